What follows belongs to an exercise in optimizing a design on an open flow for small area and a short achievable clock period; a production flow would make more cautious choices. At most, simulation tests tie the RTL to the original design; equivalence was not proved. Runs are listed by start time; runs that overlapped did not see each other's results, and the first one shown may already differ from the original design. The series may have gaps, and a smaller design here may also do less where the tests do not look. Only the layout flow was run in runs 4 to 14, 23, 25 to 27, 30 and 33; the RTL was not checked for function there. The clock port is modelled as an ideal driver, which makes a skipped or thinned clock tree look cheaper than it is; a real chip needs a root buffer or a tree.

### design.v
`timescale 1ns / 1ps
module FIR
#(
parameter data_in = 16,
parameter no_tap = 10   
)
(
    input i_clk,
    input signed [data_in-1:0] i_serial_in ,
    input i_data_wr,
    output signed [2*data_in-1:0] o_data_out ,
    output o_data_rdy,
    input i_reset
    );
    reg signed [2*data_in:0] acc;
    reg [$clog2(no_tap):0] counter;
    reg r_data_wr_en;
    wire signed [data_in-1:0] impulse_response [no_tap-1:0];
    reg signed [data_in-1:0] data_reg [no_tap-1:0];
    reg r_data_rdy;
    reg signed [2*data_in-1:0] r_data_out;
    integer i;
    assign impulse_response[0] = 'h0a;
    assign impulse_response[1] = 'h00;
    assign impulse_response[2] = 'h00;
    assign impulse_response[3] = 'hfd;
    assign impulse_response[4] = 'h0c;
    assign impulse_response[5] = 'hfc;
    assign impulse_response[6] = 'h0c;
    assign impulse_response[7] = 'h01;
    assign impulse_response[8] = 'h00;
    assign impulse_response[9] = 'hfd;
    always @(posedge i_clk) begin
        if(i_reset) begin
            acc <= 0;
            counter <= 0;
            r_data_rdy <= 0;
            r_data_out <= 0;
            for(i = 0; i < no_tap; i=i+1) begin
                data_reg[i] <= 0;
            end
        end else begin
        if(r_data_wr_en) begin
            counter <= 0;
            r_data_rdy <= 1;
            r_data_out <= acc;
            acc <= 0;
            data_reg[0] <= i_serial_in;
            for(i = 1; i < no_tap; i=i+1) begin
                data_reg[i] <= data_reg[i-1];
            end
        end else begin
            r_data_rdy <= 0;
            if(counter < no_tap) begin
                counter <= counter + 1;
                acc <= acc + impulse_response[counter]*data_reg[counter];
            end
        end
        end
    end
        always @(posedge i_clk)
         begin
            if(i_reset) begin
                r_data_wr_en <= 0;
            end else if(r_data_wr_en == 0 & i_data_wr ==1) begin
                r_data_wr_en <= 1;
            end else if(r_data_wr_en == 1 & i_data_wr ==0) begin
                r_data_wr_en <= 0;
            end else begin
                r_data_wr_en <= 0;
            end
    end
    assign o_data_rdy = r_data_rdy;
    assign o_data_out = r_data_out;
endmodule
### run.sh
#!/bin/bash
# synth_recipe.tcl (not shown) runs the flow's synth.tcl, then flattens the netlist and writes it again
# the make line also repeats each setting of config.mk as NAME=value (left out here)
make -C /OpenROAD-flow-scripts/flow DESIGN_CONFIG=/design/flow/config.mk WORK_HOME=/design/flow/orfs CLKGATE_MAP_FILE= SYNTH_SCRIPT=/design/flow/synth_recipe.tcl finish
### config.mk
export PLATFORM = sky130hd
export DESIGN_NAME = FIR
export DESIGN_NICKNAME = FIR
export VERILOG_FILES = /design/flow/design.v
export SDC_FILE = /design/flow/constraint.sdc
export NUM_CORES = 4
export LEC_CHECK = 0
export CAP_MARGIN = 20
export CORE_MARGIN = 2
export CORE_UTILIZATION = 40
export SLEW_MARGIN = 20
### constraint.sdc
create_clock -name core_clock -period 10.0 [get_ports {i_clk}]
set_input_delay 2.0000 -clock core_clock [delete_from_list [all_inputs] [get_ports {i_clk}]]
set_output_delay 2.0000 -clock core_clock [all_outputs]
set_load 0.01 [all_outputs]
==> impl_results.md, run 1 <==
* EDFF count, synth at 0
* Io pins at 52
* Drt pass-1 iters at 6
* Die extent in x at 196 um
* Critical Path End Type: register
* Core Box Area at 0.0364 sq mm
* Post_cts resized at 0
* Nets@finish at 1847
* Async SR Flop Fraction at 0
* CTS Root Buffer Type: clkbuf_16
* Drt total wl at 35.1 mm
* Max_cap viols at 0
* Largest register FFs at 160
* Via Count at 10814
* Initial antenna violation count at 0
* Unique masters post-synth at 60
* Clk Latency, worst-skew pair at 550 ps
* Ys flop type: dfxtp_1
* Commonest cells in the netlist: 252 x nor2_1, 231 x dfxtp_1, 195 x mux2i_1
* Vias in the first global route at 11079
* Hold Fails Final Rpt at 0
* Area contributors post-synth: dfxtp_1 31%, fa_1 14%, mux2i_1 13%, ha_1 11%, nor2_1 6.4%
* Least-Margin Pin Slew at 1090 ps
* Share of layout cells above drive strength 1 at 0.0539
* Most common cell in the netlist: nor2_1
* DRT antenna net count at 0
* Die span in y at 196 um
* # Post-CTS Setup Buffers at 0
* RSZ-0062 raised after global routing: false
* I/O Buffers at 51
* Final HPWL DP at 25.2 mm
* Clock skew at 9.53 ps
* Leading area contributor after synthesis: dfxtp_1
* Setup Viol. Count Final at 0
* Clock Tree Buf Depth at 3
* Period utilization at 0.832
* Seq/Total Area, Yosys at 0.313
* TritonCTS clock tree: yes
* Critical path class: reg2reg
* Vias per inst at 5.19
* Total nets after synthesis at 1831
* Post-layout util at 0.457
* GRT Total Usage at 0.189
* Hold Path Class: reg2reg
* Mapped Cells at 1582
* Crit Path Max Fanout at 19
* Final min period at 8320 ps
* Max-slew headroom at 0.272
* Synthesized area at 0.0148 sq mm
* Hold_buf cts at 0
* Num rows at 70
* CTS Buf Count at 27
* CTS H-Tree Depth at 1
* CP Data Arrival Time at 8800 ps
* Setup TNS at 0 ps
* Global-route wire length before repair at 59.1 mm
* Fmax at 120 MHz
* Status: timing/DRC/antenna clean
* Global route overflow at 0
* Total number of yosys warnings at 2
* Clock slew at reported path FFs at 60 ps
* Clock sink count at 231
* Startpoint types: register
* CP max stage cell: fa_1
* Max Slew Vio Count at 0
* RePlAce Congestion at 0.859
* Post-synth top area share at 0.313
* Antenna Cells at 0
* DR DRC count at 0
* Synthesis-to-layout area growth at 12.8%
* Die area at 0.0385 sq mm
* Max incr delay on CP at 560 ps
* Initial core utilization at 0.405
* DR iter-0 viols at 739
* Synth Register Bits at 231
* Largest net degree at the start of global routing at 158
* DR WL/cell at 16.9 um
* Critical Path Most Common Cell: fa_1
* Worst Path Required at 10480 ps
* Final worst slack at 1680 ps
* Mean Syn Cell Area at 9.33 sq um
* Place WS at 1790 ps
[routing by layer]
metal | routed length (um) | share of wire | track usage
met5 | 0 | 0 | 0
met3 | 1580 | 0.045 | 0.0268
met2 | 15700 | 0.45 | 0.302
met4 | 1220 | 0.035 | 0.0626
met1 | 16600 | 0.47 | 0.264
[layout make-up]
class / count / area, sq um
Fill cell: 3531 / 19800
Multi-Input combinational cell: 1078 / 9110
Sequential cell: 231 / 4630
Clock buffer: 33 / 748
Inverter: 193 / 724
Timing Repair Buffer: 67 / 648
Tap cell: 468 / 586
Clock inverter: 13 / 204
[layout by cell type, fill, tap and decap left out, types with 5 or more instances in the layout]
| master | n |
|---|---|
| a21o_1 | 15 |
| nand2_1 | 74 |
| clkbuf_8 | 5 |
| and3_1 | 6 |
| nor3b_1 | 9 |
| a222oi_1 | 16 |
| fa_1 | 102 |
| o21ai_0 | 19 |
| a22oi_1 | 35 |
| a31oi_1 | 7 |
| or3_1 | 7 |
| nor2_1 | 252 |
| or2_2 | 14 |
| ha_1 | 128 |
| buf_4 | 14 |
| xnor2_1 | 9 |
| a221oi_1 | 8 |
| a21oi_1 | 47 |
| and3b_1 | 6 |
| dfxtp_1 | 230 |
| mux2i_1 | 195 |
| nor3_1 | 9 |
| a22o_1 | 6 |
| xor2_1 | 9 |
| nand3_1 | 27 |
| clkdlybuf4s50_1 | 50 |
| and2_1 | 15 |
| bufinv_16 | 5 |
| inv_1 | 193 |
| clkbuf_16 | 27 |
| nand2b_1 | 7 |
[worst max-delay path: cells and delay by family, from the launching register on]
family	cells	cell delay [ps]
buf+inv	6	540
mux	2	380
fa+ha+maj	8	3790
flops	1	420
simple gates	5	1810
compound gates	5	1320
[cell families after synthesis]
group,count (synthesis),synth area share
buffers and inverters,273,0.0709
other,2,0.000509
AO/OA/AOI/OAI,187,0.0902
adder cells (fa/ha/maj),230,0.247
flip-flops,231,0.313
multiplexers,195,0.132
AND/OR/NAND/NOR,445,0.134
XOR/XNOR,19,0.0118
[stage by stage]
step	hold slack [ps]	instances	cell area [sq um]
finish	471	2083	16600
global route	501	2083	16600
CTS	474	2083	16600
detailed placement	464	2037	15700
global placement	460	2037	15700
floorplan	444	1582	14800
[path summary, 6_finish.rpt]
check,cells after the start,start,end,slack [ps]
max reg2reg,26,counter[1],acc[31],1680
max,26,counter[1],acc[31],1680
min reg2reg,2,acc[8],acc[8],470
min,2,acc[8],acc[8],470
Power of run 1 is not shown: the default activity estimate is doubtful for this run.
==> run 2, diff against run 1 <==
==> design.v (replaced) <==
`timescale 1ns / 1ps
module FIR
#(
parameter data_in = 16,
parameter no_tap = 10
)
(
    input i_clk,
    input signed [data_in-1:0] i_serial_in ,
    input i_data_wr,
    output signed [2*data_in-1:0] o_data_out ,
    output o_data_rdy,
    input i_reset
    );
    localparam [25:0] CINIT = 26'h267800c;
    reg [15:0] r [0:9];
    reg [15:0] hold;
    reg [25:0] acc;
    reg [25:0] out;
    reg        rdy;
    reg        wr;           
    reg  [3:0] age;          
    reg  [3:0] k;            
    reg  [3:0] nv;           
    reg        ins;          
    reg sA8, sA256, sA1, sA1la, sB2, sB4p, sB4n;
    reg vp, vl;              
    integer i;
    wire [3:0] age_p  = age + 4'd1 + {3'd0, wr};
    wire [3:0] age_n  = i_reset ? 4'd0 : (age_p >= 4'd10 ? age_p - 4'd10 : age_p);
    wire [3:0] k_n    = wr ? 4'd0 : (k == 4'd11 ? 4'd11 : k + 4'd1);
    wire [3:0] nv_n   = i_reset ? 4'd0 : ((wr && nv != 4'd10) ? nv + 4'd1 : nv);
    wire       re_n   = (k_n != 4'd0) && (k_n <= 4'd10);
    wire [3:0] agel_n = (age_n == 4'd9) ? 4'd0 : age_n + 4'd1;
    always @(posedge i_clk) begin
        age <= age_n;
        k   <= k_n;
        nv  <= nv_n;
        ins <= (age_n == 4'd9);
        vp  <= age_n < nv_n;
        vl  <= agel_n < nv_n;
        sA8   <= re_n && (age_n == 4'd0 || age_n == 4'd4 || age_n == 4'd6);
        sA256 <= re_n && (age_n == 4'd3 || age_n == 4'd5 || age_n == 4'd9);
        sA1   <= re_n && (age_n == 4'd7);
        sA1la <= re_n && (age_n == 4'd2 || age_n == 4'd8);
        sB2   <= re_n && (age_n == 4'd0);
        sB4p  <= re_n && (age_n == 4'd4 || age_n == 4'd6);
        sB4n  <= re_n && (age_n == 4'd3 || age_n == 4'd5 || age_n == 4'd9);
    end
    always @(posedge i_clk) begin
        r[0] <= ins ? hold : r[9];
        for (i = 1; i < 10; i = i + 1) r[i] <= r[i-1];
        if (wr) hold <= i_serial_in;
    end
    wire [15:0] x  = r[0];
    wire [15:0] xl = r[9];
    wire [15:0] fx  = vp ? {~x[15],  x[14:0]}  : 16'h8000;
    wire [15:0] fxl = vl ? {~xl[15], xl[14:0]} : 16'h8000;
    wire [15:0] gx  = vp ? {x[15], ~x[14:0]} : 16'h7fff;
    wire [25:0] laneA = (sA8   ? {7'd0, fx, 3'd0}  : 26'd0)
                      | (sA256 ? {2'd0, fx, 8'd0}  : 26'd0)
                      | (sA1   ? {10'd0, fx}       : 26'd0)
                      | (sA1la ? {10'd0, fxl}      : 26'd0);
    wire [25:0] laneB = (sB2   ? {9'd0, fx, 1'd0}  : 26'd0)
                      | (sB4p  ? {8'd0, fx, 2'd0}  : 26'd0)
                      | (sB4n  ? {8'd0, gx, 2'd0}  : 26'd0);
    wire [25:0] sum = acc + laneA + laneB;
    always @(posedge i_clk) begin
        acc <= wr ? CINIT : sum;
        if (i_reset) out <= 26'd0;
        else if (wr) out <= (nv == 4'd0) ? 26'd0 : sum;
        rdy <= !i_reset && wr;
        wr  <= !i_reset && i_data_wr && !wr;
    end
    assign o_data_rdy = rdy;
    assign o_data_out = {{6{out[25]}}, out};
endmodule
==> impl_results.md, run 2 <==
* Status: timing/DRC/antenna clean
* Share of layout cells above drive strength 1 at 0.0925
* Clock slew at reported path FFs at 70 ps
* CP max stage cell: nor2b_1
* Crit-path leading delay family: compound AO/OA/AOI/OAI gates
* Seq/Total Area, Yosys at 0.547
* Clock sink count at 251
* Max Slew Vio Count at 0
* GR Layer Usage met3 at 0.0293
* Worst Path Required at 10420 ps
* Ys flop type: dfxtp_1
* Commonest cells after routing, fill and taps aside: 234 x dfxtp_1, 72 x inv_1, 60 x a21oi_1, 52 x nand2_1, 51 x clkdlybuf4s50_1
* Final HPWL DP at 13.6 mm
* TritonCTS clock tree: yes
* Final min period at 4560 ps
* Commonest cells in the netlist: 235 x dfxtp_1, 72 x inv_1, 60 x a21oi_1
* Unique masters post-synth at 66
* Crit path from: vp
* Final Cell Area at 0.0111 sq mm
* Met2 GRT Util at 0.247
* Antenna Cells at 0
* Hold_buf cts at 0
* EDFF count, synth at 16
* Most common cell in the netlist: dfxtp_1
* Max_cap viols at 0
* Global route overflow at 0
* # Post-CTS Setup Buffers at 0
* Least-Margin Pin Slew at 1050 ps
* DR DRC count at 0
* Die span in y at 158 um
* Critical Path End Type: register
* Met1 Use GR at 0.221
* Critical path class: reg2reg
* Setup TNS at 0 ps
* CTS Root Buffer Type: clkbuf_16
* Vias per inst at 4.97
* Setup Viol. Count Final at 0
* I/O Buffers at 51
* Mean Syn Cell Area at 10.7 sq um
* Max-slew headroom at 0.299
* CTS H-Tree Depth at 1
* GRT Total Usage at 0.160
* Area contributors post-synth: dfxtp_1 50%, ha_1 5.8%, edfxtp_1 5.1%, fa_1 3.8%, a21oi_1 3.2%
* Clk Latency, worst-skew pair at 540 ps
* Num rows at 56
* Via Count at 6256
* Worst R2R Start: vp
* Synthesized area at 0.00948 sq mm
* Total number of yosys warnings at 2
* Fmax at 219 MHz
* Vias in the first global route at 5993
* Leading area contributor after synthesis: dfxtp_1
* Hold Fails Final Rpt at 0
* Synth Register Bits at 251
* Drt total wl at 19.7 mm
* Die extent in x at 158 um
* Post_cts resized at 0
* Startpoint types: register
* Initial antenna violation count at 0
* Drt pass-1 iters at 5
* Async SR Flop Fraction at 0
* Post-synth top area share at 0.496
* Initial core utilization at 0.406
* Hold wc startpoint: r[2][8]
* DR iter-0 viols at 394
* Largest register FFs at 160
* Largest net degree at the start of global routing at 43
* RePlAce Congestion at 0.878
* Crit-path cells: buf_4 > nor2b_1 > nand3_1 > o21ai_0 > fa_1 > inv_1 > ha_1 > a21oi_1 > o21ai_0 > o21ai_2 > o2111ai_1 > a31oi_1 > mux2_2
* DRT antenna net count at 0
* Clock skew at 14.4 ps
* Period utilization at 0.456
* Max incr delay on CP at 880 ps
* Global-route wire length before repair at 31.3 mm
* Io pins at 52
* Mapped Cells at 882
* Critical Path Most Common Cell: o21ai_0
* Total nets after synthesis at 963
* CTS Buf Count at 26
* Commonest non-fill, non-tap cell in the layout: dfxtp_1
* Bufs and invs on worst path at 2
* Placed Area at 0.0102 sq mm
* Nets@finish at 1002
* Core Box Area at 0.0233 sq mm
* Hold Path Class: reg2reg
* Die area at 0.0249 sq mm
* Clock Tree Buf Depth at 3
* Synthesis-to-layout area growth at 16.8%
* Top Usage Layer GRT: met2
* DR WL/cell at 15.7 um
* RSZ-0062 raised after global routing: false
* Crit Path Max Fanout at 40
* CP Data Arrival Time at 4980 ps
==> run 2: routing by layer <==
layer | vias to the layer above | routed length, um
met3 | 49 | 843
met5 | - | 0
met4 | 0 | 803
met1 | 2947 | 9430
met2 | 134 | 8650
li1 | 3126 | -
==> run 2: final timing paths <==
path	to	slack, ps	cells after the start
max reg2reg	acc[24]	5440	13
min reg2reg	r[3][8]	320	0
min	r[3][8]	320	0
max	acc[24]	5440	13
==> run 2: stage by stage <==
stage          cells  hold WS (ps)  setup slack (ps)   util
2_1_floorplan    882           310              6330      -
3_3_place_gp    1212           310              5190  0.437
3_5_place_dp    1212           312              5160  0.437
4_1_cts         1260           326              5550  0.474
5_1_grt         1260           327              5200  0.474
6_report        1260           318              5440  0.474
==> run 2: logic make-up (layout without fill, tap and decap cells) <==
kind of cell,count (synthesis),after routing,synth area share
fa+ha+maj,62,62,0.0961
compound gates,201,201,0.146
flops,251,251,0.547
xor+xnor,24,24,0.0230
buf+inv,117,176,0.0535
mux,21,21,0.0244
simple gates,206,206,0.110
==> run 2: layout make-up <==
type | instances | area [sq um]
multi-input combinational | 514 | 3790
tap | 319 | 399
inverter | 73 | 274
sequential | 251 | 5190
clock buffer | 36 | 738
clock inverter | 12 | 144
fill | 2180 | 12300
timing repair buffer | 55 | 541
Power of run 2 is not shown: the default activity estimate is doubtful for this run.
==> run 3, diff against run 2 <==
--- a/config.mk
+++ b/config.mk
@@ -10,2 +10,3 @@
 export CORE_UTILIZATION = 40
+export SETUP_SLACK_MARGIN = 5
 export SLEW_MARGIN = 20
==> impl_results.md, run 3 <==
* Status: timing/DRC/antenna clean
* Initial antenna violation count at 0
* Synth Register Bits at 251
* Worst hold margin at 318 ps
* Async SR Flop Fraction at 0
* Num rows at 56
* Period utilization at 0.456
* Critical path class: reg2reg
* Die area at 0.0249 sq mm
* Max-slew headroom at 0.299
* GRT Total Usage at 0.160
* RePlAce Congestion at 0.878
* Largest register FFs at 160
* DR DRC count at 0
* CP Data Arrival Time at 4980 ps
* Setup TNS at 0 ps
* DR WL/cell at 15.7 um
* Clk Latency, worst-skew pair at 540 ps
* Worst Path Required at 10420 ps
* Commonest non-fill, non-tap cell in the layout: dfxtp_1
* Ys flop type: dfxtp_1
* # Post-CTS Setup Buffers at 0
* Die extent in x at 158 um
* Max Slew Vio Count at 0
* Initial core utilization at 0.406
* Hold Path Class: reg2reg
* Final HPWL DP at 13.6 mm
* Cell Count Post-Placement at 1212
* Max_cap viols at 0
* Most common cell in the netlist: dfxtp_1
* Post_cts resized at 0
* Synthesized area at 0.00948 sq mm
* Leading area contributor after synthesis: dfxtp_1
* Setup slack, reg-to-reg at 5440 ps
* # fillers at 2180
* CTS H-Tree Depth at 1
* TritonCTS clock tree: yes
* Area contributors post-synth: dfxtp_1 50%, ha_1 5.8%, edfxtp_1 5.1%, fa_1 3.8%, a21oi_1 3.2%
* Fmax at 219 MHz
* Clock skew at 14.4 ps
* Core Box Area at 0.0233 sq mm
* Critical Path End Type: register
* Drt pass-1 iters at 5
* Antenna Cells at 0
* Commonest cells in the netlist: 235 x dfxtp_1, 72 x inv_1, 60 x a21oi_1
* RR Endpoint: acc[24]
* Share of layout cells above drive strength 1 at 0.0925
* R2R depth at 13
* Nets@finish at 1002
* Synthesis-to-layout area growth at 16.8%
* Io pins at 52
* Mapped Cells at 882
* Crit path from: vp
* Clock sink count at 251
* Via Count at 6256
* Vias per inst at 4.97
* Mean Syn Cell Area at 10.7 sq um
* EDFF count, synth at 16
* Vias in the first global route at 5993
* Final worst slack at 5440 ps
* Clock slew at reported path FFs at 70 ps
* CTS Buf Count at 26
* Unique masters post-synth at 66
* Least-Margin Pin Slew at 1050 ps
* Hold Fails Final Rpt at 0
* Place WS at 5160 ps
* Seq/Total Area, Yosys at 0.547
* Setup Viol. Count Final at 0
* Worst R2R Start: vp
* Clock Tree Buf Depth at 3
* Total number of yosys warnings at 2
* Post-synth top area share at 0.496
* Setup crit end: acc[24]
* Non-Filler Instances at 1260
* Global-route wire length before repair at 31.3 mm
* Startpoint types: register
* Crit Path Max Fanout at 40
* Hold_buf cts at 0
* Largest net degree at the start of global routing at 43
* DR iter-0 viols at 394
* CTS Root Buffer Type: clkbuf_16
* Drt total wl at 19.7 mm
* Commonest cells after routing, fill and taps aside: 234 x dfxtp_1, 72 x inv_1, 60 x a21oi_1, 52 x nand2_1, 51 x clkdlybuf4s50_1
* Total nets after synthesis at 963
* I/O Buffers at 51
* RSZ-0062 raised after global routing: false
* Global route overflow at 0
* Final min period at 4560 ps
* DRT antenna net count at 0
* Die span in y at 158 um
[run 3: worst min path at each step]
stage	from	end	slack [ps]	depth (start not counted)
6_report	r[2][8]	r[3][8]	320	0
3_3_place_gp	r[1][10]	r[2][10]	310	0
2_1_floorplan	r[1][0]	r[2][0]	310	0
5_1_grt	r[7][4]	r[8][4]	330	0
3_5_place_dp	r[2][2]	r[3][2]	310	0
4_1_cts	r[3][11]	r[4][11]	330	0
[run 3: area by class of cell]
class / instances / area (sq um) / area share
clock buffers: 36 / 738 / 0.0667
clock inverters: 12 / 144 / 0.0130
inverters: 73 / 274 / 0.0248
multi-input cells: 514 / 3790 / 0.342
flip-flops and latches: 251 / 5190 / 0.469
well taps: 319 / 399 / 0.0361
repair buffers: 55 / 541 / 0.0488
[run 3: cell families after synthesis]
family | after synthesis | synth area share
multiplexers | 21 | 0.0244
flip-flops | 251 | 0.547
XOR/XNOR | 24 | 0.0230
adder cells (fa/ha/maj) | 62 | 0.0961
AND/OR/NAND/NOR | 206 | 0.110
AO/OA/AOI/OAI | 201 | 0.146
buffers and inverters | 117 | 0.0535
[run 3: per-stage QoR]
step	utilization	area [sq um]
5_1_grt	0.474	11100
4_1_cts	0.474	11100
3_3_place_gp	0.437	10200
2_1_floorplan	-	9480
6_report	0.474	11100
3_5_place_dp	0.437	10200
[run 3: per-layer routing]
metal	track usage	wire length, um	up-vias
met3	0.0293	843	49
met1	0.221	9430	2947
li1	-	-	3126
met5	0	0	-
met2	0.247	8650	134
met4	0.0682	803	0
[run 3: worst max-delay path: stages, from the launching register on]
cell       delay (ps)
dfxtp_1           310
buf_4             320
nor2b_1           880
nand3_1           130
o21ai_0           160
fa_1              450
inv_1              70
ha_1              280
a21oi_1           230
o21ai_0           250
o21ai_2           360
o2111ai_1         320
a31oi_1           300
mux2_2            350
Power of run 3 is not shown: the default activity estimate is doubtful for this run.
==> run 4, diff against run 3 <==
==> design.v (replaced) <==
`timescale 1ns / 1ps
module FIR
#(
parameter data_in = 16,
parameter no_tap = 10
)
(
    input i_clk,
    input signed [data_in-1:0] i_serial_in ,
    input i_data_wr,
    output signed [2*data_in-1:0] o_data_out ,
    output o_data_rdy,
    input i_reset
    );
    localparam [25:0] CINIT = 26'h267800c;
    reg [15:0] r [0:9];
    reg [15:0] hold;
    reg [25:0] acc;
    reg [25:0] out;
    reg        rdy;
    reg        wr;           
    reg  [3:0] age;          
    reg  [3:0] k;            
    reg  [3:0] nv;           
    reg        nz;           
    reg        selH, selR;   
    reg sA8, sA256, sLAv, sLAi, sB2, sB4p, sB4n, sB1;
    integer i;
    wire [3:0] age_p  = age + 4'd1 + {3'd0, wr};
    wire [3:0] age_n  = (age_p >= 4'd10) ? age_p - 4'd10 : age_p;
    wire [3:0] k_n    = wr ? 4'd0 : (k == 4'd11 ? 4'd11 : k + 4'd1);
    wire [3:0] nv_n   = (wr && nv != 4'd10) ? nv + 4'd1 : nv;
    wire       re_n   = (k_n != 4'd0) && (k_n <= 4'd10);
    wire [3:0] agel_n = (age_n == 4'd9) ? 4'd0 : age_n + 4'd1;    
    wire       vl_n   = agel_n < nv_n;
    wire       la_n   = re_n && (age_n == 4'd2 || age_n == 4'd8);
    always @(posedge i_clk) begin
        age  <= i_reset ? 4'd0 : age_n;
        k    <= k_n;
        nv   <= i_reset ? 4'd0 : nv_n;
        nz   <= !i_reset && (nv_n != 4'd0);
        selH <= vl_n && (age_n == 4'd9);
        selR <= vl_n && (age_n != 4'd9);
        sA8  <= re_n && (age_n == 4'd0 || age_n == 4'd4 || age_n == 4'd6);
        sA256<= re_n && (age_n == 4'd3 || age_n == 4'd5 || age_n == 4'd9);
        sLAv <= la_n && vl_n;
        sLAi <= la_n && !vl_n;
        sB2  <= re_n && (age_n == 4'd0);
        sB4p <= re_n && (age_n == 4'd4 || age_n == 4'd6);
        sB4n <= re_n && (age_n == 4'd3 || age_n == 4'd5 || age_n == 4'd9);
        sB1  <= re_n && (age_n == 4'd7);
    end
    always @(posedge i_clk) begin
        r[0] <= ({16{selH}} & hold) | ({16{selR}} & r[9]);
        for (i = 1; i < 10; i = i + 1) r[i] <= r[i-1];
        if (wr) hold <= i_serial_in;
    end
    wire [15:0] x  = r[0];
    wire [15:0] xl = r[9];
    wire [15:0] fx  = {~x[15], x[14:0]};               
    wire [15:0] gx  = {x[15], ~x[14:0]};               
    wire [15:0] fxl = ({16{sLAv}} & {~xl[15], xl[14:0]}) | {sLAi, 15'd0};
    wire [25:0] laneA = (sA8   ? {7'd0, fx, 3'd0}  : 26'd0)
                      | (sA256 ? {2'd0, fx, 8'd0}  : 26'd0)
                      | {10'd0, fxl};
    wire [25:0] laneB = (sB2   ? {9'd0, fx, 1'd0}  : 26'd0)
                      | (sB4p  ? {8'd0, fx, 2'd0}  : 26'd0)
                      | (sB4n  ? {8'd0, gx, 2'd0}  : 26'd0)
                      | (sB1   ? {10'd0, fx}       : 26'd0);
    wire [25:0] sum = acc + laneA + laneB;
    always @(posedge i_clk) begin
        acc <= wr ? CINIT : sum;
        if (i_reset) out <= 26'd0;
        else if (wr) out <= nz ? sum : 26'd0;
        rdy <= !i_reset && wr;
        wr  <= !i_reset && i_data_wr && !wr;
    end
    assign o_data_rdy = rdy;
    assign o_data_out = {{6{out[25]}}, out};
endmodule
--- a/config.mk
+++ b/config.mk
@@ -10,3 +10,2 @@
 export CORE_UTILIZATION = 40
-export SETUP_SLACK_MARGIN = 5
 export SLEW_MARGIN = 20
==> impl_results.md, run 4 <==
* Status: timing/DRC/antenna clean
* Fmax at 249 MHz
* Met1 Use GR at 0.237
* Final HPWL DP at 13.2 mm
* Setup Viol. Count Final at 0
* Max Slew Vio Count at 0
* Worst Path Required at 10410 ps
* Least-Margin Pin Slew at 1050 ps
* CTS Buf Count at 25
* Io pins at 52
* Global-route wire length before repair at 30.1 mm
* Unique masters post-synth at 62
* Die span in y at 154 um
* Largest net degree at the start of global routing at 54
* Post-synth top area share at 0.524
* Seq/Total Area, Yosys at 0.577
* Setup TNS at 0 ps
* Top Usage Layer GRT: met1
* Startpoint types: register
* RePlAce Congestion at 0.887
* GRT Total Usage at 0.160
* Crit Path Max Fanout at 32
* Total number of yosys warnings at 2
* Hold_buf cts at 0
* Synthesis-to-layout area growth at 17.5%
* Period utilization at 0.402
* I/O Buffers at 51
* CP Data Arrival Time at 4420 ps
* CTS H-Tree Depth at 1
* Commonest cells in the netlist: 236 x dfxtp_1, 65 x inv_1, 45 x a21oi_1, 45 x nand2_1, 43 x nor2_1
* Vias per inst at 5.09
* CTS Root Buffer Type: clkbuf_16
* Clock skew at 11.8 ps
* DRT antenna net count at 0
* Ys flop type: dfxtp_1
* TritonCTS clock tree: yes
* Nets@finish at 923
* Num rows at 54
* DR iter-0 viols at 454
* Most common cell in the netlist: dfxtp_1
* Initial core utilization at 0.411
* Critical Path End Type: register
* Clock sink count at 252
* Met2 GRT Util at 0.236
* Area contributors post-synth: dfxtp_1 52%, ha_1 5.4%, edfxtp_1 5.3%, fa_1 4.2%, inv_1 2.7%
* Die area at 0.0238 sq mm
* Synth Register Bits at 252
* Critical path class: reg2reg
* EDFF count, synth at 16
* GR Layer Usage met3 at 0.0317
* DR WL/cell at 16.4 um
* Die extent in x at 154 um
* Global route overflow at 0
* Drt pass-1 iters at 7
* Clk Latency, worst-skew pair at 530 ps
* Final min period at 4020 ps
* Commonest cells after routing, fill and taps aside: 235 x dfxtp_1, 65 x inv_1, 51 x clkdlybuf4s50_1, 45 x a21oi_1, 45 x nand2_1
* Async SR Flop Fraction at 0
* Via Count at 5823
* Max_cap viols at 0
* Largest register FFs at 160
* Drt total wl at 18.8 mm
* Share of layout cells above drive strength 1 at 0.0832
* Hold Fails Final Rpt at 0
* RSZ-0062 raised after global routing: false
* Commonest non-fill, non-tap cell in the layout: dfxtp_1
* Clock slew at reported path FFs at 70 ps
* Mean Syn Cell Area at 11.2 sq um
* Post_cts resized at 0
* Total nets after synthesis at 881
* Mapped Cells at 804
* Max-slew headroom at 0.296
* Synthesized area at 0.00902 sq mm
* Initial antenna violation count at 0
* Core Box Area at 0.0220 sq mm
* Clock Tree Buf Depth at 3
* Vias in the first global route at 5591
* Leading area contributor after synthesis: dfxtp_1
* Antenna Cells at 0
* # Post-CTS Setup Buffers at 0
* Hold Path Class: reg2reg
* DR DRC count at 0
==> run 4: cell count changes after synthesis, moves of 7 or more <==
cell      previous run  this run
a21oi_1             60        45
a22o_1               9        24
a21o_1              16         8
nor2_1              35        43
o21ai_0             37        30
a32o_1              12         0
nand3_1             21        14
nor2b_1             27         5
a221oi_1             0        14
xor2_1               8        15
inv_1               72        65
nand2_1             52        45
==> run 4: final cells by class <==
type,instances,area [sq um]
well taps,280,350
fillers,1993,11400
clock inverters,14,179
flip-flops and latches,252,5210
repair buffers,53,526
inverters,66,248
multi-input cells,448,3400
clock buffers,32,692
==> run 4: final timing paths <==
check	startpoint	endpoint	slack, ps	cells after the start
worst max register to register	sB4n	out[19]	5980	11
worst min register to register	r[7][12]	r[8][12]	320	0
worst max-delay path	sB4n	out[19]	5980	11
worst min-delay path	r[7][12]	r[8][12]	320	0
==> run 4: routing by layer <==
layer | share of wire | up-vias | routed length, um
li1 | - | 2867 | -
met1 | 0.50 | 2764 | 9340
met2 | 0.43 | 157 | 8030
met3 | 0.050 | 35 | 943
met4 | 0.026 | 0 | 483
met5 | 0 | - | 0
==> run 4: worst max-delay path: stages, from the launching register on <==
cell and delay, ps:
dfxtp_1 1010, mux2_2 300, a221oi_1 60, fa_1 520, inv_1 40, ha_1 390, a2111o_1 450, o22ai_2 260
o21ai_0 270, a21oi_1 220, xor2_1 240, o21ai_0 110
==> run 4: kinds of logic (layout without fill, tap and decap cells) <==
| family | count (synthesis) | after routing | synth area share |
|---|---|---|---|
| fa+ha+maj | 58 | 58 | 0.0962 |
| simple gates | 158 | 158 | 0.0850 |
| mux | 16 | 16 | 0.0196 |
| buf+inv | 104 | 165 | 0.0459 |
| flops | 252 | 252 | 0.577 |
| compound gates | 188 | 188 | 0.149 |
| xor+xnor | 28 | 28 | 0.0272 |
==> run 4: stage by stage <==
stage	instance area (sq um)	hold WS, ps	instances	util	setup WS, ps
finish	10600	321	1145	0.483	5980
global route	10600	326	1145	0.483	5630
CTS	10600	315	1145	0.483	6070
detailed placement	9730	312	1099	0.443	5990
global placement	9730	310	1099	0.443	6010
floorplan	9020	310	804	-	6210
Power of run 4 is not shown: the default activity estimate is doubtful for this run.
==> run 5, diff against run 4 <==
==> flow/run.sh (new file) <==
#!/bin/bash
# Standard ORFS layout (standard.sh), with repair_timing asked to
# leave more setup slack than the default so it keeps improving the paths.
set -euo pipefail
bash standard.sh SETUP_SLACK_MARGIN=7 finish > make_finish.log 2>&1
==> standard.sh (new file) <==
#!/bin/bash
# synth_recipe.tcl (not shown) runs the flow's synth.tcl, then flattens the netlist and writes it again
# the make line also repeats each setting of config.mk as NAME=value (left out here)
make -C /OpenROAD-flow-scripts/flow DESIGN_CONFIG=/design/flow/config.mk WORK_HOME=/design/flow/orfs CLKGATE_MAP_FILE= SYNTH_SCRIPT=/design/flow/synth_recipe.tcl "${@:-finish}"
removed: run.sh
==> impl_results.md, run 5 <==
* Status: timing/DRC/antenna clean
* Final min period at 3320 ps
* DR WL/cell at 17.3 um
* Commonest cells after routing, fill and taps aside: 189 x dfxtp_1, 52 x buf_4, 50 x inv_1, 45 x nand2_1, 41 x nor2_1
* Die extent in x at 154 um
* Placed Area at 0.00989 sq mm
* Critical path class: reg2reg
* RSZ-0062 raised after global routing: true
* Seq/Total Area, Yosys at 0.577
* Non-Filler Instances at 1216
* Die area at 0.0238 sq mm
* Most common cell in the netlist: dfxtp_1
* Final HPWL DP at 12.7 mm
* # fillers at 1833
* Worst Path Required at 10410 ps
* Ys flop type: dfxtp_1
* Startpoint types: register
* Clock sink count at 252
* Die span in y at 154 um
* DR iter-0 viols at 530
* Worst R2R Start: sB4n
* Global-route wire length before repair at 31.4 mm
* Commonest non-fill, non-tap cell in the layout: dfxtp_1
* Total nets after synthesis at 881
* Nets@finish at 994
* Share of layout cells above drive strength 1 at 0.337
* Initial antenna violation count at 0
* Via Count at 6233
* R2R depth at 14
* Async SR Flop Fraction at 0
* Total number of yosys warnings at 2
* Num rows at 54
* Mapped Cells at 804
* Leading area contributor after synthesis: dfxtp_1
* CP Data Arrival Time at 3730 ps
* GRT Total Usage at 0.168
* Clock skew at 11.8 ps
* Crit Path Max Fanout at 4
* Synthesis-to-layout area growth at 33.4%
* Hold Path Class: reg2reg
* Setup crit end: acc[21]
* Fmax at 301 MHz
* Max-slew headroom at 0.467
* TritonCTS clock tree: yes
* Largest net degree at the start of global routing at 28
* RR Endpoint: acc[21]
* Initial core utilization at 0.411
* Mean Syn Cell Area at 11.2 sq um
* Critical Path End Type: register
* Hold Fails Final Rpt at 0
* Unique masters post-synth at 62
* Final Cell Area at 0.0120 sq mm
* Largest register FFs at 160
* Max_cap viols at 0
* Drt pass-1 iters at 5
* Io pins at 52
* CTS H-Tree Depth at 1
* Setup TNS at 0 ps
* Area contributors post-synth: dfxtp_1 52%, ha_1 5.4%, edfxtp_1 5.3%, fa_1 4.2%, inv_1 2.7%
* EDFF count, synth at 16
* Core Box Area at 0.0220 sq mm
* Vias in the first global route at 5822
* Clk Latency, worst-skew pair at 520 ps
* Post-synth top area share at 0.524
* CTS Root Buffer Type: clkbuf_16
* CTS Buf Count at 26
* Clock Tree Buf Depth at 3
* Max Slew Vio Count at 0
* I/O Buffers at 51
* Least-Margin Pin Slew at 799 ps
* Synthesized area at 0.00902 sq mm
* Global route overflow at 0
* Synth Register Bits at 252
* DR DRC count at 0
* Clock slew at reported path FFs at 60 ps
* RePlAce Congestion at 0.905
* Setup slack, reg-to-reg at 6680 ps
* Antenna Cells at 0
* Setup Viol. Count Final at 0
* Commonest cells in the netlist: 236 x dfxtp_1, 65 x inv_1, 45 x a21oi_1, 45 x nand2_1, 43 x nor2_1
* Crit path from: sB4n
* Vias per inst at 5.13
* DRT antenna net count at 0
* Drt total wl at 21.0 mm
* Period utilization at 0.332
* Cell Count Post-Placement at 1097
## run 5: changes by cell type in the layout (fill, tap and decap cells not counted), moves of 10 or more
cell and change:
a21oi_1 -10, a221oi_1 -11, buf_2 +17, buf_4 +50
buf_6 +31, clkdlybuf4s50_1 -34, dfxtp_1 -46, dfxtp_2 +27
dfxtp_4 +19, ha_1 -16, ha_4 +14, inv_1 -15
inv_2 +11, o21ai_0 -13
## run 5: how the worst min path moves through the flow
| stage | from | end | slack [ps] | cells after the start |
|---|---|---|---|---|
| 2_1_floorplan | r[1][0] | r[2][0] | 310 | 0 |
| 3_3_place_gp | r[1][1] | r[2][1] | 310 | 0 |
| 3_5_place_dp | r[2][4] | r[3][4] | 310 | 0 |
| 4_1_cts | r[3][7] | r[4][7] | 330 | 0 |
| 5_1_grt | r[1][11] | r[2][11] | 330 | 0 |
| 6_report | r[1][11] | r[2][11] | 320 | 0 |
## run 5: per-layer routing
layer  up-vias  routed length (um)  GRT usage
met5         -                   0          0
met4         0                 652     0.0574
met3        46                 894     0.0266
met2       177                9630      0.259
met1      3001                9840      0.241
li1       3009                   -          -
## run 5: final cells by class
type	instances	area, sq um	share of cell area
flip-flops and latches	252	5310	0.441
multi-input cells	448	4150	0.345
clock inverters	9	111	0.00925
inverters	66	272	0.0225
clock buffers	38	768	0.0638
well taps	280	350	0.0291
repair buffers	122	1070	0.0888
repair inverters	1	8.76	0.000727
## run 5: cell families (layout without fill, tap and decap cells)
| group | Yosys count | after routing | synth area share |
|---|---|---|---|
| flip-flops | 252 | 252 | 0.577 |
| AO/OA/AOI/OAI | 188 | 188 | 0.149 |
| AND/OR/NAND/NOR | 158 | 158 | 0.0850 |
| buffers and inverters | 104 | 236 | 0.0459 |
| adder cells (fa/ha/maj) | 58 | 58 | 0.0962 |
| XOR/XNOR | 28 | 28 | 0.0272 |
| multiplexers | 16 | 16 | 0.0196 |
## run 5: what timing repair did
| action | CTS | global route |
|---|---|---|
| buffers inserted | 36 | 35 |
| resized for setup | 237 | 101 |
| endpoints found under the setup margin | 86 | 71 |
| cloned | 0 | 1 |
| pin swaps | 56 | 53 |
| hold buffers | 0 | 0 |
## run 5: metrics by stage
stage,worst slack (ps),util,hold slack [ps]
after floorplan,6940,-,310
after global placement,6040,0.450,310
after detailed placement,6030,0.450,312
after CTS,6730,0.517,325
after global routing,6550,0.548,326
final,6680,0.548,323
## run 5: critical path, stage by stage, from the launching register on
cell and delay (ps):
dfxtp_4 370, buf_6 120, mux2_4 270, a221oi_4 200, fa_1 470, inv_2 80
ha_4 200, nor2b_2 150, o31a_1 330, o22ai_4 220, o221ai_4 200, buf_6 160
a21oi_4 140, xnor2_2 90, or2_1 200
Power of run 5 is not shown: the default activity estimate is doubtful for this run.
==> run 6, diff against run 5 <==
==> design.v (replaced) <==
`timescale 1ns / 1ps
module FIR
#(
parameter data_in = 16,
parameter no_tap = 10
)
(
    input i_clk,
    input signed [data_in-1:0] i_serial_in ,
    input i_data_wr,
    output signed [2*data_in-1:0] o_data_out ,
    output o_data_rdy,
    input i_reset
    );
    reg [15:0] r [0:8];
    reg [15:0] hold;
    reg [25:0] acc;          
    reg        cy;
    reg [25:0] out;
    reg        rdy;
    reg        wr;           
    reg        ld;           
    reg  [3:0] lab;          
    reg  [3:0] k;            
    reg  [3:0] nv;           
    reg        repl;         
    reg sA256, sA8, sAh, sAl, sB4n, sB4p, sBh, sB1;
    integer i;
    wire       wr_n  = !i_reset && i_data_wr && !wr;
    wire [3:0] lab_p = lab + 4'd1 + {3'd0, wr};
    wire [3:0] lab_n = (lab_p >= 4'd9) ? lab_p - 4'd9 : lab_p;
    wire [3:0] k_n   = wr ? 4'd1 : (k == 4'd11 ? 4'd11 : k + 4'd1);
    wire [3:0] nv_n  = (wr && nv != 4'd10) ? nv + 4'd1 : nv;
    wire       rd_n  = (k_n != 4'd0) && (k_n <= 4'd9);    
    wire [3:0] age_n = (lab_n == 4'd0) ? 4'd9 : lab_n;     
    wire       rv_n  = rd_n && (age_n < nv_n);             
    wire       h_n   = rd_n && (age_n == 4'd1) && (nv_n != 4'd0);
    always @(posedge i_clk) begin
        wr   <= wr_n;
        ld   <= wr_n && (nv != 4'd0);
        rdy  <= !i_reset && wr;
        lab  <= i_reset ? 4'd0 : lab_n;
        k    <= k_n;
        nv   <= i_reset ? 4'd0 : nv_n;
        repl <= (lab_n == 4'd0) && (k_n >= 4'd2) && (k_n <= 4'd10);
        sA256<= rv_n && (age_n == 4'd3 || age_n == 4'd5 || age_n == 4'd9);
        sB4n <= rv_n && (age_n == 4'd3 || age_n == 4'd5 || age_n == 4'd9);
        sA8  <= rv_n && (age_n == 4'd4 || age_n == 4'd6);
        sB4p <= rv_n && (age_n == 4'd4 || age_n == 4'd6);
        sB1  <= rv_n && (age_n == 4'd7);
        sAl  <= rd_n && ((age_n == 4'd2 && nv_n >= 4'd4) || (age_n == 4'd8 && nv_n == 4'd10));
        sAh  <= h_n;
        sBh  <= h_n;
    end
    always @(posedge i_clk) begin
        r[0] <= repl ? hold : r[8];
        for (i = 1; i < 9; i = i + 1) r[i] <= r[i-1];
        if (wr) hold <= i_serial_in;
    end
    wire [15:0] x  = r[8];
    wire [15:0] fx = {~x[15], x[14:0]};                
    wire [15:0] gx = {x[15], ~x[14:0]};                
    wire [15:0] fl = {~r[7][15], r[7][14:0]};
    wire [15:0] fh = {~hold[15], hold[14:0]};
    wire [25:0] laneA = (sA256 ? {2'd0, fx, 8'd0}  : 26'd0)
                      | (sA8   ? {7'd0, fx, 3'd0}  : 26'd0)
                      | (sAh   ? {7'd0, fh, 3'd0}  : 26'd0)
                      | (sAl   ? {10'd0, fl}       : 26'd0);
    wire [25:0] laneB = (sB4n  ? {8'd0, gx, 2'd0}  : 26'd0)
                      | (sB4p  ? {8'd0, fx, 2'd0}  : 26'd0)
                      | (sBh   ? {9'd0, fh, 1'd0}  : 26'd0)
                      | (sB1   ? {10'd0, fx}       : 26'd0);
    reg [25:0] cinit;
    always @(*) begin
        case (nv)
            4'd0, 4'd1, 4'd2: cinit = 26'h3fb0000;
            4'd3:             cinit = 26'h3788004;
            4'd4:             cinit = 26'h3728004;
            4'd5:             cinit = 26'h2f08008;
            4'd6:             cinit = 26'h2ea8008;
            4'd7, 4'd8:       cinit = 26'h2ea0008;
            default:          cinit = 26'h267800c;
        endcase
    end
    wire [25:0] a0 = wr ? cinit : acc;
    wire [25:0] ps = a0 ^ laneA ^ laneB;
    wire [25:0] pc = {(a0[24:0] & laneA[24:0]) | (a0[24:0] & laneB[24:0]) | (laneA[24:0] & laneB[24:0]), 1'b0};
    wire [13:0] lo = {1'b0, ps[12:0]} + {1'b0, pc[12:0]};
    wire [12:0] hi = ps[25:13] + pc[25:13] + {12'd0, cy & !wr};
    always @(posedge i_clk) begin
        acc <= {hi, lo[12:0]};
        cy  <= lo[13];
        if (i_reset) out <= 26'd0;
        else if (ld) out <= acc;
    end
    assign o_data_rdy = rdy;
    assign o_data_out = {{6{out[25]}}, out};
endmodule
==> run.sh (new file) <==
#!/bin/bash
# synth_recipe.tcl (not shown) runs the flow's synth.tcl, then flattens the netlist and writes it again
# the make line also repeats each setting of config.mk as NAME=value (left out here)
make -C /OpenROAD-flow-scripts/flow DESIGN_CONFIG=/design/flow/config.mk WORK_HOME=/design/flow/orfs CLKGATE_MAP_FILE= SYNTH_SCRIPT=/design/flow/synth_recipe.tcl finish
removed: flow/run.sh
removed: standard.sh
==> impl_results.md, run 6 <==
* CTS H-Tree Depth at 1
* GRT Total Usage at 0.143
* CP max stage cell: dfxtp_1
* Global route overflow at 0
* Mean Syn Cell Area at 11.5 sq um
* CTS Buf Count at 25
* DR DRC count at 0
* Largest register FFs at 144
* Mapped Cells at 769
* Max-slew headroom at 0.336
* Die area at 0.0233 sq mm
* Clock Tree Buf Depth at 3
* Commonest non-fill, non-tap cell in the layout: dfxtp_1
* Hold Path Class: reg2reg
* Hold Fails Final Rpt at 0
* Die extent in x at 153 um
* Setup slack, reg-to-reg at 5620 ps
* Drt pass-1 iters at 6
* Drt total wl at 16.8 mm
* Startpoint types: register
* Final Cell Area at 0.0104 sq mm
* EDFF count, synth at 16
* CTS Root Buffer Type: clkbuf_16
* Critical path class: reg2reg
* DRT antenna net count at 0
* Global-route wire length before repair at 27.1 mm
* Most common cell in the netlist: dfxtp_1
* Area contributors post-synth: dfxtp_1 52%, ha_1 5.7%, edfxtp_1 5.4%, fa_1 4.7%, mux2i_1 3.6%
* Leading area contributor after synthesis: dfxtp_1
* Total nets after synthesis at 849
* Core Box Area at 0.0218 sq mm
* Synth Register Bits at 244
* Seq/Total Area, Yosys at 0.570
* Clock sink count at 244
* Setup crit end: acc[25]
* # Post-CTS Setup Buffers at 0
* Nets@finish at 901
* Bufs and invs on worst path at 1
* Post_cts resized at 0
* Cell Count Post-Placement at 1074
* Io pins at 52
* Initial antenna violation count at 0
* Largest net degree at the start of global routing at 48
* Crit-path leading delay family: adder cells
* Non-Filler Instances at 1119
* Setup Viol. Count Final at 0
* Crit path depth at 12
* Worst R2R Start: sB4n
* Total number of yosys warnings at 2
* Clock slew at reported path FFs at 60 ps
* Crit Path Max Fanout at 18
* Setup TNS at 0 ps
* TritonCTS clock tree: yes
* Num rows at 54
* Final min period at 4380 ps
* RSZ-0062 raised after global routing: false
* RR Endpoint: acc[25]
* Post-synth top area share at 0.515
* Worst Hold Depth at 0
* R2R depth at 12
* Placed Area at 0.00961 sq mm
* Crit-path cells: inv_1 > o2111ai_1 > fa_1 > fa_1 > fa_1 > a21o_1 > a21oi_2 > nor2b_1 > or4_1 > a211o_1 > o31ai_2 > xor2_1
* Max incr delay on CP at 670 ps
* Antenna Cells at 0
* Hold wc startpoint: r[0][2]
* I/O Buffers at 51
* Share of layout cells above drive strength 1 at 0.0989
* DR iter-0 viols at 284
* Final HPWL DP at 11.8 mm
* Unique masters post-synth at 62
* Initial core utilization at 0.407
* Commonest cells after routing, fill and taps aside: 227 x dfxtp_1, 58 x nand2_1, 56 x nor2_1, 51 x clkdlybuf4s50_1, 50 x inv_1
* RePlAce Congestion at 0.834
* Fmax at 228 MHz
* Synthesis-to-layout area growth at 17.8%
* Vias per inst at 4.83
* Critical Path End Type: register
* Status: timing/DRC/antenna clean
* Period utilization at 0.438
* Clk Latency, worst-skew pair at 510 ps
* Crit path from: sB4n
* DR WL/cell at 15.0 um
* Commonest cells in the netlist: 228 x dfxtp_1, 58 x nand2_1, 56 x nor2_1
* Clock skew at 10.4 ps
* Ys flop type: dfxtp_1
* Max Slew Vio Count at 0
* Die span in y at 153 um
* Synthesized area at 0.00886 sq mm
* Worst Path Required at 10450 ps
* Vias in the first global route at 5113
* Via Count at 5406
* Max_cap viols at 0
* Least-Margin Pin Slew at 995 ps
* Async SR Flop Fraction at 0
* CP Data Arrival Time at 4820 ps
* Hold_buf cts at 0
* Post-layout util at 0.479
* Critical Path Most Common Cell: fa_1
[run 6: cell types whose count changed after synthesis, moves of 8 or more]
cell / delta
a21oi_1: -17
o21ai_0: -9
xnor2_1: +9
a22o_1: -21
nor2_1: +13
mux2_2: +8
inv_1: -15
dfxtp_1: -8
a221oi_1: -9
and2_1: -12
nand2_1: +13
mux2i_1: +29
[run 6: worst min path at each step]
stage / endpoint / slack (ps)
2_1_floorplan: r[1][0] / 310
3_3_place_gp: r[2][4] / 310
3_5_place_dp: r[2][12] / 310
4_1_cts: r[5][8] / 320
5_1_grt: r[6][15] / 320
6_report: r[1][2] / 320
[run 6: metal layers]
layer | track usage | routed length, um | vias up
met3 | 0.0267 | 839 | 25
li1 | - | - | 2711
met2 | 0.209 | 7070 | 136
met1 | 0.216 | 8550 | 2534
met4 | 0.0384 | 348 | 0
met5 | 0 | 0 | -
[run 6: worst register-to-register path, cell delays in order (launching register included)]
cell,delay (ps)
dfxtp_1,670
inv_1,370
o2111ai_1,340
fa_1,480
fa_1,480
fa_1,420
a21o_1,210
a21oi_2,160
nor2b_1,70
or4_1,430
a211o_1,320
o31ai_2,210
xor2_1,150
[run 6: per-stage QoR]
step           setup WS (ps)  hold slack (ps)
2_1_floorplan           5630              310
3_3_place_gp            5740              310
3_5_place_dp            5660              312
4_1_cts                 5640              325
5_1_grt                 5350              324
6_report                5620              320
[run 6: logic make-up after synthesis]
| group | Yosys count | share of synthesized area |
|---|---|---|
| fa+ha+maj | 61 | 0.104 |
| compound gates | 119 | 0.0949 |
| xor+xnor | 33 | 0.0365 |
| flops | 244 | 0.570 |
| simple gates | 176 | 0.0920 |
| buf+inv | 81 | 0.0369 |
| mux | 55 | 0.0661 |
[run 6: area by class of cell]
cell class	instances	area, sq um
fill	1990	11300
sequential	244	5050
multi-input combinational	444	3480
clock buffer	36	717
timing repair buffer	54	533
tap	280	350
inverter	52	195
clock inverter	9	103
Power of run 6 is not shown: the default activity estimate is doubtful for this run.
==> run 7, diff against run 6 <==
==> flow/run.sh (new file) <==
#!/bin/bash
# Standard ORFS layout (standard.sh), with repair_timing asked to
# leave more setup slack than the default so it keeps improving the paths.
set -euo pipefail
bash standard.sh SETUP_SLACK_MARGIN=7 finish > make_finish.log 2>&1
==> standard.sh (new file) <==
#!/bin/bash
# synth_recipe.tcl (not shown) runs the flow's synth.tcl, then flattens the netlist and writes it again
# the make line also repeats each setting of config.mk as NAME=value (left out here)
make -C /OpenROAD-flow-scripts/flow DESIGN_CONFIG=/design/flow/config.mk WORK_HOME=/design/flow/orfs CLKGATE_MAP_FILE= SYNTH_SCRIPT=/design/flow/synth_recipe.tcl "${@:-finish}"
removed: run.sh
==> impl_results.md, run 7 <==
* Status: timing/DRC/antenna clean
* EDFF count, synth at 16
* Most common cell in the netlist: dfxtp_1
* Fmax at 275 MHz
* Async SR Flop Fraction at 0
* Vias in the first global route at 5534
* Commonest cells after routing, fill and taps aside: 195 x dfxtp_1, 57 x nand2_1, 54 x nor2_1, 47 x inv_1, 34 x ha_1
* Drt total wl at 18.5 mm
* Total number of yosys warnings at 2
* CP max stage cell: fa_1
* Largest net degree at the start of global routing at 41
* DR WL/cell at 16.1 um
* Non-Filler Instances at 1152
* GRT Total Usage at 0.157
* Io pins at 52
* Die span in y at 153 um
* Setup TNS at 0 ps
* Hold_buf cts at 0
* Unique masters post-synth at 62
* Largest register FFs at 144
* Commonest cells in the netlist: 228 x dfxtp_1, 58 x nand2_1, 56 x nor2_1
* CTS Buf Count at 25
* Clock skew at 12.3 ps
* Post-synth top area share at 0.515
* Cell Count Post-Placement at 1073
* RSZ-0062 raised after global routing: true
* Drt pass-1 iters at 5
* Critical path class: reg2reg
* Num rows at 54
* Nets@finish at 933
* Critical Path End Type: register
* Clock slew at reported path FFs at 70 ps
* Critical Path Most Common Cell: fa_2
* CP Data Arrival Time at 4090 ps
* Mean Syn Cell Area at 11.5 sq um
* Share of layout cells above drive strength 1 at 0.260
* Synthesis-to-layout area growth at 26.4%
* DR DRC count at 0
* Final min period at 3640 ps
* Max-slew headroom at 0.414
* Leading area contributor after synthesis: dfxtp_1
* Max incr delay on CP at 470 ps
* Period utilization at 0.364
* DR iter-0 viols at 328
* TritonCTS clock tree: yes
* Max_cap viols at 0
* Clk Latency, worst-skew pair at 530 ps
* Synth Register Bits at 244
* Startpoint types: register
* Mapped Cells at 769
* Core Box Area at 0.0218 sq mm
* Die area at 0.0233 sq mm
* Worst Path Required at 10460 ps
* # fillers at 1909
* Global route overflow at 0
* CTS Root Buffer Type: clkbuf_16
* DRT antenna net count at 0
* Vias per inst at 4.87
* Final HPWL DP at 11.9 mm
* CTS H-Tree Depth at 1
* Initial core utilization at 0.407
* Global-route wire length before repair at 29.5 mm
* Max Slew Vio Count at 0
* Crit Path Max Fanout at 4
* Die extent in x at 153 um
* Crit-path cells: buf_6 > a22oi_2 > nand3_1 > fa_1 > fa_2 > fa_2 > a21o_1 > a21oi_2 > nor2b_2 > or4_4 > a211o_1 > o31ai_2 > xor2_1
* Hold Fails Final Rpt at 0
* RePlAce Congestion at 0.825
* Clock Tree Buf Depth at 3
* Crit-path leading delay family: adder cells
* I/O Buffers at 51
* Clock sink count at 244
* Bufs and invs on worst path at 1
* Commonest non-fill, non-tap cell in the layout: dfxtp_1
* Total nets after synthesis at 849
* Initial antenna violation count at 0
* Post-layout util at 0.514
* Seq/Total Area, Yosys at 0.570
* Via Count at 5615
* Setup Viol. Count Final at 0
* Antenna Cells at 0
* Hold Path Class: reg2reg
* Ys flop type: dfxtp_1
* Area contributors post-synth: dfxtp_1 52%, ha_1 5.7%, edfxtp_1 5.4%, fa_1 4.7%, mux2i_1 3.6%
* Least-Margin Pin Slew at 877 ps
* Synthesized area at 0.00886 sq mm
[run 7: cell types whose count changed in the layout (fill, tap and decap cells not counted), sizes merged, moves of 3 or more]
cell,previous run,this run
buf,3,61
clkdlybuf4s50,51,18
inv,52,55
clkdlybuf4s15,0,7
clkbuf,36,31
[run 7: cells by family after synthesis]
logic type	Yosys count	synth area share
buf+inv	81	0.0369
mux	55	0.0661
flops	244	0.570
xor+xnor	33	0.0365
simple gates	176	0.0920
fa+ha+maj	61	0.104
compound gates	119	0.0949
[run 7: layout make-up]
class,count,area (sq um),area share
Clock buffer,31,699,0.0625
Clock inverter,15,220,0.0197
Tap cell,280,350,0.0313
Inverter,52,213,0.0190
Timing Repair Buffer,86,847,0.0757
Multi-Input combinational cell,444,3760,0.336
Sequential cell,244,5100,0.456
[run 7: worst paths after layout]
kind / end / start / slack [ps] / cells past startpoint
worst max register to register: acc[25] / sB4n / 6360 / 13
worst min register to register: r[7][5] / r[6][5] / 320 / 0
worst max-delay path: acc[25] / sB4n / 6360 / 13
worst min-delay path: r[7][5] / r[6][5] / 320 / 0
[run 7: stage by stage]
stage	instance area, sq um	hold slack, ps	worst slack [ps]
floorplan	8920	310	6370
global placement	9630	310	5860
detailed placement	9630	312	5740
CTS	10800	324	6410
global route	11200	323	6220
finish	11200	320	6360
[run 7: metal layers]
metal / vias up / share of wire / GRT usage
met3: 44 / 0.044 / 0.0276
met5: - / 0 / 0
met4: 0 / 0.034 / 0.0551
met1: 2660 / 0.48 / 0.224
met2: 130 / 0.44 / 0.241
li1: 2781 / - / -
[run 7: what timing repair did]
action                                  CTS  global route
gates resized for setup                 189            60
endpoints found under the setup margin   60            41
setup buffers                            19            14
cloned                                    0             0
pin swaps                                11            32
Power of run 7 is not shown: the default activity estimate is doubtful for this run.
==> run 8, diff against run 7 <==
--- a/design.v
+++ b/design.v
@@ -72,14 +72,8 @@
                       | (sB1   ? {10'd0, fx}       : 26'd0);
-    reg [25:0] cinit;
-    always @(*) begin
-        case (nv)
-            4'd0, 4'd1, 4'd2: cinit = 26'h3fb0000;
-            4'd3:             cinit = 26'h3788004;
-            4'd4:             cinit = 26'h3728004;
-            4'd5:             cinit = 26'h2f08008;
-            4'd6:             cinit = 26'h2ea8008;
-            4'd7, 4'd8:       cinit = 26'h2ea0008;
-            default:          cinit = 26'h267800c;
-        endcase
-    end
+    wire g3 = nv >= 4'd3, g4 = nv >= 4'd4, g5 = nv >= 4'd5;
+    wire g6 = nv >= 4'd6, g7 = nv >= 4'd7, g9 = nv >= 4'd9;
+    wire [25:0] cinit = {1'b1, !g5, !g3 || (g5 && !g9), 2'b11, !g6,
+                         !g4 || (g6 && !g9), g9, !g3 || (g4 && !g5) || g6,
+                         !g3 || g9, (g3 && !g7) || g9, 11'd0, g5,
+                         (g3 && !g5) || g9, 2'b00};
     wire [25:0] a0 = wr ? cinit : acc;
@@ -88,3 +82,4 @@
     wire [13:0] lo = {1'b0, ps[12:0]} + {1'b0, pc[12:0]};
-    wire [12:0] hi = ps[25:13] + pc[25:13] + {12'd0, cy & !wr};
+    wire [13:0] hc = {ps[25:13], 1'b1} + {pc[25:13], cy & !wr};
+    wire [12:0] hi = hc[13:1];
     always @(posedge i_clk) begin
--- a/flow/run.sh
+++ b/flow/run.sh
@@ -4,2 +4,2 @@
 set -euo pipefail
-bash standard.sh SETUP_SLACK_MARGIN=7 finish > make_finish.log 2>&1
+bash standard.sh SETUP_SLACK_MARGIN=6.5  finish > make_finish.log 2>&1
==> impl_results.md, run 8 <==
* Initial core utilization at 0.404
* Final HPWL DP at 12.0 mm
* Worst Path Required at 8000 ps
* GRT Total Usage at 0.149
* Leading area contributor after synthesis: dfxtp_1
* RR Endpoint: sB4p
* Post-synth top area share at 0.499
* Crit-path leading delay family: buffers and inverters
* Io pins at 52
* DR DRC count at 0
* Commonest cells after routing, fill and taps aside: 212 x dfxtp_1, 60 x nor2_1, 59 x nand2_1, 49 x clkdlybuf4s50_1, 37 x ha_1
* Num rows at 54
* Hold EP: r[7][15]
* RSZ-0062 raised after global routing: false
* Setup Viol. Count Final at 0
* Commonest non-fill, non-tap cell in the layout: dfxtp_1
* Nets@finish at 927
* DR WL/cell at 14.9 um
* Status: timing/DRC/antenna clean
* Hold Fails Final Rpt at 0
* Share of layout cells above drive strength 1 at 0.127
* Initial antenna violation count at 0
* Critical Path End Type: output port
* Global route overflow at 0
* Mapped Cells at 792
* CP max stage cell: clkdlybuf4s50_1
* CP Data Arrival Time at 1420 ps
* R2R depth at 15
* Commonest cells in the netlist: 218 x dfxtp_1, 60 x nor2_1, 59 x nand2_1
* Worst Hold Depth at 0
* Total number of yosys warnings at 2
* Max_cap viols at 0
* Core Box Area at 0.0216 sq mm
* Synthesized area at 0.00874 sq mm
* Hold wc startpoint: r[6][15]
* Worst R2R Start: wr
* Worst hold margin at 320 ps
* Ys flop type: dfxtp_1
* Mean Syn Cell Area at 11.0 sq um
* Setup slack, reg-to-reg at 6650 ps
* Via Count at 5578
* Startpoint types: register
* Total nets after synthesis at 874
* Area contributors post-synth: dfxtp_1 50%, ha_1 6.2%, edfxtp_1 5.5%, fa_1 4.6%, mux2i_1 4.0%
* Async SR Flop Fraction at 0
* Setup TNS at 0 ps
* Clock sink count at 234
* Hold Path Class: reg2reg
* Critical path class: reg2out
* Least-Margin Pin Slew at 759 ps
* Max Slew Vio Count at 0
* Hold_buf cts at 0
* CTS H-Tree Depth at 1
* DR iter-0 viols at 313
* Max-slew headroom at 0.493
* Vias in the first global route at 5251
* Fmax at 292 MHz
* EDFF count, synth at 16
* Period utilization at 0.342
* Clock Tree Buf Depth at 3
* Die area at 0.0230 sq mm
* Unique masters post-synth at 58
* CTS Buf Count at 22
* Largest register FFs at 144
* CTS Root Buffer Type: clkbuf_16
* I/O Buffers at 51
* Bufs and invs on worst path at 1
* Vias per inst at 4.89
* Clock slew at reported path FFs at 60 ps
* Clock skew at 7.74 ps
* Die span in y at 152 um
* Most common cell in the netlist: dfxtp_1
* Final min period at 3420 ps
* # fillers at 1942
* Crit Path Max Fanout at 8
* Die extent in x at 152 um
* TritonCTS clock tree: yes
* Seq/Total Area, Yosys at 0.554
* Crit-path cells: clkdlybuf4s50_1
* Clk Latency, worst-skew pair at 500 ps
* DRT antenna net count at 0
* Max incr delay on CP at 550 ps
* Antenna Cells at 0
* Synth Register Bits at 234
* RePlAce Congestion at 0.818
* Drt total wl at 16.9 mm
* Global-route wire length before repair at 27.3 mm
* Synthesis-to-layout area growth at 20.6%
* Largest net degree at the start of global routing at 37
* Drt pass-1 iters at 5
## run 8: cell types whose count changed in the layout (fill, tap and decap cells not counted), sizes merged, moves of 6 or more
cell and delta:
buf -48, clkdlybuf4s50 +31, nor2b +23, inv -22
nand3 +17, mux2 -11, dfxtp -10, clkdlybuf4s15 -7
xnor2 -7, a21oi +6
## run 8: stage by stage
| stage | worst slack (ps) | std cells | area (sq um) | util |
|---|---|---|---|---|
| 5_1_grt | 6500 | 1141 | 10500 | 0.487 |
| 3_3_place_gp | 6140 | 1090 | 9520 | 0.440 |
| 2_1_floorplan | 6500 | 792 | 8830 | - |
| 4_1_cts | 6490 | 1135 | 10400 | 0.481 |
| 6_report | 6580 | 1141 | 10500 | 0.487 |
| 3_5_place_dp | 6000 | 1090 | 9520 | 0.440 |
## run 8: logic make-up (layout without fill, tap and decap cells)
family                     Yosys count  in the layout  share of synthesized area
AOI/OAI and AO/OA                  128            128                     0.0995
adders and majority gates           63             63                      0.107
and+or+nand+nor                    228            228                      0.125
buffers and inverters               69            138                     0.0339
xor gates and xnor gates            24             24                     0.0249
muxes                               46             46                     0.0543
DFF                                234            234                      0.554
## run 8: worst max-delay path by stage
stage	start	cells after the start	end
after floorplan	wr	19	sB4p
after global placement	wr	14	sB4p
after detailed placement	wr	14	sB4p
after CTS	wr	15	sB4p
after global routing	wr	15	sB4p
final	out[25]	1	o_data_out[25]
## run 8: cell type report
class / count / area, sq um / area share
Tap cell: 280 / 350 / 0.0332
Multi-Input combinational cell: 489 / 3750 / 0.356
Inverter: 34 / 143 / 0.0135
Clock buffer: 30 / 661 / 0.0627
Clock inverter: 10 / 146 / 0.0139
Sequential cell: 234 / 4860 / 0.461
Timing Repair Buffer: 64 / 629 / 0.0597
## run 8: worst register-to-register path, stage by stage, from the launching register on
cell and delay [ps]:
dfxtp_4 430, clkinv_8 130, ha_4 190, inv_2 60
ha_4 220, inv_4 80, ha_4 140, nor2b_4 180
nand2_1 70, a311o_2 460, or2_4 290, o21ai_2 120
ha_1 250, a21o_1 200, nand3b_1 190, nor4_2 260
## run 8: layer usage
layer,vias to the layer above,GRT usage,wire [um]
met3,25,0.0266,935
met5,-,0,0
met4,0,0.0403,320
met2,139,0.223,7170
met1,2599,0.221,8520
li1,2815,-,-
## run 8: timing repair
item / in CTS / in global routing
pin swaps: 2 / 9
gates resized for setup: 10 / 33
setup buffers: 5 / 6
endpoints found under the setup margin: 18 / 18
Power of run 8 is not shown: the default activity estimate is doubtful for this run.
==> run 9, diff against run 8 <==
--- a/flow/run.sh
+++ b/flow/run.sh
@@ -4,2 +4,2 @@
 set -euo pipefail
-bash standard.sh SETUP_SLACK_MARGIN=6.5  finish > make_finish.log 2>&1
+bash standard.sh SETUP_SLACK_MARGIN=7  finish > make_finish.log 2>&1
==> impl_results.md, run 9 <==
* Die span in y at 152 um
* Largest register FFs at 144
* Unique masters post-synth at 58
* Crit-path cells: inv_6 > ha_4 > nand2b_4 > buf_4 > nor2_4 > nand2_1 > o21ai_1 > nor2_1 > a21oi_2 > fa_1 > inv_2 > ha_4 > o211ai_1 > o21ai_2 > nand3_2 > a311oi_4 > mux2i_1 > nor2_1
* Final min period at 3240 ps
* Critical Path End Type: register
* Total number of yosys warnings at 2
* Drt pass-1 iters at 5
* Placed Area at 0.00956 sq mm
* Crit-path leading delay family: adder cells
* Die extent in x at 152 um
* Io pins at 52
* Async SR Flop Fraction at 0
* Synthesized area at 0.00874 sq mm
* Post-Synth Adder-Cell Area at 0.107
* RePlAce Congestion at 0.811
* DR iter-0 viols at 298
* Final HPWL DP at 11.8 mm
* Mapped Cells at 792
* Max_cap viols at 0
* TritonCTS clock tree: yes
* CP max stage cell: fa_1
* Bufs and invs on worst path at 3
* Leading area contributor after synthesis: dfxtp_1
* Seq/Total Area, Yosys at 0.554
* Clock skew at 8.36 ps
* Core Box Area at 0.0216 sq mm
* Post-synth top area share at 0.499
* Vias per inst at 4.81
* RSZ-0062 raised after global routing: true
* CTS Root Buffer Type: clkbuf_16
* Share of layout cells above drive strength 1 at 0.253
* Hold_buf cts at 0
* Largest net degree at the start of global routing at 37
* CTS H-Tree Depth at 1
* Least-Margin Pin Slew at 785 ps
* Hold Path Class: reg2reg
* Antenna Cells at 0
* Setup TNS at 0 ps
* Nets@finish at 956
* # fillers at 1921
* Global route overflow at 0
* DR DRC count at 0
* Worst Path Required at 10410 ps
* Num rows at 54
* Final Cell Area at 0.0111 sq mm
* Initial core utilization at 0.404
* Ys flop type: dfxtp_1
* Simple-gate area share of the yosys netlist at 0.125
* Via Count at 5631
* CTS Buf Count at 23
* Synth Area in Compound Gates at 0.0995
* Commonest cells after routing, fill and taps aside: 185 x dfxtp_1, 58 x nand2_1, 56 x nor2_1, 35 x buf_4, 34 x mux2i_1
* GRT Total Usage at 0.154
* Largest family of logic cells by synthesized area: simple AND/OR/NAND/NOR gates
* Hold Fails Final Rpt at 0
* Area contributors post-synth: dfxtp_1 50%, ha_1 6.2%, edfxtp_1 5.5%, fa_1 4.6%, mux2i_1 4.0%
* I/O Buffers at 51
* Setup Viol. Count Final at 0
* Xor/xnor share of the synthesized area at 0.0249
* Synth Register Bits at 234
* Fmax at 308 MHz
* Synthesis-to-layout area growth at 26.8%
* CP Data Arrival Time at 3650 ps
* Mean Syn Cell Area at 11.0 sq um
* Max-slew headroom at 0.476
* Crit Path Max Fanout at 4
* Vias in the first global route at 5338
* Clock slew at reported path FFs at 60 ps
* Commonest cells in the netlist: 218 x dfxtp_1, 60 x nor2_1, 59 x nand2_1
* DR WL/cell at 15.1 um
* Status: timing/DRC/antenna clean
* Period utilization at 0.324
* Clk Latency, worst-skew pair at 530 ps
* Initial antenna violation count at 0
* Clock Tree Buf Depth at 3
* Die area at 0.0230 sq mm
* Startpoint types: register
* Global-route wire length before repair at 28.0 mm
* Clock sink count at 234
* EDFF count, synth at 16
* Critical path class: reg2reg
* DRT antenna net count at 0
* Total nets after synthesis at 874
* Setup slack, reg-to-reg at 6760 ps
* Most common cell in the netlist: dfxtp_1
* Mux contribution to synthesized area at 0.0543
* Max Slew Vio Count at 0
* Commonest non-fill, non-tap cell in the layout: dfxtp_1
* Drt total wl at 17.7 mm
* Max incr delay on CP at 490 ps
-- run 9: cell counts after synthesis --
Identical to the previous run, type by type.
-- run 9: path summary, 6_finish.rpt --
path	endpoint	cells past startpoint	from
setup / recovery	acc[25]	18	nv[1]
setup reg to reg	acc[25]	18	nv[1]
hold / removal	r[4][15]	0	r[3][15]
hold reg to reg	r[4][15]	0	r[3][15]
-- run 9: final cells by class --
type	count	area, sq um	share of cell area
Multi-Input combinational cell	489	3980	0.359
Tap cell	280	350	0.0316
Timing Repair Buffer	92	816	0.0737
Clock buffer	29	649	0.0586
Clock inverter	13	240	0.0217
Sequential cell	234	4900	0.442
Inverter	34	145	0.0131
-- run 9: cell families (layout without fill, tap and decap cells) --
logic type,after synthesis,count (layout)
xor gates and xnor gates,24,24
buffers and inverters,69,168
DFF,234,234
muxes,46,46
adders and majority gates,63,63
and+or+nand+nor,228,228
AOI/OAI and AO/OA,128,128
-- run 9: metrics by stage --
stage / std cells / worst slack, ps / hold WS (ps) / util
detailed placement: 1090 / 6040 / 312 / 0.442
CTS: 1161 / 6740 / 318 / 0.499
floorplan: 792 / 6590 / 310 / -
finish: 1171 / 6760 / 317 / 0.512
global route: 1171 / 6620 / 324 / 0.512
global placement: 1090 / 6220 / 310 / 0.442
-- run 9: layer usage --
metal | vias up | part of all wire | track usage
li1 | 2876 | - | -
met1 | 2608 | 0.50 | 0.220
met2 | 122 | 0.43 | 0.239
met3 | 25 | 0.051 | 0.0296
met4 | 0 | 0.020 | 0.0435
met5 | - | 0 | 0
-- run 9: timing repair --
item / 4_1_cts / 5_1_grt
gates resized for setup: 210 / 48
setup endpoints to repair: 56 / 48
setup buffers: 29 / 10
gates cloned: 0 / 0
pin swaps: 40 / 26
Power of run 9 is not shown: the default activity estimate is doubtful for this run.
==> run 10, diff against run 9 <==
--- a/design.v
+++ b/design.v
@@ -24,3 +24,3 @@
     reg  [3:0] k;            
-    reg  [3:0] nv;           
+    reg [10:1] t;            
     reg        repl;         
@@ -32,10 +32,10 @@
     wire [3:0] k_n   = wr ? 4'd1 : (k == 4'd11 ? 4'd11 : k + 4'd1);
-    wire [3:0] nv_n  = (wr && nv != 4'd10) ? nv + 4'd1 : nv;
+    wire [10:1] t_n  = t | ({10{wr}} & {t[9:1], 1'b1});
     wire       rd_n  = (k_n != 4'd0) && (k_n <= 4'd9);    
     wire [3:0] age_n = (lab_n == 4'd0) ? 4'd9 : lab_n;     
-    wire       rv_n  = rd_n && (age_n < nv_n);             
-    wire       h_n   = rd_n && (age_n == 4'd1) && (nv_n != 4'd0);
+    wire       rv_n  = rd_n && t_n[age_n + 4'd1];          
+    wire       h_n   = rd_n && (age_n == 4'd1) && t_n[1];
     always @(posedge i_clk) begin
         wr   <= wr_n;
-        ld   <= wr_n && (nv != 4'd0);
+        ld   <= wr_n && t[1];
         rdy  <= !i_reset && wr;
@@ -43,3 +43,3 @@
         k    <= k_n;
-        nv   <= i_reset ? 4'd0 : nv_n;
+        t    <= i_reset ? 10'd0 : t_n;
         repl <= (lab_n == 4'd0) && (k_n >= 4'd2) && (k_n <= 4'd10);
@@ -50,3 +50,3 @@
         sB1  <= rv_n && (age_n == 4'd7);
-        sAl  <= rd_n && ((age_n == 4'd2 && nv_n >= 4'd4) || (age_n == 4'd8 && nv_n == 4'd10));
+        sAl  <= rd_n && ((age_n == 4'd2 && t_n[4]) || (age_n == 4'd8 && t_n[10]));
         sAh  <= h_n;
@@ -72,4 +72,3 @@
                       | (sB1   ? {10'd0, fx}       : 26'd0);
-    wire g3 = nv >= 4'd3, g4 = nv >= 4'd4, g5 = nv >= 4'd5;
-    wire g6 = nv >= 4'd6, g7 = nv >= 4'd7, g9 = nv >= 4'd9;
+    wire g3 = t[3], g4 = t[4], g5 = t[5], g6 = t[6], g7 = t[7], g9 = t[9];
     wire [25:0] cinit = {1'b1, !g5, !g3 || (g5 && !g9), 2'b11, !g6,
==> impl_results.md, run 10 <==
* Initial core utilization at 0.405
* CTS H-Tree Depth at 1
* Initial antenna violation count at 0
* I/O Buffers at 51
* DRT antenna net count at 0
* Nets@finish at 945
* Commonest cells in the netlist: 224 x dfxtp_1, 71 x nor2_1, 60 x nand2_1
* Max-slew headroom at 0.435
* Die area at 0.0232 sq mm
* Worst Path Required at 8000 ps
* Setup TNS at 0 ps
* Global route overflow at 0
* Clk Latency, worst-skew pair at 520 ps
* Clock sink count at 240
* Reg area at 0.00503 sq mm
* Bufs and invs on worst path at 1
* Least-Margin Pin Slew at 846 ps
* Total number of yosys warnings at 2
* CP max stage cell: dfxtp_4
* Drt pass-1 iters at 6
* Hold Path Class: reg2reg
* Crit path from: out[25]
* Clock skew at 13.0 ps
* Mapped Cells at 793
* Max incr delay on CP at 420 ps
* Met2 wire length at 8.24 mm
* Synthesis-to-layout area growth at 25.4%
* Total nets after synthesis at 867
* Crit-path cells: buf_6
* Drt total wl at 18.8 mm
* Post-synth top area share at 0.509
* EDFF count, synth at 16
* Commonest cells after routing, fill and taps aside: 187 x dfxtp_1, 70 x nor2_1, 59 x nand2_1, 32 x a21oi_1, 31 x mux2i_1
* Critical Path End Type: output port
* Max_cap viols at 0
* R2R depth at 11
* Startpoint types: register
* Worst R2R Start: r[8][0]
* Final HPWL DP at 12.0 mm
* Clock slew at reported path FFs at 60 ps
* Hold Fails Final Rpt at 0
* Async SR Flop Fraction at 0
* Core Box Area at 0.0218 sq mm
* Setup Viol. Count Final at 0
* Hold EP: r[7][15]
* RR Endpoint: acc[10]
* Fmax at 327 MHz
* CTS Buf Count at 25
* Crit-path leading delay family: flip-flops
* RSZ-0062 raised after global routing: true
* Synth Register Bits at 240
* Via Count at 5754
* Max Slew Vio Count at 0
* DR WL/cell at 16.1 um
* Antenna Cells at 0
* Critical path class: reg2out
* DR iter-0 viols at 290
* RePlAce Congestion at 0.841
* Multi-input gate area at 0.00382 sq mm
* Setup slack, reg-to-reg at 7060 ps
* Leading area contributor after synthesis: dfxtp_1
* Area contributors post-synth: dfxtp_1 51%, edfxtp_1 5.4%, ha_1 5.0%, fa_1 4.5%, mux2i_1 3.5%
* Most common cell in the netlist: dfxtp_1
* WL met1 at 9.32 mm
* Largest net degree at the start of global routing at 43
* Num rows at 54
* TritonCTS clock tree: yes
* Period utilization at 0.306
* Hold_buf cts at 0
* Die extent in x at 152 um
* Crit Path Max Fanout at 8
* DR DRC count at 0
* Vias in the first global route at 5416
* Non-Filler Instances at 1170
* Unique masters post-synth at 60
* CP Data Arrival Time at 1060 ps
* Max Used Layer: met4
* Mean Syn Cell Area at 11.1 sq um
* Cell Count Post-Placement at 1090
* GRT Total Usage at 0.153
* Io pins at 52
* Share of layout cells above drive strength 1 at 0.247
* Status: timing/DRC/antenna clean
* Die span in y at 152 um
* Seq/Total Area, Yosys at 0.563
* Clock Tree Buf Depth at 3
* # fillers at 1925
* Vias per inst at 4.92
* Hold wc startpoint: r[6][15]
* Commonest non-fill, non-tap cell in the layout: dfxtp_1
* Worst Hold Depth at 0
* Final min period at 3060 ps
* CTS Root Buffer Type: clkbuf_16
* Global-route wire length before repair at 28.8 mm
* Met3 wire length at 854 um
* Ys flop type: dfxtp_1
* Largest register FFs at 144
* Synthesized area at 0.00882 sq mm
run 10: cell types whose count changed after synthesis, moves of 7 or more:
| cell | previous run | this run |
|---|---|---|
| o21a_1 | 6 | 13 |
| nor2b_1 | 36 | 21 |
| ha_1 | 43 | 35 |
| xnor2_1 | 16 | 25 |
| o211ai_1 | 4 | 11 |
| nand3_1 | 30 | 18 |
| a22oi_1 | 11 | 18 |
| o21ai_0 | 26 | 19 |
| nor2_1 | 60 | 71 |
run 10: metrics by stage:
step                cell area [sq um]  setup WS [ps]  utilization  hold WS (ps)
finish                          11100           6940        0.508           318
global route                    11100           6900        0.508           329
CTS                             10600           6910        0.487           322
detailed placement               9600           6140        0.441           312
global placement                 9600           6180        0.441           310
floorplan                        8920           6790            -           310
run 10: kinds of logic after synthesis:
group,count (synthesis),synth area share
DFF,240,0.563
and+or+nand+nor,216,0.115
AOI/OAI and AO/OA,133,0.101
buffers and inverters,70,0.0326
adders and majority gates,55,0.0951
muxes,48,0.0569
xor gates and xnor gates,31,0.0359
run 10: final cells by class:
cell class | count | share of cell area
clock inverters | 16 | 0.0184
inverters | 34 | 0.0122
clock buffers | 30 | 0.0638
well taps | 280 | 0.0317
repair buffers | 87 | 0.0733
multi-input cells | 483 | 0.345
flip-flops and latches | 240 | 0.455
run 10: how the worst max path moves through the flow:
stage | to | cells past startpoint
3_3_place_gp | sB4n | 11
6_report | o_data_out[26] | 1
4_1_cts | o_data_out[31] | 1
5_1_grt | o_data_out[26] | 1
2_1_floorplan | acc[12] | 14
3_5_place_dp | sB4n | 11
run 10: per-layer routing:
metal  global-route usage  vias up
li1                     -     2872
met1                0.221     2710
met2                0.233      139
met3               0.0267       33
met4               0.0494        0
met5                    0        -
run 10: worst register-to-register path, cell delays in order, from the launching register on:
cell	delay (ps)
dfxtp_4	380
mux2i_1	200
nand3_1	120
fa_1	490
ha_1	310
a21o_1	190
a21oi_4	160
nor2b_2	60
or4_4	440
a211oi_4	280
buf_4	160
xnor2_2	50
run 10: repair_timing:
action,4_1_cts,5_1_grt
pin swaps,7,27
setup endpoints to repair,59,46
resized for setup,175,71
buffers inserted,15,19
Power of run 10 is not shown: the default activity estimate is doubtful for this run.
==> run 11, diff against run 10 <==
--- a/flow/run.sh
+++ b/flow/run.sh
@@ -4,2 +4,2 @@
 set -euo pipefail
-bash standard.sh SETUP_SLACK_MARGIN=7  finish > make_finish.log 2>&1
+bash standard.sh SETUP_SLACK_MARGIN=7 "BUFFER_PORTS_ARGS=-buffer_cell sky130_fd_sc_hd__buf_2" "CTS_ARGS=-sink_clustering_enable -repair_clock_nets -dont_use_dummy_load" finish > make_finish.log 2>&1
--- a/config.mk
+++ b/config.mk
@@ -9,3 +9,4 @@
 export CORE_MARGIN = 2
-export CORE_UTILIZATION = 40
+export CORE_UTILIZATION = 65
+export PLACE_DENSITY = 0.75
 export SLEW_MARGIN = 20
==> impl_results.md, run 11 <==
* Io pins at 52
* DR iter-0 viols at 449
* Mean Syn Cell Area at 11.1 sq um
* Max Slew Vio Count at 0
* Least-Margin Pin Slew at 916 ps
* Drt total wl at 20.6 mm
* Total number of yosys warnings at 2
* Worst hold margin at 322 ps
* Vias per inst at 5.93
* Ys flop type: dfxtp_1
* Period utilization at 0.307
* CTS H-Tree Depth at 1
* Synthesis-to-layout area growth at 17.5%
* RePlAce Congestion at 0.867
* Multi-input gate area at 0.00383 sq mm
* DRT antenna net count at 0
* DR WL/cell at 19.9 um
* Die span in y at 120 um
* Drt pass-1 iters at 5
* Die area at 0.0145 sq mm
* Core Box Area at 0.0132 sq mm
* Final min period at 3070 ps
* Commonest cells in the netlist: 224 x dfxtp_1, 71 x nor2_1, 60 x nand2_1
* CTS Buf Count at 23
* EDFF count, synth at 16
* Final HPWL DP at 12.7 mm
* Async SR Flop Fraction at 0
* I/O Buffers at 51
* Clock skew at 34.9 ps
* Largest net degree at the start of global routing at 43
* Most common cell in the netlist: dfxtp_1
* Worst Path Required at 10390 ps
* Area contributors post-synth: dfxtp_1 51%, edfxtp_1 5.4%, ha_1 5.0%, fa_1 4.5%, mux2i_1 3.5%
* Setup Viol. Count Final at 0
* TritonCTS clock tree: yes
* Clk Latency, worst-skew pair at 510 ps
* Hold Fails Final Rpt at 0
* Vias in the first global route at 6183
* Initial antenna violation count at 0
* Global-route wire length before repair at 31.7 mm
* Critical Path End Type: register
* CP Data Arrival Time at 3460 ps
* Setup TNS at 0 ps
* Status: timing/DRC/antenna clean
* Clock slew at reported path FFs at 60 ps
* Commonest non-fill, non-tap cell in the layout: dfxtp_1
* Largest register FFs at 144
* Num rows at 42
* Nets@finish at 937
* Max_cap viols at 0
* Unique masters post-synth at 60
* Max-slew headroom at 0.389
* Synthesized area at 0.00882 sq mm
* Global route overflow at 0
* DR DRC count at 0
* Synth Register Bits at 240
* Leading area contributor after synthesis: dfxtp_1
* Commonest cells after routing, fill and taps aside: 205 x dfxtp_1, 69 x nor2_1, 59 x nand2_1, 42 x buf_2, 33 x a21oi_1
* Post-synth top area share at 0.509
* Clock Tree Buf Depth at 3
* Fmax at 326 MHz
* Crit Path Max Fanout at 7
* Seq/Total Area, Yosys at 0.563
* Hold Path Class: reg2reg
* Critical path class: reg2reg
* GRT Total Usage at 0.281
* Antenna Cells at 0
* Startpoint types: register
* Total nets after synthesis at 867
* Die extent in x at 120 um
* Reg area at 0.00501 sq mm
* Via Count at 6151
* # fillers at 816
* RSZ-0062 raised after global routing: true
* Initial core utilization at 0.666
* Share of layout cells above drive strength 1 at 0.224
* Clock sink count at 240
* CTS Root Buffer Type: clkbuf_16
* Post-layout util at 0.782
* Mapped Cells at 793
==> run 11: cell counts after synthesis <==
Identical to the previous run, type by type.
==> run 11: area by class of cell <==
cell class / count / share of cell area
Multi-Input combinational cell: 483 / 0.370
Sequential cell: 240 / 0.484
Tap cell: 176 / 0.0213
Clock buffer: 23 / 0.0555
Timing Repair Buffer: 81 / 0.0566
Inverter: 34 / 0.0130
==> run 11: final timing paths <==
check	startpoint	endpoint	slack [ps]	cells past startpoint
hold reg to reg	r[2][1]	r[3][1]	320	0
setup reg to reg	sB4n	acc[24]	6930	10
setup / recovery	sB4n	acc[24]	6930	10
hold / removal	r[2][1]	r[3][1]	320	0
==> run 11: through the flow <==
| stage | setup WS (ps) | area, sq um | std cells |
|---|---|---|---|
| after global placement | 6120 | 9210 | 986 |
| after detailed placement | 6000 | 9210 | 986 |
| after global routing | 6820 | 10400 | 1037 |
| after floorplan | 6790 | 8920 | 793 |
| final | 6930 | 10400 | 1037 |
| after CTS | 6960 | 10100 | 1031 |
==> run 11: metal layers <==
layer  share of wire  global-route usage  vias up
li1                -                   -     2837
met1            0.40               0.360     2977
met2            0.50               0.476      272
met3           0.065              0.0495       65
met4           0.037               0.106        0
met5               0                   0        -
==> run 11: repair_timing <==
action	4_1_cts	5_1_grt
cloned	0	1
pin swaps	10	21
endpoints found under the setup margin	37	29
resized for setup	30	50
setup buffers	22	5
hold buffers	0	0
==> run 11: kinds of logic after synthesis <==
kind of cell	count (synthesis)	synth area share
AOI/OAI and AO/OA	133	0.101
xor gates and xnor gates	31	0.0359
adders and majority gates	55	0.0951
buffers and inverters	70	0.0326
DFF	240	0.563
muxes	48	0.0569
and+or+nand+nor	216	0.115
==> run 11: worst max-delay path: stages, from the launching register on <==
cell	delay (ps)
dfxtp_4	370
buf_4	180
a222oi_1	380
inv_1	110
fa_1	580
ha_4	240
o21a_1	170
o21a_1	180
a41o_1	290
o41ai_2	350
xnor2_1	110
Power of run 11 is not shown: the default activity estimate is doubtful for this run.
==> run 12, diff against run 11 <==
==> flow/run.sh (replaced) <==
#!/bin/bash
# Standard ORFS layout (standard.sh), with repair_timing asked to
# leave more setup slack than the default so it keeps improving the paths.
set -euo pipefail
bash standard.sh SETUP_SLACK_MARGIN=7 "BUFFER_PORTS_ARGS=-buffer_cell sky130_fd_sc_hd__buf_2" finish > make_finish.log 2>&1
==> impl_results.md, run 12 <==
* Largest family of logic cells by synthesized area: simple AND/OR/NAND/NOR gates
* Crit Path Max Fanout at 5
* RePlAce Congestion at 0.867
* Hold Fails Final Rpt at 0
* CTS H-Tree Depth at 1
* RR Endpoint: acc[10]
* # fillers at 755
* DR WL/cell at 20.1 um
* Num rows at 42
* CP Data Arrival Time at 3470 ps
* Commonest non-fill, non-tap cell in the layout: dfxtp_1
* Total nets after synthesis at 867
* Reg area at 0.00502 sq mm
* Hold wc startpoint: r[1][3]
* Xor/xnor share of the synthesized area at 0.0359
* Fmax at 328 MHz
* Critical path class: reg2reg
* Global-route wire length before repair at 31.9 mm
* Synth Register Bits at 240
* Setup TNS at 0 ps
* Unique masters post-synth at 60
* Setup Viol. Count Final at 0
* Startpoint types: register
* Max_cap viols at 0
* R2R depth at 11
* Drt pass-1 iters at 7
* DR iter-0 viols at 463
* Drt total wl at 21.4 mm
* I/O Buffers at 51
* Post-synth top area share at 0.509
* DRT antenna net count at 0
* GRT Total Usage at 0.282
* Worst Hold Depth at 0
* Core Box Area at 0.0132 sq mm
* Synthesis-to-layout area growth at 20.8%
* Total number of yosys warnings at 2
* Max Slew Vio Count at 0
* Max-slew headroom at 0.367
* Synth Area in Compound Gates at 0.101
* Final HPWL DP at 12.7 mm
* Ys flop type: dfxtp_1
* Clk Latency, worst-skew pair at 510 ps
* Largest net degree at the start of global routing at 43
* Least-Margin Pin Slew at 948 ps
* Commonest cells in the netlist: 224 x dfxtp_1, 71 x nor2_1, 60 x nand2_1
* Worst R2R Start: r[8][0]
* Share of layout cells above drive strength 1 at 0.246
* Post-Synth Adder-Cell Area at 0.0951
* Area contributors post-synth: dfxtp_1 51%, edfxtp_1 5.4%, ha_1 5.0%, fa_1 4.5%, mux2i_1 3.5%
* Clock sink count at 240
* Clock Tree Buf Depth at 3
* Commonest cells after routing, fill and taps aside: 197 x dfxtp_1, 70 x nor2_1, 59 x nand2_1, 44 x buf_2, 31 x buf_4
* Mux contribution to synthesized area at 0.0569
* Multi-input gate area at 0.00386 sq mm
* Simple-gate area share of the yosys netlist at 0.115
* Clock skew at 17.9 ps
* Global route overflow at 0
* Largest register FFs at 144
* CTS Root Buffer Type: clkbuf_16
* Async SR Flop Fraction at 0
* Synthesized area at 0.00882 sq mm
* Hold Path Class: reg2reg
* Final min period at 3050 ps
* Die span in y at 120 um
* Die area at 0.0145 sq mm
* Post-layout util at 0.804
* Period utilization at 0.305
* Mapped Cells at 793
* Initial core utilization at 0.666
* Critical Path End Type: register
* Initial antenna violation count at 0
* Worst Path Required at 10420 ps
* DR DRC count at 0
* Io pins at 52
* Seq/Total Area, Yosys at 0.563
* Clock slew at reported path FFs at 60 ps
* Leading area contributor after synthesis: dfxtp_1
* Most common cell in the netlist: dfxtp_1
* CTS Buf Count at 23
* RSZ-0062 raised after global routing: true
* Status: timing/DRC/antenna clean
* EDFF count, synth at 16
* Mean Syn Cell Area at 11.1 sq um
* Die extent in x at 120 um
* Setup slack, reg-to-reg at 6950 ps
* Nets@finish at 944
* Antenna Cells at 0
* TritonCTS clock tree: yes
* Hold EP: r[2][3]
* Via Count at 6198
* Vias per inst at 5.84
* Vias in the first global route at 6195
run 12: how the worst max path moves through the flow:
stage / start / to / slack [ps] / cells after the start
floorplan: wr / acc[12] / 6790 / 14
global route: r[8][0] / acc[10] / 6880 / 11
finish: r[8][0] / acc[10] / 6950 / 11
detailed placement: wr / sB4n / 6000 / 11
global placement: wr / sB4n / 6120 / 10
CTS: out[25] / o_data_out[28] / 6970 / 1
run 12: metrics by stage:
stage	hold WS (ps)	area (sq um)	cells	worst slack [ps]
6_report	322	10600	1062	6950
5_1_grt	325	10600	1062	6880
4_1_cts	323	10300	1046	6970
3_5_place_dp	312	9210	986	6000
3_3_place_gp	310	9210	986	6120
2_1_floorplan	310	8920	793	6790
run 12: final cells by class:
class / instances / share of cell area
multi-input combinational: 483 / 0.362
clock inverter: 9 / 0.0120
tap: 176 / 0.0207
sequential: 240 / 0.472
inverter: 34 / 0.0127
clock buffer: 32 / 0.0602
timing repair buffer: 88 / 0.0607
run 12: logic make-up after synthesis:
kind of cell / Yosys count
DFF: 240
and+or+nand+nor: 216
AOI/OAI and AO/OA: 133
buffers and inverters: 70
adders and majority gates: 55
muxes: 48
xor gates and xnor gates: 31
run 12: critical path, cell delays in order (launching register included):
cell and delay, ps:
dfxtp_4 390, mux2i_2 220, nand3_2 100, fa_1 560, ha_1 240, a21o_1 190
a21oi_4 160, nor2b_1 70, or4_4 450, a211oi_4 310, buf_4 160, xnor2_1 120
run 12: metal layers:
metal,vias to the layer above,share of wire,wire length [um],track usage
li1,2868,-,-,-
met1,2975,0.40,8630,0.359
met2,280,0.50,10700,0.481
met3,75,0.056,1200,0.0495
met4,0,0.040,849,0.110
met5,-,0,0,0
run 12: what timing repair did:
action,CTS,global route
setup endpoints to repair,37,37
endpoints found under the hold margin,0,0
setup buffers,19,15
resized for setup,40,53
gates cloned,0,1
pin swaps,10,23
hold buffers,0,0
Power of run 12 is not shown: the default activity estimate is doubtful for this run.
==> run 13, diff against run 12 <==
==> flow/run.sh (replaced) <==
#!/bin/bash
# Standard ORFS layout (standard.sh), with repair_timing asked to
# leave more setup slack than the default so it keeps improving the paths.
set -euo pipefail
bash standard.sh SETUP_SLACK_MARGIN=7 "BUFFER_PORTS_ARGS=-buffer_cell sky130_fd_sc_hd__buf_2" "CTS_ARGS=-sink_clustering_enable -repair_clock_nets -dont_use_dummy_load -buf_list sky130_fd_sc_hd__clkbuf_8" finish > make_finish.log 2>&1
==> impl_results.md, run 13 <==
* Status: timing/DRC/antenna clean
* Io pins at 52
* Critical path class: reg2out
* Total nets after synthesis at 867
* Hold Fails Final Rpt at 0
* Antenna Cells at 0
* GRT Total Usage at 0.268
* DR iter-0 viols at 360
* Max incr delay on CP at 400 ps
* Global route overflow at 0
* I/O Buffers at 51
* Mean Syn Cell Area at 11.1 sq um
* Initial core utilization at 0.666
* Fmax at 331 MHz
* CTS Buf Count at 36
* Most common cell in the netlist: dfxtp_1
* Setup TNS at 0 ps
* Global-route wire length before repair at 30.2 mm
* Total number of yosys warnings at 2
* TritonCTS clock tree: yes
* Core Box Area at 0.0132 sq mm
* Mapped Cells at 793
* Vias in the first global route at 6094
* Worst Path Required at 8000 ps
* CP Data Arrival Time at 1020 ps
* Startpoint types: register
* RePlAce Congestion at 0.867
* Die area at 0.0145 sq mm
* Crit-path leading delay family: flip-flops
* Post-synth top area share at 0.509
* Largest net degree at the start of global routing at 43
* Clock slew at reported path FFs at 60 ps
* Vias per inst at 5.77
* Crit Path Max Fanout at 8
* Max-slew headroom at 0.410
* Nets@finish at 949
* Die extent in x at 120 um
* Period utilization at 0.302
* Num rows at 42
* Die span in y at 120 um
* Via Count at 6049
* Ys flop type: dfxtp_1
* Crit-path cells: buf_2
* Area contributors post-synth: dfxtp_1 51%, edfxtp_1 5.4%, ha_1 5.0%, fa_1 4.5%, mux2i_1 3.5%
* Bufs and invs on worst path at 1
* Final min period at 3020 ps
* Final HPWL DP at 12.7 mm
* Largest register FFs at 144
* Clock sink count at 240
* DR WL/cell at 18.4 um
* Synth Register Bits at 240
* Synthesized area at 0.00882 sq mm
* Share of layout cells above drive strength 1 at 0.234
* Seq/Total Area, Yosys at 0.563
* Clock skew at 44.0 ps
* CTS Root Buffer Type: clkbuf_8
* EDFF count, synth at 16
* CTS H-Tree Depth at 2
* Async SR Flop Fraction at 0
* Drt pass-1 iters at 6
* Drt total wl at 19.3 mm
* Clock Tree Buf Depth at 3
* Commonest cells after routing, fill and taps aside: 201 x dfxtp_1, 70 x nor2_1, 60 x nand2_1, 42 x buf_2, 36 x clkbuf_8
* Synthesis-to-layout area growth at 16.3%
* Unique masters post-synth at 60
* Clk Latency, worst-skew pair at 510 ps
* Max Slew Vio Count at 0
* DRT antenna net count at 0
* RSZ-0062 raised after global routing: true
* Setup Viol. Count Final at 0
* Leading area contributor after synthesis: dfxtp_1
* # fillers at 870
* CP max stage cell: dfxtp_4
* Max_cap viols at 0
* Initial antenna violation count at 0
* Commonest cells in the netlist: 224 x dfxtp_1, 71 x nor2_1, 60 x nand2_1
* Critical Path End Type: output port
* Commonest non-fill, non-tap cell in the layout: dfxtp_1
* Hold Path Class: reg2reg
* DR DRC count at 0
* Least-Margin Pin Slew at 884 ps
-- run 13: cell types whose count changed in the layout (fill, tap and decap cells not counted), sizes merged --
cell,before,now
buf,87,79
bufinv,3,0
clkbuf,33,37
clkinv,3,0
clkinvlp,4,2
inv,33,32
-- run 13: logic make-up (layout without fill, tap and decap cells) --
family / after synthesis / in the layout / share of synthesized area
AO/OA/AOI/OAI: 133 / 133 / 0.101
flip-flops: 240 / 240 / 0.563
adder cells (fa/ha/maj): 55 / 55 / 0.0951
multiplexers: 48 / 48 / 0.0569
AND/OR/NAND/NOR: 216 / 216 / 0.115
XOR/XNOR: 31 / 31 / 0.0359
buffers and inverters: 70 / 150 / 0.0326
-- run 13: metal layers --
| layer | routed length (um) | share of wire | track usage | vias up |
|---|---|---|---|---|
| li1 | - | - | - | 2852 |
| met5 | 0 | 0 | 0 | - |
| met2 | 9430 | 0.49 | 0.445 | 240 |
| met1 | 8270 | 0.43 | 0.342 | 2904 |
| met4 | 510 | 0.026 | 0.116 | 0 |
| met3 | 1070 | 0.056 | 0.0519 | 53 |
-- run 13: what timing repair did --
action                     CTS  global route
setup buffers               18             8
gates cloned                 0             1
resized for setup           37            43
hold buffers                 0             0
pin swaps                    8            27
setup endpoints to repair   40            28
-- run 13: worst paths after layout --
check,from,end,slack [ps],cells past startpoint
setup reg to reg,sB4p,acc[12],7020,11
hold / removal,r[3][15],r[4][15],300,0
hold reg to reg,r[3][15],r[4][15],300,0
setup / recovery,out[25],o_data_out[29],6980,1
-- run 13: per-stage QoR --
stage,utilization,hold WS [ps],cell area (sq um),setup WS [ps],cells
3_3_place_gp,0.696,310,9210,6120,986
4_1_cts,0.755,302,9990,6980,1040
6_report,0.774,301,10300,6980,1049
2_1_floorplan,-,310,8920,6790,793
5_1_grt,0.774,310,10300,6920,1049
3_5_place_dp,0.696,312,9210,6000,986
-- run 13: final cells by class --
class / count / area, sq um / area share
inverters: 34 / 135 / 0.0132
flip-flops and latches: 240 / 5020 / 0.489
clock buffers: 36 / 495 / 0.0483
repair buffers: 80 / 587 / 0.0572
well taps: 176 / 220 / 0.0215
multi-input cells: 483 / 3800 / 0.371
Power of run 13 is not shown: the default activity estimate is doubtful for this run.
==> run 14, diff against run 13 <==
==> flow/run.sh (replaced) <==
#!/bin/bash
# Standard ORFS layout (standard.sh), with repair_timing asked to
# leave more setup slack than the default so it keeps improving the paths.
set -euo pipefail
bash standard.sh SETUP_SLACK_MARGIN=7 "BUFFER_PORTS_ARGS=-buffer_cell sky130_fd_sc_hd__buf_2" "CTS_ARGS=-sink_clustering_enable -repair_clock_nets -dont_use_dummy_load -buf_list sky130_fd_sc_hd__clkbuf_4" finish > make_finish.log 2>&1
==> impl_results.md, run 14 <==
* Antenna Cells at 0
* DR WL/cell at 18.4 um
* Initial antenna violation count at 0
* CTS H-Tree Depth at 2
* Mapped Cells at 793
* DR iter-0 viols at 443
* Global-route wire length before repair at 31.7 mm
* Drt pass-1 iters at 5
* Clock sink count at 240
* Synthesis-to-layout area growth at 17.7%
* Largest net degree at the start of global routing at 43
* Critical Path End Type: output port
* EDFF count, synth at 16
* Vias in the first global route at 6389
* Bufs and invs on worst path at 1
* Setup Viol. Count Final at 0
* Fmax at 320 MHz
* CTS Buf Count at 55
* Hold_buf cts at 0
* Total nets after synthesis at 867
* CTS Root Buffer Type: clkbuf_4
* Crit-path cells: buf_6
* Unique masters post-synth at 60
* DR DRC count at 0
* Synthesized area at 0.00882 sq mm
* Synth Register Bits at 240
* RSZ-0062 raised after global routing: true
* DRT antenna net count at 0
* Die area at 0.0145 sq mm
* Commonest cells in the netlist: 224 x dfxtp_1, 71 x nor2_1, 60 x nand2_1
* Core Box Area at 0.0132 sq mm
* I/O Buffers at 51
* Ys flop type: dfxtp_1
* Final min period at 3130 ps
* Hold Path Class: reg2reg
* Share of layout cells above drive strength 1 at 0.268
* Clock skew at 63.4 ps
* Seq/Total Area, Yosys at 0.563
* Commonest non-fill, non-tap cell in the layout: dfxtp_1
* Least-Margin Pin Slew at 905 ps
* Clock slew at reported path FFs at 60 ps
* Io pins at 52
* Global route overflow at 0
* GRT Total Usage at 0.281
* Mean Syn Cell Area at 11.1 sq um
* Nets@finish at 980
* Post-synth top area share at 0.509
* Num rows at 42
* Max Slew Vio Count at 0
* Max incr delay on CP at 360 ps
* Setup TNS at 0 ps
* Period utilization at 0.313
* Commonest cells after routing, fill and taps aside: 189 x dfxtp_1, 70 x nor2_1, 60 x nand2_1, 55 x clkbuf_4, 36 x buf_4
* Total number of yosys warnings at 2
* Clock Tree Buf Depth at 3
* CP max stage cell: dfxtp_4
* TritonCTS clock tree: yes
* Vias per inst at 5.70
* RePlAce Congestion at 0.867
* Startpoint types: register
* Die span in y at 120 um
* Final HPWL DP at 12.7 mm
* Crit Path Max Fanout at 2
* Die extent in x at 120 um
* Area contributors post-synth: dfxtp_1 51%, edfxtp_1 5.4%, ha_1 5.0%, fa_1 4.5%, mux2i_1 3.5%
* Max_cap viols at 0
* Crit-path leading delay family: flip-flops
* Status: timing/DRC/antenna clean
* Drt total wl at 19.9 mm
* Initial core utilization at 0.666
* CP Data Arrival Time at 1130 ps
* Via Count at 6155
* Hold Fails Final Rpt at 0
* Clk Latency, worst-skew pair at 660 ps
* Most common cell in the netlist: dfxtp_1
* Setup slack, reg-to-reg at 6990 ps
* Critical path class: reg2out
* Worst Path Required at 8000 ps
* Leading area contributor after synthesis: dfxtp_1
* Largest register FFs at 144
* Async SR Flop Fraction at 0
* Max-slew headroom at 0.396
==> run 14: metrics by stage <==
stage | cells | cell area [sq um] | worst slack, ps | hold slack, ps | utilization
3_5_place_dp | 986 | 9210 | 6000 | 312 | 0.696
4_1_cts | 1071 | 10200 | 6850 | 309 | 0.771
6_report | 1080 | 10400 | 6870 | 315 | 0.784
2_1_floorplan | 793 | 8920 | 6790 | 310 | -
5_1_grt | 1080 | 10400 | 6830 | 284 | 0.784
3_3_place_gp | 986 | 9210 | 6120 | 310 | 0.696
==> run 14: final timing paths <==
path / start / end / cells after the start
worst max-delay path: out[22] / o_data_out[22] / 1
worst min-delay path: r[6][8] / r[7][8] / 0
worst min register to register: r[6][8] / r[7][8] / 0
worst max register to register: r[8][0] / acc[12] / 11
==> run 14: routing by layer <==
metal / track usage / vias up / part of all wire
met2: 0.482 / 216 / 0.50
met4: 0.110 / 0 / 0.024
li1: - / 2929 / -
met1: 0.347 / 2969 / 0.42
met5: 0 / - / 0
met3: 0.0585 / 41 / 0.059
==> run 14: area by class of cell <==
cell class | count | area (sq um)
repair buffers | 92 | 798
multi-input cells | 483 | 3780
inverters | 34 | 135
fillers | 841 | 2870
flip-flops and latches | 240 | 5030
clock buffers | 55 | 413
well taps | 176 | 220
==> run 14: logic make-up after synthesis <==
| family | count (synthesis) | share of synthesized area |
|---|---|---|
| AND/OR/NAND/NOR | 216 | 0.115 |
| adder cells (fa/ha/maj) | 55 | 0.0951 |
| multiplexers | 48 | 0.0569 |
| flip-flops | 240 | 0.563 |
| buffers and inverters | 70 | 0.0326 |
| XOR/XNOR | 31 | 0.0359 |
| AO/OA/AOI/OAI | 133 | 0.101 |
==> run 14: timing repair <==
item                       4_1_cts  5_1_grt
pin swaps                       10       22
resized for setup               87       21
setup endpoints to repair       62       46
cloned                           0        0
buffers inserted                30        9
Power of run 14 is not shown: the default activity estimate is doubtful for this run.
==> run 15, diff against run 14 <==
--- a/design.v
+++ b/design.v
@@ -24,4 +24,6 @@
     reg  [3:0] k;            
-    reg [10:1] t;            
+    reg        e0;           
+    reg        e1;           
     reg        repl;         
+    reg        zap;          
     reg sA256, sA8, sAh, sAl, sB4n, sB4p, sBh, sB1;
@@ -32,10 +34,10 @@
     wire [3:0] k_n   = wr ? 4'd1 : (k == 4'd11 ? 4'd11 : k + 4'd1);
-    wire [10:1] t_n  = t | ({10{wr}} & {t[9:1], 1'b1});
+    wire       e0_n  = e0 && !wr;
+    wire       e1_n  = wr ? e0 : e1;
     wire       rd_n  = (k_n != 4'd0) && (k_n <= 4'd9);    
+    wire       rr_n  = rd_n && !e1_n;                      
     wire [3:0] age_n = (lab_n == 4'd0) ? 4'd9 : lab_n;     
-    wire       rv_n  = rd_n && t_n[age_n + 4'd1];          
-    wire       h_n   = rd_n && (age_n == 4'd1) && t_n[1];
     always @(posedge i_clk) begin
         wr   <= wr_n;
-        ld   <= wr_n && t[1];
+        ld   <= wr_n && !e0;
         rdy  <= !i_reset && wr;
@@ -43,15 +45,17 @@
         k    <= k_n;
-        t    <= i_reset ? 10'd0 : t_n;
+        e0   <= i_reset || e0_n;
+        e1   <= i_reset || e1_n;
         repl <= (lab_n == 4'd0) && (k_n >= 4'd2) && (k_n <= 4'd10);
-        sA256<= rv_n && (age_n == 4'd3 || age_n == 4'd5 || age_n == 4'd9);
-        sB4n <= rv_n && (age_n == 4'd3 || age_n == 4'd5 || age_n == 4'd9);
-        sA8  <= rv_n && (age_n == 4'd4 || age_n == 4'd6);
-        sB4p <= rv_n && (age_n == 4'd4 || age_n == 4'd6);
-        sB1  <= rv_n && (age_n == 4'd7);
-        sAl  <= rd_n && ((age_n == 4'd2 && t_n[4]) || (age_n == 4'd8 && t_n[10]));
-        sAh  <= h_n;
-        sBh  <= h_n;
+        zap  <= e1_n && (lab_n != 4'd0);
+        sA256<= rr_n && (age_n == 4'd3 || age_n == 4'd5 || age_n == 4'd9);
+        sB4n <= rr_n && (age_n == 4'd3 || age_n == 4'd5 || age_n == 4'd9);
+        sA8  <= rr_n && (age_n == 4'd4 || age_n == 4'd6);
+        sB4p <= rr_n && (age_n == 4'd4 || age_n == 4'd6);
+        sB1  <= rr_n && (age_n == 4'd7);
+        sAl  <= rr_n && (age_n == 4'd2 || age_n == 4'd8);
+        sAh  <= rd_n && !e0_n && (age_n == 4'd1);
+        sBh  <= rd_n && !e0_n && (age_n == 4'd1);
     end
     always @(posedge i_clk) begin
-        r[0] <= repl ? hold : r[8];
+        r[0] <= repl ? hold : (zap ? 16'd0 : r[8]);
         for (i = 1; i < 9; i = i + 1) r[i] <= r[i-1];
@@ -72,7 +76,3 @@
                       | (sB1   ? {10'd0, fx}       : 26'd0);
-    wire g3 = t[3], g4 = t[4], g5 = t[5], g6 = t[6], g7 = t[7], g9 = t[9];
-    wire [25:0] cinit = {1'b1, !g5, !g3 || (g5 && !g9), 2'b11, !g6,
-                         !g4 || (g6 && !g9), g9, !g3 || (g4 && !g5) || g6,
-                         !g3 || g9, (g3 && !g7) || g9, 11'd0, g5,
-                         (g3 && !g5) || g9, 2'b00};
+    wire [25:0] cinit = e0 ? 26'h3fb0000 : 26'h267800c;
     wire [25:0] a0 = wr ? cinit : acc;
==> flow/run.sh (replaced) <==
#!/bin/bash
# Standard ORFS layout (standard.sh), with repair_timing asked to
# leave more setup slack than the default so it keeps improving the paths.
set -euo pipefail
bash standard.sh SETUP_SLACK_MARGIN=7.2 "BUFFER_PORTS_ARGS=-buffer_cell sky130_fd_sc_hd__buf_2" "CTS_ARGS=-sink_clustering_enable -repair_clock_nets -dont_use_dummy_load -buf_list sky130_fd_sc_hd__clkbuf_8" finish > make_finish.log 2>&1
==> impl_results.md, run 15 <==
* Largest net degree at the start of global routing at 35
* DR iter-0 viols at 430
* Startpoint types: register
* CTS Buf Count at 34
* Global route overflow at 0
* Final HPWL DP at 11.4 mm
* Clock skew at 61.9 ps
* Hold Fails Final Rpt at 0
* Critical Path End Type: register
* DR DRC count at 0
* Clk Latency, worst-skew pair at 520 ps
* Clock sink count at 233
* Synth Register Bits at 233
* Initial core utilization at 0.670
* Post-synth top area share at 0.511
* Seq/Total Area, Yosys at 0.568
* Worst Path Required at 10350 ps
* Die extent in x at 118 um
* Leading area contributor after synthesis: dfxtp_1
* Fmax at 326 MHz
* Critical path class: reg2reg
* Drt total wl at 17.5 mm
* Mean Syn Cell Area at 10.9 sq um
* Max_cap viols at 0
* Most common cell in the netlist: dfxtp_1
* Clock slew at reported path FFs at 60 ps
* Clock Tree Buf Depth at 3
* DR WL/cell at 16.7 um
* Status: timing/DRC/antenna clean
* Commonest non-fill, non-tap cell in the layout: dfxtp_1
* Io pins at 52
* Final min period at 3060 ps
* Max-slew headroom at 0.350
* Share of layout cells above drive strength 1 at 0.243
* Max Slew Vio Count at 0
* Crit Path Max Fanout at 3
* Hold Path Class: reg2reg
* Antenna Cells at 0
* Setup Viol. Count Final at 0
* Total number of yosys warnings at 2
* Area contributors post-synth: dfxtp_1 51%, edfxtp_1 5.7%, ha_1 5.2%, fa_1 4.7%, nand2_1 3.8%
* Largest register FFs at 144
* Global-route wire length before repair at 28.5 mm
* CTS Root Buffer Type: clkbuf_8
* Synthesis-to-layout area growth at 19.7%
* CTS H-Tree Depth at 2
* Initial antenna violation count at 0
* DRT antenna net count at 0
* Least-Margin Pin Slew at 973 ps
* Vias in the first global route at 5680
* EDFF count, synth at 16
* Xor/xnor share of the synthesized area at 0.0340
* Mapped Cells at 780
* Ys flop type: dfxtp_1
* Total nets after synthesis at 854
* I/O Buffers at 51
* Setup TNS at 0 ps
* Num rows at 41
* RSZ-0062 raised after global routing: true
* Die area at 0.0140 sq mm
* Mux contribution to synthesized area at 0.0354
* Synth Area in Compound Gates at 0.103
* GRT Total Usage at 0.255
* Nets@finish at 951
* Vias per inst at 5.43
* Die span in y at 118 um
* Unique masters post-synth at 59
* Via Count at 5687
* Post-Synth Adder-Cell Area at 0.0987
* Largest family of logic cells by synthesized area: simple AND/OR/NAND/NOR gates
* Async SR Flop Fraction at 0
* Simple-gate area share of the yosys netlist at 0.122
* Commonest cells after routing, fill and taps aside: 183 x dfxtp_1, 84 x nand2_1, 53 x nor2_1, 43 x inv_1, 39 x buf_4
* TritonCTS clock tree: yes
* Commonest cells in the netlist: 217 x dfxtp_1, 86 x nand2_1, 53 x nor2_1
* CP Data Arrival Time at 3420 ps
* Core Box Area at 0.0127 sq mm
* Drt pass-1 iters at 8
* RePlAce Congestion at 0.869
* Synthesized area at 0.00849 sq mm
* Period utilization at 0.306
-- run 15: final cells by class --
type | count | area [sq um]
clock buffer | 34 | 468
fill | 783 | 2500
inverter | 47 | 196
multi-input combinational | 466 | 3560
sequential | 233 | 4880
tap | 172 | 215
timing repair buffer | 95 | 842
-- run 15: logic make-up after synthesis --
kind of cell / after synthesis
AO/OA/AOI/OAI: 131
XOR/XNOR: 30
adder cells (fa/ha/maj): 55
buffers and inverters: 81
flip-flops: 233
multiplexers: 30
AND/OR/NAND/NOR: 220
-- run 15: routing by layer --
layer  GRT usage  vias to the layer above  wire (um)
li1            -                     2811          -
met1       0.348                     2611       8160
met2       0.405                      222       7960
met3      0.0545                       43        979
met4      0.0873                        0        435
met5           0                        -          0
-- run 15: final timing paths --
check | from | to | slack [ps] | cells after the start
max | hold[1] | acc[12] | 6940 | 9
min | r[5][11] | r[6][11] | 310 | 0
max reg2reg | hold[1] | acc[12] | 6940 | 9
min reg2reg | r[5][11] | r[6][11] | 310 | 0
-- run 15: timing repair --
action | in CTS | in global routing
hold buffers | 0 | 0
pin swaps | 14 | 19
buffers inserted | 30 | 13
resized for setup | 103 | 13
endpoints found under the hold margin | 0 | 0
gates cloned | 0 | 0
setup endpoints to repair | 59 | 50
-- run 15: per-stage QoR --
stage	instances	utilization	hold WS [ps]	instance area (sq um)	setup slack, ps
6_report	1047	0.802	315	10200	6940
5_1_grt	1047	0.802	310	10200	6840
4_1_cts	1034	0.789	306	9990	6910
3_5_place_dp	970	0.699	312	8860	6320
3_3_place_gp	970	0.699	309	8860	6540
2_1_floorplan	780	-	310	8570	7080
-- run 15: worst max-delay path: stages, from the launching register on --
cell,delay [ps]
edfxtp_1,430
a221o_1,350
fa_2,570
ha_4,210
a211oi_2,220
o21bai_1,110
o311a_1,330
a311oi_2,350
mux2i_1,240
nand3_1,90
Power of run 15 is not shown: the default activity estimate is doubtful for this run.
==> run 16, diff against run 15 <==
==> flow/run.sh (replaced) <==
#!/bin/bash
# Standard ORFS layout (standard.sh), with repair_timing asked to
# leave more setup slack than the default so it keeps improving the paths.
set -euo pipefail
bash standard.sh SETUP_SLACK_MARGIN=7 "BUFFER_PORTS_ARGS=-buffer_cell sky130_fd_sc_hd__buf_2" "CTS_ARGS=-sink_clustering_enable -repair_clock_nets -dont_use_dummy_load -buf_list sky130_fd_sc_hd__clkbuf_8" finish > make_finish.log 2>&1
==> impl_results.md, run 16 <==
* Status: timing/DRC/antenna clean
* Unique masters post-synth at 59
* EDFF count, synth at 16
* I/O Buffers at 51
* Initial core utilization at 0.670
* Global-route wire length before repair at 28.0 mm
* Commonest non-fill, non-tap cell in the layout: dfxtp_1
* Commonest cells after routing, fill and taps aside: 205 x dfxtp_1, 84 x nand2_1, 53 x nor2_1, 45 x buf_2, 43 x inv_1
* Initial antenna violation count at 0
* Share of layout cells above drive strength 1 at 0.195
* Clock slew at reported path FFs at 80 ps
* DR WL/cell at 17.1 um
* Post-synth top area share at 0.511
* DRT antenna net count at 0
* Fmax at 323 MHz
* Clock sink count at 233
* RSZ-0062 raised after global routing: true
* Drt pass-1 iters at 5
* Critical Path End Type: register
* Area contributors post-synth: dfxtp_1 51%, edfxtp_1 5.7%, ha_1 5.2%, fa_1 4.7%, nand2_1 3.8%
* Max Slew Vio Count at 0
* DR iter-0 viols at 418
* Period utilization at 0.309
* Vias per inst at 5.55
* Setup Viol. Count Final at 0
* Setup TNS at 0 ps
* # fillers at 834
* RePlAce Congestion at 0.861
* Ys flop type: dfxtp_1
* Vias in the first global route at 5646
* Crit Path Max Fanout at 4
* Largest net degree at the start of global routing at 35
* Largest register FFs at 144
* Hold Path Class: reg2reg
* CTS H-Tree Depth at 2
* Least-Margin Pin Slew at 989 ps
* Commonest cells in the netlist: 217 x dfxtp_1, 86 x nand2_1, 53 x nor2_1
* Io pins at 52
* Most common cell in the netlist: dfxtp_1
* Synthesis-to-layout area growth at 14.6%
* Max_cap viols at 0
* Clock skew at 44.5 ps
* Nets@finish at 929
* Die area at 0.0140 sq mm
* Via Count at 5686
* Die extent in x at 118 um
* Clock Tree Buf Depth at 3
* Startpoint types: register
* Final HPWL DP at 11.8 mm
* Final min period at 3090 ps
* CP Data Arrival Time at 3460 ps
* Mapped Cells at 780
* Mean Syn Cell Area at 10.9 sq um
* Worst hold margin at 307 ps
* Max-slew headroom at 0.340
* DR DRC count at 0
* Die span in y at 118 um
* CTS Root Buffer Type: clkbuf_8
* Seq/Total Area, Yosys at 0.568
* Num rows at 41
* Total number of yosys warnings at 2
* Synth Register Bits at 233
* CTS Buf Count at 35
* Antenna Cells at 0
* Hold Fails Final Rpt at 0
* Worst Path Required at 10370 ps
* Core Box Area at 0.0127 sq mm
* TritonCTS clock tree: yes
* Critical path class: reg2reg
* Leading area contributor after synthesis: dfxtp_1
* Total nets after synthesis at 854
* Async SR Flop Fraction at 0
* Synthesized area at 0.00849 sq mm
* GRT Total Usage at 0.252
* Drt total wl at 17.6 mm
* Global route overflow at 0
* Clk Latency, worst-skew pair at 530 ps
[run 16: cell counts after synthesis]
Identical to the previous run, type by type.
[run 16: worst max-delay path, stage by stage, from the launching register on]
cell,delay (ps)
dfxtp_4,360
clkinvlp_4,110
o21ai_0,90
a221o_1,300
fa_2,630
ha_4,220
a211oi_2,160
o21bai_1,120
o311a_1,390
a311oi_2,300
mux2i_1,230
nand3_1,80
[run 16: per-layer routing]
layer | vias up | wire length (um) | GRT usage
met3 | 43 | 1050 | 0.0497
met1 | 2655 | 8030 | 0.349
met5 | - | 0 | 0
met2 | 225 | 8050 | 0.397
li1 | 2763 | - | -
met4 | 0 | 449 | 0.0873
[run 16: cell type report]
class,instances,area [sq um],share of cell area
clock buffer,35,482,0.0495
inverter,47,188,0.0193
multi-input combinational,466,3510,0.360
sequential,233,4860,0.499
tap,172,215,0.0221
timing repair buffer,71,479,0.0492
timing repair inverter,1,5.00,0.000514
[run 16: repair_timing]
action                                  CTS  global route
hold buffers                              0             0
setup buffers                            14             5
endpoints found under the setup margin   30            23
pin swaps                                 8            23
resized for setup                        27            37
gates cloned                              1             0
endpoints found under the hold margin     0             0
[run 16: worst paths after layout]
| kind | startpoint | depth (start not counted) | slack (ps) | to |
|---|---|---|---|---|
| max | sB4n | 11 | 6910 | acc[12] |
| min | r[1][3] | 0 | 310 | r[2][3] |
| min reg2reg | r[1][3] | 0 | 310 | r[2][3] |
| max reg2reg | sB4n | 11 | 6910 | acc[12] |
[run 16: kinds of logic (layout without fill, tap and decap cells)]
| logic type | after synthesis | count (layout) | synth area share |
|---|---|---|---|
| muxes | 30 | 30 | 0.0354 |
| buffers and inverters | 81 | 154 | 0.0389 |
| adders and majority gates | 55 | 55 | 0.0987 |
| xor gates and xnor gates | 30 | 30 | 0.0340 |
| and+or+nand+nor | 220 | 220 | 0.122 |
| DFF | 233 | 233 | 0.568 |
| AOI/OAI and AO/OA | 131 | 131 | 0.103 |
[run 16: stage by stage]
step / std cells / util / setup WS (ps) / instance area (sq um)
2_1_floorplan: 780 / - / 7010 / 8520
3_3_place_gp: 970 / 0.696 / 6520 / 8820
3_5_place_dp: 970 / 0.696 / 6390 / 8820
4_1_cts: 1020 / 0.752 / 6910 / 9530
5_1_grt: 1025 / 0.768 / 6790 / 9730
6_report: 1025 / 0.768 / 6910 / 9730
Power of run 16 is not shown: the default activity estimate is doubtful for this run.
==> run 17, diff against run 16 <==
--- a/design.v
+++ b/design.v
@@ -17,3 +17,3 @@
     reg [25:0] acc;          
-    reg        cy;
+    reg        c1, c2;
     reg [25:0] out;
@@ -80,10 +80,12 @@
     wire [25:0] pc = {(a0[24:0] & laneA[24:0]) | (a0[24:0] & laneB[24:0]) | (laneA[24:0] & laneB[24:0]), 1'b0};
-    wire [13:0] lo = {1'b0, ps[12:0]} + {1'b0, pc[12:0]};
-    wire [13:0] hc = {ps[25:13], 1'b1} + {pc[25:13], cy & !wr};
-    wire [12:0] hi = hc[13:1];
+    wire [9:0]  lo = {1'b0, ps[8:0]} + {1'b0, pc[8:0]};
+    wire [10:0] mc = {1'b0, ps[17:9], 1'b1} + {1'b0, pc[17:9], c1 & !wr};
+    wire [8:0]  hc = {ps[25:18], 1'b1} + {pc[25:18], c2 & !wr};
+    wire [7:0]  ohi = acc[25:18] + {7'd0, c2};
     always @(posedge i_clk) begin
-        acc <= {hi, lo[12:0]};
-        cy  <= lo[13];
+        acc <= {hc[8:1], mc[9:1], lo[8:0]};
+        c1  <= lo[9];
+        c2  <= mc[10];
         if (i_reset) out <= 26'd0;
-        else if (ld) out <= acc;
+        else if (ld) out <= {ohi, acc[17:0]};
     end
==> impl_results.md, run 17 <==
* CTS Buf Count at 36
* Final HPWL DP at 12.4 mm
* Max-slew headroom at 0.556
* RePlAce Congestion at 0.872
* CP max stage cell: dfxtp_4
* EDFF count, synth at 16
* Xor/xnor share of the synthesized area at 0.0347
* RR Endpoint: c1
* Multi-input gate area at 0.00341 sq mm
* Worst R2R Start: sBh
* Setup crit end: o_data_out[31]
* Least-Margin Pin Slew at 665 ps
* Clock sink count at 234
* DR iter-0 viols at 447
* I/O Buffers at 51
* Nets@finish at 939
* Reg area at 0.00488 sq mm
* Area contributors post-synth: dfxtp_1 51%, edfxtp_1 5.6%, ha_1 5.4%, fa_1 4.9%, nand2_1 3.9%
* Unique masters post-synth at 55
* Die span in y at 119 um
* Vias in the first global route at 5911
* Total nets after synthesis at 867
* Final min period at 2980 ps
* Worst Hold Depth at 0
* Clock slew at reported path FFs at 60 ps
* Vias per inst at 5.58
* DR DRC count at 0
* Mapped Cells at 790
* Clock skew at 27.4 ps
* Fmax at 335 MHz
* Status: timing/DRC/antenna clean
* Initial core utilization at 0.672
* Die extent in x at 119 um
* Largest family of logic cells by synthesized area: simple AND/OR/NAND/NOR gates
* Worst Path Required at 8000 ps
* Commonest non-fill, non-tap cell in the layout: dfxtp_1
* Max incr delay on CP at 360 ps
* Total number of yosys warnings at 2
* Most common cell in the netlist: dfxtp_1
* Hold_buf cts at 0
* Seq/Total Area, Yosys at 0.566
* Top Usage Layer GRT: met2
* Hold Path Class: reg2reg
* Leading area contributor after synthesis: dfxtp_1
* Met2 GRT Util at 0.447
* R2R depth at 11
* Largest register FFs at 144
* Simple-gate area share of the yosys netlist at 0.116
* Synth Register Bits at 234
* Critical Path End Type: output port
* Crit Path Max Fanout at 8
* RSZ-0062 raised after global routing: true
* Clk Latency, worst-skew pair at 500 ps
* Clock Tree Buf Depth at 3
* Met1 Use GR at 0.335
* # fillers at 891
* Post-synth top area share at 0.510
* DRT antenna net count at 0
* GRT Total Usage at 0.264
* Setup slack, reg-to-reg at 7130 ps
* Mean Syn Cell Area at 10.8 sq um
* Drt total wl at 18.5 mm
* Crit path from: out[25]
* Global-route wire length before repair at 29.3 mm
* Ys flop type: dfxtp_1
* CP Data Arrival Time at 980 ps
* Io pins at 52
* Critical path class: reg2out
* Antenna Cells at 0
* GR Layer Usage met3 at 0.0512
* Setup TNS at 0 ps
* Initial antenna violation count at 0
* Setup Viol. Count Final at 0
* Async SR Flop Fraction at 0
* Drt pass-1 iters at 5
* Global route overflow at 0
* Synth Area in Compound Gates at 0.101
* Post-Synth Adder-Cell Area at 0.103
* Commonest cells after routing, fill and taps aside: 203 x dfxtp_1, 88 x nand2_1, 59 x nor2_1, 54 x inv_1, 52 x buf_2
* Startpoint types: register
* Synthesized area at 0.00855 sq mm
* Crit-path cells: buf_2
* CTS H-Tree Depth at 2
* Share of layout cells above drive strength 1 at 0.167
* Max Slew Vio Count at 0
* Bufs and invs on worst path at 1
* Synthesis-to-layout area growth at 12.4%
* TritonCTS clock tree: yes
* Core Box Area at 0.0127 sq mm
* Commonest cells in the netlist: 218 x dfxtp_1, 89 x nand2_1, 59 x nor2_1
* Period utilization at 0.298
* DR WL/cell at 17.9 um
* Die area at 0.0141 sq mm
* CTS Root Buffer Type: clkbuf_8
* Max_cap viols at 0
* Largest net degree at the start of global routing at 35
* Num rows at 41
* Crit-path leading delay family: flip-flops
* Crit path depth at 1
* Mux contribution to synthesized area at 0.0351
* Via Count at 5757
* Hold Fails Final Rpt at 0
[run 17: cell count changes after synthesis, sizes merged, moves of 5 or more]
cell,delta
a211oi,+8
mux2i,-5
inv,+9
nand2b,-7
nor2,+5
a21oi,-6
[run 17: worst min path at each step]
stage | to | from | slack, ps
5_1_grt | r[6][0] | r[5][0] | 310
2_1_floorplan | r[1][0] | r[0][0] | 310
3_5_place_dp | r[1][14] | r[0][14] | 310
4_1_cts | r[3][1] | r[2][1] | 320
3_3_place_gp | r[4][4] | r[3][4] | 310
6_report | r[3][1] | r[2][1] | 320
[run 17: final cells by class]
type,instances,area share
clock buffers,36,0.0515
inverters,56,0.0228
multi-input cells,467,0.355
flip-flops and latches,234,0.507
well taps,172,0.0224
repair buffers,67,0.0412
[run 17: kinds of logic (layout without fill, tap and decap cells)]
family,Yosys count,after routing
compound gates,128,128
fa+ha+maj,58,58
mux,28,28
buf+inv,89,159
flops,234,234
xor+xnor,33,33
simple gates,220,220
[run 17: metrics by stage]
stage | utilization | setup slack [ps] | hold WS [ps] | instance area [sq um] | cells
after floorplan | - | 7040 | 310 | 8580 | 790
after global placement | 0.699 | 6590 | 309 | 8890 | 981
after detailed placement | 0.699 | 6510 | 312 | 8890 | 981
after CTS | 0.745 | 7000 | 318 | 9480 | 1022
after global routing | 0.756 | 6980 | 315 | 9620 | 1032
final | 0.756 | 7020 | 317 | 9620 | 1032
[run 17: what timing repair did]
| item | 4_1_cts | 5_1_grt |
|---|---|---|
| endpoints found under the setup margin | 28 | 23 |
| setup buffers | 5 | 10 |
| pin swaps | 0 | 4 |
| endpoints found under the hold margin | 0 | 0 |
| resized for setup | 16 | 20 |
[run 17: worst register-to-register path, delay by kind of cell, from the launching register on]
kind                     cells  cell delay [ps]
flip-flops                   1              380
buffers and inverters        2              260
adder cells (fa/ha/maj)      2              740
AND/OR/NAND/NOR              2              250
AO/OA/AOI/OAI                5             1130
[run 17: layer usage]
metal	wire length, um	part of all wire	up-vias
met5	0	0	-
met4	551	0.030	0
met3	1050	0.057	54
met2	8980	0.49	220
met1	7910	0.43	2715
li1	-	-	2768
Power of run 17 is not shown: the default activity estimate is doubtful for this run.
==> run 18, diff against run 17 <==
--- a/design.v
+++ b/design.v
@@ -17,3 +17,3 @@
     reg [25:0] acc;          
-    reg        c1, c2;
+    reg        cy;
     reg [25:0] out;
@@ -80,12 +80,10 @@
     wire [25:0] pc = {(a0[24:0] & laneA[24:0]) | (a0[24:0] & laneB[24:0]) | (laneA[24:0] & laneB[24:0]), 1'b0};
-    wire [9:0]  lo = {1'b0, ps[8:0]} + {1'b0, pc[8:0]};
-    wire [10:0] mc = {1'b0, ps[17:9], 1'b1} + {1'b0, pc[17:9], c1 & !wr};
-    wire [8:0]  hc = {ps[25:18], 1'b1} + {pc[25:18], c2 & !wr};
-    wire [7:0]  ohi = acc[25:18] + {7'd0, c2};
+    wire [13:0] lo = {1'b0, ps[12:0]} + {1'b0, pc[12:0]};
+    wire [13:0] hc = {ps[25:13], 1'b1} + {pc[25:13], cy & !wr};
+    wire [12:0] hi = hc[13:1];
     always @(posedge i_clk) begin
-        acc <= {hc[8:1], mc[9:1], lo[8:0]};
-        c1  <= lo[9];
-        c2  <= mc[10];
+        acc <= {hi, lo[12:0]};
+        cy  <= lo[13];
         if (i_reset) out <= 26'd0;
-        else if (ld) out <= {ohi, acc[17:0]};
+        else if (ld) out <= acc;
     end
==> flow/run.sh (replaced) <==
#!/bin/bash
# The standard layout (standard.sh: ORFS from synthesis to the routed
# layout, with the standard synthesis unchanged), with three changes to how
# the layout is made:
#  - repair_timing is asked to leave 7 ns of setup slack instead of 0, so it
#    keeps sizing the critical paths below the 10 ns clock;
#  - the port buffers that buffer_ports inserts are buf_2;
#  - clock tree synthesis uses clkbuf_8 and inserts no dummy loads.
# Each tool's full output goes to ORFS's logs under orfs/logs; make's own
# output goes to make_finish.log in this folder.
set -euo pipefail
bash standard.sh SETUP_SLACK_MARGIN=7 \
  "BUFFER_PORTS_ARGS=-buffer_cell sky130_fd_sc_hd__buf_2" \
  "CTS_ARGS=-sink_clustering_enable -repair_clock_nets -dont_use_dummy_load -buf_list sky130_fd_sc_hd__clkbuf_8" \
  finish > make_finish.log 2>&1
==> impl_results.md, run 18 <==
* Hold Fails Final Rpt at 0
* Largest net degree at the start of global routing at 35
* Antenna Cells at 0
* Critical Path End Type: register
* Final min period at 3090 ps
* Synth Register Bits at 233
* DR iter-0 viols at 418
* Startpoint types: register
* Worst R2R Start: sB4n
* Initial core utilization at 0.670
* Clock slew at reported path FFs at 80 ps
* Critical path class: reg2reg
* Clock Tree Buf Depth at 3
* Commonest non-fill, non-tap cell in the layout: dfxtp_1
* Fmax at 323 MHz
* Post-synth top area share at 0.511
* CTS Root Buffer Type: clkbuf_8
* Hold Path Class: reg2reg
* Worst Path Required at 10370 ps
* Synthesis-to-layout area growth at 14.6%
* Hold wc startpoint: r[1][3]
* Final HPWL DP at 11.8 mm
* Async SR Flop Fraction at 0
* DRT antenna net count at 0
* Seq/Total Area, Yosys at 0.568
* I/O Buffers at 51
* R2R depth at 11
* Num rows at 41
* Status: timing/DRC/antenna clean
* Largest register FFs at 144
* Clock skew at 44.5 ps
* RePlAce Congestion at 0.861
* Global route overflow at 0
* Setup Viol. Count Final at 0
* Drt total wl at 17.6 mm
* Worst Hold Depth at 0
* Mean Syn Cell Area at 10.9 sq um
* DR DRC count at 0
* DR WL/cell at 17.1 um
* Hold EP: r[2][3]
* Clk Latency, worst-skew pair at 530 ps
* Via Count at 5686
* Die span in y at 118 um
* Die area at 0.0140 sq mm
* Commonest cells in the netlist: 217 x dfxtp_1, 86 x nand2_1, 53 x nor2_1
* Mapped Cells at 780
* Max-slew headroom at 0.340
* Nets@finish at 929
* Io pins at 52
* CTS Buf Count at 35
* Core Box Area at 0.0127 sq mm
* Least-Margin Pin Slew at 989 ps
* CP Data Arrival Time at 3460 ps
* Unique masters post-synth at 59
* Vias in the first global route at 5646
* EDFF count, synth at 16
* Drt pass-1 iters at 5
* Leading area contributor after synthesis: dfxtp_1
* Max_cap viols at 0
* Setup TNS at 0 ps
* Share of layout cells above drive strength 1 at 0.195
* Synthesized area at 0.00849 sq mm
* Most common cell in the netlist: dfxtp_1
* Total nets after synthesis at 854
* Max Slew Vio Count at 0
* Initial antenna violation count at 0
* TritonCTS clock tree: yes
* RR Endpoint: acc[12]
* RSZ-0062 raised after global routing: true
* Die extent in x at 118 um
* Period utilization at 0.309
* Setup slack, reg-to-reg at 6910 ps
* Total number of yosys warnings at 2
* Ys flop type: dfxtp_1
* CTS H-Tree Depth at 2
* Crit path from: sB4n
* Vias per inst at 5.55
* Clock sink count at 233
* Global-route wire length before repair at 28.0 mm
* Area contributors post-synth: dfxtp_1 51%, edfxtp_1 5.7%, ha_1 5.2%, fa_1 4.7%, nand2_1 3.8%
* Crit Path Max Fanout at 4
* GRT Total Usage at 0.252
* Commonest cells after routing, fill and taps aside: 205 x dfxtp_1, 84 x nand2_1, 53 x nor2_1, 45 x buf_2, 43 x inv_1
==> run 18: how the worst max path moves through the flow <==
stage,end,slack [ps],cells past startpoint
floorplan,acc[12],7010,12
global placement,acc[12],6520,10
detailed placement,acc[12],6390,10
CTS,acc[12],6910,11
global route,acc[12],6790,11
finish,acc[12],6910,11
==> run 18: timing repair <==
item / CTS / global route
pin swaps: 8 / 23
gates resized for setup: 27 / 37
endpoints found under the setup margin: 30 / 23
buffers inserted: 14 / 5
hold buffers: 0 / 0
gates cloned: 1 / 0
==> run 18: metal layers <==
metal,track usage,wire [um]
met2,0.397,8050
met5,0,0
met1,0.349,8030
met3,0.0497,1050
met4,0.0873,449
==> run 18: metrics by stage <==
step | worst slack [ps] | cell area (sq um) | hold slack (ps) | std cells | utilization
final | 6910 | 9730 | 307 | 1025 | 0.768
after global routing | 6790 | 9730 | 308 | 1025 | 0.768
after CTS | 6910 | 9530 | 309 | 1020 | 0.752
after detailed placement | 6390 | 8820 | 312 | 970 | 0.696
after global placement | 6520 | 8820 | 310 | 970 | 0.696
after floorplan | 7010 | 8520 | 310 | 780 | -
==> run 18: cell type report <==
class	count	area [sq um]
Timing Repair inverter	1	5.00
Tap cell	172	215
Timing Repair Buffer	71	479
Clock buffer	35	482
Multi-Input combinational cell	466	3510
Sequential cell	233	4860
Inverter	47	188
Fill cell	834	2940
==> run 18: kinds of logic after synthesis <==
group / after synthesis / share of synthesized area
simple gates: 220 / 0.122
fa+ha+maj: 55 / 0.0987
flops: 233 / 0.568
compound gates: 131 / 0.103
buf+inv: 81 / 0.0389
mux: 30 / 0.0354
xor+xnor: 30 / 0.0340
==> run 18: critical path, stage by stage (launching register included) <==
cell and delay [ps]:
dfxtp_4 360, clkinvlp_4 110, o21ai_0 90, a221o_1 300
fa_2 630, ha_4 220, a211oi_2 160, o21bai_1 120
o311a_1 390, a311oi_2 300, mux2i_1 230, nand3_1 80
Power of run 18 is not shown: the default activity estimate is doubtful for this run.
==> run 19, diff against run 18 <==
--- a/design.v
+++ b/design.v
@@ -17,3 +17,3 @@
     reg [25:0] acc;          
-    reg        cy;
+    reg        c1, c2;
     reg [25:0] out;
@@ -80,10 +80,12 @@
     wire [25:0] pc = {(a0[24:0] & laneA[24:0]) | (a0[24:0] & laneB[24:0]) | (laneA[24:0] & laneB[24:0]), 1'b0};
-    wire [13:0] lo = {1'b0, ps[12:0]} + {1'b0, pc[12:0]};
-    wire [13:0] hc = {ps[25:13], 1'b1} + {pc[25:13], cy & !wr};
-    wire [12:0] hi = hc[13:1];
+    wire [9:0]  lo = {1'b0, ps[8:0]} + {1'b0, pc[8:0]};
+    wire [10:0] mc = {1'b0, ps[17:9], 1'b1} + {1'b0, pc[17:9], c1 & !wr};
+    wire [8:0]  hc = {ps[25:18], 1'b1} + {pc[25:18], c2 & !wr};
+    wire [7:0]  ohi = acc[25:18] + {7'd0, c2};
     always @(posedge i_clk) begin
-        acc <= {hi, lo[12:0]};
-        cy  <= lo[13];
+        acc <= {hc[8:1], mc[9:1], lo[8:0]};
+        c1  <= lo[9];
+        c2  <= mc[10];
         if (i_reset) out <= 26'd0;
-        else if (ld) out <= acc;
+        else if (ld) out <= {ohi, acc[17:0]};
     end
==> flow/run.sh (replaced) <==
#!/bin/bash
# Standard ORFS layout (standard.sh), with repair_timing asked to
# leave more setup slack than the default so it keeps improving the paths.
set -euo pipefail
bash standard.sh SETUP_SLACK_MARGIN=7 "BUFFER_PORTS_ARGS=-buffer_cell sky130_fd_sc_hd__buf_1" "CTS_ARGS=-sink_clustering_enable -repair_clock_nets -dont_use_dummy_load -buf_list sky130_fd_sc_hd__clkbuf_8 -sink_clustering_size 20 -sink_clustering_max_diameter 60" finish > make_finish.log 2>&1
==> impl_results.md, run 19 <==
* Status: timing/DRC/antenna clean
* CTS Buf Count at 16
* Setup crit end: o_data_out[25]
* Max Slew Vio Count at 0
* Initial core utilization at 0.672
* Crit Path Max Fanout at 8
* Least-Margin Pin Slew at 996 ps
* Clock Tree Buf Depth at 3
* Clock sink count at 234
* CTS Root Buffer Type: clkbuf_8
* Core Box Area at 0.0127 sq mm
* Hold Fails Final Rpt at 0
* DR WL/cell at 17.5 um
* Drt pass-1 iters at 6
* GRT Total Usage at 0.247
* Startpoint types: register
* Crit-path cells: buf_2
* Antenna Cells at 0
* Worst Path Required at 8000 ps
* Reg area at 0.00490 sq mm
* Hold Path Class: reg2reg
* Vias per inst at 5.59
* Clock skew at 49.9 ps
* Max-slew headroom at 0.335
* Global-route wire length before repair at 27.7 mm
* Area contributors post-synth: dfxtp_1 51%, edfxtp_1 5.6%, ha_1 5.4%, fa_1 4.9%, nand2_1 3.9%
* Die span in y at 119 um
* Drt total wl at 17.7 mm
* RSZ-0062 raised after global routing: true
* DR iter-0 viols at 497
* DRT antenna net count at 0
* Total nets after synthesis at 867
* Seq/Total Area, Yosys at 0.566
* Worst R2R Start: r[8][2]
* Leading area contributor after synthesis: dfxtp_1
* DR DRC count at 0
* Setup Viol. Count Final at 0
* Most common cell in the netlist: dfxtp_1
* Period utilization at 0.303
* Global route overflow at 0
* Die area at 0.0141 sq mm
* Commonest non-fill, non-tap cell in the layout: dfxtp_1
* Final min period at 3030 ps
* Met2 GRT Util at 0.404
* Bufs and invs on worst path at 1
* CP Data Arrival Time at 1030 ps
* RePlAce Congestion at 0.871
* Share of layout cells above drive strength 1 at 0.141
* Unique masters post-synth at 55
* Largest register FFs at 144
* Commonest cells in the netlist: 218 x dfxtp_1, 89 x nand2_1, 59 x nor2_1
* Async SR Flop Fraction at 0
* TritonCTS clock tree: yes
* Synthesis-to-layout area growth at 9.62%
* Via Count at 5663
* Synth Register Bits at 234
* Largest net degree at the start of global routing at 35
* Critical Path End Type: output port
* Setup TNS at 0 ps
* Met1 Use GR at 0.344
* Total number of yosys warnings at 2
* Critical path class: reg2out
* Commonest cells after routing, fill and taps aside: 189 x dfxtp_1, 88 x nand2_1, 59 x nor2_1, 54 x inv_1, 36 x o21ai_0
* Mean Syn Cell Area at 10.8 sq um
* Crit-path leading delay family: flip-flops
* I/O Buffers at 51
* Top Usage Layer GRT: met2
* Vias in the first global route at 5526
* Post-layout util at 0.737
* Mapped Cells at 790
* RR Endpoint: c2
* Multi-input gate area at 0.00340 sq mm
* CTS H-Tree Depth at 1
* Fmax at 330 MHz
* Clk Latency, worst-skew pair at 510 ps
* Setup slack, reg-to-reg at 7100 ps
* CP max stage cell: dfxtp_4
* GR Layer Usage met3 at 0.0319
* Die extent in x at 119 um
* Ys flop type: dfxtp_1
* # fillers at 908
* Post-synth top area share at 0.510
* Num rows at 41
* EDFF count, synth at 16
* Max_cap viols at 0
* Synthesized area at 0.00855 sq mm
* R2R depth at 11
* Final HPWL DP at 12.2 mm
* Crit path from: out[25]
* Clock slew at reported path FFs at 110 ps
* Crit path depth at 1
* Io pins at 52
* Max incr delay on CP at 410 ps
* Initial antenna violation count at 0
* Nets@finish at 920
run 19: cell count changes after synthesis, moves of 4 or more:
cell	before	now
inv_1	46	55
a211oi_1	2	10
nand2b_1	26	19
mux2i_1	30	24
nor2_1	53	59
xnor2_1	18	23
a21oi_1	25	21
o21ai_1	4	0
run 19: area by class of cell:
| cell class | count | share of cell area |
|---|---|---|
| Inverter | 56 | 0.0236 |
| Sequential cell | 234 | 0.522 |
| Timing Repair Buffer | 68 | 0.0454 |
| Multi-Input combinational cell | 467 | 0.362 |
| Tap cell | 172 | 0.0229 |
| Clock buffer | 16 | 0.0235 |
run 19: cells by family after synthesis:
kind of cell	count (synthesis)	share of synthesized area
adders and majority gates	58	0.103
muxes	28	0.0351
DFF	234	0.566
xor gates and xnor gates	33	0.0347
buffers and inverters	89	0.0429
AOI/OAI and AO/OA	128	0.101
and+or+nand+nor	220	0.116
run 19: worst min-delay path by stage:
stage / startpoint / to / slack [ps] / depth (start not counted)
after global routing: r[1][0] / r[2][0] / 330 / 0
final: r[2][13] / r[3][13] / 330 / 0
after global placement: r[4][8] / r[5][8] / 310 / 0
after floorplan: r[0][0] / r[1][0] / 310 / 0
after detailed placement: r[2][15] / r[3][15] / 310 / 0
after CTS: r[2][13] / r[3][13] / 330 / 0
run 19: metal layers:
layer / vias up / wire length, um / share of wire
li1: 2736 / - / -
met1: 2674 / 7930 / 0.45
met2: 208 / 8410 / 0.47
met3: 45 / 915 / 0.052
met4: 0 / 464 / 0.026
met5: - / 0 / 0
run 19: per-stage QoR:
stage	std cells	instance area (sq um)	hold slack [ps]	worst slack [ps]
after floorplan	790	8580	310	7040
after global placement	982	8830	309	6580
after detailed placement	982	8830	312	6510
after CTS	1003	9210	333	6960
after global routing	1013	9380	331	6920
final	1013	9380	328	6970
run 19: what timing repair did:
action	4_1_cts	5_1_grt
setup buffers	5	10
gates resized for setup	50	38
hold buffers	0	0
endpoints found under the setup margin	46	40
pin swaps	0	1
endpoints found under the hold margin	0	0
Power of run 19 is not shown: the default activity estimate is doubtful for this run.
==> run 20, diff against run 19 <==
==> flow/run.sh (replaced) <==
#!/bin/bash
# Standard ORFS layout (standard.sh), with repair_timing asked to
# leave more setup slack than the default so it keeps improving the paths.
set -euo pipefail
bash standard.sh SETUP_SLACK_MARGIN=7 "BUFFER_PORTS_ARGS=-buffer_cell sky130_fd_sc_hd__buf_2" "CTS_ARGS=-sink_clustering_enable -repair_clock_nets -dont_use_dummy_load -root_buf sky130_fd_sc_hd__clkbuf_16 -tree_buf sky130_fd_sc_hd__clkbuf_16 -buf_list sky130_fd_sc_hd__clkbuf_8" finish > make_finish.log 2>&1
==> impl_results.md, run 20 <==
* Status: timing/DRC/antenna clean
* DR iter-0 viols at 475
* Nets@finish at 936
* Global route overflow at 0
* TritonCTS clock tree: yes
* CP Data Arrival Time at 950 ps
* DR WL/cell at 18.1 um
* GRT Total Usage at 0.267
* Setup Viol. Count Final at 0
* DRT antenna net count at 0
* Drt pass-1 iters at 5
* CTS H-Tree Depth at 2
* Antenna Cells at 0
* Mean Syn Cell Area at 10.8 sq um
* Drt total wl at 18.6 mm
* Hold Path Class: reg2reg
* Share of layout cells above drive strength 1 at 0.160
* RePlAce Congestion at 0.872
* Final worst slack at 7050 ps
* CTS Buf Count at 36
* Multi-input gate area at 0.00341 sq mm
* Commonest cells after routing, fill and taps aside: 209 x dfxtp_1, 88 x nand2_1, 59 x nor2_1, 54 x inv_1, 52 x buf_2
* Seq/Total Area, Yosys at 0.566
* Startpoint types: register
* Hold EP: r[3][1]
* GR Layer Usage met3 at 0.0526
* Ys flop type: dfxtp_1
* Vias in the first global route at 5908
* DR DRC count at 0
* Vias per inst at 5.62
* Unique masters post-synth at 55
* Hold_buf cts at 0
* Clock skew at 27.5 ps
* Critical path class: reg2out
* Setup slack, reg-to-reg at 7140 ps
* Synthesis-to-layout area growth at 12.7%
* Critical Path End Type: output port
* Setup TNS at 0 ps
* Final HPWL DP at 12.4 mm
* Commonest non-fill, non-tap cell in the layout: dfxtp_1
* Max-slew headroom at 0.290
* Final min period at 2950 ps
* Die extent in x at 119 um
* Clock slew at reported path FFs at 60 ps
* RR Endpoint: c2
* Max Slew Vio Count at 0
* Io pins at 52
* Core Box Area at 0.0127 sq mm
* Worst Hold Depth at 0
* Max incr delay on CP at 350 ps
* Max_cap viols at 0
* Mapped Cells at 790
* Clock Tree Buf Depth at 3
* Synthesized area at 0.00855 sq mm
* Hold wc startpoint: r[2][1]
* Met2 GRT Util at 0.453
* Met1 Use GR at 0.336
* Crit-path cells: buf_2
* Clock sink count at 234
* Die area at 0.0141 sq mm
* Fmax at 339 MHz
* Period utilization at 0.295
* Worst R2R Start: sB4n
* Bufs and invs on worst path at 1
* RSZ-0062 raised after global routing: false
* Leading area contributor after synthesis: dfxtp_1
* Least-Margin Pin Slew at 1060 ps
* Clk Latency, worst-skew pair at 460 ps
* Post-synth top area share at 0.510
* Area contributors post-synth: dfxtp_1 51%, edfxtp_1 5.6%, ha_1 5.4%, fa_1 4.9%, nand2_1 3.9%
* Initial core utilization at 0.672
* # fillers at 896
* Largest register FFs at 144
* Hold Fails Final Rpt at 0
* R2R depth at 11
* Reg area at 0.00487 sq mm
* Largest net degree at the start of global routing at 35
* CTS Root Buffer Type: clkbuf_16
* Num rows at 41
* CP max stage cell: dfxtp_1
* Synth Register Bits at 234
* Crit Path Max Fanout at 2
* Initial antenna violation count at 0
* Total nets after synthesis at 867
* Async SR Flop Fraction at 0
* Die span in y at 119 um
* Top Usage Layer GRT: met2
* Place WS at 6510 ps
* Via Count at 5787
* Crit-path leading delay family: flip-flops
* Total number of yosys warnings at 2
* Commonest cells in the netlist: 218 x dfxtp_1, 89 x nand2_1, 59 x nor2_1
* I/O Buffers at 51
* EDFF count, synth at 16
* Worst Path Required at 8000 ps
* Global-route wire length before repair at 29.5 mm
* Most common cell in the netlist: dfxtp_1
run 20: cell types whose count changed in the layout (fill, tap and decap cells not counted), moves of 5 or more:
cell,change
buf_2,+33
buf_1,-20
dfxtp_1,+20
dfxtp_2,-19
clkbuf_8,+15
buf_6,-7
clkbuf_16,+5
clkbuf_2,-5
run 20: kinds of logic after synthesis:
group	count (synthesis)	share of synthesized area
xor gates and xnor gates	33	0.0347
adders and majority gates	58	0.103
AOI/OAI and AO/OA	128	0.101
DFF	234	0.566
muxes	28	0.0351
and+or+nand+nor	220	0.116
buffers and inverters	89	0.0429
run 20: timing repair:
item / 4_1_cts / 5_1_grt
endpoints found under the setup margin: 26 / 16
buffers inserted: 4 / 8
pin swaps: 1 / 4
endpoints found under the hold margin: 0 / 0
resized for setup: 15 / 19
run 20: area by class of cell:
| type | count | share of cell area |
|---|---|---|
| clock buffers | 36 | 0.0572 |
| inverters | 56 | 0.0227 |
| flip-flops and latches | 234 | 0.505 |
| multi-input cells | 467 | 0.354 |
| repair buffers | 64 | 0.0388 |
| well taps | 172 | 0.0223 |
run 20: worst max-delay path by stage:
stage | start | cells after the start | to
6_report | out[8] | 1 | o_data_out[8]
5_1_grt | out[11] | 1 | o_data_out[11]
4_1_cts | wr | 11 | sB4n
3_5_place_dp | sB4n | 12 | c2
3_3_place_gp | sB4n | 12 | c2
2_1_floorplan | wr | 13 | c2
run 20: metal layers:
metal | vias up | part of all wire
met5 | - | 0
met4 | 0 | 0.027
met3 | 52 | 0.061
met2 | 238 | 0.49
met1 | 2734 | 0.42
li1 | 2763 | -
run 20: through the flow:
stage,area [sq um],std cells,util,hold slack (ps)
detailed placement,8890,981,0.699,312
finish,9640,1029,0.758,318
global placement,8890,981,0.699,309
global route,9640,1029,0.758,318
CTS,9530,1021,0.749,320
floorplan,8580,790,-,310
run 20: worst reg2reg max path, cell delays in order (launching register included):
cell	delay, ps
dfxtp_4	430
a22oi_1	100
and3_1	220
fa_1	500
inv_1	70
fa_2	400
a21o_1	180
a21oi_2	170
nor2b_1	60
o21a_1	210
o41ai_4	270
o21ai_1	120
Power of run 20 is not shown: the default activity estimate is doubtful for this run.
==> run 21, diff against run 20 <==
==> flow/run.sh (replaced) <==
#!/bin/bash
# The standard layout (standard.sh: ORFS from synthesis to the routed
# layout, with the standard synthesis unchanged), with three changes to how
# the layout is made:
#  - repair_timing is asked to leave 7 ns of setup slack instead of 0, so it
#    keeps sizing the critical paths below the 10 ns clock;
#  - the port buffers that buffer_ports inserts are buf_2;
#  - clock tree synthesis uses clkbuf_8 and inserts no dummy loads.
# Each tool's full output goes to ORFS's logs under orfs/logs; make's own
# output goes to make_finish.log in this folder.
set -euo pipefail
bash standard.sh SETUP_SLACK_MARGIN=7 \
  "BUFFER_PORTS_ARGS=-buffer_cell sky130_fd_sc_hd__buf_2" \
  "CTS_ARGS=-sink_clustering_enable -repair_clock_nets -dont_use_dummy_load -buf_list sky130_fd_sc_hd__clkbuf_8" \
  finish > make_finish.log 2>&1
==> impl_results.md, run 21 <==
* Largest family of logic cells by synthesized area: simple AND/OR/NAND/NOR gates
* Initial antenna violation count at 0
* Most common cell in the netlist: dfxtp_1
* DR WL/cell at 17.9 um
* Vias in the first global route at 5911
* Clk Latency, worst-skew pair at 500 ps
* Clock skew at 27.4 ps
* Startpoint types: register
* Setup Viol. Count Final at 0
* Initial core utilization at 0.672
* Drt pass-1 iters at 5
* Global-route wire length before repair at 29.3 mm
* Setup slack, reg-to-reg at 7130 ps
* Synthesis-to-layout area growth at 12.4%
* Commonest cells in the netlist: 218 x dfxtp_1, 89 x nand2_1, 59 x nor2_1
* Global route overflow at 0
* Xor/xnor share of the synthesized area at 0.0347
* Drt total wl at 18.5 mm
* Hold Fails Final Rpt at 0
* Total number of yosys warnings at 2
* Mean Syn Cell Area at 10.8 sq um
* Synth Area in Compound Gates at 0.101
* Synthesized area at 0.00855 sq mm
* Synth Register Bits at 234
* TritonCTS clock tree: yes
* Final min period at 2980 ps
* Vias per inst at 5.58
* Io pins at 52
* Async SR Flop Fraction at 0
* Crit-path leading delay family: flip-flops
* Largest register FFs at 144
* Ys flop type: dfxtp_1
* Simple-gate area share of the yosys netlist at 0.116
* Critical Path End Type: output port
* Clock Tree Buf Depth at 3
* I/O Buffers at 51
* Mux contribution to synthesized area at 0.0351
* DRT antenna net count at 0
* Status: timing/DRC/antenna clean
* # fillers at 891
* RePlAce Congestion at 0.872
* Share of layout cells above drive strength 1 at 0.167
* Least-Margin Pin Slew at 665 ps
* Critical path class: reg2out
* Die extent in x at 119 um
* Crit Path Max Fanout at 8
* Worst R2R Start: sBh
* Core Box Area at 0.0127 sq mm
* Commonest non-fill, non-tap cell in the layout: dfxtp_1
* RSZ-0062 raised after global routing: true
* Hold_buf cts at 0
* Area contributors post-synth: dfxtp_1 51%, edfxtp_1 5.6%, ha_1 5.4%, fa_1 4.9%, nand2_1 3.9%
* Hold Path Class: reg2reg
* Post-Synth Adder-Cell Area at 0.103
* Die span in y at 119 um
* Largest net degree at the start of global routing at 35
* Worst Path Required at 8000 ps
* Via Count at 5757
* Num rows at 41
* Max incr delay on CP at 360 ps
* Crit-path cells: buf_2
* EDFF count, synth at 16
* Max-slew headroom at 0.556
* Reg area at 0.00488 sq mm
* Multi-input gate area at 0.00341 sq mm
* Bufs and invs on worst path at 1
* CTS H-Tree Depth at 2
* Final HPWL DP at 12.4 mm
* Hold wc startpoint: r[2][1]
* CP Data Arrival Time at 980 ps
* Fmax at 335 MHz
* CTS Root Buffer Type: clkbuf_8
* Clock sink count at 234
* DR DRC count at 0
* Antenna Cells at 0
* Total nets after synthesis at 867
* GRT Total Usage at 0.264
* Nets@finish at 939
* Post-synth top area share at 0.510
* Max_cap viols at 0
* Setup TNS at 0 ps
* Period utilization at 0.298
* Unique masters post-synth at 55
* Commonest cells after routing, fill and taps aside: 203 x dfxtp_1, 88 x nand2_1, 59 x nor2_1, 54 x inv_1, 52 x buf_2
* Crit path from: out[25]
* Seq/Total Area, Yosys at 0.566
* Max Slew Vio Count at 0
* Leading area contributor after synthesis: dfxtp_1
* Clock slew at reported path FFs at 60 ps
* DR iter-0 viols at 447
* CP max stage cell: dfxtp_4
* Die area at 0.0141 sq mm
* Mapped Cells at 790
* CTS Buf Count at 36
-- run 21: logic make-up after synthesis --
logic type | after synthesis
flops | 234
buf+inv | 89
mux | 28
xor+xnor | 33
compound gates | 128
fa+ha+maj | 58
simple gates | 220
-- run 21: layout make-up --
cell class	instances	area share
Sequential cell	234	0.507
Multi-Input combinational cell	467	0.355
Clock buffer	36	0.0515
Timing Repair Buffer	67	0.0412
Inverter	56	0.0228
Tap cell	172	0.0224
-- run 21: worst paths after layout --
check                   endpoint  cells after the start
setup / recovery  o_data_out[31]                      1
hold / removal           r[3][1]                      0
setup reg to reg              c1                     11
hold reg to reg          r[3][1]                      0
-- run 21: stage by stage --
step	worst slack, ps	util	instance area (sq um)	cells	hold WS (ps)
6_report	7020	0.756	9620	1032	317
5_1_grt	6980	0.756	9620	1032	315
4_1_cts	7000	0.745	9480	1022	318
3_5_place_dp	6510	0.699	8890	981	312
3_3_place_gp	6590	0.699	8890	981	309
2_1_floorplan	7040	-	8580	790	310
-- run 21: per-layer routing --
layer / up-vias / global-route usage / wire length, um
li1: 2768 / - / -
met1: 2715 / 0.335 / 7910
met2: 220 / 0.447 / 8980
met3: 54 / 0.0512 / 1050
met4: 0 / 0.103 / 551
met5: - / 0 / 0
-- run 21: timing repair --
item                       in CTS  in global routing
resized for setup              16                 20
setup endpoints to repair      28                 23
buffers inserted                5                 10
pin swaps                       0                  4
Power of run 21 is not shown: the default activity estimate is doubtful for this run.
==> run 22, diff against run 21 <==
==> flow/run.sh (replaced) <==
#!/bin/bash
# Standard ORFS layout (standard.sh), with repair_timing asked to
# leave more setup slack than the default so it keeps improving the paths.
set -euo pipefail
bash standard.sh SETUP_SLACK_MARGIN=7 "BUFFER_PORTS_ARGS=-buffer_cell sky130_fd_sc_hd__buf_2" "CTS_ARGS=-sink_clustering_enable -repair_clock_nets -dont_use_dummy_load -buf_list sky130_fd_sc_hd__clkbuf_16 -sink_clustering_size 30 -sink_clustering_max_diameter 80" finish > make_finish.log 2>&1
==> impl_results.md, run 22 <==
* Status: timing/DRC/antenna clean
* Largest register FFs at 144
* Vias per inst at 5.58
* Post-synth top area share at 0.510
* Synthesized area at 0.00855 sq mm
* Initial antenna violation count at 0
* Die area at 0.0141 sq mm
* RSZ-0062 raised after global routing: true
* Placed Area at 0.00889 sq mm
* Most common cell in the netlist: dfxtp_1
* Final HPWL DP at 12.4 mm
* Io pins at 52
* Met3 wire length at 1.01 mm
* Ys flop type: dfxtp_1
* Global-route wire length before repair at 28.0 mm
* Synth Register Bits at 234
* Least-Margin Pin Slew at 649 ps
* Async SR Flop Fraction at 0
* Synthesis-to-layout area growth at 10.3%
* Nets@finish at 917
* Crit path from: out[25]
* Startpoint types: register
* GRT Total Usage at 0.249
* DR iter-0 viols at 523
* CP max stage cell: dfxtp_4
* WL met1 at 7.77 mm
* Commonest cells in the netlist: 218 x dfxtp_1, 89 x nand2_1, 59 x nor2_1
* Seq/Total Area, Yosys at 0.566
* Vias in the first global route at 5569
* Met2 wire length at 8.59 mm
* Final Cell Area at 0.00944 sq mm
* DR WL/cell at 17.6 um
* CP Data Arrival Time at 980 ps
* Die extent in x at 119 um
* Mapped Cells at 790
* Drt pass-1 iters at 7
* Clock skew at 63.3 ps
* Critical path class: reg2out
* Clock Tree Buf Depth at 3
* Crit-path leading delay family: flip-flops
* Fmax at 336 MHz
* Post-layout util at 0.742
* Mean Syn Cell Area at 10.8 sq um
* Worst Path Required at 8000 ps
* Commonest cells after routing, fill and taps aside: 204 x dfxtp_1, 88 x nand2_1, 59 x nor2_1, 54 x inv_1, 52 x buf_2
* Max Slew Vio Count at 0
* Via Count at 5635
* Bufs and invs on worst path at 1
* Share of layout cells above drive strength 1 at 0.144
* CTS H-Tree Depth at 1
* Drt total wl at 17.8 mm
* Num rows at 41
* RePlAce Congestion at 0.872
* Antenna Cells at 0
* Hold_buf cts at 0
* Cell Count Post-Placement at 981
* Leading area contributor after synthesis: dfxtp_1
* Commonest non-fill, non-tap cell in the layout: dfxtp_1
* CTS Buf Count at 12
* Area contributors post-synth: dfxtp_1 51%, edfxtp_1 5.6%, ha_1 5.4%, fa_1 4.9%, nand2_1 3.9%
* EDFF count, synth at 16
* Hold wc startpoint: r[4][7]
* CTS Root Buffer Type: clkbuf_16
* # fillers at 928
* Unique masters post-synth at 55
* Crit Path Max Fanout at 8
* Clock slew at reported path FFs at 110 ps
* Global route overflow at 0
* Die span in y at 119 um
* Max-slew headroom at 0.567
* I/O Buffers at 51
* Largest net degree at the start of global routing at 35
* Critical Path End Type: output port
* Total nets after synthesis at 867
* Total number of yosys warnings at 2
* DR DRC count at 0
* Final min period at 2980 ps
* Clk Latency, worst-skew pair at 480 ps
* Hold Fails Final Rpt at 0
* Setup Viol. Count Final at 0
* Crit-path cells: buf_2
* Period utilization at 0.298
* Worst R2R Start: sB4p
* Core Box Area at 0.0127 sq mm
* TritonCTS clock tree: yes
* Max_cap viols at 0
* Non-Filler Instances at 1010
* Setup TNS at 0 ps
* Max Used Layer: met4
* Hold Path Class: reg2reg
* Max incr delay on CP at 380 ps
* Initial core utilization at 0.672
* DRT antenna net count at 0
* Clock sink count at 234
==> run 22: cell counts after synthesis <==
Identical to the previous run, type by type.
==> run 22: per-layer routing <==
| layer | global-route usage | up-vias |
|---|---|---|
| met5 | 0 | - |
| met4 | 0.0655 | 0 |
| met3 | 0.0367 | 35 |
| met2 | 0.420 | 212 |
| met1 | 0.338 | 2662 |
| li1 | - | 2726 |
==> run 22: logic make-up (layout without fill, tap and decap cells) <==
logic type / Yosys count / after routing / synth area share
flops: 234 / 234 / 0.566
simple gates: 220 / 220 / 0.116
compound gates: 128 / 128 / 0.101
buf+inv: 89 / 137 / 0.0429
fa+ha+maj: 58 / 58 / 0.103
xor+xnor: 33 / 33 / 0.0347
mux: 28 / 28 / 0.0351
==> run 22: layout make-up <==
cell class | count | area (sq um) | share of cell area
clock buffers | 12 | 300 | 0.0318
inverters | 56 | 221 | 0.0235
multi-input cells | 467 | 3410 | 0.362
flip-flops and latches | 234 | 4880 | 0.517
well taps | 172 | 215 | 0.0228
repair buffers | 69 | 409 | 0.0434
==> run 22: path summary, 6_finish.rpt <==
| path | to | slack, ps | depth (start not counted) |
|---|---|---|---|
| setup reg to reg | acc[17] | 7130 | 9 |
| hold / removal | r[5][7] | 320 | 0 |
| setup / recovery | o_data_out[31] | 7020 | 1 |
| hold reg to reg | r[5][7] | 320 | 0 |
==> run 22: through the flow <==
stage	hold slack (ps)	worst slack, ps
2_1_floorplan	310	7040
3_3_place_gp	309	6590
3_5_place_dp	312	6510
4_1_cts	317	7000
5_1_grt	330	6980
6_report	322	7020
==> run 22: repair_timing <==
item,CTS,global route
gates resized for setup,15,21
buffers inserted,6,11
setup endpoints to repair,26,25
endpoints found under the hold margin,0,0
pin swaps,0,3
Power of run 22 is not shown: the default activity estimate is doubtful for this run.
==> run 23, diff against run 22 <==
--- a/design.v
+++ b/design.v
@@ -28,3 +28,3 @@
     reg        zap;          
-    reg sA256, sA8, sAh, sAl, sB4n, sB4p, sBh, sB1;
+    reg sA256, sA16, sAh, sAl, sB4n, sBh, sB1;
     integer i;
@@ -50,5 +50,5 @@
         sA256<= rr_n && (age_n == 4'd3 || age_n == 4'd5 || age_n == 4'd9);
-        sB4n <= rr_n && (age_n == 4'd3 || age_n == 4'd5 || age_n == 4'd9);
-        sA8  <= rr_n && (age_n == 4'd4 || age_n == 4'd6);
-        sB4p <= rr_n && (age_n == 4'd4 || age_n == 4'd6);
+        sB4n <= rr_n && (age_n == 4'd3 || age_n == 4'd4 || age_n == 4'd5 ||
+                         age_n == 4'd6 || age_n == 4'd9);
+        sA16 <= rr_n && (age_n == 4'd4 || age_n == 4'd6);
         sB1  <= rr_n && (age_n == 4'd7);
@@ -69,3 +69,3 @@
     wire [25:0] laneA = (sA256 ? {2'd0, fx, 8'd0}  : 26'd0)
-                      | (sA8   ? {7'd0, fx, 3'd0}  : 26'd0)
+                      | (sA16  ? {6'd0, fx, 4'd0}  : 26'd0)
                       | (sAh   ? {7'd0, fh, 3'd0}  : 26'd0)
@@ -73,6 +73,5 @@
     wire [25:0] laneB = (sB4n  ? {8'd0, gx, 2'd0}  : 26'd0)
-                      | (sB4p  ? {8'd0, fx, 2'd0}  : 26'd0)
                       | (sBh   ? {9'd0, fh, 1'd0}  : 26'd0)
                       | (sB1   ? {10'd0, fx}       : 26'd0);
-    wire [25:0] cinit = e0 ? 26'h3fb0000 : 26'h267800c;
+    wire [25:0] cinit = e0 ? 26'h3fb0000 : 26'h25f8014;
     wire [25:0] a0 = wr ? cinit : acc;
==> impl_results.md, run 23 <==
* Status: timing/DRC/antenna clean
* Clock skew at 51.5 ps
* Largest register FFs at 144
* Crit Path Max Fanout at 6
* Clock Tree Buf Depth at 3
* GRT Total Usage at 0.241
* Post-Synth Adder-Cell Area at 0.104
* DRT antenna net count at 0
* Xor/xnor share of the synthesized area at 0.0330
* Io pins at 52
* CP max stage cell: fa_1
* Setup TNS at 0 ps
* Worst hold margin at 326 ps
* Core Box Area at 0.0127 sq mm
* DR iter-0 viols at 491
* Die extent in x at 118 um
* RePlAce Congestion at 0.954
* Drt pass-1 iters at 5
* Leading area contributor after synthesis: dfxtp_1
* Vias per inst at 5.63
* Worst R2R Start: sA16
* DR DRC count at 0
* Largest family of logic cells by synthesized area: compound AO/OA/AOI/OAI gates
* Clk Latency, worst-skew pair at 470 ps
* Crit path from: sA16
* Max incr delay on CP at 570 ps
* Area contributors post-synth: dfxtp_1 52%, edfxtp_1 5.7%, ha_1 5.5%, fa_1 5.0%, nand2_1 2.7%
* Die span in y at 118 um
* Total nets after synthesis at 833
* Post-synth top area share at 0.518
* Commonest non-fill, non-tap cell in the layout: dfxtp_1
* Fmax at 325 MHz
* EDFF count, synth at 16
* Synth Area in Compound Gates at 0.112
* Initial antenna violation count at 0
* Critical path class: reg2reg
* CTS Buf Count at 12
* CTS H-Tree Depth at 1
* TritonCTS clock tree: yes
* Max Slew Vio Count at 0
* Max_cap viols at 0
* Least-Margin Pin Slew at 1040 ps
* Share of layout cells above drive strength 1 at 0.151
* Global route overflow at 0
* Total number of yosys warnings at 2
* Global-route wire length before repair at 27.2 mm
* Final worst slack at 6930 ps
* Setup Viol. Count Final at 0
* Commonest cells in the netlist: 219 x dfxtp_1, 60 x nand2_1, 57 x inv_1, 57 x nor2_1, 37 x ha_1
* Startpoint types: register
* Synthesized area at 0.00846 sq mm
* Clock sink count at 235
* Crit-path cells: clkinvlp_4 > o21ai_2 > a221oi_2 > fa_1 > inv_1 > ha_1 > and3b_1 > o211ai_1 > a21boi_1 > o21a_1 > o21a_1 > o41a_1 > xor2_1
* RSZ-0062 raised after global routing: true
* Synthesis-to-layout area growth at 10.7%
* Clock slew at reported path FFs at 110 ps
* Synth Register Bits at 235
* Critical Path End Type: register
* Period utilization at 0.307
* Drt total wl at 16.9 mm
* Commonest cells after routing, fill and taps aside: 207 x dfxtp_1, 58 x nand2_1, 57 x nor2_1, 55 x inv_1, 44 x buf_2
* Hold wc startpoint: r[4][0]
* Critical Path Most Common Cell: o21a_1
* Bufs and invs on worst path at 2
* Nets@finish at 881
* Mux contribution to synthesized area at 0.0249
* Simple-gate area share of the yosys netlist at 0.106
* Die area at 0.0139 sq mm
* Initial core utilization at 0.667
* Hold Fails Final Rpt at 0
* CP Data Arrival Time at 3450 ps
* Num rows at 41
* Ys flop type: dfxtp_1
* DR WL/cell at 17.4 um
* Async SR Flop Fraction at 0
* Worst Path Required at 10370 ps
* Final min period at 3070 ps
* Mean Syn Cell Area at 11.2 sq um
* Largest net degree at the start of global routing at 35
* Unique masters post-synth at 60
* Most common cell in the netlist: dfxtp_1
* Antenna Cells at 0
* Seq/Total Area, Yosys at 0.575
* Place WS at 6470 ps
* I/O Buffers at 51
* CTS Root Buffer Type: clkbuf_16
* Hold Path Class: reg2reg
* Max-slew headroom at 0.303
* Mapped Cells at 756
* Via Count at 5488
* Vias in the first global route at 5369
* Crit-path leading delay family: compound AO/OA/AOI/OAI gates
* Hold_buf cts at 0
* Final HPWL DP at 11.5 mm
==> run 23: through the flow <==
stage,utilization,cell area (sq um),std cells
floorplan,-,8490,756
global placement,0.694,8790,947
detailed placement,0.694,8790,947
CTS,0.726,9200,966
global route,0.739,9360,974
finish,0.739,9360,974
==> run 23: layout make-up <==
class | count | area, sq um
flip-flops and latches | 235 | 4900
fillers | 935 | 3310
multi-input cells | 430 | 3280
repair buffers | 67 | 439
clock buffers | 12 | 300
inverters | 58 | 229
well taps | 172 | 215
==> run 23: cell families after synthesis <==
| kind of cell | after synthesis |
|---|---|
| AO/OA/AOI/OAI | 132 |
| XOR/XNOR | 31 |
| adder cells (fa/ha/maj) | 58 |
| buffers and inverters | 91 |
| flip-flops | 235 |
| multiplexers | 21 |
| AND/OR/NAND/NOR | 188 |
==> run 23: worst paths after layout <==
check | endpoint | slack (ps) | depth (start not counted)
setup / recovery | acc[17] | 6930 | 13
hold / removal | r[5][0] | 330 | 0
setup reg to reg | acc[17] | 6930 | 13
hold reg to reg | r[5][0] | 330 | 0
==> run 23: repair_timing <==
item                       CTS  global route
pin swaps                    2            16
setup endpoints to repair   29            19
hold endpoints to repair     0             0
gates resized for setup     16            29
buffers inserted             7             8
==> run 23: metal layers <==
layer	global-route usage	vias up	wire length, um
li1	-	2637	-
met1	0.320	2605	7170
met2	0.415	204	8420
met3	0.0305	42	894
met4	0.0708	0	427
met5	0	-	0
Power of run 23 is not shown: the default activity estimate is doubtful for this run.
==> run 24, diff against run 23 <==
--- a/design.v
+++ b/design.v
@@ -28,3 +28,3 @@
     reg        zap;          
-    reg sA256, sA16, sAh, sAl, sB4n, sBh, sB1;
+    reg sA256, sA8, sAh, sAl, sB4n, sB4p, sBh, sB1;
     integer i;
@@ -50,5 +50,5 @@
         sA256<= rr_n && (age_n == 4'd3 || age_n == 4'd5 || age_n == 4'd9);
-        sB4n <= rr_n && (age_n == 4'd3 || age_n == 4'd4 || age_n == 4'd5 ||
-                         age_n == 4'd6 || age_n == 4'd9);
-        sA16 <= rr_n && (age_n == 4'd4 || age_n == 4'd6);
+        sB4n <= rr_n && (age_n == 4'd3 || age_n == 4'd5 || age_n == 4'd9);
+        sA8  <= rr_n && (age_n == 4'd4 || age_n == 4'd6);
+        sB4p <= rr_n && (age_n == 4'd4 || age_n == 4'd6);
         sB1  <= rr_n && (age_n == 4'd7);
@@ -69,3 +69,3 @@
     wire [25:0] laneA = (sA256 ? {2'd0, fx, 8'd0}  : 26'd0)
-                      | (sA16  ? {6'd0, fx, 4'd0}  : 26'd0)
+                      | (sA8   ? {7'd0, fx, 3'd0}  : 26'd0)
                       | (sAh   ? {7'd0, fh, 3'd0}  : 26'd0)
@@ -73,5 +73,6 @@
     wire [25:0] laneB = (sB4n  ? {8'd0, gx, 2'd0}  : 26'd0)
+                      | (sB4p  ? {8'd0, fx, 2'd0}  : 26'd0)
                       | (sBh   ? {9'd0, fh, 1'd0}  : 26'd0)
                       | (sB1   ? {10'd0, fx}       : 26'd0);
-    wire [25:0] cinit = e0 ? 26'h3fb0000 : 26'h25f8014;
+    wire [25:0] cinit = e0 ? 26'h3fb0000 : 26'h267800c;
     wire [25:0] a0 = wr ? cinit : acc;
--- a/config.mk
+++ b/config.mk
@@ -9,4 +9,4 @@
 export CORE_MARGIN = 2
-export CORE_UTILIZATION = 65
-export PLACE_DENSITY = 0.75
+export CORE_UTILIZATION = 75
+export PLACE_DENSITY = 0.85
 export SLEW_MARGIN = 20
==> impl_results.md, run 24 <==
* Status: timing/DRC/antenna clean
* Async SR Flop Fraction at 0
* Io pins at 52
* Met3 wire length at 1.31 mm
* Nets@finish at 915
* Total number of yosys warnings at 2
* Non-Filler Instances at 979
* Critical Path End Type: register
* Worst hold margin at 325 ps
* Critical Path Most Common Cell: buf_4
* Num rows at 39
* GRT Total Usage at 0.295
* Crit path from: sAl
* Max-slew headroom at 0.533
* Commonest cells after routing, fill and taps aside: 207 x dfxtp_1, 88 x nand2_1, 59 x nor2_1, 54 x inv_1, 53 x buf_2
* Final worst slack at 6920 ps
* Vias in the first global route at 5779
* R2R depth at 11
* CTS H-Tree Depth at 1
* Die extent in x at 111 um
* Max incr delay on CP at 530 ps
* Critical path class: reg2reg
* Max_cap viols at 0
* Post-synth top area share at 0.510
* Share of layout cells above drive strength 1 at 0.141
* Hold_buf cts at 0
* Leading area contributor after synthesis: dfxtp_1
* Hold Path Class: reg2reg
* Via Count at 5873
* DR DRC count at 0
* Cell Count Post-Placement at 952
* Crit-path cells: buf_4 > buf_4 > a222oi_1 > fa_1 > inv_1 > ha_1 > o21ai_1 > nand2b_1 > a21o_1 > a21oi_2 > o21ai_0
* CTS Root Buffer Type: clkbuf_16
* Worst R2R Start: sAl
* DRT antenna net count at 0
* Mean Syn Cell Area at 10.8 sq um
* Most common cell in the netlist: dfxtp_1
* Max Slew Vio Count at 0
* Setup TNS at 0 ps
* Met2 wire length at 9.40 mm
* Crit Path Max Fanout at 8
* Drt pass-1 iters at 5
* Worst Path Required at 10350 ps
* Drt total wl at 18.9 mm
* Fmax at 324 MHz
* Antenna Cells at 0
* Core Box Area at 0.0113 sq mm
* I/O Buffers at 51
* RePlAce Congestion at 0.867
* Synth Register Bits at 234
* Initial antenna violation count at 0
* Clock skew at 34.6 ps
* Die span in y at 111 um
* Ys flop type: dfxtp_1
* Crit-path leading delay family: compound AO/OA/AOI/OAI gates
* Total nets after synthesis at 867
* Setup Viol. Count Final at 0
* Final HPWL DP at 12.2 mm
* Commonest cells in the netlist: 218 x dfxtp_1, 89 x nand2_1, 59 x nor2_1
* Startpoint types: register
* DR WL/cell at 19.3 um
* Clock slew at reported path FFs at 110 ps
* Largest net degree at the start of global routing at 35
* Vias per inst at 6.00
* EDFF count, synth at 16
* Worst Hold Depth at 0
* WL met1 at 7.45 mm
* Synthesis-to-layout area growth at 9.74%
* Commonest non-fill, non-tap cell in the layout: dfxtp_1
* Seq/Total Area, Yosys at 0.566
* DR iter-0 viols at 572
* Clock sink count at 234
* Period utilization at 0.308
* Clk Latency, worst-skew pair at 470 ps
* Final min period at 3080 ps
* Die area at 0.0123 sq mm
* CP max stage cell: fa_1
* TritonCTS clock tree: yes
* Initial core utilization at 0.759
* Unique masters post-synth at 55
* Least-Margin Pin Slew at 699 ps
* Global route overflow at 0
* Setup slack, reg-to-reg at 6920 ps
* RR Endpoint: c1
* Hold EP: r[7][14]
* Max Used Layer: met4
* Mapped Cells at 790
* Area contributors post-synth: dfxtp_1 51%, edfxtp_1 5.6%, ha_1 5.4%, fa_1 4.9%, nand2_1 3.9%
* Global-route wire length before repair at 28.9 mm
* Synthesized area at 0.00855 sq mm
* Hold Fails Final Rpt at 0
* Place WS at 6440 ps
* CTS Buf Count at 12
* Hold wc startpoint: r[6][14]
* Bufs and invs on worst path at 3
* CP Data Arrival Time at 3430 ps
* Clock Tree Buf Depth at 3
* Largest register FFs at 144
* RSZ-0062 raised after global routing: true
==> run 24: metrics by stage <==
| step | area (sq um) | utilization |
|---|---|---|
| after floorplan | 8580 | - |
| after global placement | 8850 | 0.785 |
| after detailed placement | 8850 | 0.785 |
| after CTS | 9250 | 0.821 |
| after global routing | 9390 | 0.833 |
| final | 9390 | 0.833 |
==> run 24: final cells by class <==
class / count / area (sq um)
well taps: 143 / 179
inverters: 56 / 226
flip-flops and latches: 234 / 4880
repair buffers: 67 / 383
fillers: 633 / 1880
multi-input cells: 467 / 3420
clock buffers: 12 / 300
==> run 24: worst max-delay path by stage <==
stage,endpoint,cells after the start
5_1_grt,c1,11
3_5_place_dp,c2,12
6_report,c1,11
2_1_floorplan,c2,13
4_1_cts,acc[16],11
3_3_place_gp,c2,12
==> run 24: repair_timing <==
action	CTS	global route
buffers inserted	5	10
pin swaps	0	5
resized for setup	17	19
setup endpoints to repair	26	15
==> run 24: cells by family after synthesis <==
kind of cell               share of synthesized area
DFF                                            0.566
buffers and inverters                         0.0429
and+or+nand+nor                                0.116
muxes                                         0.0351
AOI/OAI and AO/OA                              0.101
xor gates and xnor gates                      0.0347
adders and majority gates                      0.103
==> run 24: layer usage <==
layer  up-vias  GRT usage
met1      2821      0.368
li1       2715          -
met4         0      0.102
met2       272      0.523
met5         -          0
met3        65     0.0454
Power of run 24 is not shown: the default activity estimate is doubtful for this run.
==> run 25, diff against run 24 <==
--- a/design.v
+++ b/design.v
@@ -28,3 +28,3 @@
     reg        zap;          
-    reg sA256, sA8, sAh, sAl, sB4n, sB4p, sBh, sB1;
+    reg sA256, sA16, sAh, sAl, sB4n, sBh, sB1;
     integer i;
@@ -50,5 +50,5 @@
         sA256<= rr_n && (age_n == 4'd3 || age_n == 4'd5 || age_n == 4'd9);
-        sB4n <= rr_n && (age_n == 4'd3 || age_n == 4'd5 || age_n == 4'd9);
-        sA8  <= rr_n && (age_n == 4'd4 || age_n == 4'd6);
-        sB4p <= rr_n && (age_n == 4'd4 || age_n == 4'd6);
+        sB4n <= rr_n && (age_n == 4'd3 || age_n == 4'd4 || age_n == 4'd5 ||
+                         age_n == 4'd6 || age_n == 4'd9);
+        sA16 <= rr_n && (age_n == 4'd4 || age_n == 4'd6);
         sB1  <= rr_n && (age_n == 4'd7);
@@ -69,3 +69,3 @@
     wire [25:0] laneA = (sA256 ? {2'd0, fx, 8'd0}  : 26'd0)
-                      | (sA8   ? {7'd0, fx, 3'd0}  : 26'd0)
+                      | (sA16  ? {6'd0, fx, 4'd0}  : 26'd0)
                       | (sAh   ? {7'd0, fh, 3'd0}  : 26'd0)
@@ -73,6 +73,5 @@
     wire [25:0] laneB = (sB4n  ? {8'd0, gx, 2'd0}  : 26'd0)
-                      | (sB4p  ? {8'd0, fx, 2'd0}  : 26'd0)
                       | (sBh   ? {9'd0, fh, 1'd0}  : 26'd0)
                       | (sB1   ? {10'd0, fx}       : 26'd0);
-    wire [25:0] cinit = e0 ? 26'h3fb0000 : 26'h267800c;
+    wire [25:0] cinit = e0 ? 26'h3fb0000 : 26'h25f8014;
     wire [25:0] a0 = wr ? cinit : acc;
==> impl_results.md, run 25 <==
* Least-Margin Pin Slew at 783 ps
* Final HPWL DP at 12.9 mm
* Die span in y at 110 um
* Critical path class: reg2reg
* Io pins at 52
* Setup TNS at 0 ps
* DRT antenna net count at 0
* Leading area contributor after synthesis: dfxtp_1
* Synth Register Bits at 235
* Hold wc startpoint: r[4][11]
* Core Box Area at 0.0109 sq mm
* Mux contribution to synthesized area at 0.0249
* Total number of yosys warnings at 2
* Bufs and invs on worst path at 2
* Setup crit end: acc[17]
* Nets@finish at 891
* Clock slew at reported path FFs at 120 ps
* Top Usage Layer GRT: met2
* Largest net degree at the start of global routing at 35
* Post-layout util at 0.863
* GRT Total Usage at 0.341
* Startpoint types: register
* Share of layout cells above drive strength 1 at 0.188
* Total nets after synthesis at 833
* Final min period at 3450 ps
* Die area at 0.0121 sq mm
* Xor/xnor share of the synthesized area at 0.0330
* Period utilization at 0.345
* EDFF count, synth at 16
* Fmax at 290 MHz
* Max-slew headroom at 0.478
* Clock skew at 23.3 ps
* TritonCTS clock tree: yes
* Met2 GRT Util at 0.590
* Hold Path Class: reg2reg
* CP Data Arrival Time at 3810 ps
* Async SR Flop Fraction at 0
* Largest family of logic cells by synthesized area: compound AO/OA/AOI/OAI gates
* Crit path depth at 12
* DR iter-0 viols at 945
* Crit path from: r[8][6]
* Seq/Total Area, Yosys at 0.575
* GR Layer Usage met3 at 0.0694
* Max incr delay on CP at 710 ps
* CTS H-Tree Depth at 1
* DR WL/cell at 23.8 um
* Commonest non-fill, non-tap cell in the layout: dfxtp_1
* Place WS at 6430 ps
* Post-Synth Adder-Cell Area at 0.104
* CP max stage cell: a222oi_1
* Vias per inst at 6.56
* Met1 Use GR at 0.397
* Initial antenna violation count at 0
* Worst Path Required at 10360 ps
* Simple-gate area share of the yosys netlist at 0.106
* Drt total wl at 22.7 mm
* Setup slack, reg-to-reg at 6550 ps
* DR DRC count at 0
* Antenna Cells at 0
* RR Endpoint: acc[17]
* Post-synth top area share at 0.518
* Initial core utilization at 0.773
* Max_cap viols at 0
* Crit-path leading delay family: compound AO/OA/AOI/OAI gates
* Crit-path cells: inv_2 > a222oi_1 > fa_2 > inv_2 > ha_4 > and3b_2 > o211ai_1 > a21boi_2 > o21a_1 > o21a_1 > o41a_1 > xor2_1
* Most common cell in the netlist: dfxtp_1
* CTS Root Buffer Type: clkbuf_16
* R2R depth at 12
* Ys flop type: dfxtp_1
* Mapped Cells at 756
* Vias in the first global route at 6142
* RSZ-0062 raised after global routing: true
* Worst R2R Start: r[8][6]
* RePlAce Congestion at 0.916
* Synthesis-to-layout area growth at 11.6%
* Die extent in x at 110 um
* Critical Path End Type: register
* Setup Viol. Count Final at 0
* Global-route wire length before repair at 31.2 mm
* Commonest cells after routing, fill and taps aside: 203 x dfxtp_1, 58 x nand2_1, 56 x nor2_1, 51 x inv_1, 44 x buf_2
* Crit Path Max Fanout at 4
* Drt pass-1 iters at 8
* Hold Fails Final Rpt at 0
* Area contributors post-synth: dfxtp_1 52%, edfxtp_1 5.7%, ha_1 5.5%, fa_1 5.0%, nand2_1 2.7%
* Global route overflow at 0
* Synthesized area at 0.00846 sq mm
* Largest register FFs at 144
* Synth Area in Compound Gates at 0.112
* Clk Latency, worst-skew pair at 470 ps
* Clock Tree Buf Depth at 3
* I/O Buffers at 51
* Max Slew Vio Count at 0
* Num rows at 38
* Final worst slack at 6550 ps
* CTS Buf Count at 11
* Unique masters post-synth at 60
* Status: timing/DRC/antenna clean
* Clock sink count at 235
* Via Count at 6248
* Mean Syn Cell Area at 11.2 sq um
* Commonest cells in the netlist: 219 x dfxtp_1, 60 x nand2_1, 57 x inv_1, 57 x nor2_1, 37 x ha_1
## run 25: layer usage
layer  routed length [um]  up-vias
met4                 1760        0
met1                 7730     2909
met3                 2310      184
li1                     -     2654
met2                10900      501
met5                    0        -
## run 25: layout make-up
class / instances / area [sq um]
tap: 140 / 175
sequential: 235 / 4900
timing repair buffer: 78 / 518
fill: 472 / 1500
multi-input combinational: 430 / 3330
inverter: 58 / 233
clock buffer: 11 / 275
## run 25: logic make-up after synthesis
logic type | Yosys count
fa+ha+maj | 58
buf+inv | 91
flops | 235
compound gates | 132
xor+xnor | 31
simple gates | 188
mux | 21
## run 25: metrics by stage
step,cells,hold WS [ps],area (sq um)
6_report,952,310,9440
5_1_grt,952,331,9440
4_1_cts,938,329,9180
3_5_place_dp,915,312,8750
3_3_place_gp,915,310,8750
2_1_floorplan,756,310,8490
## run 25: worst min path at each step
stage / end / slack, ps / cells past startpoint
global route: r[5][11] / 330 / 0
detailed placement: r[2][10] / 310 / 0
global placement: r[7][14] / 310 / 0
finish: r[5][11] / 310 / 0
CTS: r[5][11] / 330 / 0
floorplan: r[1][0] / 310 / 0
## run 25: what timing repair did
item,in CTS,in global routing
resized for setup,24,48
hold buffers,0,0
pin swaps,8,18
endpoints found under the setup margin,30,27
buffers inserted,12,14
Power of run 25 is not shown: the default activity estimate is doubtful for this run.
==> run 26, diff against run 25 <==
==> flow/run.sh (replaced) <==
#!/bin/bash
# The standard layout (standard.sh: ORFS from synthesis to the routed
# layout, with the standard synthesis unchanged), with these changes to how
# the layout is made:
#  - repair_timing is asked to leave 7 ns of setup slack instead of 0, so it
#    keeps sizing the critical paths below the 10 ns clock;
#  - the port buffers that buffer_ports inserts are buf_2;
#  - clock tree synthesis uses clkbuf_16 in clusters of up to 30 registers,
#    inserts no dummy loads, and (flow/pre_cts.tcl) drives the leaf buffers
#    straight from the root buffer, without the H-tree level between them.
# Each tool's full output goes to ORFS's logs under orfs/logs; make's own
# output goes to make_finish.log in this folder.
set -euo pipefail
bash standard.sh SETUP_SLACK_MARGIN=7 \
  "BUFFER_PORTS_ARGS=-buffer_cell sky130_fd_sc_hd__buf_2" \
  "CTS_ARGS=-sink_clustering_enable -repair_clock_nets -dont_use_dummy_load -buf_list sky130_fd_sc_hd__clkbuf_16 -sink_clustering_size 30 -sink_clustering_max_diameter 80" \
  "PRE_CTS_TCL=$PWD/flow/pre_cts.tcl" \
  finish > make_finish.log 2>&1
==> flow/pre_cts.tcl (new file) <==
# Wraps clock_tree_synthesis. TritonCTS builds a root buffer, one or more
# H-tree levels and leaf buffers; this connects the leaf buffers straight to
# the root buffer's output and deletes the H-tree level buffers, so every
# register's clock passes through the same two buffers (root, leaf) and the
# whole tree has less delay. No register's clock is delayed.
rename clock_tree_synthesis my_cts_orig
proc clock_tree_synthesis {args} {
  my_cts_orig {*}$args
  set block [ord::get_db_block]
  set removed 0
  foreach inst [$block getInsts] {
    set name [$inst getName]
    if {![regexp {^clkbuf_[1-9][0-9]*_[0-9]+__f_} $name]} continue
    set in_net [[$inst findITerm A] getNet]
    set out_net [[$inst findITerm X] getNet]
    foreach it [$out_net getITerms] {
      if {[$it getInst] != $inst} { $it disconnect; $it connect $in_net }
    }
    odb::dbInst_destroy $inst
    odb::dbNet_destroy $out_net
    incr removed
  }
  puts "pre_cts.tcl: removed $removed H-tree level clock buffers"
}
--- a/config.mk
+++ b/config.mk
@@ -9,4 +9,4 @@
 export CORE_MARGIN = 2
-export CORE_UTILIZATION = 75
-export PLACE_DENSITY = 0.85
+export CORE_UTILIZATION = 65
+export PLACE_DENSITY = 0.75
 export SLEW_MARGIN = 20
==> impl_results.md, run 26 <==
* RR Endpoint: acc[17]
* RePlAce Congestion at 0.954
* Hold wc startpoint: r[4][0]
* Most common cell in the netlist: dfxtp_1
* Setup slack, reg-to-reg at 6950 ps
* Setup TNS at 0 ps
* Clock skew at 59.1 ps
* Initial antenna violation count at 0
* Max_cap viols at 0
* Initial core utilization at 0.667
* Worst R2R Start: sA16
* Largest register FFs at 144
* Commonest cells after routing, fill and taps aside: 208 x dfxtp_1, 58 x nand2_1, 57 x nor2_1, 55 x inv_1, 51 x buf_2
* Global-route wire length before repair at 27.2 mm
* Multi-input gate area at 0.00328 sq mm
* Final worst slack at 6950 ps
* Cell Count Post-Placement at 947
* CP max stage cell: fa_1
* Core Box Area at 0.0127 sq mm
* DR DRC count at 0
* Fmax at 328 MHz
* Nets@finish at 881
* CP Data Arrival Time at 3350 ps
* Num rows at 41
* Worst Path Required at 10300 ps
* Status: timing/DRC/antenna clean
* Final min period at 3050 ps
* Least-Margin Pin Slew at 1010 ps
* DR iter-0 viols at 464
* Total nets after synthesis at 833
* Drt total wl at 16.9 mm
* Setup Viol. Count Final at 0
* Bufs and invs on worst path at 2
* Place WS at 6470 ps
* Leading area contributor after synthesis: dfxtp_1
* Seq/Total Area, Yosys at 0.575
* Mean Syn Cell Area at 11.2 sq um
* GRT Total Usage at 0.250
* Area contributors post-synth: dfxtp_1 52%, edfxtp_1 5.7%, ha_1 5.5%, fa_1 5.0%, nand2_1 2.7%
* Hold Fails Final Rpt at 0
* R2R depth at 13
* Max Slew Vio Count at 0
* Startpoint types: register
* Mapped Cells at 756
* Max-slew headroom at 0.323
* Non-Filler Instances at 974
* Global route overflow at 0
* Io pins at 52
* Period utilization at 0.305
* Unique masters post-synth at 60
* Via Count at 5436
* Commonest non-fill, non-tap cell in the layout: dfxtp_1
* Critical Path End Type: register
* EDFF count, synth at 16
* Die area at 0.0139 sq mm
* Share of layout cells above drive strength 1 at 0.150
* Vias in the first global route at 5391
* Total number of yosys warnings at 2
* Synth Register Bits at 235
* Final HPWL DP at 11.5 mm
* Antenna Cells at 0
* Vias per inst at 5.58
* Die span in y at 118 um
* Hold Path Class: reg2reg
* Crit-path leading delay family: compound AO/OA/AOI/OAI gates
* Critical Path Most Common Cell: o21a_1
* Synthesized area at 0.00846 sq mm
* Commonest cells in the netlist: 219 x dfxtp_1, 60 x nand2_1, 57 x inv_1, 57 x nor2_1, 37 x ha_1
* DRT antenna net count at 0
* I/O Buffers at 51
* Die extent in x at 118 um
* Worst Hold Depth at 0
* Max incr delay on CP at 570 ps
* DR WL/cell at 17.3 um
* Drt pass-1 iters at 6
* Ys flop type: dfxtp_1
* Clk Latency, worst-skew pair at 410 ps
* Crit Path Max Fanout at 6
* Post-synth top area share at 0.518
* Reg area at 0.00489 sq mm
* # fillers at 949
* Async SR Flop Fraction at 0
* Crit-path cells: clkinvlp_4 > o21ai_2 > a221oi_2 > fa_1 > inv_1 > ha_1 > and3b_1 > o211ai_1 > a21boi_1 > o21a_1 > o21a_1 > o41a_1 > xor2_1
* Synthesis-to-layout area growth at 9.74%
* Critical path class: reg2reg
* Hold EP: r[5][0]
* Largest net degree at the start of global routing at 35
* Clock slew at reported path FFs at 110 ps
* RSZ-0062 raised after global routing: true
* Clock sink count at 235
==> run 26: cell types whose count changed in the layout (fill, tap and decap cells not counted), sizes merged <==
cell	previous run	this run
buf	78	69
clkinvlp	2	1
clkbuf	11	10
inv	56	57
==> run 26: per-layer routing <==
layer / part of all wire / GRT usage / wire length, um / up-vias
li1: - / - / - / 2640
met1: 0.43 / 0.319 / 7260 / 2589
met2: 0.49 / 0.415 / 8310 / 170
met3: 0.050 / 0.0494 / 838 / 37
met4: 0.028 / 0.108 / 473 / 0
met5: 0 / 0 / 0 / -
==> run 26: cells by family after synthesis <==
logic type | count (synthesis) | synth area share
compound gates | 132 | 0.112
mux | 21 | 0.0249
flops | 235 | 0.575
fa+ha+maj | 58 | 0.104
xor+xnor | 31 | 0.0330
simple gates | 188 | 0.106
buf+inv | 91 | 0.0445
==> run 26: worst max-delay path by stage <==
stage	startpoint	depth (start not counted)	endpoint
floorplan	wr	14	acc[17]
global placement	sBh	13	acc[17]
detailed placement	sBh	13	acc[17]
CTS	hold[8]	11	acc[17]
global route	sA16	13	acc[17]
finish	sA16	13	acc[17]
==> run 26: stage by stage <==
step | hold slack (ps) | cell area [sq um] | util
2_1_floorplan | 310 | 8490 | -
3_3_place_gp | 310 | 8790 | 0.694
3_5_place_dp | 312 | 8790 | 0.694
4_1_cts | 325 | 9150 | 0.722
5_1_grt | 331 | 9280 | 0.732
6_report | 324 | 9280 | 0.732
==> run 26: repair_timing <==
item / in CTS / in global routing
endpoints found under the setup margin: 29 / 11
pin swaps: 2 / 15
endpoints found under the hold margin: 0 / 0
hold buffers: 0 / 0
buffers inserted: 8 / 9
gates resized for setup: 16 / 19
==> run 26: cell type report <==
cell class              count  area share
well taps                 172      0.0232
clock buffers              10      0.0270
repair buffers             69      0.0442
multi-input cells         430       0.354
flip-flops and latches    235       0.527
inverters                  58      0.0247
Power of run 26 is not shown: the default activity estimate is doubtful for this run.
==> run 27, diff against run 26 <==
--- a/design.v
+++ b/design.v
@@ -17,3 +17,3 @@
     reg [25:0] acc;          
-    reg        c1, c2;
+    reg        c1, c2, c3;
     reg [25:0] out;
@@ -27,2 +27,3 @@
     reg        repl;         
+    reg        fls;          
     reg        zap;          
@@ -49,2 +50,3 @@
         zap  <= e1_n && (lab_n != 4'd0);
+        fls  <= (k_n == 4'd10);
         sA256<= rr_n && (age_n == 4'd3 || age_n == 4'd5 || age_n == 4'd9);
@@ -79,12 +81,18 @@
     wire [25:0] pc = {(a0[24:0] & laneA[24:0]) | (a0[24:0] & laneB[24:0]) | (laneA[24:0] & laneB[24:0]), 1'b0};
-    wire [9:0]  lo = {1'b0, ps[8:0]} + {1'b0, pc[8:0]};
-    wire [10:0] mc = {1'b0, ps[17:9], 1'b1} + {1'b0, pc[17:9], c1 & !wr};
-    wire [8:0]  hc = {ps[25:18], 1'b1} + {pc[25:18], c2 & !wr};
-    wire [7:0]  ohi = acc[25:18] + {7'd0, c2};
+    wire        f  = fls && !wr;
+    wire        d1 = f && c1 && (&acc[12:7]);
+    wire        t2 = c2 && d1;                                    
+    wire        d2 = f && (t2 ? (&acc[18:14]) : ((c2 || d1) && (&acc[18:13])));
+    wire        t3 = c3 && d2;
+    wire [7:0]  s0 = {1'b0, ps[6:0]} + {1'b0, pc[6:0]};
+    wire [7:0]  s1 = {1'b0, ps[12:7], 1'b1} + {1'b0, pc[12:7], c1 && !wr};
+    wire [7:0]  s2 = {1'b0, ps[18:13], 1'b1} + {1'b0, pc[18:15], pc[14] | t2, pc[13], (c2 ^ d1) && !wr};
+    wire [7:0]  s3 = {ps[25:19], 1'b1} + {pc[25:21], pc[20] | t3, pc[19], (c3 ^ d2) && !wr};
     always @(posedge i_clk) begin
-        acc <= {hc[8:1], mc[9:1], lo[8:0]};
-        c1  <= lo[9];
-        c2  <= mc[10];
+        acc <= {s3[7:1], s2[6:1], s1[6:1], s0[6:0]};
+        c1  <= s0[7];
+        c2  <= s1[7] && !fls;
+        c3  <= s2[7] && !fls;
         if (i_reset) out <= 26'd0;
-        else if (ld) out <= {ohi, acc[17:0]};
+        else if (ld) out <= acc;
     end
==> impl_results.md, run 27 <==
* Critical path class: reg2reg
* Status: timing/DRC/antenna clean
* Crit Path Max Fanout at 2
* DR iter-0 viols at 384
* Period utilization at 0.296
* Die area at 0.0140 sq mm
* Commonest non-fill, non-tap cell in the layout: dfxtp_1
* Die extent in x at 119 um
* Max Used Layer: met4
* Fmax at 338 MHz
* Synth Register Bits at 237
* Seq/Total Area, Yosys at 0.575
* Reg area at 0.00493 sq mm
* Mapped Cells at 754
* # fillers at 936
* Leading area contributor after synthesis: dfxtp_1
* Die span in y at 119 um
* EDFF count, synth at 16
* DR DRC count at 0
* Num rows at 41
* Met2 wire length at 7.16 mm
* Vias in the first global route at 5270
* Nets@finish at 878
* Startpoint types: register
* Clock slew at reported path FFs at 100 ps
* Io pins at 52
* Global route overflow at 0
* Share of layout cells above drive strength 1 at 0.157
* Most common cell in the netlist: dfxtp_1
* Initial antenna violation count at 0
* Clock skew at 51.6 ps
* DR WL/cell at 16.7 um
* WL met1 at 7.76 mm
* GRT Total Usage at 0.245
* Met3 wire length at 849 um
* Hold Path Class: reg2reg
* Largest register FFs at 144
* Worst Path Required at 10340 ps
* Drt total wl at 16.1 mm
* Area contributors post-synth: dfxtp_1 52%, edfxtp_1 5.6%, ha_1 5.6%, fa_1 5.2%, mux2i_1 3.2%
* I/O Buffers at 51
* Clk Latency, worst-skew pair at 410 ps
* Mean Syn Cell Area at 11.3 sq um
* Vias per inst at 5.54
* DRT antenna net count at 0
* Post-layout util at 0.734
* Setup Viol. Count Final at 0
* Critical Path End Type: register
* Max_cap viols at 0
* RSZ-0062 raised after global routing: true
* Drt pass-1 iters at 6
* Synthesis-to-layout area growth at 9.60%
* Synthesized area at 0.00852 sq mm
* Setup TNS at 0 ps
* Max-slew headroom at 0.371
* Commonest cells in the netlist: 221 x dfxtp_1, 52 x nand2_1, 51 x inv_1
* Post-synth top area share at 0.519
* Core Box Area at 0.0127 sq mm
* Largest net degree at the start of global routing at 35
* Antenna Cells at 0
* Final min period at 2960 ps
* Total nets after synthesis at 833
* Global-route wire length before repair at 26.8 mm
* Commonest cells after routing, fill and taps aside: 206 x dfxtp_1, 51 x buf_2, 49 x nand2_1, 47 x inv_1, 45 x nor2_1
* Clock sink count at 237
* Max Slew Vio Count at 0
* Final HPWL DP at 11.3 mm
* Async SR Flop Fraction at 0
* Worst hold margin at 266 ps
* Multi-input gate area at 0.00336 sq mm
* Via Count at 5372
* Ys flop type: dfxtp_1
* Hold Fails Final Rpt at 0
* Unique masters post-synth at 58
* Initial core utilization at 0.670
* RePlAce Congestion at 0.878
* Total number of yosys warnings at 2
* Least-Margin Pin Slew at 943 ps
* CP Data Arrival Time at 3300 ps
* Hold_buf cts at 0
## run 27: final cells by class
cell class	instances	area share
Clock buffer	10	0.0268
Inverter	51	0.0213
Multi-Input combinational cell	432	0.359
Sequential cell	237	0.528
Tap cell	172	0.0230
Timing Repair Buffer	67	0.0419
## run 27: final timing paths
path | from | end | slack [ps] | cells after the start
setup / recovery | wr | acc[24] | 7040 | 16
hold / removal | r[1][13] | r[2][13] | 270 | 0
setup reg to reg | wr | acc[24] | 7040 | 16
hold reg to reg | r[1][13] | r[2][13] | 270 | 0
## run 27: cells by family (layout without fill, tap and decap cells)
logic type,count (synthesis),after routing,share of synthesized area
muxes,28,28,0.0335
buffers and inverters,85,128,0.0404
and+or+nand+nor,183,183,0.108
adders and majority gates,60,60,0.107
DFF,237,237,0.575
AOI/OAI and AO/OA,136,136,0.110
xor gates and xnor gates,25,25,0.0257
## run 27: per-stage QoR
step | cells | worst slack (ps) | area [sq um]
2_1_floorplan | 754 | 7000 | 8570
3_3_place_gp | 944 | 6640 | 8880
3_5_place_dp | 944 | 6520 | 8880
4_1_cts | 965 | 6970 | 9250
5_1_grt | 969 | 6930 | 9340
6_report | 969 | 7040 | 9340
## run 27: repair_timing
item	4_1_cts	5_1_grt
buffers inserted	11	4
gates resized for setup	17	20
pin swaps	6	13
endpoints found under the setup margin	29	15
## run 27: critical path, cell delays in order, from the launching register on
cell and delay, ps:
dfxtp_4 370, inv_8 60, nand2_4 40, or4_4 560, ha_4 170, inv_2 40
a21oi_2 50, nor4bb_2 290, ha_1 300, nand2_2 80, fa_2 210, inv_2 40
a21o_1 170, a21oi_2 150, o21bai_1 80, a21oi_1 160, xnor2_1 140
## run 27: layer usage
layer / track usage / vias up
met2: 0.378 / 180
li1: - / 2638
met3: 0.0410 / 25
met1: 0.340 / 2529
met5: 0 / -
met4: 0.109 / 0
Power of run 27 is not shown: the default activity estimate is doubtful for this run.
==> run 28, diff against run 27 <==
--- a/design.v
+++ b/design.v
@@ -17,3 +17,3 @@
     reg [25:0] acc;          
-    reg        c1, c2, c3;
+    reg        c1, c2;
     reg [25:0] out;
@@ -81,16 +81,11 @@
     wire [25:0] pc = {(a0[24:0] & laneA[24:0]) | (a0[24:0] & laneB[24:0]) | (laneA[24:0] & laneB[24:0]), 1'b0};
-    wire        f  = fls && !wr;
-    wire        d1 = f && c1 && (&acc[12:7]);
-    wire        t2 = c2 && d1;                                    
-    wire        d2 = f && (t2 ? (&acc[18:14]) : ((c2 || d1) && (&acc[18:13])));
-    wire        t3 = c3 && d2;
-    wire [7:0]  s0 = {1'b0, ps[6:0]} + {1'b0, pc[6:0]};
-    wire [7:0]  s1 = {1'b0, ps[12:7], 1'b1} + {1'b0, pc[12:7], c1 && !wr};
-    wire [7:0]  s2 = {1'b0, ps[18:13], 1'b1} + {1'b0, pc[18:15], pc[14] | t2, pc[13], (c2 ^ d1) && !wr};
-    wire [7:0]  s3 = {ps[25:19], 1'b1} + {pc[25:21], pc[20] | t3, pc[19], (c3 ^ d2) && !wr};
+    wire [9:0]  lo = {1'b0, ps[8:0]} + {1'b0, pc[8:0]};
+    wire [10:0] mc = {1'b0, ps[17:9], 1'b1} + {1'b0, pc[17:9], c1 & !wr};
+    wire        d1 = fls && !wr && c1 && (&acc[17:9]);
+    wire [7:0]  ph = {pc[25:20], pc[19] | (c2 && d1), pc[18]};
+    wire [8:0]  hc = {ps[25:18], 1'b1} + {ph, (c2 ^ d1) && !wr};
     always @(posedge i_clk) begin
-        acc <= {s3[7:1], s2[6:1], s1[6:1], s0[6:0]};
-        c1  <= s0[7];
-        c2  <= s1[7] && !fls;
-        c3  <= s2[7] && !fls;
+        acc <= {hc[8:1], mc[9:1], lo[8:0]};
+        c1  <= lo[9];
+        c2  <= mc[10] && !fls;
         if (i_reset) out <= 26'd0;
--- a/flow/run.sh
+++ b/flow/run.sh
@@ -13,3 +13,3 @@
 set -euo pipefail
-bash standard.sh SETUP_SLACK_MARGIN=7 \
+bash standard.sh SETUP_SLACK_MARGIN=7.1 \
   "BUFFER_PORTS_ARGS=-buffer_cell sky130_fd_sc_hd__buf_2" \
==> impl_results.md, run 28 <==
* Area contributors post-synth: dfxtp_1 52%, edfxtp_1 5.7%, ha_1 5.3%, fa_1 5.0%, mux2i_1 3.2%
* Clock skew at 53.7 ps
* Hold_buf cts at 0
* RR Endpoint: c2
* Reg area at 0.00493 sq mm
* Largest register FFs at 144
* Largest net degree at the start of global routing at 35
* Global-route wire length before repair at 26.8 mm
* Crit-path leading delay family: flip-flops
* Max_cap viols at 0
* Hold Fails Final Rpt at 0
* DR iter-0 viols at 430
* RSZ-0062 raised after global routing: true
* Setup slack, reg-to-reg at 7060 ps
* Seq/Total Area, Yosys at 0.578
* Clock slew at reported path FFs at 100 ps
* Hold wc startpoint: r[0][0]
* Mapped Cells at 755
* Io pins at 52
* Period utilization at 0.295
* Vias in the first global route at 5286
* Drt pass-1 iters at 5
* Setup TNS at 0 ps
* Clk Latency, worst-skew pair at 400 ps
* GRT Total Usage at 0.249
* Via Count at 5508
* Vias per inst at 5.60
* Worst Path Required at 8000 ps
* Unique masters post-synth at 56
* Setup Viol. Count Final at 0
* Synthesis-to-layout area growth at 12.5%
* Least-Margin Pin Slew at 1020 ps
* Bufs and invs on worst path at 1
* Crit-path cells: buf_2
* Mean Syn Cell Area at 11.2 sq um
* Num rows at 41
* I/O Buffers at 51
* Final HPWL DP at 11.7 mm
* Post-synth top area share at 0.521
* Max-slew headroom at 0.318
* Max Slew Vio Count at 0
* Commonest cells after routing, fill and taps aside: 192 x dfxtp_1, 60 x nand2_1, 57 x inv_1, 53 x nor2_1, 44 x buf_2
* Async SR Flop Fraction at 0
* Clock sink count at 236
* Commonest non-fill, non-tap cell in the layout: dfxtp_1
* Nets@finish at 889
* Most common cell in the netlist: dfxtp_1
* Ys flop type: dfxtp_1
* Initial core utilization at 0.667
* Initial antenna violation count at 0
* Antenna Cells at 0
* Core Box Area at 0.0127 sq mm
* Total nets after synthesis at 831
* CP max stage cell: dfxtp_4
* Synth Register Bits at 236
* DRT antenna net count at 0
* Hold Path Class: reg2reg
* Hold EP: r[1][0]
* Worst R2R Start: sA16
* Multi-input gate area at 0.00339 sq mm
* Global route overflow at 0
* Crit Path Max Fanout at 8
* Synthesized area at 0.00846 sq mm
* Final min period at 2950 ps
* Total number of yosys warnings at 2
* Die span in y at 118 um
* Fmax at 339 MHz
* Critical path class: reg2out
* Drt total wl at 17.2 mm
* Commonest cells in the netlist: 220 x dfxtp_1, 62 x nand2_1, 59 x inv_1
* Status: timing/DRC/antenna clean
* Worst Hold Depth at 0
* Share of layout cells above drive strength 1 at 0.192
* EDFF count, synth at 16
* # fillers at 873
* Die extent in x at 118 um
* Critical Path End Type: output port
* Die area at 0.0139 sq mm
* DR WL/cell at 17.5 um
* RePlAce Congestion at 0.936
* DR DRC count at 0
* R2R depth at 12
* Startpoint types: register
* Max incr delay on CP at 410 ps
* Leading area contributor after synthesis: dfxtp_1
* CP Data Arrival Time at 950 ps
[run 28: cell count changes after synthesis, sizes merged, moves of 4 or more]
| cell | delta |
|---|---|
| a221oi | +5 |
| o21ai | +8 |
| nand2b | -6 |
| a22oi | -17 |
| inv | +8 |
| nand2 | +10 |
| nor2 | +8 |
| xor2 | +4 |
| o22ai | -4 |
| clkbuf | -7 |
| o31ai | +8 |
| xnor2 | -4 |
[run 28: per-stage QoR]
stage | utilization | hold WS (ps) | setup WS, ps | instance area (sq um) | cells
finish | 0.750 | 283 | 7050 | 9510 | 983
floorplan | - | 310 | 7070 | 8510 | 755
detailed placement | 0.698 | 312 | 6190 | 8850 | 951
global route | 0.750 | 287 | 6960 | 9510 | 983
CTS | 0.732 | 287 | 7060 | 9270 | 972
global placement | 0.698 | 310 | 6400 | 8850 | 951
[run 28: area by class of cell]
cell class,instances,share of cell area
Inverter,59,0.0237
Clock buffer,10,0.0263
Multi-Input combinational cell,432,0.357
Sequential cell,236,0.519
Timing Repair Buffer,74,0.0517
Tap cell,172,0.0226
[run 28: routing by layer]
| metal | track usage | part of all wire | up-vias |
|---|---|---|---|
| met3 | 0.0334 | 0.040 | 24 |
| met4 | 0.0949 | 0.017 | 0 |
| met2 | 0.422 | 0.50 | 160 |
| met1 | 0.327 | 0.44 | 2666 |
| met5 | 0 | 0 | - |
| li1 | - | - | 2658 |
[run 28: cell families after synthesis]
family | synth area share
AOI/OAI and AO/OA | 0.108
buffers and inverters | 0.0413
DFF | 0.578
adders and majority gates | 0.103
and+or+nand+nor | 0.109
muxes | 0.0333
xor gates and xnor gates | 0.0277
[run 28: worst max path at each step]
stage	start	end	slack, ps	cells past startpoint
final	out[25]	o_data_out[25]	7050	1
after CTS	r[8][7]	c2	7060	10
after global routing	sA16	c2	6960	12
after detailed placement	wr	sB4n	6190	9
after floorplan	wr	sB4n	7070	10
after global placement	wr	sB4n	6400	9
[run 28: what timing repair did]
item                                    CTS  global route
setup buffers                            11            11
endpoints found under the setup margin   38            37
hold endpoints to repair                  0             0
pin swaps                                 6            19
gates resized for setup                  27            50
Power of run 28 is not shown: the default activity estimate is doubtful for this run.
==> run 29, diff against run 28 <==
--- a/flow/run.sh
+++ b/flow/run.sh
@@ -13,3 +13,3 @@
 set -euo pipefail
-bash standard.sh SETUP_SLACK_MARGIN=7.1 \
+bash standard.sh SETUP_SLACK_MARGIN=7 \
   "BUFFER_PORTS_ARGS=-buffer_cell sky130_fd_sc_hd__buf_2" \
==> impl_results.md, run 29 <==
* Status: timing/DRC/antenna clean
* Via Count at 5407
* Initial antenna violation count at 0
* Cell Count Post-Placement at 951
* Mapped Cells at 755
* Global route overflow at 0
* RePlAce Congestion at 0.931
* Initial core utilization at 0.667
* DRT antenna net count at 0
* Final min period at 2960 ps
* Commonest cells in the netlist: 220 x dfxtp_1, 62 x nand2_1, 59 x inv_1
* Final HPWL DP at 11.9 mm
* DR WL/cell at 17.3 um
* Die span in y at 118 um
* Final worst slack at 7040 ps
* Total nets after synthesis at 831
* Num rows at 41
* Vias in the first global route at 5340
* Least-Margin Pin Slew at 1040 ps
* Critical Path End Type: register
* Clock sink count at 236
* Fmax at 338 MHz
* Synth Register Bits at 236
* # fillers at 893
* DR iter-0 viols at 517
* Commonest cells after routing, fill and taps aside: 212 x dfxtp_1, 60 x nand2_1, 56 x inv_1, 53 x nor2_1, 51 x buf_2
* GRT Total Usage at 0.250
* EDFF count, synth at 16
* Bufs and invs on worst path at 0
* Hold wc startpoint: r[4][6]
* I/O Buffers at 51
* Nets@finish at 881
* Antenna Cells at 0
* Most common cell in the netlist: dfxtp_1
* DR DRC count at 0
* Ys flop type: dfxtp_1
* Post-synth top area share at 0.521
* Drt total wl at 16.9 mm
* Unique masters post-synth at 56
* Final Cell Area at 0.00937 sq mm
* Clk Latency, worst-skew pair at 400 ps
* Die extent in x at 118 um
* Crit Path Max Fanout at 14
* Synthesized area at 0.00846 sq mm
* Commonest non-fill, non-tap cell in the layout: dfxtp_1
* Crit path from: sBh
* CP Data Arrival Time at 3260 ps
* Setup Viol. Count Final at 0
* CP max stage cell: dfxtp_4
* Place WS at 6190 ps
* Worst R2R Start: sBh
* Startpoint types: register
* Placed Area at 0.00883 sq mm
* Core Box Area at 0.0127 sq mm
* Area contributors post-synth: dfxtp_1 52%, edfxtp_1 5.7%, ha_1 5.3%, fa_1 5.0%, mux2i_1 3.2%
* RSZ-0062 raised after global routing: true
* Clock skew at 36.4 ps
* Total number of yosys warnings at 2
* Max-slew headroom at 0.303
* Max_cap viols at 0
* Share of layout cells above drive strength 1 at 0.151
* Critical path class: reg2reg
* Crit-path leading delay family: compound AO/OA/AOI/OAI gates
* Seq/Total Area, Yosys at 0.578
* Io pins at 52
* Setup TNS at 0 ps
* Drt pass-1 iters at 9
* Max incr delay on CP at 410 ps
* Worst Path Required at 10300 ps
* Synthesis-to-layout area growth at 10.8%
* Vias per inst at 5.55
* Hold Fails Final Rpt at 0
* Die area at 0.0139 sq mm
* Non-Filler Instances at 975
* Max Slew Vio Count at 0
* Crit-path cells: nor2b_1 > a221o_1 > ha_1 > or2_2 > ha_1 > a21o_1 > a21oi_2 > nor2b_1 > o21a_1 > o41ai_2 > xor2_1
* Hold Path Class: reg2reg
* Clock slew at reported path FFs at 110 ps
* Leading area contributor after synthesis: dfxtp_1
* Largest net degree at the start of global routing at 35
* Largest register FFs at 144
* Mean Syn Cell Area at 11.2 sq um
* Period utilization at 0.296
* Global-route wire length before repair at 27.0 mm
* Async SR Flop Fraction at 0
run 29: per-layer routing:
metal  GRT usage  wire (um)  part of all wire
met2       0.419       8280              0.49
met4      0.0986        459             0.027
met5           0          0                 0
met1       0.328       7490              0.44
met3      0.0402        666             0.039
run 29: area by class of cell:
class	count	area, sq um	area share
tap	172	215	0.0230
timing repair buffer	66	393	0.0419
multi-input combinational	432	3370	0.360
clock buffer	10	250	0.0267
sequential	236	4910	0.524
inverter	59	233	0.0248
run 29: logic make-up after synthesis:
kind of cell,synth area share
AOI/OAI and AO/OA,0.108
xor gates and xnor gates,0.0277
adders and majority gates,0.103
buffers and inverters,0.0413
DFF,0.578
muxes,0.0333
and+or+nand+nor,0.109
run 29: through the flow:
stage               hold slack, ps   util
floorplan                      310      -
global placement               310  0.697
detailed placement             312  0.697
CTS                            328  0.726
global route                   334  0.739
finish                         317  0.739
run 29: repair_timing:
| item | 4_1_cts | 5_1_grt |
|---|---|---|
| endpoints found under the setup margin | 28 | 11 |
| setup buffers | 5 | 9 |
| hold buffers | 0 | 0 |
| pin swaps | 6 | 10 |
| gates resized for setup | 21 | 28 |
| gates cloned | 0 | 0 |
run 29: worst paths after layout:
path	endpoint	slack, ps	depth (start not counted)
worst min-delay path	r[5][6]	320	0
worst max register to register	acc[25]	7040	11
worst min register to register	r[5][6]	320	0
worst max-delay path	acc[25]	7040	11
run 29: worst register-to-register path: stages (launching register included):
cell and delay (ps):
dfxtp_4 410, nor2b_1 160, a221o_1 320, ha_1 200, or2_2 310, ha_1 330, a21o_1 220, a21oi_2 140
nor2b_1 60, o21a_1 200, o41ai_2 350, xor2_1 170
Power of run 29 is not shown: the default activity estimate is doubtful for this run.
==> run 30, diff against run 29 <==
--- a/design.v
+++ b/design.v
@@ -50,3 +50,3 @@
         zap  <= e1_n && (lab_n != 4'd0);
-        fls  <= (k_n == 4'd10);
+        fls  <= (k_n == 4'd10) && !wr_n;
         sA256<= rr_n && (age_n == 4'd3 || age_n == 4'd5 || age_n == 4'd9);
@@ -82,10 +82,10 @@
     wire [9:0]  lo = {1'b0, ps[8:0]} + {1'b0, pc[8:0]};
-    wire [10:0] mc = {1'b0, ps[17:9], 1'b1} + {1'b0, pc[17:9], c1 & !wr};
-    wire        d1 = fls && !wr && c1 && (&acc[17:9]);
+    wire [10:0] mc = {1'b0, ps[17:9], 1'b1} + {1'b0, pc[17:9], c1};
+    wire        d1 = fls && c1 && (&acc[17:9]);
     wire [7:0]  ph = {pc[25:20], pc[19] | (c2 && d1), pc[18]};
-    wire [8:0]  hc = {ps[25:18], 1'b1} + {ph, (c2 ^ d1) && !wr};
+    wire [8:0]  hc = {ps[25:18], 1'b1} + {ph, c2 ^ d1};
     always @(posedge i_clk) begin
         acc <= {hc[8:1], mc[9:1], lo[8:0]};
-        c1  <= lo[9];
-        c2  <= mc[10] && !fls;
+        c1  <= lo[9] && !wr_n;
+        c2  <= mc[10] && !fls && !wr_n;
         if (i_reset) out <= 26'd0;
==> impl_results.md, run 30 <==
* Multi-input gate area at 0.00322 sq mm
* Hold Fails Final Rpt at 0
* Clock slew at reported path FFs at 100 ps
* Nets@finish at 855
* Unique masters post-synth at 50
* Antenna Cells at 0
* Total nets after synthesis at 799
* Ys flop type: dfxtp_1
* # fillers at 834
* Post-synth top area share at 0.529
* Most common cell in the netlist: dfxtp_1
* Vias per inst at 5.61
* DR DRC count at 0
* Clk Latency, worst-skew pair at 410 ps
* Seq/Total Area, Yosys at 0.586
* Core Box Area at 0.0126 sq mm
* GRT Total Usage at 0.262
* RR Endpoint: acc[16]
* Startpoint types: register
* Clock skew at 31.7 ps
* Worst Hold Depth at 0
* Share of layout cells above drive strength 1 at 0.169
* Setup Viol. Count Final at 0
* Global-route wire length before repair at 26.4 mm
* Crit Path Max Fanout at 15
* Global route overflow at 0
* Status: timing/DRC/antenna clean
* Synthesis-to-layout area growth at 11.5%
* RePlAce Congestion at 0.907
* Final HPWL DP at 11.9 mm
* Vias in the first global route at 5155
* Reg area at 0.00492 sq mm
* Max_cap viols at 0
* Die extent in x at 117 um
* DR WL/cell at 18.4 um
* Max-slew headroom at 0.534
* Critical path class: reg2reg
* Setup TNS at 0 ps
* Area contributors post-synth: dfxtp_1 53%, edfxtp_1 5.8%, ha_1 5.4%, fa_1 5.0%, mux2i_1 3.2%
* Num rows at 41
* Initial core utilization at 0.663
* Drt total wl at 17.4 mm
* DRT antenna net count at 0
* Crit path from: sBh
* I/O Buffers at 51
* Largest net degree at the start of global routing at 33
* Hold EP: r[6][1]
* Async SR Flop Fraction at 0
* Met1 Use GR at 0.340
* Commonest non-fill, non-tap cell in the layout: dfxtp_1
* Die span in y at 117 um
* Fmax at 334 MHz
* Initial antenna violation count at 0
* GR Layer Usage met3 at 0.0700
* Commonest cells after routing, fill and taps aside: 207 x dfxtp_1, 51 x nor2_1, 50 x buf_2, 48 x inv_1, 45 x nand2_1
* DR iter-0 viols at 528
* Synthesized area at 0.00833 sq mm
* Max Slew Vio Count at 0
* Critical Path End Type: register
* Largest register FFs at 144
* R2R depth at 10
* Hold Path Class: reg2reg
* Commonest cells in the netlist: 220 x dfxtp_1, 53 x inv_1, 51 x nor2_1
* Die area at 0.0137 sq mm
* Least-Margin Pin Slew at 699 ps
* Final min period at 2990 ps
* Synth Register Bits at 236
* Top Usage Layer GRT: met2
* Worst R2R Start: sBh
* Total number of yosys warnings at 2
* Worst Path Required at 10320 ps
* RSZ-0062 raised after global routing: true
* CP Data Arrival Time at 3310 ps
* Hold wc startpoint: r[5][1]
* Met2 GRT Util at 0.428
* Period utilization at 0.299
* Leading area contributor after synthesis: dfxtp_1
* Io pins at 52
* Mapped Cells at 723
* Clock sink count at 236
* Mean Syn Cell Area at 11.5 sq um
* EDFF count, synth at 16
* Drt pass-1 iters at 8
* Setup slack, reg-to-reg at 7010 ps
* Via Count at 5327
## run 30: cell types whose count changed after synthesis, sizes merged, moves of 4 or more
cell	delta
a221oi	-4
a222oi	+4
a22o	+6
inv	-6
nand2	-16
o21ai	-16
xnor2	+4
## run 30: how the worst max path moves through the flow
stage / to / depth (start not counted)
2_1_floorplan: c2 / 12
3_3_place_gp: c2 / 8
3_5_place_dp: sA256 / 8
4_1_cts: c1 / 14
5_1_grt: acc[16] / 11
6_report: acc[16] / 10
## run 30: through the flow
step,std cells,instance area (sq um),hold WS (ps),worst slack [ps],utilization
after floorplan,723,8350,310,7030,-
after global placement,918,8690,310,6660,0.692
after detailed placement,918,8690,312,6560,0.692
after CTS,934,9040,327,7000,0.719
after global routing,949,9290,327,6930,0.739
final,949,9290,318,7010,0.739
## run 30: routing by layer
layer | vias up | part of all wire
met5 | - | 0
met4 | 0 | 0.020
met3 | 28 | 0.057
met2 | 179 | 0.48
met1 | 2573 | 0.45
li1 | 2547 | -
## run 30: worst max-delay path, stage by stage (launching register included)
cell	delay, ps
dfxtp_4	360
buf_12	150
a222oi_1	580
fa_1	530
inv_2	90
ha_4	210
a21oi_4	160
nor2b_1	60
o21a_1	220
o41ai_4	420
xnor2_1	160
## run 30: cells by family (layout without fill, tap and decap cells)
family / count (synthesis) / count (layout) / synth area share
multiplexers: 28 / 28 / 0.0342
AO/OA/AOI/OAI: 121 / 121 / 0.104
flip-flops: 236 / 236 / 0.586
buffers and inverters: 83 / 137 / 0.0401
adder cells (fa/ha/maj): 57 / 57 / 0.105
AND/OR/NAND/NOR: 169 / 169 / 0.0982
XOR/XNOR: 29 / 29 / 0.0323
## run 30: final cells by class
type                       instances  share of cell area
multi-input combinational        404               0.347
tap                              172              0.0232
sequential                       236               0.529
clock buffer                      10              0.0269
timing repair buffer              74              0.0513
inverter                          53              0.0222
## run 30: timing repair
action,in CTS,in global routing
gates cloned,0,1
resized for setup,12,35
pin swaps,0,16
setup buffers,6,14
hold buffers,0,0
endpoints found under the setup margin,22,23
Power of run 30 is not shown: the default activity estimate is doubtful for this run.
==> run 31, diff against run 30 <==
--- a/design.v
+++ b/design.v
@@ -17,3 +17,3 @@
     reg [25:0] acc;          
-    reg        c1, c2;
+    reg        c1, c2, c3;
     reg [25:0] out;
@@ -81,11 +81,16 @@
     wire [25:0] pc = {(a0[24:0] & laneA[24:0]) | (a0[24:0] & laneB[24:0]) | (laneA[24:0] & laneB[24:0]), 1'b0};
-    wire [9:0]  lo = {1'b0, ps[8:0]} + {1'b0, pc[8:0]};
-    wire [10:0] mc = {1'b0, ps[17:9], 1'b1} + {1'b0, pc[17:9], c1};
-    wire        d1 = fls && c1 && (&acc[17:9]);
-    wire [7:0]  ph = {pc[25:20], pc[19] | (c2 && d1), pc[18]};
-    wire [8:0]  hc = {ps[25:18], 1'b1} + {ph, c2 ^ d1};
+    wire        f  = fls;
+    wire        d1 = f && c1 && (&acc[12:7]);
+    wire        t2 = c2 && d1;                                    
+    wire        d2 = f && (t2 ? (&acc[18:14]) : ((c2 || d1) && (&acc[18:13])));
+    wire        t3 = c3 && d2;
+    wire [7:0]  s0 = {1'b0, ps[6:0]} + {1'b0, pc[6:0]};
+    wire [7:0]  s1 = {1'b0, ps[12:7], 1'b1} + {1'b0, pc[12:7], c1};
+    wire [7:0]  s2 = {1'b0, ps[18:13], 1'b1} + {1'b0, pc[18:15], pc[14] | t2, pc[13], c2 ^ d1};
+    wire [7:0]  s3 = {ps[25:19], 1'b1} + {pc[25:21], pc[20] | t3, pc[19], c3 ^ d2};
     always @(posedge i_clk) begin
-        acc <= {hc[8:1], mc[9:1], lo[8:0]};
-        c1  <= lo[9] && !wr_n;
-        c2  <= mc[10] && !fls && !wr_n;
+        acc <= {s3[7:1], s2[6:1], s1[6:1], s0[6:0]};
+        c1  <= s0[7] && !wr_n;
+        c2  <= s1[7] && !fls && !wr_n;
+        c3  <= s2[7] && !fls && !wr_n;
         if (i_reset) out <= 26'd0;
==> impl_results.md, run 31 <==
* Commonest cells in the netlist: 221 x dfxtp_1, 59 x inv_1, 51 x nor2_1
* Drt pass-1 iters at 8
* Commonest cells after routing, fill and taps aside: 210 x dfxtp_1, 58 x inv_1, 51 x nor2_1, 50 x buf_2, 41 x nand2_1
* Synthesized area at 0.00865 sq mm
* Die span in y at 119 um
* Initial core utilization at 0.658
* DR WL/cell at 17.7 um
* Clock skew at 39.6 ps
* Crit Path Max Fanout at 8
* Total nets after synthesis at 846
* Die extent in x at 119 um
* Leading area contributor after synthesis: dfxtp_1
* Io pins at 52
* Mean Syn Cell Area at 11.3 sq um
* EDFF count, synth at 16
* Area contributors post-synth: dfxtp_1 51%, edfxtp_1 5.6%, ha_1 5.5%, fa_1 5.1%, mux2i_1 3.2%
* Die area at 0.0142 sq mm
* Total number of yosys warnings at 2
* Critical path class: reg2out
* Global-route wire length before repair at 27.9 mm
* Non-Filler Instances at 973
* I/O Buffers at 51
* Share of layout cells above drive strength 1 at 0.133
* Final Cell Area at 0.00936 sq mm
* RePlAce Congestion at 0.909
* Clock slew at reported path FFs at 100 ps
* Final min period at 2900 ps
* Fmax at 345 MHz
* Drt total wl at 17.3 mm
* Bufs and invs on worst path at 1
* Hold Path Class: reg2reg
* Mapped Cells at 767
* Hold Fails Final Rpt at 0
* Largest net degree at the start of global routing at 35
* Ys flop type: dfxtp_1
* CP max stage cell: dfxtp_2
* Place WS at 6340 ps
* Startpoint types: register
* Post-synth top area share at 0.512
* Synth Register Bits at 237
* Clock sink count at 237
* DR DRC count at 0
* Largest register FFs at 144
* Critical Path End Type: output port
* Initial antenna violation count at 0
* Max-slew headroom at 0.336
* CP Data Arrival Time at 900 ps
* GRT Total Usage at 0.257
* Setup Viol. Count Final at 0
* Most common cell in the netlist: dfxtp_1
* Synthesis-to-layout area growth at 8.20%
* Nets@finish at 878
* Global route overflow at 0
* # fillers at 942
* Cell Count Post-Placement at 958
* Via Count at 5530
* Vias per inst at 5.68
* Seq/Total Area, Yosys at 0.567
* Num rows at 42
* Unique masters post-synth at 61
* Worst Path Required at 8000 ps
* Final worst slack at 7100 ps
* Vias in the first global route at 5536
* DRT antenna net count at 0
* Status: timing/DRC/antenna clean
* Crit-path cells: buf_2
* Max_cap viols at 0
* Crit-path leading delay family: flip-flops
* Clk Latency, worst-skew pair at 410 ps
* Least-Margin Pin Slew at 994 ps
* Async SR Flop Fraction at 0
* RSZ-0062 raised after global routing: true
* Placed Area at 0.00896 sq mm
* DR iter-0 viols at 549
* Period utilization at 0.290
* Max Slew Vio Count at 0
* Max incr delay on CP at 370 ps
* Final HPWL DP at 11.9 mm
* Setup TNS at 0 ps
* Core Box Area at 0.0131 sq mm
* Hold_buf cts at 0
* Antenna Cells at 0
* Commonest non-fill, non-tap cell in the layout: dfxtp_1
==> run 31: cell types whose count changed in the layout (fill, tap and decap cells not counted), sizes merged, moves of 4 or more <==
cell,change
buf,-17
nand2,-4
a22o,-5
inv,+7
a22oi,+11
nor3,+4
o21bai,+5
a21oi,+6
o22ai,+4
nand2b,+6
==> run 31: metal layers <==
layer  routed length, um  share of wire  track usage  up-vias
li1                    -              -            -     2648
met4                 434          0.025       0.0941        0
met1                7480           0.43        0.335     2628
met2                8230           0.48        0.421      212
met5                   0              0            0        -
met3                1110          0.064       0.0565       42
==> run 31: metrics by stage <==
stage | utilization | hold slack, ps
6_report | 0.712 | 284
5_1_grt | 0.712 | 304
4_1_cts | 0.709 | 290
3_5_place_dp | 0.682 | 312
3_3_place_gp | 0.682 | 310
2_1_floorplan | - | 310
==> run 31: logic make-up after synthesis <==
kind of cell,Yosys count,synth area share
xor gates and xnor gates,29,0.0311
DFF,237,0.567
adders and majority gates,60,0.106
AOI/OAI and AO/OA,143,0.118
and+or+nand+nor,172,0.0980
buffers and inverters,97,0.0459
muxes,29,0.0341
==> run 31: path summary, 6_finish.rpt <==
kind | start | end | slack (ps) | cells after the start
setup / recovery | out[25] | o_data_out[29] | 7100 | 1
hold / removal | r[4][14] | r[5][14] | 280 | 0
setup reg to reg | wr | c1 | 7110 | 14
hold reg to reg | r[4][14] | r[5][14] | 280 | 0
==> run 31: cell type report <==
cell class              count  area, sq um  share of cell area
flip-flops and latches    237         4920               0.526
multi-input cells         433         3390               0.362
repair buffers             56          319              0.0341
clock buffers              11          275              0.0294
inverters                  60          230              0.0246
well taps                 176          220              0.0235
==> run 31: repair_timing <==
action	in CTS	in global routing
gates resized for setup	7	18
buffers inserted	3	1
endpoints found under the setup margin	20	20
pin swaps	0	2
Power of run 31 is not shown: the default activity estimate is doubtful for this run.
==> run 32, diff against run 31 <==
--- a/flow/run.sh
+++ b/flow/run.sh
@@ -7,3 +7,3 @@
 #  - the port buffers that buffer_ports inserts are buf_2;
-#  - clock tree synthesis uses clkbuf_16 in clusters of up to 30 registers,
+#  - clock tree synthesis uses clkbuf_16 in clusters of up to 25 registers,
 #    inserts no dummy loads, and (flow/pre_cts.tcl) drives the leaf buffers
@@ -15,3 +15,3 @@
   "BUFFER_PORTS_ARGS=-buffer_cell sky130_fd_sc_hd__buf_2" \
-  "CTS_ARGS=-sink_clustering_enable -repair_clock_nets -dont_use_dummy_load -buf_list sky130_fd_sc_hd__clkbuf_16 -sink_clustering_size 30 -sink_clustering_max_diameter 80" \
+  "CTS_ARGS=-sink_clustering_enable -repair_clock_nets -dont_use_dummy_load -buf_list sky130_fd_sc_hd__clkbuf_16 -sink_clustering_size 25 -sink_clustering_max_diameter 70" \
   "PRE_CTS_TCL=$PWD/flow/pre_cts.tcl" \
==> impl_results.md, run 32 <==
* Commonest non-fill, non-tap cell in the layout: dfxtp_1
* DR DRC count at 0
* Via Count at 5493
* Area contributors post-synth: dfxtp_1 51%, edfxtp_1 5.6%, ha_1 5.5%, fa_1 5.1%, mux2i_1 3.2%
* Final min period at 2920 ps
* Vias in the first global route at 5501
* Ys flop type: dfxtp_1
* Max_cap viols at 0
* Unique masters post-synth at 61
* Global route overflow at 0
* Post-Synth Adder-Cell Area at 0.106
* Worst R2R Start: acc[9]
* Core Box Area at 0.0131 sq mm
* Clock sink count at 237
* Worst Path Required at 8000 ps
* Synth Register Bits at 237
* Most common cell in the netlist: dfxtp_1
* Status: timing/DRC/antenna clean
* Xor/xnor share of the synthesized area at 0.0311
* Critical path class: reg2out
* Crit Path Max Fanout at 8
* Drt pass-1 iters at 6
* Hold Path Class: reg2reg
* Hold Fails Final Rpt at 0
* Largest family of logic cells by synthesized area: compound AO/OA/AOI/OAI gates
* Simple-gate area share of the yosys netlist at 0.0980
* Die area at 0.0142 sq mm
* Share of layout cells above drive strength 1 at 0.132
* Post-synth top area share at 0.512
* Max Slew Vio Count at 0
* Mapped Cells at 767
* Global-route wire length before repair at 28.1 mm
* Drt total wl at 17.5 mm
* Total nets after synthesis at 846
* Largest register FFs at 144
* Synthesis-to-layout area growth at 8.31%
* Period utilization at 0.292
* Crit path from: out[25]
* Vias per inst at 5.64
* Synth Area in Compound Gates at 0.118
* DRT antenna net count at 0
* RePlAce Congestion at 0.909
* Seq/Total Area, Yosys at 0.567
* DR iter-0 viols at 497
* Critical Path End Type: output port
* Setup Viol. Count Final at 0
* Initial core utilization at 0.658
* CP Data Arrival Time at 920 ps
* Num rows at 42
* Bufs and invs on worst path at 1
* Io pins at 52
* Leading area contributor after synthesis: dfxtp_1
* Mux contribution to synthesized area at 0.0341
* Mean Syn Cell Area at 11.3 sq um
* Fmax at 343 MHz
* Max-slew headroom at 0.325
* Clock skew at 33.5 ps
* Post-layout util at 0.713
* Initial antenna violation count at 0
* Worst Hold Depth at 0
* DR WL/cell at 17.9 um
* R2R depth at 14
* Crit path depth at 1
* CP max stage cell: dfxtp_2
* Antenna Cells at 0
* EDFF count, synth at 16
* I/O Buffers at 51
* Largest net degree at the start of global routing at 35
* Die extent in x at 119 um
* Die span in y at 119 um
* Commonest cells in the netlist: 221 x dfxtp_1, 59 x inv_1, 51 x nor2_1
* Max incr delay on CP at 370 ps
* Async SR Flop Fraction at 0
* Commonest cells after routing, fill and taps aside: 209 x dfxtp_1, 58 x inv_1, 51 x nor2_1, 50 x buf_2, 42 x nand2_1
* Least-Margin Pin Slew at 1010 ps
* Synthesized area at 0.00865 sq mm
* Setup TNS at 0 ps
* Total number of yosys warnings at 2
* Clk Latency, worst-skew pair at 410 ps
* Crit-path cells: buf_2
* Hold wc startpoint: r[2][15]
* GRT Total Usage at 0.259
* Startpoint types: register
* Nets@finish at 879
* Crit-path leading delay family: flip-flops
* Final HPWL DP at 11.9 mm
* RSZ-0062 raised after global routing: true
* Clock slew at reported path FFs at 90 ps
## run 32: cell count changes in the layout (fill, tap and decap cells not counted), sizes merged
cell	delta
clkbuf	+1
## run 32: worst paths after layout
| check | to | slack [ps] |
|---|---|---|
| setup / recovery | o_data_out[29] | 7080 |
| hold / removal | r[3][15] | 310 |
| setup reg to reg | acc[25] | 7130 |
| hold reg to reg | r[3][15] | 310 |
## run 32: per-stage QoR
step	cells	worst slack, ps	hold WS (ps)	area, sq um
global route	974	6980	317	9370
global placement	958	6540	310	8960
CTS	973	7010	322	9330
detailed placement	958	6340	312	8960
finish	974	7080	311	9370
floorplan	767	7030	310	8650
## run 32: layout make-up
type,instances,area [sq um]
inverters,60,230
repair buffers,56,312
multi-input cells,433,3380
clock buffers,12,300
fillers,951,3770
flip-flops and latches,237,4920
well taps,176,220
## run 32: cell families after synthesis
logic type / after synthesis
simple gates: 172
fa+ha+maj: 60
xor+xnor: 29
mux: 29
buf+inv: 97
flops: 237
compound gates: 143
## run 32: routing by layer
metal  up-vias  wire (um)  global-route usage  part of all wire
met5         -          0                   0                 0
li1       2652          -                   -                 -
met2       222       8480               0.430              0.49
met3        31       1160              0.0508             0.066
met1      2588       7420               0.338              0.43
met4         0        393              0.0963             0.023
## run 32: timing repair
action,4_1_cts,5_1_grt
hold buffers,0,0
resized for setup,7,16
pin swaps,0,1
buffers inserted,3,1
setup endpoints to repair,27,13
cloned,0,0
Power of run 32 is not shown: the default activity estimate is doubtful for this run.
==> run 33, diff against run 32 <==
--- a/design.v
+++ b/design.v
@@ -81,6 +81,7 @@
     wire [25:0] pc = {(a0[24:0] & laneA[24:0]) | (a0[24:0] & laneB[24:0]) | (laneA[24:0] & laneB[24:0]), 1'b0};
-    wire        f  = fls;
-    wire        d1 = f && c1 && (&acc[12:7]);
+    wire        b1 = &acc[12:7];
+    wire        a2 = &acc[18:14];
+    wire        d1 = fls && c1 && b1;
     wire        t2 = c2 && d1;                                    
-    wire        d2 = f && (t2 ? (&acc[18:14]) : ((c2 || d1) && (&acc[18:13])));
+    wire        d2 = fls && a2 && ((acc[13] && (c2 || (c1 && b1))) || (c2 && c1 && b1));
     wire        t3 = c3 && d2;
--- a/flow/run.sh
+++ b/flow/run.sh
@@ -7,3 +7,3 @@
 #  - the port buffers that buffer_ports inserts are buf_2;
-#  - clock tree synthesis uses clkbuf_16 in clusters of up to 25 registers,
+#  - clock tree synthesis uses a buf_16 root and clkbuf_16 leaves in clusters of up to 25 registers,
 #    inserts no dummy loads, and (flow/pre_cts.tcl) drives the leaf buffers
@@ -15,3 +15,3 @@
   "BUFFER_PORTS_ARGS=-buffer_cell sky130_fd_sc_hd__buf_2" \
-  "CTS_ARGS=-sink_clustering_enable -repair_clock_nets -dont_use_dummy_load -buf_list sky130_fd_sc_hd__clkbuf_16 -sink_clustering_size 25 -sink_clustering_max_diameter 70" \
+  "CTS_ARGS=-sink_clustering_enable -repair_clock_nets -dont_use_dummy_load -buf_list sky130_fd_sc_hd__clkbuf_16 -root_buf sky130_fd_sc_hd__buf_16 -sink_clustering_size 25 -sink_clustering_max_diameter 70" \
   "PRE_CTS_TCL=$PWD/flow/pre_cts.tcl" \
==> impl_results.md, run 33 <==
* Non-Filler Instances at 973
* DR iter-0 viols at 504
* Antenna Cells at 0
* Clock sink count at 237
* Max-slew headroom at 0.497
* Largest register FFs at 144
* Clk Latency, worst-skew pair at 370 ps
* Seq/Total Area, Yosys at 0.568
* Multi-input gate area at 0.00338 sq mm
* Period utilization at 0.290
* Largest family of logic cells by synthesized area: compound AO/OA/AOI/OAI gates
* Hold Fails Final Rpt at 0
* CP max stage cell: dfxtp_2
* Hold_buf cts at 0
* Global-route wire length before repair at 26.7 mm
* Final HPWL DP at 11.6 mm
* Vias per inst at 5.63
* Die extent in x at 119 um
* Commonest cells after routing, fill and taps aside: 212 x dfxtp_1, 53 x inv_1, 51 x nor2_1, 51 x buf_2, 45 x nand2_1
* DR WL/cell at 17.3 um
* Worst hold margin at 323 ps
* Total number of yosys warnings at 2
* Crit-path cells: buf_2
* Xor/xnor share of the synthesized area at 0.0312
* Fmax at 345 MHz
* Mapped Cells at 767
* Least-Margin Pin Slew at 753 ps
* Vias in the first global route at 5456
* Crit-path leading delay family: flip-flops
* Worst Path Required at 8000 ps
* Drt pass-1 iters at 8
* DR DRC count at 0
* RSZ-0062 raised after global routing: true
* Initial antenna violation count at 0
* Crit Path Max Fanout at 8
* Bufs and invs on worst path at 1
* Critical path class: reg2out
* Crit path depth at 1
* Mux contribution to synthesized area at 0.0342
* Unique masters post-synth at 61
* Startpoint types: register
* EDFF count, synth at 16
* R2R depth at 10
* Setup Viol. Count Final at 0
* Area contributors post-synth: dfxtp_1 51%, edfxtp_1 5.6%, ha_1 5.4%, fa_1 5.1%, mux2i_1 3.2%
* Most common cell in the netlist: dfxtp_1
* Die span in y at 119 um
* Num rows at 42
* Io pins at 52
* Synth Area in Compound Gates at 0.117
* Post-Synth Adder-Cell Area at 0.105
* Max_cap viols at 0
* Mean Syn Cell Area at 11.3 sq um
* Drt total wl at 16.8 mm
* Global route overflow at 0
* Commonest non-fill, non-tap cell in the layout: dfxtp_1
* Leading area contributor after synthesis: dfxtp_1
* RePlAce Congestion at 0.840
* Reg area at 0.00492 sq mm
* Ys flop type: dfxtp_1
* Hold Path Class: reg2reg
* Post-synth top area share at 0.512
* Share of layout cells above drive strength 1 at 0.125
* Worst Hold Depth at 0
* Largest net degree at the start of global routing at 35
* Clock skew at 18.8 ps
* Critical Path End Type: output port
* Synthesis-to-layout area growth at 8.25%
* Cell Count Post-Placement at 957
* GRT Total Usage at 0.245
* Setup TNS at 0 ps
* Nets@finish at 877
* Synthesized area at 0.00863 sq mm
* Clock slew at reported path FFs at 90 ps
* I/O Buffers at 51
* Synth Register Bits at 237
* Via Count at 5478
* Async SR Flop Fraction at 0
* DRT antenna net count at 0
* Die area at 0.0142 sq mm
* Max Slew Vio Count at 0
* Simple-gate area share of the yosys netlist at 0.101
* Initial core utilization at 0.660
* Final min period at 2900 ps
* Max incr delay on CP at 380 ps
* Commonest cells in the netlist: 221 x dfxtp_1, 54 x inv_1, 51 x nor2_1
* # fillers at 947
* Total nets after synthesis at 845
* CP Data Arrival Time at 900 ps
* Core Box Area at 0.0131 sq mm
* Status: timing/DRC/antenna clean
run 33: worst reg2reg max path, stage by stage (launching register included):
cell and delay [ps]:
dfxtp_4 420, inv_4 140, ha_2 310, xor2_2 230, ha_1 300, nand2b_1 110, nor4b_1 370, a211o_1 230
nor2_4 80, mux2_4 330, a221oi_2 260
run 33: timing repair:
item | 4_1_cts | 5_1_grt
resized for setup | 5 | 13
buffers inserted | 2 | 2
gates cloned | 0 | 0
endpoints found under the setup margin | 28 | 16
endpoints found under the hold margin | 0 | 0
run 33: layout make-up:
type	instances	share of cell area
sequential	237	0.527
multi-input combinational	437	0.362
timing repair buffer	56	0.0331
clock buffer	12	0.0324
tap	176	0.0236
inverter	55	0.0228
run 33: metal layers:
metal	up-vias	part of all wire	track usage
li1	2637	-	-
met1	2617	0.43	0.308
met2	180	0.49	0.405
met3	44	0.046	0.0465
met4	0	0.032	0.125
met5	-	0	0
run 33: path summary, 6_finish.rpt:
check | from | slack (ps) | end
setup / recovery | out[25] | 7100 | o_data_out[29]
hold / removal | r[2][14] | 320 | r[3][14]
setup reg to reg | wr | 7130 | sB4n
hold reg to reg | r[2][14] | 320 | r[3][14]
run 33: kinds of logic after synthesis:
family / after synthesis
buf+inv: 93
simple gates: 177
xor+xnor: 29
mux: 29
flops: 237
fa+ha+maj: 59
compound gates: 143
run 33: metrics by stage:
stage / cell area [sq um] / util / setup WS [ps]
floorplan: 8640 / - / 7000
global placement: 8940 / 0.684 / 6230
detailed placement: 8940 / 0.684 / 5950
CTS: 9300 / 0.710 / 6990
global route: 9350 / 0.714 / 6970
finish: 9350 / 0.714 / 7100
Power of run 33 is not shown: the default activity estimate is doubtful for this run.
==> run 34, diff against run 33 <==
--- a/design.v
+++ b/design.v
@@ -81,7 +81,6 @@
     wire [25:0] pc = {(a0[24:0] & laneA[24:0]) | (a0[24:0] & laneB[24:0]) | (laneA[24:0] & laneB[24:0]), 1'b0};
-    wire        b1 = &acc[12:7];
-    wire        a2 = &acc[18:14];
-    wire        d1 = fls && c1 && b1;
+    wire        f  = fls;
+    wire        d1 = f && c1 && (&acc[12:7]);
     wire        t2 = c2 && d1;                                    
-    wire        d2 = fls && a2 && ((acc[13] && (c2 || (c1 && b1))) || (c2 && c1 && b1));
+    wire        d2 = f && (t2 ? (&acc[18:14]) : ((c2 || d1) && (&acc[18:13])));
     wire        t3 = c3 && d2;
==> impl_results.md, run 34 <==
* Critical Path End Type: output port
* Final min period at 2890 ps
* GR Layer Usage met3 at 0.0508
* Setup Viol. Count Final at 0
* Die span in y at 119 um
* Clk Latency, worst-skew pair at 380 ps
* Status: timing/DRC/antenna clean
* Most common cell in the netlist: dfxtp_1
* Seq/Total Area, Yosys at 0.567
* Setup slack, reg-to-reg at 7120 ps
* Setup TNS at 0 ps
* Commonest cells after routing, fill and taps aside: 209 x dfxtp_1, 58 x inv_1, 51 x nor2_1, 50 x buf_2, 42 x nand2_1
* Multi-input gate area at 0.00338 sq mm
* Least-Margin Pin Slew at 1020 ps
* Setup crit end: o_data_out[29]
* Max incr delay on CP at 370 ps
* Critical path class: reg2out
* Via Count at 5503
* RR Endpoint: acc[25]
* R2R depth at 14
* Initial antenna violation count at 0
* Drt pass-1 iters at 7
* Commonest non-fill, non-tap cell in the layout: dfxtp_1
* DR DRC count at 0
* Leading area contributor after synthesis: dfxtp_1
* Fmax at 346 MHz
* Met1 Use GR at 0.339
* Hold Fails Final Rpt at 0
* Max Slew Vio Count at 0
* Vias per inst at 5.65
* Worst R2R Start: acc[9]
* RSZ-0062 raised after global routing: true
* Worst hold margin at 311 ps
* Worst Path Required at 8000 ps
* Die area at 0.0142 sq mm
* Area contributors post-synth: dfxtp_1 51%, edfxtp_1 5.6%, ha_1 5.5%, fa_1 5.1%, mux2i_1 3.2%
* RePlAce Congestion at 0.909
* Met2 GRT Util at 0.430
* GRT Total Usage at 0.259
* Io pins at 52
* Startpoint types: register
* CP Data Arrival Time at 890 ps
* Num rows at 42
* I/O Buffers at 51
* Unique masters post-synth at 61
* Drt total wl at 17.4 mm
* Total number of yosys warnings at 2
* Hold_buf cts at 0
* Period utilization at 0.289
* Reg area at 0.00492 sq mm
* Nets@finish at 879
* EDFF count, synth at 16
* Global route overflow at 0
* Core Box Area at 0.0131 sq mm
* DR iter-0 viols at 507
* Crit Path Max Fanout at 8
* Antenna Cells at 0
* Mean Syn Cell Area at 11.3 sq um
* Crit path from: out[25]
* Ys flop type: dfxtp_1
* Top Usage Layer GRT: met2
* Clock slew at reported path FFs at 90 ps
* Crit-path leading delay family: flip-flops
* Largest register FFs at 144
* Initial core utilization at 0.658
* DR WL/cell at 17.9 um
* Synth Register Bits at 237
* CP max stage cell: dfxtp_2
* # fillers at 951
* Vias in the first global route at 5495
* Mapped Cells at 767
* Final HPWL DP at 11.9 mm
* Crit-path cells: buf_2
* Post-layout util at 0.713
* Largest net degree at the start of global routing at 35
* Die extent in x at 119 um
* Crit path depth at 1
* Bufs and invs on worst path at 1
* Post-synth top area share at 0.512
* Synthesized area at 0.00865 sq mm
* Synthesis-to-layout area growth at 8.33%
* Max-slew headroom at 0.322
* Clock sink count at 237
* Hold Path Class: reg2reg
* Total nets after synthesis at 846
* DRT antenna net count at 0
* Global-route wire length before repair at 28.1 mm
* Max_cap viols at 0
* Async SR Flop Fraction at 0
* Clock skew at 33.8 ps
* Share of layout cells above drive strength 1 at 0.132
* Commonest cells in the netlist: 221 x dfxtp_1, 59 x inv_1, 51 x nor2_1
run 34: kinds of logic after synthesis:
| kind of cell | synth area share |
|---|---|
| buffers and inverters | 0.0459 |
| AOI/OAI and AO/OA | 0.118 |
| xor gates and xnor gates | 0.0311 |
| muxes | 0.0341 |
| adders and majority gates | 0.106 |
| DFF | 0.567 |
| and+or+nand+nor | 0.0980 |
run 34: cell type report:
cell class                 count  area share
sequential                   237       0.526
multi-input combinational    433       0.361
timing repair buffer          56      0.0333
clock buffer                  12      0.0323
inverter                      60      0.0246
tap                          176      0.0235
run 34: repair_timing:
action,CTS,global route
pin swaps,0,1
endpoints found under the hold margin,0,0
setup buffers,3,1
resized for setup,6,17
setup endpoints to repair,20,20
run 34: worst min path at each step:
stage / from / endpoint / slack (ps) / cells past startpoint
after floorplan: r[0][0] / r[1][0] / 310 / 0
after global placement: r[4][10] / r[5][10] / 310 / 0
after detailed placement: r[1][4] / r[2][4] / 310 / 0
after CTS: r[2][15] / r[3][15] / 320 / 0
after global routing: r[0][15] / r[1][15] / 320 / 0
final: r[2][15] / r[3][15] / 310 / 0
run 34: per-stage QoR:
step	cells	cell area [sq um]	worst slack (ps)
after CTS	973	9330	7010
after global placement	958	8960	6540
final	974	9370	7110
after detailed placement	958	8960	6340
after floorplan	767	8650	7030
after global routing	974	9370	6980
run 34: metal layers:
layer  routed length [um]  share of wire  up-vias
met2                 8400           0.48      228
met3                 1100          0.063       33
li1                     -              -     2653
met5                    0              0        -
met4                  399          0.023        0
met1                 7530           0.43     2589
Power of run 34 is not shown: the default activity estimate is doubtful for this run.
==> run 35, diff against run 34 <==
--- a/design.v
+++ b/design.v
@@ -32,4 +32,6 @@
     wire       wr_n  = !i_reset && i_data_wr && !wr;
-    wire [3:0] lab_p = lab + 4'd1 + {3'd0, wr};
-    wire [3:0] lab_n = (lab_p >= 4'd9) ? lab_p - 4'd9 : lab_p;
+    wire       wrq   = i_data_wr && !wr;                   
+    wire [3:0] lab1  = (lab == 4'd8) ? 4'd0 : lab + 4'd1;
+    wire [3:0] lab2  = (lab == 4'd7) ? 4'd0 : (lab == 4'd8) ? 4'd1 : lab + 4'd2;
+    wire [3:0] lab_n = wr ? lab2 : lab1;
     wire [3:0] k_n   = wr ? 4'd1 : (k == 4'd11 ? 4'd11 : k + 4'd1);
@@ -50,3 +52,3 @@
         zap  <= e1_n && (lab_n != 4'd0);
-        fls  <= (k_n == 4'd10) && !wr_n;
+        fls  <= (k_n == 4'd10) && !wrq;
         sA256<= rr_n && (age_n == 4'd3 || age_n == 4'd5 || age_n == 4'd9);
@@ -81,6 +83,7 @@
     wire [25:0] pc = {(a0[24:0] & laneA[24:0]) | (a0[24:0] & laneB[24:0]) | (laneA[24:0] & laneB[24:0]), 1'b0};
-    wire        f  = fls;
-    wire        d1 = f && c1 && (&acc[12:7]);
+    wire        b1 = &acc[12:7];
+    wire        a2 = &acc[18:14];
+    wire        d1 = fls && c1 && b1;
     wire        t2 = c2 && d1;                                    
-    wire        d2 = f && (t2 ? (&acc[18:14]) : ((c2 || d1) && (&acc[18:13])));
+    wire        d2 = fls && a2 && ((acc[13] && (c2 || (c1 && b1))) || (c2 && c1 && b1));
     wire        t3 = c3 && d2;
@@ -92,5 +95,5 @@
         acc <= {s3[7:1], s2[6:1], s1[6:1], s0[6:0]};
-        c1  <= s0[7] && !wr_n;
-        c2  <= s1[7] && !fls && !wr_n;
-        c3  <= s2[7] && !fls && !wr_n;
+        c1  <= s0[7] && !wrq;
+        c2  <= s1[7] && !fls && !wrq;
+        c3  <= s2[7] && !fls && !wrq;
         if (i_reset) out <= 26'd0;
==> impl_results.md, run 35 <==
* Status: timing/DRC/antenna clean
* Ys flop type: dfxtp_1
* Setup slack, reg-to-reg at 7160 ps
* Max_cap viols at 0
* Seq/Total Area, Yosys at 0.586
* DR DRC count at 0
* Total number of yosys warnings at 2
* Area contributors post-synth: dfxtp_1 53%, edfxtp_1 5.7%, ha_1 5.4%, fa_1 5.3%, mux2i_1 3.1%
* Largest register FFs at 144
* Hold Fails Final Rpt at 0
* Die area at 0.0138 sq mm
* Critical Path End Type: output port
* Cell Count Post-Placement at 915
* Post-synth top area share at 0.528
* Max-slew headroom at 0.374
* Commonest non-fill, non-tap cell in the layout: dfxtp_1
* Clock sink count at 237
* # Post-CTS Setup Buffers at 0
* GRT Total Usage at 0.238
* Setup TNS at 0 ps
* DR WL/cell at 16.8 um
* DRT antenna net count at 0
* Most common cell in the netlist: dfxtp_1
* Global-route wire length before repair at 25.7 mm
* Crit Path Max Fanout at 8
* Worst Hold Depth at 0
* Crit path depth at 1
* Drt pass-1 iters at 6
* Mapped Cells at 723
* Commonest cells in the netlist: 221 x dfxtp_1, 49 x nor2_1, 47 x inv_1
* RePlAce Congestion at 0.879
* Clock slew at reported path FFs at 90 ps
* Crit-path cells: buf_2
* RR Endpoint: c2
* Startpoint types: register
* Drt total wl at 15.6 mm
* Async SR Flop Fraction at 0
* Worst hold margin at 318 ps
* Final HPWL DP at 11.4 mm
* Synthesized area at 0.00838 sq mm
* Placed Area at 0.00870 sq mm
* Vias in the first global route at 5043
* RSZ-0062 raised after global routing: true
* Vias per inst at 5.54
* Synthesis-to-layout area growth at 8.02%
* Initial core utilization at 0.664
* Unique masters post-synth at 62
* Nets@finish at 834
* Global route overflow at 0
* Total nets after synthesis at 800
* CP max stage cell: dfxtp_2
* Die span in y at 118 um
* Die extent in x at 118 um
* Hold EP: r[5][2]
* Max incr delay on CP at 380 ps
* Io pins at 52
* Largest net degree at the start of global routing at 49
* Crit-path leading delay family: flip-flops
* Least-Margin Pin Slew at 938 ps
* Leading area contributor after synthesis: dfxtp_1
* # fillers at 892
* EDFF count, synth at 16
* Share of layout cells above drive strength 1 at 0.130
* Clock skew at 24.6 ps
* R2R depth at 12
* CP Data Arrival Time at 910 ps
* Worst R2R Start: wr
* Antenna Cells at 0
* Critical path class: reg2out
* DR iter-0 viols at 653
* I/O Buffers at 51
* Core Box Area at 0.0126 sq mm
* Clk Latency, worst-skew pair at 380 ps
* Non-Filler Instances at 927
* Synth Register Bits at 237
* Mean Syn Cell Area at 11.6 sq um
* Initial antenna violation count at 0
* Final Cell Area at 0.00905 sq mm
* Bufs and invs on worst path at 1
* Hold wc startpoint: r[4][2]
* Setup Viol. Count Final at 0
* Max Slew Vio Count at 0
* Via Count at 5135
* Num rows at 41
* Fmax at 344 MHz
* Hold Path Class: reg2reg
* Period utilization at 0.291
* Worst Path Required at 8000 ps
* Final min period at 2910 ps
* Commonest cells after routing, fill and taps aside: 214 x dfxtp_1, 51 x buf_2, 49 x nor2_1, 47 x inv_1, 44 x nand2_1
==> run 35: logic make-up (layout without fill, tap and decap cells) <==
group / after synthesis / after routing / share of synthesized area
buffers and inverters: 82 / 114 / 0.0409
multiplexers: 27 / 27 / 0.0338
flip-flops: 237 / 237 / 0.586
AO/OA/AOI/OAI: 128 / 128 / 0.110
AND/OR/NAND/NOR: 170 / 170 / 0.102
XOR/XNOR: 21 / 21 / 0.0220
adder cells (fa/ha/maj): 58 / 58 / 0.106
==> run 35: layer usage <==
metal  share of wire  GRT usage
met5               0          0
met4           0.024     0.0941
met3           0.064     0.0518
met2            0.44      0.361
met1            0.47      0.337
==> run 35: how the worst max path moves through the flow <==
stage                     endpoint  slack, ps  startpoint
finish              o_data_out[25]       7090     out[25]
global route                acc[6]       6990          wr
CTS                         acc[6]       6960          wr
detailed placement         acc[18]       6840         sBh
global placement           acc[18]       6900         sBh
floorplan                       c2       7020          wr
==> run 35: layout make-up <==
type	instances	area (sq um)	area share
clock buffer	12	303	0.0335
multi-input combinational	404	3140	0.347
sequential	237	4920	0.543
inverter	49	189	0.0209
timing repair buffer	53	283	0.0313
tap	172	215	0.0238
==> run 35: timing repair <==
action                                  CTS  global route
endpoints found under the setup margin   17             9
resized for setup                         4            13
hold buffers                              0             0
==> run 35: worst reg2reg max path: stages, from the launching register on <==
cell	delay, ps
dfxtp_2	380
buf_12	190
inv_6	200
nand2_1	110
fa_1	570
inv_1	80
ha_1	290
a21o_1	170
a21oi_1	210
nor2b_1	70
o21a_1	180
o21ai_1	160
a21oi_1	80
==> run 35: per-stage QoR <==
step,worst slack (ps),utilization
2_1_floorplan,7020,-
3_3_place_gp,6900,0.690
3_5_place_dp,6840,0.690
4_1_cts,6960,0.714
5_1_grt,6990,0.717
6_report,7090,0.717
Power of run 35 is not shown: the default activity estimate is doubtful for this run.
==> run 36, diff against run 35 <==
--- a/flow/run.sh
+++ b/flow/run.sh
@@ -7,3 +7,3 @@
 #  - the port buffers that buffer_ports inserts are buf_2;
-#  - clock tree synthesis uses a buf_16 root and clkbuf_16 leaves in clusters of up to 25 registers,
+#  - clock tree synthesis uses a buf_16 root and buf_12 leaves in clusters of up to 25 registers,
 #    inserts no dummy loads, and (flow/pre_cts.tcl) drives the leaf buffers
@@ -15,3 +15,3 @@
   "BUFFER_PORTS_ARGS=-buffer_cell sky130_fd_sc_hd__buf_2" \
-  "CTS_ARGS=-sink_clustering_enable -repair_clock_nets -dont_use_dummy_load -buf_list sky130_fd_sc_hd__clkbuf_16 -root_buf sky130_fd_sc_hd__buf_16 -sink_clustering_size 25 -sink_clustering_max_diameter 70" \
+  "CTS_ARGS=-sink_clustering_enable -repair_clock_nets -dont_use_dummy_load -buf_list sky130_fd_sc_hd__buf_12 -root_buf sky130_fd_sc_hd__buf_16 -sink_clustering_size 25 -sink_clustering_max_diameter 70" \
   "PRE_CTS_TCL=$PWD/flow/pre_cts.tcl" \
==> impl_results.md, run 36 <==
* Setup Viol. Count Final at 0
* Die extent in x at 118 um
* GRT Total Usage at 0.240
* Initial core utilization at 0.664
* Initial antenna violation count at 0
* Max_cap viols at 0
* Async SR Flop Fraction at 0
* Vias per inst at 5.53
* Fmax at 345 MHz
* Synth Register Bits at 237
* DR iter-0 viols at 804
* Commonest cells after routing, fill and taps aside: 214 x dfxtp_1, 51 x buf_2, 49 x nor2_1, 47 x inv_1, 44 x nand2_1
* Leading area contributor after synthesis: dfxtp_1
* Final min period at 2900 ps
* Drt total wl at 15.6 mm
* Hold Path Class: reg2reg
* Nets@finish at 834
* Place WS at 6840 ps
* # Post-CTS Setup Buffers at 0
* RePlAce Congestion at 0.879
* Largest net degree at the start of global routing at 49
* Share of layout cells above drive strength 1 at 0.130
* Mean Syn Cell Area at 11.6 sq um
* Most common cell in the netlist: dfxtp_1
* Antenna Cells at 0
* Critical Path End Type: output port
* I/O Buffers at 51
* Die area at 0.0138 sq mm
* Die span in y at 118 um
* Via Count at 5130
* RSZ-0062 raised after global routing: true
* Max-slew headroom at 0.346
* Startpoint types: register
* Vias in the first global route at 5012
* Core Box Area at 0.0126 sq mm
* Critical path class: reg2out
* Num rows at 41
* Period utilization at 0.290
* Ys flop type: dfxtp_1
* Hold_buf cts at 0
* Unique masters post-synth at 62
* Max Slew Vio Count at 0
* Bufs and invs on worst path at 1
* Final Cell Area at 0.00899 sq mm
* Max incr delay on CP at 380 ps
* Final worst slack at 7100 ps
* Clock sink count at 237
* Commonest cells in the netlist: 221 x dfxtp_1, 49 x nor2_1, 47 x inv_1
* Clk Latency, worst-skew pair at 370 ps
* Global route overflow at 0
* Crit Path Max Fanout at 8
* EDFF count, synth at 16
* DRT antenna net count at 0
* CP max stage cell: dfxtp_2
* DR DRC count at 0
* Mapped Cells at 723
* Drt pass-1 iters at 8
* Placed Area at 0.00870 sq mm
* Io pins at 52
* Total number of yosys warnings at 2
* Global-route wire length before repair at 25.7 mm
* Hold Fails Final Rpt at 0
* Post-synth top area share at 0.528
* Least-Margin Pin Slew at 979 ps
* Largest register FFs at 144
* Crit-path cells: buf_2
* Synthesized area at 0.00838 sq mm
* Worst Path Required at 8000 ps
* Status: timing/DRC/antenna clean
* Setup TNS at 0 ps
* Clock slew at reported path FFs at 100 ps
* Clock skew at 28.1 ps
* Synthesis-to-layout area growth at 7.36%
* CP Data Arrival Time at 900 ps
* Area contributors post-synth: dfxtp_1 53%, edfxtp_1 5.7%, ha_1 5.4%, fa_1 5.3%, mux2i_1 3.1%
* Seq/Total Area, Yosys at 0.586
* Final HPWL DP at 11.4 mm
* Total nets after synthesis at 800
* Commonest non-fill, non-tap cell in the layout: dfxtp_1
* DR WL/cell at 16.9 um
* Crit-path leading delay family: flip-flops
-- run 36: cell counts after synthesis --
Identical to the previous run, type by type.
-- run 36: timing repair --
item / in CTS / in global routing
endpoints found under the hold margin: 0 / 0
endpoints found under the setup margin: 10 / 17
gates resized for setup: 3 / 14
-- run 36: worst paths after layout --
| kind | from | endpoint | slack, ps | depth (start not counted) |
|---|---|---|---|---|
| worst min register to register | r[4][2] | r[5][2] | 320 | 0 |
| worst min-delay path | r[4][2] | r[5][2] | 320 | 0 |
| worst max register to register | r[8][5] | c2 | 7150 | 11 |
| worst max-delay path | out[25] | o_data_out[25] | 7100 | 1 |
-- run 36: metrics by stage --
stage	utilization	hold WS (ps)	cells
finish	0.713	321	927
global route	0.713	322	927
CTS	0.710	319	927
detailed placement	0.690	312	915
global placement	0.690	310	915
floorplan	-	310	723
-- run 36: final cells by class --
class	instances	area [sq um]
well taps	172	215
clock buffers	12	248
inverters	49	189
repair buffers	53	283
multi-input cells	404	3140
flip-flops and latches	237	4920
fillers	897	3630
-- run 36: per-layer routing --
layer	routed length, um	GRT usage	share of wire
met1	7360	0.337	0.47
met2	6900	0.362	0.44
met3	976	0.0654	0.062
met4	381	0.0798	0.024
met5	0	0	0
-- run 36: logic make-up (layout without fill, tap and decap cells) --
kind of cell	count (synthesis)	count (layout)	share of synthesized area
buffers and inverters	82	114	0.0409
adders and majority gates	58	58	0.106
and+or+nand+nor	170	170	0.102
DFF	237	237	0.586
xor gates and xnor gates	21	21	0.0220
muxes	27	27	0.0338
AOI/OAI and AO/OA	128	128	0.110
Power of run 36 is not shown: the default activity estimate is doubtful for this run.
==> run 37, diff against run 36 <==
--- a/flow/run.sh
+++ b/flow/run.sh
@@ -7,3 +7,3 @@
 #  - the port buffers that buffer_ports inserts are buf_2;
-#  - clock tree synthesis uses a buf_16 root and buf_12 leaves in clusters of up to 25 registers,
+#  - clock tree synthesis uses a buf_16 root and buf_12 leaves in clusters of up to 30 registers,
 #    inserts no dummy loads, and (flow/pre_cts.tcl) drives the leaf buffers
@@ -15,3 +15,3 @@
   "BUFFER_PORTS_ARGS=-buffer_cell sky130_fd_sc_hd__buf_2" \
-  "CTS_ARGS=-sink_clustering_enable -repair_clock_nets -dont_use_dummy_load -buf_list sky130_fd_sc_hd__buf_12 -root_buf sky130_fd_sc_hd__buf_16 -sink_clustering_size 25 -sink_clustering_max_diameter 70" \
+  "CTS_ARGS=-sink_clustering_enable -repair_clock_nets -dont_use_dummy_load -buf_list sky130_fd_sc_hd__buf_12 -root_buf sky130_fd_sc_hd__buf_16 -sink_clustering_size 30 -sink_clustering_max_diameter 80" \
   "PRE_CTS_TCL=$PWD/flow/pre_cts.tcl" \
==> impl_results.md, run 37 <==
* Status: timing/DRC/antenna clean
* Area contributors post-synth: dfxtp_1 53%, edfxtp_1 5.7%, ha_1 5.4%, fa_1 5.3%, mux2i_1 3.1%
* Die area at 0.0138 sq mm
* Crit-path cells: buf_2
* CP max stage cell: dfxtp_1
* # fillers at 903
* DRT antenna net count at 0
* Die extent in x at 118 um
* Final min period at 2920 ps
* Worst Path Required at 8000 ps
* Hold_buf cts at 0
* Vias per inst at 5.55
* Mux contribution to synthesized area at 0.0338
* DR WL/cell at 16.9 um
* Hold wc startpoint: r[5][4]
* Most common cell in the netlist: dfxtp_1
* Synth Area in Compound Gates at 0.110
* Post-synth top area share at 0.528
* R2R depth at 11
* Critical Path End Type: output port
* Simple-gate area share of the yosys netlist at 0.102
* Critical path class: reg2out
* EDFF count, synth at 16
* Hold Fails Final Rpt at 0
* Initial core utilization at 0.664
* Drt total wl at 15.6 mm
* Total number of yosys warnings at 2
* Bufs and invs on worst path at 1
* DR iter-0 viols at 655
* Hold Path Class: reg2reg
* Max incr delay on CP at 420 ps
* Total nets after synthesis at 800
* RR Endpoint: c2
* Nets@finish at 832
* Worst R2R Start: r[8][5]
* Setup TNS at 0 ps
* Clk Latency, worst-skew pair at 360 ps
* Worst Hold Depth at 0
* Commonest cells in the netlist: 221 x dfxtp_1, 49 x nor2_1, 47 x inv_1
* Io pins at 52
* Mean Syn Cell Area at 11.6 sq um
* Final HPWL DP at 11.4 mm
* Clock skew at 28.8 ps
* Commonest non-fill, non-tap cell in the layout: dfxtp_1
* Initial antenna violation count at 0
* Crit-path leading delay family: flip-flops
* Synth Register Bits at 237
* Async SR Flop Fraction at 0
* Vias in the first global route at 5028
* Clock slew at reported path FFs at 110 ps
* Synthesized area at 0.00838 sq mm
* # Post-CTS Setup Buffers at 0
* Die span in y at 118 um
* Largest register FFs at 144
* Unique masters post-synth at 62
* RSZ-0062 raised after global routing: false
* Max Slew Vio Count at 0
* Max_cap viols at 0
* Antenna Cells at 0
* Global route overflow at 0
* Mapped Cells at 723
* Least-Margin Pin Slew at 975 ps
* Largest net degree at the start of global routing at 49
* RePlAce Congestion at 0.879
* DR DRC count at 0
* GRT Total Usage at 0.238
* Share of layout cells above drive strength 1 at 0.122
* Xor/xnor share of the synthesized area at 0.0220
* Post-Synth Adder-Cell Area at 0.106
* Setup slack, reg-to-reg at 7140 ps
* Crit Path Max Fanout at 8
* Leading area contributor after synthesis: dfxtp_1
* Seq/Total Area, Yosys at 0.586
* Ys flop type: dfxtp_1
* Period utilization at 0.292
* Commonest cells after routing, fill and taps aside: 215 x dfxtp_1, 51 x buf_2, 49 x nor2_1, 47 x inv_1, 44 x nand2_1
* Setup Viol. Count Final at 0
* Synthesis-to-layout area growth at 6.74%
* Startpoint types: register
* Core Box Area at 0.0126 sq mm
* CP Data Arrival Time at 920 ps
* Max-slew headroom at 0.349
* Fmax at 343 MHz
* Global-route wire length before repair at 25.7 mm
* Hold EP: r[6][4]
* Via Count at 5132
* I/O Buffers at 51
* Num rows at 41
* Clock sink count at 237
* Drt pass-1 iters at 8
* Largest family of logic cells by synthesized area: compound AO/OA/AOI/OAI gates
-- run 37: cell counts after synthesis --
Identical to the previous run, type by type.
-- run 37: kinds of logic after synthesis --
kind of cell / count (synthesis)
DFF: 237
and+or+nand+nor: 170
AOI/OAI and AO/OA: 128
buffers and inverters: 82
adders and majority gates: 58
muxes: 27
xor gates and xnor gates: 21
-- run 37: per-stage QoR --
step	instance area [sq um]	utilization	hold slack [ps]	worst slack (ps)	std cells
floorplan	8380	-	310	7020	723
global placement	8700	0.690	310	6900	915
detailed placement	8700	0.690	312	6840	915
CTS	8920	0.707	302	7030	925
global route	8940	0.708	295	7010	925
finish	8940	0.708	300	7080	925
-- run 37: layer usage --
metal | track usage | part of all wire | up-vias
met2 | 0.365 | 0.44 | 182
met3 | 0.0441 | 0.055 | 21
met5 | 0 | 0 | -
met4 | 0.0911 | 0.023 | 0
li1 | - | - | 2487
met1 | 0.340 | 0.48 | 2442
-- run 37: worst max path at each step --
stage             from  depth (start not counted)        endpoint  slack, ps
5_1_grt        out[25]                          1  o_data_out[26]       7010
2_1_floorplan       wr                         12              c2       7020
3_3_place_gp       sBh                         10         acc[18]       6900
4_1_cts             wr                         11          acc[6]       7030
6_report       out[25]                          1  o_data_out[25]       7080
3_5_place_dp       sBh                         10         acc[18]       6840
-- run 37: area by class of cell --
type | count | area (sq um) | share of cell area
inverters | 49 | 189 | 0.0211
clock buffers | 10 | 208 | 0.0232
flip-flops and latches | 237 | 4910 | 0.550
multi-input cells | 404 | 3130 | 0.350
well taps | 172 | 215 | 0.0241
repair buffers | 53 | 283 | 0.0316
-- run 37: repair_timing --
action                                 in CTS  in global routing
pin swaps                                   0                  0
gates resized for setup                     3                 10
endpoints found under the hold margin       0                  0
setup endpoints to repair                   9                  9
-- run 37: worst register-to-register path: stages, from the launching register on --
cell,delay (ps)
dfxtp_1,400
inv_1,120
a222oi_1,460
fa_1,510
inv_1,120
ha_1,240
a21o_1,170
a21oi_1,210
nor2b_1,70
o21a_1,180
o21ai_1,160
a21oi_1,80
Power of run 37 is not shown: the default activity estimate is doubtful for this run.
==> run 38, diff against run 37 <==
==> flow/run.sh (replaced) <==
#!/bin/bash
# The standard layout (standard.sh: ORFS from synthesis to the routed
# layout, with the standard synthesis unchanged), with these changes to how
# the layout is made:
#  - repair_timing is asked to leave 7.2 ns of setup slack instead of 0, so it
#    keeps sizing the critical paths below the 10 ns clock;
#  - the port buffers that buffer_ports inserts are buf_2;
#  - clock tree synthesis uses a buf_16 root and buf_12 leaves in clusters of up to 25 registers,
#    inserts no dummy loads, and (flow/pre_cts.tcl) drives the leaf buffers
#    straight from the root buffer, without the H-tree level between them.
# Each tool's full output goes to ORFS's logs under orfs/logs; make's own
# output goes to make_finish.log in this folder.
set -euo pipefail
bash standard.sh SETUP_SLACK_MARGIN=7.2 \
  "BUFFER_PORTS_ARGS=-buffer_cell sky130_fd_sc_hd__buf_2" \
  "CTS_ARGS=-sink_clustering_enable -repair_clock_nets -dont_use_dummy_load -buf_list sky130_fd_sc_hd__buf_12 -root_buf sky130_fd_sc_hd__buf_16 -sink_clustering_size 25 -sink_clustering_max_diameter 70" \
  "PRE_CTS_TCL=$PWD/flow/pre_cts.tcl" \
  finish > make_finish.log 2>&1
==> impl_results.md, run 38 <==
* Max-slew headroom at 0.388
* Largest net degree at the start of global routing at 36
* Crit-path leading delay family: flip-flops
* Post-synth top area share at 0.528
* Final min period at 2880 ps
* Crit-path cells: buf_2
* Max Slew Vio Count at 0
* GRT Total Usage at 0.253
* Mapped Cells at 723
* Clock slew at reported path FFs at 100 ps
* Met3 wire length at 810 um
* Most common cell in the netlist: dfxtp_1
* Synth Register Bits at 237
* Initial antenna violation count at 0
* RSZ-0062 raised after global routing: true
* I/O Buffers at 51
* Crit Path Max Fanout at 8
* Io pins at 52
* Hold Path Class: reg2reg
* Antenna Cells at 0
* DR WL/cell at 17.8 um
* Reg area at 0.00496 sq mm
* RR Endpoint: acc[11]
* Worst R2R Start: hold[4]
* Max incr delay on CP at 380 ps
* Critical Path End Type: output port
* Setup Viol. Count Final at 0
* Period utilization at 0.288
* # fillers at 839
* Setup TNS at 0 ps
* Area contributors post-synth: dfxtp_1 53%, edfxtp_1 5.7%, ha_1 5.4%, fa_1 5.3%, mux2i_1 3.1%
* Max_cap viols at 0
* Bufs and invs on worst path at 1
* CP max stage cell: dfxtp_4
* DRT antenna net count at 0
* Drt pass-1 iters at 6
* Final HPWL DP at 11.4 mm
* Worst Path Required at 8000 ps
* Multi-input gate area at 0.00317 sq mm
* Die span in y at 118 um
* Commonest cells in the netlist: 221 x dfxtp_1, 49 x nor2_1, 47 x inv_1
* Met2 wire length at 7.96 mm
* RePlAce Congestion at 0.825
* Clock skew at 50.2 ps
* DR iter-0 viols at 610
* Vias in the first global route at 5211
* Setup crit end: o_data_out[30]
* Die extent in x at 118 um
* Hold Fails Final Rpt at 0
* Unique masters post-synth at 62
* Async SR Flop Fraction at 0
* Initial core utilization at 0.664
* Die area at 0.0138 sq mm
* Status: timing/DRC/antenna clean
* Crit path from: out[25]
* Setup slack, reg-to-reg at 7230 ps
* Global-route wire length before repair at 27.2 mm
* Commonest cells after routing, fill and taps aside: 186 x dfxtp_1, 49 x nor2_1, 46 x inv_1, 44 x nand2_1, 35 x ha_1
* Share of layout cells above drive strength 1 at 0.195
* Least-Margin Pin Slew at 917 ps
* Clock sink count at 237
* EDFF count, synth at 16
* R2R depth at 10
* Ys flop type: dfxtp_1
* DR DRC count at 0
* Num rows at 41
* Startpoint types: register
* Total nets after synthesis at 800
* CP Data Arrival Time at 880 ps
* Largest register FFs at 144
* Fmax at 347 MHz
* Crit path depth at 1
* Synthesized area at 0.00838 sq mm
* Critical path class: reg2out
* Mean Syn Cell Area at 11.6 sq um
* Seq/Total Area, Yosys at 0.586
* WL met1 at 7.77 mm
* Synthesis-to-layout area growth at 12.0%
* Core Box Area at 0.0126 sq mm
* Commonest non-fill, non-tap cell in the layout: dfxtp_1
* Clk Latency, worst-skew pair at 370 ps
* Global route overflow at 0
* Total number of yosys warnings at 2
* Drt total wl at 16.8 mm
* Vias per inst at 5.59
* Nets@finish at 852
* Via Count at 5287
* Leading area contributor after synthesis: dfxtp_1
* Max Used Layer: met4
[run 38: cell counts after synthesis]
No cell type changed its count.
[run 38: kinds of logic after synthesis]
group,count (synthesis),synth area share
flip-flops,237,0.586
multiplexers,27,0.0338
XOR/XNOR,21,0.0220
AND/OR/NAND/NOR,170,0.102
buffers and inverters,82,0.0409
adder cells (fa/ha/maj),58,0.106
AO/OA/AOI/OAI,128,0.110
[run 38: final cells by class]
class	instances	area share
clock buffers	12	0.0264
inverters	49	0.0201
multi-input cells	404	0.338
flip-flops and latches	237	0.529
well taps	172	0.0229
repair buffers	71	0.0627
[run 38: worst min path at each step]
| stage | start | endpoint | cells past startpoint |
|---|---|---|---|
| CTS | r[4][4] | r[5][4] | 0 |
| detailed placement | r[0][12] | r[1][12] | 0 |
| floorplan | r[0][0] | r[1][0] | 0 |
| global route | r[4][4] | r[5][4] | 0 |
| finish | r[4][4] | r[5][4] | 0 |
| global placement | r[6][15] | r[7][15] | 0 |
[run 38: through the flow]
step	instance area (sq um)	worst slack (ps)	cells	hold WS, ps	util
floorplan	8390	7180	723	310	-
global placement	8700	6870	914	310	0.689
detailed placement	8700	6780	914	312	0.689
CTS	9260	7110	938	269	0.733
global route	9380	7080	945	280	0.743
finish	9380	7120	945	270	0.743
[run 38: what timing repair did]
item,4_1_cts,5_1_grt
hold buffers,0,0
pin swaps,2,12
gates resized for setup,61,18
buffers inserted,12,7
setup endpoints to repair,45,42
[run 38: routing by layer]
metal / GRT usage / vias up
li1: - / 2525
met1: 0.358 / 2564
met2: 0.402 / 177
met3: 0.0465 / 21
met4: 0.0776 / 0
met5: 0 / -
Power of run 38 is not shown: the default activity estimate is doubtful for this run.
==> run 39, diff against run 38 <==
==> flow/run.sh (replaced) <==
#!/bin/bash
# The standard layout (standard.sh: ORFS from synthesis to the routed
# layout, with the standard synthesis unchanged), with these changes to how
# the layout is made:
#  - repair_timing is asked to leave 7.1 ns of setup slack instead of 0, so it
#    keeps sizing the critical paths below the 10 ns clock;
#  - the port buffers that buffer_ports inserts are buf_2;
#  - clock tree synthesis uses a buf_16 root and buf_12 leaves in clusters of up to 30 registers,
#    inserts no dummy loads, and (flow/pre_cts.tcl) drives the leaf buffers
#    straight from the root buffer, without the H-tree level between them.
# Each tool's full output goes to ORFS's logs under orfs/logs; make's own
# output goes to make_finish.log in this folder.
set -euo pipefail
bash standard.sh SETUP_SLACK_MARGIN=7.1 \
  "BUFFER_PORTS_ARGS=-buffer_cell sky130_fd_sc_hd__buf_2" \
  "CTS_ARGS=-sink_clustering_enable -repair_clock_nets -dont_use_dummy_load -buf_list sky130_fd_sc_hd__buf_12 -root_buf sky130_fd_sc_hd__buf_16 -sink_clustering_size 30 -sink_clustering_max_diameter 80" \
  "PRE_CTS_TCL=$PWD/flow/pre_cts.tcl" \
  finish > make_finish.log 2>&1
==> impl_results.md, run 39 <==
* Vias in the first global route at 4944
* R2R depth at 10
* Clock slew at reported path FFs at 120 ps
* Critical Path End Type: output port
* Area contributors post-synth: dfxtp_1 53%, edfxtp_1 5.7%, ha_1 5.4%, fa_1 5.3%, mux2i_1 3.1%
* Xor/xnor share of the synthesized area at 0.0220
* Post-Synth Adder-Cell Area at 0.106
* Hold_buf cts at 0
* Final worst slack at 7150 ps
* Via Count at 5135
* Hold EP: r[7][10]
* Crit path from: out[14]
* Commonest cells after routing, fill and taps aside: 214 x dfxtp_1, 51 x buf_2, 49 x nor2_1, 47 x inv_1, 45 x nand2_1
* # fillers at 935
* EDFF count, synth at 16
* Largest register FFs at 144
* Non-Filler Instances at 927
* Io pins at 52
* Clk Latency, worst-skew pair at 360 ps
* Least-Margin Pin Slew at 1010 ps
* Mux contribution to synthesized area at 0.0338
* Max_cap viols at 0
* Worst Hold Depth at 0
* Final min period at 2850 ps
* Most common cell in the netlist: dfxtp_1
* Final HPWL DP at 11.7 mm
* Worst R2R Start: sAl
* Nets@finish at 834
* DRT antenna net count at 0
* Die extent in x at 118 um
* Total nets after synthesis at 800
* Largest net degree at the start of global routing at 36
* Core Box Area at 0.0126 sq mm
* CP Data Arrival Time at 850 ps
* Unique masters post-synth at 62
* Leading area contributor after synthesis: dfxtp_1
* Setup slack, reg-to-reg at 7210 ps
* DR DRC count at 0
* Hold Path Class: reg2reg
* Reg area at 0.00492 sq mm
* Cell Count Post-Placement at 915
* GRT Total Usage at 0.241
* RSZ-0062 raised after global routing: true
* Ys flop type: dfxtp_1
* Setup Viol. Count Final at 0
* Hold wc startpoint: r[6][10]
* Met1 Use GR at 0.348
* Startpoint types: register
* Bufs and invs on worst path at 1
* Die span in y at 118 um
* Drt pass-1 iters at 9
* Crit-path leading delay family: flip-flops
* Share of layout cells above drive strength 1 at 0.125
* Crit-path cells: buf_2
* Synthesized area at 0.00838 sq mm
* Clock skew at 36.3 ps
* Commonest non-fill, non-tap cell in the layout: dfxtp_1
* Crit Path Max Fanout at 2
* Multi-input gate area at 0.00313 sq mm
* Global route overflow at 0
* Mapped Cells at 723
* Synth Register Bits at 237
* Total number of yosys warnings at 2
* Async SR Flop Fraction at 0
* CP max stage cell: dfxtp_1
* GR Layer Usage met3 at 0.0436
* Max Slew Vio Count at 0
* Drt total wl at 16.0 mm
* Worst Path Required at 8000 ps
* Fmax at 351 MHz
* Global-route wire length before repair at 26.0 mm
* Initial antenna violation count at 0
* Commonest cells in the netlist: 221 x dfxtp_1, 49 x nor2_1, 47 x inv_1
* Max incr delay on CP at 350 ps
* RePlAce Congestion at 0.898
* Status: timing/DRC/antenna clean
* Place WS at 6850 ps
* Num rows at 41
* Critical path class: reg2out
* DR WL/cell at 17.3 um
* Hold Fails Final Rpt at 0
* Antenna Cells at 0
* Seq/Total Area, Yosys at 0.586
* I/O Buffers at 51
* Top Usage Layer GRT: met2
* Largest family of logic cells by synthesized area: compound AO/OA/AOI/OAI gates
* Met2 GRT Util at 0.371
* Synthesis-to-layout area growth at 6.89%
* Post-synth top area share at 0.528
* DR iter-0 viols at 667
* Initial core utilization at 0.664
* Simple-gate area share of the yosys netlist at 0.102
* Max-slew headroom at 0.326
* Period utilization at 0.285
* Vias per inst at 5.54
* Synth Area in Compound Gates at 0.110
* RR Endpoint: acc[18]
* Clock sink count at 237
* Die area at 0.0138 sq mm
* Mean Syn Cell Area at 11.6 sq um
* Setup TNS at 0 ps
==> run 39: cell count changes in the layout (fill, tap and decap cells not counted), sizes merged <==
cell	before	now
buf	83	65
==> run 39: layout make-up <==
cell class / instances / area share
clock buffers: 10 / 0.0232
inverters: 49 / 0.0205
flip-flops and latches: 237 / 0.550
multi-input cells: 404 / 0.349
repair buffers: 55 / 0.0331
well taps: 172 / 0.0240
==> run 39: repair_timing <==
action / CTS / global route
buffers inserted: 0 / 2
endpoints found under the setup margin: 17 / 16
gates resized for setup: 5 / 6
pin swaps: 0 / 2
==> run 39: metrics by stage <==
step | util | hold slack, ps | cell area, sq um
after floorplan | - | 310 | 8380
after global placement | 0.690 | 309 | 8700
after detailed placement | 0.690 | 312 | 8700
after CTS | 0.707 | 318 | 8920
after global routing | 0.709 | 332 | 8950
final | 0.709 | 317 | 8950
==> run 39: logic make-up (layout without fill, tap and decap cells) <==
group / after synthesis / in the layout
AO/OA/AOI/OAI: 128 / 128
XOR/XNOR: 21 / 21
adder cells (fa/ha/maj): 58 / 58
buffers and inverters: 82 / 114
flip-flops: 237 / 237
multiplexers: 27 / 27
AND/OR/NAND/NOR: 170 / 170
==> run 39: metal layers <==
metal | part of all wire | up-vias
li1 | - | 2504
met1 | 0.47 | 2440
met2 | 0.45 | 165
met3 | 0.054 | 26
met4 | 0.022 | 0
met5 | 0 | -
==> run 39: worst max-delay path by stage <==
stage	endpoint	slack, ps	depth (start not counted)
6_report	o_data_out[14]	7150	1
5_1_grt	c2	7010	11
4_1_cts	acc[18]	7040	10
3_5_place_dp	acc[18]	6850	10
3_3_place_gp	acc[18]	6910	10
2_1_floorplan	acc[6]	7090	12
Power of run 39 is not shown: the default activity estimate is doubtful for this run.
==> run 40, diff against run 39 <==
--- a/flow/run.sh
+++ b/flow/run.sh
@@ -7,3 +7,3 @@
 #  - the port buffers that buffer_ports inserts are buf_2;
-#  - clock tree synthesis uses a buf_16 root and buf_12 leaves in clusters of up to 30 registers,
+#  - clock tree synthesis uses a buf_16 root and buf_12 leaves in clusters of up to 25 registers,
 #    inserts no dummy loads, and (flow/pre_cts.tcl) drives the leaf buffers
@@ -15,3 +15,3 @@
   "BUFFER_PORTS_ARGS=-buffer_cell sky130_fd_sc_hd__buf_2" \
-  "CTS_ARGS=-sink_clustering_enable -repair_clock_nets -dont_use_dummy_load -buf_list sky130_fd_sc_hd__buf_12 -root_buf sky130_fd_sc_hd__buf_16 -sink_clustering_size 30 -sink_clustering_max_diameter 80" \
+  "CTS_ARGS=-sink_clustering_enable -repair_clock_nets -dont_use_dummy_load -buf_list sky130_fd_sc_hd__buf_12 -root_buf sky130_fd_sc_hd__buf_16 -sink_clustering_size 25 -sink_clustering_max_diameter 70" \
   "PRE_CTS_TCL=$PWD/flow/pre_cts.tcl" \
==> impl_results.md, run 40 <==
* Status: timing/DRC/antenna clean
* Leading area contributor after synthesis: dfxtp_1
* Total nets after synthesis at 800
* Commonest cells in the netlist: 221 x dfxtp_1, 49 x nor2_1, 47 x inv_1
* Max-slew headroom at 0.353
* Die extent in x at 118 um
* Critical Path End Type: output port
* Antenna Cells at 0
* Global-route wire length before repair at 26.1 mm
* Clock skew at 26.7 ps
* I/O Buffers at 51
* Vias per inst at 5.56
* Commonest cells after routing, fill and taps aside: 211 x dfxtp_1, 51 x buf_2, 49 x nor2_1, 47 x inv_1, 44 x nand2_1
* Final HPWL DP at 11.7 mm
* Ys flop type: dfxtp_1
* Die span in y at 118 um
* Crit Path Max Fanout at 2
* Nets@finish at 836
* Seq/Total Area, Yosys at 0.586
* EDFF count, synth at 16
* Mean Syn Cell Area at 11.6 sq um
* Startpoint types: register
* Final min period at 2850 ps
* CP max stage cell: dfxtp_1
* Crit-path cells: buf_2
* Worst Path Required at 8000 ps
* Post-synth top area share at 0.528
* Initial core utilization at 0.664
* Commonest non-fill, non-tap cell in the layout: dfxtp_1
* Largest register FFs at 144
* Largest net degree at the start of global routing at 36
* Hold Path Class: reg2reg
* Critical path class: reg2out
* Max incr delay on CP at 350 ps
* Via Count at 5165
* Area contributors post-synth: dfxtp_1 53%, edfxtp_1 5.7%, ha_1 5.4%, fa_1 5.3%, mux2i_1 3.1%
* Total number of yosys warnings at 2
* GRT Total Usage at 0.243
* Bufs and invs on worst path at 1
* Setup TNS at 0 ps
* Setup Viol. Count Final at 0
* Die area at 0.0138 sq mm
* Max Slew Vio Count at 0
* Clk Latency, worst-skew pair at 370 ps
* DR WL/cell at 17.2 um
* Mapped Cells at 723
* Initial antenna violation count at 0
* Unique masters post-synth at 62
* Async SR Flop Fraction at 0
* Core Box Area at 0.0126 sq mm
* Global route overflow at 0
* Share of layout cells above drive strength 1 at 0.133
* Fmax at 351 MHz
* Clock sink count at 237
* DR iter-0 viols at 641
* Clock slew at reported path FFs at 90 ps
* Synthesis-to-layout area growth at 7.48%
* Hold Fails Final Rpt at 0
* Num rows at 41
* Synth Register Bits at 237
* DRT antenna net count at 0
* Least-Margin Pin Slew at 969 ps
* Max_cap viols at 0
* # fillers at 932
* Drt pass-1 iters at 7
* RSZ-0062 raised after global routing: true
* RePlAce Congestion at 0.898
* Period utilization at 0.285
* DR DRC count at 0
* Crit-path leading delay family: flip-flops
* Synthesized area at 0.00838 sq mm
* Vias in the first global route at 4992
* Most common cell in the netlist: dfxtp_1
* Io pins at 52
* Drt total wl at 16.0 mm
* CP Data Arrival Time at 850 ps
[run 40: cell counts after synthesis]
Identical to the previous run, type by type.
[run 40: final cells by class]
type / count / area (sq um) / share of cell area
Timing Repair Buffer: 55 / 297 / 0.0329
Inverter: 49 / 184 / 0.0204
Clock buffer: 12 / 248 / 0.0275
Sequential cell: 237 / 4920 / 0.547
Tap cell: 172 / 215 / 0.0239
Multi-Input combinational cell: 404 / 3130 / 0.348
[run 40: metal layers]
| layer | wire length, um | track usage |
|---|---|---|
| met5 | 0 | 0 |
| met3 | 842 | 0.0509 |
| met4 | 351 | 0.0783 |
| met1 | 7630 | 0.345 |
| met2 | 7150 | 0.376 |
[run 40: cells by family (layout without fill, tap and decap cells)]
kind of cell | Yosys count | count (layout) | synth area share
AO/OA/AOI/OAI | 128 | 128 | 0.110
XOR/XNOR | 21 | 21 | 0.0220
adder cells (fa/ha/maj) | 58 | 58 | 0.106
buffers and inverters | 82 | 116 | 0.0409
flip-flops | 237 | 237 | 0.586
multiplexers | 27 | 27 | 0.0338
AND/OR/NAND/NOR | 170 | 170 | 0.102
[run 40: path summary, 6_finish.rpt]
path            from            end  slack, ps  cells past startpoint
max           out[2]  o_data_out[2]       7150                      1
min          r[4][5]        r[5][5]        310                      0
max reg2reg      sAl        acc[18]       7230                     10
min reg2reg  r[4][5]        r[5][5]        310                      0
[run 40: timing repair]
action                                 CTS  global route
setup endpoints to repair               18            19
hold buffers                             0             0
endpoints found under the hold margin    0             0
setup buffers                            0             2
resized for setup                        5            11
pin swaps                                0             2
[run 40: through the flow]
| stage | hold WS (ps) | std cells | worst slack, ps | cell area [sq um] | util |
|---|---|---|---|---|---|
| 6_report | 310 | 929 | 7150 | 9000 | 0.713 |
| 2_1_floorplan | 310 | 723 | 7090 | 8380 | - |
| 5_1_grt | 317 | 929 | 7080 | 9000 | 0.713 |
| 4_1_cts | 311 | 927 | 7070 | 8960 | 0.710 |
| 3_3_place_gp | 309 | 915 | 6910 | 8700 | 0.690 |
| 3_5_place_dp | 312 | 915 | 6850 | 8700 | 0.690 |
Power of run 40 is not shown: the default activity estimate is doubtful for this run.
==> run 41, diff against run 40 <==
--- a/flow/run.sh
+++ b/flow/run.sh
@@ -4,3 +4,3 @@
 # the layout is made:
-#  - repair_timing is asked to leave 7.1 ns of setup slack instead of 0, so it
+#  - repair_timing is asked to leave 7.15 ns of setup slack instead of 0, so it
 #    keeps sizing the critical paths below the 10 ns clock;
@@ -13,3 +13,3 @@
 set -euo pipefail
-bash standard.sh SETUP_SLACK_MARGIN=7.1 \
+bash standard.sh SETUP_SLACK_MARGIN=7.15 \
   "BUFFER_PORTS_ARGS=-buffer_cell sky130_fd_sc_hd__buf_2" \
==> impl_results.md, run 41 <==
* Status: timing/DRC/antenna clean
* Largest register FFs at 144
* Initial antenna violation count at 0
* Die extent in x at 118 um
* Mean Syn Cell Area at 11.6 sq um
* Commonest cells in the netlist: 221 x dfxtp_1, 49 x nor2_1, 47 x inv_1
* Via Count at 5185
* Fmax at 348 MHz
* RePlAce Congestion at 0.825
* Leading area contributor after synthesis: dfxtp_1
* Worst Hold Depth at 0
* Clk Latency, worst-skew pair at 370 ps
* Die span in y at 118 um
* CP Data Arrival Time at 880 ps
* Vias in the first global route at 5116
* DR DRC count at 0
* Share of layout cells above drive strength 1 at 0.177
* Max Slew Vio Count at 0
* Global-route wire length before repair at 26.6 mm
* Unique masters post-synth at 62
* Post-synth top area share at 0.528
* Num rows at 41
* Commonest cells after routing, fill and taps aside: 187 x dfxtp_1, 49 x nor2_1, 46 x inv_1, 44 x nand2_1
* R2R depth at 10
* Largest net degree at the start of global routing at 36
* Global route overflow at 0
* Total nets after synthesis at 800
* Synthesis-to-layout area growth at 9.84%
* Die area at 0.0138 sq mm
* Most common cell in the netlist: dfxtp_1
* Worst Path Required at 8000 ps
* DR WL/cell at 17.7 um
* Post-layout util at 0.729
* I/O Buffers at 51
* Hold Fails Final Rpt at 0
* Critical Path End Type: output port
* Vias per inst at 5.55
* Clock skew at 49.6 ps
* Async SR Flop Fraction at 0
* Clock slew at reported path FFs at 90 ps
* Worst hold margin at 270 ps
* CP max stage cell: dfxtp_4
* Startpoint types: register
* Final HPWL DP at 11.4 mm
* Antenna Cells at 0
* Hold_buf cts at 0
* Critical path class: reg2out
* Final min period at 2880 ps
* EDFF count, synth at 16
* Synth Register Bits at 237
* Core Box Area at 0.0126 sq mm
* Commonest non-fill, non-tap cell in the layout: dfxtp_1
* Crit Path Max Fanout at 8
* Period utilization at 0.288
* Crit-path cells: buf_2
* Setup Viol. Count Final at 0
* Max_cap viols at 0
* Hold Path Class: reg2reg
* Crit path depth at 1
* Area contributors post-synth: dfxtp_1 53%, edfxtp_1 5.7%, ha_1 5.4%, fa_1 5.3%, mux2i_1 3.1%
* Max incr delay on CP at 380 ps
* Initial core utilization at 0.664
* Seq/Total Area, Yosys at 0.586
* Bufs and invs on worst path at 1
* DRT antenna net count at 0
* RSZ-0062 raised after global routing: true
* Ys flop type: dfxtp_1
* DR iter-0 viols at 530
* Crit-path leading delay family: flip-flops
* Clock sink count at 237
* Io pins at 52
* Total number of yosys warnings at 2
* # fillers at 868
* Mapped Cells at 723
* Drt total wl at 16.5 mm
* Nets@finish at 841
* Drt pass-1 iters at 5
* Max-slew headroom at 0.384
* GRT Total Usage at 0.248
* Synthesized area at 0.00838 sq mm
* Least-Margin Pin Slew at 923 ps
* Setup TNS at 0 ps
-- run 41: cell counts after synthesis --
Identical to the previous run, type by type.
-- run 41: layout make-up --
type                    instances  area, sq um  area share
well taps                     172          215      0.0234
flip-flops and latches        237         4960       0.539
repair buffers                 60          437      0.0475
inverters                      49          189      0.0205
clock buffers                  12          248      0.0269
multi-input cells             404         3150       0.343
-- run 41: routing by layer --
layer  global-route usage  vias to the layer above  routed length (um)
met5                    0                        -                   0
met2                0.388                      159                7650
met3               0.0470                       27                 831
met4               0.0783                        0                 309
li1                     -                     2507                   -
met1                0.353                     2492                7730
-- run 41: repair_timing --
| item | in CTS | in global routing |
|---|---|---|
| gates resized for setup | 15 | 47 |
| pin swaps | 1 | 5 |
| endpoints found under the setup margin | 27 | 41 |
| buffers inserted | 2 | 6 |
-- run 41: cells by family after synthesis --
kind of cell,count (synthesis),share of synthesized area
compound gates,128,0.110
simple gates,170,0.102
buf+inv,82,0.0409
xor+xnor,21,0.0220
mux,27,0.0338
fa+ha+maj,58,0.106
flops,237,0.586
-- run 41: path summary, 6_finish.rpt --
check	from	end	slack (ps)
worst max-delay path	out[25]	o_data_out[30]	7120
worst min-delay path	r[4][4]	r[5][4]	270
worst max register to register	hold[4]	c2	7270
worst min register to register	r[4][4]	r[5][4]	270
-- run 41: metrics by stage --
stage / instance area, sq um / cells / setup WS, ps
after floorplan: 8390 / 723 / 7180
after detailed placement: 8700 / 914 / 6780
after global placement: 8700 / 914 / 6870
after global routing: 9200 / 934 / 7080
final: 9200 / 934 / 7120
after CTS: 8990 / 928 / 7110
Power of run 41 is not shown: the default activity estimate is doubtful for this run.
==> run 42, diff against run 41 <==
--- a/flow/run.sh
+++ b/flow/run.sh
@@ -4,3 +4,3 @@
 # the layout is made:
-#  - repair_timing is asked to leave 7.15 ns of setup slack instead of 0, so it
+#  - repair_timing is asked to leave 7.1 ns of setup slack instead of 0, so it
 #    keeps sizing the critical paths below the 10 ns clock;
@@ -13,3 +13,3 @@
 set -euo pipefail
-bash standard.sh SETUP_SLACK_MARGIN=7.15 \
+bash standard.sh SETUP_SLACK_MARGIN=7.1 \
   "BUFFER_PORTS_ARGS=-buffer_cell sky130_fd_sc_hd__buf_2" \
--- a/config.mk
+++ b/config.mk
@@ -9,4 +9,4 @@
 export CORE_MARGIN = 2
-export CORE_UTILIZATION = 65
-export PLACE_DENSITY = 0.75
+export CORE_UTILIZATION = 60
+export PLACE_DENSITY = 0.7
 export SLEW_MARGIN = 20
==> impl_results.md, run 42 <==
* Status: timing/DRC/antenna clean
* Nets@finish at 834
* Synth Register Bits at 237
* RSZ-0062 raised after global routing: true
* # fillers at 1040
* Initial antenna violation count at 0
* Clk Latency, worst-skew pair at 370 ps
* Largest net degree at the start of global routing at 38
* Unique masters post-synth at 62
* Period utilization at 0.292
* Io pins at 52
* Total number of yosys warnings at 2
* Via Count at 5128
* Initial core utilization at 0.608
* DR DRC count at 0
* # Post-CTS Setup Buffers at 0
* Ys flop type: dfxtp_1
* Global route overflow at 0
* Clock skew at 51.6 ps
* Final HPWL DP at 11.9 mm
* Area contributors post-synth: dfxtp_1 53%, edfxtp_1 5.7%, ha_1 5.4%, fa_1 5.3%, mux2i_1 3.1%
* CP max stage cell: dfxtp_4
* Crit-path leading delay family: flip-flops
* Commonest non-fill, non-tap cell in the layout: dfxtp_1
* Vias in the first global route at 5021
* Fmax at 343 MHz
* Worst Path Required at 8000 ps
* Commonest cells in the netlist: 221 x dfxtp_1, 49 x nor2_1, 47 x inv_1
* Setup Viol. Count Final at 0
* Largest register FFs at 144
* I/O Buffers at 51
* Max-slew headroom at 0.430
* Seq/Total Area, Yosys at 0.586
* Die span in y at 122 um
* Commonest cells after routing, fill and taps aside: 207 x dfxtp_1, 49 x nor2_1, 47 x inv_1, 44 x nand2_1, 44 x buf_2
* Die extent in x at 122 um
* EDFF count, synth at 16
* Max incr delay on CP at 430 ps
* Mean Syn Cell Area at 11.6 sq um
* Share of layout cells above drive strength 1 at 0.142
* Critical Path End Type: output port
* Hold Fails Final Rpt at 0
* Post-synth top area share at 0.528
* Hold Path Class: reg2reg
* Async SR Flop Fraction at 0
* Crit Path Max Fanout at 8
* Drt pass-1 iters at 7
* DR WL/cell at 17.8 um
* Max Slew Vio Count at 0
* Place WS at 6780 ps
* Vias per inst at 5.48
* Die area at 0.0149 sq mm
* DR iter-0 viols at 381
* Synthesized area at 0.00838 sq mm
* Final worst slack at 7080 ps
* Total nets after synthesis at 800
* Drt total wl at 16.7 mm
* Clock slew at reported path FFs at 100 ps
* Setup slack, reg-to-reg at 7210 ps
* Startpoint types: register
* Multi-input gate area at 0.00315 sq mm
* DRT antenna net count at 0
* GRT Total Usage at 0.239
* Critical path class: reg2out
* Antenna Cells at 0
* Worst hold margin at 265 ps
* Reg area at 0.00493 sq mm
* Final min period at 2920 ps
* Setup TNS at 0 ps
* Num rows at 43
* RePlAce Congestion at 0.849
* CP Data Arrival Time at 920 ps
* Clock sink count at 237
* Crit-path cells: buf_6
* Global-route wire length before repair at 26.4 mm
* Core Box Area at 0.0138 sq mm
* Bufs and invs on worst path at 1
* Post-layout util at 0.659
* Least-Margin Pin Slew at 853 ps
* Max_cap viols at 0
* Synthesis-to-layout area growth at 8.34%
* Most common cell in the netlist: dfxtp_1
* Leading area contributor after synthesis: dfxtp_1
* Mapped Cells at 723
==> run 42: cell counts after synthesis <==
No cell type changed its count.
==> run 42: cell families after synthesis <==
| logic type | after synthesis | synth area share |
|---|---|---|
| AOI/OAI and AO/OA | 128 | 0.110 |
| muxes | 27 | 0.0338 |
| adders and majority gates | 58 | 0.106 |
| DFF | 237 | 0.586 |
| xor gates and xnor gates | 21 | 0.0220 |
| buffers and inverters | 82 | 0.0409 |
| and+or+nand+nor | 170 | 0.102 |
==> run 42: repair_timing <==
| item | CTS | global route |
|---|---|---|
| pin swaps | 0 | 4 |
| hold buffers | 0 | 0 |
| gates resized for setup | 14 | 22 |
| setup endpoints to repair | 22 | 21 |
==> run 42: through the flow <==
step	instances	instance area (sq um)
finish	935	9070
global route	935	9070
CTS	935	9010
detailed placement	923	8710
global placement	923	8710
floorplan	723	8380
==> run 42: cell type report <==
cell class | instances | share of cell area
multi-input combinational | 404 | 0.347
clock buffer | 12 | 0.0273
timing repair buffer | 53 | 0.0360
tap | 180 | 0.0248
sequential | 237 | 0.544
inverter | 49 | 0.0205
==> run 42: path summary, 6_finish.rpt <==
| kind | startpoint | endpoint | cells past startpoint |
|---|---|---|---|
| min | r[3][3] | r[4][3] | 0 |
| min reg2reg | r[3][3] | r[4][3] | 0 |
| max | out[25] | o_data_out[27] | 1 |
| max reg2reg | sAl | acc[18] | 10 |
==> run 42: layer usage <==
layer | vias up | wire, um | track usage
met4 | 0 | 279 | 0.0697
met3 | 25 | 871 | 0.0641
li1 | 2494 | - | -
met5 | - | 0 | 0
met2 | 154 | 7610 | 0.374
met1 | 2455 | 7910 | 0.329
Power of run 42 is not shown: the default activity estimate is doubtful for this run.
==> run 43, diff against run 42 <==
--- a/config.mk
+++ b/config.mk
@@ -9,4 +9,4 @@
 export CORE_MARGIN = 2
-export CORE_UTILIZATION = 60
-export PLACE_DENSITY = 0.7
+export CORE_UTILIZATION = 70
+export PLACE_DENSITY = 0.8
 export SLEW_MARGIN = 20
==> impl_results.md, run 43 <==
* Status: timing/DRC/antenna clean
* Max Slew Vio Count at 0
* Antenna Cells at 0
* Critical path class: reg2out
* Ys flop type: dfxtp_1
* Setup TNS at 0 ps
* Num rows at 39
* Async SR Flop Fraction at 0
* Final worst slack at 7140 ps
* Via Count at 5225
* GRT Total Usage at 0.264
* Global route overflow at 0
* Total number of yosys warnings at 2
* Mean Syn Cell Area at 11.6 sq um
* Synthesis-to-layout area growth at 6.99%
* Clk Latency, worst-skew pair at 360 ps
* Max incr delay on CP at 380 ps
* Nets@finish at 836
* Hold Fails Final Rpt at 0
* Most common cell in the netlist: dfxtp_1
* Drt pass-1 iters at 9
* Setup Viol. Count Final at 0
* RePlAce Congestion at 0.913
* Die extent in x at 113 um
* Worst Path Required at 8000 ps
* Leading area contributor after synthesis: dfxtp_1
* Total nets after synthesis at 800
* Top Usage Layer GRT: met2
* Crit-path cells: buf_2
* Initial core utilization at 0.724
* RSZ-0062 raised after global routing: true
* DRT antenna net count at 0
* Unique masters post-synth at 62
* Worst R2R Start: r[8][5]
* Post-layout util at 0.775
* Hold Path Class: reg2reg
* Io pins at 52
* Met2 GRT Util at 0.411
* Core Box Area at 0.0116 sq mm
* I/O Buffers at 51
* Startpoint types: register
* CP Data Arrival Time at 860 ps
* Commonest cells in the netlist: 221 x dfxtp_1, 49 x nor2_1, 47 x inv_1
* Synthesized area at 0.00838 sq mm
* Clock skew at 31.1 ps
* Least-Margin Pin Slew at 976 ps
* Global-route wire length before repair at 25.8 mm
* # fillers at 769
* Reg area at 0.00492 sq mm
* Worst hold margin at 324 ps
* Initial antenna violation count at 1
* Largest net degree at the start of global routing at 36
* Crit path from: out[25]
* EDFF count, synth at 16
* Critical Path End Type: output port
* Bufs and invs on worst path at 1
* DR DRC count at 0
* Hold_buf cts at 0
* Crit Path Max Fanout at 8
* Place WS at 6840 ps
* Seq/Total Area, Yosys at 0.586
* Final HPWL DP at 11.6 mm
* Clock slew at reported path FFs at 80 ps
* Mapped Cells at 723
* Post-synth top area share at 0.528
* Period utilization at 0.286
* Share of layout cells above drive strength 1 at 0.131
* Max-slew headroom at 0.348
* Crit-path leading delay family: flip-flops
* Commonest cells after routing, fill and taps aside: 213 x dfxtp_1, 51 x buf_2, 49 x nor2_1, 47 x inv_1, 45 x nand2_1
* GR Layer Usage met3 at 0.0574
* Synth Register Bits at 237
* Final min period at 2860 ps
* Met1 Use GR at 0.371
* DR iter-0 viols at 711
* Clock sink count at 237
* Fmax at 349 MHz
* Vias in the first global route at 4998
* Die area at 0.0129 sq mm
* Largest register FFs at 144
* Multi-input gate area at 0.00314 sq mm
* Drt total wl at 16.3 mm
* Vias per inst at 5.81
* DR WL/cell at 18.1 um
* CP max stage cell: dfxtp_4
* Die span in y at 113 um
* Hold wc startpoint: r[6][0]
* Commonest non-fill, non-tap cell in the layout: dfxtp_1
* Max_cap viols at 0
* Area contributors post-synth: dfxtp_1 53%, edfxtp_1 5.7%, ha_1 5.4%, fa_1 5.3%, mux2i_1 3.1%
[run 43: cell count changes in the layout (fill, tap and decap cells not counted), sizes merged]
cell  delta
buf      +2
[run 43: cells by family (layout without fill, tap and decap cells)]
| logic type | count (synthesis) | after routing | share of synthesized area |
|---|---|---|---|
| compound gates | 128 | 128 | 0.110 |
| flops | 237 | 237 | 0.586 |
| simple gates | 170 | 170 | 0.102 |
| buf+inv | 82 | 116 | 0.0409 |
| fa+ha+maj | 58 | 58 | 0.106 |
| mux | 27 | 27 | 0.0338 |
| xor+xnor | 21 | 21 | 0.0220 |
[run 43: routing by layer]
layer	part of all wire	up-vias
met5	0	-
met4	0.022	0
met3	0.067	43
met2	0.46	236
met1	0.45	2437
li1	-	2509
[run 43: final timing paths]
check / cells past startpoint / end / slack [ps]
setup reg to reg: 11 / acc[11] / 7230
setup / recovery: 1 / o_data_out[30] / 7140
hold / removal: 0 / r[7][0] / 320
hold reg to reg: 0 / r[7][0] / 320
[run 43: what timing repair did]
action,CTS,global route
cloned,0,0
setup buffers,0,2
resized for setup,7,7
pin swaps,0,4
endpoints found under the setup margin,16,9
endpoints found under the hold margin,0,0
[run 43: through the flow]
stage          instances  area, sq um
4_1_cts              898         8930
2_1_floorplan        723         8380
3_5_place_dp         886         8670
5_1_grt              900         8960
6_report             900         8960
3_3_place_gp         886         8670
[run 43: layout make-up]
cell class	instances	area share
Multi-Input combinational cell	404	0.350
Tap cell	143	0.0200
Sequential cell	237	0.549
Inverter	49	0.0205
Clock buffer	12	0.0276
Timing Repair Buffer	55	0.0327
Power of run 43 is not shown: the default activity estimate is doubtful for this run.
==> run 44, diff against run 43 <==
--- a/design.v
+++ b/design.v
@@ -21,3 +21,3 @@
     reg        wr;           
-    reg        ld;           
+    wire       ld;           
     reg  [3:0] lab;          
@@ -44,3 +44,2 @@
         wr   <= wr_n;
-        ld   <= wr_n && !e0;
         rdy  <= !i_reset && wr;
@@ -62,2 +61,3 @@
     end
+    assign ld = wr && !e0;
     always @(posedge i_clk) begin
--- a/config.mk
+++ b/config.mk
@@ -9,4 +9,4 @@
 export CORE_MARGIN = 2
-export CORE_UTILIZATION = 70
-export PLACE_DENSITY = 0.8
+export CORE_UTILIZATION = 65
+export PLACE_DENSITY = 0.75
 export SLEW_MARGIN = 20
==> impl_results.md, run 44 <==
* Post-Synth Adder-Cell Area at 0.108
* Mapped Cells at 744
* Setup TNS at 0 ps
* Simple-gate area share of the yosys netlist at 0.108
* DR WL/cell at 16.4 um
* Mux contribution to synthesized area at 0.00166
* Leading area contributor after synthesis: dfxtp_1
* Xor/xnor share of the synthesized area at 0.0233
* Commonest cells after routing, fill and taps aside: 210 x dfxtp_1, 97 x nand2_1, 51 x buf_2, 47 x inv_1, 44 x a21oi_1
* Fmax at 348 MHz
* Global-route wire length before repair at 25.3 mm
* Clock slew at reported path FFs at 100 ps
* Antenna Cells at 0
* Io pins at 52
* Global route overflow at 0
* Placed Area at 0.00861 sq mm
* Async SR Flop Fraction at 0
* Initial antenna violation count at 0
* Clock sink count at 236
* Vias per inst at 5.46
* Final Cell Area at 0.00893 sq mm
* Hold_buf cts at 0
* Area contributors post-synth: dfxtp_1 53%, edfxtp_1 5.8%, ha_1 5.4%, fa_1 5.3%, nand2_1 4.4%
* RePlAce Congestion at 0.861
* Nets@finish at 858
* GRT Total Usage at 0.247
* Worst Path Required at 8000 ps
* Max Slew Vio Count at 0
* Critical Path End Type: output port
* Synthesis-to-layout area growth at 8.00%
* Mean Syn Cell Area at 11.1 sq um
* CP max stage cell: dfxtp_4
* Seq/Total Area, Yosys at 0.590
* Crit-path leading delay family: flip-flops
* Commonest non-fill, non-tap cell in the layout: dfxtp_1
* Setup Viol. Count Final at 0
* Crit Path Max Fanout at 8
* Post-synth top area share at 0.532
* Final min period at 2880 ps
* Num rows at 41
* Die extent in x at 117 um
* Clk Latency, worst-skew pair at 370 ps
* Largest net degree at the start of global routing at 35
* I/O Buffers at 51
* Clock skew at 41.8 ps
* Startpoint types: register
* Largest register FFs at 144
* Via Count at 5194
* Synth Register Bits at 236
* Bufs and invs on worst path at 1
* Max-slew headroom at 0.378
* Vias in the first global route at 5050
* Drt total wl at 15.6 mm
* Die span in y at 117 um
* Total nets after synthesis at 821
* EDFF count, synth at 16
* Max_cap viols at 0
* DR DRC count at 0
* RSZ-0062 raised after global routing: true
* Ys flop type: dfxtp_1
* DRT antenna net count at 0
* Die area at 0.0136 sq mm
* Initial core utilization at 0.661
* Core Box Area at 0.0125 sq mm
* Status: timing/DRC/antenna clean
* CP Data Arrival Time at 880 ps
* Hold Path Class: reg2reg
* Hold Fails Final Rpt at 0
* Crit-path cells: buf_2
* Drt pass-1 iters at 6
* Synth Area in Compound Gates at 0.127
* Unique masters post-synth at 60
* Least-Margin Pin Slew at 931 ps
* Synthesized area at 0.00827 sq mm
* Most common cell in the netlist: dfxtp_1
* Total number of yosys warnings at 2
* Commonest cells in the netlist: 220 x dfxtp_1, 97 x nand2_1, 48 x inv_1
* Largest family of logic cells by synthesized area: compound AO/OA/AOI/OAI gates
* Period utilization at 0.288
* DR iter-0 viols at 642
* Critical path class: reg2out
* Max incr delay on CP at 380 ps
* Share of layout cells above drive strength 1 at 0.134
* Final HPWL DP at 11.2 mm
==> run 44: changes by cell type after synthesis, sizes merged, moves of 2 or more <==
cell   previous run  this run
mux2i            27         1
o21a              6         9
nor3              5         3
xnor2            17        19
buf              13        11
nor2             49        23
nor4b             2         0
a21oi            21        48
and2              9         7
nand2            47        97
==> run 44: logic make-up after synthesis <==
| kind of cell | count (synthesis) |
|---|---|
| flops | 236 |
| simple gates | 188 |
| compound gates | 157 |
| buf+inv | 82 |
| fa+ha+maj | 58 |
| xor+xnor | 22 |
| mux | 1 |
==> run 44: worst paths after layout <==
path / slack [ps] / startpoint / cells after the start / end
worst min-delay path: 280 / r[3][3] / 0 / r[4][3]
worst min register to register: 280 / r[3][3] / 0 / r[4][3]
worst max register to register: 7180 / sB4n / 10 / acc[17]
worst max-delay path: 7120 / out[25] / 1 / o_data_out[31]
==> run 44: through the flow <==
step	utilization	instances	setup slack, ps	hold WS (ps)
after floorplan	-	744	7150	310
after global placement	0.688	937	7060	310
after detailed placement	0.688	937	6960	312
after CTS	0.710	950	7090	277
after global routing	0.714	951	7060	278
final	0.714	951	7120	276
==> run 44: area by class of cell <==
cell class,count,area (sq um)
Tap cell,172,215
Multi-Input combinational cell,426,3070
Fill cell,927,3580
Sequential cell,236,4900
Timing Repair Buffer,55,313
Inverter,50,188
Clock buffer,12,248
==> run 44: what timing repair did <==
item                       CTS  global route
setup buffers                1             1
pin swaps                    4             4
gates resized for setup      9            12
setup endpoints to repair   15            19
cloned                       0             0
==> run 44: metal layers <==
metal  vias up  part of all wire  GRT usage
li1       2565                 -          -
met4         0             0.016     0.0824
met3        22             0.050     0.0669
met5         -                 0          0
met2       161              0.46      0.381
met1      2446              0.47      0.343
Power of run 44 is not shown: the default activity estimate is doubtful for this run.
==> run 45, diff against run 44 <==
--- a/config.mk
+++ b/config.mk
@@ -9,4 +9,4 @@
 export CORE_MARGIN = 2
-export CORE_UTILIZATION = 65
-export PLACE_DENSITY = 0.75
+export CORE_UTILIZATION = 70
+export PLACE_DENSITY = 0.8
 export SLEW_MARGIN = 20
==> impl_results.md, run 45 <==
* Final worst slack at 7150 ps
* Bufs and invs on worst path at 1
* Async SR Flop Fraction at 0
* Final HPWL DP at 11.2 mm
* Antenna Cells at 0
* Commonest cells in the netlist: 220 x dfxtp_1, 97 x nand2_1, 48 x inv_1
* Die extent in x at 113 um
* RePlAce Congestion at 0.894
* Drt total wl at 16.8 mm
* Mapped Cells at 744
* Critical Path End Type: output port
* Initial antenna violation count at 0
* Crit-path cells: buf_2
* Ys flop type: dfxtp_1
* Max incr delay on CP at 380 ps
* Fmax at 350 MHz
* Die span in y at 113 um
* Area contributors post-synth: dfxtp_1 53%, edfxtp_1 5.8%, ha_1 5.4%, fa_1 5.3%, nand2_1 4.4%
* Unique masters post-synth at 60
* I/O Buffers at 51
* Place WS at 6760 ps
* # fillers at 709
* Vias per inst at 5.85
* Most common cell in the netlist: dfxtp_1
* Setup TNS at 0 ps
* Post-synth top area share at 0.532
* Clock sink count at 236
* Share of layout cells above drive strength 1 at 0.125
* Hold_buf cts at 0
* Total number of yosys warnings at 2
* Mean Syn Cell Area at 11.1 sq um
* Synthesized area at 0.00827 sq mm
* Hold Fails Final Rpt at 0
* DRT antenna net count at 0
* Post-layout util at 0.773
* DR iter-0 viols at 803
* Hold Path Class: reg2reg
* Total nets after synthesis at 821
* CP max stage cell: dfxtp_4
* Worst Path Required at 8000 ps
* Commonest cells after routing, fill and taps aside: 213 x dfxtp_1, 97 x nand2_1, 51 x buf_2, 48 x inv_1, 45 x a21oi_1
* Largest net degree at the start of global routing at 35
* Die area at 0.0127 sq mm
* Critical path class: reg2out
* Core Box Area at 0.0115 sq mm
* Final min period at 2850 ps
* Seq/Total Area, Yosys at 0.590
* Max_cap viols at 0
* Via Count at 5384
* Global-route wire length before repair at 27.1 mm
* Drt pass-1 iters at 6
* Status: timing/DRC/antenna clean
* Period utilization at 0.285
* Least-Margin Pin Slew at 979 ps
* Nets@finish at 857
* Crit-path leading delay family: flip-flops
* Num rows at 39
* Initial core utilization at 0.721
* EDFF count, synth at 16
* Crit Path Max Fanout at 8
* CP Data Arrival Time at 850 ps
* Largest register FFs at 144
* Max-slew headroom at 0.346
* RSZ-0062 raised after global routing: true
* Setup Viol. Count Final at 0
* Max Slew Vio Count at 0
* Io pins at 52
* DR WL/cell at 18.2 um
* Clock skew at 13.4 ps
* Synthesis-to-layout area growth at 7.18%
* Worst hold margin at 329 ps
* Clock slew at reported path FFs at 90 ps
* Startpoint types: register
* Global route overflow at 0
* Clk Latency, worst-skew pair at 360 ps
* Synth Register Bits at 236
* DR DRC count at 0
* GRT Total Usage at 0.275
* Vias in the first global route at 5381
* Leading area contributor after synthesis: dfxtp_1
* Commonest non-fill, non-tap cell in the layout: dfxtp_1
[run 45: area by class of cell]
class | instances | area [sq um] | share of cell area
flip-flops and latches | 236 | 4910 | 0.553
clock buffers | 11 | 228 | 0.0257
repair buffers | 55 | 309 | 0.0349
well taps | 143 | 179 | 0.0202
inverters | 50 | 190 | 0.0214
multi-input cells | 426 | 3060 | 0.345
[run 45: kinds of logic after synthesis]
group / after synthesis / synth area share
DFF: 236 / 0.590
adders and majority gates: 58 / 0.108
buffers and inverters: 82 / 0.0416
AOI/OAI and AO/OA: 157 / 0.127
and+or+nand+nor: 188 / 0.108
xor gates and xnor gates: 22 / 0.0233
muxes: 1 / 0.00166
[run 45: final timing paths]
check	start	to	slack (ps)	cells past startpoint
setup / recovery	out[25]	o_data_out[25]	7150	1
hold / removal	r[5][9]	r[6][9]	330	0
setup reg to reg	hold[1]	acc[6]	7220	9
hold reg to reg	r[5][9]	r[6][9]	330	0
[run 45: layer usage]
metal / wire length [um] / vias to the layer above / track usage
met1: 7600 / 2565 / 0.364
li1: - / 2564 / -
met3: 934 / 45 / 0.0487
met5: 0 / - / 0
met2: 7870 / 210 / 0.460
met4: 401 / 0 / 0.0959
[run 45: per-stage QoR]
stage | cells | instance area (sq um)
4_1_cts | 919 | 8820
6_report | 921 | 8870
3_3_place_gp | 907 | 8560
5_1_grt | 921 | 8870
3_5_place_dp | 907 | 8560
2_1_floorplan | 744 | 8280
[run 45: what timing repair did]
item	in CTS	in global routing
gates resized for setup	7	9
endpoints found under the setup margin	18	7
pin swaps	0	3
buffers inserted	1	2
hold endpoints to repair	0	0
Power of run 45 is not shown: the default activity estimate is doubtful for this run.
==> run 46, diff against run 45 <==
--- a/flow/run.sh
+++ b/flow/run.sh
@@ -4,3 +4,3 @@
 # the layout is made:
-#  - repair_timing is asked to leave 7.1 ns of setup slack instead of 0, so it
+#  - repair_timing is asked to leave 7.05 ns of setup slack instead of 0, so it
 #    keeps sizing the critical paths below the 10 ns clock;
@@ -13,3 +13,3 @@
 set -euo pipefail
-bash standard.sh SETUP_SLACK_MARGIN=7.1 \
+bash standard.sh SETUP_SLACK_MARGIN=7.05 \
   "BUFFER_PORTS_ARGS=-buffer_cell sky130_fd_sc_hd__buf_2" \
==> impl_results.md, run 46 <==
* Total number of yosys warnings at 2
* EDFF count, synth at 16
* DR DRC count at 0
* Least-Margin Pin Slew at 951 ps
* Critical Path End Type: output port
* CP Data Arrival Time at 860 ps
* Drt total wl at 16.5 mm
* Mean Syn Cell Area at 11.1 sq um
* Leading area contributor after synthesis: dfxtp_1
* Unique masters post-synth at 60
* Max_cap viols at 0
* Mapped Cells at 744
* Largest family of logic cells by synthesized area: compound AO/OA/AOI/OAI gates
* Clock slew at reported path FFs at 100 ps
* Setup Viol. Count Final at 0
* Synthesized area at 0.00827 sq mm
* Clk Latency, worst-skew pair at 360 ps
* Total nets after synthesis at 821
* Drt pass-1 iters at 9
* RSZ-0062 raised after global routing: false
* Synthesis-to-layout area growth at 6.70%
* Final HPWL DP at 11.2 mm
* Most common cell in the netlist: dfxtp_1
* Commonest non-fill, non-tap cell in the layout: dfxtp_1
* Post-synth top area share at 0.532
* Initial core utilization at 0.721
* Clock sink count at 236
* Max incr delay on CP at 370 ps
* Vias per inst at 5.79
* Critical path class: reg2out
* Via Count at 5325
* Largest net degree at the start of global routing at 35
* Die area at 0.0127 sq mm
* Hold Path Class: reg2reg
* Post-Synth Adder-Cell Area at 0.108
* Final min period at 2860 ps
* I/O Buffers at 51
* Nets@finish at 855
* Status: timing/DRC/antenna clean
* Period utilization at 0.286
* DR iter-0 viols at 738
* Clock skew at 18.1 ps
* Vias in the first global route at 5381
* Simple-gate area share of the yosys netlist at 0.108
* Synth Area in Compound Gates at 0.127
* Commonest cells in the netlist: 220 x dfxtp_1, 97 x nand2_1, 48 x inv_1
* CP max stage cell: dfxtp_2
* Fmax at 350 MHz
* Initial antenna violation count at 0
* Setup TNS at 0 ps
* Synth Register Bits at 236
* Commonest cells after routing, fill and taps aside: 213 x dfxtp_1, 97 x nand2_1, 51 x buf_2, 48 x inv_1, 46 x a21oi_1
* Die span in y at 113 um
* Ys flop type: dfxtp_1
* Seq/Total Area, Yosys at 0.590
* Core Box Area at 0.0115 sq mm
* Crit-path cells: buf_2
* Global route overflow at 0
* GRT Total Usage at 0.275
* Xor/xnor share of the synthesized area at 0.0233
* Global-route wire length before repair at 27.1 mm
* DR WL/cell at 17.9 um
* Crit Path Max Fanout at 8
* Max-slew headroom at 0.365
* Area contributors post-synth: dfxtp_1 53%, edfxtp_1 5.8%, ha_1 5.4%, fa_1 5.3%, nand2_1 4.4%
* Share of layout cells above drive strength 1 at 0.121
* Worst Path Required at 8000 ps
* Mux contribution to synthesized area at 0.00166
* Antenna Cells at 0
* Hold Fails Final Rpt at 0
* DRT antenna net count at 0
* Num rows at 39
* Io pins at 52
* Bufs and invs on worst path at 1
* Async SR Flop Fraction at 0
* Largest register FFs at 144
* Max Slew Vio Count at 0
* Crit-path leading delay family: flip-flops
* Startpoint types: register
* Die extent in x at 113 um
* RePlAce Congestion at 0.894
run 46: cell counts after synthesis:
No cell type changed its count.
run 46: worst register-to-register path, delay by kind of cell, from the launching register on:
| family | cells | cell delay [ps] |
|---|---|---|
| compound gates | 4 | 710 |
| xor+xnor | 1 | 150 |
| fa+ha+maj | 2 | 990 |
| buf+inv | 2 | 310 |
| flops | 1 | 470 |
| simple gates | 1 | 120 |
run 46: worst paths after layout:
kind              slack [ps]  depth (start not counted)  startpoint              to
hold / removal           320                          0    r[2][15]        r[3][15]
setup reg to reg        7200                         10          wr         acc[18]
setup / recovery        7140                          1     out[25]  o_data_out[26]
hold reg to reg          320                          0    r[2][15]        r[3][15]
run 46: per-layer routing:
metal	track usage	routed length, um
met1	0.364	7410
met2	0.460	7900
met3	0.0487	888
met4	0.0959	292
met5	0	0
run 46: cell type report:
class / instances / area (sq um)
repair buffers: 53 / 283
flip-flops and latches: 236 / 4900
fillers: 716 / 2640
inverters: 50 / 188
clock buffers: 11 / 228
multi-input cells: 426 / 3050
well taps: 143 / 179
run 46: logic make-up after synthesis:
group	count (synthesis)
muxes	1
buffers and inverters	82
xor gates and xnor gates	22
AOI/OAI and AO/OA	157
adders and majority gates	58
and+or+nand+nor	188
DFF	236
run 46: what timing repair did:
item | in CTS | in global routing
hold endpoints to repair | 0 | 0
buffers inserted | 1 | 0
hold buffers | 0 | 0
pin swaps | 0 | 1
endpoints found under the setup margin | 9 | 14
resized for setup | 5 | 6
run 46: through the flow:
| step | cell area [sq um] | setup slack [ps] | util | std cells | hold slack [ps] |
|---|---|---|---|---|---|
| 3_3_place_gp | 8560 | 6940 | 0.747 | 907 | 310 |
| 3_5_place_dp | 8560 | 6760 | 0.747 | 907 | 312 |
| 2_1_floorplan | 8280 | 7150 | - | 744 | 310 |
| 4_1_cts | 8820 | 7050 | 0.769 | 919 | 330 |
| 5_1_grt | 8830 | 7070 | 0.770 | 919 | 332 |
| 6_report | 8830 | 7140 | 0.770 | 919 | 322 |
Power of run 46 is not shown: the default activity estimate is doubtful for this run.
==> run 47, diff against run 46 <==
--- a/flow/run.sh
+++ b/flow/run.sh
@@ -4,3 +4,3 @@
 # the layout is made:
-#  - repair_timing is asked to leave 7.05 ns of setup slack instead of 0, so it
+#  - repair_timing is asked to leave 7.15 ns of setup slack instead of 0, so it
 #    keeps sizing the critical paths below the 10 ns clock;
@@ -13,3 +13,3 @@
 set -euo pipefail
-bash standard.sh SETUP_SLACK_MARGIN=7.05 \
+bash standard.sh SETUP_SLACK_MARGIN=7.15 \
   "BUFFER_PORTS_ARGS=-buffer_cell sky130_fd_sc_hd__buf_2" \
==> impl_results.md, run 47 <==
* Status: timing/DRC/antenna clean
* Simple-gate area share of the yosys netlist at 0.108
* DR iter-0 viols at 611
* Commonest cells after routing, fill and taps aside: 192 x dfxtp_1, 96 x nand2_1, 47 x inv_1, 44 x buf_2, 43 x a21oi_1
* Total number of yosys warnings at 2
* Antenna Cells at 0
* Setup TNS at 0 ps
* Share of layout cells above drive strength 1 at 0.175
* Largest family of logic cells by synthesized area: compound AO/OA/AOI/OAI gates
* Worst Hold Depth at 0
* CP max stage cell: dfxtp_4
* DR DRC count at 0
* Global-route wire length before repair at 26.9 mm
* Vias per inst at 5.79
* Io pins at 52
* Synthesis-to-layout area growth at 9.91%
* Bufs and invs on worst path at 1
* Fmax at 349 MHz
* Total nets after synthesis at 821
* Largest net degree at the start of global routing at 35
* Async SR Flop Fraction at 0
* Die span in y at 113 um
* Commonest non-fill, non-tap cell in the layout: dfxtp_1
* Hold Path Class: reg2reg
* EDFF count, synth at 16
* Die area at 0.0127 sq mm
* Most common cell in the netlist: dfxtp_1
* Synth Area in Compound Gates at 0.127
* Max incr delay on CP at 380 ps
* Clock sink count at 236
* Synthesized area at 0.00827 sq mm
* Die extent in x at 113 um
* Crit Path Max Fanout at 8
* Clk Latency, worst-skew pair at 360 ps
* Critical path class: reg2out
* Unique masters post-synth at 60
* Vias in the first global route at 5282
* Max Slew Vio Count at 0
* Leading area contributor after synthesis: dfxtp_1
* Drt total wl at 16.7 mm
* Mux contribution to synthesized area at 0.00166
* Startpoint types: register
* Hold Fails Final Rpt at 0
* Nets@finish at 868
* R2R depth at 10
* Setup Viol. Count Final at 0
* Post-Synth Adder-Cell Area at 0.108
* Ys flop type: dfxtp_1
* Global route overflow at 0
* Initial core utilization at 0.721
* Worst Path Required at 8000 ps
* Max-slew headroom at 0.374
* # fillers at 713
* Period utilization at 0.287
* Crit-path leading delay family: flip-flops
* Via Count at 5392
* Place WS at 6900 ps
* Final HPWL DP at 11.3 mm
* CP Data Arrival Time at 870 ps
* Final worst slack at 7130 ps
* Mapped Cells at 744
* Seq/Total Area, Yosys at 0.590
* DRT antenna net count at 0
* Drt pass-1 iters at 8
* Crit-path cells: buf_2
* Least-Margin Pin Slew at 937 ps
* Commonest cells in the netlist: 220 x dfxtp_1, 97 x nand2_1, 48 x inv_1
* I/O Buffers at 51
* DR WL/cell at 18.0 um
* Num rows at 39
* Post-synth top area share at 0.532
* Final min period at 2870 ps
* RePlAce Congestion at 0.887
* Clock skew at 20.5 ps
* Clock slew at reported path FFs at 80 ps
* Core Box Area at 0.0115 sq mm
* Critical Path End Type: output port
* RSZ-0062 raised after global routing: true
* Max_cap viols at 0
* Crit path depth at 1
* Area contributors post-synth: dfxtp_1 53%, edfxtp_1 5.8%, ha_1 5.4%, fa_1 5.3%, nand2_1 4.4%
* Xor/xnor share of the synthesized area at 0.0233
* Mean Syn Cell Area at 11.1 sq um
* Largest register FFs at 144
* GRT Total Usage at 0.273
* Initial antenna violation count at 0
* Synth Register Bits at 236
## run 47: path summary, 6_finish.rpt
check                 from              to  slack [ps]
setup / recovery   out[25]  o_data_out[31]        7130
hold / removal    r[5][15]        r[6][15]         330
setup reg to reg   hold[4]         acc[11]        7160
hold reg to reg   r[5][15]        r[6][15]         330
## run 47: cells by family after synthesis
| kind of cell | after synthesis |
|---|---|
| adders and majority gates | 58 |
| xor gates and xnor gates | 22 |
| buffers and inverters | 82 |
| AOI/OAI and AO/OA | 157 |
| DFF | 236 |
| and+or+nand+nor | 188 |
| muxes | 1 |
## run 47: layout make-up
cell class | count | area, sq um | area share
inverter | 50 | 188 | 0.0206
tap | 143 | 179 | 0.0197
timing repair buffer | 65 | 454 | 0.0500
multi-input combinational | 426 | 3090 | 0.340
sequential | 236 | 4930 | 0.542
clock buffer | 12 | 248 | 0.0272
## run 47: metal layers
layer,GRT usage,part of all wire,vias to the layer above
met5,0,0,-
met4,0.0854,0.019,0
met1,0.371,0.45,2556
li1,-,-,2599
met3,0.0557,0.057,26
met2,0.447,0.48,211
## run 47: worst reg2reg max path, stage by stage (launching register included)
cell	delay [ps]
edfxtp_1	450
a222oi_1	620
fa_1	530
inv_2	100
ha_4	190
a21o_1	160
a21oi_2	160
nor2b_1	70
o21a_1	210
o21ai_2	150
o21a_1	130
## run 47: per-stage QoR
stage               hold slack, ps  instance area [sq um]  cells  utilization
floorplan                      310                   8280    744            -
detailed placement             312                   8570    908        0.747
CTS                            331                   8860    921        0.773
finish                         329                   9090    932        0.793
global placement               310                   8570    908        0.747
global route                   336                   9090    932        0.793
## run 47: repair_timing
item                       CTS  global route
setup buffers                1            10
hold buffers                 0             0
setup endpoints to repair   22            34
resized for setup           15            39
cloned                       0             1
pin swaps                    3            13
Power of run 47 is not shown: the default activity estimate is doubtful for this run.

[what the ideal ports hide]
The flow's constraints put no driver on any port. The routed layouts listed below were extracted and timed again, unchanged, in two steps. Step 1: set_driving_cell puts a clkbuf_16 on i_clk and a buf_2 on each other input, an assumption about the parent block. Step 2 times the ports against the registers' clock, not the clock port: input delays grow and output delays shrink by t, the midpoint of the rising clock arrivals with the driver on. a / b / c = ideal / step 1 / step 2; a / b = the first two.
| run | t, ns | slack for setup (ns) | worst data-port slew with drivers (ns) |
|---|---|---|---|
| run 1 | 0.591 | 1.678 / 1.678 / 1.678 | 0.05 |
| run 2 | 0.571 | 5.442 / 5.442 / 5.160 | 0.04 |
| run 3 | 0.571 | 5.442 / 5.442 / 5.160 | 0.04 |
| run 4 | 0.572 | 5.983 / 5.983 / 5.983 | 0.03 |
| run 5 | 0.562 | 6.683 / 6.683 / 6.626 | 0.04 |
| run 6 | 0.552 | 5.623 / 5.623 / 5.623 | 0.03 |
| run 7 | 0.575 | 6.365 / 6.365 / 6.365 | 0.03 |
| run 8 | 0.545 | 6.575 / 6.531 / 6.652 | 0.03 |
| run 9 | 0.563 | 6.758 / 6.758 / 6.758 | 0.04 |
| run 10 | 0.557 | 6.944 / 6.899 / 6.719 | 0.03 |
| run 11 | 0.535 | 6.930 / 6.930 / 6.865 | 0.03 |
| run 12 | 0.542 | 6.949 / 6.935 / 6.883 | 0.04 |
| run 13 | 0.530 | 6.983 / 6.943 / 6.872 | 0.03 |
| run 14 | 0.657 | 6.872 / 6.835 / 6.859 | 0.04 |
| run 15 | 0.534 | 6.935 / 6.935 / 6.935 | 0.04 |
| run 16 | 0.541 | 6.906 / 6.906 / 6.906 | 0.03 |
| run 17 | 0.526 | 7.018 / 6.981 / 6.994 | 0.04 |
| run 18 | 0.541 | 6.906 / 6.906 / 6.906 | 0.03 |
| run 19 | 0.518 | 6.972 / 6.935 / 7.097 | 0.03 |
| run 20 | 0.491 | 7.052 / 7.009 / 7.000 | 0.04 |
| run 21 | 0.526 | 7.018 / 6.981 / 6.994 | 0.04 |
| run 22 | 0.485 | 7.021 / 6.980 / 7.029 | 0.03 |
| run 23 | 0.486 | 6.926 / 6.926 / 6.926 | 0.03 |
| run 24 | 0.495 | 6.918 / 6.918 / 6.918 | 0.03 |
| run 25 | 0.504 | 6.553 / 6.553 / 6.553 | 0.04 |
| run 26 | 0.418 | 6.951 / 6.951 / 6.951 | 0.03 |
| run 27 | 0.419 | 7.038 / 7.038 / 7.038 | 0.04 |
| run 28 | 0.415 | 7.049 / 7.007 / 7.060 | 0.04 |
| run 29 | 0.429 | 7.045 / 7.009 / 7.045 | 0.03 |
| run 30 | 0.436 | 7.009 / 7.009 / 6.777 | 0.04 |
| run 31 | 0.433 | 7.105 / 7.063 / 6.876 | 0.04 |
| run 32 | 0.439 | 7.083 / 7.042 / 6.870 | 0.03 |
| run 33 | 0.412 | 7.098 / 7.049 / 6.721 | 0.04 |
| run 34 | 0.419 | 7.109 / 7.061 / 6.873 | 0.03 |
| run 35 | 0.416 | 7.091 / 7.043 / 7.124 | 0.03 |
| run 36 | 0.401 | 7.105 / 7.057 / 7.134 | 0.03 |
| run 37 | 0.388 | 7.083 / 7.038 / 7.138 | 0.03 |
| run 38 | 0.390 | 7.121 / 7.075 / 7.208 | 0.04 |
| run 39 | 0.391 | 7.152 / 7.105 / 7.206 | 0.03 |
| run 40 | 0.400 | 7.152 / 7.105 / 7.230 | 0.03 |
| run 41 | 0.388 | 7.125 / 7.080 / 7.212 | 0.04 |
| run 42 | 0.392 | 7.082 / 7.034 / 7.119 | 0.03 |
| run 43 | 0.395 | 7.136 / 7.089 / 7.185 | 0.04 |
| run 44 | 0.399 | 7.124 / 7.076 / 7.180 | 0.04 |
| run 45 | 0.399 | 7.146 / 7.098 / 7.100 | 0.04 |
| run 46 | 0.401 | 7.139 / 7.091 / 7.079 | 0.04 |
| run 47 | 0.400 | 7.131 / 7.085 / 7.157 | 0.03 |
After both steps setup and hold are still met in every run listed. For run 33, which loses most, drivers alone change the setup slack by -0.049 ns; drivers and shift together by -0.377 ns.
